Context: an optimization exercise on an open-source flow, tuned for small area. The choices shown serve that exercise and are no tape-out recipe. The RTL was checked by simulation tests, not by an equivalence proof against the original design. Runs are listed by start time; runs that overlapped did not see each other's results, and the first one shown may already differ from the original design. Some runs may be left out. An edit can pass the tests and still lose a function that they never use.

===== design/flow/design.v =====
module accumlator #(
    parameter WIDTH = 16
) (
    input clock,
    input rstn,
    input clr,
    input add_sub,
    input [WIDTH-1:0] D,
    output [WIDTH-1:0] Q
);
  localparam DATA_WIDTH = WIDTH / 4;
  reg count0, count1, count2;
  reg [WIDTH:0] b_tmp0, b_tmp1, b_tmp2;
  reg [(DATA_WIDTH*1)-1:0] sum0;
  reg [(DATA_WIDTH*2)-1:0] sum1;
  reg [(DATA_WIDTH*3)-1:0] sum2;
  reg [(DATA_WIDTH*4)-1:0] sum3;
  reg add_sub0, add_sub1, add_sub2;
  reg clr0, clr1, clr2;
  always @(posedge clock or negedge rstn) begin
    if (~rstn) begin
      sum0     <= 0;
      clr0     <= 0;
      count0   <= 0;
      b_tmp0   <= 0;
      add_sub0 <= 0;
    end
    else begin
      case ({
        clr, add_sub
      })
        2'b00:   {count0, sum0} <= {1'b0, sum0} + {1'b0, D[(DATA_WIDTH*1)-1:0]};
        2'b01:   {count0, sum0} <= {1'b0, sum0} - {1'b0, D[(DATA_WIDTH*1)-1:0]};
        2'b10:   {count0, sum0} <= 0 + {1'b0, D[(DATA_WIDTH*1)-1:0]};
        default: {count0, sum0} <= 0 - {1'b0, D[(DATA_WIDTH*1)-1:0]};
      endcase
      clr0     <= clr;
      b_tmp0   <= D;
      add_sub0 <= add_sub;
    end
  end
  always @(posedge clock or negedge rstn) begin
    if (~rstn) begin
      sum1     <= 0;
      clr1     <= 0;
      count1   <= 0;
      b_tmp1   <= 0;
      add_sub1 <= 0;
    end
    else begin
      case ({
        clr0, add_sub0
      })
        2'b00:   {count1, sum1} <= {{1'b0, sum1[(DATA_WIDTH*2)-1:DATA_WIDTH]} + {1'b0, b_tmp0[(DATA_WIDTH*2)-1:DATA_WIDTH]} + count0, sum0};
        2'b01:   {count1, sum1} <= {{1'b0, sum1[(DATA_WIDTH*2)-1:DATA_WIDTH]} - {1'b0, b_tmp0[(DATA_WIDTH*2)-1:DATA_WIDTH]} - count0, sum0};
        2'b10:   {count1, sum1} <= 0 + {1'b0, b_tmp0[(DATA_WIDTH*2)-1:DATA_WIDTH]};
        default: {count1, sum1} <= 0 - {1'b0, b_tmp0[(DATA_WIDTH*2)-1:DATA_WIDTH]};
      endcase
      clr1     <= clr0;
      b_tmp1   <= b_tmp0;
      add_sub1 <= add_sub0;
    end
  end
  always @(posedge clock or negedge rstn) begin
    if (~rstn) begin
      sum2     <= 0;
      clr2     <= 0;
      count2   <= 0;
      b_tmp2   <= 0;
      add_sub2 <= 0;
    end
    else begin
      case ({
        clr1, add_sub1
      })
        2'b00:   {count2, sum2} <= {{1'b0, sum2[(DATA_WIDTH*3)-1:DATA_WIDTH*2]} + {1'b0, b_tmp1[(DATA_WIDTH*3)-1:DATA_WIDTH*2]} + count1, sum1};
        2'b01:   {count2, sum2} <= {{1'b0, sum2[(DATA_WIDTH*3)-1:DATA_WIDTH*2]} - {1'b0, b_tmp1[(DATA_WIDTH*3)-1:DATA_WIDTH*2]} - count1, sum1};
        2'b10:   {count2, sum2} <= 0 + {1'b0, b_tmp1[(DATA_WIDTH*3)-1:DATA_WIDTH*2]};
        default: {count2, sum2} <= 0 - {1'b0, b_tmp1[(DATA_WIDTH*3)-1:DATA_WIDTH*2]};
      endcase
      b_tmp2   <= b_tmp1;
      clr2     <= clr1;
      add_sub2 <= add_sub1;
    end
  end
  always @(posedge clock or negedge rstn) begin
    if (~rstn) begin
      sum3 <= 0;
    end
    else begin
      case ({
        clr2, add_sub2
      })
        2'b00:   sum3 <= {sum3[(DATA_WIDTH*4)-1:DATA_WIDTH*3] + {1'b0, b_tmp2[(DATA_WIDTH*4)-1:DATA_WIDTH*3]} + count2, sum2};
        2'b01:   sum3 <= {sum3[(DATA_WIDTH*4)-1:DATA_WIDTH*3] - {1'b0, b_tmp2[(DATA_WIDTH*4)-1:DATA_WIDTH*3]} - count2, sum2};
        2'b10:   sum3 <= 0 + {1'b0, b_tmp2[(DATA_WIDTH*4)-1:DATA_WIDTH*3]};
        default: sum3 <= 0 - {1'b0, b_tmp2[(DATA_WIDTH*4)-1:DATA_WIDTH*3]};
      endcase
    end
  end
  assign Q = sum3;
endmodule
module sin_rom (
    input         clka,
    input         rstn,
    input  [ 9:0] addra,
    output [15:0] douta
);
  reg [7:0] addr;
  always @(posedge clka or negedge rstn) begin
    if (~rstn) begin
      addr <= 8'd0;
    end
    else begin
      case (addra[9:8])
        2'b00: begin
          addr <= addra[7:0];
        end
        2'b01: begin
          addr <= ~addra[7:0];
        end
        2'b10: begin
          addr <= addra[7:0];
        end
        2'b11: begin
          addr <= ~addra[7:0];
        end
        default: begin
          addr <= 8'd0;
        end
      endcase
    end
  end
  reg [15:0] douta_buf;
  always @(posedge clka) begin
    if (~rstn) begin
      douta_buf <= 0;
    end
    else begin
      case (addr)
        8'h00: douta_buf <= 16'b0000000000000000;
        8'h01: douta_buf <= 16'b0000000011001001;
        8'h02: douta_buf <= 16'b0000000110010010;
        8'h03: douta_buf <= 16'b0000001001011011;
        8'h04: douta_buf <= 16'b0000001100100100;
        8'h05: douta_buf <= 16'b0000001111101101;
        8'h06: douta_buf <= 16'b0000010010110110;
        8'h07: douta_buf <= 16'b0000010101111111;
        8'h08: douta_buf <= 16'b0000011001000111;
        8'h09: douta_buf <= 16'b0000011100010000;
        8'h0A: douta_buf <= 16'b0000011111011001;
        8'h0B: douta_buf <= 16'b0000100010100010;
        8'h0C: douta_buf <= 16'b0000100101101010;
        8'h0D: douta_buf <= 16'b0000101000110011;
        8'h0E: douta_buf <= 16'b0000101011111011;
        8'h0F: douta_buf <= 16'b0000101111000011;
        8'h10: douta_buf <= 16'b0000110010001011;
        8'h11: douta_buf <= 16'b0000110101010011;
        8'h12: douta_buf <= 16'b0000111000011011;
        8'h13: douta_buf <= 16'b0000111011100011;
        8'h14: douta_buf <= 16'b0000111110101011;
        8'h15: douta_buf <= 16'b0001000001110010;
        8'h16: douta_buf <= 16'b0001000100111001;
        8'h17: douta_buf <= 16'b0001001000000001;
        8'h18: douta_buf <= 16'b0001001011001000;
        8'h19: douta_buf <= 16'b0001001110001110;
        8'h1A: douta_buf <= 16'b0001010001010101;
        8'h1B: douta_buf <= 16'b0001010100011011;
        8'h1C: douta_buf <= 16'b0001010111100010;
        8'h1D: douta_buf <= 16'b0001011010101000;
        8'h1E: douta_buf <= 16'b0001011101101101;
        8'h1F: douta_buf <= 16'b0001100000110011;
        8'h20: douta_buf <= 16'b0001100011111000;
        8'h21: douta_buf <= 16'b0001100110111101;
        8'h22: douta_buf <= 16'b0001101010000010;
        8'h23: douta_buf <= 16'b0001101101000111;
        8'h24: douta_buf <= 16'b0001110000001011;
        8'h25: douta_buf <= 16'b0001110011001111;
        8'h26: douta_buf <= 16'b0001110110010011;
        8'h27: douta_buf <= 16'b0001111001010110;
        8'h28: douta_buf <= 16'b0001111100011001;
        8'h29: douta_buf <= 16'b0001111111011100;
        8'h2A: douta_buf <= 16'b0010000010011111;
        8'h2B: douta_buf <= 16'b0010000101100001;
        8'h2C: douta_buf <= 16'b0010001000100011;
        8'h2D: douta_buf <= 16'b0010001011100101;
        8'h2E: douta_buf <= 16'b0010001110100110;
        8'h2F: douta_buf <= 16'b0010010001100111;
        8'h30: douta_buf <= 16'b0010010100101000;
        8'h31: douta_buf <= 16'b0010010111101000;
        8'h32: douta_buf <= 16'b0010011010101000;
        8'h33: douta_buf <= 16'b0010011101100111;
        8'h34: douta_buf <= 16'b0010100000100110;
        8'h35: douta_buf <= 16'b0010100011100101;
        8'h36: douta_buf <= 16'b0010100110100011;
        8'h37: douta_buf <= 16'b0010101001100001;
        8'h38: douta_buf <= 16'b0010101100011111;
        8'h39: douta_buf <= 16'b0010101111011100;
        8'h3A: douta_buf <= 16'b0010110010011000;
        8'h3B: douta_buf <= 16'b0010110101010101;
        8'h3C: douta_buf <= 16'b0010111000010001;
        8'h3D: douta_buf <= 16'b0010111011001100;
        8'h3E: douta_buf <= 16'b0010111110000111;
        8'h3F: douta_buf <= 16'b0011000001000001;
        8'h40: douta_buf <= 16'b0011000011111011;
        8'h41: douta_buf <= 16'b0011000110110101;
        8'h42: douta_buf <= 16'b0011001001101110;
        8'h43: douta_buf <= 16'b0011001100100110;
        8'h44: douta_buf <= 16'b0011001111011110;
        8'h45: douta_buf <= 16'b0011010010010110;
        8'h46: douta_buf <= 16'b0011010101001101;
        8'h47: douta_buf <= 16'b0011011000000100;
        8'h48: douta_buf <= 16'b0011011010111010;
        8'h49: douta_buf <= 16'b0011011101101111;
        8'h4A: douta_buf <= 16'b0011100000100100;
        8'h4B: douta_buf <= 16'b0011100011011000;
        8'h4C: douta_buf <= 16'b0011100110001100;
        8'h4D: douta_buf <= 16'b0011101001000000;
        8'h4E: douta_buf <= 16'b0011101011110010;
        8'h4F: douta_buf <= 16'b0011101110100101;
        8'h50: douta_buf <= 16'b0011110001010110;
        8'h51: douta_buf <= 16'b0011110100000111;
        8'h52: douta_buf <= 16'b0011110110111000;
        8'h53: douta_buf <= 16'b0011111001101000;
        8'h54: douta_buf <= 16'b0011111100010111;
        8'h55: douta_buf <= 16'b0011111111000101;
        8'h56: douta_buf <= 16'b0100000001110011;
        8'h57: douta_buf <= 16'b0100000100100001;
        8'h58: douta_buf <= 16'b0100000111001110;
        8'h59: douta_buf <= 16'b0100001001111010;
        8'h5A: douta_buf <= 16'b0100001100100101;
        8'h5B: douta_buf <= 16'b0100001111010000;
        8'h5C: douta_buf <= 16'b0100010001111010;
        8'h5D: douta_buf <= 16'b0100010100100100;
        8'h5E: douta_buf <= 16'b0100010111001101;
        8'h5F: douta_buf <= 16'b0100011001110101;
        8'h60: douta_buf <= 16'b0100011100011100;
        8'h61: douta_buf <= 16'b0100011111000011;
        8'h62: douta_buf <= 16'b0100100001101001;
        8'h63: douta_buf <= 16'b0100100100001111;
        8'h64: douta_buf <= 16'b0100100110110100;
        8'h65: douta_buf <= 16'b0100101001011000;
        8'h66: douta_buf <= 16'b0100101011111011;
        8'h67: douta_buf <= 16'b0100101110011110;
        8'h68: douta_buf <= 16'b0100110000111111;
        8'h69: douta_buf <= 16'b0100110011100001;
        8'h6A: douta_buf <= 16'b0100110110000001;
        8'h6B: douta_buf <= 16'b0100111000100001;
        8'h6C: douta_buf <= 16'b0100111010111111;
        8'h6D: douta_buf <= 16'b0100111101011110;
        8'h6E: douta_buf <= 16'b0100111111111011;
        8'h6F: douta_buf <= 16'b0101000010010111;
        8'h70: douta_buf <= 16'b0101000100110011;
        8'h71: douta_buf <= 16'b0101000111001110;
        8'h72: douta_buf <= 16'b0101001001101001;
        8'h73: douta_buf <= 16'b0101001100000010;
        8'h74: douta_buf <= 16'b0101001110011011;
        8'h75: douta_buf <= 16'b0101010000110011;
        8'h76: douta_buf <= 16'b0101010011001010;
        8'h77: douta_buf <= 16'b0101010101100000;
        8'h78: douta_buf <= 16'b0101010111110101;
        8'h79: douta_buf <= 16'b0101011010001010;
        8'h7A: douta_buf <= 16'b0101011100011101;
        8'h7B: douta_buf <= 16'b0101011110110000;
        8'h7C: douta_buf <= 16'b0101100001000010;
        8'h7D: douta_buf <= 16'b0101100011010100;
        8'h7E: douta_buf <= 16'b0101100101100100;
        8'h7F: douta_buf <= 16'b0101100111110011;
        8'h80: douta_buf <= 16'b0101101010000010;
        8'h81: douta_buf <= 16'b0101101100010000;
        8'h82: douta_buf <= 16'b0101101110011101;
        8'h83: douta_buf <= 16'b0101110000101001;
        8'h84: douta_buf <= 16'b0101110010110100;
        8'h85: douta_buf <= 16'b0101110100111110;
        8'h86: douta_buf <= 16'b0101110111000111;
        8'h87: douta_buf <= 16'b0101111001010000;
        8'h88: douta_buf <= 16'b0101111011010111;
        8'h89: douta_buf <= 16'b0101111101011110;
        8'h8A: douta_buf <= 16'b0101111111100011;
        8'h8B: douta_buf <= 16'b0110000001101000;
        8'h8C: douta_buf <= 16'b0110000011101100;
        8'h8D: douta_buf <= 16'b0110000101101111;
        8'h8E: douta_buf <= 16'b0110000111110001;
        8'h8F: douta_buf <= 16'b0110001001110001;
        8'h90: douta_buf <= 16'b0110001011110010;
        8'h91: douta_buf <= 16'b0110001101110001;
        8'h92: douta_buf <= 16'b0110001111101111;
        8'h93: douta_buf <= 16'b0110010001101100;
        8'h94: douta_buf <= 16'b0110010011101000;
        8'h95: douta_buf <= 16'b0110010101100011;
        8'h96: douta_buf <= 16'b0110010111011101;
        8'h97: douta_buf <= 16'b0110011001010111;
        8'h98: douta_buf <= 16'b0110011011001111;
        8'h99: douta_buf <= 16'b0110011101000110;
        8'h9A: douta_buf <= 16'b0110011110111101;
        8'h9B: douta_buf <= 16'b0110100000110010;
        8'h9C: douta_buf <= 16'b0110100010100110;
        8'h9D: douta_buf <= 16'b0110100100011001;
        8'h9E: douta_buf <= 16'b0110100110001100;
        8'h9F: douta_buf <= 16'b0110100111111101;
        8'hA0: douta_buf <= 16'b0110101001101101;
        8'hA1: douta_buf <= 16'b0110101011011100;
        8'hA2: douta_buf <= 16'b0110101101001010;
        8'hA3: douta_buf <= 16'b0110101110111000;
        8'hA4: douta_buf <= 16'b0110110000100100;
        8'hA5: douta_buf <= 16'b0110110010001111;
        8'hA6: douta_buf <= 16'b0110110011111001;
        8'hA7: douta_buf <= 16'b0110110101100010;
        8'hA8: douta_buf <= 16'b0110110111001010;
        8'hA9: douta_buf <= 16'b0110111000110000;
        8'hAA: douta_buf <= 16'b0110111010010110;
        8'hAB: douta_buf <= 16'b0110111011111011;
        8'hAC: douta_buf <= 16'b0110111101011111;
        8'hAD: douta_buf <= 16'b0110111111000001;
        8'hAE: douta_buf <= 16'b0111000000100011;
        8'hAF: douta_buf <= 16'b0111000010000011;
        8'hB0: douta_buf <= 16'b0111000011100010;
        8'hB1: douta_buf <= 16'b0111000101000001;
        8'hB2: douta_buf <= 16'b0111000110011110;
        8'hB3: douta_buf <= 16'b0111000111111010;
        8'hB4: douta_buf <= 16'b0111001001010101;
        8'hB5: douta_buf <= 16'b0111001010101111;
        8'hB6: douta_buf <= 16'b0111001100000111;
        8'hB7: douta_buf <= 16'b0111001101011111;
        8'hB8: douta_buf <= 16'b0111001110110101;
        8'hB9: douta_buf <= 16'b0111010000001011;
        8'hBA: douta_buf <= 16'b0111010001011111;
        8'hBB: douta_buf <= 16'b0111010010110010;
        8'hBC: douta_buf <= 16'b0111010100000100;
        8'hBD: douta_buf <= 16'b0111010101010101;
        8'hBE: douta_buf <= 16'b0111010110100101;
        8'hBF: douta_buf <= 16'b0111010111110100;
        8'hC0: douta_buf <= 16'b0111011001000001;
        8'hC1: douta_buf <= 16'b0111011010001110;
        8'hC2: douta_buf <= 16'b0111011011011001;
        8'hC3: douta_buf <= 16'b0111011100100011;
        8'hC4: douta_buf <= 16'b0111011101101100;
        8'hC5: douta_buf <= 16'b0111011110110100;
        8'hC6: douta_buf <= 16'b0111011111111010;
        8'hC7: douta_buf <= 16'b0111100001000000;
        8'hC8: douta_buf <= 16'b0111100010000100;
        8'hC9: douta_buf <= 16'b0111100011000111;
        8'hCA: douta_buf <= 16'b0111100100001001;
        8'hCB: douta_buf <= 16'b0111100101001010;
        8'hCC: douta_buf <= 16'b0111100110001010;
        8'hCD: douta_buf <= 16'b0111100111001000;
        8'hCE: douta_buf <= 16'b0111101000000101;
        8'hCF: douta_buf <= 16'b0111101001000010;
        8'hD0: douta_buf <= 16'b0111101001111101;
        8'hD1: douta_buf <= 16'b0111101010110110;
        8'hD2: douta_buf <= 16'b0111101011101111;
        8'hD3: douta_buf <= 16'b0111101100100110;
        8'hD4: douta_buf <= 16'b0111101101011101;
        8'hD5: douta_buf <= 16'b0111101110010010;
        8'hD6: douta_buf <= 16'b0111101111000101;
        8'hD7: douta_buf <= 16'b0111101111111000;
        8'hD8: douta_buf <= 16'b0111110000101001;
        8'hD9: douta_buf <= 16'b0111110001011010;
        8'hDA: douta_buf <= 16'b0111110010001001;
        8'hDB: douta_buf <= 16'b0111110010110111;
        8'hDC: douta_buf <= 16'b0111110011100011;
        8'hDD: douta_buf <= 16'b0111110100001111;
        8'hDE: douta_buf <= 16'b0111110100111001;
        8'hDF: douta_buf <= 16'b0111110101100010;
        8'hE0: douta_buf <= 16'b0111110110001010;
        8'hE1: douta_buf <= 16'b0111110110110000;
        8'hE2: douta_buf <= 16'b0111110111010110;
        8'hE3: douta_buf <= 16'b0111110111111010;
        8'hE4: douta_buf <= 16'b0111111000011101;
        8'hE5: douta_buf <= 16'b0111111000111111;
        8'hE6: douta_buf <= 16'b0111111001011111;
        8'hE7: douta_buf <= 16'b0111111001111111;
        8'hE8: douta_buf <= 16'b0111111010011101;
        8'hE9: douta_buf <= 16'b0111111010111010;
        8'hEA: douta_buf <= 16'b0111111011010101;
        8'hEB: douta_buf <= 16'b0111111011110000;
        8'hEC: douta_buf <= 16'b0111111100001001;
        8'hED: douta_buf <= 16'b0111111100100001;
        8'hEE: douta_buf <= 16'b0111111100111000;
        8'hEF: douta_buf <= 16'b0111111101001101;
        8'hF0: douta_buf <= 16'b0111111101100010;
        8'hF1: douta_buf <= 16'b0111111101110101;
        8'hF2: douta_buf <= 16'b0111111110000111;
        8'hF3: douta_buf <= 16'b0111111110010111;
        8'hF4: douta_buf <= 16'b0111111110100111;
        8'hF5: douta_buf <= 16'b0111111110110101;
        8'hF6: douta_buf <= 16'b0111111111000010;
        8'hF7: douta_buf <= 16'b0111111111001110;
        8'hF8: douta_buf <= 16'b0111111111011000;
        8'hF9: douta_buf <= 16'b0111111111100001;
        8'hFA: douta_buf <= 16'b0111111111101001;
        8'hFB: douta_buf <= 16'b0111111111110000;
        8'hFC: douta_buf <= 16'b0111111111110110;
        8'hFD: douta_buf <= 16'b0111111111111010;
        8'hFE: douta_buf <= 16'b0111111111111101;
        8'hFF: douta_buf <= 16'b0111111111111111;
      endcase
    end
  end
  reg [1:0] state;
  always @(posedge clka or negedge rstn) begin
    if (~rstn) begin
      state <= 2'd0;
    end
    else begin
      state[0] <= addra[9];
      state[1] <= state[0];
    end
  end
  reg [15:0] sin;
  always @(posedge clka or negedge rstn) begin
    if (~rstn) begin
      sin <= 16'd0;
    end
    else begin
      if (state[1]) begin
        sin <= ~douta_buf;
      end
      else begin
        sin <= douta_buf;
      end
    end
  end
  assign douta = sin;
endmodule
module sin_dds #(
    parameter OUTPUT_WIDTH = 12,
    parameter PHASE_WIDTH  = 32
) (
    input                     clock,
    input                     rstn,
    input                     en,
    input [PHASE_WIDTH-1 : 0] fre_word,
    input [PHASE_WIDTH-1 : 0] pha_word,
    output signed [OUTPUT_WIDTH-1 : 0] wave_sin
);
  wire [PHASE_WIDTH-1:0] Q;
  accumlator #(
      .WIDTH(PHASE_WIDTH)
  ) u_accumlator (
      .clock  (clock),
      .rstn   (rstn),
      .clr    (1'b0),
      .add_sub(1'b0),
      .D      (fre_word),
      .Q      (Q)
  );
  reg [PHASE_WIDTH-1:0] phase;
  always @(posedge clock or negedge rstn) begin
    if (~rstn) begin
      phase <= 0;
    end
    else begin
      phase <= Q + pha_word;
    end
  end
  reg [9:0] addr;
  always @(posedge clock or negedge rstn) begin
    if (~rstn) begin
      addr <= 0;
    end
    else begin
      addr <= phase[PHASE_WIDTH-1:PHASE_WIDTH-10];
    end
  end
  wire [15:0] douta;
  sin_rom u_sin_rom (
      .clka (clock),
      .rstn (rstn),
      .addra(addr),
      .douta(douta)
  );
  assign wave_sin = en ? douta >>> (16 - OUTPUT_WIDTH) : 'b0;
endmodule   
module triangle_dds (
    input             [31:0] incre_word,
    decre_word,
    input             [31:0] pha_word,
    input                    clk,
    rstn,
    en,
    output reg signed [13:0] data
);
  reg  [31:0] cnt;
  reg         direction;
  reg         sign;
  wire [31:0] cnt_total;
  wire [31:0] minus_cnt1, minus_cnt2;
  wire [31:0] next_cnt;
  assign cnt_total  = cnt + pha_word;
  assign minus_cnt1 = 32'h8000_0000 - cnt_total;
  assign minus_cnt2 = cnt_total - 32'hFFFF_FFFF;
  assign next_cnt   = (direction == 1'b0) ? cnt_total + incre_word : cnt_total + decre_word;
  always @(posedge clk or negedge rstn) begin
    if (!rstn) begin
      cnt  <= 32'b0;
      data <= 14'sb0;
    end
    else begin
      if (en) begin
        if (direction == 1'b0) cnt <= cnt + incre_word;
        else cnt <= cnt + decre_word;
        if ({sign, direction} == 2'b00) data <= cnt_total[31:18] << 1;
        else if ({sign, direction} == 2'b01) begin
          data <= minus_cnt1[31:18] << 1;
          if (minus_cnt1[30] == 1'b1) data <= 14'h1FFF;
        end
        else if ({sign, direction} == 2'b11) data <= minus_cnt1[31:18] << 1;
        else data <= minus_cnt2[31:18] << 1;
      end
    end
  end
  always @(posedge clk or negedge rstn) begin
    if (!rstn) begin
      direction <= 1'b0;
      sign      <= 1'b0;
    end
    else begin
      if (en == 1'b1) begin
        if (next_cnt[31] == 1'b1)   
          sign <= 1'b1;
        else if (next_cnt[31] == 1'b0)   
          sign <= 1'b0;
        if (next_cnt[31:30] == 2'b01 | next_cnt[31:30] == 2'b10) direction <= 1'b1;
        else if (next_cnt[31:30] == 2'b11 | next_cnt[31:30] == 2'b00) direction <= 1'b0;
      end
    end
  end
endmodule
module square_dds (
    input             [31:0] cnt_word,
    input             [31:0] cmp_word,
    input             [31:0] pha_word,
    input  signed     [13:0] amp_word,
    input                    clk,
    input                    rstn,
    input                    en,
    output reg signed [13:0] data
);
  reg  [31:0] cnt;
  wire [31:0] cnt_total;
  assign cnt_total = cnt + pha_word;
  always @(posedge clk, negedge rstn) begin
    if (!rstn) begin
      cnt <= 1'b0;
    end
    else begin
      if (en) begin
        if (cnt >= cnt_word) begin
          cnt <= 1'b0;
        end
        else begin
          cnt <= cnt + 1'b1;
        end
      end
      else begin
        cnt <= cnt;
      end
    end
  end
  always @(*) begin
    if (cnt_total >= cmp_word) data = amp_word;
    else data = 'b0;
  end
endmodule
module mult_pipe (
    input                    CLK,
    input                    RSTN,
    input  signed     [15:0] A,
    input  signed     [13:0] B,
    output reg signed [29:0] P
);
  reg signed [15:0] a_r;
  reg signed [13:0] b_r;
  reg signed [29:0] m_r;
  always @(posedge CLK or negedge RSTN) begin
    if (~RSTN) begin
      a_r <= 0;
      b_r <= 0;
      m_r <= 0;
      P   <= 0;
    end
    else begin
      a_r <= A;
      b_r <= B;
      m_r <= a_r * b_r;
      P   <= m_r;
    end
  end
endmodule   
module dds (
    input                clock,
    input                rstn,
    input                en,
    input         [ 1:0] wave_type,
    input  signed [15:0] amp_word,
    input         [31:0] pha_word,
    input         [31:0] sin_fre_word,
    input         [31:0] tri_incre_word,
    input         [31:0] tri_decre_word,
    input         [31:0] sqr_cnt_word,
    input         [31:0] sqr_cmp_word,
    output signed [13:0] wave_out
);
  wire signed [13:0] sine_wave;
  wire signed [13:0] triangle_wave;
  wire signed [13:0] square_wave;
  wire signed [13:0] mul_in;   
  wire signed [29:0] mul_out;   
  assign mul_in   = (wave_type == 2'b00) ? sine_wave : ((wave_type == 2'b01) ? triangle_wave : 14'b0);
  assign wave_out = wave_type[1] ? square_wave : mul_out[29:16];   
  sin_dds #(
      .OUTPUT_WIDTH(14),   
      .PHASE_WIDTH (32)    
  ) u_sin_dds (
      .clock   (clock),
      .rstn    (rstn),
      .en      (en),
      .fre_word(sin_fre_word),
      .pha_word(pha_word),
      .wave_sin(sine_wave)
  );
  triangle_dds u_triangle_dds (
      .incre_word(tri_incre_word),
      .decre_word(tri_decre_word),
      .pha_word  (pha_word),
      .clk       (clock),
      .rstn      (rstn),
      .en        (en),
      .data      (triangle_wave)
  );
  square_dds u_square_dds (
      .cnt_word(sqr_cnt_word),
      .cmp_word(sqr_cmp_word),
      .pha_word(pha_word),
      .amp_word(amp_word[13:0]),   
      .clk     (clock),
      .rstn    (rstn),
      .en      (en),
      .data    (square_wave)
  );
  mult_pipe MULT_MACRO_inst1 (
      .P    (mul_out),    
      .A    (amp_word),   
      .B    (mul_in),     
      .CLK  (clock),
      .RSTN (rstn)
  );
endmodule   

===== design/flow/config.mk =====
export PLATFORM = sky130hd
export DESIGN_NAME = dds
export DESIGN_NICKNAME = dds
export VERILOG_FILES = /design/flow/design.v
export SDC_FILE = /design/flow/constraint.sdc
export NUM_CORES = 4
export LEC_CHECK = 0
export CAP_MARGIN = 20
export CORE_MARGIN = 2
export CORE_UTILIZATION = 40
export SLEW_MARGIN = 20

===== design/flow/constraint.sdc =====
create_clock -name core_clock -period 13.0 [get_ports {clock}]
set_input_delay 2.6000 -clock core_clock [delete_from_list [all_inputs] [get_ports {clock}]]
set_output_delay 2.6000 -clock core_clock [all_outputs]
set_load 0.01 [all_outputs]

===== design/flow/run.sh =====
#!/bin/bash
# synth_recipe.tcl (not shown) runs the flow's synth.tcl, then flattens the netlist and writes it again
# the make line also repeats each setting of config.mk as NAME=value (left out here)
make -C /OpenROAD-flow-scripts/flow DESIGN_CONFIG=/design/flow/config.mk WORK_HOME=/design/flow/orfs CLKGATE_MAP_FILE= SYNTH_SCRIPT=/design/flow/synth_recipe.tcl finish

==> summary.md, run 1 <==
| Metric | Value |
|---|---|
| Setup Buffers After CTS | `0` |
| Number of synthesized flops with an enable pin | `0` |
| Worst-path maximum fanout | `14` |
| Grt total ovfl | `0` |
| Root Driver | `clkbuf_16` |
| Most common library cells after synthesis | `inv_1 (371), ha_1 (339), dfrtp_1 (313), nor2_1 (245), nand2_1 (231)` |
| Clock skew | `0.0615 ns` |
| Syn Std Cell Area | `30800 µm²` |
| Layout net count | `4252` |
| Die X | `282 µm` |
| Fill count | `7396` |
| Synth Flop Type | `dfrtp_1` |
| Clock Tree Buf Depth | `3` |
| Row count | `101` |
| Most frequent cell after synthesis | `inv_1` |
| CP Capture Type | `primary output` |
| Worst skew pair latency | `0.60 ns` |
| Max-cap viol count | `0` |
| Largest net degree at the start of global routing | `83` |
| FF-to-FF Start | `MULT_MACRO_inst1.b_r[6]` |
| Antenna Nets Post-Route | `0` |
| Drt wl/cell | `18.8 µm` |
| GRT Overall Usage | `21.9%` |
| TritonCTS clock tree | `built` |
| Number of global-route vias before repair | `24703` |
| WHS | `0.315 ns` |
| Vias per cell | `5.34` |
| Max_slew headroom | `24.0%` |
| Post_cts resized | `0` |
| Most common cell on crit path | `a21oi_1` |
| Worst path bufs/invs | `3` |
| CTS Buf Count | `40` |
| Clock sinks | `326` |
| Mapped Avg Cell Area | `9.30 µm²` |
| WS Path Type | `in2out` |
| Fmax achieved | `88.2 MHz` |
| Critical path's slowest cell | `clkdlybuf4s50_1` |
| Setup violators final | `0` |
| RSZ-0062 raised after global routing | `no` |
| Synth Register Bits | `326` |
| Routability congestion estimate | `0.941` |
| Via count | `24208` |
| Final Hold Fails | `0` |
| Worst reg2reg path depth | `22` |
| Clk slew on worst S/H paths | `0.06 ns` |
| Post-synth ARST share | `96.0%` |
| H-tree lvl count | `2` |
| Crit-path max cell delay | `0.49 ns` |
| Synth warn | `6` |
| DRC Markers | `0` |
| Initial DRC Count | `1732` |
| Worst Hold Class | `reg2reg` |
| Seq/Total Area, Yosys | `26.2%` |
| Die height | `282 µm` |
| First-pass GRT wire length | `136 mm` |
| Setup crit start | `pha_word[0]` |
| Netlist cell types | `89` |
| Setup_tns | `0 ns` |
| Hpwl dp | `65.9 mm` |
| Top Ports | `227` |
| CP required | `10.40 ns` |
| Core Area | `76200 µm²` |
| Initial antenna violation count | `2` |
| Synth Instances | `3318` |
| WHS Path Cells | `0` |
| Run status | `complete, no violations` |
| Die ar. | `79300 µm²` |
| PortBufs | `226` |
| Dominant cells by area after synthesis | `dfrtp_1 (25%), fa_1 (15%), ha_1 (14%)` |
| Crit path max-delay family | `compound AO/OA/AOI/OAI gates` |
| Post-synth top area share | `25.4%` |
| WP depth | `28` |
| Fin crit share | `87.2%` |
| Crit path DAT | `8.74 ns` |
| Synthesis-to-layout area growth | `15.0%` |
| Yosys top cell by area | `dfrtp_1` |
| Drt first pass iters | `6` |
| Slew Viols, Final | `0` |
| Final WL | `85.2 mm` |
| Final Critical Period | `11.34 ns` |
| Initial Util | `40.5%` |
| Fraction of layout cells with a size suffix above 1 | `5.28%` |
| Cts hold-fix bufs | `0` |
| CP startpoint kind | `primary input` |
| Worst Max-Slew Pin Slew | `1.14 ns` |
| Mapped Nets | `4098` |
| Hold path start | `MULT_MACRO_inst1.m_r[19]` |
## metrics by stage
stage / utilization (%) / instances / setup slack (ns) / instance area (µm²)
3_3_place_gp: 44.7 / 4459 / 1.70 / 34100
4_1_cts: 46.5 / 4534 / 1.58 / 35500
6_report: 46.5 / 4535 / 1.66 / 35500
2_1_floorplan: - / 3318 / 3.23 / 30800
3_5_place_dp: 44.7 / 4460 / 1.61 / 34100
5_1_grt: 46.5 / 4534 / 1.27 / 35500
## state kept, by name, summed over array words and instances (netlist names), 14 cells and up
name and cells:
u_sin_dds.u_accumlator.b_tmp1 16, u_sin_dds.u_accumlator.sum1 16, MULT_MACRO_inst1.m_r 14, u_sin_dds.u_accumlator.sum2 24, MULT_MACRO_inst1.P 14, u_triangle_dds.cnt 32
u_triangle_dds.data 14, u_square_dds.cnt 32, u_sin_dds.u_sin_rom.sin 14, MULT_MACRO_inst1.b_r 14, MULT_MACRO_inst1.a_r 16, u_sin_dds.u_accumlator.sum3 32
u_sin_dds.u_accumlator.b_tmp0 24
## area by class of cell
class / count / area [µm²] / share of cell area, %
multi-input cells: 2480 / 20800 / 58.8
flip-flops and latches: 326 / 8100 / 22.8
repair buffers: 249 / 2440 / 6.87
inverters: 375 / 1410 / 3.97
well taps: 1030 / 1290 / 3.63
clock buffers: 51 / 1080 / 3.06
clock inverters: 23 / 310 / 0.875
diodes: 1 / 2.50 / 0.00706
## cell families after synthesis
logic type	after synthesis	share of synthesized area, %
flops	326	26.2
compound gates	749	16.2
fa+ha+maj	567	28.5
simple gates	876	13.8
buf+inv	512	6.24
mux	89	3.31
xor+xnor	199	5.67
## path summary, 6_finish.rpt
check	slack, ns	to
setup / recovery	1.66	wave_out[6]
hold / removal	0.31	MULT_MACRO_inst1.P[19]
setup reg to reg	5.83	MULT_MACRO_inst1.m_r[29]
hold reg to reg	0.31	MULT_MACRO_inst1.P[19]
max in group asynchronous	9.10	MULT_MACRO_inst1.a_r[1]
min in group asynchronous	1.98	u_sin_dds.u_accumlator.sum2[7]
## cell usage in the layout (no fill, tap or decap), types with 23 or more instances in the layout
cell / count
a31oi_1: 23
a21o_1: 115
dfrtp_1: 309
o211ai_1: 29
o21ai_0: 137
a21oi_1: 192
xor2_1: 91
nand2b_1: 30
clkdlybuf4s50_1: 223
ha_1: 339
mux2i_1: 31
clkbuf_16: 41
and3_1: 25
nor3_1: 36
nand2_1: 231
nor2b_1: 41
nand4_1: 30
and2_1: 130
nor2_1: 245
nand3_1: 53
inv_1: 371
o21bai_1: 23
xnor2_1: 107
fa_1: 228
a211oi_1: 40
mux2_2: 53
## routing by layer
| layer | track usage [%] | share of wire, % | vias up |
|---|---|---|---|
| met4 | 6.36 | 2.8 | 2 |
| met5 | 0 | 0.015 | - |
| met1 | 28.5 | 42 | 11764 |
| li1 | - | - | 11654 |
| met3 | 3.09 | 5.6 | 143 |
| met2 | 37.9 | 49 | 645 |
Power of run 1 is not shown: the default activity estimate is doubtful for this run.
==> inputs of run 2 (changes only) <==
==> design/flow/design.v (replaced) <==
module accumlator (
    input         clock,
    input         rstn,
    input  [31:0] D,
    output [31:0] Q
);
  reg        c0, c1, c2;
  reg [31:8] b0;
  reg [31:16] b1;
  reg [31:24] b2;
  reg [7:0]  s0;
  reg [15:0] s1;
  reg [23:0] s2;
  reg [31:0] s3;
  always @(posedge clock or negedge rstn) begin
    if (~rstn) begin
      {c0, s0} <= 0;
      {c1, s1} <= 0;
      {c2, s2} <= 0;
      s3 <= 0;
      b0 <= 0;
      b1 <= 0;
      b2 <= 0;
    end
    else begin
      {c0, s0} <= {1'b0, s0} + {1'b0, D[7:0]};
      {c1, s1} <= {{1'b0, s1[15:8]} + {1'b0, b0[15:8]} + c0, s0};
      {c2, s2} <= {{1'b0, s2[23:16]} + {1'b0, b1[23:16]} + c1, s1};
      s3 <= {s3[31:24] + b2[31:24] + c2, s2};
      b0 <= D[31:8];
      b1 <= b0[31:16];
      b2 <= b1[31:24];
    end
  end
  assign Q = s3;
endmodule
module sin_rom(addra, douta);
  input [9:0] addra;
  wire [9:0] addra;
  output [15:0] douta;
  wire [15:0] douta;
  wire _0000_;
  wire _0001_;
  wire _0002_;
  wire _0003_;
  wire _0004_;
  wire _0005_;
  wire _0006_;
  wire _0007_;
  wire _0008_;
  wire _0009_;
  wire _0010_;
  wire _0011_;
  wire _0012_;
  wire _0013_;
  wire _0014_;
  wire _0015_;
  wire _0016_;
  wire _0017_;
  wire _0018_;
  wire _0019_;
  wire _0020_;
  wire _0021_;
  wire _0022_;
  wire _0023_;
  wire _0024_;
  wire _0025_;
  wire _0026_;
  wire _0027_;
  wire _0028_;
  wire _0029_;
  wire _0030_;
  wire _0031_;
  wire _0032_;
  wire _0033_;
  wire _0034_;
  wire _0035_;
  wire _0036_;
  wire _0037_;
  wire _0038_;
  wire _0039_;
  wire _0040_;
  wire _0041_;
  wire _0042_;
  wire _0043_;
  wire _0044_;
  wire _0045_;
  wire _0046_;
  wire _0047_;
  wire _0048_;
  wire _0049_;
  wire _0050_;
  wire _0051_;
  wire _0052_;
  wire _0053_;
  wire _0054_;
  wire _0055_;
  wire _0056_;
  wire _0057_;
  wire _0058_;
  wire _0059_;
  wire _0060_;
  wire _0061_;
  wire _0062_;
  wire _0063_;
  wire _0064_;
  wire _0065_;
  wire _0066_;
  wire _0067_;
  wire _0068_;
  wire _0069_;
  wire _0070_;
  wire _0071_;
  wire _0072_;
  wire _0073_;
  wire _0074_;
  wire _0075_;
  wire _0076_;
  wire _0077_;
  wire _0078_;
  wire _0079_;
  wire _0080_;
  wire _0081_;
  wire _0082_;
  wire _0083_;
  wire _0084_;
  wire _0085_;
  wire _0086_;
  wire _0087_;
  wire _0088_;
  wire _0089_;
  wire _0090_;
  wire _0091_;
  wire _0092_;
  wire _0093_;
  wire _0094_;
  wire _0095_;
  wire _0096_;
  wire _0097_;
  wire _0098_;
  wire _0099_;
  wire _0100_;
  wire _0101_;
  wire _0102_;
  wire _0103_;
  wire _0104_;
  wire _0105_;
  wire _0106_;
  wire _0107_;
  wire _0108_;
  wire _0109_;
  wire _0110_;
  wire _0111_;
  wire _0112_;
  wire _0113_;
  wire _0114_;
  wire _0115_;
  wire _0116_;
  wire _0117_;
  wire _0118_;
  wire _0119_;
  wire _0120_;
  wire _0121_;
  wire _0122_;
  wire _0123_;
  wire _0124_;
  wire _0125_;
  wire _0126_;
  wire _0127_;
  wire _0128_;
  wire _0129_;
  wire _0130_;
  wire _0131_;
  wire _0132_;
  wire _0133_;
  wire _0134_;
  wire _0135_;
  wire _0136_;
  wire _0137_;
  wire _0138_;
  wire _0139_;
  wire _0140_;
  wire _0141_;
  wire _0142_;
  wire _0143_;
  wire _0144_;
  wire _0145_;
  wire _0146_;
  wire _0147_;
  wire _0148_;
  wire _0149_;
  wire _0150_;
  wire _0151_;
  wire _0152_;
  wire _0153_;
  wire _0154_;
  wire _0155_;
  wire _0156_;
  wire _0157_;
  wire _0158_;
  wire _0159_;
  wire _0160_;
  wire _0161_;
  wire _0162_;
  wire _0163_;
  wire _0164_;
  wire _0165_;
  wire _0166_;
  wire _0167_;
  wire _0168_;
  wire _0169_;
  wire _0170_;
  wire _0171_;
  wire _0172_;
  wire _0173_;
  wire _0174_;
  wire _0175_;
  wire _0176_;
  wire _0177_;
  wire _0178_;
  wire _0179_;
  wire _0180_;
  wire _0181_;
  wire _0182_;
  wire _0183_;
  wire _0184_;
  wire _0185_;
  wire _0186_;
  wire _0187_;
  wire _0188_;
  wire _0189_;
  wire _0190_;
  wire _0191_;
  wire _0192_;
  wire _0193_;
  wire _0194_;
  wire _0195_;
  wire _0196_;
  wire _0197_;
  wire _0198_;
  wire _0199_;
  wire _0200_;
  wire _0201_;
  wire _0202_;
  wire _0203_;
  wire _0204_;
  wire _0205_;
  wire _0206_;
  wire _0207_;
  wire _0208_;
  wire _0209_;
  wire _0210_;
  wire _0211_;
  wire _0212_;
  wire _0213_;
  wire _0214_;
  wire _0215_;
  wire _0216_;
  wire _0217_;
  wire _0218_;
  wire _0219_;
  wire _0220_;
  wire _0221_;
  wire _0222_;
  wire _0223_;
  wire _0224_;
  wire _0225_;
  wire _0226_;
  wire _0227_;
  wire _0228_;
  wire _0229_;
  wire _0230_;
  wire _0231_;
  wire _0232_;
  wire _0233_;
  wire _0234_;
  wire _0235_;
  wire _0236_;
  wire _0237_;
  wire _0238_;
  wire _0239_;
  wire _0240_;
  wire _0241_;
  wire _0242_;
  wire _0243_;
  wire _0244_;
  wire _0245_;
  wire _0246_;
  wire _0247_;
  wire _0248_;
  wire _0249_;
  wire _0250_;
  wire _0251_;
  wire _0252_;
  wire _0253_;
  wire _0254_;
  wire _0255_;
  wire _0256_;
  wire _0257_;
  wire _0258_;
  wire _0259_;
  wire _0260_;
  wire _0261_;
  wire _0262_;
  wire _0263_;
  wire _0264_;
  wire _0265_;
  wire _0266_;
  wire _0267_;
  wire _0268_;
  wire _0269_;
  wire _0270_;
  wire _0271_;
  wire _0272_;
  wire _0273_;
  wire _0274_;
  wire _0275_;
  wire _0276_;
  wire _0277_;
  wire _0278_;
  wire _0279_;
  wire _0280_;
  wire _0281_;
  wire _0282_;
  wire _0283_;
  wire _0284_;
  wire _0285_;
  wire _0286_;
  wire _0287_;
  wire _0288_;
  wire _0289_;
  wire _0290_;
  wire _0291_;
  wire _0292_;
  wire _0293_;
  wire _0294_;
  wire _0295_;
  wire _0296_;
  wire _0297_;
  wire _0298_;
  wire _0299_;
  wire _0300_;
  wire _0301_;
  wire _0302_;
  wire _0303_;
  wire _0304_;
  wire _0305_;
  wire _0306_;
  wire _0307_;
  wire _0308_;
  wire _0309_;
  wire _0310_;
  wire _0311_;
  wire _0312_;
  wire _0313_;
  wire _0314_;
  wire _0315_;
  wire _0316_;
  wire _0317_;
  wire _0318_;
  wire _0319_;
  wire _0320_;
  wire _0321_;
  wire _0322_;
  wire _0323_;
  wire _0324_;
  wire _0325_;
  wire _0326_;
  wire _0327_;
  wire _0328_;
  wire _0329_;
  wire _0330_;
  wire _0331_;
  wire _0332_;
  wire _0333_;
  wire _0334_;
  wire _0335_;
  wire _0336_;
  wire _0337_;
  wire _0338_;
  wire _0339_;
  wire _0340_;
  wire _0341_;
  wire _0342_;
  wire _0343_;
  wire _0344_;
  wire _0345_;
  wire _0346_;
  wire _0347_;
  wire _0348_;
  wire _0349_;
  wire _0350_;
  wire _0351_;
  wire _0352_;
  wire _0353_;
  wire _0354_;
  wire _0355_;
  wire _0356_;
  wire _0357_;
  wire _0358_;
  wire _0359_;
  wire _0360_;
  wire _0361_;
  wire _0362_;
  wire _0363_;
  wire _0364_;
  wire _0365_;
  wire _0366_;
  wire _0367_;
  wire _0368_;
  wire _0369_;
  wire _0370_;
  wire _0371_;
  wire _0372_;
  wire _0373_;
  wire _0374_;
  wire _0375_;
  wire _0376_;
  wire _0377_;
  wire _0378_;
  wire _0379_;
  wire _0380_;
  wire _0381_;
  wire _0382_;
  wire _0383_;
  wire _0384_;
  wire _0385_;
  wire _0386_;
  wire _0387_;
  wire _0388_;
  wire _0389_;
  wire _0390_;
  wire _0391_;
  wire _0392_;
  wire _0393_;
  wire _0394_;
  wire _0395_;
  wire _0396_;
  wire _0397_;
  wire _0398_;
  wire _0399_;
  wire _0400_;
  wire _0401_;
  wire _0402_;
  wire _0403_;
  wire _0404_;
  wire _0405_;
  wire _0406_;
  wire _0407_;
  wire _0408_;
  wire _0409_;
  wire _0410_;
  wire _0411_;
  wire _0412_;
  wire _0413_;
  wire _0414_;
  wire _0415_;
  wire _0416_;
  wire _0417_;
  wire _0418_;
  wire _0419_;
  wire _0420_;
  wire _0421_;
  wire _0422_;
  wire _0423_;
  wire _0424_;
  wire _0425_;
  wire _0426_;
  wire _0427_;
  wire _0428_;
  wire _0429_;
  wire _0430_;
  wire _0431_;
  wire _0432_;
  wire _0433_;
  wire _0434_;
  wire _0435_;
  wire _0436_;
  wire _0437_;
  wire _0438_;
  wire _0439_;
  wire _0440_;
  wire _0441_;
  wire _0442_;
  wire _0443_;
  wire _0444_;
  wire _0445_;
  wire _0446_;
  wire _0447_;
  wire _0448_;
  wire _0449_;
  wire _0450_;
  wire _0451_;
  wire _0452_;
  wire _0453_;
  wire _0454_;
  wire _0455_;
  wire _0456_;
  wire _0457_;
  wire _0458_;
  wire _0459_;
  wire _0460_;
  wire _0461_;
  wire _0462_;
  wire _0463_;
  wire _0464_;
  wire _0465_;
  wire _0466_;
  wire _0467_;
  wire _0468_;
  wire _0469_;
  wire _0470_;
  wire _0471_;
  wire _0472_;
  wire _0473_;
  wire _0474_;
  wire _0475_;
  wire _0476_;
  wire _0477_;
  wire _0478_;
  wire _0479_;
  wire _0480_;
  wire _0481_;
  wire _0482_;
  wire _0483_;
  wire _0484_;
  wire _0485_;
  wire _0486_;
  wire _0487_;
  wire _0488_;
  wire _0489_;
  wire _0490_;
  wire _0491_;
  wire _0492_;
  wire _0493_;
  wire _0494_;
  wire _0495_;
  wire _0496_;
  wire _0497_;
  wire _0498_;
  wire _0499_;
  wire _0500_;
  wire _0501_;
  wire _0502_;
  wire _0503_;
  wire _0504_;
  wire _0505_;
  wire _0506_;
  wire _0507_;
  wire _0508_;
  wire _0509_;
  wire _0510_;
  wire _0511_;
  wire _0512_;
  wire _0513_;
  wire _0514_;
  wire _0515_;
  wire _0516_;
  wire _0517_;
  wire _0518_;
  wire _0519_;
  wire _0520_;
  wire _0521_;
  wire _0522_;
  wire _0523_;
  wire _0524_;
  wire _0525_;
  wire _0526_;
  wire _0527_;
  wire _0528_;
  wire _0529_;
  wire _0530_;
  wire _0531_;
  wire _0532_;
  wire _0533_;
  wire _0534_;
  wire _0535_;
  wire _0536_;
  wire _0537_;
  wire _0538_;
  wire _0539_;
  wire _0540_;
  wire _0541_;
  wire _0542_;
  wire _0543_;
  wire _0544_;
  wire _0545_;
  wire _0546_;
  wire _0547_;
  wire _0548_;
  wire _0549_;
  wire _0550_;
  wire _0551_;
  wire _0552_;
  wire _0553_;
  wire _0554_;
  wire _0555_;
  wire _0556_;
  wire _0557_;
  wire _0558_;
  wire _0559_;
  wire _0560_;
  wire _0561_;
  wire _0562_;
  wire _0563_;
  wire _0564_;
  wire _0565_;
  wire _0566_;
  wire _0567_;
  wire _0568_;
  wire _0569_;
  wire _0570_;
  wire _0571_;
  wire _0572_;
  wire _0573_;
  wire _0574_;
  wire _0575_;
  wire _0576_;
  wire _0577_;
  wire _0578_;
  wire _0579_;
  wire _0580_;
  wire _0581_;
  wire _0582_;
  wire _0583_;
  wire _0584_;
  wire _0585_;
  wire _0586_;
  wire _0587_;
  wire _0588_;
  wire _0589_;
  wire _0590_;
  wire _0591_;
  wire _0592_;
  wire _0593_;
  wire _0594_;
  wire _0595_;
  wire _0596_;
  wire _0597_;
  wire _0598_;
  wire _0599_;
  wire _0600_;
  wire [15:0] val;
  assign _0157_ = addra[4] ^ addra[8];
  assign _0168_ = ~_0157_;
  assign _0179_ = addra[1] ^ addra[8];
  assign _0189_ = addra[8] ^ addra[3];
  assign _0200_ = ~(_0179_ | _0189_);
  assign _0211_ = _0168_ | _0200_;
  assign _0222_ = addra[2] ^ addra[8];
  assign _0233_ = ~(_0222_ | _0189_);
  assign _0243_ = ~(_0211_ | _0233_);
  assign _0254_ = addra[6] ^ addra[8];
  assign _0265_ = addra[5] ^ addra[8];
  assign _0276_ = _0265_ & _0254_;
  assign _0287_ = ~((_0243_ & _0254_) | _0276_);
  assign _0297_ = addra[7] ^ addra[8];
  assign _0308_ = _0287_ & ~(_0297_);
  assign _0319_ = ~addra[9];
  assign douta[14] = _0308_ ^ _0319_;
  assign _0339_ = _0179_ & _0189_;
  assign _0350_ = _0168_ & ~(_0339_);
  assign _0361_ = _0222_ & _0189_;
  assign _0372_ = _0350_ & ~(_0361_);
  assign _0382_ = _0265_ & ~(_0372_);
  assign _0393_ = _0382_ | _0254_;
  assign _0404_ = ~(_0265_ | _0254_);
  assign _0415_ = addra[0] ^ addra[8];
  assign _0426_ = _0415_ & _0179_;
  assign _0436_ = ~(_0426_ | _0222_);
  assign _0447_ = _0189_ & ~(_0436_);
  assign _0458_ = _0447_ | _0157_;
  assign _0469_ = _0404_ & ~(_0458_);
  assign _0480_ = _0297_ & ~(_0469_);
  assign _0490_ = ~((_0393_ & _0308_) | _0480_);
  assign douta[13] = _0490_ ^ _0319_;
  assign _0511_ = _0415_ & _0222_;
  assign _0522_ = _0511_ & _0339_;
  assign _0532_ = _0168_ & ~(_0522_);
  assign _0543_ = _0265_ & ~(_0532_);
  assign _0554_ = ~_0297_;
  assign _0565_ = ~((_0543_ | _0287_) & _0554_);
  assign _0567_ = ~(_0415_ | _0179_);
  assign _0568_ = _0222_ & ~(_0567_);
  assign _0569_ = ~(_0568_ | _0189_);
  assign _0570_ = _0157_ & ~(_0569_);
  assign _0571_ = _0570_ | _0265_;
  assign _0572_ = ~_0222_;
  assign _0573_ = _0426_ & ~(_0572_);
  assign _0574_ = ~_0573_;
  assign _0575_ = _0157_ & _0189_;
  assign _0576_ = ~_0575_;
  assign _0577_ = ~((_0574_ | _0576_) & _0382_);
  assign _0578_ = ~((_0571_ & _0577_) | _0254_);
  assign _0579_ = ~(_0157_ | _0189_);
  assign _0580_ = _0179_ & _0222_;
  assign _0581_ = _0580_ | _0157_;
  assign _0582_ = _0579_ | ~(_0581_);
  assign _0583_ = _0265_ & ~(_0582_);
  assign _0584_ = _0583_ | _0254_;
  assign _0585_ = ~_0265_;
  assign _0586_ = _0585_ & ~(_0458_);
  assign _0587_ = ~((_0584_ | _0586_) & _0297_);
  assign _0588_ = ~((_0565_ | _0578_) & _0587_);
  assign douta[12] = _0588_ ^ addra[9];
  assign _0589_ = ~(_0576_ | _0436_);
  assign _0590_ = _0458_ & ~(_0589_);
  assign _0591_ = ~((_0590_ & _0585_) | _0583_);
  assign _0592_ = ~_0579_;
  assign _0593_ = _0573_ | _0592_;
  assign _0594_ = _0254_ & ~(_0265_);
  assign _0595_ = _0593_ | ~(_0594_);
  assign _0596_ = ~((_0591_ | _0254_) & _0595_);
  assign _0597_ = _0200_ & ~(_0222_);
  assign _0598_ = ~_0597_;
  assign _0599_ = _0575_ & ~(_0572_);
  assign _0600_ = ~((_0598_ & _0532_) | _0599_);
  assign _0000_ = ~_0372_;
  assign _0001_ = ~_0254_;
  assign _0002_ = ~((_0000_ | _0001_) & _0287_);
  assign _0003_ = ~((_0600_ | _0585_) & _0002_);
  assign _0004_ = _0157_ & ~(_0233_);
  assign _0005_ = _0004_ & ~(_0522_);
  assign _0006_ = _0382_ & ~(_0005_);
  assign _0007_ = _0522_ | _0265_;
  assign _0008_ = _0570_ & ~(_0007_);
  assign _0009_ = ~((_0006_ | _0008_) & _0001_);
  assign _0010_ = ~(_0003_ & _0009_);
  assign _0011_ = _0010_ | _0469_;
  assign _0012_ = _0554_ ? _0011_ : _0596_;
  assign douta[11] = _0012_ ^ _0319_;
  assign _0013_ = _0265_ & ~(_0157_);
  assign _0014_ = _0013_ & _0233_;
  assign _0015_ = _0222_ | ~(_0567_);
  assign _0016_ = _0015_ & ~(_0576_);
  assign _0017_ = _0001_ & ~(_0016_);
  assign _0018_ = ~((_0014_ | _0583_) & _0017_);
  assign _0019_ = _0233_ & ~(_0426_);
  assign _0020_ = ~(_0019_ | _0447_);
  assign _0021_ = ~_0404_;
  assign _0022_ = _0575_ | ~(_0594_);
  assign _0023_ = _0022_ | ~(_0593_);
  assign _0024_ = ~((_0020_ | _0021_) & _0023_);
  assign _0025_ = _0018_ & ~(_0024_);
  assign _0026_ = _0580_ & ~(_0189_);
  assign _0027_ = _0026_ | _0157_;
  assign _0028_ = _0189_ & ~(_0222_);
  assign _0029_ = _0028_ & ~(_0426_);
  assign _0030_ = _0189_ & ~(_0415_);
  assign _0031_ = ~(_0179_ | _0222_);
  assign _0032_ = _0030_ & ~(_0031_);
  assign _0033_ = ~_0032_;
  assign _0034_ = _0222_ & ~(_0179_);
  assign _0035_ = _0179_ & ~(_0222_);
  assign _0036_ = ~(_0034_ | _0035_);
  assign _0037_ = _0189_ & ~(_0036_);
  assign _0038_ = _0033_ & ~(_0037_);
  assign _0039_ = ~(_0038_ & _0570_);
  assign _0040_ = ~((_0027_ | _0029_) & _0039_);
  assign _0041_ = _0038_ & ~(_0233_);
  assign _0042_ = _0041_ ^ _0168_;
  assign _0043_ = _0265_ ? _0042_ : _0040_;
  assign _0044_ = _0031_ | _0189_;
  assign _0045_ = _0044_ & _0532_;
  assign _0046_ = ~_0276_;
  assign _0047_ = _0045_ | _0046_;
  assign _0048_ = _0570_ & ~(_0361_);
  assign _0049_ = _0157_ & ~(_0026_);
  assign _0050_ = ~_0028_;
  assign _0051_ = ~_0594_;
  assign _0052_ = ~((_0049_ & _0050_) | _0051_);
  assign _0053_ = ~((_0569_ | _0000_) & _0052_);
  assign _0054_ = ~((_0047_ | _0048_) & _0053_);
  assign _0055_ = ~((_0043_ & _0001_) | _0054_);
  assign _0056_ = _0554_ ? _0055_ : _0025_;
  assign douta[10] = _0056_ ^ addra[9];
  assign _0057_ = _0179_ & ~(_0415_);
  assign _0058_ = _0572_ ? _0415_ : _0057_;
  assign _0059_ = _0579_ & ~(_0058_);
  assign _0060_ = ~_0179_;
  assign _0061_ = _0059_ & ~(_0060_);
  assign _0062_ = _0061_ | _0254_;
  assign _0063_ = ~_0567_;
  assign _0064_ = ~(_0415_ | _0222_);
  assign _0065_ = ~(_0511_ | _0064_);
  assign _0066_ = _0063_ & ~(_0065_);
  assign _0067_ = _0567_ | _0426_;
  assign _0068_ = _0222_ ? _0067_ : _0179_;
  assign _0069_ = _0068_ & _0189_;
  assign _0070_ = ~(_0068_ | _0189_);
  assign _0071_ = ~(_0069_ | _0070_);
  assign _0072_ = ~((_0066_ & _0168_) | _0071_);
  assign _0073_ = ~((_0062_ | _0072_) & _0585_);
  assign _0074_ = _0071_ | ~(_0532_);
  assign _0075_ = _0028_ & ~(_0567_);
  assign _0076_ = _0157_ & ~(_0075_);
  assign _0077_ = _0522_ | ~(_0076_);
  assign _0078_ = _0064_ | _0189_;
  assign _0079_ = ~(_0078_ | _0036_);
  assign _0080_ = ~((_0077_ | _0079_) & _0254_);
  assign _0081_ = _0074_ & ~(_0080_);
  assign _0082_ = ~_0415_;
  assign _0083_ = _0179_ & ~(_0189_);
  assign _0084_ = ~_0083_;
  assign _0085_ = ~((_0082_ & _0222_) | _0084_);
  assign _0086_ = _0189_ & ~(_0179_);
  assign _0087_ = _0085_ | _0086_;
  assign _0088_ = ~_0511_;
  assign _0089_ = _0189_ & ~(_0064_);
  assign _0090_ = ~(_0088_ & _0089_);
  assign _0091_ = ~(_0090_ | _0426_);
  assign _0092_ = ~(_0087_ | _0091_);
  assign _0093_ = _0265_ & ~(_0254_);
  assign _0094_ = _0415_ & ~(_0179_);
  assign _0095_ = ~(_0094_ | _0189_);
  assign _0096_ = _0036_ | ~(_0095_);
  assign _0097_ = _0096_ ^ _0076_;
  assign _0098_ = ~(_0573_ | _0436_);
  assign _0099_ = _0189_ & ~(_0157_);
  assign _0100_ = ~_0099_;
  assign _0101_ = _0098_ | _0100_;
  assign _0102_ = ~((_0097_ & _0101_) | _0046_);
  assign _0103_ = ~((_0092_ & _0093_) | _0102_);
  assign _0104_ = ~((_0073_ | _0081_) & _0103_);
  assign _0105_ = ~_0189_;
  assign _0106_ = _0105_ & ~(_0573_);
  assign _0107_ = _0585_ & ~(_0106_);
  assign _0108_ = _0575_ | _0582_;
  assign _0109_ = ~((_0107_ & _0108_) | _0014_);
  assign _0110_ = _0098_ | _0589_;
  assign _0111_ = ~((_0110_ | _0021_) & _0297_);
  assign _0112_ = ~((_0109_ & _0254_) | _0111_);
  assign _0113_ = ~(_0361_ | _0233_);
  assign _0114_ = _0189_ & ~(_0568_);
  assign _0115_ = _0114_ & _0015_;
  assign _0116_ = _0113_ & ~(_0115_);
  assign _0117_ = _0116_ ? _0168_ : _0581_;
  assign _0118_ = _0093_ & ~(_0117_);
  assign _0119_ = _0112_ & ~(_0118_);
  assign _0120_ = ~((_0104_ & _0554_) | _0119_);
  assign douta[9] = _0120_ ^ addra[9];
  assign _0121_ = _0233_ & ~(_0094_);
  assign _0122_ = ~_0065_;
  assign _0123_ = ~((_0121_ | _0122_) & _0157_);
  assign _0124_ = _0066_ | _0592_;
  assign _0125_ = ~(_0124_ | _0034_);
  assign _0126_ = _0123_ & ~(_0125_);
  assign _0127_ = ~(_0067_ | _0222_);
  assign _0128_ = _0067_ & _0222_;
  assign _0129_ = ~(_0127_ | _0128_);
  assign _0130_ = ~((_0129_ & _0099_) | _0265_);
  assign _0131_ = _0031_ & ~(_0579_);
  assign _0132_ = ~((_0131_ | _0058_) & _0265_);
  assign _0133_ = ~(_0132_ & _0001_);
  assign _0134_ = ~((_0126_ & _0130_) | _0133_);
  assign _0135_ = _0554_ & ~(_0134_);
  assign _0136_ = _0088_ & ~(_0078_);
  assign _0137_ = _0089_ & ~(_0129_);
  assign _0138_ = _0136_ | _0137_;
  assign _0139_ = ~((_0138_ | _0157_) & _0585_);
  assign _0140_ = _0137_ | _0576_;
  assign _0141_ = _0415_ & ~(_0189_);
  assign _0142_ = _0141_ & ~(_0572_);
  assign _0143_ = _0142_ | _0168_;
  assign _0144_ = ~(_0129_ | _0189_);
  assign _0145_ = _0143_ | _0144_;
  assign _0146_ = _0140_ & ~(_0145_);
  assign _0147_ = _0415_ & ~(_0222_);
  assign _0148_ = ~((_0147_ | _0067_) & _0099_);
  assign _0149_ = ~(_0067_ | _0044_);
  assign _0150_ = _0149_ | _0585_;
  assign _0151_ = _0148_ & ~(_0150_);
  assign _0152_ = _0086_ & ~(_0064_);
  assign _0153_ = ~(_0152_ & _0157_);
  assign _0154_ = ~((_0151_ & _0153_) | _0001_);
  assign _0155_ = ~((_0139_ | _0146_) & _0154_);
  assign _0156_ = ~_0035_;
  assign _0158_ = _0147_ | _0105_;
  assign _0159_ = _0156_ & ~(_0158_);
  assign _0160_ = _0157_ & ~(_0083_);
  assign _0161_ = _0094_ & _0233_;
  assign _0162_ = _0160_ & ~(_0161_);
  assign _0163_ = _0159_ | ~(_0162_);
  assign _0164_ = _0147_ | ~(_0086_);
  assign _0165_ = _0085_ | _0157_;
  assign _0166_ = _0164_ & ~(_0165_);
  assign _0167_ = _0163_ & ~(_0166_);
  assign _0169_ = ~((_0575_ & _0580_) | _0265_);
  assign _0170_ = ~((_0169_ & _0067_) | _0254_);
  assign _0171_ = ~((_0167_ | _0585_) & _0170_);
  assign _0172_ = _0019_ | _0168_;
  assign _0173_ = ~((_0172_ | _0114_) & _0585_);
  assign _0174_ = ~((_0095_ & _0122_) | _0157_);
  assign _0175_ = _0036_ & ~(_0083_);
  assign _0176_ = _0174_ & ~(_0175_);
  assign _0177_ = ~((_0113_ & _0013_) | _0001_);
  assign _0178_ = ~((_0173_ | _0176_) & _0177_);
  assign _0180_ = ~((_0171_ & _0178_) | _0554_);
  assign _0181_ = ~((_0135_ & _0155_) | _0180_);
  assign douta[8] = _0181_ ^ _0319_;
  assign _0182_ = _0032_ & ~(_0580_);
  assign _0183_ = ~(_0182_ | _0152_);
  assign _0184_ = _0065_ & _0200_;
  assign _0185_ = _0049_ & ~(_0184_);
  assign _0186_ = _0183_ & _0185_;
  assign _0187_ = _0265_ & ~(_0186_);
  assign _0188_ = _0222_ ? _0067_ : _0082_;
  assign _0190_ = _0188_ & ~(_0189_);
  assign _0191_ = _0168_ & ~(_0091_);
  assign _0192_ = _0190_ | ~(_0191_);
  assign _0193_ = _0169_ & ~(_0082_);
  assign _0194_ = ~((_0187_ & _0192_) | _0193_);
  assign _0195_ = _0168_ & ~(_0233_);
  assign _0196_ = _0265_ & ~(_0028_);
  assign _0197_ = ~((_0131_ | _0195_) & _0196_);
  assign _0198_ = ~_0036_;
  assign _0199_ = ~((_0088_ & _0198_) | _0105_);
  assign _0201_ = ~_0243_;
  assign _0202_ = _0157_ & ~(_0086_);
  assign _0203_ = _0067_ & ~(_0189_);
  assign _0204_ = _0202_ & ~(_0203_);
  assign _0205_ = _0201_ & ~(_0204_);
  assign _0206_ = ~_0203_;
  assign _0207_ = ~((_0206_ & _0350_) | _0265_);
  assign _0208_ = ~((_0199_ | _0205_) & _0207_);
  assign _0209_ = _0197_ & _0208_;
  assign _0210_ = _0254_ ? _0209_ : _0194_;
  assign _0212_ = ~(_0121_ | _0142_);
  assign _0213_ = _0212_ & _0033_;
  assign _0214_ = _0213_ | _0168_;
  assign _0215_ = ~(_0184_ | _0027_);
  assign _0216_ = _0182_ | _0522_;
  assign _0217_ = ~(_0216_ | _0091_);
  assign _0218_ = ~(_0215_ & _0217_);
  assign _0219_ = ~((_0214_ & _0218_) | _0585_);
  assign _0220_ = _0233_ & ~(_0057_);
  assign _0221_ = _0185_ & ~(_0220_);
  assign _0223_ = _0057_ | ~(_0361_);
  assign _0224_ = _0028_ & ~(_0067_);
  assign _0225_ = _0223_ & ~(_0224_);
  assign _0226_ = _0063_ & ~(_0183_);
  assign _0227_ = _0083_ | _0157_;
  assign _0228_ = ~((_0226_ | _0227_) & _0585_);
  assign _0229_ = ~((_0221_ & _0225_) | _0228_);
  assign _0230_ = _0219_ | _0229_;
  assign _0231_ = ~(_0067_ & _0265_);
  assign _0232_ = _0579_ & ~(_0015_);
  assign _0234_ = ~((_0231_ | _0232_) & _0001_);
  assign _0235_ = ~_0049_;
  assign _0236_ = _0168_ & ~(_0086_);
  assign _0237_ = ~((_0236_ & _0206_) | _0265_);
  assign _0238_ = ~((_0204_ | _0235_) & _0237_);
  assign _0239_ = _0234_ | ~(_0238_);
  assign _0240_ = ~((_0230_ | _0001_) & _0239_);
  assign _0241_ = _0554_ ? _0240_ : _0210_;
  assign douta[7] = _0241_ ^ addra[9];
  assign _0242_ = ~((_0038_ & _0581_) | _0099_);
  assign _0244_ = _0019_ | _0027_;
  assign _0245_ = _0189_ & ~(_0127_);
  assign _0246_ = _0245_ & ~(_0580_);
  assign _0247_ = _0189_ & ~(_0066_);
  assign _0248_ = ~_0013_;
  assign _0249_ = ~((_0247_ | _0150_) & _0248_);
  assign _0250_ = ~((_0244_ | _0246_) & _0249_);
  assign _0251_ = ~((_0242_ | _0265_) & _0250_);
  assign _0252_ = ~((_0251_ & _0001_) | _0554_);
  assign _0253_ = _0141_ & ~(_0580_);
  assign _0255_ = ~((_0030_ & _0168_) | _0253_);
  assign _0256_ = ~(_0255_ & _0585_);
  assign _0257_ = _0140_ & ~(_0256_);
  assign _0258_ = _0105_ & ~(_0036_);
  assign _0259_ = _0157_ & ~(_0258_);
  assign _0260_ = ~((_0191_ & _0179_) | _0259_);
  assign _0261_ = _0265_ & ~(_0260_);
  assign _0262_ = ~((_0257_ | _0261_) & _0254_);
  assign _0263_ = _0168_ & ~(_0067_);
  assign _0264_ = _0263_ & ~(_0182_);
  assign _0266_ = _0265_ & ~(_0264_);
  assign _0267_ = ~((_0127_ | _0243_) & _0076_);
  assign _0268_ = ~((_0266_ & _0267_) | _0001_);
  assign _0269_ = _0037_ & ~(_0567_);
  assign _0270_ = _0269_ | _0168_;
  assign _0271_ = _0270_ | _0029_;
  assign _0272_ = _0157_ & ~(_0222_);
  assign _0273_ = _0272_ & ~(_0057_);
  assign _0274_ = _0271_ & ~(_0273_);
  assign _0275_ = _0141_ | _0157_;
  assign _0277_ = ~((_0188_ & _0189_) | _0275_);
  assign _0278_ = _0585_ & ~(_0277_);
  assign _0279_ = ~((_0274_ | _0144_) & _0278_);
  assign _0280_ = _0585_ & ~(_0030_);
  assign _0281_ = _0253_ | ~(_0280_);
  assign _0282_ = _0573_ & ~(_0157_);
  assign _0283_ = ~((_0281_ | _0282_) & _0001_);
  assign _0284_ = ~((_0592_ & _0415_) | _0585_);
  assign _0285_ = ~(_0212_ | _0127_);
  assign _0286_ = _0285_ & ~(_0157_);
  assign _0288_ = _0284_ & ~(_0286_);
  assign _0289_ = ~((_0283_ | _0288_) & _0554_);
  assign _0290_ = ~((_0268_ & _0279_) | _0289_);
  assign _0291_ = ~((_0252_ & _0262_) | _0290_);
  assign douta[6] = _0291_ ^ addra[9];
  assign _0292_ = _0106_ & ~(_0572_);
  assign _0293_ = _0292_ | _0168_;
  assign _0294_ = ~(_0098_ & _0579_);
  assign _0295_ = ~((_0293_ | _0226_) & _0294_);
  assign _0296_ = ~((_0079_ | _0000_) & _0404_);
  assign _0298_ = _0243_ & ~(_0069_);
  assign _0299_ = ~((_0296_ | _0298_) & _0297_);
  assign _0300_ = ~((_0295_ & _0594_) | _0299_);
  assign _0301_ = _0090_ | _0034_;
  assign _0302_ = _0203_ | _0026_;
  assign _0303_ = _0301_ & ~(_0302_);
  assign _0304_ = ~(_0038_ & _0004_);
  assign _0305_ = _0303_ ^ _0304_;
  assign _0306_ = _0254_ & ~(_0016_);
  assign _0307_ = _0089_ & ~(_0128_);
  assign _0309_ = ~((_0307_ | _0275_) & _0211_);
  assign _0310_ = ~((_0306_ & _0309_) | _0585_);
  assign _0311_ = ~((_0305_ | _0254_) & _0310_);
  assign _0312_ = _0031_ | ~(_0195_);
  assign _0313_ = ~(_0158_ | _0034_);
  assign _0314_ = ~((_0312_ | _0313_) & _0585_);
  assign _0315_ = ~((_0225_ & _0160_) | _0314_);
  assign _0316_ = _0105_ ? _0031_ : _0066_;
  assign _0317_ = _0316_ | _0275_;
  assign _0318_ = _0157_ & ~(_0136_);
  assign _0320_ = ~(_0318_ & _0183_);
  assign _0321_ = ~((_0317_ & _0320_) | _0585_);
  assign _0322_ = _0315_ | _0321_;
  assign _0323_ = _0585_ & ~(_0436_);
  assign _0324_ = _0590_ ? _0574_ : _0222_;
  assign _0325_ = ~(_0576_ & _0458_);
  assign _0326_ = ~((_0325_ & _0598_) | _0585_);
  assign _0327_ = ~((_0323_ & _0324_) | _0326_);
  assign _0328_ = ~((_0327_ | _0254_) & _0554_);
  assign _0329_ = ~((_0322_ & _0254_) | _0328_);
  assign _0330_ = ~((_0300_ & _0311_) | _0329_);
  assign douta[5] = _0330_ ^ addra[9];
  assign _0331_ = ~(_0142_ | _0211_);
  assign _0332_ = ~((_0149_ | _0157_) & _0585_);
  assign _0333_ = ~((_0331_ & _0301_) | _0332_);
  assign _0334_ = _0254_ & ~(_0333_);
  assign _0335_ = _0245_ | _0168_;
  assign _0336_ = _0147_ | _0057_;
  assign _0337_ = _0168_ & ~(_0336_);
  assign _0338_ = ~_0113_;
  assign _0340_ = ~((_0337_ & _0338_) | _0585_);
  assign _0341_ = ~((_0335_ | _0253_) & _0340_);
  assign _0342_ = ~((_0334_ & _0341_) | _0554_);
  assign _0343_ = _0100_ & ~(_0059_);
  assign _0344_ = _0343_ | _0115_;
  assign _0345_ = ~((_0091_ | _0070_) & _0157_);
  assign _0346_ = ~((_0344_ & _0345_) | _0585_);
  assign _0347_ = ~(_0049_ & _0598_);
  assign _0348_ = _0222_ ? _0415_ : _0179_;
  assign _0349_ = _0348_ & ~(_0105_);
  assign _0351_ = _0347_ | _0349_;
  assign _0352_ = _0036_ & ~(_0105_);
  assign _0353_ = _0352_ | _0157_;
  assign _0354_ = _0142_ | _0353_;
  assign _0355_ = _0354_ | _0144_;
  assign _0356_ = ~((_0351_ & _0355_) | _0265_);
  assign _0357_ = ~((_0346_ | _0356_) & _0001_);
  assign _0358_ = _0091_ | ~(_0162_);
  assign _0359_ = _0035_ | _0157_;
  assign _0360_ = ~((_0359_ | _0147_) & _0265_);
  assign _0362_ = _0358_ & ~(_0360_);
  assign _0363_ = _0227_ | ~(_0225_);
  assign _0364_ = _0141_ | _0168_;
  assign _0365_ = ~(_0158_ | _0128_);
  assign _0366_ = ~((_0364_ | _0365_) & _0585_);
  assign _0367_ = _0363_ & ~(_0366_);
  assign _0368_ = ~((_0362_ | _0367_) & _0254_);
  assign _0369_ = _0168_ & ~(_0200_);
  assign _0370_ = ~(_0067_ & _0189_);
  assign _0371_ = ~((_0369_ & _0370_) | _0265_);
  assign _0373_ = _0091_ | ~(_0204_);
  assign _0374_ = _0258_ | _0458_;
  assign _0375_ = ~((_0576_ | _0568_) & _0265_);
  assign _0376_ = _0374_ & ~(_0375_);
  assign _0377_ = ~((_0371_ & _0373_) | _0376_);
  assign _0378_ = ~((_0377_ | _0254_) & _0554_);
  assign _0379_ = _0368_ & ~(_0378_);
  assign _0380_ = ~((_0342_ & _0357_) | _0379_);
  assign douta[4] = _0380_ ^ _0319_;
  assign _0381_ = ~(_0216_ | _0141_);
  assign _0383_ = _0381_ ^ _0582_;
  assign _0384_ = ~(_0227_ | _0447_);
  assign _0385_ = _0265_ & ~(_0384_);
  assign _0386_ = _0079_ | ~(_0049_);
  assign _0387_ = _0089_ & ~(_0094_);
  assign _0388_ = _0386_ | _0387_;
  assign _0389_ = ~((_0385_ & _0388_) | _0254_);
  assign _0390_ = ~((_0383_ | _0265_) & _0389_);
  assign _0391_ = _0157_ & ~(_0511_);
  assign _0392_ = _0092_ | ~(_0391_);
  assign _0394_ = ~(_0158_ | _0567_);
  assign _0395_ = _0394_ | _0275_;
  assign _0396_ = ~((_0392_ & _0395_) | _0051_);
  assign _0397_ = _0075_ | ~(_0532_);
  assign _0398_ = _0397_ | _0184_;
  assign _0399_ = _0335_ | _0285_;
  assign _0400_ = ~((_0398_ & _0399_) | _0046_);
  assign _0401_ = _0396_ | _0400_;
  assign _0402_ = _0390_ & ~(_0401_);
  assign _0403_ = _0105_ & ~(_0348_);
  assign _0405_ = ~((_0403_ | _0245_) & _0157_);
  assign _0406_ = _0105_ & ~(_0188_);
  assign _0407_ = _0406_ | ~(_0195_);
  assign _0408_ = ~(_0370_ | _0580_);
  assign _0409_ = _0407_ | _0408_;
  assign _0410_ = ~((_0405_ & _0409_) | _0254_);
  assign _0411_ = _0286_ | _0195_;
  assign _0412_ = ~_0269_;
  assign _0413_ = _0089_ & ~(_0568_);
  assign _0414_ = ~(_0415_ | _0189_);
  assign _0416_ = _0413_ | _0414_;
  assign _0417_ = ~((_0416_ | _0201_) & _0254_);
  assign _0418_ = ~((_0411_ & _0412_) | _0417_);
  assign _0419_ = ~(_0410_ | _0418_);
  assign _0420_ = ~(_0285_ | _0353_);
  assign _0421_ = _0254_ & ~(_0420_);
  assign _0422_ = ~((_0067_ & _0089_) | _0168_);
  assign _0423_ = ~_0422_;
  assign _0424_ = _0423_ | _0406_;
  assign _0425_ = _0413_ | _0597_;
  assign _0427_ = ~((_0425_ | _0143_) & _0001_);
  assign _0428_ = ~(_0313_ | _0027_);
  assign _0429_ = _0428_ & ~(_0403_);
  assign _0430_ = ~((_0427_ | _0429_) & _0585_);
  assign _0431_ = ~((_0421_ & _0424_) | _0430_);
  assign _0432_ = ~((_0419_ & _0265_) | _0431_);
  assign _0433_ = _0297_ ? _0432_ : _0402_;
  assign douta[3] = _0433_ ^ _0319_;
  assign _0434_ = ~(_0217_ | _0067_);
  assign _0435_ = _0168_ ? _0116_ : _0434_;
  assign _0437_ = _0414_ | _0157_;
  assign _0438_ = ~(_0437_ | _0408_);
  assign _0439_ = _0001_ & ~(_0438_);
  assign _0440_ = _0172_ | _0026_;
  assign _0441_ = _0440_ | _0216_;
  assign _0442_ = ~((_0439_ & _0441_) | _0404_);
  assign _0443_ = ~((_0435_ & _0585_) | _0442_);
  assign _0444_ = ~((_0413_ | _0083_) & _0157_);
  assign _0445_ = _0444_ & ~(_0232_);
  assign _0446_ = ~((_0336_ & _0099_) | _0585_);
  assign _0448_ = ~((_0067_ | _0592_) & _0446_);
  assign _0449_ = _0157_ & ~(_0161_);
  assign _0450_ = _0449_ & ~(_0365_);
  assign _0451_ = ~((_0448_ | _0450_) & _0254_);
  assign _0452_ = ~((_0445_ & _0130_) | _0451_);
  assign _0453_ = _0443_ | _0452_;
  assign _0454_ = _0573_ | ~(_0089_);
  assign _0455_ = _0220_ | _0157_;
  assign _0456_ = _0454_ & ~(_0455_);
  assign _0457_ = _0456_ | _0046_;
  assign _0459_ = _0414_ & _0036_;
  assign _0460_ = ~(_0459_ | _0271_);
  assign _0461_ = _0030_ | _0352_;
  assign _0462_ = ~((_0461_ | _0143_) & _0594_);
  assign _0463_ = _0532_ & ~(_0037_);
  assign _0464_ = _0084_ & ~(_0232_);
  assign _0465_ = ~(_0463_ & _0464_);
  assign _0466_ = _0462_ | ~(_0465_);
  assign _0467_ = ~((_0457_ | _0460_) & _0466_);
  assign _0468_ = _0273_ & ~(_0030_);
  assign _0470_ = ~_0369_;
  assign _0471_ = ~(_0470_ | _0182_);
  assign _0472_ = ~((_0468_ | _0471_) & _0001_);
  assign _0473_ = _0034_ | ~(_0236_);
  assign _0474_ = _0473_ | _0149_;
  assign _0475_ = ~_0160_;
  assign _0476_ = ~((_0461_ | _0475_) & _0585_);
  assign _0477_ = _0474_ & ~(_0476_);
  assign _0478_ = ~((_0472_ & _0021_) | _0477_);
  assign _0479_ = _0467_ | _0478_;
  assign _0481_ = _0297_ ? _0479_ : _0453_;
  assign douta[2] = _0481_ ^ _0319_;
  assign _0482_ = _0580_ | _0339_;
  assign _0483_ = ~((_0482_ | _0567_) & _0422_);
  assign _0484_ = _0059_ | _0051_;
  assign _0485_ = _0483_ & ~(_0484_);
  assign _0486_ = ~(_0365_ & _0168_);
  assign _0487_ = ~((_0485_ & _0486_) | _0554_);
  assign _0488_ = ~(_0184_ | _0159_);
  assign _0489_ = _0223_ & ~(_0095_);
  assign _0491_ = _0157_ & ~(_0489_);
  assign _0492_ = ~((_0488_ & _0350_) | _0491_);
  assign _0493_ = _0276_ & ~(_0492_);
  assign _0494_ = _0487_ & ~(_0493_);
  assign _0495_ = _0255_ & ~(_0179_);
  assign _0496_ = ~((_0495_ | _0343_) & _0265_);
  assign _0497_ = _0488_ & ~(_0168_);
  assign _0498_ = _0318_ & ~(_0394_);
  assign _0499_ = _0585_ & ~(_0498_);
  assign _0500_ = ~(_0184_ | _0165_);
  assign _0501_ = _0387_ | ~(_0500_);
  assign _0502_ = ~((_0499_ & _0501_) | _0254_);
  assign _0503_ = ~((_0496_ | _0497_) & _0502_);
  assign _0504_ = _0339_ | _0168_;
  assign _0505_ = _0504_ | _0348_;
  assign _0506_ = ~((_0078_ | _0198_) & _0463_);
  assign _0507_ = ~((_0505_ & _0506_) | _0265_);
  assign _0508_ = _0168_ & ~(_0159_);
  assign _0509_ = _0078_ | _0034_;
  assign _0510_ = ~((_0508_ & _0509_) | _0585_);
  assign _0512_ = ~((_0138_ | _0211_) & _0510_);
  assign _0513_ = _0507_ | ~(_0512_);
  assign _0514_ = _0470_ | _0224_;
  assign _0515_ = _0365_ | _0235_;
  assign _0516_ = ~((_0514_ & _0515_) | _0265_);
  assign _0517_ = _0088_ & ~(_0019_);
  assign _0518_ = _0115_ | ~(_0517_);
  assign _0519_ = ~(_0044_ & _0582_);
  assign _0520_ = ~((_0519_ | _0032_) & _0265_);
  assign _0521_ = ~((_0518_ & _0157_) | _0520_);
  assign _0523_ = ~((_0516_ | _0521_) & _0001_);
  assign _0524_ = ~(_0523_ & _0554_);
  assign _0525_ = ~((_0513_ & _0254_) | _0524_);
  assign _0526_ = ~((_0494_ & _0503_) | _0525_);
  assign douta[1] = _0526_ ^ addra[9];
  assign _0527_ = _0415_ & ~(_0270_);
  assign _0528_ = _0594_ & ~(_0527_);
  assign _0529_ = _0121_ | _0157_;
  assign _0530_ = _0529_ | _0434_;
  assign _0531_ = _0049_ & ~(_0459_);
  assign _0533_ = _0246_ | ~(_0531_);
  assign _0534_ = ~(_0301_ & _0195_);
  assign _0535_ = ~((_0533_ & _0534_) | _0046_);
  assign _0536_ = ~((_0528_ & _0530_) | _0535_);
  assign _0537_ = _0142_ | ~(_0369_);
  assign _0538_ = _0205_ | ~(_0090_);
  assign _0539_ = ~((_0537_ | _0413_) & _0538_);
  assign _0540_ = _0029_ | ~(_0500_);
  assign _0541_ = ~((_0423_ | _0121_) & _0540_);
  assign _0542_ = _0265_ ? _0541_ : _0539_;
  assign _0544_ = ~(_0542_ & _0001_);
  assign _0545_ = ~(_0536_ & _0544_);
  assign _0546_ = ~((_0337_ & _0148_) | _0046_);
  assign _0547_ = ~((_0509_ & _0454_) | _0168_);
  assign _0548_ = _0546_ & ~(_0547_);
  assign _0549_ = _0121_ | ~(_0202_);
  assign _0550_ = _0549_ | _0413_;
  assign _0551_ = _0030_ | ~(_0036_);
  assign _0552_ = _0551_ | _0165_;
  assign _0553_ = ~((_0550_ & _0552_) | _0051_);
  assign _0555_ = _0548_ | _0553_;
  assign _0556_ = _0454_ | ~(_0352_);
  assign _0557_ = _0184_ | _0172_;
  assign _0558_ = ~(_0557_ | _0226_);
  assign _0559_ = ~((_0556_ & _0174_) | _0558_);
  assign _0560_ = ~((_0570_ & _0060_) | _0254_);
  assign _0561_ = ~(_0416_ & _0168_);
  assign _0562_ = ~((_0560_ & _0561_) | _0093_);
  assign _0563_ = ~((_0559_ & _0265_) | _0562_);
  assign _0564_ = _0555_ | _0563_;
  assign _0566_ = _0554_ ? _0564_ : _0545_;
  assign douta[0] = _0566_ ^ addra[9];
  assign val[15] = 1'h0;
  assign douta[15] = addra[9];
endmodule
module sin_dds (
    input         clock,
    input         rstn,
    input         en,
    input  [31:0] fre_word,
    input  [31:0] pha_word,
    output [13:0] wave_sin
);
  wire [31:0] Q;
  accumlator u_accumlator (
      .clock(clock),
      .rstn (rstn),
      .D    (fre_word),
      .Q    (Q)
  );
  wire [31:0] phase_sum = Q + pha_word;
  reg  [9:0] ph0, ph1, ph2, ph3;
  reg  [13:0] sin;
  wire [15:0] douta;
  always @(posedge clock or negedge rstn) begin
    if (~rstn) begin
      ph0 <= 0;
      ph1 <= 0;
      ph2 <= 0;
      ph3 <= 0;
      sin <= 0;
    end
    else begin
      ph0 <= phase_sum[31:22];
      ph1 <= ph0;
      ph2 <= ph1;
      ph3 <= ph2;
      sin <= douta[15:2];
    end
  end
  sin_rom u_sin_rom (
      .addra(ph3),
      .douta(douta)
  );
  assign wave_sin = en ? sin : 14'b0;
endmodule
module triangle_dds (
    input             [31:0] incre_word,
    decre_word,
    input             [31:0] pha_word,
    input                    clk,
    rstn,
    en,
    output reg signed [13:0] data
);
  reg  [31:0] cnt;
  reg         direction;
  reg         sign;
  wire [31:0] cnt_total;
  wire [31:0] minus_cnt1, minus_cnt2;
  wire [31:0] next_cnt;
  assign cnt_total  = cnt + pha_word;
  assign minus_cnt1 = 32'h8000_0000 - cnt_total;
  assign minus_cnt2 = cnt_total - 32'hFFFF_FFFF;
  assign next_cnt   = (direction == 1'b0) ? cnt_total + incre_word : cnt_total + decre_word;
  always @(posedge clk or negedge rstn) begin
    if (!rstn) begin
      cnt  <= 32'b0;
      data <= 14'sb0;
    end
    else begin
      if (en) begin
        if (direction == 1'b0) cnt <= cnt + incre_word;
        else cnt <= cnt + decre_word;
        if ({sign, direction} == 2'b00) data <= cnt_total[31:18] << 1;
        else if ({sign, direction} == 2'b01) begin
          data <= minus_cnt1[31:18] << 1;
          if (minus_cnt1[30] == 1'b1) data <= 14'h1FFF;
        end
        else if ({sign, direction} == 2'b11) data <= minus_cnt1[31:18] << 1;
        else data <= minus_cnt2[31:18] << 1;
      end
    end
  end
  always @(posedge clk or negedge rstn) begin
    if (!rstn) begin
      direction <= 1'b0;
      sign      <= 1'b0;
    end
    else begin
      if (en == 1'b1) begin
        if (next_cnt[31] == 1'b1)   
          sign <= 1'b1;
        else if (next_cnt[31] == 1'b0)   
          sign <= 1'b0;
        if (next_cnt[31:30] == 2'b01 | next_cnt[31:30] == 2'b10) direction <= 1'b1;
        else if (next_cnt[31:30] == 2'b11 | next_cnt[31:30] == 2'b00) direction <= 1'b0;
      end
    end
  end
endmodule
module square_dds (
    input             [31:0] cnt_word,
    input             [31:0] cmp_word,
    input             [31:0] pha_word,
    input  signed     [13:0] amp_word,
    input                    clk,
    input                    rstn,
    input                    en,
    output reg signed [13:0] data
);
  reg  [31:0] cnt;
  wire [31:0] cnt_total;
  assign cnt_total = cnt + pha_word;
  always @(posedge clk, negedge rstn) begin
    if (!rstn) begin
      cnt <= 1'b0;
    end
    else begin
      if (en) begin
        if (cnt >= cnt_word) begin
          cnt <= 1'b0;
        end
        else begin
          cnt <= cnt + 1'b1;
        end
      end
      else begin
        cnt <= cnt;
      end
    end
  end
  always @(*) begin
    if (cnt_total >= cmp_word) data = amp_word;
    else data = 'b0;
  end
endmodule
module mult_pipe (
    input             CLK,
    input             RSTN,
    input      [15:0] A,
    input      [13:0] B,
    output reg [13:0] P
);
  wire [13:0] prod_hi;
  reg  [13:0] p1, p2;
  mult_core u_core (
      .A(A),
      .B(B),
      .P(prod_hi)
  );
  always @(posedge CLK or negedge RSTN) begin
    if (~RSTN) begin
      p1 <= 0;
      p2 <= 0;
      P  <= 0;
    end
    else begin
      p1 <= prod_hi;
      p2 <= p1;
      P  <= p2;
    end
  end
endmodule
module mult_core (
    input  [15:0] A,
    input  [13:0] B,
    output [13:0] P
);
  wire pp1;
  wire pp2;
  wire pp3;
  wire pp4;
  wire pp5;
  wire pp6;
  wire pp7;
  wire pp8;
  wire pp9;
  wire pp10;
  wire pp11;
  wire pp12;
  wire pp13;
  wire pp14;
  wire pp15;
  wire pp16;
  wire pp17;
  wire pp18;
  wire pp19;
  wire pp20;
  wire pp21;
  wire pp22;
  wire pp23;
  wire pp24;
  wire pp25;
  wire pp26;
  wire pp27;
  wire pp28;
  wire pp29;
  wire pp30;
  wire pp31;
  wire pp32;
  wire pp33;
  wire pp34;
  wire pp35;
  wire pp36;
  wire pp37;
  wire pp38;
  wire pp39;
  wire pp40;
  wire pp41;
  wire pp42;
  wire pp43;
  wire pp44;
  wire pp45;
  wire pp46;
  wire pp47;
  wire pp48;
  wire pp49;
  wire pp50;
  wire pp51;
  wire pp52;
  wire pp53;
  wire pp54;
  wire pp55;
  wire pp56;
  wire pp57;
  wire pp58;
  wire pp59;
  wire pp60;
  wire pp61;
  wire pp62;
  wire pp63;
  wire pp64;
  wire pp65;
  wire pp66;
  wire pp67;
  wire pp68;
  wire pp69;
  wire pp70;
  wire pp71;
  wire pp72;
  wire pp73;
  wire pp74;
  wire pp75;
  wire pp76;
  wire pp77;
  wire pp78;
  wire pp79;
  wire pp80;
  wire pp81;
  wire pp82;
  wire pp83;
  wire pp84;
  wire pp85;
  wire pp86;
  wire pp87;
  wire pp88;
  wire pp89;
  wire pp90;
  wire pp91;
  wire pp92;
  wire pp93;
  wire pp94;
  wire pp95;
  wire pp96;
  wire pp97;
  wire pp98;
  wire pp99;
  wire pp100;
  wire pp101;
  wire pp102;
  wire pp103;
  wire pp104;
  wire pp105;
  wire pp106;
  wire pp107;
  wire pp108;
  wire pp109;
  wire pp110;
  wire pp111;
  wire pp112;
  wire pp113;
  wire pp114;
  wire pp115;
  wire pp116;
  wire pp117;
  wire pp118;
  wire pp119;
  wire pp120;
  wire pp121;
  wire pp122;
  wire pp123;
  wire pp124;
  wire pp125;
  wire pp126;
  wire pp127;
  wire pp128;
  wire pp129;
  wire pp130;
  wire pp131;
  wire pp132;
  wire pp133;
  wire pp134;
  wire pp135;
  wire pp136;
  wire pp137;
  wire pp138;
  wire pp139;
  wire pp140;
  wire pp141;
  wire pp142;
  wire pp143;
  wire pp144;
  wire pp145;
  wire pp146;
  wire pp147;
  wire pp148;
  wire pp149;
  wire pp150;
  wire pp151;
  wire pp152;
  wire pp153;
  wire pp154;
  wire pp155;
  wire pp156;
  wire pp157;
  wire pp158;
  wire pp159;
  wire pp160;
  wire pp161;
  wire pp162;
  wire pp163;
  wire pp164;
  wire pp165;
  wire pp166;
  wire pp167;
  wire pp168;
  wire pp169;
  wire pp170;
  wire pp171;
  wire pp172;
  wire pp173;
  wire pp174;
  wire pp175;
  wire pp176;
  wire pp177;
  wire pp178;
  wire pp179;
  wire pp180;
  wire pp181;
  wire pp182;
  wire pp183;
  wire pp184;
  wire pp185;
  wire pp186;
  wire pp187;
  wire pp188;
  wire pp189;
  wire pp190;
  wire pp191;
  wire pp192;
  wire pp193;
  wire pp194;
  wire pp195;
  wire pp196;
  wire pp197;
  wire pp198;
  wire pp199;
  wire pp200;
  wire pp201;
  wire pp202;
  wire pp203;
  wire pp204;
  wire pp205;
  wire pp206;
  wire pp207;
  wire pp208;
  wire pp209;
  wire pp210;
  wire pp211;
  wire pp212;
  wire pp213;
  wire pp214;
  wire pp215;
  wire pp216;
  wire pp217;
  wire pp218;
  wire pp219;
  wire pp220;
  wire pp221;
  wire pp222;
  wire pp223;
  wire pp224;
  wire s225;
  wire c226;
  wire s227;
  wire c228;
  wire s229;
  wire c230;
  wire s231;
  wire c232;
  wire s233;
  wire c234;
  wire s235;
  wire c236;
  wire s237;
  wire c238;
  wire s239;
  wire c240;
  wire s241;
  wire c242;
  wire s243;
  wire c244;
  wire s245;
  wire c246;
  wire s247;
  wire c248;
  wire s249;
  wire c250;
  wire s251;
  wire c252;
  wire s253;
  wire c254;
  wire s255;
  wire c256;
  wire s257;
  wire c258;
  wire s259;
  wire c260;
  wire s261;
  wire c262;
  wire s263;
  wire c264;
  wire s265;
  wire c266;
  wire s267;
  wire c268;
  wire s269;
  wire c270;
  wire s271;
  wire c272;
  wire s273;
  wire c274;
  wire s275;
  wire c276;
  wire s277;
  wire c278;
  wire s279;
  wire c280;
  wire s281;
  wire c282;
  wire s283;
  wire c284;
  wire s285;
  wire c286;
  wire s287;
  wire c288;
  wire s289;
  wire c290;
  wire s291;
  wire c292;
  wire s293;
  wire c294;
  wire s295;
  wire c296;
  wire s297;
  wire c298;
  wire s299;
  wire c300;
  wire s301;
  wire c302;
  wire s303;
  wire c304;
  wire s305;
  wire c306;
  wire s307;
  wire c308;
  wire s309;
  wire c310;
  wire s311;
  wire c312;
  wire s313;
  wire c314;
  wire s315;
  wire c316;
  wire s317;
  wire c318;
  wire s319;
  wire c320;
  wire s321;
  wire c322;
  wire s323;
  wire c324;
  wire s325;
  wire c326;
  wire s327;
  wire c328;
  wire s329;
  wire c330;
  wire s331;
  wire c332;
  wire s333;
  wire c334;
  wire s335;
  wire c336;
  wire s337;
  wire c338;
  wire s339;
  wire c340;
  wire s341;
  wire c342;
  wire s343;
  wire c344;
  wire s345;
  wire c346;
  wire s347;
  wire c348;
  wire s349;
  wire c350;
  wire s351;
  wire c352;
  wire s353;
  wire c354;
  wire s355;
  wire c356;
  wire s357;
  wire c358;
  wire s359;
  wire c360;
  wire s361;
  wire c362;
  wire s363;
  wire c364;
  wire s365;
  wire c366;
  wire s367;
  wire c368;
  wire s369;
  wire c370;
  wire s371;
  wire c372;
  wire s373;
  wire c374;
  wire s375;
  wire c376;
  wire s377;
  wire c378;
  wire s379;
  wire c380;
  wire s381;
  wire c382;
  wire s383;
  wire c384;
  wire s385;
  wire c386;
  wire s387;
  wire c388;
  wire s389;
  wire c390;
  wire s391;
  wire c392;
  wire s393;
  wire c394;
  wire s395;
  wire c396;
  wire s397;
  wire c398;
  wire s399;
  wire c400;
  wire s401;
  wire c402;
  wire s403;
  wire c404;
  wire s405;
  wire c406;
  wire s407;
  wire c408;
  wire s409;
  wire c410;
  wire s411;
  wire c412;
  wire s413;
  wire c414;
  wire s415;
  wire c416;
  wire s417;
  wire c418;
  wire s419;
  wire c420;
  wire s421;
  wire c422;
  wire s423;
  wire c424;
  wire s425;
  wire c426;
  wire s427;
  wire c428;
  wire s429;
  wire c430;
  wire s431;
  wire c432;
  wire s433;
  wire c434;
  wire s435;
  wire c436;
  wire s437;
  wire c438;
  wire s439;
  wire c440;
  wire s441;
  wire c442;
  wire s443;
  wire c444;
  wire s445;
  wire c446;
  wire s447;
  wire c448;
  wire s449;
  wire c450;
  wire s451;
  wire c452;
  wire s453;
  wire c454;
  wire s455;
  wire c456;
  wire s457;
  wire c458;
  wire s459;
  wire c460;
  wire s461;
  wire c462;
  wire s463;
  wire c464;
  wire s465;
  wire c466;
  wire s467;
  wire c468;
  wire s469;
  wire c470;
  wire s471;
  wire c472;
  wire s473;
  wire c474;
  wire s475;
  wire c476;
  wire s477;
  wire c478;
  wire s479;
  wire c480;
  wire s481;
  wire c482;
  wire s483;
  wire c484;
  wire s485;
  wire c486;
  wire s487;
  wire c488;
  wire s489;
  wire c490;
  wire s491;
  wire c492;
  wire s493;
  wire c494;
  wire s495;
  wire c496;
  wire s497;
  wire c498;
  wire s499;
  wire c500;
  wire s501;
  wire c502;
  wire s503;
  wire c504;
  wire s505;
  wire c506;
  wire s507;
  wire c508;
  wire s509;
  wire c510;
  wire s511;
  wire c512;
  wire s513;
  wire c514;
  wire s515;
  wire c516;
  wire s517;
  wire c518;
  wire s519;
  wire c520;
  wire s521;
  wire c522;
  wire s523;
  wire c524;
  wire s525;
  wire c526;
  wire s527;
  wire c528;
  wire s529;
  wire c530;
  wire s531;
  wire c532;
  wire s533;
  wire c534;
  wire s535;
  wire c536;
  wire s537;
  wire c538;
  wire s539;
  wire c540;
  wire s541;
  wire c542;
  wire s543;
  wire c544;
  wire s545;
  wire c546;
  wire s547;
  wire c548;
  wire s549;
  wire c550;
  wire s551;
  wire c552;
  wire s553;
  wire c554;
  wire s555;
  wire c556;
  wire s557;
  wire c558;
  wire s559;
  wire c560;
  wire s561;
  wire c562;
  wire s563;
  wire c564;
  wire s565;
  wire c566;
  wire s567;
  wire c568;
  wire s569;
  wire c570;
  wire s571;
  wire c572;
  wire s573;
  wire c574;
  wire s575;
  wire c576;
  wire s577;
  wire c578;
  wire s579;
  wire c580;
  wire s581;
  wire c582;
  wire s583;
  wire c584;
  wire s585;
  wire c586;
  wire lc587;
  wire lc588;
  wire lc589;
  wire lc590;
  wire lc591;
  wire lc592;
  wire lc593;
  wire lc594;
  wire lc595;
  wire lc596;
  wire lc597;
  wire lc598;
  wire lc599;
  wire lc600;
  wire lc601;
  wire lc602;
  wire s603;
  wire c604;
  wire s605;
  wire c606;
  wire s607;
  wire c608;
  wire s609;
  wire c610;
  wire s611;
  wire c612;
  wire s613;
  wire c614;
  wire s615;
  wire c616;
  wire s617;
  wire c618;
  wire s619;
  wire c620;
  wire s621;
  wire c622;
  wire s623;
  wire c624;
  wire s625;
  wire c626;
  wire s627;
  wire c628;
  wire s629;
  wire c630;
  assign pp1 = A[0] & B[0];
  assign pp2 = A[0] & B[1];
  assign pp3 = A[0] & B[2];
  assign pp4 = A[0] & B[3];
  assign pp5 = A[0] & B[4];
  assign pp6 = A[0] & B[5];
  assign pp7 = A[0] & B[6];
  assign pp8 = A[0] & B[7];
  assign pp9 = A[0] & B[8];
  assign pp10 = A[0] & B[9];
  assign pp11 = A[0] & B[10];
  assign pp12 = A[0] & B[11];
  assign pp13 = A[0] & B[12];
  assign pp14 = ~(A[0] & B[13]);
  assign pp15 = A[1] & B[0];
  assign pp16 = A[1] & B[1];
  assign pp17 = A[1] & B[2];
  assign pp18 = A[1] & B[3];
  assign pp19 = A[1] & B[4];
  assign pp20 = A[1] & B[5];
  assign pp21 = A[1] & B[6];
  assign pp22 = A[1] & B[7];
  assign pp23 = A[1] & B[8];
  assign pp24 = A[1] & B[9];
  assign pp25 = A[1] & B[10];
  assign pp26 = A[1] & B[11];
  assign pp27 = A[1] & B[12];
  assign pp28 = ~(A[1] & B[13]);
  assign pp29 = A[2] & B[0];
  assign pp30 = A[2] & B[1];
  assign pp31 = A[2] & B[2];
  assign pp32 = A[2] & B[3];
  assign pp33 = A[2] & B[4];
  assign pp34 = A[2] & B[5];
  assign pp35 = A[2] & B[6];
  assign pp36 = A[2] & B[7];
  assign pp37 = A[2] & B[8];
  assign pp38 = A[2] & B[9];
  assign pp39 = A[2] & B[10];
  assign pp40 = A[2] & B[11];
  assign pp41 = A[2] & B[12];
  assign pp42 = ~(A[2] & B[13]);
  assign pp43 = A[3] & B[0];
  assign pp44 = A[3] & B[1];
  assign pp45 = A[3] & B[2];
  assign pp46 = A[3] & B[3];
  assign pp47 = A[3] & B[4];
  assign pp48 = A[3] & B[5];
  assign pp49 = A[3] & B[6];
  assign pp50 = A[3] & B[7];
  assign pp51 = A[3] & B[8];
  assign pp52 = A[3] & B[9];
  assign pp53 = A[3] & B[10];
  assign pp54 = A[3] & B[11];
  assign pp55 = A[3] & B[12];
  assign pp56 = ~(A[3] & B[13]);
  assign pp57 = A[4] & B[0];
  assign pp58 = A[4] & B[1];
  assign pp59 = A[4] & B[2];
  assign pp60 = A[4] & B[3];
  assign pp61 = A[4] & B[4];
  assign pp62 = A[4] & B[5];
  assign pp63 = A[4] & B[6];
  assign pp64 = A[4] & B[7];
  assign pp65 = A[4] & B[8];
  assign pp66 = A[4] & B[9];
  assign pp67 = A[4] & B[10];
  assign pp68 = A[4] & B[11];
  assign pp69 = A[4] & B[12];
  assign pp70 = ~(A[4] & B[13]);
  assign pp71 = A[5] & B[0];
  assign pp72 = A[5] & B[1];
  assign pp73 = A[5] & B[2];
  assign pp74 = A[5] & B[3];
  assign pp75 = A[5] & B[4];
  assign pp76 = A[5] & B[5];
  assign pp77 = A[5] & B[6];
  assign pp78 = A[5] & B[7];
  assign pp79 = A[5] & B[8];
  assign pp80 = A[5] & B[9];
  assign pp81 = A[5] & B[10];
  assign pp82 = A[5] & B[11];
  assign pp83 = A[5] & B[12];
  assign pp84 = ~(A[5] & B[13]);
  assign pp85 = A[6] & B[0];
  assign pp86 = A[6] & B[1];
  assign pp87 = A[6] & B[2];
  assign pp88 = A[6] & B[3];
  assign pp89 = A[6] & B[4];
  assign pp90 = A[6] & B[5];
  assign pp91 = A[6] & B[6];
  assign pp92 = A[6] & B[7];
  assign pp93 = A[6] & B[8];
  assign pp94 = A[6] & B[9];
  assign pp95 = A[6] & B[10];
  assign pp96 = A[6] & B[11];
  assign pp97 = A[6] & B[12];
  assign pp98 = ~(A[6] & B[13]);
  assign pp99 = A[7] & B[0];
  assign pp100 = A[7] & B[1];
  assign pp101 = A[7] & B[2];
  assign pp102 = A[7] & B[3];
  assign pp103 = A[7] & B[4];
  assign pp104 = A[7] & B[5];
  assign pp105 = A[7] & B[6];
  assign pp106 = A[7] & B[7];
  assign pp107 = A[7] & B[8];
  assign pp108 = A[7] & B[9];
  assign pp109 = A[7] & B[10];
  assign pp110 = A[7] & B[11];
  assign pp111 = A[7] & B[12];
  assign pp112 = ~(A[7] & B[13]);
  assign pp113 = A[8] & B[0];
  assign pp114 = A[8] & B[1];
  assign pp115 = A[8] & B[2];
  assign pp116 = A[8] & B[3];
  assign pp117 = A[8] & B[4];
  assign pp118 = A[8] & B[5];
  assign pp119 = A[8] & B[6];
  assign pp120 = A[8] & B[7];
  assign pp121 = A[8] & B[8];
  assign pp122 = A[8] & B[9];
  assign pp123 = A[8] & B[10];
  assign pp124 = A[8] & B[11];
  assign pp125 = A[8] & B[12];
  assign pp126 = ~(A[8] & B[13]);
  assign pp127 = A[9] & B[0];
  assign pp128 = A[9] & B[1];
  assign pp129 = A[9] & B[2];
  assign pp130 = A[9] & B[3];
  assign pp131 = A[9] & B[4];
  assign pp132 = A[9] & B[5];
  assign pp133 = A[9] & B[6];
  assign pp134 = A[9] & B[7];
  assign pp135 = A[9] & B[8];
  assign pp136 = A[9] & B[9];
  assign pp137 = A[9] & B[10];
  assign pp138 = A[9] & B[11];
  assign pp139 = A[9] & B[12];
  assign pp140 = ~(A[9] & B[13]);
  assign pp141 = A[10] & B[0];
  assign pp142 = A[10] & B[1];
  assign pp143 = A[10] & B[2];
  assign pp144 = A[10] & B[3];
  assign pp145 = A[10] & B[4];
  assign pp146 = A[10] & B[5];
  assign pp147 = A[10] & B[6];
  assign pp148 = A[10] & B[7];
  assign pp149 = A[10] & B[8];
  assign pp150 = A[10] & B[9];
  assign pp151 = A[10] & B[10];
  assign pp152 = A[10] & B[11];
  assign pp153 = A[10] & B[12];
  assign pp154 = ~(A[10] & B[13]);
  assign pp155 = A[11] & B[0];
  assign pp156 = A[11] & B[1];
  assign pp157 = A[11] & B[2];
  assign pp158 = A[11] & B[3];
  assign pp159 = A[11] & B[4];
  assign pp160 = A[11] & B[5];
  assign pp161 = A[11] & B[6];
  assign pp162 = A[11] & B[7];
  assign pp163 = A[11] & B[8];
  assign pp164 = A[11] & B[9];
  assign pp165 = A[11] & B[10];
  assign pp166 = A[11] & B[11];
  assign pp167 = A[11] & B[12];
  assign pp168 = ~(A[11] & B[13]);
  assign pp169 = A[12] & B[0];
  assign pp170 = A[12] & B[1];
  assign pp171 = A[12] & B[2];
  assign pp172 = A[12] & B[3];
  assign pp173 = A[12] & B[4];
  assign pp174 = A[12] & B[5];
  assign pp175 = A[12] & B[6];
  assign pp176 = A[12] & B[7];
  assign pp177 = A[12] & B[8];
  assign pp178 = A[12] & B[9];
  assign pp179 = A[12] & B[10];
  assign pp180 = A[12] & B[11];
  assign pp181 = A[12] & B[12];
  assign pp182 = ~(A[12] & B[13]);
  assign pp183 = A[13] & B[0];
  assign pp184 = A[13] & B[1];
  assign pp185 = A[13] & B[2];
  assign pp186 = A[13] & B[3];
  assign pp187 = A[13] & B[4];
  assign pp188 = A[13] & B[5];
  assign pp189 = A[13] & B[6];
  assign pp190 = A[13] & B[7];
  assign pp191 = A[13] & B[8];
  assign pp192 = A[13] & B[9];
  assign pp193 = A[13] & B[10];
  assign pp194 = A[13] & B[11];
  assign pp195 = A[13] & B[12];
  assign pp196 = ~(A[13] & B[13]);
  assign pp197 = A[14] & B[0];
  assign pp198 = A[14] & B[1];
  assign pp199 = A[14] & B[2];
  assign pp200 = A[14] & B[3];
  assign pp201 = A[14] & B[4];
  assign pp202 = A[14] & B[5];
  assign pp203 = A[14] & B[6];
  assign pp204 = A[14] & B[7];
  assign pp205 = A[14] & B[8];
  assign pp206 = A[14] & B[9];
  assign pp207 = A[14] & B[10];
  assign pp208 = A[14] & B[11];
  assign pp209 = A[14] & B[12];
  assign pp210 = ~(A[14] & B[13]);
  assign pp211 = ~(A[15] & B[0]);
  assign pp212 = ~(A[15] & B[1]);
  assign pp213 = ~(A[15] & B[2]);
  assign pp214 = ~(A[15] & B[3]);
  assign pp215 = ~(A[15] & B[4]);
  assign pp216 = ~(A[15] & B[5]);
  assign pp217 = ~(A[15] & B[6]);
  assign pp218 = ~(A[15] & B[7]);
  assign pp219 = ~(A[15] & B[8]);
  assign pp220 = ~(A[15] & B[9]);
  assign pp221 = ~(A[15] & B[10]);
  assign pp222 = ~(A[15] & B[11]);
  assign pp223 = ~(A[15] & B[12]);
  assign pp224 = A[15] & B[13];
  assign {c226, s225} = {1'b0, pp14} + {1'b0, pp27} + {1'b0, pp40};
  assign {c228, s227} = {1'b0, pp28} + {1'b0, pp41} + {1'b0, pp54};
  assign {c230, s229} = {1'b0, pp42} + {1'b0, pp55} + {1'b0, pp68};
  assign s231 = pp81 ^ pp94;
  assign c232 = pp81 & pp94;
  assign {c234, s233} = {1'b0, pp56} + {1'b0, pp69} + {1'b0, pp82};
  assign s235 = pp10 ^ pp23;
  assign c236 = pp10 & pp23;
  assign {c238, s237} = {1'b0, pp11} + {1'b0, pp24} + {1'b0, pp37};
  assign s239 = pp50 ^ pp63;
  assign c240 = pp50 & pp63;
  assign {c242, s241} = {1'b0, pp12} + {1'b0, pp25} + {1'b0, pp38};
  assign {c244, s243} = {1'b0, pp51} + {1'b0, pp64} + {1'b0, pp77};
  assign s245 = pp90 ^ pp103;
  assign c246 = pp90 & pp103;
  assign {c248, s247} = {1'b0, pp13} + {1'b0, pp26} + {1'b0, pp39};
  assign {c250, s249} = {1'b0, pp52} + {1'b0, pp65} + {1'b0, pp78};
  assign {c252, s251} = {1'b0, pp91} + {1'b0, pp104} + {1'b0, pp117};
  assign s253 = pp130 ^ pp143;
  assign c254 = pp130 & pp143;
  assign {c256, s255} = {1'b0, pp53} + {1'b0, pp66} + {1'b0, pp79};
  assign {c258, s257} = {1'b0, pp92} + {1'b0, pp105} + {1'b0, pp118};
  assign {c260, s259} = {1'b0, pp131} + {1'b0, pp144} + {1'b0, pp157};
  assign {c262, s261} = {1'b0, pp170} + {1'b0, pp183} + {1'b0, 1'b1};
  assign {c264, s263} = {1'b0, pp67} + {1'b0, pp80} + {1'b0, pp93};
  assign {c266, s265} = {1'b0, pp106} + {1'b0, pp119} + {1'b0, pp132};
  assign {c268, s267} = {1'b0, pp145} + {1'b0, pp158} + {1'b0, pp171};
  assign {c270, s269} = {1'b0, pp184} + {1'b0, pp197} + {1'b0, c226};
  assign {c272, s271} = {1'b0, pp107} + {1'b0, pp120} + {1'b0, pp133};
  assign {c274, s273} = {1'b0, pp146} + {1'b0, pp159} + {1'b0, pp172};
  assign {c276, s275} = {1'b0, pp185} + {1'b0, pp198} + {1'b0, pp211};
  assign {c278, s277} = {1'b0, 1'b1} + {1'b0, c228} + {1'b0, s229};
  assign {c280, s279} = {1'b0, pp95} + {1'b0, pp108} + {1'b0, pp121};
  assign {c282, s281} = {1'b0, pp134} + {1'b0, pp147} + {1'b0, pp160};
  assign {c284, s283} = {1'b0, pp173} + {1'b0, pp186} + {1'b0, pp199};
  assign {c286, s285} = {1'b0, pp212} + {1'b0, c230} + {1'b0, c232};
  assign {c288, s287} = {1'b0, pp70} + {1'b0, pp83} + {1'b0, pp96};
  assign {c290, s289} = {1'b0, pp109} + {1'b0, pp122} + {1'b0, pp135};
  assign {c292, s291} = {1'b0, pp148} + {1'b0, pp161} + {1'b0, pp174};
  assign {c294, s293} = {1'b0, pp187} + {1'b0, pp200} + {1'b0, pp213};
  assign {c296, s295} = {1'b0, pp84} + {1'b0, pp97} + {1'b0, pp110};
  assign {c298, s297} = {1'b0, pp123} + {1'b0, pp136} + {1'b0, pp149};
  assign {c300, s299} = {1'b0, pp162} + {1'b0, pp175} + {1'b0, pp188};
  assign {c302, s301} = {1'b0, pp98} + {1'b0, pp111} + {1'b0, pp124};
  assign {c304, s303} = {1'b0, pp137} + {1'b0, pp150} + {1'b0, pp163};
  assign {c306, s305} = {1'b0, pp112} + {1'b0, pp125} + {1'b0, pp138};
  assign s307 = pp7 ^ pp20;
  assign c308 = pp7 & pp20;
  assign {c310, s309} = {1'b0, pp8} + {1'b0, pp21} + {1'b0, pp34};
  assign s311 = pp47 ^ pp60;
  assign c312 = pp47 & pp60;
  assign {c314, s313} = {1'b0, pp9} + {1'b0, pp22} + {1'b0, pp35};
  assign {c316, s315} = {1'b0, pp48} + {1'b0, pp61} + {1'b0, pp74};
  assign s317 = pp87 ^ pp100;
  assign c318 = pp87 & pp100;
  assign {c320, s319} = {1'b0, pp36} + {1'b0, pp49} + {1'b0, pp62};
  assign {c322, s321} = {1'b0, pp75} + {1'b0, pp88} + {1'b0, pp101};
  assign {c324, s323} = {1'b0, pp114} + {1'b0, pp127} + {1'b0, s235};
  assign {c326, s325} = {1'b0, pp76} + {1'b0, pp89} + {1'b0, pp102};
  assign {c328, s327} = {1'b0, pp115} + {1'b0, pp128} + {1'b0, pp141};
  assign {c330, s329} = {1'b0, c236} + {1'b0, s237} + {1'b0, s239};
  assign {c332, s331} = {1'b0, pp116} + {1'b0, pp129} + {1'b0, pp142};
  assign {c334, s333} = {1'b0, pp155} + {1'b0, c238} + {1'b0, c240};
  assign {c336, s335} = {1'b0, s241} + {1'b0, s243} + {1'b0, s245};
  assign {c338, s337} = {1'b0, pp156} + {1'b0, pp169} + {1'b0, c242};
  assign {c340, s339} = {1'b0, c244} + {1'b0, c246} + {1'b0, s247};
  assign {c342, s341} = {1'b0, s249} + {1'b0, s251} + {1'b0, s253};
  assign {c344, s343} = {1'b0, s225} + {1'b0, c248} + {1'b0, c250};
  assign {c346, s345} = {1'b0, c252} + {1'b0, c254} + {1'b0, s255};
  assign {c348, s347} = {1'b0, s257} + {1'b0, s259} + {1'b0, s261};
  assign {c350, s349} = {1'b0, s227} + {1'b0, c256} + {1'b0, c258};
  assign {c352, s351} = {1'b0, c260} + {1'b0, c262} + {1'b0, s263};
  assign {c354, s353} = {1'b0, s265} + {1'b0, s267} + {1'b0, s269};
  assign {c356, s355} = {1'b0, s231} + {1'b0, c264} + {1'b0, c266};
  assign {c358, s357} = {1'b0, c268} + {1'b0, c270} + {1'b0, s271};
  assign {c360, s359} = {1'b0, s273} + {1'b0, s275} + {1'b0, s277};
  assign {c362, s361} = {1'b0, s233} + {1'b0, c272} + {1'b0, c274};
  assign {c364, s363} = {1'b0, c276} + {1'b0, c278} + {1'b0, s279};
  assign {c366, s365} = {1'b0, s281} + {1'b0, s283} + {1'b0, s285};
  assign {c368, s367} = {1'b0, c234} + {1'b0, c280} + {1'b0, c282};
  assign {c370, s369} = {1'b0, c284} + {1'b0, c286} + {1'b0, s287};
  assign {c372, s371} = {1'b0, s289} + {1'b0, s291} + {1'b0, s293};
  assign {c374, s373} = {1'b0, pp201} + {1'b0, pp214} + {1'b0, c288};
  assign {c376, s375} = {1'b0, c290} + {1'b0, c292} + {1'b0, c294};
  assign {c378, s377} = {1'b0, s295} + {1'b0, s297} + {1'b0, s299};
  assign {c380, s379} = {1'b0, pp176} + {1'b0, pp189} + {1'b0, pp202};
  assign {c382, s381} = {1'b0, pp215} + {1'b0, c296} + {1'b0, c298};
  assign {c384, s383} = {1'b0, c300} + {1'b0, s301} + {1'b0, s303};
  assign {c386, s385} = {1'b0, pp151} + {1'b0, pp164} + {1'b0, pp177};
  assign {c388, s387} = {1'b0, pp190} + {1'b0, pp203} + {1'b0, pp216};
  assign {c390, s389} = {1'b0, c302} + {1'b0, c304} + {1'b0, s305};
  assign {c392, s391} = {1'b0, pp126} + {1'b0, pp139} + {1'b0, pp152};
  assign {c394, s393} = {1'b0, pp165} + {1'b0, pp178} + {1'b0, pp191};
  assign {c396, s395} = {1'b0, pp204} + {1'b0, pp217} + {1'b0, c306};
  assign {c398, s397} = {1'b0, pp140} + {1'b0, pp153} + {1'b0, pp166};
  assign {c400, s399} = {1'b0, pp179} + {1'b0, pp192} + {1'b0, pp205};
  assign {c402, s401} = {1'b0, pp154} + {1'b0, pp167} + {1'b0, pp180};
  assign s403 = pp5 ^ pp18;
  assign c404 = pp5 & pp18;
  assign {c406, s405} = {1'b0, pp6} + {1'b0, pp19} + {1'b0, pp32};
  assign s407 = pp45 ^ pp58;
  assign c408 = pp45 & pp58;
  assign {c410, s409} = {1'b0, pp33} + {1'b0, pp46} + {1'b0, pp59};
  assign {c412, s411} = {1'b0, pp72} + {1'b0, pp85} + {1'b0, s307};
  assign {c414, s413} = {1'b0, pp73} + {1'b0, pp86} + {1'b0, pp99};
  assign {c416, s415} = {1'b0, c308} + {1'b0, s309} + {1'b0, s311};
  assign {c418, s417} = {1'b0, pp113} + {1'b0, c310} + {1'b0, c312};
  assign {c420, s419} = {1'b0, s313} + {1'b0, s315} + {1'b0, s317};
  assign {c422, s421} = {1'b0, c314} + {1'b0, c316} + {1'b0, c318};
  assign {c424, s423} = {1'b0, s319} + {1'b0, s321} + {1'b0, s323};
  assign {c426, s425} = {1'b0, c320} + {1'b0, c322} + {1'b0, c324};
  assign {c428, s427} = {1'b0, s325} + {1'b0, s327} + {1'b0, s329};
  assign {c430, s429} = {1'b0, c326} + {1'b0, c328} + {1'b0, c330};
  assign {c432, s431} = {1'b0, s331} + {1'b0, s333} + {1'b0, s335};
  assign {c434, s433} = {1'b0, c332} + {1'b0, c334} + {1'b0, c336};
  assign {c436, s435} = {1'b0, s337} + {1'b0, s339} + {1'b0, s341};
  assign {c438, s437} = {1'b0, c338} + {1'b0, c340} + {1'b0, c342};
  assign {c440, s439} = {1'b0, s343} + {1'b0, s345} + {1'b0, s347};
  assign {c442, s441} = {1'b0, c344} + {1'b0, c346} + {1'b0, c348};
  assign {c444, s443} = {1'b0, s349} + {1'b0, s351} + {1'b0, s353};
  assign {c446, s445} = {1'b0, c350} + {1'b0, c352} + {1'b0, c354};
  assign {c448, s447} = {1'b0, s355} + {1'b0, s357} + {1'b0, s359};
  assign {c450, s449} = {1'b0, c356} + {1'b0, c358} + {1'b0, c360};
  assign {c452, s451} = {1'b0, s361} + {1'b0, s363} + {1'b0, s365};
  assign {c454, s453} = {1'b0, c362} + {1'b0, c364} + {1'b0, c366};
  assign {c456, s455} = {1'b0, s367} + {1'b0, s369} + {1'b0, s371};
  assign {c458, s457} = {1'b0, c368} + {1'b0, c370} + {1'b0, c372};
  assign {c460, s459} = {1'b0, s373} + {1'b0, s375} + {1'b0, s377};
  assign {c462, s461} = {1'b0, c374} + {1'b0, c376} + {1'b0, c378};
  assign {c464, s463} = {1'b0, s379} + {1'b0, s381} + {1'b0, s383};
  assign {c466, s465} = {1'b0, c380} + {1'b0, c382} + {1'b0, c384};
  assign {c468, s467} = {1'b0, s385} + {1'b0, s387} + {1'b0, s389};
  assign {c470, s469} = {1'b0, c386} + {1'b0, c388} + {1'b0, c390};
  assign {c472, s471} = {1'b0, s391} + {1'b0, s393} + {1'b0, s395};
  assign {c474, s473} = {1'b0, pp218} + {1'b0, c392} + {1'b0, c394};
  assign {c476, s475} = {1'b0, c396} + {1'b0, s397} + {1'b0, s399};
  assign {c478, s477} = {1'b0, pp193} + {1'b0, pp206} + {1'b0, pp219};
  assign {c480, s479} = {1'b0, c398} + {1'b0, c400} + {1'b0, s401};
  assign {c482, s481} = {1'b0, pp168} + {1'b0, pp181} + {1'b0, pp194};
  assign {c484, s483} = {1'b0, pp207} + {1'b0, pp220} + {1'b0, c402};
  assign {c486, s485} = {1'b0, pp182} + {1'b0, pp195} + {1'b0, pp208};
  assign s487 = pp4 ^ pp17;
  assign c488 = pp4 & pp17;
  assign {c490, s489} = {1'b0, pp31} + {1'b0, pp44} + {1'b0, pp57};
  assign {c492, s491} = {1'b0, pp71} + {1'b0, c404} + {1'b0, s405};
  assign {c494, s493} = {1'b0, c406} + {1'b0, c408} + {1'b0, s409};
  assign {c496, s495} = {1'b0, c410} + {1'b0, c412} + {1'b0, s413};
  assign {c498, s497} = {1'b0, c414} + {1'b0, c416} + {1'b0, s417};
  assign {c500, s499} = {1'b0, c418} + {1'b0, c420} + {1'b0, s421};
  assign {c502, s501} = {1'b0, c422} + {1'b0, c424} + {1'b0, s425};
  assign {c504, s503} = {1'b0, c426} + {1'b0, c428} + {1'b0, s429};
  assign {c506, s505} = {1'b0, c430} + {1'b0, c432} + {1'b0, s433};
  assign {c508, s507} = {1'b0, c434} + {1'b0, c436} + {1'b0, s437};
  assign {c510, s509} = {1'b0, c438} + {1'b0, c440} + {1'b0, s441};
  assign {c512, s511} = {1'b0, c442} + {1'b0, c444} + {1'b0, s445};
  assign {c514, s513} = {1'b0, c446} + {1'b0, c448} + {1'b0, s449};
  assign {c516, s515} = {1'b0, c450} + {1'b0, c452} + {1'b0, s453};
  assign {c518, s517} = {1'b0, c454} + {1'b0, c456} + {1'b0, s457};
  assign {c520, s519} = {1'b0, c458} + {1'b0, c460} + {1'b0, s461};
  assign {c522, s521} = {1'b0, c462} + {1'b0, c464} + {1'b0, s465};
  assign {c524, s523} = {1'b0, c466} + {1'b0, c468} + {1'b0, s469};
  assign {c526, s525} = {1'b0, c470} + {1'b0, c472} + {1'b0, s473};
  assign {c528, s527} = {1'b0, c474} + {1'b0, c476} + {1'b0, s477};
  assign {c530, s529} = {1'b0, c478} + {1'b0, c480} + {1'b0, s481};
  assign {c532, s531} = {1'b0, pp221} + {1'b0, c482} + {1'b0, c484};
  assign {c534, s533} = {1'b0, pp196} + {1'b0, pp209} + {1'b0, pp222};
  assign s535 = pp3 ^ pp16;
  assign c536 = pp3 & pp16;
  assign {c538, s537} = {1'b0, pp30} + {1'b0, pp43} + {1'b0, s487};
  assign {c540, s539} = {1'b0, s403} + {1'b0, c488} + {1'b0, s489};
  assign {c542, s541} = {1'b0, s407} + {1'b0, c490} + {1'b0, s491};
  assign {c544, s543} = {1'b0, s411} + {1'b0, c492} + {1'b0, s493};
  assign {c546, s545} = {1'b0, s415} + {1'b0, c494} + {1'b0, s495};
  assign {c548, s547} = {1'b0, s419} + {1'b0, c496} + {1'b0, s497};
  assign {c550, s549} = {1'b0, s423} + {1'b0, c498} + {1'b0, s499};
  assign {c552, s551} = {1'b0, s427} + {1'b0, c500} + {1'b0, s501};
  assign {c554, s553} = {1'b0, s431} + {1'b0, c502} + {1'b0, s503};
  assign {c556, s555} = {1'b0, s435} + {1'b0, c504} + {1'b0, s505};
  assign {c558, s557} = {1'b0, s439} + {1'b0, c506} + {1'b0, s507};
  assign {c560, s559} = {1'b0, s443} + {1'b0, c508} + {1'b0, s509};
  assign {c562, s561} = {1'b0, s447} + {1'b0, c510} + {1'b0, s511};
  assign {c564, s563} = {1'b0, s451} + {1'b0, c512} + {1'b0, s513};
  assign {c566, s565} = {1'b0, s455} + {1'b0, c514} + {1'b0, s515};
  assign {c568, s567} = {1'b0, s459} + {1'b0, c516} + {1'b0, s517};
  assign {c570, s569} = {1'b0, s463} + {1'b0, c518} + {1'b0, s519};
  assign {c572, s571} = {1'b0, s467} + {1'b0, c520} + {1'b0, s521};
  assign {c574, s573} = {1'b0, s471} + {1'b0, c522} + {1'b0, s523};
  assign {c576, s575} = {1'b0, s475} + {1'b0, c524} + {1'b0, s525};
  assign {c578, s577} = {1'b0, s479} + {1'b0, c526} + {1'b0, s527};
  assign {c580, s579} = {1'b0, s483} + {1'b0, c528} + {1'b0, s529};
  assign {c582, s581} = {1'b0, s485} + {1'b0, c530} + {1'b0, s531};
  assign {c584, s583} = {1'b0, c486} + {1'b0, c532} + {1'b0, s533};
  assign {c586, s585} = {1'b0, pp210} + {1'b0, pp223} + {1'b0, c534};
  assign lc587 = (pp1 & 1'b0) | (pp1 & 1'b0) | (1'b0 & 1'b0);
  assign lc588 = (pp2 & pp15) | (pp2 & lc587) | (pp15 & lc587);
  assign lc589 = (pp29 & s535) | (pp29 & lc588) | (s535 & lc588);
  assign lc590 = (c536 & s537) | (c536 & lc589) | (s537 & lc589);
  assign lc591 = (c538 & s539) | (c538 & lc590) | (s539 & lc590);
  assign lc592 = (c540 & s541) | (c540 & lc591) | (s541 & lc591);
  assign lc593 = (c542 & s543) | (c542 & lc592) | (s543 & lc592);
  assign lc594 = (c544 & s545) | (c544 & lc593) | (s545 & lc593);
  assign lc595 = (c546 & s547) | (c546 & lc594) | (s547 & lc594);
  assign lc596 = (c548 & s549) | (c548 & lc595) | (s549 & lc595);
  assign lc597 = (c550 & s551) | (c550 & lc596) | (s551 & lc596);
  assign lc598 = (c552 & s553) | (c552 & lc597) | (s553 & lc597);
  assign lc599 = (c554 & s555) | (c554 & lc598) | (s555 & lc598);
  assign lc600 = (c556 & s557) | (c556 & lc599) | (s557 & lc599);
  assign lc601 = (c558 & s559) | (c558 & lc600) | (s559 & lc600);
  assign lc602 = (c560 & s561) | (c560 & lc601) | (s561 & lc601);
  assign {c604, s603} = {1'b0, c562} + {1'b0, s563} + {1'b0, 1'b0};
  assign {c606, s605} = {1'b0, c564} + {1'b0, s565} + {1'b0, c604};
  assign {c608, s607} = {1'b0, c566} + {1'b0, s567} + {1'b0, c606};
  assign {c610, s609} = {1'b0, c568} + {1'b0, s569} + {1'b0, c608};
  assign {c612, s611} = {1'b0, c570} + {1'b0, s571} + {1'b0, c610};
  assign {c614, s613} = {1'b0, c572} + {1'b0, s573} + {1'b0, c612};
  assign {c616, s615} = {1'b0, c574} + {1'b0, s575} + {1'b0, c614};
  assign {c618, s617} = {1'b0, c576} + {1'b0, s577} + {1'b0, 1'b0};
  assign {c620, s619} = {1'b0, c578} + {1'b0, s579} + {1'b0, c618};
  assign {c622, s621} = {1'b0, c580} + {1'b0, s581} + {1'b0, c620};
  assign {c624, s623} = {1'b0, c582} + {1'b0, s583} + {1'b0, c622};
  assign {c626, s625} = {1'b0, c584} + {1'b0, s585} + {1'b0, c624};
  assign {c628, s627} = {1'b0, pp224} + {1'b0, c586} + {1'b0, c626};
  assign {c630, s629} = {1'b0, 1'b1} + {1'b0, 1'b0} + {1'b0, c628};
  wire [6:0] tlo_t = {s615, s613, s611, s609, s607, s605, s603};
  wire [6:0] thi_t = {s629, s627, s625, s623, s621, s619, s617};
  wire c16 = lc602;
  wire c23 = c616 | (c16 & (&tlo_t));
  wire [6:0] rlo = tlo_t + {6'b0, c16};
  wire [6:0] rhi = thi_t + {6'b0, c23};
  assign P = {rhi, rlo};
endmodule
module dds (
    input                clock,
    input                rstn,
    input                en,
    input         [ 1:0] wave_type,
    input  signed [15:0] amp_word,
    input         [31:0] pha_word,
    input         [31:0] sin_fre_word,
    input         [31:0] tri_incre_word,
    input         [31:0] tri_decre_word,
    input         [31:0] sqr_cnt_word,
    input         [31:0] sqr_cmp_word,
    output signed [13:0] wave_out
);
  wire [13:0] sine_wave;
  wire [13:0] triangle_wave;
  wire [13:0] square_wave;
  wire [13:0] mul_in;
  wire [13:0] mul_out;
  assign mul_in   = (wave_type == 2'b00) ? sine_wave : ((wave_type == 2'b01) ? triangle_wave : 14'b0);
  assign wave_out = wave_type[1] ? square_wave : mul_out;
  sin_dds u_sin_dds (
      .clock   (clock),
      .rstn    (rstn),
      .en      (en),
      .fre_word(sin_fre_word),
      .pha_word(pha_word),
      .wave_sin(sine_wave)
  );
  triangle_dds u_triangle_dds (
      .incre_word(tri_incre_word),
      .decre_word(tri_decre_word),
      .pha_word  (pha_word),
      .clk       (clock),
      .rstn      (rstn),
      .en        (en),
      .data      (triangle_wave)
  );
  square_dds u_square_dds (
      .cnt_word(sqr_cnt_word),
      .cmp_word(sqr_cmp_word),
      .pha_word(pha_word),
      .amp_word(amp_word[13:0]),
      .clk     (clock),
      .rstn    (rstn),
      .en      (en),
      .data    (square_wave)
  );
  mult_pipe u_mult (
      .CLK (clock),
      .RSTN(rstn),
      .A   (amp_word),
      .B   (mul_in),
      .P   (mul_out)
  );
endmodule
==> summary.md, run 2 <==
| Metric | Value |
|---|---|
| Final Critical Period | `11.28 ns` |
| Seq/Total Area, Yosys | `27.5%` |
| Mapped Avg Cell Area | `9.24 µm²` |
| Largest regs | `u_sin_dds.u_accumlator.s3: 32 flops, u_square_dds.cnt: 32 flops, u_triangle_dds.cnt: 32 flops` |
| Synth Instances | `3023` |
| Initial Util | `40.6%` |
| Core Area | `68800 µm²` |
| Synthesis-to-layout area growth | `16.5%` |
| Max-cap viol count | `0` |
| Worst Hold Class | `reg2reg` |
| Mapped Nets | `3711` |
| Most common library cells after synthesis | `dfrtp_1 (307), ha_1 (287), inv_1 (277), nand2_1 (231), nor2_1 (222)` |
| Layout net count | `3898` |
| Die ar. | `72000 µm²` |
| Via count | `23122` |
| Area occupied by multi-input gates | `18900 µm²` |
| Fmax achieved | `88.6 MHz` |
| Routability congestion estimate | `0.906` |
| GRT Overall Usage | `23.4%` |
| Row count | `96` |
| Dominant cells by area after synthesis | `dfrtp_1 (27%), fa_1 (13%), ha_1 (13%)` |
| Hpwl dp | `63.8 mm` |
| Clock Tree Buf Depth | `3` |
| Inserted Diodes | `0` |
| Synth Area in Adders | `26.4%` |
| Drt wl/cell | `19.9 µm` |
| Post_cts resized | `0` |
| TritonCTS clock tree | `built` |
| XOR/XNOR Fraction of Synth Area | `5.88%` |
| Grt total ovfl | `0` |
| Clk slew on worst S/H paths | `0.06 ns` |
| Largest net degree at the start of global routing | `115` |
| DRC Markers | `0` |
| WS Path Type | `in2out` |
| Post-synth top area share | `27.5%` |
| PortBufs | `226` |
| Setup violators final | `0` |
| Yosys top cell by area | `dfrtp_1` |
| First-pass GRT wire length | `132 mm` |
| H-tree lvl count | `2` |
| Max_slew headroom | `28.7%` |
| Netlist cell types | `81` |
| Root Driver | `clkbuf_16` |
| Clock sinks | `307` |
| Vias per cell | `5.55` |
| Most frequent cells in the layout | `dfrtp_1 (306), ha_1 (287), inv_1 (276)` |
| Number of synthesized flops with an enable pin | `0` |
| Most frequent cell after synthesis | `dfrtp_1` |
| CTS Buf Count | `35` |
| Fill count | `6434` |
| Worst skew pair latency | `0.56 ns` |
| Mux contribution to synthesized area | `2.64%` |
| Antenna Nets Post-Route | `0` |
| Fin crit share | `86.8%` |
| CP required | `10.40 ns` |
| Worst-path maximum fanout | `14` |
| Synth warn | `5` |
| Cts hold-fix bufs | `0` |
| Register Area | `7680 µm²` |
| RSZ-0062 raised after global routing | `no` |
| Drt first pass iters | `6` |
| Area share of and/or/nand/nor cells after synthesis | `16.1%` |
| Synth Register Bits | `307` |
| Setup_tns | `0 ns` |
| Main combinational cell family by area after synthesis | `adder cells` |
| Clock skew | `0.0341 ns` |
| Commonest non-fill, non-tap cell in the layout | `dfrtp_1` |
| Slew Viols, Final | `0` |
| Fraction of layout cells with a size suffix above 1 | `6.19%` |
| Run status | `complete, no violations` |
| Die height | `268 µm` |
| Top Ports | `227` |
| CP startpoint kind | `primary input` |
| Crit path DAT | `8.68 ns` |
| Post-synth ARST share | `100%` |
| Syn Std Cell Area | `27900 µm²` |
| Die X | `268 µm` |
| Initial antenna violation count | `0` |
| Synth Flop Type | `dfrtp_1` |
| Final WL | `83.0 mm` |
| Number of global-route vias before repair | `24284` |
| Worst Max-Slew Pin Slew | `1.07 ns` |
| Setup Buffers After CTS | `0` |
| Initial DRC Count | `1837` |
| CP Capture Type | `primary output` |
| Post-synthesis compound-gate area fraction | `16.1%` |
| Final Hold Fails | `0` |
[run 2: cell count changes in the layout (fill, tap and decap cells not counted), moves of 24 or more]
cell and change:
inv_1 -95, ha_1 -52, and2_1 +44, a21o_1 -43, fa_1 -40, mux2i_1 -27
nor2_1 -24, nor3_1 +24, xor2_1 -24
[run 2: cell families after synthesis]
family | count (synthesis)
compound gates | 678
mux | 63
simple gates | 915
xor+xnor | 186
buf+inv | 397
flops | 307
fa+ha+maj | 477
[run 2: critical path: stages]
cell and delay, ns:
clkdlybuf4s50_1 0.62, ha_1 0.28, a21o_1 0.16, a21oi_1 0.22, o21bai_1 0.09, a21o_1 0.20, a21oi_1 0.31, o211ai_1 0.22
a31oi_1 0.27, a21oi_1 0.20, o21ai_0 0.31, a311oi_1 0.22, a31oi_1 0.46, xnor2_1 0.18, ha_1 0.27, nor2b_1 0.13
o21ai_0 0.15, nand2b_1 0.08, a21oi_1 0.14, nor2b_1 0.06, o21ai_0 0.20, nand2b_1 0.40, nand3_1 0.23, o221ai_1 0.14
clkdlybuf4s50_1 0.53
[run 2: stage by stage]
step | setup WS [ns] | hold WS [ns] | instance area, µm² | cells | utilization, %
6_report | 1.72 | 0.332 | 32600 | 4164 | 47.3
5_1_grt | 1.15 | 0.334 | 32600 | 4164 | 47.3
4_1_cts | 1.69 | 0.331 | 32600 | 4164 | 47.3
3_5_place_dp | 1.63 | 0.335 | 31300 | 4104 | 45.5
3_3_place_gp | 1.76 | 0.332 | 31300 | 4104 | 45.5
2_1_floorplan | 2.76 | 0.331 | 27900 | 3023 | -
[run 2: layer usage]
metal | GRT usage (%) | wire length (µm) | vias up
li1 | - | - | 10819
met5 | 0 | 0 | -
met3 | 3.13 | 4270 | 166
met2 | 40.6 | 40700 | 702
met4 | 8.64 | 2930 | 0
met1 | 29.8 | 35200 | 11435
[run 2: path summary, 6_finish.rpt]
check | slack (ns) | to | depth (start not counted) | start
setup / recovery | 1.72 | wave_out[6] | 25 | pha_word[1]
hold / removal | 0.33 | u_sin_dds.u_accumlator.b2[31] | 0 | u_sin_dds.u_accumlator.b1[31]
setup reg to reg | 5.07 | u_mult.p1[13] | 24 | u_triangle_dds.data[13]
hold reg to reg | 0.33 | u_sin_dds.u_accumlator.b2[31] | 0 | u_sin_dds.u_accumlator.b1[31]
max in group asynchronous | 8.69 | u_triangle_dds.direction | 3 | rstn
min in group asynchronous | 2.13 | u_sin_dds.u_accumlator.s0[6] | 1 | rstn
[run 2: layout make-up]
| cell class | count | share of cell area, % |
|---|---|---|
| clock buffers | 46 | 3.16 |
| inverters | 279 | 3.22 |
| repair buffers | 268 | 7.92 |
| well taps | 931 | 3.58 |
| flip-flops and latches | 307 | 23.6 |
| clock inverters | 14 | 0.542 |
| multi-input cells | 2319 | 58.0 |
Power of run 2 is not shown: the default activity estimate is doubtful for this run.
==> inputs of run 3 (changes only) <==
--- a/design/flow/design.v
+++ b/design/flow/design.v
@@ -14,24 +14,56 @@
   reg [31:0] s3;
+  wire [7:0] a0_s, a1_s, a2_s, a3_s;
+  wire       a0_co, a1_co, a2_co, a3_co;
+  rca #(8) u_a0 (.a(s0),        .b(D[7:0]),    .ci(1'b0), .s(a0_s), .co(a0_co));
+  rca #(8) u_a1 (.a(s1[15:8]),  .b(b0[15:8]),  .ci(c0),   .s(a1_s), .co(a1_co));
+  rca #(8) u_a2 (.a(s2[23:16]), .b(b1[23:16]), .ci(c1),   .s(a2_s), .co(a2_co));
+  rca #(8) u_a3 (.a(s3[31:24]), .b(b2[31:24]), .ci(c2),   .s(a3_s), .co(a3_co));
   always @(posedge clock or negedge rstn) begin
     if (~rstn) begin
-      {c0, s0} <= 0;
-      {c1, s1} <= 0;
-      {c2, s2} <= 0;
-      s3 <= 0;
-      b0 <= 0;
-      b1 <= 0;
-      b2 <= 0;
+      {c0, s0}   <= 0;
+      s1[15:8]   <= 0;
+      s2[23:16]  <= 0;
+      s2[7:0]    <= 0;
+      s3[31:24]  <= 0;
+      b0         <= 0;
     end
     else begin
-      {c0, s0} <= {1'b0, s0} + {1'b0, D[7:0]};
-      {c1, s1} <= {{1'b0, s1[15:8]} + {1'b0, b0[15:8]} + c0, s0};
-      {c2, s2} <= {{1'b0, s2[23:16]} + {1'b0, b1[23:16]} + c1, s1};
-      s3 <= {s3[31:24] + b2[31:24] + c2, s2};
-      b0 <= D[31:8];
-      b1 <= b0[31:16];
-      b2 <= b1[31:24];
+      {c0, s0}   <= {a0_co, a0_s};
+      s1[15:8]   <= a1_s;
+      s2[23:16]  <= a2_s;
+      s2[7:0]    <= s1[7:0];
+      s3[31:24]  <= a3_s;
+      b0         <= D[31:8];
     end
   end
+  always @(posedge clock) begin
+    s1[7:0]    <= s0;
+    c1         <= a1_co;
+    s2[15:8]   <= s1[15:8];
+    c2         <= a2_co;
+    s3[23:0]   <= s2;
+    b1         <= b0[31:16];
+    b2         <= b1[31:24];
+  end
   assign Q = s3;
 endmodule
+module rca #(
+    parameter N = 8
+) (
+    input  [N-1:0] a,
+    input  [N-1:0] b,
+    input          ci,
+    output [N-1:0] s,
+    output         co
+);
+  wire [N:0] c;
+  assign c[0] = ci;
+  genvar i;
+  generate
+    for (i = 0; i < N; i = i + 1) begin : g_bit
+      assign {c[i+1], s[i]} = {1'b0, a[i]} + {1'b0, b[i]} + {1'b0, c[i]};
+    end
+  endgenerate
+  assign co = c[N];
+endmodule
 module sin_rom(addra, douta);
@@ -1277,3 +1309,6 @@
   );
-  wire [31:0] phase_sum = Q + pha_word;
+  wire        c22 = carry_out22(Q[21:0], pha_word[21:0]);
+  wire [9:0]  phase_top;
+  wire        unused_co;
+  rca #(10) u_top (.a(Q[31:22]), .b(pha_word[31:22]), .ci(c22), .s(phase_top), .co(unused_co));
   reg  [9:0] ph0, ph1, ph2, ph3;
@@ -1284,15 +1319,14 @@
       ph0 <= 0;
-      ph1 <= 0;
-      ph2 <= 0;
       ph3 <= 0;
-      sin <= 0;
     end
     else begin
-      ph0 <= phase_sum[31:22];
-      ph1 <= ph0;
-      ph2 <= ph1;
+      ph0 <= phase_top;
       ph3 <= ph2;
-      sin <= douta[15:2];
     end
   end
+  always @(posedge clock) begin
+    ph1 <= ph0;
+    ph2 <= ph1;
+    sin <= douta[15:2];
+  end
   sin_rom u_sin_rom (
@@ -1302,2 +1336,11 @@
   assign wave_sin = en ? sin : 14'b0;
+  function carry_out22(input [21:0] a, input [21:0] b);
+    integer i;
+    reg c;
+    begin
+      c = 1'b0;
+      for (i = 0; i < 22; i = i + 1) c = (a[i] & b[i]) | (c & (a[i] | b[i]));
+      carry_out22 = c;
+    end
+  endfunction
 endmodule
@@ -1312,30 +1355,35 @@
 );
-  reg  [31:0] cnt;
-  reg         direction;
-  reg         sign;
-  wire [31:0] cnt_total;
-  wire [31:0] minus_cnt1, minus_cnt2;
-  wire [31:0] next_cnt;
-  assign cnt_total  = cnt + pha_word;
-  assign minus_cnt1 = 32'h8000_0000 - cnt_total;
-  assign minus_cnt2 = cnt_total - 32'hFFFF_FFFF;
-  assign next_cnt   = (direction == 1'b0) ? cnt_total + incre_word : cnt_total + decre_word;
-  always @(posedge clk or negedge rstn) begin
-    if (!rstn) begin
-      cnt  <= 32'b0;
-      data <= 14'sb0;
-    end
-    else begin
-      if (en) begin
-        if (direction == 1'b0) cnt <= cnt + incre_word;
-        else cnt <= cnt + decre_word;
-        if ({sign, direction} == 2'b00) data <= cnt_total[31:18] << 1;
-        else if ({sign, direction} == 2'b01) begin
-          data <= minus_cnt1[31:18] << 1;
-          if (minus_cnt1[30] == 1'b1) data <= 14'h1FFF;
-        end
-        else if ({sign, direction} == 2'b11) data <= minus_cnt1[31:18] << 1;
-        else data <= minus_cnt2[31:18] << 1;
-      end
-    end
+  reg [31:0] cnt;
+  reg        direction;
+  reg        sign;
+  wire [31:0] x = direction ? decre_word : incre_word;
+  wire [15:0] ylo, yhi0;
+  wire        c16, unused_c32;
+  rca #(16) u_ylo (.a(cnt[15:0]),  .b(x[15:0]),  .ci(1'b0), .s(ylo),  .co(c16));
+  rca #(16) u_yhi (.a(cnt[31:16]), .b(x[31:16]), .ci(1'b0), .s(yhi0), .co(unused_c32));
+  wire [15:0] yhi = yhi0 + {15'b0, c16};
+  wire [31:0] cnt_next = {yhi, ylo};
+  wire [31:0] cs_s = cnt ^ pha_word ^ x;
+  wire [31:0] cs_c = (cnt & pha_word) | (cnt & x) | (pha_word & x);
+  wire        k30 = carry_out30(cs_s[29:0], {cs_c[28:0], 1'b0});
+  wire        n30 = cs_s[30] ^ cs_c[29] ^ k30;
+  wire        k31 = (cs_s[30] & cs_c[29]) | (cs_s[30] & k30) | (cs_c[29] & k30);
+  wire        n31 = cs_s[31] ^ cs_c[30] ^ k31;
+  wire        k18 = carry_out18(cnt[17:0], pha_word[17:0]);
+  wire [12:0] t;
+  wire        unused_t;
+  rca #(13) u_t (.a(cnt[30:18]), .b(pha_word[30:18]), .ci(k18), .s(t), .co(unused_t));
+  wire [17:0] lp = cnt[17:0] ^ pha_word[17:0];
+  wire        low_ones = &lp;                                           
+  wire        low_zero = (lp == {cnt[16:0] | pha_word[16:0], 1'b0});   
+  wire [12:0] m1 = ~t + {12'b0, low_zero};   
+  wire [12:0] m2 = t + {12'b0, low_ones};    
+  reg [13:0] data_next;
+  always @(*) begin
+    case ({sign, direction})
+      2'b00:   data_next = {t, 1'b0};
+      2'b01:   data_next = m1[12] ? 14'h1FFF : {m1, 1'b0};
+      2'b11:   data_next = {m1, 1'b0};
+      default: data_next = {m2, 1'b0};
+    endcase
   end
@@ -1343,2 +1391,4 @@
     if (!rstn) begin
+      cnt       <= 32'b0;
+      data      <= 14'sb0;
       direction <= 1'b0;
@@ -1346,13 +1396,27 @@
     end
-    else begin
-      if (en == 1'b1) begin
-        if (next_cnt[31] == 1'b1)   
-          sign <= 1'b1;
-        else if (next_cnt[31] == 1'b0)   
-          sign <= 1'b0;
-        if (next_cnt[31:30] == 2'b01 | next_cnt[31:30] == 2'b10) direction <= 1'b1;
-        else if (next_cnt[31:30] == 2'b11 | next_cnt[31:30] == 2'b00) direction <= 1'b0;
-      end
+    else if (en) begin
+      cnt       <= cnt_next;
+      data      <= data_next;
+      sign      <= n31;
+      direction <= n31 ^ n30;
     end
   end
+  function carry_out30(input [29:0] a, input [29:0] b);
+    integer i;
+    reg c;
+    begin
+      c = 1'b0;
+      for (i = 0; i < 30; i = i + 1) c = (a[i] & b[i]) | (c & (a[i] | b[i]));
+      carry_out30 = c;
+    end
+  endfunction
+  function carry_out18(input [17:0] a, input [17:0] b);
+    integer i;
+    reg c;
+    begin
+      c = 1'b0;
+      for (i = 0; i < 18; i = i + 1) c = (a[i] & b[i]) | (c & (a[i] | b[i]));
+      carry_out18 = c;
+    end
+  endfunction
 endmodule
@@ -1366,29 +1430,30 @@
     input                    en,
-    output reg signed [13:0] data
+    output     signed [13:0] data
 );
-  reg  [31:0] cnt;
-  wire [31:0] cnt_total;
-  assign cnt_total = cnt + pha_word;
+  reg [31:0] cnt;
+  wire wrap = carry_out32(cnt, ~cnt_word, 1'b1);
   always @(posedge clk, negedge rstn) begin
     if (!rstn) begin
-      cnt <= 1'b0;
+      cnt <= 32'b0;
     end
-    else begin
-      if (en) begin
-        if (cnt >= cnt_word) begin
-          cnt <= 1'b0;
-        end
-        else begin
-          cnt <= cnt + 1'b1;
-        end
-      end
-      else begin
-        cnt <= cnt;
-      end
+    else if (en) begin
+      if (wrap) cnt <= 32'b0;
+      else cnt <= cnt + 1'b1;
     end
   end
-  always @(*) begin
-    if (cnt_total >= cmp_word) data = amp_word;
-    else data = 'b0;
-  end
+  wire [31:0] cs_s = cnt ^ pha_word ^ ~cmp_word;
+  wire [31:0] cs_c = (cnt & pha_word) | (cnt & ~cmp_word) | (pha_word & ~cmp_word);
+  wire        c_sum = carry_out32(cnt, pha_word, 1'b0);
+  wire        c_row = carry_out32(cs_s, {cs_c[30:0], 1'b1}, 1'b0);
+  wire        ge = c_sum ? (cs_c[31] & c_row) : (cs_c[31] | c_row);
+  assign data = ge ? amp_word : 14'sb0;
+  function carry_out32(input [31:0] a, input [31:0] b, input ci);
+    integer i;
+    reg c;
+    begin
+      c = ci;
+      for (i = 0; i < 32; i = i + 1) c = (a[i] & b[i]) | (c & (a[i] | b[i]));
+      carry_out32 = c;
+    end
+  endfunction
 endmodule
@@ -1411,3 +1476,2 @@
       p1 <= 0;
-      p2 <= 0;
       P  <= 0;
@@ -1416,3 +1480,2 @@
       p1 <= prod_hi;
-      p2 <= p1;
       P  <= p2;
@@ -1420,2 +1483,3 @@
   end
+  always @(posedge CLK) p2 <= p1;
 endmodule
--- a/design/flow/config.mk
+++ b/design/flow/config.mk
@@ -9,3 +9,4 @@
 export CORE_MARGIN = 2
-export CORE_UTILIZATION = 40
+export CORE_UTILIZATION = 65
+export PLACE_DENSITY = 0.75
 export SLEW_MARGIN = 20
==> summary.md, run 3 <==
| Metric | Value |
|---|---|
| Run status | `complete, no violations` |
| Worst Hold Class | `reg2reg` |
| Clock skew | `0.0306 ns` |
| Most common cell on crit path | `fa_1` |
| WHS | `0.316 ns` |
| Setup violators final | `0` |
| Area after DPL | `28800 µm²` |
| Synth warn | `5` |
| Crit-path max cell delay | `0.61 ns` |
| Die height | `204 µm` |
| Critical path's slowest cell | `nor2_1` |
| Most common library cells after synthesis | `fa_1 (321), inv_1 (307), nor2_1 (216), nand2_1 (208), dfrtp_1 (193)` |
| Worst Max-Slew Pin Slew | `1.03 ns` |
| PortBufs | `226` |
| Largest net degree at the start of global routing | `86` |
| CTS Buf Count | `35` |
| Post_cts resized | `0` |
| RSZ-0062 raised after global routing | `no` |
| Most frequent cell after synthesis | `fa_1` |
| Root Driver | `clkbuf_16` |
| Layout net count | `3555` |
| CP Capture Type | `flop` |
| Setup Buffers After CTS | `0` |
| Synth Flop Type | `dfrtp_1` |
| Vias per cell | `6.25` |
| Worst-path maximum fanout | `12` |
| Mapped Nets | `3365` |
| Number of global-route vias before repair | `22675` |
| Row count | `73` |
| Drt first pass iters | `8` |
| Drt wl/cell | `23.8 µm` |
| Post-synth ARST share | `62.9%` |
| DRC Markers | `0` |
| Post-route cell area | `30000 µm²` |
| Largest regs | `u_sin_dds.u_accumlator.s3: 32 flops, u_square_dds.cnt: 32 flops, u_triangle_dds.cnt: 32 flops` |
| Initial antenna violation count | `2` |
| Synthesis-to-layout area growth | `15.7%` |
| Commonest non-fill, non-tap cell in the layout | `fa_1` |
| Final Critical Period | `11.65 ns` |
| Die ar. | `41500 µm²` |
| Routability congestion estimate | `1.05` |
| Antenna Nets Post-Route | `0` |
| Yosys top cell by area | `fa_1` |
| Post-synth top area share | `24.8%` |
| Max_slew headroom | `31.3%` |
| Clk slew on worst S/H paths | `0.06 ns` |
| Fmax achieved | `85.9 MHz` |
| Synth Instances | `2681` |
| Core Area | `39500 µm²` |
| WS Path Type | `in2reg` |
| Setup_tns | `0 ns` |
| Worst skew pair latency | `0.57 ns` |
| Via count | `21386` |
| H-tree lvl count | `2` |
| Final Hold Fails | `0` |
| Final core occ | `75.8%` |
| Top Ports | `227` |
| Fraction of layout cells with a size suffix above 1 | `5.04%` |
| Crit path DAT | `12.13 ns` |
| Cts hold-fix bufs | `0` |
| First-pass GRT wire length | `127 mm` |
| Most frequent cells in the layout | `fa_1 (321), inv_1 (307), clkdlybuf4s50_1 (223)` |
| Initial DRC Count | `1935` |
| Max-cap viol count | `0` |
| Seq/Total Area, Yosys | `27.4%` |
| CP required | `13.48 ns` |
| Inserted Diodes | `0` |
| Fin crit share | `89.6%` |
| CP startpoint kind | `primary input` |
| Mapped Avg Cell Area | `9.67 µm²` |
| TritonCTS clock tree | `built` |
| Slew Viols, Final | `0` |
| Final WL | `81.3 mm` |
| Clock sinks | `307` |
| Clock Tree Buf Depth | `3` |
| Dominant cells by area after synthesis | `fa_1 (25%), dfrtp_1 (19%), dfxtp_1 (8.8%)` |
| Die X | `204 µm` |
| Hpwl dp | `60.1 mm` |
| Syn Std Cell Area | `25900 µm²` |
| Initial Util | `65.5%` |
| Netlist cell types | `77` |
| GRT Overall Usage | `40.2%` |
| Synth Register Bits | `307` |
| Number of synthesized flops with an enable pin | `0` |
| Grt total ovfl | `0` |
## run 3: metrics by stage
stage          std cells  worst slack [ns]
4_1_cts             3423              1.35
6_report            3423              1.35
3_3_place_gp        3359              1.00
3_5_place_dp        3359             0.777
2_1_floorplan       2681              2.33
5_1_grt             3423             0.823
## run 3: cell families after synthesis
| family | synth area share (%) |
|---|---|
| AND/OR/NAND/NOR | 15.0 |
| buffers and inverters | 6.12 |
| multiplexers | 2.12 |
| AO/OA/AOI/OAI | 12.2 |
| XOR/XNOR | 3.95 |
| flip-flops | 27.4 |
| adder cells (fa/ha/maj) | 33.1 |
## run 3: layout make-up
type	count	area, µm²
clock buffers	43	967
clock inverters	21	236
fillers	2632	9570
inverters	311	1170
multi-input cells	1955	17300
flip-flops and latches	307	7110
well taps	525	657
repair buffers	261	2520
## run 3: path summary, 6_finish.rpt
check	start	endpoint	slack [ns]	cells past startpoint
worst max register to register	u_triangle_dds.direction	u_triangle_dds.cnt[28]	3.57	26
max in group asynchronous	rstn	u_triangle_dds.direction	9.59	2
worst min-delay path	u_sin_dds.ph2[7]	u_sin_dds.ph3[7]	0.32	0
min in group asynchronous	rstn	u_sin_dds.u_accumlator.c0	2.05	1
worst min register to register	u_sin_dds.ph2[7]	u_sin_dds.ph3[7]	0.32	0
worst max-delay path	pha_word[1]	u_triangle_dds.data[8]	1.35	37
## run 3: metal layers
layer  track usage (%)  vias to the layer above  routed length (µm)
li1                  -                     9289                   -
met1              49.0                    10496               29600
met2              66.9                     1243               39100
met3              7.57                      354                6900
met4              24.1                        4                5700
met5                 0                        -                  29
## run 3: critical path: cells and delay by family
| family | cells | cell delay, ns |
|---|---|---|
| xor gates and xnor gates | 1 | 0.16 |
| buffers and inverters | 4 | 0.87 |
| AOI/OAI and AO/OA | 14 | 1.94 |
| and+or+nand+nor | 5 | 1.25 |
| adders and majority gates | 13 | 5.29 |
Power of run 3 is not shown: the default activity estimate is doubtful for this run.
==> inputs of run 4 (changes only) <==
==> design/flow/flow/run.sh (new file) <==
#!/bin/bash
# Own layout flow: the standard synthesis, then the combinational logic
# between the registers is mapped again for area (registers, full and half
# adders kept as they are, full adders flipped to need fewer inverters), then
# the standard layout from floorplan to finish.
set -euo pipefail
W=$(pwd)
F=$W/flow
R=$W/orfs/results/${FLOW_PLATFORM}/dds/base
LIB=$FLOW_HOME/platforms/sky130hd/lib/sky130_fd_sc_hd__tt_025C_1v80.lib
YOSYS=$(command -v yosys || echo $FLOW_HOME/../tools/install/yosys/bin/yosys)
PORTBUF=${PORTBUF:-}
[ -f $F/portbuf.txt ] && PORTBUF=$(cat $F/portbuf.txt)
if [ -n "$PORTBUF" ]; then export BUFFER_PORTS_ARGS="-buffer_cell $PORTBUF"; fi

bash standard.sh synth > $W/flow_1_synth.log 2>&1
cp $R/1_2_yosys.v $W/std_1_2_yosys.v

KEEP=$(tr '\n' ' ' < $F/keep.txt)
cat > $W/resynth_a.ys <<EOY
read_liberty -ignore_miss_func -ignore_miss_dir $LIB
blackbox $KEEP
read_verilog $W/std_1_2_yosys.v
hierarchy -top $FLOW_TOP
flatten
opt_clean -purge
opt -purge
select -module $FLOW_TOP
write_json $W/resynth_a.json
EOY
$YOSYS -s $W/resynth_a.ys > $W/flow_2_resynth_a.log 2>&1
python3 $F/polar.py $W/resynth_a.json $W/resynth_b.json > $W/flow_3_polar.log 2>&1
cat > $W/resynth_b.ys <<EOY
read_json $W/resynth_b.json
hierarchy -top $FLOW_TOP
opt -purge
abc -liberty $LIB $(cat $F/dontuse.txt) -script $F/abc_area.script
opt_clean -purge
setundef -zero
hilomap -singleton -hicell sky130_fd_sc_hd__conb_1 HI -locell sky130_fd_sc_hd__conb_1 LO
splitnets
opt_clean -purge
insbuf -buf sky130_fd_sc_hd__buf_4 A X
check
stat -liberty $LIB
write_verilog -noattr -noexpr -nohex -nodec $W/resynth.v
EOY
$YOSYS -s $W/resynth_b.ys > $W/flow_4_resynth_b.log 2>&1

grep -oE "sky130_fd_sc_hd__df[a-z0-9_]+ [^ ]+" $W/std_1_2_yosys.v | sort > $W/regs_std.txt
grep -oE "sky130_fd_sc_hd__df[a-z0-9_]+ [^ ]+" $W/resynth.v | sort > $W/regs_new.txt
if cmp -s $W/regs_std.txt $W/regs_new.txt; then
  cp $W/resynth.v $R/1_2_yosys.v
  rm -f $R/1_synth.odb $R/1_synth.sdc
else
  echo "register mismatch; keeping the standard netlist" >> $W/flow_4_resynth_b.log
fi

bash standard.sh finish > $W/flow_5_layout.log 2>&1
==> design/flow/flow/abc_area.script (new file) <==
strash
dch -f
map -a
topo
==> design/flow/flow/dontuse.txt (new file) <==
-dont_use sky130_fd_sc_hd__probe_p_8 -dont_use sky130_fd_sc_hd__probec_p_8 -dont_use sky130_fd_sc_hd__lpflow_bleeder_1 -dont_use sky130_fd_sc_hd__lpflow_clkbufkapwr_1 -dont_use sky130_fd_sc_hd__lpflow_clkbufkapwr_16 -dont_use sky130_fd_sc_hd__lpflow_clkbufkapwr_2 -dont_use sky130_fd_sc_hd__lpflow_clkbufkapwr_4 -dont_use sky130_fd_sc_hd__lpflow_clkbufkapwr_8 -dont_use sky130_fd_sc_hd__lpflow_clkinvkapwr_1 -dont_use sky130_fd_sc_hd__lpflow_clkinvkapwr_16 -dont_use sky130_fd_sc_hd__lpflow_clkinvkapwr_2 -dont_use sky130_fd_sc_hd__lpflow_clkinvkapwr_4 -dont_use sky130_fd_sc_hd__lpflow_clkinvkapwr_8 -dont_use sky130_fd_sc_hd__lpflow_decapkapwr_12 -dont_use sky130_fd_sc_hd__lpflow_decapkapwr_3 -dont_use sky130_fd_sc_hd__lpflow_decapkapwr_4 -dont_use sky130_fd_sc_hd__lpflow_decapkapwr_6 -dont_use sky130_fd_sc_hd__lpflow_decapkapwr_8 -dont_use sky130_fd_sc_hd__lpflow_inputiso0n_1 -dont_use sky130_fd_sc_hd__lpflow_inputiso0p_1 -dont_use sky130_fd_sc_hd__lpflow_inputiso1n_1 -dont_use sky130_fd_sc_hd__lpflow_inputiso1p_1 -dont_use sky130_fd_sc_hd__lpflow_inputisolatch_1 -dont_use sky130_fd_sc_hd__lpflow_isobufsrc_1 -dont_use sky130_fd_sc_hd__lpflow_isobufsrc_16 -dont_use sky130_fd_sc_hd__lpflow_isobufsrc_2 -dont_use sky130_fd_sc_hd__lpflow_isobufsrc_4 -dont_use sky130_fd_sc_hd__lpflow_isobufsrc_8 -dont_use sky130_fd_sc_hd__lpflow_isobufsrckapwr_16 -dont_use sky130_fd_sc_hd__lpflow_lsbuf_lh_hl_isowell_tap_1 -dont_use sky130_fd_sc_hd__lpflow_lsbuf_lh_hl_isowell_tap_2 -dont_use sky130_fd_sc_hd__lpflow_lsbuf_lh_hl_isowell_tap_4 -dont_use sky130_fd_sc_hd__lpflow_lsbuf_lh_isowell_4 -dont_use sky130_fd_sc_hd__lpflow_lsbuf_lh_isowell_tap_1 -dont_use sky130_fd_sc_hd__lpflow_lsbuf_lh_isowell_tap_2 -dont_use sky130_fd_sc_hd__lpflow_lsbuf_lh_isowell_tap_4 
==> design/flow/flow/keep.txt (new file) <==
sky130_fd_sc_hd__conb_1
sky130_fd_sc_hd__decap_12
sky130_fd_sc_hd__decap_3
sky130_fd_sc_hd__decap_4
sky130_fd_sc_hd__decap_6
sky130_fd_sc_hd__decap_8
sky130_fd_sc_hd__dfbbn_1
sky130_fd_sc_hd__dfbbn_2
sky130_fd_sc_hd__dfbbp_1
sky130_fd_sc_hd__dfrbp_1
sky130_fd_sc_hd__dfrbp_2
sky130_fd_sc_hd__dfrtn_1
sky130_fd_sc_hd__dfrtp_1
sky130_fd_sc_hd__dfrtp_2
sky130_fd_sc_hd__dfrtp_4
sky130_fd_sc_hd__dfsbp_1
sky130_fd_sc_hd__dfsbp_2
sky130_fd_sc_hd__dfstp_1
sky130_fd_sc_hd__dfstp_2
sky130_fd_sc_hd__dfstp_4
sky130_fd_sc_hd__dfxbp_1
sky130_fd_sc_hd__dfxbp_2
sky130_fd_sc_hd__dfxtp_1
sky130_fd_sc_hd__dfxtp_2
sky130_fd_sc_hd__dfxtp_4
sky130_fd_sc_hd__diode_2
sky130_fd_sc_hd__dlclkp_1
sky130_fd_sc_hd__dlclkp_2
sky130_fd_sc_hd__dlclkp_4
sky130_fd_sc_hd__dlrbn_1
sky130_fd_sc_hd__dlrbn_2
sky130_fd_sc_hd__dlrbp_1
sky130_fd_sc_hd__dlrbp_2
sky130_fd_sc_hd__dlrtn_1
sky130_fd_sc_hd__dlrtn_2
sky130_fd_sc_hd__dlrtn_4
sky130_fd_sc_hd__dlrtp_1
sky130_fd_sc_hd__dlrtp_2
sky130_fd_sc_hd__dlrtp_4
sky130_fd_sc_hd__dlxbn_1
sky130_fd_sc_hd__dlxbn_2
sky130_fd_sc_hd__dlxbp_1
sky130_fd_sc_hd__dlxtn_1
sky130_fd_sc_hd__dlxtn_2
sky130_fd_sc_hd__dlxtn_4
sky130_fd_sc_hd__dlxtp_1
sky130_fd_sc_hd__edfxbp_1
sky130_fd_sc_hd__edfxtp_1
sky130_fd_sc_hd__fa_1
sky130_fd_sc_hd__fa_2
sky130_fd_sc_hd__fa_4
sky130_fd_sc_hd__fah_1
sky130_fd_sc_hd__fahcin_1
sky130_fd_sc_hd__fahcon_1
sky130_fd_sc_hd__ha_1
sky130_fd_sc_hd__ha_2
sky130_fd_sc_hd__ha_4
sky130_fd_sc_hd__lpflow_bleeder_1
sky130_fd_sc_hd__lpflow_decapkapwr_12
sky130_fd_sc_hd__lpflow_decapkapwr_3
sky130_fd_sc_hd__lpflow_decapkapwr_4
sky130_fd_sc_hd__lpflow_decapkapwr_6
sky130_fd_sc_hd__lpflow_decapkapwr_8
sky130_fd_sc_hd__lpflow_inputisolatch_1
sky130_fd_sc_hd__sdfbbn_1
sky130_fd_sc_hd__sdfbbn_2
sky130_fd_sc_hd__sdfbbp_1
sky130_fd_sc_hd__sdfrbp_1
sky130_fd_sc_hd__sdfrbp_2
sky130_fd_sc_hd__sdfrtn_1
sky130_fd_sc_hd__sdfrtp_1
sky130_fd_sc_hd__sdfrtp_2
sky130_fd_sc_hd__sdfrtp_4
sky130_fd_sc_hd__sdfsbp_1
sky130_fd_sc_hd__sdfsbp_2
sky130_fd_sc_hd__sdfstp_1
sky130_fd_sc_hd__sdfstp_2
sky130_fd_sc_hd__sdfstp_4
sky130_fd_sc_hd__sdfxbp_1
sky130_fd_sc_hd__sdfxbp_2
sky130_fd_sc_hd__sdfxtp_1
sky130_fd_sc_hd__sdfxtp_2
sky130_fd_sc_hd__sdfxtp_4
sky130_fd_sc_hd__sdlclkp_1
sky130_fd_sc_hd__sdlclkp_2
sky130_fd_sc_hd__sdlclkp_4
sky130_fd_sc_hd__sedfxbp_1
sky130_fd_sc_hd__sedfxbp_2
sky130_fd_sc_hd__sedfxtp_1
sky130_fd_sc_hd__sedfxtp_2
sky130_fd_sc_hd__sedfxtp_4
==> design/flow/flow/polar.py (new file) <==
#!/usr/bin/env python3
"""Flip full adders (fa cells are self-dual: complementing all three inputs
complements both outputs) to minimise inverters between black-box cells.
Reads/writes a yosys JSON netlist of generic gates plus black-box cells."""
import json, sys, collections
FA = ('sky130_fd_sc_hd__fa_1', 'sky130_fd_sc_hd__fa_2', 'sky130_fd_sc_hd__fa_4')
FA_IN, FA_OUT = ('A', 'B', 'CIN'), ('COUT', 'SUM')
d = json.load(open(sys.argv[1]))
top = [m for m in d['modules'] if d['modules'][m].get('attributes', {}).get('top')]
mname = top[0] if top else 'dds'
m = d['modules'][mname]
cells = m['cells']
# drivers
drv = {}
for cn, c in cells.items():
    for p, bits in c['connections'].items():
        if c.get('port_directions', {}).get(p) == 'output':
            for i, b in enumerate(bits):
                if isinstance(b, int): drv[b] = (cn, p)
for pn, p in m['ports'].items():
    if p['direction'] == 'input':
        for b in p['bits']:
            if isinstance(b, int): drv[b] = ('$PORT', pn)
loads = collections.defaultdict(list)
for cn, c in cells.items():
    for p, bits in c['connections'].items():
        if c.get('port_directions', {}).get(p) == 'input':
            for b in bits:
                if isinstance(b, int): loads[b].append((cn, p))
outbits = set()
for pn, p in m['ports'].items():
    if p['direction'] == 'output':
        for b in p['bits']:
            if isinstance(b, int): outbits.add(b)

def base(b):
    par = 0
    seen = 0
    while b in drv and cells.get(drv[b][0], {}).get('type') == '$_NOT_' and seen < 50:
        b = cells[drv[b][0]]['connections']['A'][0]; par ^= 1; seen += 1
    return b, par

fas = [cn for cn, c in cells.items() if c['type'] in FA]
flip = {cn: 0 for cn in fas}
def kind(b):
    if b not in drv: return 'const'
    cn, p = drv[b]
    if cn == '$PORT': return 'fixed'
    t = cells[cn]['type']
    if t in FA: return 'fa'
    if t.startswith('$'): return 'logic'
    return 'fixed'

def native(b):
    k = kind(b)
    if k == 'fa': return flip[drv[b][0]]
    return 0

# collect fa input demands
fa_inputs = {cn: [base(cells[cn]['connections'][p][0]) if isinstance(cells[cn]['connections'][p][0], int) else (None, 0) for p in FA_IN] for cn in fas}
# fixed demands: non-fa black-box inputs (flops, ha), output ports: require true value of their (base, par) source
fixed_demand = collections.defaultdict(set)
for cn, c in cells.items():
    t = c['type']
    if t in FA or t.startswith('$'): continue
    for p, bits in c['connections'].items():
        if c.get('port_directions', {}).get(p) == 'input':
            for b in bits:
                if isinstance(b, int):
                    bb, par = base(b)
                    fixed_demand[bb].add(par)
for b in outbits:
    bb, par = base(b); fixed_demand[bb].add(par)
def cost_of_base(bb, fa_pols):
    k = kind(bb)
    if k in ('logic', 'const') or bb is None: return 0.0
    nat = native(bb)
    pols = set(p ^ nat for p in fixed_demand.get(bb, ())) | set(p ^ nat for p in fa_pols)
    c = 1.0 if 1 in pols else 0.0
    if k == 'fa' and nat == 1 and logic_load.get(bb): c += 0.3
    return c
logic_load = {}
for cn in fas:
    for p in FA_OUT:
        b = cells[cn]['connections'][p][0]
        logic_load[b] = any(cells[l]['type'].startswith('$') and cells[l]['type'] != '$_NOT_' for l, _ in loads[b])

def demands():
    dm = collections.defaultdict(list)
    for cn in fas:
        for (bb, par) in fa_inputs[cn]:
            if bb is not None: dm[bb].append(par ^ flip[cn])
    return dm
def total():
    dm = demands()
    bases = set(dm) | set(fixed_demand) | set(cells[cn]['connections'][p][0] for cn in fas for p in FA_OUT)
    return sum(cost_of_base(b, dm.get(b, [])) for b in bases)

cur = total()
pass
for it in range(20):
    improved = False
    for cn in fas:
        flip[cn] ^= 1
        t = total()
        if t < cur - 1e-9:
            cur = t; improved = True
        else:
            flip[cn] ^= 1
    pass
    if not improved: break

# rewrite: for flipped fa, invert inputs and outputs with $_NOT_ cells
nextbit = [max(b for c in cells.values() for bits in c['connections'].values() for b in bits if isinstance(b, int)) + 1]
for p in m['ports'].values():
    for b in p['bits']:
        if isinstance(b, int): nextbit[0] = max(nextbit[0], b + 1)
def nb():
    nextbit[0] += 1; return nextbit[0] - 1
k = 0
def add_not(a, y):
    global k
    k += 1
    cells[f'$polar_not${k}'] = {'hide_name': 1, 'type': '$_NOT_', 'parameters': {}, 'attributes': {},
                                'port_directions': {'A': 'input', 'Y': 'output'},
                                'connections': {'A': [a], 'Y': [y]}}
for cn in fas:
    if not flip[cn]: continue
    c = cells[cn]
    for p in FA_IN:
        a = c['connections'][p][0]
        if isinstance(a, str):
            c['connections'][p] = ['1' if a == '0' else '0']
        else:
            y = nb(); add_not(a, y); c['connections'][p] = [y]
    for p in FA_OUT:
        o = c['connections'][p][0]
        y = nb(); c['connections'][p] = [y]; add_not(y, o)
json.dump(d, open(sys.argv[2], 'w'))
==> design/flow/standard.sh (new file) <==
#!/bin/bash
# synth_recipe.tcl (not shown) runs the flow's synth.tcl, then flattens the netlist and writes it again
# the make line also repeats each setting of config.mk as NAME=value (left out here)
make -C /OpenROAD-flow-scripts/flow DESIGN_CONFIG=/design/flow/config.mk WORK_HOME=/design/flow/orfs CLKGATE_MAP_FILE= SYNTH_SCRIPT=/design/flow/synth_recipe.tcl "${@:-finish}"
removed: design/flow/run.sh
==> summary.md, run 4 <==
| Metric | Value |
|---|---|
| Run status | `complete, no violations` |
| WHS Path Cells | `0` |
| Synth warn | `5` |
| Fraction of layout cells with a size suffix above 1 | `4.33%` |
| Antenna Nets Post-Route | `0` |
| Final Critical Period | `12.05 ns` |
| Setup_tns | `0 ns` |
| Die X | `197 µm` |
| Drt first pass iters | `7` |
| Die height | `197 µm` |
| Hold endpoint | `u_sin_dds.u_accumlator.s2[6]` |
| Number of global-route vias before repair | `23049` |
| Core Area | `36700 µm²` |
| Synthesis-to-layout area growth | `17.6%` |
| Crit-path max cell delay | `0.63 ns` |
| Hpwl dp | `57.9 mm` |
| Setup violators final | `0` |
| Max-cap viol count | `0` |
| CP startpoint kind | `primary input` |
| CTS Buf Count | `35` |
| Synth Instances | `2612` |
| DRC Markers | `0` |
| Row count | `70` |
| Setup Buffers After CTS | `0` |
| TritonCTS clock tree | `built` |
| Drt wl/cell | `22.9 µm` |
| FF-to-FF Start | `u_triangle_dds.direction` |
| Die ar. | `38900 µm²` |
| Clock skew | `0.0129 ns` |
| Clock Tree Buf Depth | `3` |
| Root Driver | `clkbuf_16` |
| Initial antenna violation count | `3` |
| Via count | `21807` |
| First-pass GRT wire length | `123 mm` |
| Vias per cell | `6.41` |
| Crit path DAT | `12.44 ns` |
| WS Path Type | `in2reg` |
| Initial Util | `66.1%` |
| Worst Max-Slew Pin Slew | `1.15 ns` |
| Max_slew headroom | `23.0%` |
| Most common cell on crit path | `nor2_1` |
| Clk slew on worst S/H paths | `0.06 ns` |
| GRT Overall Usage | `41.3%` |
| CP Capture Type | `flop` |
| Mapped Nets | `3296` |
| Hold path start | `u_sin_dds.u_accumlator.s1[6]` |
| Clock sinks | `307` |
| Layout net count | `3588` |
| Final core occ | `77.7%` |
| PortBufs | `226` |
| Routability congestion estimate | `1.05` |
| Setup crit start | `pha_word[1]` |
| CP required | `13.38 ns` |
| Post_cts resized | `0` |
| RSZ-0062 raised after global routing | `no` |
| Fin crit share | `92.7%` |
| Grt total ovfl | `0` |
| Worst Hold Class | `reg2reg` |
| H-tree lvl count | `2` |
| Syn Std Cell Area | `24200 µm²` |
| Worst-path maximum fanout | `13` |
| Most frequent cells in the layout | `nand2_1 (393), clkinv_1 (328), nor2_1 (328)` |
| Fmax achieved | `83.0 MHz` |
| Initial DRC Count | `2434` |
| Mapped Avg Cell Area | `9.28 µm²` |
| Slew Viols, Final | `0` |
| Largest net degree at the start of global routing | `73` |
| Commonest non-fill, non-tap cell in the layout | `nand2_1` |
| Top Ports | `227` |
| FF-to-FF setup slack | `3.16 ns` |
| R2r endpoint | `u_triangle_dds.cnt[31]` |
| Cts hold-fix bufs | `0` |
| Worst skew pair latency | `0.56 ns` |
| Final Hold Fails | `0` |
| Final WL | `77.7 mm` |
| Worst reg2reg path depth | `25` |
| Critical path's slowest cell | `nor2_1` |
| Largest regs | `u_sin_dds.u_accumlator.s3: 32 flops, u_square_dds.cnt: 32 flops, u_triangle_dds.cnt: 32 flops` |
-- run 4: worst max path at each step --
stage | to | slack [ns] | cells after the start
6_report | u_triangle_dds.data[1] | 0.95 | 47
5_1_grt | u_triangle_dds.data[1] | 0.34 | 47
4_1_cts | u_triangle_dds.data[1] | 1.03 | 47
3_5_place_dp | u_triangle_dds.data[2] | 0.58 | 47
3_3_place_gp | u_triangle_dds.data[1] | 0.82 | 47
2_1_floorplan | u_mult.p1[13] | 2.06 | 27
-- run 4: metrics by stage --
step           instance area, µm²  std cells  hold slack, ns  setup WS [ns]
5_1_grt                     28500       3400           0.326          0.341
3_3_place_gp                27300       3334           0.310          0.822
3_5_place_dp                27300       3335           0.312          0.582
2_1_floorplan               24200       2612           0.310           2.06
6_report                    28500       3401           0.320          0.947
4_1_cts                     28500       3399           0.326           1.03
-- run 4: layout make-up --
class	count	area, µm²
multi-input cells	1977	15900
fillers	2364	8170
flip-flops and latches	307	7110
repair buffers	255	2490
inverters	328	1230
clock buffers	48	1010
well taps	468	586
clock inverters	16	169
diodes	2	5.00
-- run 4: worst max-delay path: cells and delay by family --
kind	cells	cell delay, ns
AO/OA/AOI/OAI	10	1.33
buffers and inverters	4	1.02
XOR/XNOR	2	0.33
adder cells (fa/ha/maj)	13	4.96
AND/OR/NAND/NOR	18	2.20
-- run 4: per-layer routing --
metal	track usage [%]	up-vias	part of all wire, %
met5	0	-	0.035
met4	23.3	4	6.3
met3	10.6	448	12
met2	67.4	1600	47
met1	50.4	10422	35
li1	-	9333	-
Power of run 4 is not shown: the default activity estimate is doubtful for this run.
==> inputs of run 5 (changes only) <==
--- a/design/flow/flow/run.sh
+++ b/design/flow/flow/run.sh
@@ -11,5 +11,3 @@
 YOSYS=$(command -v yosys || echo $FLOW_HOME/../tools/install/yosys/bin/yosys)
-PORTBUF=${PORTBUF:-}
-[ -f $F/portbuf.txt ] && PORTBUF=$(cat $F/portbuf.txt)
-if [ -n "$PORTBUF" ]; then export BUFFER_PORTS_ARGS="-buffer_cell $PORTBUF"; fi
+if [ -f $F/env.sh ]; then source $F/env.sh; fi
 
==> design/flow/flow/env.sh (new file) <==
export BUFFER_PORTS_ARGS="-buffer_cell sky130_fd_sc_hd__buf_1"
export CTS_ARGS="-sink_clustering_enable -repair_clock_nets -dont_use_dummy_load -buf_list sky130_fd_sc_hd__clkbuf_4 -sink_clustering_size 8 -sink_clustering_max_diameter 40"
==> summary.md, run 5 <==
| Metric | Value |
|---|---|
| Run status | `complete, no violations` |
| Mapped Avg Cell Area | `9.28 µm²` |
| Fin crit share | `86.4%` |
| CP Capture Type | `flop` |
| Routability congestion estimate | `0.988` |
| Crit path DAT | `11.92 ns` |
| CP startpoint kind | `primary input` |
| Initial antenna violation count | `2` |
| Largest regs | `u_sin_dds.u_accumlator.s3: 32 flops, u_square_dds.cnt: 32 flops, u_triangle_dds.cnt: 32 flops` |
| Final Hold Fails | `0` |
| WHS | `0.305 ns` |
| Drt first pass iters | `6` |
| Setup Buffers After CTS | `0` |
| Syn Std Cell Area | `24200 µm²` |
| Initial DRC Count | `1934` |
| Via count | `21364` |
| Worst-path maximum fanout | `15` |
| Synth Instances | `2612` |
| Setup crit start | `wave_type[0]` |
| Final worst slack | `1.77 ns` |
| Layout net count | `3604` |
| DRC Markers | `0` |
| Fmax achieved | `89.1 MHz` |
| Clock Tree Buf Depth | `3` |
| Worst reg2reg path depth | `26` |
| Post_cts resized | `0` |
| Largest net degree at the start of global routing | `152` |
| Root Driver | `clkbuf_4` |
| CTS Buf Count | `50` |
| Hpwl dp | `58.9 mm` |
| Max_slew headroom | `18.3%` |
| TritonCTS clock tree | `built` |
| Row count | `70` |
| FF-to-FF Start | `u_triangle_dds.direction` |
| Initial Util | `66.1%` |
| Die ar. | `38900 µm²` |
| Vias per cell | `6.30` |
| PortBufs | `226` |
| Final core occ | `71.8%` |
| Synthesis-to-layout area growth | `8.60%` |
| Core Area | `36700 µm²` |
| Worst skew pair latency | `0.78 ns` |
| Worst slack, placed | `0.989 ns` |
| Max-cap viol count | `0` |
| CP required | `13.69 ns` |
| Clock sinks | `307` |
| Die height | `197 µm` |
| Final WL | `74.6 mm` |
| Cts hold-fix bufs | `0` |
| Worst Max-Slew Pin Slew | `1.22 ns` |
| Synth warn | `5` |
| Drt wl/cell | `22.0 µm` |
| Antenna Nets Post-Route | `0` |
| Most frequent cells in the layout | `nand2_1 (393), clkinv_1 (328), nor2_1 (328)` |
| Clk slew on worst S/H paths | `0.09 ns` |
| Slew Viols, Final | `0` |
| Number of global-route vias before repair | `22590` |
| Fraction of layout cells with a size suffix above 1 | `4.18%` |
| CP endpoint | `u_mult.p1[13]` |
| FF-to-FF setup slack | `3.35 ns` |
| Top Ports | `227` |
| WS Path Type | `in2reg` |
| Mapped Nets | `3296` |
| Die X | `197 µm` |
| Clock skew | `0.135 ns` |
| Setup violators final | `0` |
| Commonest non-fill, non-tap cell in the layout | `nand2_1` |
| H-tree lvl count | `2` |
| Setup_tns | `0 ns` |
| Final Critical Period | `11.23 ns` |
| First-pass GRT wire length | `118 mm` |
| R2r endpoint | `u_triangle_dds.cnt[31]` |
| Worst Hold Class | `reg2reg` |
| RSZ-0062 raised after global routing | `no` |
| Grt total ovfl | `0` |
| GRT Overall Usage | `39.8%` |
## run 5: layout make-up
class                   count  area [µm²]
diodes                      3        7.51
multi-input cells        1977       15900
well taps                 468         586
repair buffers            256        1090
fillers                  2665       10400
flip-flops and latches    307        7110
clock buffers              50         375
inverters                 328        1230
## run 5: worst min path at each step
stage,start,to,slack (ns),depth (start not counted)
6_report,u_mult.p2[5],u_mult.P[5],0.30,0
5_1_grt,u_sin_dds.ph2[4],u_sin_dds.ph3[4],0.31,0
4_1_cts,u_sin_dds.ph2[3],u_sin_dds.ph3[3],0.29,0
3_5_place_dp,u_sin_dds.u_accumlator.s2[11],u_sin_dds.u_accumlator.s3[11],0.31,0
3_3_place_gp,u_sin_dds.u_accumlator.s2[11],u_sin_dds.u_accumlator.s3[11],0.31,0
2_1_floorplan,u_sin_dds.ph1[0],u_sin_dds.ph2[0],0.31,0
## run 5: worst max-delay path, stage by stage
cell	delay (ns)
buf_1	0.26
nor2_1	0.74
nand2_1	0.10
a21oi_1	0.96
clkinv_1	0.50
nor2_1	0.25
fa_1	0.20
clkinv_1	0.08
fa_1	0.39
fa_1	0.45
fa_1	0.46
fa_1	0.39
clkinv_1	0.06
ha_1	0.14
clkinv_1	0.09
fa_1	0.42
fa_1	0.47
fa_1	0.45
fa_1	0.42
fa_1	0.43
fa_1	0.52
o41ai_1	0.53
ha_1	0.27
ha_1	0.21
nand2_1	0.10
nor3_1	0.22
xor2_1	0.19
## run 5: per-stage QoR
stage	instance area, µm²	instances
finish	26300	3389
global placement	25900	3336
CTS	26300	3386
detailed placement	25900	3336
floorplan	24200	2612
global route	26300	3389
## run 5: layer usage
metal	GRT usage [%]	up-vias	wire length, µm
met5	0	-	0
met4	20.4	0	4190
met1	50.0	10378	27900
met3	8.98	330	7480
li1	-	9341	-
met2	65.3	1315	35100
Power of run 5 is not shown: the default activity estimate is doubtful for this run.
==> inputs of run 6 (changes only) <==
==> design/flow/flow/env.sh (replaced) <==
export BUFFER_PORTS_ARGS="-buffer_cell sky130_fd_sc_hd__buf_1"
export CTS_ARGS="-sink_clustering_enable -repair_clock_nets -dont_use_dummy_load -buf_list sky130_fd_sc_hd__clkbuf_8 -sink_clustering_size 12 -sink_clustering_max_diameter 50"
==> summary.md, run 6 <==
| Metric | Value |
|---|---|
| Drt wl/cell | `22.3 µm` |
| Core Area | `36700 µm²` |
| Max_slew headroom | `22.0%` |
| TritonCTS clock tree | `built` |
| M1 WL | `28.2 mm` |
| Root Driver | `clkbuf_8` |
| WS Path Type | `in2reg` |
| Setup_tns | `0 ns` |
| Crit-path max cell delay | `0.58 ns` |
| Synthesis-to-layout area growth | `9.12%` |
| Grt total ovfl | `0` |
| Clock Tree Buf Depth | `3` |
| Synth warn | `5` |
| Worst slack, placed | `0.989 ns` |
| Vias per cell | `6.31` |
| Fraction of layout cells with a size suffix above 1 | `3.75%` |
| Run status | `complete, no violations` |
| Routability congestion estimate | `0.988` |
| CP startpoint kind | `primary input` |
| Die height | `197 µm` |
| Most common cell on crit path | `nor2_1` |
| Hpwl dp | `58.9 mm` |
| DRC Markers | `0` |
| Final Critical Period | `11.41 ns` |
| Via count | `21276` |
| PortBufs | `226` |
| Fin crit share | `87.8%` |
| Worst-path maximum fanout | `13` |
| GRT Overall Usage | `40.1%` |
| Slew Viols, Final | `0` |
| Cts hold-fix bufs | `0` |
| CP Capture Type | `flop` |
| Mapped Avg Cell Area | `9.28 µm²` |
| Commonest non-fill, non-tap cell in the layout | `nand2_1` |
| Mapped Nets | `3296` |
| Critical path's slowest cell | `nor2_1` |
| Top Ports | `227` |
| Clock skew | `0.0707 ns` |
| Worst Max-Slew Pin Slew | `1.17 ns` |
| Number of global-route vias before repair | `22642` |
| Largest net degree at the start of global routing | `152` |
| WHS | `0.291 ns` |
| Routed wl met2 | `35.5 mm` |
| Clock sinks | `307` |
| Fill count | `2641` |
| Setup Buffers After CTS | `0` |
| RSZ-0062 raised after global routing | `no` |
| Largest regs | `u_sin_dds.u_accumlator.s3: 32 flops, u_square_dds.cnt: 32 flops, u_triangle_dds.cnt: 32 flops` |
| Setup violators final | `0` |
| Initial antenna violation count | `0` |
| Clk slew on worst S/H paths | `0.08 ns` |
| Most frequent cells in the layout | `nand2_1 (393), clkinv_1 (328), nor2_1 (328)` |
| Layout net count | `3591` |
| Worst Hold Class | `reg2reg` |
| Initial DRC Count | `1981` |
| Max-cap viol count | `0` |
| First-pass GRT wire length | `119 mm` |
| Final WL | `75.4 mm` |
| Syn Std Cell Area | `24200 µm²` |
| Die X | `197 µm` |
| Initial Util | `66.1%` |
| Post_cts resized | `0` |
| Final Hold Fails | `0` |
| Synth Instances | `2612` |
| Row count | `70` |
| CP required | `13.43 ns` |
| Area occupied by multi-input gates | `15900 µm²` |
| Area after DPL | `25900 µm²` |
| Post-route cell area | `26500 µm²` |
| Worst skew pair latency | `0.60 ns` |
| Die ar. | `38900 µm²` |
| Drt first pass iters | `6` |
| Crit path DAT | `11.84 ns` |
| Fmax achieved | `87.6 MHz` |
| Max Used Layer | `met4` |
| Antenna Nets Post-Route | `0` |
| Final worst slack | `1.59 ns` |
| Inserted Diodes | `0` |
| Met3 WL post-DR | `7.50 mm` |
| Register Area | `7110 µm²` |
| CTS Buf Count | `37` |
| H-tree lvl count | `2` |
-- run 6: area by class of cell --
cell class	count	share of cell area, %
Tap cell	468	2.21
Clock buffer	37	1.92
Multi-Input combinational cell	1977	60.2
Sequential cell	307	26.9
Inverter	328	4.65
Timing Repair Buffer	256	4.13
-- run 6: path summary, 6_finish.rpt --
kind,end,cells past startpoint,start,slack [ns]
max,u_triangle_dds.data[10],47,pha_word[2],1.59
min,u_mult.P[5],0,u_mult.p2[5],0.29
max reg2reg,u_triangle_dds.cnt[31],26,u_triangle_dds.direction,3.35
min reg2reg,u_mult.P[5],0,u_mult.p2[5],0.29
max in group asynchronous,u_mult.P[3],2,rstn,9.59
min in group asynchronous,u_sin_dds.u_accumlator.s0[7],1,rstn,2.06
-- run 6: per-stage QoR --
step / cells / utilization, %
finish: 3373 / 72.1
global route: 3373 / 72.1
CTS: 3373 / 72.1
global placement: 3336 / 70.7
detailed placement: 3336 / 70.7
floorplan: 2612 / -
-- run 6: metal layers --
layer / GRT usage [%] / vias to the layer above
li1: - / 9299
met1: 50.3 / 10333
met2: 66.1 / 1324
met3: 9.05 / 320
met4: 20.2 / 0
met5: 0 / -
-- run 6: critical path, delay by kind of cell --
family	cells	cell delay, ns
adder cells (fa/ha/maj)	13	4.89
AND/OR/NAND/NOR	17	1.92
AO/OA/AOI/OAI	10	1.30
buffers and inverters	5	0.79
XOR/XNOR	2	0.31
Power of run 6 is not shown: the default activity estimate is doubtful for this run.
--- run 7: outline of the changes from run 6 ---
design/flow/design.v: 2631 -> 1623 lines; modules unchanged: 6
  sin_rom: edited, 1226 -> 202 lines
  triangle_dds: edited, 76 -> 83 lines
  square_dds: edited, 37 -> 46 lines
==> module sin_rom as of run 7 <==
module sin_rom (
    input  [ 9:0] addra,
    output [15:0] douta
);
  wire [7:0] idx = addra[8] ? ~addra[7:0] : addra[7:0];
  wire [5:0] seg = idx[7:2];
  wire [1:0] frac = idx[1:0];
  reg  [12:0] base;
  reg  [5:0] slope;
  reg  [0:0] res;
  always @(*) begin
    case (seg)
      6'd0: begin base = 13'd0; slope = 6'd50; end
      6'd1: begin base = 13'd201; slope = 6'd50; end
      6'd2: begin base = 13'd401; slope = 6'd50; end
      6'd3: begin base = 13'd602; slope = 6'd50; end
      6'd4: begin base = 13'd802; slope = 6'd50; end
      6'd5: begin base = 13'd1002; slope = 6'd50; end
      6'd6: begin base = 13'd1202; slope = 6'd49; end
      6'd7: begin base = 13'd1400; slope = 6'd49; end
      6'd8: begin base = 13'd1598; slope = 6'd49; end
      6'd9: begin base = 13'd1794; slope = 6'd49; end
      6'd10: begin base = 13'd1989; slope = 6'd49; end
      6'd11: begin base = 13'd2184; slope = 6'd48; end
      6'd12: begin base = 13'd2377; slope = 6'd48; end
      6'd13: begin base = 13'd2568; slope = 6'd48; end
      6'd14: begin base = 13'd2759; slope = 6'd47; end
      6'd15: begin base = 13'd2947; slope = 6'd47; end
      6'd16: begin base = 13'd3134; slope = 6'd46; end
      6'd17: begin base = 13'd3319; slope = 6'd46; end
      6'd18: begin base = 13'd3502; slope = 6'd45; end
      6'd19: begin base = 13'd3682; slope = 6'd45; end
      6'd20: begin base = 13'd3861; slope = 6'd44; end
      6'd21: begin base = 13'd4036; slope = 6'd44; end
      6'd22: begin base = 13'd4211; slope = 6'd43; end
      6'd23: begin base = 13'd4382; slope = 6'd42; end
      6'd24: begin base = 13'd4551; slope = 6'd41; end
      6'd25: begin base = 13'd4716; slope = 6'd41; end
      6'd26: begin base = 13'd4879; slope = 6'd40; end
      6'd27: begin base = 13'd5039; slope = 6'd39; end
      6'd28: begin base = 13'd5195; slope = 6'd39; end
      6'd29: begin base = 13'd5350; slope = 6'd38; end
      6'd30: begin base = 13'd5501; slope = 6'd37; end
      6'd31: begin base = 13'd5648; slope = 6'd36; end
      6'd32: begin base = 13'd5792; slope = 6'd35; end
      6'd33: begin base = 13'd5933; slope = 6'd34; end
      6'd34: begin base = 13'd6068; slope = 6'd34; end
      6'd35: begin base = 13'd6203; slope = 6'd32; end
      6'd36: begin base = 13'd6331; slope = 6'd32; end
      6'd37: begin base = 13'd6458; slope = 6'd30; end
      6'd38: begin base = 13'd6578; slope = 6'd30; end
      6'd39: begin base = 13'd6696; slope = 6'd29; end
      6'd40: begin base = 13'd6810; slope = 6'd28; end
      6'd41: begin base = 13'd6921; slope = 6'd26; end
      6'd42: begin base = 13'd7026; slope = 6'd25; end
      6'd43: begin base = 13'd7127; slope = 6'd24; end
      6'd44: begin base = 13'd7224; slope = 6'd23; end
      6'd45: begin base = 13'd7317; slope = 6'd22; end
      6'd46: begin base = 13'd7405; slope = 6'd21; end
      6'd47: begin base = 13'd7489; slope = 6'd20; end
      6'd48: begin base = 13'd7567; slope = 6'd19; end
      6'd49: begin base = 13'd7642; slope = 6'd18; end
      6'd50: begin base = 13'd7713; slope = 6'd16; end
      6'd51: begin base = 13'd7778; slope = 6'd15; end
      6'd52: begin base = 13'd7839; slope = 6'd14; end
      6'd53: begin base = 13'd7895; slope = 6'd13; end
      6'd54: begin base = 13'd7945; slope = 6'd12; end
      6'd55: begin base = 13'd7991; slope = 6'd11; end
      6'd56: begin base = 13'd8034; slope = 6'd9; end
      6'd57: begin base = 13'd8071; slope = 6'd8; end
      6'd58: begin base = 13'd8103; slope = 6'd7; end
      6'd59: begin base = 13'd8129; slope = 6'd6; end
      6'd60: begin base = 13'd8152; slope = 6'd4; end
      6'd61: begin base = 13'd8169; slope = 6'd3; end
      6'd62: begin base = 13'd8182; slope = 6'd2; end
      6'd63: begin base = 13'd8188; slope = 6'd1; end
      default: begin base = 13'd0; slope = 6'd0; end
    endcase
  end
  always @(*) begin
    case (idx)
      8'd9: res = 1'd1;
      8'd10: res = 1'd1;
      8'd11: res = 1'd1;
      8'd26: res = 1'd1;
      8'd27: res = 1'd1;
      8'd29: res = 1'd1;
      8'd30: res = 1'd1;
      8'd31: res = 1'd1;
      8'd40: res = 1'd1;
      8'd41: res = 1'd1;
      8'd45: res = 1'd1;
      8'd46: res = 1'd1;
      8'd47: res = 1'd1;
      8'd48: res = 1'd1;
      8'd49: res = 1'd1;
      8'd50: res = 1'd1;
      8'd52: res = 1'd1;
      8'd53: res = 1'd1;
      8'd57: res = 1'd1;
      8'd58: res = 1'd1;
      8'd59: res = 1'd1;
      8'd60: res = 1'd1;
      8'd61: res = 1'd1;
      8'd65: res = 1'd1;
      8'd66: res = 1'd1;
      8'd67: res = 1'd1;
      8'd74: res = 1'd1;
      8'd75: res = 1'd1;
      8'd76: res = 1'd1;
      8'd77: res = 1'd1;
      8'd82: res = 1'd1;
      8'd83: res = 1'd1;
      8'd84: res = 1'd1;
      8'd85: res = 1'd1;
      8'd93: res = 1'd1;
      8'd94: res = 1'd1;
      8'd95: res = 1'd1;
      8'd98: res = 1'd1;
      8'd99: res = 1'd1;
      8'd100: res = 1'd1;
      8'd101: res = 1'd1;
      8'd105: res = 1'd1;
      8'd106: res = 1'd1;
      8'd107: res = 1'd1;
      8'd109: res = 1'd1;
      8'd110: res = 1'd1;
      8'd111: res = 1'd1;
      8'd112: res = 1'd1;
      8'd113: res = 1'd1;
      8'd114: res = 1'd1;
      8'd125: res = 1'd1;
      8'd126: res = 1'd1;
      8'd129: res = 1'd1;
      8'd130: res = 1'd1;
      8'd131: res = 1'd1;
      8'd135: res = 1'd1;
      8'd136: res = 1'd1;
      8'd137: res = 1'd1;
      8'd142: res = 1'd1;
      8'd143: res = 1'd1;
      8'd144: res = 1'd1;
      8'd145: res = 1'd1;
      8'd150: res = 1'd1;
      8'd151: res = 1'd1;
      8'd152: res = 1'd1;
      8'd153: res = 1'd1;
      8'd154: res = 1'd1;
      8'd156: res = 1'd1;
      8'd157: res = 1'd1;
      8'd158: res = 1'd1;
      8'd160: res = 1'd1;
      8'd161: res = 1'd1;
      8'd166: res = 1'd1;
      8'd167: res = 1'd1;
      8'd169: res = 1'd1;
      8'd170: res = 1'd1;
      8'd171: res = 1'd1;
      8'd173: res = 1'd1;
      8'd174: res = 1'd1;
      8'd175: res = 1'd1;
      8'd177: res = 1'd1;
      8'd178: res = 1'd1;
      8'd179: res = 1'd1;
      8'd192: res = 1'd1;
      8'd193: res = 1'd1;
      8'd194: res = 1'd1;
      8'd196: res = 1'd1;
      8'd197: res = 1'd1;
      8'd202: res = 1'd1;
      8'd203: res = 1'd1;
      8'd205: res = 1'd1;
      8'd206: res = 1'd1;
      8'd207: res = 1'd1;
      8'd216: res = 1'd1;
      8'd217: res = 1'd1;
      8'd218: res = 1'd1;
      8'd220: res = 1'd1;
      8'd221: res = 1'd1;
      8'd222: res = 1'd1;
      8'd225: res = 1'd1;
      8'd226: res = 1'd1;
      8'd227: res = 1'd1;
      8'd236: res = 1'd1;
      8'd237: res = 1'd1;
      8'd238: res = 1'd1;
      8'd241: res = 1'd1;
      8'd242: res = 1'd1;
      8'd243: res = 1'd1;
      8'd245: res = 1'd1;
      8'd246: res = 1'd1;
      8'd247: res = 1'd1;
      8'd252: res = 1'd1;
      8'd253: res = 1'd1;
      8'd254: res = 1'd1;
      default: res = 1'd0;
    endcase
  end
  wire [7:0] prod = ({8{frac[0]}} & ({{2{1'b0}}, slope} << 0)) + ({8{frac[1]}} & ({{2{1'b0}}, slope} << 1));
  wire [12:0] val = base + {{5{1'b0}}, prod} + {{12{1'b0}}, res};
  assign douta = addra[9] ? {1'b1, ~val, 2'b11} : {1'b0, val, 2'b00};
endmodule
==> module triangle_dds as of run 7 <==
module triangle_dds (
    input             [31:0] incre_word,
    decre_word,
    input             [31:0] pha_word,
    input                    clk,
    rstn,
    en,
    output reg signed [13:0] data
);
  reg [31:0] cnt;
  reg        direction;
  reg        sign;
  wire        sel_d = en & direction;
  wire        sel_i = en & ~direction;
  wire [31:0] x = ({32{sel_d}} & decre_word) | ({32{sel_i}} & incre_word);
  wire [10:0] y0;
  wire [10:0] y1a;
  wire [9:0]  y2a;
  wire        c11, c22a, unused_c32;
  rca #(11) u_y0 (.a(cnt[10:0]),  .b(x[10:0]),  .ci(1'b0), .s(y0),  .co(c11));
  rca #(11) u_y1 (.a(cnt[21:11]), .b(x[21:11]), .ci(1'b0), .s(y1a), .co(c22a));
  rca #(10) u_y2 (.a(cnt[31:22]), .b(x[31:22]), .ci(1'b0), .s(y2a), .co(unused_c32));
  wire        c22 = c22a | (c11 & (&y1a));
  wire [10:0] y1 = y1a + {10'b0, c11};
  wire [9:0]  y2 = y2a + {9'b0, c22};
  wire [31:0] cnt_next = {y2, y1, y0};
  wire        k30 = carry_out30(cnt_next[29:0], pha_word[29:0]);
  wire        n30 = cnt_next[30] ^ pha_word[30] ^ k30;
  wire        k31 = (cnt_next[30] & pha_word[30]) | (cnt_next[30] & k30) | (pha_word[30] & k30);
  wire        n31 = cnt_next[31] ^ pha_word[31] ^ k31;
  wire        k18 = carry_out18(cnt[17:0], pha_word[17:0]);
  wire [12:0] t;
  wire        unused_t;
  rca #(13) u_t (.a(cnt[30:18]), .b(pha_word[30:18]), .ci(k18), .s(t), .co(unused_t));
  wire [17:0] lp = cnt[17:0] ^ pha_word[17:0];
  wire        low_ones = &lp;                                           
  wire        low_zero = (lp == {cnt[16:0] | pha_word[16:0], 1'b0});   
  wire [12:0] m1 = ~t + {12'b0, low_zero};   
  wire [12:0] m2 = t + {12'b0, low_ones};    
  reg [13:0] data_next;
  always @(*) begin
    case ({sign, direction})
      2'b00:   data_next = {t, 1'b0};
      2'b01:   data_next = m1[12] ? 14'h1FFF : {m1, 1'b0};
      2'b11:   data_next = {m1, 1'b0};
      default: data_next = {m2, 1'b0};
    endcase
  end
  always @(posedge clk or negedge rstn) begin
    if (!rstn) begin
      cnt       <= 32'b0;
      data      <= 14'sb0;
      direction <= 1'b0;
      sign      <= 1'b0;
    end
    else begin
      cnt <= cnt_next;
      if (en) begin
        data      <= data_next;
        sign      <= n31;
        direction <= n31 ^ n30;
      end
    end
  end
  function carry_out30(input [29:0] a, input [29:0] b);
    integer i;
    reg c;
    begin
      c = 1'b0;
      for (i = 0; i < 30; i = i + 1) c = (a[i] & b[i]) | (c & (a[i] | b[i]));
      carry_out30 = c;
    end
  endfunction
  function carry_out18(input [17:0] a, input [17:0] b);
    integer i;
    reg c;
    begin
      c = 1'b0;
      for (i = 0; i < 18; i = i + 1) c = (a[i] & b[i]) | (c & (a[i] | b[i]));
      carry_out18 = c;
    end
  endfunction
endmodule
==> module square_dds, changes in run 7 <==
@@ -12,2 +12,12 @@
   wire wrap = carry_out32(cnt, ~cnt_word, 1'b1);
+  wire [32:0] ic;
+  wire [31:0] inc;
+  assign ic[0] = en;
+  genvar i;
+  generate
+    for (i = 0; i < 32; i = i + 1) begin : g_inc
+      assign inc[i]  = cnt[i] ^ ic[i];
+      assign ic[i+1] = cnt[i] & ic[i];
+    end
+  endgenerate
   always @(posedge clk, negedge rstn) begin
@@ -16,5 +26,4 @@
     end
-    else if (en) begin
-      if (wrap) cnt <= 32'b0;
-      else cnt <= cnt + 1'b1;
+    else begin
+      cnt <= (en & wrap) ? 32'b0 : inc;
     end
--- a/design/flow/flow/run.sh
+++ b/design/flow/flow/run.sh
@@ -1,6 +1,2 @@
 #!/bin/bash
-# Own layout flow: the standard synthesis, then the combinational logic
-# between the registers is mapped again for area (registers, full and half
-# adders kept as they are, full adders flipped to need fewer inverters), then
-# the standard layout from floorplan to finish.
 set -euo pipefail
@@ -16,2 +12,18 @@
 
+rm -rf $W/scripts_area
+cp -r $FLOW_HOME/scripts $W/scripts_area
+cp $F/abc_synth.script $W/scripts_area/abc_speed.script
+mkdir -p $W/std_results
+cp $R/1_2_yosys.v $R/1_synth.odb $R/1_synth.sdc $W/std_results/
+rm -f $R/1_2_yosys.v $R/1_synth.odb $R/1_synth.sdc
+bash standard.sh SCRIPTS_DIR=$W/scripts_area $R/1_2_yosys.v > $W/flow_1b_synth_area.log 2>&1 || cp $W/std_1_2_yosys.v $R/1_2_yosys.v
+grep -oE "sky130_fd_sc_hd__df[a-z0-9_]+ [^ ]+" $W/std_1_2_yosys.v | sort > $W/regs_std.txt
+grep -oE "sky130_fd_sc_hd__df[a-z0-9_]+ [^ ]+" $R/1_2_yosys.v | sort > $W/regs_area.txt
+if cmp -s $W/regs_std.txt $W/regs_area.txt; then
+  cp $R/1_2_yosys.v $W/area_1_2_yosys.v
+else
+  echo "register mismatch; using the standard netlist" >> $W/flow_1b_synth_area.log
+  cp $W/std_1_2_yosys.v $W/area_1_2_yosys.v
+fi
+
 KEEP=$(tr '\n' ' ' < $F/keep.txt)
@@ -20,3 +32,3 @@
 blackbox $KEEP
-read_verilog $W/std_1_2_yosys.v
+read_verilog $W/area_1_2_yosys.v
 hierarchy -top $FLOW_TOP
@@ -47,3 +59,2 @@
 
-grep -oE "sky130_fd_sc_hd__df[a-z0-9_]+ [^ ]+" $W/std_1_2_yosys.v | sort > $W/regs_std.txt
 grep -oE "sky130_fd_sc_hd__df[a-z0-9_]+ [^ ]+" $W/resynth.v | sort > $W/regs_new.txt
@@ -51,6 +62,7 @@
   cp $W/resynth.v $R/1_2_yosys.v
-  rm -f $R/1_synth.odb $R/1_synth.sdc
 else
-  echo "register mismatch; keeping the standard netlist" >> $W/flow_4_resynth_b.log
+  echo "register mismatch; using the synthesis netlist" >> $W/flow_4_resynth_b.log
+  cp $W/area_1_2_yosys.v $R/1_2_yosys.v
 fi
+rm -f $R/1_synth.odb $R/1_synth.sdc
 
==> design/flow/flow/abc_area.script (replaced) <==
strash
dc2
dch -f
map -a -F 2
strash
dch -f
map -a
topo
==> design/flow/flow/abc_synth.script (new file) <==
strash
dch
map -a
topo
==> design/flow/flow/env.sh (replaced) <==
export BUFFER_PORTS_ARGS="-buffer_cell sky130_fd_sc_hd__buf_1"
export CTS_ARGS="-sink_clustering_enable -repair_clock_nets -dont_use_dummy_load -buf_list sky130_fd_sc_hd__clkbuf_4 -sink_clustering_size 8 -sink_clustering_max_diameter 40"
--- a/design/flow/flow/keep.txt
+++ b/design/flow/flow/keep.txt
@@ -54,5 +54,2 @@
 sky130_fd_sc_hd__fahcon_1
-sky130_fd_sc_hd__ha_1
-sky130_fd_sc_hd__ha_2
-sky130_fd_sc_hd__ha_4
 sky130_fd_sc_hd__lpflow_bleeder_1
--- a/design/flow/config.mk
+++ b/design/flow/config.mk
@@ -9,4 +9,4 @@
 export CORE_MARGIN = 2
-export CORE_UTILIZATION = 65
-export PLACE_DENSITY = 0.75
+export CORE_UTILIZATION = 50
+export PLACE_DENSITY = 0.65
 export SLEW_MARGIN = 20
==> summary.md, run 7 <==
| Metric | Value |
|---|---|
| Synth Instances | `2261` |
| Layout net count | `3080` |
| Initial DRC Count | `1163` |
| Final Hold Fails | `0` |
| Synth warn | `6` |
| Fin crit share | `85.3%` |
| RSZ-0062 raised after global routing | `no` |
| Worst Hold Class | `reg2reg` |
| CP required | `13.57 ns` |
| Syn Std Cell Area | `21200 µm²` |
| Drt first pass iters | `5` |
| Fmax achieved | `90.2 MHz` |
| Mapped Nets | `2767` |
| Clk slew on worst S/H paths | `0.08 ns` |
| Row count | `75` |
| Hpwl dp | `49.7 mm` |
| Number of global-route vias before repair | `18218` |
| GRT Overall Usage | `29.4%` |
| Final WL | `62.3 mm` |
| Cts hold-fix bufs | `0` |
| Setup violators final | `0` |
| Max-cap viol count | `0` |
| Max_slew headroom | `35.9%` |
| Synthesis-to-layout area growth | `10.4%` |
| Final Critical Period | `11.08 ns` |
| Grt total ovfl | `0` |
| DRC Markers | `0` |
| Setup crit start | `en` |
| Die ar. | `44000 µm²` |
| Run status | `complete, no violations` |
| Worst reg2reg path depth | `56` |
| FF-to-FF setup slack | `3.05 ns` |
| Most frequent cells in the layout | `nand2_1 (375), nor2_1 (340), fa_1 (293)` |
| R2r endpoint | `u_triangle_dds.direction` |
| CP startpoint kind | `primary input` |
| Setup_tns | `0 ns` |
| Post_cts resized | `0` |
| Drt wl/cell | `20.0 µm` |
| Clock sinks | `307` |
| Crit-path max cell delay | `0.48 ns` |
| Clock Tree Buf Depth | `3` |
| CTS Buf Count | `52` |
| Critical path's slowest cell | `fa_1` |
| Commonest non-fill, non-tap cell in the layout | `nand2_1` |
| Largest regs | `u_sin_dds.u_accumlator.s3: 32 flops, u_square_dds.cnt: 32 flops, u_triangle_dds.cnt: 32 flops` |
| Root Driver | `clkbuf_4` |
| CP Capture Type | `flop` |
| Initial Util | `50.6%` |
| Worst-path maximum fanout | `11` |
| Crit path DAT | `11.65 ns` |
| Largest net degree at the start of global routing | `149` |
| Most common cell on crit path | `fa_1` |
| WS Path Type | `in2reg` |
| Via count | `17695` |
| Mapped Avg Cell Area | `9.36 µm²` |
| Worst Max-Slew Pin Slew | `0.938 ns` |
| Clock skew | `0.0979 ns` |
| FF-to-FF Start | `u_triangle_dds.direction` |
| Die height | `210 µm` |
| WHS Path Cells | `0` |
| Setup Buffers After CTS | `0` |
| Worst skew pair latency | `0.78 ns` |
| Fill count | `3791` |
| Hold endpoint | `u_mult.P[0]` |
| Fraction of layout cells with a size suffix above 1 | `5.91%` |
| Slew Viols, Final | `0` |
| Die X | `210 µm` |
| Routability congestion estimate | `0.938` |
| Top Ports | `227` |
| TritonCTS clock tree | `built` |
| First-pass GRT wire length | `99.8 mm` |
| Antenna Nets Post-Route | `0` |
| Core Area | `41900 µm²` |
| Initial antenna violation count | `11` |
| Vias per cell | `5.68` |
| Hold path start | `u_mult.p2[0]` |
| PortBufs | `226` |
| H-tree lvl count | `2` |
[run 7: cell type report]
| type | instances | area (µm²) | share of cell area (%) |
|---|---|---|---|
| Sequential cell | 307 | 7110 | 30.4 |
| Timing Repair Buffer | 259 | 1110 | 4.76 |
| Tap cell | 539 | 674 | 2.88 |
| Antenna cell | 6 | 15.0 | 0.0642 |
| Inverter | 290 | 1090 | 4.66 |
| Multi-Input combinational cell | 1664 | 13000 | 55.5 |
| Clock buffer | 52 | 390 | 1.67 |
[run 7: worst max path at each step]
stage | to | slack, ns
floorplan | u_triangle_dds.direction | 1.33
global placement | u_triangle_dds.direction | 1.31
detailed placement | u_triangle_dds.data[12] | 1.16
CTS | u_triangle_dds.data[12] | 1.91
global route | u_triangle_dds.direction | 0.96
finish | u_triangle_dds.direction | 1.92
[run 7: stage by stage]
stage | setup slack, ns | hold WS, ns | instance area [µm²] | utilization (%) | cells
after CTS | 1.91 | 0.296 | 23400 | 55.8 | 3111
after detailed placement | 1.16 | 0.312 | 23000 | 54.9 | 3059
after global routing | 0.957 | 0.303 | 23400 | 55.8 | 3114
after floorplan | 1.33 | 0.310 | 21200 | - | 2261
final | 1.92 | 0.299 | 23400 | 55.9 | 3117
after global placement | 1.31 | 0.311 | 23000 | 54.9 | 3059
[run 7: worst max-delay path: cells and delay by family]
family | cells | cell delay, ns
compound gates | 14 | 2.35
buf+inv | 2 | 0.21
fa+ha+maj | 11 | 4.89
xor+xnor | 3 | 0.55
simple gates | 13 | 1.04
[run 7: metal layers]
| layer | global-route usage, % | vias to the layer above | routed length (µm) |
|---|---|---|---|
| li1 | - | 8151 | - |
| met1 | 37.4 | 8718 | 25000 |
| met2 | 50.1 | 665 | 30500 |
| met3 | 5.85 | 151 | 4440 |
| met4 | 10.9 | 10 | 2310 |
| met5 | 0 | - | 71 |
Power of run 7 is not shown: the default activity estimate is doubtful for this run.
==> inputs of run 8 (changes only) <==
--- a/design/flow/design.v
+++ b/design/flow/design.v
@@ -68,203 +68,1227 @@
 endmodule
-module sin_rom (
-    input  [ 9:0] addra,
-    output [15:0] douta
-);
-  wire [7:0] idx = addra[8] ? ~addra[7:0] : addra[7:0];
-  wire [5:0] seg = idx[7:2];
-  wire [1:0] frac = idx[1:0];
-  reg  [12:0] base;
-  reg  [5:0] slope;
-  reg  [0:0] res;
-  always @(*) begin
-    case (seg)
-      6'd0: begin base = 13'd0; slope = 6'd50; end
-      6'd1: begin base = 13'd201; slope = 6'd50; end
-      6'd2: begin base = 13'd401; slope = 6'd50; end
-      6'd3: begin base = 13'd602; slope = 6'd50; end
-      6'd4: begin base = 13'd802; slope = 6'd50; end
-      6'd5: begin base = 13'd1002; slope = 6'd50; end
-      6'd6: begin base = 13'd1202; slope = 6'd49; end
-      6'd7: begin base = 13'd1400; slope = 6'd49; end
-      6'd8: begin base = 13'd1598; slope = 6'd49; end
-      6'd9: begin base = 13'd1794; slope = 6'd49; end
-      6'd10: begin base = 13'd1989; slope = 6'd49; end
-      6'd11: begin base = 13'd2184; slope = 6'd48; end
-      6'd12: begin base = 13'd2377; slope = 6'd48; end
-      6'd13: begin base = 13'd2568; slope = 6'd48; end
-      6'd14: begin base = 13'd2759; slope = 6'd47; end
-      6'd15: begin base = 13'd2947; slope = 6'd47; end
-      6'd16: begin base = 13'd3134; slope = 6'd46; end
-      6'd17: begin base = 13'd3319; slope = 6'd46; end
-      6'd18: begin base = 13'd3502; slope = 6'd45; end
-      6'd19: begin base = 13'd3682; slope = 6'd45; end
-      6'd20: begin base = 13'd3861; slope = 6'd44; end
-      6'd21: begin base = 13'd4036; slope = 6'd44; end
-      6'd22: begin base = 13'd4211; slope = 6'd43; end
-      6'd23: begin base = 13'd4382; slope = 6'd42; end
-      6'd24: begin base = 13'd4551; slope = 6'd41; end
-      6'd25: begin base = 13'd4716; slope = 6'd41; end
-      6'd26: begin base = 13'd4879; slope = 6'd40; end
-      6'd27: begin base = 13'd5039; slope = 6'd39; end
-      6'd28: begin base = 13'd5195; slope = 6'd39; end
-      6'd29: begin base = 13'd5350; slope = 6'd38; end
-      6'd30: begin base = 13'd5501; slope = 6'd37; end
-      6'd31: begin base = 13'd5648; slope = 6'd36; end
-      6'd32: begin base = 13'd5792; slope = 6'd35; end
-      6'd33: begin base = 13'd5933; slope = 6'd34; end
-      6'd34: begin base = 13'd6068; slope = 6'd34; end
-      6'd35: begin base = 13'd6203; slope = 6'd32; end
-      6'd36: begin base = 13'd6331; slope = 6'd32; end
-      6'd37: begin base = 13'd6458; slope = 6'd30; end
-      6'd38: begin base = 13'd6578; slope = 6'd30; end
-      6'd39: begin base = 13'd6696; slope = 6'd29; end
-      6'd40: begin base = 13'd6810; slope = 6'd28; end
-      6'd41: begin base = 13'd6921; slope = 6'd26; end
-      6'd42: begin base = 13'd7026; slope = 6'd25; end
-      6'd43: begin base = 13'd7127; slope = 6'd24; end
-      6'd44: begin base = 13'd7224; slope = 6'd23; end
-      6'd45: begin base = 13'd7317; slope = 6'd22; end
-      6'd46: begin base = 13'd7405; slope = 6'd21; end
-      6'd47: begin base = 13'd7489; slope = 6'd20; end
-      6'd48: begin base = 13'd7567; slope = 6'd19; end
-      6'd49: begin base = 13'd7642; slope = 6'd18; end
-      6'd50: begin base = 13'd7713; slope = 6'd16; end
-      6'd51: begin base = 13'd7778; slope = 6'd15; end
-      6'd52: begin base = 13'd7839; slope = 6'd14; end
-      6'd53: begin base = 13'd7895; slope = 6'd13; end
-      6'd54: begin base = 13'd7945; slope = 6'd12; end
-      6'd55: begin base = 13'd7991; slope = 6'd11; end
-      6'd56: begin base = 13'd8034; slope = 6'd9; end
-      6'd57: begin base = 13'd8071; slope = 6'd8; end
-      6'd58: begin base = 13'd8103; slope = 6'd7; end
-      6'd59: begin base = 13'd8129; slope = 6'd6; end
-      6'd60: begin base = 13'd8152; slope = 6'd4; end
-      6'd61: begin base = 13'd8169; slope = 6'd3; end
-      6'd62: begin base = 13'd8182; slope = 6'd2; end
-      6'd63: begin base = 13'd8188; slope = 6'd1; end
-      default: begin base = 13'd0; slope = 6'd0; end
-    endcase
-  end
-  always @(*) begin
-    case (idx)
-      8'd9: res = 1'd1;
-      8'd10: res = 1'd1;
-      8'd11: res = 1'd1;
-      8'd26: res = 1'd1;
-      8'd27: res = 1'd1;
-      8'd29: res = 1'd1;
-      8'd30: res = 1'd1;
-      8'd31: res = 1'd1;
-      8'd40: res = 1'd1;
-      8'd41: res = 1'd1;
-      8'd45: res = 1'd1;
-      8'd46: res = 1'd1;
-      8'd47: res = 1'd1;
-      8'd48: res = 1'd1;
-      8'd49: res = 1'd1;
-      8'd50: res = 1'd1;
-      8'd52: res = 1'd1;
-      8'd53: res = 1'd1;
-      8'd57: res = 1'd1;
-      8'd58: res = 1'd1;
-      8'd59: res = 1'd1;
-      8'd60: res = 1'd1;
-      8'd61: res = 1'd1;
-      8'd65: res = 1'd1;
-      8'd66: res = 1'd1;
-      8'd67: res = 1'd1;
-      8'd74: res = 1'd1;
-      8'd75: res = 1'd1;
-      8'd76: res = 1'd1;
-      8'd77: res = 1'd1;
-      8'd82: res = 1'd1;
-      8'd83: res = 1'd1;
-      8'd84: res = 1'd1;
-      8'd85: res = 1'd1;
-      8'd93: res = 1'd1;
-      8'd94: res = 1'd1;
-      8'd95: res = 1'd1;
-      8'd98: res = 1'd1;
-      8'd99: res = 1'd1;
-      8'd100: res = 1'd1;
-      8'd101: res = 1'd1;
-      8'd105: res = 1'd1;
-      8'd106: res = 1'd1;
-      8'd107: res = 1'd1;
-      8'd109: res = 1'd1;
-      8'd110: res = 1'd1;
-      8'd111: res = 1'd1;
-      8'd112: res = 1'd1;
-      8'd113: res = 1'd1;
-      8'd114: res = 1'd1;
-      8'd125: res = 1'd1;
-      8'd126: res = 1'd1;
-      8'd129: res = 1'd1;
-      8'd130: res = 1'd1;
-      8'd131: res = 1'd1;
-      8'd135: res = 1'd1;
-      8'd136: res = 1'd1;
-      8'd137: res = 1'd1;
-      8'd142: res = 1'd1;
-      8'd143: res = 1'd1;
-      8'd144: res = 1'd1;
-      8'd145: res = 1'd1;
-      8'd150: res = 1'd1;
-      8'd151: res = 1'd1;
-      8'd152: res = 1'd1;
-      8'd153: res = 1'd1;
-      8'd154: res = 1'd1;
-      8'd156: res = 1'd1;
-      8'd157: res = 1'd1;
-      8'd158: res = 1'd1;
-      8'd160: res = 1'd1;
-      8'd161: res = 1'd1;
-      8'd166: res = 1'd1;
-      8'd167: res = 1'd1;
-      8'd169: res = 1'd1;
-      8'd170: res = 1'd1;
-      8'd171: res = 1'd1;
-      8'd173: res = 1'd1;
-      8'd174: res = 1'd1;
-      8'd175: res = 1'd1;
-      8'd177: res = 1'd1;
-      8'd178: res = 1'd1;
-      8'd179: res = 1'd1;
-      8'd192: res = 1'd1;
-      8'd193: res = 1'd1;
-      8'd194: res = 1'd1;
-      8'd196: res = 1'd1;
-      8'd197: res = 1'd1;
-      8'd202: res = 1'd1;
-      8'd203: res = 1'd1;
-      8'd205: res = 1'd1;
-      8'd206: res = 1'd1;
-      8'd207: res = 1'd1;
-      8'd216: res = 1'd1;
-      8'd217: res = 1'd1;
-      8'd218: res = 1'd1;
-      8'd220: res = 1'd1;
-      8'd221: res = 1'd1;
-      8'd222: res = 1'd1;
-      8'd225: res = 1'd1;
-      8'd226: res = 1'd1;
-      8'd227: res = 1'd1;
-      8'd236: res = 1'd1;
-      8'd237: res = 1'd1;
-      8'd238: res = 1'd1;
-      8'd241: res = 1'd1;
-      8'd242: res = 1'd1;
-      8'd243: res = 1'd1;
-      8'd245: res = 1'd1;
-      8'd246: res = 1'd1;
-      8'd247: res = 1'd1;
-      8'd252: res = 1'd1;
-      8'd253: res = 1'd1;
-      8'd254: res = 1'd1;
-      default: res = 1'd0;
-    endcase
-  end
-  wire [7:0] prod = ({8{frac[0]}} & ({{2{1'b0}}, slope} << 0)) + ({8{frac[1]}} & ({{2{1'b0}}, slope} << 1));
-  wire [12:0] val = base + {{5{1'b0}}, prod} + {{12{1'b0}}, res};
-  assign douta = addra[9] ? {1'b1, ~val, 2'b11} : {1'b0, val, 2'b00};
+module sin_rom(addra, douta);
+  input [9:0] addra;
+  wire [9:0] addra;
+  output [15:0] douta;
+  wire [15:0] douta;
+  wire _0000_;
+  wire _0001_;
+  wire _0002_;
+  wire _0003_;
+  wire _0004_;
+  wire _0005_;
+  wire _0006_;
+  wire _0007_;
+  wire _0008_;
+  wire _0009_;
+  wire _0010_;
+  wire _0011_;
+  wire _0012_;
+  wire _0013_;
+  wire _0014_;
+  wire _0015_;
+  wire _0016_;
+  wire _0017_;
+  wire _0018_;
+  wire _0019_;
+  wire _0020_;
+  wire _0021_;
+  wire _0022_;
+  wire _0023_;
+  wire _0024_;
+  wire _0025_;
+  wire _0026_;
+  wire _0027_;
+  wire _0028_;
+  wire _0029_;
+  wire _0030_;
+  wire _0031_;
+  wire _0032_;
+  wire _0033_;
+  wire _0034_;
+  wire _0035_;
+  wire _0036_;
+  wire _0037_;
+  wire _0038_;
+  wire _0039_;
+  wire _0040_;
+  wire _0041_;
+  wire _0042_;
+  wire _0043_;
+  wire _0044_;
+  wire _0045_;
+  wire _0046_;
+  wire _0047_;
+  wire _0048_;
+  wire _0049_;
+  wire _0050_;
+  wire _0051_;
+  wire _0052_;
+  wire _0053_;
+  wire _0054_;
+  wire _0055_;
+  wire _0056_;
+  wire _0057_;
+  wire _0058_;
+  wire _0059_;
+  wire _0060_;
+  wire _0061_;
+  wire _0062_;
+  wire _0063_;
+  wire _0064_;
+  wire _0065_;
+  wire _0066_;
+  wire _0067_;
+  wire _0068_;
+  wire _0069_;
+  wire _0070_;
+  wire _0071_;
+  wire _0072_;
+  wire _0073_;
+  wire _0074_;
+  wire _0075_;
+  wire _0076_;
+  wire _0077_;
+  wire _0078_;
+  wire _0079_;
+  wire _0080_;
+  wire _0081_;
+  wire _0082_;
+  wire _0083_;
+  wire _0084_;
+  wire _0085_;
+  wire _0086_;
+  wire _0087_;
+  wire _0088_;
+  wire _0089_;
+  wire _0090_;
+  wire _0091_;
+  wire _0092_;
+  wire _0093_;
+  wire _0094_;
+  wire _0095_;
+  wire _0096_;
+  wire _0097_;
+  wire _0098_;
+  wire _0099_;
+  wire _0100_;
+  wire _0101_;
+  wire _0102_;
+  wire _0103_;
+  wire _0104_;
+  wire _0105_;
+  wire _0106_;
+  wire _0107_;
+  wire _0108_;
+  wire _0109_;
+  wire _0110_;
+  wire _0111_;
+  wire _0112_;
+  wire _0113_;
+  wire _0114_;
+  wire _0115_;
+  wire _0116_;
+  wire _0117_;
+  wire _0118_;
+  wire _0119_;
+  wire _0120_;
+  wire _0121_;
+  wire _0122_;
+  wire _0123_;
+  wire _0124_;
+  wire _0125_;
+  wire _0126_;
+  wire _0127_;
+  wire _0128_;
+  wire _0129_;
+  wire _0130_;
+  wire _0131_;
+  wire _0132_;
+  wire _0133_;
+  wire _0134_;
+  wire _0135_;
+  wire _0136_;
+  wire _0137_;
+  wire _0138_;
+  wire _0139_;
+  wire _0140_;
+  wire _0141_;
+  wire _0142_;
+  wire _0143_;
+  wire _0144_;
+  wire _0145_;
+  wire _0146_;
+  wire _0147_;
+  wire _0148_;
+  wire _0149_;
+  wire _0150_;
+  wire _0151_;
+  wire _0152_;
+  wire _0153_;
+  wire _0154_;
+  wire _0155_;
+  wire _0156_;
+  wire _0157_;
+  wire _0158_;
+  wire _0159_;
+  wire _0160_;
+  wire _0161_;
+  wire _0162_;
+  wire _0163_;
+  wire _0164_;
+  wire _0165_;
+  wire _0166_;
+  wire _0167_;
+  wire _0168_;
+  wire _0169_;
+  wire _0170_;
+  wire _0171_;
+  wire _0172_;
+  wire _0173_;
+  wire _0174_;
+  wire _0175_;
+  wire _0176_;
+  wire _0177_;
+  wire _0178_;
+  wire _0179_;
+  wire _0180_;
+  wire _0181_;
+  wire _0182_;
+  wire _0183_;
+  wire _0184_;
+  wire _0185_;
+  wire _0186_;
+  wire _0187_;
+  wire _0188_;
+  wire _0189_;
+  wire _0190_;
+  wire _0191_;
+  wire _0192_;
+  wire _0193_;
+  wire _0194_;
+  wire _0195_;
+  wire _0196_;
+  wire _0197_;
+  wire _0198_;
+  wire _0199_;
+  wire _0200_;
+  wire _0201_;
+  wire _0202_;
+  wire _0203_;
+  wire _0204_;
+  wire _0205_;
+  wire _0206_;
+  wire _0207_;
+  wire _0208_;
+  wire _0209_;
+  wire _0210_;
+  wire _0211_;
+  wire _0212_;
+  wire _0213_;
+  wire _0214_;
+  wire _0215_;
+  wire _0216_;
+  wire _0217_;
+  wire _0218_;
+  wire _0219_;
+  wire _0220_;
+  wire _0221_;
+  wire _0222_;
+  wire _0223_;
+  wire _0224_;
+  wire _0225_;
+  wire _0226_;
+  wire _0227_;
+  wire _0228_;
+  wire _0229_;
+  wire _0230_;
+  wire _0231_;
+  wire _0232_;
+  wire _0233_;
+  wire _0234_;
+  wire _0235_;
+  wire _0236_;
+  wire _0237_;
+  wire _0238_;
+  wire _0239_;
+  wire _0240_;
+  wire _0241_;
+  wire _0242_;
+  wire _0243_;
+  wire _0244_;
+  wire _0245_;
+  wire _0246_;
+  wire _0247_;
+  wire _0248_;
+  wire _0249_;
+  wire _0250_;
+  wire _0251_;
+  wire _0252_;
+  wire _0253_;
+  wire _0254_;
+  wire _0255_;
+  wire _0256_;
+  wire _0257_;
+  wire _0258_;
+  wire _0259_;
+  wire _0260_;
+  wire _0261_;
+  wire _0262_;
+  wire _0263_;
+  wire _0264_;
+  wire _0265_;
+  wire _0266_;
+  wire _0267_;
+  wire _0268_;
+  wire _0269_;
+  wire _0270_;
+  wire _0271_;
+  wire _0272_;
+  wire _0273_;
+  wire _0274_;
+  wire _0275_;
+  wire _0276_;
+  wire _0277_;
+  wire _0278_;
+  wire _0279_;
+  wire _0280_;
+  wire _0281_;
+  wire _0282_;
+  wire _0283_;
+  wire _0284_;
+  wire _0285_;
+  wire _0286_;
+  wire _0287_;
+  wire _0288_;
+  wire _0289_;
+  wire _0290_;
+  wire _0291_;
+  wire _0292_;
+  wire _0293_;
+  wire _0294_;
+  wire _0295_;
+  wire _0296_;
+  wire _0297_;
+  wire _0298_;
+  wire _0299_;
+  wire _0300_;
+  wire _0301_;
+  wire _0302_;
+  wire _0303_;
+  wire _0304_;
+  wire _0305_;
+  wire _0306_;
+  wire _0307_;
+  wire _0308_;
+  wire _0309_;
+  wire _0310_;
+  wire _0311_;
+  wire _0312_;
+  wire _0313_;
+  wire _0314_;
+  wire _0315_;
+  wire _0316_;
+  wire _0317_;
+  wire _0318_;
+  wire _0319_;
+  wire _0320_;
+  wire _0321_;
+  wire _0322_;
+  wire _0323_;
+  wire _0324_;
+  wire _0325_;
+  wire _0326_;
+  wire _0327_;
+  wire _0328_;
+  wire _0329_;
+  wire _0330_;
+  wire _0331_;
+  wire _0332_;
+  wire _0333_;
+  wire _0334_;
+  wire _0335_;
+  wire _0336_;
+  wire _0337_;
+  wire _0338_;
+  wire _0339_;
+  wire _0340_;
+  wire _0341_;
+  wire _0342_;
+  wire _0343_;
+  wire _0344_;
+  wire _0345_;
+  wire _0346_;
+  wire _0347_;
+  wire _0348_;
+  wire _0349_;
+  wire _0350_;
+  wire _0351_;
+  wire _0352_;
+  wire _0353_;
+  wire _0354_;
+  wire _0355_;
+  wire _0356_;
+  wire _0357_;
+  wire _0358_;
+  wire _0359_;
+  wire _0360_;
+  wire _0361_;
+  wire _0362_;
+  wire _0363_;
+  wire _0364_;
+  wire _0365_;
+  wire _0366_;
+  wire _0367_;
+  wire _0368_;
+  wire _0369_;
+  wire _0370_;
+  wire _0371_;
+  wire _0372_;
+  wire _0373_;
+  wire _0374_;
+  wire _0375_;
+  wire _0376_;
+  wire _0377_;
+  wire _0378_;
+  wire _0379_;
+  wire _0380_;
+  wire _0381_;
+  wire _0382_;
+  wire _0383_;
+  wire _0384_;
+  wire _0385_;
+  wire _0386_;
+  wire _0387_;
+  wire _0388_;
+  wire _0389_;
+  wire _0390_;
+  wire _0391_;
+  wire _0392_;
+  wire _0393_;
+  wire _0394_;
+  wire _0395_;
+  wire _0396_;
+  wire _0397_;
+  wire _0398_;
+  wire _0399_;
+  wire _0400_;
+  wire _0401_;
+  wire _0402_;
+  wire _0403_;
+  wire _0404_;
+  wire _0405_;
+  wire _0406_;
+  wire _0407_;
+  wire _0408_;
+  wire _0409_;
+  wire _0410_;
+  wire _0411_;
+  wire _0412_;
+  wire _0413_;
+  wire _0414_;
+  wire _0415_;
+  wire _0416_;
+  wire _0417_;
+  wire _0418_;
+  wire _0419_;
+  wire _0420_;
+  wire _0421_;
+  wire _0422_;
+  wire _0423_;
+  wire _0424_;
+  wire _0425_;
+  wire _0426_;
+  wire _0427_;
+  wire _0428_;
+  wire _0429_;
+  wire _0430_;
+  wire _0431_;
+  wire _0432_;
+  wire _0433_;
+  wire _0434_;
+  wire _0435_;
+  wire _0436_;
+  wire _0437_;
+  wire _0438_;
+  wire _0439_;
+  wire _0440_;
+  wire _0441_;
+  wire _0442_;
+  wire _0443_;
+  wire _0444_;
+  wire _0445_;
+  wire _0446_;
+  wire _0447_;
+  wire _0448_;
+  wire _0449_;
+  wire _0450_;
+  wire _0451_;
+  wire _0452_;
+  wire _0453_;
+  wire _0454_;
+  wire _0455_;
+  wire _0456_;
+  wire _0457_;
+  wire _0458_;
+  wire _0459_;
+  wire _0460_;
+  wire _0461_;
+  wire _0462_;
+  wire _0463_;
+  wire _0464_;
+  wire _0465_;
+  wire _0466_;
+  wire _0467_;
+  wire _0468_;
+  wire _0469_;
+  wire _0470_;
+  wire _0471_;
+  wire _0472_;
+  wire _0473_;
+  wire _0474_;
+  wire _0475_;
+  wire _0476_;
+  wire _0477_;
+  wire _0478_;
+  wire _0479_;
+  wire _0480_;
+  wire _0481_;
+  wire _0482_;
+  wire _0483_;
+  wire _0484_;
+  wire _0485_;
+  wire _0486_;
+  wire _0487_;
+  wire _0488_;
+  wire _0489_;
+  wire _0490_;
+  wire _0491_;
+  wire _0492_;
+  wire _0493_;
+  wire _0494_;
+  wire _0495_;
+  wire _0496_;
+  wire _0497_;
+  wire _0498_;
+  wire _0499_;
+  wire _0500_;
+  wire _0501_;
+  wire _0502_;
+  wire _0503_;
+  wire _0504_;
+  wire _0505_;
+  wire _0506_;
+  wire _0507_;
+  wire _0508_;
+  wire _0509_;
+  wire _0510_;
+  wire _0511_;
+  wire _0512_;
+  wire _0513_;
+  wire _0514_;
+  wire _0515_;
+  wire _0516_;
+  wire _0517_;
+  wire _0518_;
+  wire _0519_;
+  wire _0520_;
+  wire _0521_;
+  wire _0522_;
+  wire _0523_;
+  wire _0524_;
+  wire _0525_;
+  wire _0526_;
+  wire _0527_;
+  wire _0528_;
+  wire _0529_;
+  wire _0530_;
+  wire _0531_;
+  wire _0532_;
+  wire _0533_;
+  wire _0534_;
+  wire _0535_;
+  wire _0536_;
+  wire _0537_;
+  wire _0538_;
+  wire _0539_;
+  wire _0540_;
+  wire _0541_;
+  wire _0542_;
+  wire _0543_;
+  wire _0544_;
+  wire _0545_;
+  wire _0546_;
+  wire _0547_;
+  wire _0548_;
+  wire _0549_;
+  wire _0550_;
+  wire _0551_;
+  wire _0552_;
+  wire _0553_;
+  wire _0554_;
+  wire _0555_;
+  wire _0556_;
+  wire _0557_;
+  wire _0558_;
+  wire _0559_;
+  wire _0560_;
+  wire _0561_;
+  wire _0562_;
+  wire _0563_;
+  wire _0564_;
+  wire _0565_;
+  wire _0566_;
+  wire _0567_;
+  wire _0568_;
+  wire _0569_;
+  wire _0570_;
+  wire _0571_;
+  wire _0572_;
+  wire _0573_;
+  wire _0574_;
+  wire _0575_;
+  wire _0576_;
+  wire _0577_;
+  wire _0578_;
+  wire _0579_;
+  wire _0580_;
+  wire _0581_;
+  wire _0582_;
+  wire _0583_;
+  wire _0584_;
+  wire _0585_;
+  wire _0586_;
+  wire _0587_;
+  wire _0588_;
+  wire _0589_;
+  wire _0590_;
+  wire _0591_;
+  wire _0592_;
+  wire _0593_;
+  wire _0594_;
+  wire _0595_;
+  wire _0596_;
+  wire _0597_;
+  wire _0598_;
+  wire _0599_;
+  wire _0600_;
+  wire [15:0] val;
+  assign _0157_ = addra[4] ^ addra[8];
+  assign _0168_ = ~_0157_;
+  assign _0179_ = addra[1] ^ addra[8];
+  assign _0189_ = addra[8] ^ addra[3];
+  assign _0200_ = ~(_0179_ | _0189_);
+  assign _0211_ = _0168_ | _0200_;
+  assign _0222_ = addra[2] ^ addra[8];
+  assign _0233_ = ~(_0222_ | _0189_);
+  assign _0243_ = ~(_0211_ | _0233_);
+  assign _0254_ = addra[6] ^ addra[8];
+  assign _0265_ = addra[5] ^ addra[8];
+  assign _0276_ = _0265_ & _0254_;
+  assign _0287_ = ~((_0243_ & _0254_) | _0276_);
+  assign _0297_ = addra[7] ^ addra[8];
+  assign _0308_ = _0287_ & ~(_0297_);
+  assign _0319_ = ~addra[9];
+  assign douta[14] = _0308_ ^ _0319_;
+  assign _0339_ = _0179_ & _0189_;
+  assign _0350_ = _0168_ & ~(_0339_);
+  assign _0361_ = _0222_ & _0189_;
+  assign _0372_ = _0350_ & ~(_0361_);
+  assign _0382_ = _0265_ & ~(_0372_);
+  assign _0393_ = _0382_ | _0254_;
+  assign _0404_ = ~(_0265_ | _0254_);
+  assign _0415_ = addra[0] ^ addra[8];
+  assign _0426_ = _0415_ & _0179_;
+  assign _0436_ = ~(_0426_ | _0222_);
+  assign _0447_ = _0189_ & ~(_0436_);
+  assign _0458_ = _0447_ | _0157_;
+  assign _0469_ = _0404_ & ~(_0458_);
+  assign _0480_ = _0297_ & ~(_0469_);
+  assign _0490_ = ~((_0393_ & _0308_) | _0480_);
+  assign douta[13] = _0490_ ^ _0319_;
+  assign _0511_ = _0415_ & _0222_;
+  assign _0522_ = _0511_ & _0339_;
+  assign _0532_ = _0168_ & ~(_0522_);
+  assign _0543_ = _0265_ & ~(_0532_);
+  assign _0554_ = ~_0297_;
+  assign _0565_ = ~((_0543_ | _0287_) & _0554_);
+  assign _0567_ = ~(_0415_ | _0179_);
+  assign _0568_ = _0222_ & ~(_0567_);
+  assign _0569_ = ~(_0568_ | _0189_);
+  assign _0570_ = _0157_ & ~(_0569_);
+  assign _0571_ = _0570_ | _0265_;
+  assign _0572_ = ~_0222_;
+  assign _0573_ = _0426_ & ~(_0572_);
+  assign _0574_ = ~_0573_;
+  assign _0575_ = _0157_ & _0189_;
+  assign _0576_ = ~_0575_;
+  assign _0577_ = ~((_0574_ | _0576_) & _0382_);
+  assign _0578_ = ~((_0571_ & _0577_) | _0254_);
+  assign _0579_ = ~(_0157_ | _0189_);
+  assign _0580_ = _0179_ & _0222_;
+  assign _0581_ = _0580_ | _0157_;
+  assign _0582_ = _0579_ | ~(_0581_);
+  assign _0583_ = _0265_ & ~(_0582_);
+  assign _0584_ = _0583_ | _0254_;
+  assign _0585_ = ~_0265_;
+  assign _0586_ = _0585_ & ~(_0458_);
+  assign _0587_ = ~((_0584_ | _0586_) & _0297_);
+  assign _0588_ = ~((_0565_ | _0578_) & _0587_);
+  assign douta[12] = _0588_ ^ addra[9];
+  assign _0589_ = ~(_0576_ | _0436_);
+  assign _0590_ = _0458_ & ~(_0589_);
+  assign _0591_ = ~((_0590_ & _0585_) | _0583_);
+  assign _0592_ = ~_0579_;
+  assign _0593_ = _0573_ | _0592_;
+  assign _0594_ = _0254_ & ~(_0265_);
+  assign _0595_ = _0593_ | ~(_0594_);
+  assign _0596_ = ~((_0591_ | _0254_) & _0595_);
+  assign _0597_ = _0200_ & ~(_0222_);
+  assign _0598_ = ~_0597_;
+  assign _0599_ = _0575_ & ~(_0572_);
+  assign _0600_ = ~((_0598_ & _0532_) | _0599_);
+  assign _0000_ = ~_0372_;
+  assign _0001_ = ~_0254_;
+  assign _0002_ = ~((_0000_ | _0001_) & _0287_);
+  assign _0003_ = ~((_0600_ | _0585_) & _0002_);
+  assign _0004_ = _0157_ & ~(_0233_);
+  assign _0005_ = _0004_ & ~(_0522_);
+  assign _0006_ = _0382_ & ~(_0005_);
+  assign _0007_ = _0522_ | _0265_;
+  assign _0008_ = _0570_ & ~(_0007_);
+  assign _0009_ = ~((_0006_ | _0008_) & _0001_);
+  assign _0010_ = ~(_0003_ & _0009_);
+  assign _0011_ = _0010_ | _0469_;
+  assign _0012_ = _0554_ ? _0011_ : _0596_;
+  assign douta[11] = _0012_ ^ _0319_;
+  assign _0013_ = _0265_ & ~(_0157_);
+  assign _0014_ = _0013_ & _0233_;
+  assign _0015_ = _0222_ | ~(_0567_);
+  assign _0016_ = _0015_ & ~(_0576_);
+  assign _0017_ = _0001_ & ~(_0016_);
+  assign _0018_ = ~((_0014_ | _0583_) & _0017_);
+  assign _0019_ = _0233_ & ~(_0426_);
+  assign _0020_ = ~(_0019_ | _0447_);
+  assign _0021_ = ~_0404_;
+  assign _0022_ = _0575_ | ~(_0594_);
+  assign _0023_ = _0022_ | ~(_0593_);
+  assign _0024_ = ~((_0020_ | _0021_) & _0023_);
+  assign _0025_ = _0018_ & ~(_0024_);
+  assign _0026_ = _0580_ & ~(_0189_);
+  assign _0027_ = _0026_ | _0157_;
+  assign _0028_ = _0189_ & ~(_0222_);
+  assign _0029_ = _0028_ & ~(_0426_);
+  assign _0030_ = _0189_ & ~(_0415_);
+  assign _0031_ = ~(_0179_ | _0222_);
+  assign _0032_ = _0030_ & ~(_0031_);
+  assign _0033_ = ~_0032_;
+  assign _0034_ = _0222_ & ~(_0179_);
+  assign _0035_ = _0179_ & ~(_0222_);
+  assign _0036_ = ~(_0034_ | _0035_);
+  assign _0037_ = _0189_ & ~(_0036_);
+  assign _0038_ = _0033_ & ~(_0037_);
+  assign _0039_ = ~(_0038_ & _0570_);
+  assign _0040_ = ~((_0027_ | _0029_) & _0039_);
+  assign _0041_ = _0038_ & ~(_0233_);
+  assign _0042_ = _0041_ ^ _0168_;
+  assign _0043_ = _0265_ ? _0042_ : _0040_;
+  assign _0044_ = _0031_ | _0189_;
+  assign _0045_ = _0044_ & _0532_;
+  assign _0046_ = ~_0276_;
+  assign _0047_ = _0045_ | _0046_;
+  assign _0048_ = _0570_ & ~(_0361_);
+  assign _0049_ = _0157_ & ~(_0026_);
+  assign _0050_ = ~_0028_;
+  assign _0051_ = ~_0594_;
+  assign _0052_ = ~((_0049_ & _0050_) | _0051_);
+  assign _0053_ = ~((_0569_ | _0000_) & _0052_);
+  assign _0054_ = ~((_0047_ | _0048_) & _0053_);
+  assign _0055_ = ~((_0043_ & _0001_) | _0054_);
+  assign _0056_ = _0554_ ? _0055_ : _0025_;
+  assign douta[10] = _0056_ ^ addra[9];
+  assign _0057_ = _0179_ & ~(_0415_);
+  assign _0058_ = _0572_ ? _0415_ : _0057_;
+  assign _0059_ = _0579_ & ~(_0058_);
+  assign _0060_ = ~_0179_;
+  assign _0061_ = _0059_ & ~(_0060_);
+  assign _0062_ = _0061_ | _0254_;
+  assign _0063_ = ~_0567_;
+  assign _0064_ = ~(_0415_ | _0222_);
+  assign _0065_ = ~(_0511_ | _0064_);
+  assign _0066_ = _0063_ & ~(_0065_);
+  assign _0067_ = _0567_ | _0426_;
+  assign _0068_ = _0222_ ? _0067_ : _0179_;
+  assign _0069_ = _0068_ & _0189_;
+  assign _0070_ = ~(_0068_ | _0189_);
+  assign _0071_ = ~(_0069_ | _0070_);
+  assign _0072_ = ~((_0066_ & _0168_) | _0071_);
+  assign _0073_ = ~((_0062_ | _0072_) & _0585_);
+  assign _0074_ = _0071_ | ~(_0532_);
+  assign _0075_ = _0028_ & ~(_0567_);
+  assign _0076_ = _0157_ & ~(_0075_);
+  assign _0077_ = _0522_ | ~(_0076_);
+  assign _0078_ = _0064_ | _0189_;
+  assign _0079_ = ~(_0078_ | _0036_);
+  assign _0080_ = ~((_0077_ | _0079_) & _0254_);
+  assign _0081_ = _0074_ & ~(_0080_);
+  assign _0082_ = ~_0415_;
+  assign _0083_ = _0179_ & ~(_0189_);
+  assign _0084_ = ~_0083_;
+  assign _0085_ = ~((_0082_ & _0222_) | _0084_);
+  assign _0086_ = _0189_ & ~(_0179_);
+  assign _0087_ = _0085_ | _0086_;
+  assign _0088_ = ~_0511_;
+  assign _0089_ = _0189_ & ~(_0064_);
+  assign _0090_ = ~(_0088_ & _0089_);
+  assign _0091_ = ~(_0090_ | _0426_);
+  assign _0092_ = ~(_0087_ | _0091_);
+  assign _0093_ = _0265_ & ~(_0254_);
+  assign _0094_ = _0415_ & ~(_0179_);
+  assign _0095_ = ~(_0094_ | _0189_);
+  assign _0096_ = _0036_ | ~(_0095_);
+  assign _0097_ = _0096_ ^ _0076_;
+  assign _0098_ = ~(_0573_ | _0436_);
+  assign _0099_ = _0189_ & ~(_0157_);
+  assign _0100_ = ~_0099_;
+  assign _0101_ = _0098_ | _0100_;
+  assign _0102_ = ~((_0097_ & _0101_) | _0046_);
+  assign _0103_ = ~((_0092_ & _0093_) | _0102_);
+  assign _0104_ = ~((_0073_ | _0081_) & _0103_);
+  assign _0105_ = ~_0189_;
+  assign _0106_ = _0105_ & ~(_0573_);
+  assign _0107_ = _0585_ & ~(_0106_);
+  assign _0108_ = _0575_ | _0582_;
+  assign _0109_ = ~((_0107_ & _0108_) | _0014_);
+  assign _0110_ = _0098_ | _0589_;
+  assign _0111_ = ~((_0110_ | _0021_) & _0297_);
+  assign _0112_ = ~((_0109_ & _0254_) | _0111_);
+  assign _0113_ = ~(_0361_ | _0233_);
+  assign _0114_ = _0189_ & ~(_0568_);
+  assign _0115_ = _0114_ & _0015_;
+  assign _0116_ = _0113_ & ~(_0115_);
+  assign _0117_ = _0116_ ? _0168_ : _0581_;
+  assign _0118_ = _0093_ & ~(_0117_);
+  assign _0119_ = _0112_ & ~(_0118_);
+  assign _0120_ = ~((_0104_ & _0554_) | _0119_);
+  assign douta[9] = _0120_ ^ addra[9];
+  assign _0121_ = _0233_ & ~(_0094_);
+  assign _0122_ = ~_0065_;
+  assign _0123_ = ~((_0121_ | _0122_) & _0157_);
+  assign _0124_ = _0066_ | _0592_;
+  assign _0125_ = ~(_0124_ | _0034_);
+  assign _0126_ = _0123_ & ~(_0125_);
+  assign _0127_ = ~(_0067_ | _0222_);
+  assign _0128_ = _0067_ & _0222_;
+  assign _0129_ = ~(_0127_ | _0128_);
+  assign _0130_ = ~((_0129_ & _0099_) | _0265_);
+  assign _0131_ = _0031_ & ~(_0579_);
+  assign _0132_ = ~((_0131_ | _0058_) & _0265_);
+  assign _0133_ = ~(_0132_ & _0001_);
+  assign _0134_ = ~((_0126_ & _0130_) | _0133_);
+  assign _0135_ = _0554_ & ~(_0134_);
+  assign _0136_ = _0088_ & ~(_0078_);
+  assign _0137_ = _0089_ & ~(_0129_);
+  assign _0138_ = _0136_ | _0137_;
+  assign _0139_ = ~((_0138_ | _0157_) & _0585_);
+  assign _0140_ = _0137_ | _0576_;
+  assign _0141_ = _0415_ & ~(_0189_);
+  assign _0142_ = _0141_ & ~(_0572_);
+  assign _0143_ = _0142_ | _0168_;
+  assign _0144_ = ~(_0129_ | _0189_);
+  assign _0145_ = _0143_ | _0144_;
+  assign _0146_ = _0140_ & ~(_0145_);
+  assign _0147_ = _0415_ & ~(_0222_);
+  assign _0148_ = ~((_0147_ | _0067_) & _0099_);
+  assign _0149_ = ~(_0067_ | _0044_);
+  assign _0150_ = _0149_ | _0585_;
+  assign _0151_ = _0148_ & ~(_0150_);
+  assign _0152_ = _0086_ & ~(_0064_);
+  assign _0153_ = ~(_0152_ & _0157_);
+  assign _0154_ = ~((_0151_ & _0153_) | _0001_);
+  assign _0155_ = ~((_0139_ | _0146_) & _0154_);
+  assign _0156_ = ~_0035_;
+  assign _0158_ = _0147_ | _0105_;
+  assign _0159_ = _0156_ & ~(_0158_);
+  assign _0160_ = _0157_ & ~(_0083_);
+  assign _0161_ = _0094_ & _0233_;
+  assign _0162_ = _0160_ & ~(_0161_);
+  assign _0163_ = _0159_ | ~(_0162_);
+  assign _0164_ = _0147_ | ~(_0086_);
+  assign _0165_ = _0085_ | _0157_;
+  assign _0166_ = _0164_ & ~(_0165_);
+  assign _0167_ = _0163_ & ~(_0166_);
+  assign _0169_ = ~((_0575_ & _0580_) | _0265_);
+  assign _0170_ = ~((_0169_ & _0067_) | _0254_);
+  assign _0171_ = ~((_0167_ | _0585_) & _0170_);
+  assign _0172_ = _0019_ | _0168_;
+  assign _0173_ = ~((_0172_ | _0114_) & _0585_);
+  assign _0174_ = ~((_0095_ & _0122_) | _0157_);
+  assign _0175_ = _0036_ & ~(_0083_);
+  assign _0176_ = _0174_ & ~(_0175_);
+  assign _0177_ = ~((_0113_ & _0013_) | _0001_);
+  assign _0178_ = ~((_0173_ | _0176_) & _0177_);
+  assign _0180_ = ~((_0171_ & _0178_) | _0554_);
+  assign _0181_ = ~((_0135_ & _0155_) | _0180_);
+  assign douta[8] = _0181_ ^ _0319_;
+  assign _0182_ = _0032_ & ~(_0580_);
+  assign _0183_ = ~(_0182_ | _0152_);
+  assign _0184_ = _0065_ & _0200_;
+  assign _0185_ = _0049_ & ~(_0184_);
+  assign _0186_ = _0183_ & _0185_;
+  assign _0187_ = _0265_ & ~(_0186_);
+  assign _0188_ = _0222_ ? _0067_ : _0082_;
+  assign _0190_ = _0188_ & ~(_0189_);
+  assign _0191_ = _0168_ & ~(_0091_);
+  assign _0192_ = _0190_ | ~(_0191_);
+  assign _0193_ = _0169_ & ~(_0082_);
+  assign _0194_ = ~((_0187_ & _0192_) | _0193_);
+  assign _0195_ = _0168_ & ~(_0233_);
+  assign _0196_ = _0265_ & ~(_0028_);
+  assign _0197_ = ~((_0131_ | _0195_) & _0196_);
+  assign _0198_ = ~_0036_;
+  assign _0199_ = ~((_0088_ & _0198_) | _0105_);
+  assign _0201_ = ~_0243_;
+  assign _0202_ = _0157_ & ~(_0086_);
+  assign _0203_ = _0067_ & ~(_0189_);
+  assign _0204_ = _0202_ & ~(_0203_);
+  assign _0205_ = _0201_ & ~(_0204_);
+  assign _0206_ = ~_0203_;
+  assign _0207_ = ~((_0206_ & _0350_) | _0265_);
+  assign _0208_ = ~((_0199_ | _0205_) & _0207_);
+  assign _0209_ = _0197_ & _0208_;
+  assign _0210_ = _0254_ ? _0209_ : _0194_;
+  assign _0212_ = ~(_0121_ | _0142_);
+  assign _0213_ = _0212_ & _0033_;
+  assign _0214_ = _0213_ | _0168_;
+  assign _0215_ = ~(_0184_ | _0027_);
+  assign _0216_ = _0182_ | _0522_;
+  assign _0217_ = ~(_0216_ | _0091_);
+  assign _0218_ = ~(_0215_ & _0217_);
+  assign _0219_ = ~((_0214_ & _0218_) | _0585_);
+  assign _0220_ = _0233_ & ~(_0057_);
+  assign _0221_ = _0185_ & ~(_0220_);
+  assign _0223_ = _0057_ | ~(_0361_);
+  assign _0224_ = _0028_ & ~(_0067_);
+  assign _0225_ = _0223_ & ~(_0224_);
+  assign _0226_ = _0063_ & ~(_0183_);
+  assign _0227_ = _0083_ | _0157_;
+  assign _0228_ = ~((_0226_ | _0227_) & _0585_);
+  assign _0229_ = ~((_0221_ & _0225_) | _0228_);
+  assign _0230_ = _0219_ | _0229_;
+  assign _0231_ = ~(_0067_ & _0265_);
+  assign _0232_ = _0579_ & ~(_0015_);
+  assign _0234_ = ~((_0231_ | _0232_) & _0001_);
+  assign _0235_ = ~_0049_;
+  assign _0236_ = _0168_ & ~(_0086_);
+  assign _0237_ = ~((_0236_ & _0206_) | _0265_);
+  assign _0238_ = ~((_0204_ | _0235_) & _0237_);
+  assign _0239_ = _0234_ | ~(_0238_);
+  assign _0240_ = ~((_0230_ | _0001_) & _0239_);
+  assign _0241_ = _0554_ ? _0240_ : _0210_;
+  assign douta[7] = _0241_ ^ addra[9];
+  assign _0242_ = ~((_0038_ & _0581_) | _0099_);
+  assign _0244_ = _0019_ | _0027_;
+  assign _0245_ = _0189_ & ~(_0127_);
+  assign _0246_ = _0245_ & ~(_0580_);
+  assign _0247_ = _0189_ & ~(_0066_);
+  assign _0248_ = ~_0013_;
+  assign _0249_ = ~((_0247_ | _0150_) & _0248_);
+  assign _0250_ = ~((_0244_ | _0246_) & _0249_);
+  assign _0251_ = ~((_0242_ | _0265_) & _0250_);
+  assign _0252_ = ~((_0251_ & _0001_) | _0554_);
+  assign _0253_ = _0141_ & ~(_0580_);
+  assign _0255_ = ~((_0030_ & _0168_) | _0253_);
+  assign _0256_ = ~(_0255_ & _0585_);
+  assign _0257_ = _0140_ & ~(_0256_);
+  assign _0258_ = _0105_ & ~(_0036_);
+  assign _0259_ = _0157_ & ~(_0258_);
+  assign _0260_ = ~((_0191_ & _0179_) | _0259_);
+  assign _0261_ = _0265_ & ~(_0260_);
+  assign _0262_ = ~((_0257_ | _0261_) & _0254_);
+  assign _0263_ = _0168_ & ~(_0067_);
+  assign _0264_ = _0263_ & ~(_0182_);
+  assign _0266_ = _0265_ & ~(_0264_);
+  assign _0267_ = ~((_0127_ | _0243_) & _0076_);
+  assign _0268_ = ~((_0266_ & _0267_) | _0001_);
+  assign _0269_ = _0037_ & ~(_0567_);
+  assign _0270_ = _0269_ | _0168_;
+  assign _0271_ = _0270_ | _0029_;
+  assign _0272_ = _0157_ & ~(_0222_);
+  assign _0273_ = _0272_ & ~(_0057_);
+  assign _0274_ = _0271_ & ~(_0273_);
+  assign _0275_ = _0141_ | _0157_;
+  assign _0277_ = ~((_0188_ & _0189_) | _0275_);
+  assign _0278_ = _0585_ & ~(_0277_);
+  assign _0279_ = ~((_0274_ | _0144_) & _0278_);
+  assign _0280_ = _0585_ & ~(_0030_);
+  assign _0281_ = _0253_ | ~(_0280_);
+  assign _0282_ = _0573_ & ~(_0157_);
+  assign _0283_ = ~((_0281_ | _0282_) & _0001_);
+  assign _0284_ = ~((_0592_ & _0415_) | _0585_);
+  assign _0285_ = ~(_0212_ | _0127_);
+  assign _0286_ = _0285_ & ~(_0157_);
+  assign _0288_ = _0284_ & ~(_0286_);
+  assign _0289_ = ~((_0283_ | _0288_) & _0554_);
+  assign _0290_ = ~((_0268_ & _0279_) | _0289_);
+  assign _0291_ = ~((_0252_ & _0262_) | _0290_);
+  assign douta[6] = _0291_ ^ addra[9];
+  assign _0292_ = _0106_ & ~(_0572_);
+  assign _0293_ = _0292_ | _0168_;
+  assign _0294_ = ~(_0098_ & _0579_);
+  assign _0295_ = ~((_0293_ | _0226_) & _0294_);
+  assign _0296_ = ~((_0079_ | _0000_) & _0404_);
+  assign _0298_ = _0243_ & ~(_0069_);
+  assign _0299_ = ~((_0296_ | _0298_) & _0297_);
+  assign _0300_ = ~((_0295_ & _0594_) | _0299_);
+  assign _0301_ = _0090_ | _0034_;
+  assign _0302_ = _0203_ | _0026_;
+  assign _0303_ = _0301_ & ~(_0302_);
+  assign _0304_ = ~(_0038_ & _0004_);
+  assign _0305_ = _0303_ ^ _0304_;
+  assign _0306_ = _0254_ & ~(_0016_);
+  assign _0307_ = _0089_ & ~(_0128_);
+  assign _0309_ = ~((_0307_ | _0275_) & _0211_);
+  assign _0310_ = ~((_0306_ & _0309_) | _0585_);
+  assign _0311_ = ~((_0305_ | _0254_) & _0310_);
+  assign _0312_ = _0031_ | ~(_0195_);
+  assign _0313_ = ~(_0158_ | _0034_);
+  assign _0314_ = ~((_0312_ | _0313_) & _0585_);
+  assign _0315_ = ~((_0225_ & _0160_) | _0314_);
+  assign _0316_ = _0105_ ? _0031_ : _0066_;
+  assign _0317_ = _0316_ | _0275_;
+  assign _0318_ = _0157_ & ~(_0136_);
+  assign _0320_ = ~(_0318_ & _0183_);
+  assign _0321_ = ~((_0317_ & _0320_) | _0585_);
+  assign _0322_ = _0315_ | _0321_;
+  assign _0323_ = _0585_ & ~(_0436_);
+  assign _0324_ = _0590_ ? _0574_ : _0222_;
+  assign _0325_ = ~(_0576_ & _0458_);
+  assign _0326_ = ~((_0325_ & _0598_) | _0585_);
+  assign _0327_ = ~((_0323_ & _0324_) | _0326_);
+  assign _0328_ = ~((_0327_ | _0254_) & _0554_);
+  assign _0329_ = ~((_0322_ & _0254_) | _0328_);
+  assign _0330_ = ~((_0300_ & _0311_) | _0329_);
+  assign douta[5] = _0330_ ^ addra[9];
+  assign _0331_ = ~(_0142_ | _0211_);
+  assign _0332_ = ~((_0149_ | _0157_) & _0585_);
+  assign _0333_ = ~((_0331_ & _0301_) | _0332_);
+  assign _0334_ = _0254_ & ~(_0333_);
+  assign _0335_ = _0245_ | _0168_;
+  assign _0336_ = _0147_ | _0057_;
+  assign _0337_ = _0168_ & ~(_0336_);
+  assign _0338_ = ~_0113_;
+  assign _0340_ = ~((_0337_ & _0338_) | _0585_);
+  assign _0341_ = ~((_0335_ | _0253_) & _0340_);
+  assign _0342_ = ~((_0334_ & _0341_) | _0554_);
+  assign _0343_ = _0100_ & ~(_0059_);
+  assign _0344_ = _0343_ | _0115_;
+  assign _0345_ = ~((_0091_ | _0070_) & _0157_);
+  assign _0346_ = ~((_0344_ & _0345_) | _0585_);
+  assign _0347_ = ~(_0049_ & _0598_);
+  assign _0348_ = _0222_ ? _0415_ : _0179_;
+  assign _0349_ = _0348_ & ~(_0105_);
+  assign _0351_ = _0347_ | _0349_;
+  assign _0352_ = _0036_ & ~(_0105_);
+  assign _0353_ = _0352_ | _0157_;
+  assign _0354_ = _0142_ | _0353_;
+  assign _0355_ = _0354_ | _0144_;
+  assign _0356_ = ~((_0351_ & _0355_) | _0265_);
+  assign _0357_ = ~((_0346_ | _0356_) & _0001_);
+  assign _0358_ = _0091_ | ~(_0162_);
+  assign _0359_ = _0035_ | _0157_;
+  assign _0360_ = ~((_0359_ | _0147_) & _0265_);
+  assign _0362_ = _0358_ & ~(_0360_);
+  assign _0363_ = _0227_ | ~(_0225_);
+  assign _0364_ = _0141_ | _0168_;
+  assign _0365_ = ~(_0158_ | _0128_);
+  assign _0366_ = ~((_0364_ | _0365_) & _0585_);
+  assign _0367_ = _0363_ & ~(_0366_);
+  assign _0368_ = ~((_0362_ | _0367_) & _0254_);
+  assign _0369_ = _0168_ & ~(_0200_);
+  assign _0370_ = ~(_0067_ & _0189_);
+  assign _0371_ = ~((_0369_ & _0370_) | _0265_);
+  assign _0373_ = _0091_ | ~(_0204_);
+  assign _0374_ = _0258_ | _0458_;
+  assign _0375_ = ~((_0576_ | _0568_) & _0265_);
+  assign _0376_ = _0374_ & ~(_0375_);
+  assign _0377_ = ~((_0371_ & _0373_) | _0376_);
+  assign _0378_ = ~((_0377_ | _0254_) & _0554_);
+  assign _0379_ = _0368_ & ~(_0378_);
+  assign _0380_ = ~((_0342_ & _0357_) | _0379_);
+  assign douta[4] = _0380_ ^ _0319_;
+  assign _0381_ = ~(_0216_ | _0141_);
+  assign _0383_ = _0381_ ^ _0582_;
+  assign _0384_ = ~(_0227_ | _0447_);
+  assign _0385_ = _0265_ & ~(_0384_);
+  assign _0386_ = _0079_ | ~(_0049_);
+  assign _0387_ = _0089_ & ~(_0094_);
+  assign _0388_ = _0386_ | _0387_;
+  assign _0389_ = ~((_0385_ & _0388_) | _0254_);
+  assign _0390_ = ~((_0383_ | _0265_) & _0389_);
+  assign _0391_ = _0157_ & ~(_0511_);
+  assign _0392_ = _0092_ | ~(_0391_);
+  assign _0394_ = ~(_0158_ | _0567_);
+  assign _0395_ = _0394_ | _0275_;
+  assign _0396_ = ~((_0392_ & _0395_) | _0051_);
+  assign _0397_ = _0075_ | ~(_0532_);
+  assign _0398_ = _0397_ | _0184_;
+  assign _0399_ = _0335_ | _0285_;
+  assign _0400_ = ~((_0398_ & _0399_) | _0046_);
+  assign _0401_ = _0396_ | _0400_;
+  assign _0402_ = _0390_ & ~(_0401_);
+  assign _0403_ = _0105_ & ~(_0348_);
+  assign _0405_ = ~((_0403_ | _0245_) & _0157_);
+  assign _0406_ = _0105_ & ~(_0188_);
+  assign _0407_ = _0406_ | ~(_0195_);
+  assign _0408_ = ~(_0370_ | _0580_);
+  assign _0409_ = _0407_ | _0408_;
+  assign _0410_ = ~((_0405_ & _0409_) | _0254_);
+  assign _0411_ = _0286_ | _0195_;
+  assign _0412_ = ~_0269_;
+  assign _0413_ = _0089_ & ~(_0568_);
+  assign _0414_ = ~(_0415_ | _0189_);
+  assign _0416_ = _0413_ | _0414_;
+  assign _0417_ = ~((_0416_ | _0201_) & _0254_);
+  assign _0418_ = ~((_0411_ & _0412_) | _0417_);
+  assign _0419_ = ~(_0410_ | _0418_);
+  assign _0420_ = ~(_0285_ | _0353_);
+  assign _0421_ = _0254_ & ~(_0420_);
+  assign _0422_ = ~((_0067_ & _0089_) | _0168_);
+  assign _0423_ = ~_0422_;
+  assign _0424_ = _0423_ | _0406_;
+  assign _0425_ = _0413_ | _0597_;
+  assign _0427_ = ~((_0425_ | _0143_) & _0001_);
+  assign _0428_ = ~(_0313_ | _0027_);
+  assign _0429_ = _0428_ & ~(_0403_);
+  assign _0430_ = ~((_0427_ | _0429_) & _0585_);
+  assign _0431_ = ~((_0421_ & _0424_) | _0430_);
+  assign _0432_ = ~((_0419_ & _0265_) | _0431_);
+  assign _0433_ = _0297_ ? _0432_ : _0402_;
+  assign douta[3] = _0433_ ^ _0319_;
+  assign _0434_ = ~(_0217_ | _0067_);
+  assign _0435_ = _0168_ ? _0116_ : _0434_;
+  assign _0437_ = _0414_ | _0157_;
+  assign _0438_ = ~(_0437_ | _0408_);
+  assign _0439_ = _0001_ & ~(_0438_);
+  assign _0440_ = _0172_ | _0026_;
+  assign _0441_ = _0440_ | _0216_;
+  assign _0442_ = ~((_0439_ & _0441_) | _0404_);
+  assign _0443_ = ~((_0435_ & _0585_) | _0442_);
+  assign _0444_ = ~((_0413_ | _0083_) & _0157_);
+  assign _0445_ = _0444_ & ~(_0232_);
+  assign _0446_ = ~((_0336_ & _0099_) | _0585_);
+  assign _0448_ = ~((_0067_ | _0592_) & _0446_);
+  assign _0449_ = _0157_ & ~(_0161_);
+  assign _0450_ = _0449_ & ~(_0365_);
+  assign _0451_ = ~((_0448_ | _0450_) & _0254_);
+  assign _0452_ = ~((_0445_ & _0130_) | _0451_);
+  assign _0453_ = _0443_ | _0452_;
+  assign _0454_ = _0573_ | ~(_0089_);
+  assign _0455_ = _0220_ | _0157_;
+  assign _0456_ = _0454_ & ~(_0455_);
+  assign _0457_ = _0456_ | _0046_;
+  assign _0459_ = _0414_ & _0036_;
+  assign _0460_ = ~(_0459_ | _0271_);
+  assign _0461_ = _0030_ | _0352_;
+  assign _0462_ = ~((_0461_ | _0143_) & _0594_);
+  assign _0463_ = _0532_ & ~(_0037_);
+  assign _0464_ = _0084_ & ~(_0232_);
+  assign _0465_ = ~(_0463_ & _0464_);
+  assign _0466_ = _0462_ | ~(_0465_);
+  assign _0467_ = ~((_0457_ | _0460_) & _0466_);
+  assign _0468_ = _0273_ & ~(_0030_);
+  assign _0470_ = ~_0369_;
+  assign _0471_ = ~(_0470_ | _0182_);
+  assign _0472_ = ~((_0468_ | _0471_) & _0001_);
+  assign _0473_ = _0034_ | ~(_0236_);
+  assign _0474_ = _0473_ | _0149_;
+  assign _0475_ = ~_0160_;
+  assign _0476_ = ~((_0461_ | _0475_) & _0585_);
+  assign _0477_ = _0474_ & ~(_0476_);
+  assign _0478_ = ~((_0472_ & _0021_) | _0477_);
+  assign _0479_ = _0467_ | _0478_;
+  assign _0481_ = _0297_ ? _0479_ : _0453_;
+  assign douta[2] = _0481_ ^ _0319_;
+  assign _0482_ = _0580_ | _0339_;
+  assign _0483_ = ~((_0482_ | _0567_) & _0422_);
+  assign _0484_ = _0059_ | _0051_;
+  assign _0485_ = _0483_ & ~(_0484_);
+  assign _0486_ = ~(_0365_ & _0168_);
+  assign _0487_ = ~((_0485_ & _0486_) | _0554_);
+  assign _0488_ = ~(_0184_ | _0159_);
+  assign _0489_ = _0223_ & ~(_0095_);
+  assign _0491_ = _0157_ & ~(_0489_);
+  assign _0492_ = ~((_0488_ & _0350_) | _0491_);
+  assign _0493_ = _0276_ & ~(_0492_);
+  assign _0494_ = _0487_ & ~(_0493_);
+  assign _0495_ = _0255_ & ~(_0179_);
+  assign _0496_ = ~((_0495_ | _0343_) & _0265_);
+  assign _0497_ = _0488_ & ~(_0168_);
+  assign _0498_ = _0318_ & ~(_0394_);
+  assign _0499_ = _0585_ & ~(_0498_);
+  assign _0500_ = ~(_0184_ | _0165_);
+  assign _0501_ = _0387_ | ~(_0500_);
+  assign _0502_ = ~((_0499_ & _0501_) | _0254_);
+  assign _0503_ = ~((_0496_ | _0497_) & _0502_);
+  assign _0504_ = _0339_ | _0168_;
+  assign _0505_ = _0504_ | _0348_;
+  assign _0506_ = ~((_0078_ | _0198_) & _0463_);
+  assign _0507_ = ~((_0505_ & _0506_) | _0265_);
+  assign _0508_ = _0168_ & ~(_0159_);
+  assign _0509_ = _0078_ | _0034_;
+  assign _0510_ = ~((_0508_ & _0509_) | _0585_);
+  assign _0512_ = ~((_0138_ | _0211_) & _0510_);
+  assign _0513_ = _0507_ | ~(_0512_);
+  assign _0514_ = _0470_ | _0224_;
+  assign _0515_ = _0365_ | _0235_;
+  assign _0516_ = ~((_0514_ & _0515_) | _0265_);
+  assign _0517_ = _0088_ & ~(_0019_);
+  assign _0518_ = _0115_ | ~(_0517_);
+  assign _0519_ = ~(_0044_ & _0582_);
+  assign _0520_ = ~((_0519_ | _0032_) & _0265_);
+  assign _0521_ = ~((_0518_ & _0157_) | _0520_);
+  assign _0523_ = ~((_0516_ | _0521_) & _0001_);
+  assign _0524_ = ~(_0523_ & _0554_);
+  assign _0525_ = ~((_0513_ & _0254_) | _0524_);
+  assign _0526_ = ~((_0494_ & _0503_) | _0525_);
+  assign douta[1] = _0526_ ^ addra[9];
+  assign _0527_ = _0415_ & ~(_0270_);
+  assign _0528_ = _0594_ & ~(_0527_);
+  assign _0529_ = _0121_ | _0157_;
+  assign _0530_ = _0529_ | _0434_;
+  assign _0531_ = _0049_ & ~(_0459_);
+  assign _0533_ = _0246_ | ~(_0531_);
+  assign _0534_ = ~(_0301_ & _0195_);
+  assign _0535_ = ~((_0533_ & _0534_) | _0046_);
+  assign _0536_ = ~((_0528_ & _0530_) | _0535_);
+  assign _0537_ = _0142_ | ~(_0369_);
+  assign _0538_ = _0205_ | ~(_0090_);
+  assign _0539_ = ~((_0537_ | _0413_) & _0538_);
+  assign _0540_ = _0029_ | ~(_0500_);
+  assign _0541_ = ~((_0423_ | _0121_) & _0540_);
+  assign _0542_ = _0265_ ? _0541_ : _0539_;
+  assign _0544_ = ~(_0542_ & _0001_);
+  assign _0545_ = ~(_0536_ & _0544_);
+  assign _0546_ = ~((_0337_ & _0148_) | _0046_);
+  assign _0547_ = ~((_0509_ & _0454_) | _0168_);
+  assign _0548_ = _0546_ & ~(_0547_);
+  assign _0549_ = _0121_ | ~(_0202_);
+  assign _0550_ = _0549_ | _0413_;
+  assign _0551_ = _0030_ | ~(_0036_);
+  assign _0552_ = _0551_ | _0165_;
+  assign _0553_ = ~((_0550_ & _0552_) | _0051_);
+  assign _0555_ = _0548_ | _0553_;
+  assign _0556_ = _0454_ | ~(_0352_);
+  assign _0557_ = _0184_ | _0172_;
+  assign _0558_ = ~(_0557_ | _0226_);
+  assign _0559_ = ~((_0556_ & _0174_) | _0558_);
+  assign _0560_ = ~((_0570_ & _0060_) | _0254_);
+  assign _0561_ = ~(_0416_ & _0168_);
+  assign _0562_ = ~((_0560_ & _0561_) | _0093_);
+  assign _0563_ = ~((_0559_ & _0265_) | _0562_);
+  assign _0564_ = _0555_ | _0563_;
+  assign _0566_ = _0554_ ? _0564_ : _0545_;
+  assign douta[0] = _0566_ ^ addra[9];
+  assign val[15] = 1'h0;
+  assign douta[15] = addra[9];
 endmodule
--- a/design/flow/flow/run.sh
+++ b/design/flow/flow/run.sh
@@ -1,2 +1,7 @@
 #!/bin/bash
+# Own layout flow: the standard synthesis, then the combinational logic
+# between the registers is mapped again for area (registers and full adders
+# kept as they are, full adders flipped to need fewer inverters, half adders
+# mapped again as logic), then the standard layout from floorplan to
+# finish, with small port buffers and a clock tree without dummy loads.
 set -euo pipefail
@@ -12,18 +17,2 @@
 
-rm -rf $W/scripts_area
-cp -r $FLOW_HOME/scripts $W/scripts_area
-cp $F/abc_synth.script $W/scripts_area/abc_speed.script
-mkdir -p $W/std_results
-cp $R/1_2_yosys.v $R/1_synth.odb $R/1_synth.sdc $W/std_results/
-rm -f $R/1_2_yosys.v $R/1_synth.odb $R/1_synth.sdc
-bash standard.sh SCRIPTS_DIR=$W/scripts_area $R/1_2_yosys.v > $W/flow_1b_synth_area.log 2>&1 || cp $W/std_1_2_yosys.v $R/1_2_yosys.v
-grep -oE "sky130_fd_sc_hd__df[a-z0-9_]+ [^ ]+" $W/std_1_2_yosys.v | sort > $W/regs_std.txt
-grep -oE "sky130_fd_sc_hd__df[a-z0-9_]+ [^ ]+" $R/1_2_yosys.v | sort > $W/regs_area.txt
-if cmp -s $W/regs_std.txt $W/regs_area.txt; then
-  cp $R/1_2_yosys.v $W/area_1_2_yosys.v
-else
-  echo "register mismatch; using the standard netlist" >> $W/flow_1b_synth_area.log
-  cp $W/std_1_2_yosys.v $W/area_1_2_yosys.v
-fi
-
 KEEP=$(tr '\n' ' ' < $F/keep.txt)
@@ -32,3 +21,3 @@
 blackbox $KEEP
-read_verilog $W/area_1_2_yosys.v
+read_verilog $W/std_1_2_yosys.v
 hierarchy -top $FLOW_TOP
@@ -59,2 +48,3 @@
 
+grep -oE "sky130_fd_sc_hd__df[a-z0-9_]+ [^ ]+" $W/std_1_2_yosys.v | sort > $W/regs_std.txt
 grep -oE "sky130_fd_sc_hd__df[a-z0-9_]+ [^ ]+" $W/resynth.v | sort > $W/regs_new.txt
@@ -62,7 +52,6 @@
   cp $W/resynth.v $R/1_2_yosys.v
+  rm -f $R/1_synth.odb $R/1_synth.sdc
 else
-  echo "register mismatch; using the synthesis netlist" >> $W/flow_4_resynth_b.log
-  cp $W/area_1_2_yosys.v $R/1_2_yosys.v
+  echo "register mismatch; keeping the standard netlist" >> $W/flow_4_resynth_b.log
 fi
-rm -f $R/1_synth.odb $R/1_synth.sdc
 
removed: design/flow/flow/abc_synth.script
==> summary.md, run 8 <==
| Metric | Value |
|---|---|
| Run status | `complete, no violations` |
| Drt first pass iters | `6` |
| Via count | `19589` |
| CP required | `13.71 ns` |
| Crit path DAT | `11.95 ns` |
| Initial Util | `50.6%` |
| RSZ-0062 raised after global routing | `no` |
| PortBufs | `226` |
| Worst Hold Class | `reg2reg` |
| Final Hold Fails | `0` |
| Fill count | `4017` |
| Row count | `76` |
| Area after DPL | `23700 µm²` |
| Most common cell on crit path | `fa_1` |
| Routability congestion estimate | `0.959` |
| Slew Viols, Final | `0` |
| Top Ports | `227` |
| Layout net count | `3298` |
| Worst Max-Slew Pin Slew | `1.09 ns` |
| Syn Std Cell Area | `21800 µm²` |
| Commonest non-fill, non-tap cell in the layout | `nand2_1` |
| Final WL | `69.9 mm` |
| Drt wl/cell | `20.7 µm` |
| Critical path's slowest cell | `fa_1` |
| WS Path Type | `in2reg` |
| Fin crit share | `86.4%` |
| Clock skew | `0.0978 ns` |
| Vias per cell | `5.80` |
| Setup_tns | `0 ns` |
| Final core occ | `55.9%` |
| H-tree lvl count | `2` |
| Cts hold-fix bufs | `0` |
| Worst-path maximum fanout | `18` |
| DRC Markers | `0` |
| Initial antenna violation count | `3` |
| Antenna Nets Post-Route | `0` |
| Hpwl dp | `55.0 mm` |
| Clock sinks | `307` |
| Largest net degree at the start of global routing | `71` |
| TritonCTS clock tree | `built` |
| Max-cap viol count | `0` |
| Die height | `213 µm` |
| Synth Instances | `2478` |
| Final Critical Period | `11.24 ns` |
| Mapped Avg Cell Area | `8.80 µm²` |
| GRT Overall Usage | `32.3%` |
| Crit-path max cell delay | `0.48 ns` |
| Fraction of layout cells with a size suffix above 1 | `4.19%` |
| Clock Tree Buf Depth | `3` |
| Synthesis-to-layout area growth | `10.5%` |
| Worst skew pair latency | `0.79 ns` |
| Fmax achieved | `89.0 MHz` |
| Clk slew on worst S/H paths | `0.09 ns` |
| Post_cts resized | `0` |
| Most frequent cells in the layout | `nand2_1 (427), nor2_1 (398), clkinv_1 (317)` |
| Largest regs | `u_sin_dds.u_accumlator.s3: 32 flops, u_square_dds.cnt: 32 flops, u_triangle_dds.cnt: 32 flops` |
| Initial DRC Count | `1698` |
| Number of global-route vias before repair | `20681` |
| First-pass GRT wire length | `112 mm` |
| Setup violators final | `0` |
| Die X | `213 µm` |
| Core Area | `43100 µm²` |
| Setup Buffers After CTS | `0` |
| Post-route cell area | `24100 µm²` |
| CP startpoint kind | `primary input` |
| CP Capture Type | `flop` |
| Root Driver | `clkbuf_4` |
| Die ar. | `45300 µm²` |
| Synth warn | `5` |
| CTS Buf Count | `53` |
| Grt total ovfl | `0` |
| Mapped Nets | `2981` |
| Max_slew headroom | `27.3%` |
-- run 8: layer usage --
layer	vias to the layer above	part of all wire (%)	track usage (%)
met5	-	0.024	0
met4	2	3.8	12.8
met3	204	7.6	5.40
met2	903	47	53.4
met1	9605	41	42.5
li1	8875	-	-
-- run 8: stage by stage --
stage               hold slack, ns  setup slack, ns  std cells
detailed placement           0.312             1.00       3325
global route                 0.285             1.15       3380
floorplan                    0.310             1.76       2478
CTS                          0.288             1.85       3378
finish                       0.286             1.76       3380
global placement             0.310             1.16       3325
-- run 8: layout make-up --
type	instances	area, µm²	share of cell area [%]
inverters	317	1190	4.94
repair buffers	262	1120	4.66
diodes	2	5.00	0.0208
clock buffers	53	398	1.65
well taps	585	732	3.04
multi-input cells	1854	13500	56.2
flip-flops and latches	307	7110	29.5
-- run 8: worst paths after layout --
path / startpoint / endpoint / slack [ns] / cells after the start
min: u_mult.p2[0] / u_mult.P[0] / 0.29 / 0
min reg2reg: u_mult.p2[0] / u_mult.P[0] / 0.29 / 0
max in group asynchronous: rstn / u_mult.P[1] / 9.52 / 2
min in group asynchronous: rstn / u_sin_dds.u_accumlator.s0[7] / 1.95 / 1
max: en / u_triangle_dds.direction / 1.76 / 41
max reg2reg: u_triangle_dds.direction / u_triangle_dds.direction / 2.39 / 40
-- run 8: critical path, delay by kind of cell --
| family | cells | cell delay, ns |
|---|---|---|
| adder cells (fa/ha/maj) | 11 | 5.02 |
| AO/OA/AOI/OAI | 11 | 1.77 |
| AND/OR/NAND/NOR | 10 | 1.19 |
| buffers and inverters | 7 | 0.97 |
| XOR/XNOR | 2 | 0.40 |
Power of run 8 is not shown: the default activity estimate is doubtful for this run.
==> inputs of run 9 (changes only) <==
==> design/flow/design.v: back to that of run 7 <==
--- a/design/flow/flow/run.sh
+++ b/design/flow/flow/run.sh
@@ -1,7 +1,2 @@
 #!/bin/bash
-# Own layout flow: the standard synthesis, then the combinational logic
-# between the registers is mapped again for area (registers and full adders
-# kept as they are, full adders flipped to need fewer inverters, half adders
-# mapped again as logic), then the standard layout from floorplan to
-# finish, with small port buffers and a clock tree without dummy loads.
 set -euo pipefail
@@ -17,2 +12,18 @@
 
+rm -rf $W/scripts_area
+cp -r $FLOW_HOME/scripts $W/scripts_area
+cp $F/abc_synth.script $W/scripts_area/abc_speed.script
+mkdir -p $W/std_results
+cp $R/1_2_yosys.v $R/1_synth.odb $R/1_synth.sdc $W/std_results/
+rm -f $R/1_2_yosys.v $R/1_synth.odb $R/1_synth.sdc
+bash standard.sh SCRIPTS_DIR=$W/scripts_area $R/1_2_yosys.v > $W/flow_1b_synth_area.log 2>&1 || cp $W/std_1_2_yosys.v $R/1_2_yosys.v
+grep -oE "sky130_fd_sc_hd__df[a-z0-9_]+ [^ ]+" $W/std_1_2_yosys.v | sort > $W/regs_std.txt
+grep -oE "sky130_fd_sc_hd__df[a-z0-9_]+ [^ ]+" $R/1_2_yosys.v | sort > $W/regs_area.txt
+if cmp -s $W/regs_std.txt $W/regs_area.txt; then
+  cp $R/1_2_yosys.v $W/area_1_2_yosys.v
+else
+  echo "register mismatch; using the standard netlist" >> $W/flow_1b_synth_area.log
+  cp $W/std_1_2_yosys.v $W/area_1_2_yosys.v
+fi
+
 KEEP=$(tr '\n' ' ' < $F/keep.txt)
@@ -21,3 +32,3 @@
 blackbox $KEEP
-read_verilog $W/std_1_2_yosys.v
+read_verilog $W/area_1_2_yosys.v
 hierarchy -top $FLOW_TOP
@@ -48,3 +59,2 @@
 
-grep -oE "sky130_fd_sc_hd__df[a-z0-9_]+ [^ ]+" $W/std_1_2_yosys.v | sort > $W/regs_std.txt
 grep -oE "sky130_fd_sc_hd__df[a-z0-9_]+ [^ ]+" $W/resynth.v | sort > $W/regs_new.txt
@@ -52,6 +62,7 @@
   cp $W/resynth.v $R/1_2_yosys.v
-  rm -f $R/1_synth.odb $R/1_synth.sdc
 else
-  echo "register mismatch; keeping the standard netlist" >> $W/flow_4_resynth_b.log
+  echo "register mismatch; using the synthesis netlist" >> $W/flow_4_resynth_b.log
+  cp $W/area_1_2_yosys.v $R/1_2_yosys.v
 fi
+rm -f $R/1_synth.odb $R/1_synth.sdc
 
==> design/flow/flow/abc_synth.script (new file) <==
strash
dc2
dch -f
map -a
strash
dch -f
map -a
topo
==> design/flow/flow/env.sh (replaced) <==
export BUFFER_PORTS_ARGS="-buffer_cell sky130_fd_sc_hd__buf_1"
export CTS_ARGS="-sink_clustering_enable -repair_clock_nets -dont_use_dummy_load -buf_list sky130_fd_sc_hd__clkbuf_4 -sink_clustering_size 10 -sink_clustering_max_diameter 50"
==> summary.md, run 9 <==
| Metric | Value |
|---|---|
| Worst-path maximum fanout | `14` |
| Clock sinks | `307` |
| Drt wl/cell | `19.7 µm` |
| Core Area | `41800 µm²` |
| Post_cts resized | `0` |
| Most frequent cells in the layout | `nand2_1 (346), nor2_1 (342), clkinv_1 (294)` |
| Commonest non-fill, non-tap cell in the layout | `nand2_1` |
| CP startpoint kind | `primary input` |
| CP Capture Type | `primary output` |
| Run status | `complete, no violations` |
| DRC Markers | `0` |
| Root Driver | `clkbuf_4` |
| Post-route cell area | `23000 µm²` |
| PortBufs | `226` |
| Crit-path max cell delay | `0.50 ns` |
| Initial DRC Count | `1301` |
| Setup Buffers After CTS | `0` |
| Largest net degree at the start of global routing | `73` |
| Max-cap viol count | `0` |
| Mapped Avg Cell Area | `9.45 µm²` |
| Die ar. | `43700 µm²` |
| Crit path max-delay family | `compound AO/OA/AOI/OAI gates` |
| Hpwl dp | `47.4 mm` |
| Worst slack, placed | `1.09 ns` |
| Layout net count | `3020` |
| Number of global-route vias before repair | `17983` |
| H-tree lvl count | `2` |
| Synth Instances | `2225` |
| Syn Std Cell Area | `21000 µm²` |
| Mapped Nets | `2731` |
| Worst skew pair latency | `0.77 ns` |
| Worst Hold Class | `reg2reg` |
| Grt total ovfl | `0` |
| Routability congestion estimate | `0.957` |
| Cts hold-fix bufs | `0` |
| Fill count | `3828` |
| Worst Max-Slew Pin Slew | `0.992 ns` |
| Setup violators final | `0` |
| Most common cell on crit path | `a221oi_1` |
| WHS | `0.302 ns` |
| Area after DPL | `22700 µm²` |
| Final Hold Fails | `0` |
| TritonCTS clock tree | `built` |
| Drt first pass iters | `7` |
| Die X | `209 µm` |
| Clock skew | `0.0866 ns` |
| Setup_tns | `0 ns` |
| RSZ-0062 raised after global routing | `no` |
| Fraction of layout cells with a size suffix above 1 | `4.86%` |
| Initial antenna violation count | `1` |
| Synthesis-to-layout area growth | `9.48%` |
| Top Ports | `227` |
| Final Critical Period | `11.56 ns` |
| Worst path bufs/invs | `2` |
| First-pass GRT wire length | `96.9 mm` |
| GRT Overall Usage | `28.5%` |
| Largest regs | `u_sin_dds.u_accumlator.s3: 32 flops, u_square_dds.cnt: 32 flops, u_triangle_dds.cnt: 32 flops` |
| Critical path's slowest cell | `fa_1` |
| Clock Tree Buf Depth | `3` |
| Clk slew on worst S/H paths | `0.10 ns` |
| Slew Viols, Final | `0` |
| WS Path Type | `in2out` |
| Vias per cell | `5.72` |
| Row count | `75` |
| Die height | `209 µm` |
| Antenna Nets Post-Route | `0` |
| CP required | `10.40 ns` |
| Synth warn | `6` |
| Crit path DAT | `8.96 ns` |
| CTS Buf Count | `42` |
| Final worst slack | `1.44 ns` |
| Fin crit share | `88.9%` |
| Max_slew headroom | `33.6%` |
| Final WL | `60.0 mm` |
| Via count | `17461` |
| Initial Util | `50.3%` |
| Fmax achieved | `86.5 MHz` |
[run 9: final timing paths]
path                                              start  slack [ns]                            end  cells past startpoint
min in group asynchronous                          rstn        1.92  u_sin_dds.u_accumlator.s1[15]                      1
hold / removal             u_sin_dds.u_accumlator.s1[6]        0.30   u_sin_dds.u_accumlator.s2[6]                      0
setup reg to reg               u_triangle_dds.direction        3.29       u_triangle_dds.direction                     43
setup / recovery                            pha_word[1]        1.44                   wave_out[10]                     36
hold reg to reg            u_sin_dds.u_accumlator.s1[6]        0.30   u_sin_dds.u_accumlator.s2[6]                      0
max in group asynchronous                          rstn        9.51                   u_mult.p1[0]                      2
[run 9: layout make-up]
cell class,count,area (µm²),share of cell area [%]
inverters,294,1100,4.80
flip-flops and latches,307,7110,30.9
well taps,539,674,2.93
repair buffers,245,995,4.32
multi-input cells,1624,12800,55.7
diodes,1,2.50,0.0109
clock buffers,42,315,1.37
[run 9: routing by layer]
metal  track usage, %  vias to the layer above  part of all wire (%)
li1                 -                     8007                     -
met1             38.9                     8592                    43
met2             46.2                      707                    47
met3             4.24                      155                   6.2
met4             11.2                        0                   3.7
met5                0                        -                     0
[run 9: per-stage QoR]
step / util, % / instances
3_3_place_gp: 54.4 / 3009
5_1_grt: 55.1 / 3052
6_report: 55.1 / 3052
4_1_cts: 55.1 / 3051
2_1_floorplan: - / 2225
3_5_place_dp: 54.4 / 3009
Power of run 9 is not shown: the default activity estimate is doubtful for this run.
==> inputs of run 10 (changes only) <==
==> design/flow/flow/env.sh (replaced) <==
export BUFFER_PORTS_ARGS="-buffer_cell sky130_fd_sc_hd__buf_1"
export CTS_ARGS="-sink_clustering_enable -repair_clock_nets -dont_use_dummy_load -buf_list sky130_fd_sc_hd__clkbuf_4 -sink_clustering_size 8 -sink_clustering_max_diameter 40"
==> summary.md, run 10 <==
| Metric | Value |
|---|---|
| DRC Markers | `0` |
| Core Area | `41800 µm²` |
| CP required | `10.40 ns` |
| Antenna Nets Post-Route | `0` |
| Root Driver | `clkbuf_4` |
| Die X | `209 µm` |
| Final core occ | `55.3%` |
| Largest regs | `u_sin_dds.u_accumlator.s3: 32 flops, u_square_dds.cnt: 32 flops, u_triangle_dds.cnt: 32 flops` |
| Routability congestion estimate | `0.957` |
| Met2 Track Usage GR | `46.2%` |
| Drt wl/cell | `19.6 µm` |
| Max-cap viol count | `0` |
| Setup_tns | `0 ns` |
| Max_slew headroom | `33.5%` |
| GRT Overall Usage | `28.5%` |
| Area occupied by multi-input gates | `12800 µm²` |
| Worst Max-Slew Pin Slew | `0.994 ns` |
| TritonCTS clock tree | `built` |
| PortBufs | `226` |
| Initial antenna violation count | `1` |
| Synth Instances | `2225` |
| Slew Viols, Final | `0` |
| Crit-path max cell delay | `0.50 ns` |
| Register Area | `7110 µm²` |
| RSZ-0062 raised after global routing | `no` |
| Vias per cell | `5.73` |
| Number of global-route vias before repair | `18079` |
| Crit path DAT | `8.95 ns` |
| Clk slew on worst S/H paths | `0.09 ns` |
| GR Util met1 | `38.7%` |
| Synthesis-to-layout area growth | `9.94%` |
| Most common cell on crit path | `a221oi_1` |
| Worst slack, placed | `1.09 ns` |
| Worst Hold Class | `reg2reg` |
| Clock skew | `0.128 ns` |
| Syn Std Cell Area | `21000 µm²` |
| H-tree lvl count | `2` |
| Fill count | `3825` |
| Die ar. | `43700 µm²` |
| Worst skew pair latency | `0.83 ns` |
| Cts hold-fix bufs | `0` |
| Row count | `75` |
| Fmax achieved | `86.6 MHz` |
| Fin crit share | `88.9%` |
| Final worst slack | `1.45 ns` |
| Initial Util | `50.3%` |
| Die height | `209 µm` |
| Final Critical Period | `11.55 ns` |
| Grt total ovfl | `0` |
| Run status | `complete, no violations` |
| Worst-path maximum fanout | `14` |
| Busiest grt layer | `met2` |
| Setup violators final | `0` |
| Clock Tree Buf Depth | `3` |
| Largest net degree at the start of global routing | `73` |
| Via count | `17565` |
| CTS Buf Count | `55` |
| Most frequent cells in the layout | `nand2_1 (346), nor2_1 (342), clkinv_1 (294)` |
| Post_cts resized | `0` |
| Mapped Nets | `2731` |
| Clock sinks | `307` |
| Mapped Avg Cell Area | `9.45 µm²` |
| Final Hold Fails | `0` |
| CP Capture Type | `primary output` |
| Commonest non-fill, non-tap cell in the layout | `nand2_1` |
| CP startpoint kind | `primary input` |
| Critical path's slowest cell | `fa_1` |
| First-pass GRT wire length | `97.0 mm` |
| M3 GR Usage | `4.16%` |
| WS Path Type | `in2out` |
| Synth warn | `6` |
| Fraction of layout cells with a size suffix above 1 | `5.35%` |
| Initial DRC Count | `1244` |
| Hpwl dp | `47.4 mm` |
| Layout net count | `3033` |
| Setup Buffers After CTS | `0` |
| Final WL | `60.1 mm` |
| Top Ports | `227` |
| Drt first pass iters | `8` |
-- run 10: per-stage QoR --
| step | hold WS [ns] | instance area [µm²] | instances |
|---|---|---|---|
| detailed placement | 0.312 | 22700 | 3009 |
| CTS | 0.307 | 23100 | 3064 |
| floorplan | 0.310 | 21000 | 2225 |
| global placement | 0.311 | 22700 | 3009 |
| finish | 0.306 | 23100 | 3065 |
| global route | 0.302 | 23100 | 3065 |
-- run 10: cell type report --
cell class	count	area share [%]
Antenna cell	1	0.0108
Clock buffer	55	1.79
Inverter	294	4.77
Multi-Input combinational cell	1624	55.4
Sequential cell	307	30.8
Tap cell	539	2.92
Timing Repair Buffer	245	4.30
-- run 10: worst paths after layout --
kind                                          startpoint                       endpoint  slack (ns)  cells past startpoint
max                                          pha_word[1]                   wave_out[10]        1.45                     36
min                        u_sin_dds.u_accumlator.b1[24]  u_sin_dds.u_accumlator.b2[24]        0.31                      0
min in group asynchronous                           rstn  u_sin_dds.u_accumlator.s1[11]        1.87                      1
max reg2reg                     u_triangle_dds.direction       u_triangle_dds.direction        3.30                     43
min reg2reg                u_sin_dds.u_accumlator.b1[24]  u_sin_dds.u_accumlator.b2[24]        0.31                      0
max in group asynchronous                           rstn               u_sin_dds.ph3[4]        9.57                      2
-- run 10: metal layers --
metal,wire [µm],vias up
li1,-,8032
met1,25600,8651
met2,28200,709
met3,3670,173
met4,2500,0
met5,0,-
-- run 10: worst max-delay path: cells and delay by family --
| kind | cells | cell delay [ns] |
|---|---|---|
| adder cells (fa/ha/maj) | 1 | 0.50 |
| AND/OR/NAND/NOR | 10 | 1.22 |
| AO/OA/AOI/OAI | 23 | 4.07 |
| buffers and inverters | 2 | 0.56 |
Power of run 10 is not shown: the default activity estimate is doubtful for this run.
==> inputs of run 11 (changes only) <==
==> design/flow/flow/abc_area.script (replaced) <==
strash
dc2
&get -n
&deepsyn -T 400
&put
dch -f
map -a
strash
dch -f
map -a
topo
==> summary.md, run 11 <==
| Metric | Value |
|---|---|
| Run status | `complete, no violations` |
| WHS Path Cells | `0` |
| Grt total ovfl | `0` |
| WS Path Type | `in2out` |
| Crit-path max cell delay | `0.50 ns` |
| First-pass GRT wire length | `98.2 mm` |
| Worst Max-Slew Pin Slew | `0.898 ns` |
| Crit path max-delay family | `compound AO/OA/AOI/OAI gates` |
| Top Ports | `227` |
| Drt wl/cell | `19.7 µm` |
| H-tree lvl count | `2` |
| CP required | `10.40 ns` |
| Max-cap viol count | `0` |
| Fin crit share | `90.7%` |
| WP depth | `43` |
| Cts hold-fix bufs | `0` |
| Number of global-route vias before repair | `18184` |
| Hpwl dp | `48.2 mm` |
| Clock sinks | `307` |
| Fraction of layout cells with a size suffix above 1 | `5.19%` |
| Die ar. | `43600 µm²` |
| Via count | `17392` |
| GRT Overall Usage | `29.1%` |
| Routed wl met2 | `30.0 mm` |
| Setup_tns | `0 ns` |
| Max Used Layer | `met5` |
| Fmax achieved | `84.8 MHz` |
| FF-to-FF setup slack | `3.18 ns` |
| Drt first pass iters | `5` |
| R2r endpoint | `u_triangle_dds.direction` |
| Worst slack, placed | `1.08 ns` |
| Root Driver | `clkbuf_4` |
| Synthesis-to-layout area growth | `10.2%` |
| Most common cell on crit path | `nor2_1` |
| Slew Viols, Final | `0` |
| Mapped Avg Cell Area | `9.36 µm²` |
| Worst Hold Class | `reg2reg` |
| Final Critical Period | `11.79 ns` |
| PortBufs | `226` |
| Initial Util | `50.3%` |
| Layout net count | `3050` |
| Initial antenna violation count | `12` |
| Hold endpoint | `u_mult.p2[12]` |
| Setup Buffers After CTS | `0` |
| Final WL | `60.9 mm` |
| Worst reg2reg path depth | `46` |
| Largest net degree at the start of global routing | `78` |
| Final Hold Fails | `0` |
| CP startpoint kind | `primary input` |
| Die X | `209 µm` |
| Syn Std Cell Area | `21000 µm²` |
| Final worst slack | `1.21 ns` |
| RSZ-0062 raised after global routing | `no` |
| Clock skew | `0.0980 ns` |
| Clk slew on worst S/H paths | `0.08 ns` |
| TritonCTS clock tree | `built` |
| Commonest non-fill, non-tap cell in the layout | `nor2_1` |
| Die height | `209 µm` |
| Worst path bufs/invs | `3` |
| Worst skew pair latency | `0.79 ns` |
| CP Capture Type | `primary output` |
| Met3 WL post-DR | `4.15 mm` |
| FF-to-FF Start | `u_triangle_dds.direction` |
| Mapped Nets | `2746` |
| Post_cts resized | `0` |
| Synth warn | `6` |
| M1 WL | `24.8 mm` |
| Crit path DAT | `9.19 ns` |
| Max_slew headroom | `40.1%` |
| Critical path's slowest cell | `fa_1` |
| Core Area | `41700 µm²` |
| Worst-path maximum fanout | `14` |
| Most frequent cells in the layout | `nor2_1 (366), nand2_1 (331), fa_1 (293)` |
| Clock Tree Buf Depth | `3` |
| Hold path start | `u_mult.p1[12]` |
| Vias per cell | `5.63` |
| WHS | `0.303 ns` |
| Setup violators final | `0` |
| Synth Instances | `2240` |
| Initial DRC Count | `1048` |
| Fill count | `3875` |
| Routability congestion estimate | `0.935` |
| DRC Markers | `0` |
| Largest regs | `u_sin_dds.u_accumlator.s3: 32 flops, u_square_dds.cnt: 32 flops, u_triangle_dds.cnt: 32 flops` |
| CTS Buf Count | `53` |
| Antenna Nets Post-Route | `0` |
| Row count | `75` |
run 11: how the worst max path moves through the flow:
stage	from	endpoint	slack, ns
2_1_floorplan	en	u_triangle_dds.direction	1.50
3_5_place_dp	en	u_triangle_dds.direction	1.08
6_report	pha_word[1]	wave_out[11]	1.21
4_1_cts	pha_word[1]	wave_out[11]	1.31
3_3_place_gp	en	u_triangle_dds.direction	1.23
5_1_grt	pha_word[1]	wave_out[11]	0.29
run 11: layout make-up:
cell class              count  area [µm²]  share of cell area, %
repair buffers            249        1030                   4.45
inverters                 289        1080                   4.70
flip-flops and latches    307        7110                   30.8
diodes                      6        15.0                 0.0650
multi-input cells        1644       12800                   55.3
clock buffers              53         398                   1.72
well taps                 539         674                   2.92
run 11: routing by layer:
| metal | global-route usage (%) | up-vias |
|---|---|---|
| met1 | 37.7 | 8567 |
| met3 | 5.43 | 140 |
| met4 | 9.85 | 14 |
| li1 | - | 8012 |
| met5 | 0 | - |
| met2 | 49.3 | 659 |
run 11: through the flow:
step           std cells  area (µm²)  utilization (%)
2_1_floorplan       2240       21000                -
3_3_place_gp        3028       22700             54.4
3_5_place_dp        3028       22700             54.4
4_1_cts             3081       23100             55.4
5_1_grt             3085       23100             55.4
6_report            3087       23100             55.4
Power of run 11 is not shown: the default activity estimate is doubtful for this run.
==> inputs of run 12 (changes only) <==
==> design/flow/design.v (replaced) <==
module accumlator (
    input         clock,
    input         rstn,
    input  [31:0] D,
    output [31:0] Q
);
  reg        c0, c1, c2;
  reg [31:8] b0;
  reg [31:16] b1;
  reg [31:24] b2;
  reg [7:0]  s0;
  reg [15:0] s1;
  reg [23:0] s2;
  reg [31:0] s3;
  wire [7:0] a0_s, a1_s, a2_s, a3_s;
  wire       a0_co, a1_co, a2_co, a3_co;
  rca #(8) u_a0 (.a(s0),        .b(D[7:0]),    .ci(1'b0), .s(a0_s), .co(a0_co));
  rca #(8) u_a1 (.a(s1[15:8]),  .b(b0[15:8]),  .ci(c0),   .s(a1_s), .co(a1_co));
  rca #(8) u_a2 (.a(s2[23:16]), .b(b1[23:16]), .ci(c1),   .s(a2_s), .co(a2_co));
  rca #(8) u_a3 (.a(s3[31:24]), .b(b2[31:24]), .ci(c2),   .s(a3_s), .co(a3_co));
  always @(posedge clock or negedge rstn) begin
    if (~rstn) begin
      {c0, s0}   <= 0;
      s1[15:8]   <= 0;
      s2[23:16]  <= 0;
      s2[7:0]    <= 0;
      s3[31:24]  <= 0;
      b0         <= 0;
    end
    else begin
      {c0, s0}   <= {a0_co, a0_s};
      s1[15:8]   <= a1_s;
      s2[23:16]  <= a2_s;
      s2[7:0]    <= s1[7:0];
      s3[31:24]  <= a3_s;
      b0         <= D[31:8];
    end
  end
  always @(posedge clock) begin
    s1[7:0]    <= s0;
    c1         <= a1_co;
    s2[15:8]   <= s1[15:8];
    c2         <= a2_co;
    s3[23:0]   <= s2;
    b1         <= b0[31:16];
    b2         <= b1[31:24];
  end
  assign Q = s3;
endmodule
module rca #(
    parameter N = 8
) (
    input  [N-1:0] a,
    input  [N-1:0] b,
    input          ci,
    output [N-1:0] s,
    output         co
);
  wire [N:0] c;
  assign c[0] = ci;
  genvar i;
  generate
    for (i = 0; i < N; i = i + 1) begin : g_bit
      assign {c[i+1], s[i]} = {1'b0, a[i]} + {1'b0, b[i]} + {1'b0, c[i]};
    end
  endgenerate
  assign co = c[N];
endmodule
module sin_rom (
    input  [ 9:0] addra,
    output [15:0] douta
);
  wire [7:0] idx = addra[8] ? ~addra[7:0] : addra[7:0];
  wire [5:0] seg = idx[7:2];
  wire [1:0] frac = idx[1:0];
  reg  [12:0] base;
  reg  [5:0] slope;
  reg  [0:0] res;
  always @(*) begin
    case (seg)
      6'd0: begin base = 13'd0; slope = 6'd50; end
      6'd1: begin base = 13'd201; slope = 6'd50; end
      6'd2: begin base = 13'd401; slope = 6'd50; end
      6'd3: begin base = 13'd602; slope = 6'd50; end
      6'd4: begin base = 13'd802; slope = 6'd50; end
      6'd5: begin base = 13'd1002; slope = 6'd50; end
      6'd6: begin base = 13'd1202; slope = 6'd49; end
      6'd7: begin base = 13'd1400; slope = 6'd49; end
      6'd8: begin base = 13'd1598; slope = 6'd49; end
      6'd9: begin base = 13'd1794; slope = 6'd49; end
      6'd10: begin base = 13'd1989; slope = 6'd49; end
      6'd11: begin base = 13'd2184; slope = 6'd48; end
      6'd12: begin base = 13'd2377; slope = 6'd48; end
      6'd13: begin base = 13'd2568; slope = 6'd48; end
      6'd14: begin base = 13'd2759; slope = 6'd47; end
      6'd15: begin base = 13'd2947; slope = 6'd47; end
      6'd16: begin base = 13'd3134; slope = 6'd46; end
      6'd17: begin base = 13'd3319; slope = 6'd46; end
      6'd18: begin base = 13'd3502; slope = 6'd45; end
      6'd19: begin base = 13'd3682; slope = 6'd45; end
      6'd20: begin base = 13'd3861; slope = 6'd44; end
      6'd21: begin base = 13'd4036; slope = 6'd44; end
      6'd22: begin base = 13'd4211; slope = 6'd43; end
      6'd23: begin base = 13'd4382; slope = 6'd42; end
      6'd24: begin base = 13'd4551; slope = 6'd41; end
      6'd25: begin base = 13'd4716; slope = 6'd41; end
      6'd26: begin base = 13'd4879; slope = 6'd40; end
      6'd27: begin base = 13'd5039; slope = 6'd39; end
      6'd28: begin base = 13'd5195; slope = 6'd39; end
      6'd29: begin base = 13'd5350; slope = 6'd38; end
      6'd30: begin base = 13'd5501; slope = 6'd37; end
      6'd31: begin base = 13'd5648; slope = 6'd36; end
      6'd32: begin base = 13'd5792; slope = 6'd35; end
      6'd33: begin base = 13'd5933; slope = 6'd34; end
      6'd34: begin base = 13'd6068; slope = 6'd34; end
      6'd35: begin base = 13'd6203; slope = 6'd32; end
      6'd36: begin base = 13'd6331; slope = 6'd32; end
      6'd37: begin base = 13'd6458; slope = 6'd30; end
      6'd38: begin base = 13'd6578; slope = 6'd30; end
      6'd39: begin base = 13'd6696; slope = 6'd29; end
      6'd40: begin base = 13'd6810; slope = 6'd28; end
      6'd41: begin base = 13'd6921; slope = 6'd26; end
      6'd42: begin base = 13'd7026; slope = 6'd25; end
      6'd43: begin base = 13'd7127; slope = 6'd24; end
      6'd44: begin base = 13'd7224; slope = 6'd23; end
      6'd45: begin base = 13'd7317; slope = 6'd22; end
      6'd46: begin base = 13'd7405; slope = 6'd21; end
      6'd47: begin base = 13'd7489; slope = 6'd20; end
      6'd48: begin base = 13'd7567; slope = 6'd19; end
      6'd49: begin base = 13'd7642; slope = 6'd18; end
      6'd50: begin base = 13'd7713; slope = 6'd16; end
      6'd51: begin base = 13'd7778; slope = 6'd15; end
      6'd52: begin base = 13'd7839; slope = 6'd14; end
      6'd53: begin base = 13'd7895; slope = 6'd13; end
      6'd54: begin base = 13'd7945; slope = 6'd12; end
      6'd55: begin base = 13'd7991; slope = 6'd11; end
      6'd56: begin base = 13'd8034; slope = 6'd9; end
      6'd57: begin base = 13'd8071; slope = 6'd8; end
      6'd58: begin base = 13'd8103; slope = 6'd7; end
      6'd59: begin base = 13'd8129; slope = 6'd6; end
      6'd60: begin base = 13'd8152; slope = 6'd4; end
      6'd61: begin base = 13'd8169; slope = 6'd3; end
      6'd62: begin base = 13'd8182; slope = 6'd2; end
      6'd63: begin base = 13'd8188; slope = 6'd1; end
      default: begin base = 13'd0; slope = 6'd0; end
    endcase
  end
  always @(*) begin
    case (idx)
      8'd9: res = 1'd1;
      8'd10: res = 1'd1;
      8'd11: res = 1'd1;
      8'd26: res = 1'd1;
      8'd27: res = 1'd1;
      8'd29: res = 1'd1;
      8'd30: res = 1'd1;
      8'd31: res = 1'd1;
      8'd40: res = 1'd1;
      8'd41: res = 1'd1;
      8'd45: res = 1'd1;
      8'd46: res = 1'd1;
      8'd47: res = 1'd1;
      8'd48: res = 1'd1;
      8'd49: res = 1'd1;
      8'd50: res = 1'd1;
      8'd52: res = 1'd1;
      8'd53: res = 1'd1;
      8'd57: res = 1'd1;
      8'd58: res = 1'd1;
      8'd59: res = 1'd1;
      8'd60: res = 1'd1;
      8'd61: res = 1'd1;
      8'd65: res = 1'd1;
      8'd66: res = 1'd1;
      8'd67: res = 1'd1;
      8'd74: res = 1'd1;
      8'd75: res = 1'd1;
      8'd76: res = 1'd1;
      8'd77: res = 1'd1;
      8'd82: res = 1'd1;
      8'd83: res = 1'd1;
      8'd84: res = 1'd1;
      8'd85: res = 1'd1;
      8'd93: res = 1'd1;
      8'd94: res = 1'd1;
      8'd95: res = 1'd1;
      8'd98: res = 1'd1;
      8'd99: res = 1'd1;
      8'd100: res = 1'd1;
      8'd101: res = 1'd1;
      8'd105: res = 1'd1;
      8'd106: res = 1'd1;
      8'd107: res = 1'd1;
      8'd109: res = 1'd1;
      8'd110: res = 1'd1;
      8'd111: res = 1'd1;
      8'd112: res = 1'd1;
      8'd113: res = 1'd1;
      8'd114: res = 1'd1;
      8'd125: res = 1'd1;
      8'd126: res = 1'd1;
      8'd129: res = 1'd1;
      8'd130: res = 1'd1;
      8'd131: res = 1'd1;
      8'd135: res = 1'd1;
      8'd136: res = 1'd1;
      8'd137: res = 1'd1;
      8'd142: res = 1'd1;
      8'd143: res = 1'd1;
      8'd144: res = 1'd1;
      8'd145: res = 1'd1;
      8'd150: res = 1'd1;
      8'd151: res = 1'd1;
      8'd152: res = 1'd1;
      8'd153: res = 1'd1;
      8'd154: res = 1'd1;
      8'd156: res = 1'd1;
      8'd157: res = 1'd1;
      8'd158: res = 1'd1;
      8'd160: res = 1'd1;
      8'd161: res = 1'd1;
      8'd166: res = 1'd1;
      8'd167: res = 1'd1;
      8'd169: res = 1'd1;
      8'd170: res = 1'd1;
      8'd171: res = 1'd1;
      8'd173: res = 1'd1;
      8'd174: res = 1'd1;
      8'd175: res = 1'd1;
      8'd177: res = 1'd1;
      8'd178: res = 1'd1;
      8'd179: res = 1'd1;
      8'd192: res = 1'd1;
      8'd193: res = 1'd1;
      8'd194: res = 1'd1;
      8'd196: res = 1'd1;
      8'd197: res = 1'd1;
      8'd202: res = 1'd1;
      8'd203: res = 1'd1;
      8'd205: res = 1'd1;
      8'd206: res = 1'd1;
      8'd207: res = 1'd1;
      8'd216: res = 1'd1;
      8'd217: res = 1'd1;
      8'd218: res = 1'd1;
      8'd220: res = 1'd1;
      8'd221: res = 1'd1;
      8'd222: res = 1'd1;
      8'd225: res = 1'd1;
      8'd226: res = 1'd1;
      8'd227: res = 1'd1;
      8'd236: res = 1'd1;
      8'd237: res = 1'd1;
      8'd238: res = 1'd1;
      8'd241: res = 1'd1;
      8'd242: res = 1'd1;
      8'd243: res = 1'd1;
      8'd245: res = 1'd1;
      8'd246: res = 1'd1;
      8'd247: res = 1'd1;
      8'd252: res = 1'd1;
      8'd253: res = 1'd1;
      8'd254: res = 1'd1;
      default: res = 1'd0;
    endcase
  end
  wire [7:0] prod = ({8{frac[0]}} & ({{2{1'b0}}, slope} << 0)) + ({8{frac[1]}} & ({{2{1'b0}}, slope} << 1));
  wire [12:0] val = base + {{5{1'b0}}, prod} + {{12{1'b0}}, res};
  assign douta = addra[9] ? {1'b1, ~val, 2'b11} : {1'b0, val, 2'b00};
endmodule
module sin_dds (
    input         clock,
    input         rstn,
    input         en,
    input  [31:0] fre_word,
    input  [31:0] pha_word,
    output [13:0] wave_sin
);
  wire [31:0] Q;
  accumlator u_accumlator (
      .clock(clock),
      .rstn (rstn),
      .D    (fre_word),
      .Q    (Q)
  );
  wire        c22 = carry_out22(Q[21:0], pha_word[21:0]);
  wire [9:0]  phase_top;
  wire        unused_co;
  rca #(10) u_top (.a(Q[31:22]), .b(pha_word[31:22]), .ci(c22), .s(phase_top), .co(unused_co));
  reg  [9:0] ph0, ph1, ph2, ph3;
  reg  [13:0] sin;
  wire [15:0] douta;
  always @(posedge clock or negedge rstn) begin
    if (~rstn) begin
      ph0 <= 0;
      ph3 <= 0;
    end
    else begin
      ph0 <= phase_top;
      ph3 <= ph2;
    end
  end
  always @(posedge clock) begin
    ph1 <= ph0;
    ph2 <= ph1;
    sin <= douta[15:2];
  end
  sin_rom u_sin_rom (
      .addra(ph3),
      .douta(douta)
  );
  assign wave_sin = en ? sin : 14'b0;
  function carry_out22(input [21:0] a, input [21:0] b);
    integer i;
    reg c;
    begin
      c = 1'b0;
      for (i = 0; i < 22; i = i + 1) c = (a[i] & b[i]) | (c & (a[i] | b[i]));
      carry_out22 = c;
    end
  endfunction
endmodule
module triangle_dds (
    input             [31:0] incre_word,
    decre_word,
    input             [31:0] pha_word,
    input                    clk,
    rstn,
    en,
    output reg signed [13:0] data
);
  reg [31:0] cnt;
  reg        direction;
  reg        sign;
  wire        sel_d = en & direction;
  wire        sel_i = en & ~direction;
  wire [31:0] x = ({32{sel_d}} & decre_word) | ({32{sel_i}} & incre_word);
  wire [10:0] y0;
  wire [10:0] y1a;
  wire [9:0]  y2a;
  wire        c11, c22a, unused_c32;
  rca #(11) u_y0 (.a(cnt[10:0]),  .b(x[10:0]),  .ci(1'b0), .s(y0),  .co(c11));
  rca #(11) u_y1 (.a(cnt[21:11]), .b(x[21:11]), .ci(1'b0), .s(y1a), .co(c22a));
  rca #(10) u_y2 (.a(cnt[31:22]), .b(x[31:22]), .ci(1'b0), .s(y2a), .co(unused_c32));
  wire        c22 = c22a | (c11 & (&y1a));
  wire [10:0] y1 = y1a + {10'b0, c11};
  wire [9:0]  y2 = y2a + {9'b0, c22};
  wire [31:0] cnt_next = {y2, y1, y0};
  wire        k30 = carry_out30(cnt_next[29:0], pha_word[29:0]);
  wire        n30 = cnt_next[30] ^ pha_word[30] ^ k30;
  wire        k31 = (cnt_next[30] & pha_word[30]) | (cnt_next[30] & k30) | (pha_word[30] & k30);
  wire        n31 = cnt_next[31] ^ pha_word[31] ^ k31;
  wire        k18 = carry_out18(cnt[17:0], pha_word[17:0]);
  wire [12:0] t;
  wire        unused_t;
  rca #(13) u_t (.a(cnt[30:18]), .b(pha_word[30:18]), .ci(k18), .s(t), .co(unused_t));
  wire [17:0] lp = cnt[17:0] ^ pha_word[17:0];
  wire        low_ones = &lp;                                           
  wire        low_zero = (lp == {cnt[16:0] | pha_word[16:0], 1'b0});   
  wire [12:0] m1 = ~t + {12'b0, low_zero};   
  wire [12:0] m2 = t + {12'b0, low_ones};    
  reg [13:0] data_next;
  always @(*) begin
    case ({sign, direction})
      2'b00:   data_next = {t, 1'b0};
      2'b01:   data_next = m1[12] ? 14'h1FFF : {m1, 1'b0};
      2'b11:   data_next = {m1, 1'b0};
      default: data_next = {m2, 1'b0};
    endcase
  end
  always @(posedge clk or negedge rstn) begin
    if (!rstn) begin
      cnt       <= 32'b0;
      data      <= 14'sb0;
      direction <= 1'b0;
      sign      <= 1'b0;
    end
    else begin
      cnt <= cnt_next;
      if (en) begin
        data      <= data_next;
        sign      <= n31;
        direction <= n31 ^ n30;
      end
    end
  end
  function carry_out30(input [29:0] a, input [29:0] b);
    integer i;
    reg c;
    begin
      c = 1'b0;
      for (i = 0; i < 30; i = i + 1) c = (a[i] & b[i]) | (c & (a[i] | b[i]));
      carry_out30 = c;
    end
  endfunction
  function carry_out18(input [17:0] a, input [17:0] b);
    integer i;
    reg c;
    begin
      c = 1'b0;
      for (i = 0; i < 18; i = i + 1) c = (a[i] & b[i]) | (c & (a[i] | b[i]));
      carry_out18 = c;
    end
  endfunction
endmodule
module square_dds (
    input             [31:0] cnt_word,
    input             [31:0] cmp_word,
    input             [31:0] pha_word,
    input  signed     [13:0] amp_word,
    input                    clk,
    input                    rstn,
    input                    en,
    output     signed [13:0] data
);
  reg [31:0] cnt;
  wire wrap = carry_out32(cnt, ~cnt_word, 1'b1);
  wire [32:0] ic;
  wire [31:0] inc;
  assign ic[0] = en;
  genvar i;
  generate
    for (i = 0; i < 32; i = i + 1) begin : g_inc
      assign inc[i]  = cnt[i] ^ ic[i];
      assign ic[i+1] = cnt[i] & ic[i];
    end
  endgenerate
  always @(posedge clk, negedge rstn) begin
    if (!rstn) begin
      cnt <= 32'b0;
    end
    else begin
      cnt <= (en & wrap) ? 32'b0 : inc;
    end
  end
  wire [31:0] cs_s = cnt ^ pha_word ^ ~cmp_word;
  wire [31:0] cs_c = (cnt & pha_word) | (cnt & ~cmp_word) | (pha_word & ~cmp_word);
  wire        c_sum = carry_out32(cnt, pha_word, 1'b0);
  wire        c_row = carry_out32(cs_s, {cs_c[30:0], 1'b1}, 1'b0);
  wire        ge = c_sum ? (cs_c[31] & c_row) : (cs_c[31] | c_row);
  assign data = ge ? amp_word : 14'sb0;
  function carry_out32(input [31:0] a, input [31:0] b, input ci);
    integer i;
    reg c;
    begin
      c = ci;
      for (i = 0; i < 32; i = i + 1) c = (a[i] & b[i]) | (c & (a[i] | b[i]));
      carry_out32 = c;
    end
  endfunction
endmodule
module mult_pipe (
    input             CLK,
    input             RSTN,
    input      [15:0] A,
    input      [13:0] B,
    output reg [13:0] P
);
  wire [13:0] prod_hi;
  reg  [13:0] p1, p2;
  mult_core u_core (
      .A(A),
      .B(B),
      .P(prod_hi)
  );
  always @(posedge CLK or negedge RSTN) begin
    if (~RSTN) begin
      p1 <= 0;
      P  <= 0;
    end
    else begin
      p1 <= prod_hi;
      P  <= p2;
    end
  end
  always @(posedge CLK) p2 <= p1;
endmodule
module mult_core (
    input  [15:0] A,
    input  [13:0] B,
    output [13:0] P
);
  wire one0;
  wire two0;
  wire neg0;
  wire pp1;
  wire pp2;
  wire pp3;
  wire pp4;
  wire pp5;
  wire pp6;
  wire pp7;
  wire pp8;
  wire pp9;
  wire pp10;
  wire pp11;
  wire pp12;
  wire pp13;
  wire pp14;
  wire pp15;
  wire pp16;
  wire pp17;
  wire one1;
  wire two1;
  wire neg1;
  wire pp18;
  wire pp19;
  wire pp20;
  wire pp21;
  wire pp22;
  wire pp23;
  wire pp24;
  wire pp25;
  wire pp26;
  wire pp27;
  wire pp28;
  wire pp29;
  wire pp30;
  wire pp31;
  wire pp32;
  wire pp33;
  wire pp34;
  wire one2;
  wire two2;
  wire neg2;
  wire pp35;
  wire pp36;
  wire pp37;
  wire pp38;
  wire pp39;
  wire pp40;
  wire pp41;
  wire pp42;
  wire pp43;
  wire pp44;
  wire pp45;
  wire pp46;
  wire pp47;
  wire pp48;
  wire pp49;
  wire pp50;
  wire pp51;
  wire one3;
  wire two3;
  wire neg3;
  wire pp52;
  wire pp53;
  wire pp54;
  wire pp55;
  wire pp56;
  wire pp57;
  wire pp58;
  wire pp59;
  wire pp60;
  wire pp61;
  wire pp62;
  wire pp63;
  wire pp64;
  wire pp65;
  wire pp66;
  wire pp67;
  wire pp68;
  wire one4;
  wire two4;
  wire neg4;
  wire pp69;
  wire pp70;
  wire pp71;
  wire pp72;
  wire pp73;
  wire pp74;
  wire pp75;
  wire pp76;
  wire pp77;
  wire pp78;
  wire pp79;
  wire pp80;
  wire pp81;
  wire pp82;
  wire pp83;
  wire pp84;
  wire pp85;
  wire one5;
  wire two5;
  wire neg5;
  wire pp86;
  wire pp87;
  wire pp88;
  wire pp89;
  wire pp90;
  wire pp91;
  wire pp92;
  wire pp93;
  wire pp94;
  wire pp95;
  wire pp96;
  wire pp97;
  wire pp98;
  wire pp99;
  wire pp100;
  wire pp101;
  wire pp102;
  wire one6;
  wire two6;
  wire neg6;
  wire pp103;
  wire pp104;
  wire pp105;
  wire pp106;
  wire pp107;
  wire pp108;
  wire pp109;
  wire pp110;
  wire pp111;
  wire pp112;
  wire pp113;
  wire pp114;
  wire pp115;
  wire pp116;
  wire pp117;
  wire pp118;
  wire pp119;
  wire s120;
  wire c121;
  wire s122;
  wire c123;
  wire s124;
  wire c125;
  wire s126;
  wire c127;
  wire s128;
  wire c129;
  wire s130;
  wire c131;
  wire s132;
  wire c133;
  wire s134;
  wire c135;
  wire s136;
  wire c137;
  wire s138;
  wire c139;
  wire s140;
  wire c141;
  wire s142;
  wire c143;
  wire s144;
  wire c145;
  wire s146;
  wire c147;
  wire s148;
  wire c149;
  wire s150;
  wire c151;
  wire s152;
  wire c153;
  wire s154;
  wire c155;
  wire s156;
  wire c157;
  wire s158;
  wire c159;
  wire s160;
  wire c161;
  wire s162;
  wire c163;
  wire s164;
  wire c165;
  wire s166;
  wire c167;
  wire s168;
  wire c169;
  wire s170;
  wire c171;
  wire s172;
  wire c173;
  wire s174;
  wire c175;
  wire s176;
  wire c177;
  wire s178;
  wire c179;
  wire s180;
  wire c181;
  wire s182;
  wire c183;
  wire s184;
  wire c185;
  wire s186;
  wire c187;
  wire s188;
  wire c189;
  wire s190;
  wire c191;
  wire s192;
  wire c193;
  wire s194;
  wire c195;
  wire s196;
  wire c197;
  wire s198;
  wire c199;
  wire s200;
  wire c201;
  wire s202;
  wire c203;
  wire s204;
  wire c205;
  wire s206;
  wire c207;
  wire s208;
  wire c209;
  wire s210;
  wire c211;
  wire s212;
  wire c213;
  wire s214;
  wire c215;
  wire s216;
  wire c217;
  wire s218;
  wire c219;
  wire s220;
  wire c221;
  wire s222;
  wire c223;
  wire s224;
  wire c225;
  wire s226;
  wire c227;
  wire s228;
  wire c229;
  wire s230;
  wire c231;
  wire s232;
  wire c233;
  wire s234;
  wire c235;
  wire s236;
  wire c237;
  wire s238;
  wire c239;
  wire s240;
  wire c241;
  wire s242;
  wire c243;
  wire s244;
  wire c245;
  wire s246;
  wire c247;
  wire s248;
  wire c249;
  wire s250;
  wire c251;
  wire s252;
  wire c253;
  wire s254;
  wire c255;
  wire s256;
  wire c257;
  wire s258;
  wire c259;
  wire s260;
  wire c261;
  wire s262;
  wire c263;
  wire s264;
  wire c265;
  wire s266;
  wire c267;
  wire s268;
  wire c269;
  wire s270;
  wire c271;
  wire s272;
  wire c273;
  wire s274;
  wire c275;
  wire s276;
  wire c277;
  wire s278;
  wire c279;
  wire s280;
  wire c281;
  wire s282;
  wire c283;
  wire s284;
  wire c285;
  wire s286;
  wire c287;
  wire s288;
  wire c289;
  wire s290;
  wire c291;
  wire s292;
  wire c293;
  wire s294;
  wire c295;
  wire s296;
  wire c297;
  wire s298;
  wire c299;
  wire s300;
  wire c301;
  wire s302;
  wire c303;
  wire s304;
  wire c305;
  wire s306;
  wire c307;
  wire s308;
  wire c309;
  wire s310;
  wire c311;
  wire lc312;
  wire lc313;
  wire lc314;
  wire lc315;
  wire lc316;
  wire lc317;
  wire lc318;
  wire lc319;
  wire lc320;
  wire lc321;
  wire lc322;
  wire lc323;
  wire lc324;
  wire lc325;
  wire lc326;
  wire lc327;
  wire s328;
  wire c329;
  wire s330;
  wire c331;
  wire s332;
  wire c333;
  wire s334;
  wire c335;
  wire s336;
  wire c337;
  wire s338;
  wire c339;
  wire s340;
  wire c341;
  wire s342;
  wire c343;
  wire s344;
  wire c345;
  wire s346;
  wire c347;
  wire s348;
  wire c349;
  wire s350;
  wire c351;
  wire s352;
  wire c353;
  wire s354;
  wire c355;
  assign one0 = B[0] ^ 1'b0;
  assign two0 = (B[1] & ~B[0] & ~1'b0) | (~B[1] & B[0] & 1'b0);
  assign neg0 = B[1];
  assign pp1 = ((one0 & A[0]) | (two0 & 1'b0)) ^ neg0;
  assign pp2 = ((one0 & A[1]) | (two0 & A[0])) ^ neg0;
  assign pp3 = ((one0 & A[2]) | (two0 & A[1])) ^ neg0;
  assign pp4 = ((one0 & A[3]) | (two0 & A[2])) ^ neg0;
  assign pp5 = ((one0 & A[4]) | (two0 & A[3])) ^ neg0;
  assign pp6 = ((one0 & A[5]) | (two0 & A[4])) ^ neg0;
  assign pp7 = ((one0 & A[6]) | (two0 & A[5])) ^ neg0;
  assign pp8 = ((one0 & A[7]) | (two0 & A[6])) ^ neg0;
  assign pp9 = ((one0 & A[8]) | (two0 & A[7])) ^ neg0;
  assign pp10 = ((one0 & A[9]) | (two0 & A[8])) ^ neg0;
  assign pp11 = ((one0 & A[10]) | (two0 & A[9])) ^ neg0;
  assign pp12 = ((one0 & A[11]) | (two0 & A[10])) ^ neg0;
  assign pp13 = ((one0 & A[12]) | (two0 & A[11])) ^ neg0;
  assign pp14 = ((one0 & A[13]) | (two0 & A[12])) ^ neg0;
  assign pp15 = ((one0 & A[14]) | (two0 & A[13])) ^ neg0;
  assign pp16 = ((one0 & A[15]) | (two0 & A[14])) ^ neg0;
  assign pp17 = ~(((one0 & A[15]) | (two0 & A[15])) ^ neg0);
  assign one1 = B[2] ^ B[1];
  assign two1 = (B[3] & ~B[2] & ~B[1]) | (~B[3] & B[2] & B[1]);
  assign neg1 = B[3];
  assign pp18 = ((one1 & A[0]) | (two1 & 1'b0)) ^ neg1;
  assign pp19 = ((one1 & A[1]) | (two1 & A[0])) ^ neg1;
  assign pp20 = ((one1 & A[2]) | (two1 & A[1])) ^ neg1;
  assign pp21 = ((one1 & A[3]) | (two1 & A[2])) ^ neg1;
  assign pp22 = ((one1 & A[4]) | (two1 & A[3])) ^ neg1;
  assign pp23 = ((one1 & A[5]) | (two1 & A[4])) ^ neg1;
  assign pp24 = ((one1 & A[6]) | (two1 & A[5])) ^ neg1;
  assign pp25 = ((one1 & A[7]) | (two1 & A[6])) ^ neg1;
  assign pp26 = ((one1 & A[8]) | (two1 & A[7])) ^ neg1;
  assign pp27 = ((one1 & A[9]) | (two1 & A[8])) ^ neg1;
  assign pp28 = ((one1 & A[10]) | (two1 & A[9])) ^ neg1;
  assign pp29 = ((one1 & A[11]) | (two1 & A[10])) ^ neg1;
  assign pp30 = ((one1 & A[12]) | (two1 & A[11])) ^ neg1;
  assign pp31 = ((one1 & A[13]) | (two1 & A[12])) ^ neg1;
  assign pp32 = ((one1 & A[14]) | (two1 & A[13])) ^ neg1;
  assign pp33 = ((one1 & A[15]) | (two1 & A[14])) ^ neg1;
  assign pp34 = ~(((one1 & A[15]) | (two1 & A[15])) ^ neg1);
  assign one2 = B[4] ^ B[3];
  assign two2 = (B[5] & ~B[4] & ~B[3]) | (~B[5] & B[4] & B[3]);
  assign neg2 = B[5];
  assign pp35 = ((one2 & A[0]) | (two2 & 1'b0)) ^ neg2;
  assign pp36 = ((one2 & A[1]) | (two2 & A[0])) ^ neg2;
  assign pp37 = ((one2 & A[2]) | (two2 & A[1])) ^ neg2;
  assign pp38 = ((one2 & A[3]) | (two2 & A[2])) ^ neg2;
  assign pp39 = ((one2 & A[4]) | (two2 & A[3])) ^ neg2;
  assign pp40 = ((one2 & A[5]) | (two2 & A[4])) ^ neg2;
  assign pp41 = ((one2 & A[6]) | (two2 & A[5])) ^ neg2;
  assign pp42 = ((one2 & A[7]) | (two2 & A[6])) ^ neg2;
  assign pp43 = ((one2 & A[8]) | (two2 & A[7])) ^ neg2;
  assign pp44 = ((one2 & A[9]) | (two2 & A[8])) ^ neg2;
  assign pp45 = ((one2 & A[10]) | (two2 & A[9])) ^ neg2;
  assign pp46 = ((one2 & A[11]) | (two2 & A[10])) ^ neg2;
  assign pp47 = ((one2 & A[12]) | (two2 & A[11])) ^ neg2;
  assign pp48 = ((one2 & A[13]) | (two2 & A[12])) ^ neg2;
  assign pp49 = ((one2 & A[14]) | (two2 & A[13])) ^ neg2;
  assign pp50 = ((one2 & A[15]) | (two2 & A[14])) ^ neg2;
  assign pp51 = ~(((one2 & A[15]) | (two2 & A[15])) ^ neg2);
  assign one3 = B[6] ^ B[5];
  assign two3 = (B[7] & ~B[6] & ~B[5]) | (~B[7] & B[6] & B[5]);
  assign neg3 = B[7];
  assign pp52 = ((one3 & A[0]) | (two3 & 1'b0)) ^ neg3;
  assign pp53 = ((one3 & A[1]) | (two3 & A[0])) ^ neg3;
  assign pp54 = ((one3 & A[2]) | (two3 & A[1])) ^ neg3;
  assign pp55 = ((one3 & A[3]) | (two3 & A[2])) ^ neg3;
  assign pp56 = ((one3 & A[4]) | (two3 & A[3])) ^ neg3;
  assign pp57 = ((one3 & A[5]) | (two3 & A[4])) ^ neg3;
  assign pp58 = ((one3 & A[6]) | (two3 & A[5])) ^ neg3;
  assign pp59 = ((one3 & A[7]) | (two3 & A[6])) ^ neg3;
  assign pp60 = ((one3 & A[8]) | (two3 & A[7])) ^ neg3;
  assign pp61 = ((one3 & A[9]) | (two3 & A[8])) ^ neg3;
  assign pp62 = ((one3 & A[10]) | (two3 & A[9])) ^ neg3;
  assign pp63 = ((one3 & A[11]) | (two3 & A[10])) ^ neg3;
  assign pp64 = ((one3 & A[12]) | (two3 & A[11])) ^ neg3;
  assign pp65 = ((one3 & A[13]) | (two3 & A[12])) ^ neg3;
  assign pp66 = ((one3 & A[14]) | (two3 & A[13])) ^ neg3;
  assign pp67 = ((one3 & A[15]) | (two3 & A[14])) ^ neg3;
  assign pp68 = ~(((one3 & A[15]) | (two3 & A[15])) ^ neg3);
  assign one4 = B[8] ^ B[7];
  assign two4 = (B[9] & ~B[8] & ~B[7]) | (~B[9] & B[8] & B[7]);
  assign neg4 = B[9];
  assign pp69 = ((one4 & A[0]) | (two4 & 1'b0)) ^ neg4;
  assign pp70 = ((one4 & A[1]) | (two4 & A[0])) ^ neg4;
  assign pp71 = ((one4 & A[2]) | (two4 & A[1])) ^ neg4;
  assign pp72 = ((one4 & A[3]) | (two4 & A[2])) ^ neg4;
  assign pp73 = ((one4 & A[4]) | (two4 & A[3])) ^ neg4;
  assign pp74 = ((one4 & A[5]) | (two4 & A[4])) ^ neg4;
  assign pp75 = ((one4 & A[6]) | (two4 & A[5])) ^ neg4;
  assign pp76 = ((one4 & A[7]) | (two4 & A[6])) ^ neg4;
  assign pp77 = ((one4 & A[8]) | (two4 & A[7])) ^ neg4;
  assign pp78 = ((one4 & A[9]) | (two4 & A[8])) ^ neg4;
  assign pp79 = ((one4 & A[10]) | (two4 & A[9])) ^ neg4;
  assign pp80 = ((one4 & A[11]) | (two4 & A[10])) ^ neg4;
  assign pp81 = ((one4 & A[12]) | (two4 & A[11])) ^ neg4;
  assign pp82 = ((one4 & A[13]) | (two4 & A[12])) ^ neg4;
  assign pp83 = ((one4 & A[14]) | (two4 & A[13])) ^ neg4;
  assign pp84 = ((one4 & A[15]) | (two4 & A[14])) ^ neg4;
  assign pp85 = ~(((one4 & A[15]) | (two4 & A[15])) ^ neg4);
  assign one5 = B[10] ^ B[9];
  assign two5 = (B[11] & ~B[10] & ~B[9]) | (~B[11] & B[10] & B[9]);
  assign neg5 = B[11];
  assign pp86 = ((one5 & A[0]) | (two5 & 1'b0)) ^ neg5;
  assign pp87 = ((one5 & A[1]) | (two5 & A[0])) ^ neg5;
  assign pp88 = ((one5 & A[2]) | (two5 & A[1])) ^ neg5;
  assign pp89 = ((one5 & A[3]) | (two5 & A[2])) ^ neg5;
  assign pp90 = ((one5 & A[4]) | (two5 & A[3])) ^ neg5;
  assign pp91 = ((one5 & A[5]) | (two5 & A[4])) ^ neg5;
  assign pp92 = ((one5 & A[6]) | (two5 & A[5])) ^ neg5;
  assign pp93 = ((one5 & A[7]) | (two5 & A[6])) ^ neg5;
  assign pp94 = ((one5 & A[8]) | (two5 & A[7])) ^ neg5;
  assign pp95 = ((one5 & A[9]) | (two5 & A[8])) ^ neg5;
  assign pp96 = ((one5 & A[10]) | (two5 & A[9])) ^ neg5;
  assign pp97 = ((one5 & A[11]) | (two5 & A[10])) ^ neg5;
  assign pp98 = ((one5 & A[12]) | (two5 & A[11])) ^ neg5;
  assign pp99 = ((one5 & A[13]) | (two5 & A[12])) ^ neg5;
  assign pp100 = ((one5 & A[14]) | (two5 & A[13])) ^ neg5;
  assign pp101 = ((one5 & A[15]) | (two5 & A[14])) ^ neg5;
  assign pp102 = ~(((one5 & A[15]) | (two5 & A[15])) ^ neg5);
  assign one6 = B[12] ^ B[11];
  assign two6 = (B[13] & ~B[12] & ~B[11]) | (~B[13] & B[12] & B[11]);
  assign neg6 = B[13];
  assign pp103 = ((one6 & A[0]) | (two6 & 1'b0)) ^ neg6;
  assign pp104 = ((one6 & A[1]) | (two6 & A[0])) ^ neg6;
  assign pp105 = ((one6 & A[2]) | (two6 & A[1])) ^ neg6;
  assign pp106 = ((one6 & A[3]) | (two6 & A[2])) ^ neg6;
  assign pp107 = ((one6 & A[4]) | (two6 & A[3])) ^ neg6;
  assign pp108 = ((one6 & A[5]) | (two6 & A[4])) ^ neg6;
  assign pp109 = ((one6 & A[6]) | (two6 & A[5])) ^ neg6;
  assign pp110 = ((one6 & A[7]) | (two6 & A[6])) ^ neg6;
  assign pp111 = ((one6 & A[8]) | (two6 & A[7])) ^ neg6;
  assign pp112 = ((one6 & A[9]) | (two6 & A[8])) ^ neg6;
  assign pp113 = ((one6 & A[10]) | (two6 & A[9])) ^ neg6;
  assign pp114 = ((one6 & A[11]) | (two6 & A[10])) ^ neg6;
  assign pp115 = ((one6 & A[12]) | (two6 & A[11])) ^ neg6;
  assign pp116 = ((one6 & A[13]) | (two6 & A[12])) ^ neg6;
  assign pp117 = ((one6 & A[14]) | (two6 & A[13])) ^ neg6;
  assign pp118 = ((one6 & A[15]) | (two6 & A[14])) ^ neg6;
  assign pp119 = ~(((one6 & A[15]) | (two6 & A[15])) ^ neg6);
  assign s120 = pp11 ^ pp26;
  assign c121 = pp11 & pp26;
  assign s122 = pp12 ^ pp27;
  assign c123 = pp12 & pp27;
  assign s124 = pp13 ^ pp28 ^ pp43;
  assign c125 = (pp13 & pp28) | (pp13 & pp43) | (pp28 & pp43);
  assign s126 = pp58 ^ pp73;
  assign c127 = pp58 & pp73;
  assign s128 = pp14 ^ pp29 ^ pp44;
  assign c129 = (pp14 & pp29) | (pp14 & pp44) | (pp29 & pp44);
  assign s130 = pp59 ^ pp74;
  assign c131 = pp59 & pp74;
  assign s132 = pp15 ^ pp30 ^ pp45;
  assign c133 = (pp15 & pp30) | (pp15 & pp45) | (pp30 & pp45);
  assign s134 = pp60 ^ pp75;
  assign c135 = pp60 & pp75;
  assign s136 = pp16 ^ pp31 ^ pp46;
  assign c137 = (pp16 & pp31) | (pp16 & pp46) | (pp31 & pp46);
  assign s138 = pp61 ^ pp76;
  assign c139 = pp61 & pp76;
  assign s140 = pp17 ^ pp32 ^ pp47;
  assign c141 = (pp17 & pp32) | (pp17 & pp47) | (pp32 & pp47);
  assign s142 = pp62 ^ pp77 ^ pp92;
  assign c143 = (pp62 & pp77) | (pp62 & pp92) | (pp77 & pp92);
  assign s144 = pp33 ^ pp48 ^ pp63;
  assign c145 = (pp33 & pp48) | (pp33 & pp63) | (pp48 & pp63);
  assign s146 = pp78 ^ pp93;
  assign c147 = pp78 & pp93;
  assign s148 = pp34 ^ pp49 ^ pp64;
  assign c149 = (pp34 & pp49) | (pp34 & pp64) | (pp49 & pp64);
  assign s150 = pp50 ^ pp65;
  assign c151 = pp50 & pp65;
  assign s152 = pp7 ^ pp22;
  assign c153 = pp7 & pp22;
  assign s154 = pp8 ^ pp23;
  assign c155 = pp8 & pp23;
  assign s156 = pp9 ^ pp24 ^ pp39;
  assign c157 = (pp9 & pp24) | (pp9 & pp39) | (pp24 & pp39);
  assign s158 = pp54 ^ pp69;
  assign c159 = pp54 & pp69;
  assign s160 = pp10 ^ pp25 ^ pp40;
  assign c161 = (pp10 & pp25) | (pp10 & pp40) | (pp25 & pp40);
  assign s162 = pp55 ^ pp70;
  assign c163 = pp55 & pp70;
  assign s164 = pp41 ^ pp56 ^ pp71;
  assign c165 = (pp41 & pp56) | (pp41 & pp71) | (pp56 & pp71);
  assign s166 = pp86 ^ neg5 ^ s120;
  assign c167 = (pp86 & neg5) | (pp86 & s120) | (neg5 & s120);
  assign s168 = pp42 ^ pp57 ^ pp72;
  assign c169 = (pp42 & pp57) | (pp42 & pp72) | (pp57 & pp72);
  assign s170 = pp87 ^ c121 ^ s122;
  assign c171 = (pp87 & c121) | (pp87 & s122) | (c121 & s122);
  assign s172 = pp88 ^ pp103 ^ neg6;
  assign c173 = (pp88 & pp103) | (pp88 & neg6) | (pp103 & neg6);
  assign s174 = c123 ^ s124 ^ s126;
  assign c175 = (c123 & s124) | (c123 & s126) | (s124 & s126);
  assign s176 = pp89 ^ pp104 ^ c125;
  assign c177 = (pp89 & pp104) | (pp89 & c125) | (pp104 & c125);
  assign s178 = c127 ^ s128 ^ s130;
  assign c179 = (c127 & s128) | (c127 & s130) | (s128 & s130);
  assign s180 = pp90 ^ pp105 ^ c129;
  assign c181 = (pp90 & pp105) | (pp90 & c129) | (pp105 & c129);
  assign s182 = c131 ^ s132 ^ s134;
  assign c183 = (c131 & s132) | (c131 & s134) | (s132 & s134);
  assign s184 = pp91 ^ pp106 ^ c133;
  assign c185 = (pp91 & pp106) | (pp91 & c133) | (pp106 & c133);
  assign s186 = c135 ^ s136 ^ s138;
  assign c187 = (c135 & s136) | (c135 & s138) | (s136 & s138);
  assign s188 = pp107 ^ 1'b1 ^ c137;
  assign c189 = (pp107 & 1'b1) | (pp107 & c137) | (1'b1 & c137);
  assign s190 = c139 ^ s140 ^ s142;
  assign c191 = (c139 & s140) | (c139 & s142) | (s140 & s142);
  assign s192 = pp108 ^ 1'b1 ^ c141;
  assign c193 = (pp108 & 1'b1) | (pp108 & c141) | (1'b1 & c141);
  assign s194 = c143 ^ s144 ^ s146;
  assign c195 = (c143 & s144) | (c143 & s146) | (s144 & s146);
  assign s196 = pp79 ^ pp94 ^ pp109;
  assign c197 = (pp79 & pp94) | (pp79 & pp109) | (pp94 & pp109);
  assign s198 = c145 ^ c147 ^ s148;
  assign c199 = (c145 & c147) | (c145 & s148) | (c147 & s148);
  assign s200 = pp80 ^ pp95 ^ pp110;
  assign c201 = (pp80 & pp95) | (pp80 & pp110) | (pp95 & pp110);
  assign s202 = 1'b1 ^ c149 ^ s150;
  assign c203 = (1'b1 & c149) | (1'b1 & s150) | (c149 & s150);
  assign s204 = pp51 ^ pp66 ^ pp81;
  assign c205 = (pp51 & pp66) | (pp51 & pp81) | (pp66 & pp81);
  assign s206 = pp96 ^ pp111 ^ c151;
  assign c207 = (pp96 & pp111) | (pp96 & c151) | (pp111 & c151);
  assign s208 = pp67 ^ pp82 ^ pp97;
  assign c209 = (pp67 & pp82) | (pp67 & pp97) | (pp82 & pp97);
  assign s210 = pp112 ^ 1'b1;
  assign c211 = pp112 & 1'b1;
  assign s212 = pp68 ^ pp83 ^ pp98;
  assign c213 = (pp68 & pp83) | (pp68 & pp98) | (pp83 & pp98);
  assign s214 = pp84 ^ pp99;
  assign c215 = pp84 & pp99;
  assign s216 = pp5 ^ pp20;
  assign c217 = pp5 & pp20;
  assign s218 = pp6 ^ pp21;
  assign c219 = pp6 & pp21;
  assign s220 = pp37 ^ pp52 ^ neg3;
  assign c221 = (pp37 & pp52) | (pp37 & neg3) | (pp52 & neg3);
  assign s222 = pp38 ^ pp53 ^ c153;
  assign c223 = (pp38 & pp53) | (pp38 & c153) | (pp53 & c153);
  assign s224 = neg4 ^ c155 ^ s156;
  assign c225 = (neg4 & c155) | (neg4 & s156) | (c155 & s156);
  assign s226 = c157 ^ c159 ^ s160;
  assign c227 = (c157 & c159) | (c157 & s160) | (c159 & s160);
  assign s228 = c161 ^ c163 ^ s164;
  assign c229 = (c161 & c163) | (c161 & s164) | (c163 & s164);
  assign s230 = c165 ^ c167 ^ s168;
  assign c231 = (c165 & c167) | (c165 & s168) | (c167 & s168);
  assign s232 = c169 ^ c171 ^ s172;
  assign c233 = (c169 & c171) | (c169 & s172) | (c171 & s172);
  assign s234 = c173 ^ c175 ^ s176;
  assign c235 = (c173 & c175) | (c173 & s176) | (c175 & s176);
  assign s236 = c177 ^ c179 ^ s180;
  assign c237 = (c177 & c179) | (c177 & s180) | (c179 & s180);
  assign s238 = c181 ^ c183 ^ s184;
  assign c239 = (c181 & c183) | (c181 & s184) | (c183 & s184);
  assign s240 = c185 ^ c187 ^ s188;
  assign c241 = (c185 & c187) | (c185 & s188) | (c187 & s188);
  assign s242 = c189 ^ c191 ^ s192;
  assign c243 = (c189 & c191) | (c189 & s192) | (c191 & s192);
  assign s244 = c193 ^ c195 ^ s196;
  assign c245 = (c193 & c195) | (c193 & s196) | (c195 & s196);
  assign s246 = c197 ^ c199 ^ s200;
  assign c247 = (c197 & c199) | (c197 & s200) | (c199 & s200);
  assign s248 = c201 ^ c203 ^ s204;
  assign c249 = (c201 & c203) | (c201 & s204) | (c203 & s204);
  assign s250 = c205 ^ c207 ^ s208;
  assign c251 = (c205 & c207) | (c205 & s208) | (c207 & s208);
  assign s252 = pp113 ^ c209 ^ c211;
  assign c253 = (pp113 & c209) | (pp113 & c211) | (c209 & c211);
  assign s254 = pp114 ^ 1'b1 ^ c213;
  assign c255 = (pp114 & 1'b1) | (pp114 & c213) | (1'b1 & c213);
  assign s256 = pp85 ^ pp100 ^ pp115;
  assign c257 = (pp85 & pp100) | (pp85 & pp115) | (pp100 & pp115);
  assign s258 = pp101 ^ pp116;
  assign c259 = pp101 & pp116;
  assign s260 = pp3 ^ pp18;
  assign c261 = pp3 & pp18;
  assign s262 = pp4 ^ pp19;
  assign c263 = pp4 & pp19;
  assign s264 = pp35 ^ neg2 ^ s216;
  assign c265 = (pp35 & neg2) | (pp35 & s216) | (neg2 & s216);
  assign s266 = pp36 ^ c217 ^ s218;
  assign c267 = (pp36 & c217) | (pp36 & s218) | (c217 & s218);
  assign s268 = s152 ^ c219 ^ s220;
  assign c269 = (s152 & c219) | (s152 & s220) | (c219 & s220);
  assign s270 = s154 ^ c221 ^ s222;
  assign c271 = (s154 & c221) | (s154 & s222) | (c221 & s222);
  assign s272 = s158 ^ c223 ^ s224;
  assign c273 = (s158 & c223) | (s158 & s224) | (c223 & s224);
  assign s274 = s162 ^ c225 ^ s226;
  assign c275 = (s162 & c225) | (s162 & s226) | (c225 & s226);
  assign s276 = s166 ^ c227 ^ s228;
  assign c277 = (s166 & c227) | (s166 & s228) | (c227 & s228);
  assign s278 = s170 ^ c229 ^ s230;
  assign c279 = (s170 & c229) | (s170 & s230) | (c229 & s230);
  assign s280 = s174 ^ c231 ^ s232;
  assign c281 = (s174 & c231) | (s174 & s232) | (c231 & s232);
  assign s282 = s178 ^ c233 ^ s234;
  assign c283 = (s178 & c233) | (s178 & s234) | (c233 & s234);
  assign s284 = s182 ^ c235 ^ s236;
  assign c285 = (s182 & c235) | (s182 & s236) | (c235 & s236);
  assign s286 = s186 ^ c237 ^ s238;
  assign c287 = (s186 & c237) | (s186 & s238) | (c237 & s238);
  assign s288 = s190 ^ c239 ^ s240;
  assign c289 = (s190 & c239) | (s190 & s240) | (c239 & s240);
  assign s290 = s194 ^ c241 ^ s242;
  assign c291 = (s194 & c241) | (s194 & s242) | (c241 & s242);
  assign s292 = s198 ^ c243 ^ s244;
  assign c293 = (s198 & c243) | (s198 & s244) | (c243 & s244);
  assign s294 = s202 ^ c245 ^ s246;
  assign c295 = (s202 & c245) | (s202 & s246) | (c245 & s246);
  assign s296 = s206 ^ c247 ^ s248;
  assign c297 = (s206 & c247) | (s206 & s248) | (c247 & s248);
  assign s298 = s210 ^ c249 ^ s250;
  assign c299 = (s210 & c249) | (s210 & s250) | (c249 & s250);
  assign s300 = s212 ^ c251 ^ s252;
  assign c301 = (s212 & c251) | (s212 & s252) | (c251 & s252);
  assign s302 = s214 ^ c253 ^ s254;
  assign c303 = (s214 & c253) | (s214 & s254) | (c253 & s254);
  assign s304 = c215 ^ c255 ^ s256;
  assign c305 = (c215 & c255) | (c215 & s256) | (c255 & s256);
  assign s306 = 1'b1 ^ c257 ^ s258;
  assign c307 = (1'b1 & c257) | (1'b1 & s258) | (c257 & s258);
  assign s308 = pp102 ^ pp117 ^ c259;
  assign c309 = (pp102 & pp117) | (pp102 & c259) | (pp117 & c259);
  assign s310 = pp118 ^ 1'b1;
  assign c311 = pp118 & 1'b1;
  assign lc312 = (pp1 & neg0) | (pp1 & 1'b0) | (neg0 & 1'b0);
  assign lc313 = (pp2 & 1'b0) | (pp2 & lc312) | (1'b0 & lc312);
  assign lc314 = (neg1 & s260) | (neg1 & lc313) | (s260 & lc313);
  assign lc315 = (c261 & s262) | (c261 & lc314) | (s262 & lc314);
  assign lc316 = (c263 & s264) | (c263 & lc315) | (s264 & lc315);
  assign lc317 = (c265 & s266) | (c265 & lc316) | (s266 & lc316);
  assign lc318 = (c267 & s268) | (c267 & lc317) | (s268 & lc317);
  assign lc319 = (c269 & s270) | (c269 & lc318) | (s270 & lc318);
  assign lc320 = (c271 & s272) | (c271 & lc319) | (s272 & lc319);
  assign lc321 = (c273 & s274) | (c273 & lc320) | (s274 & lc320);
  assign lc322 = (c275 & s276) | (c275 & lc321) | (s276 & lc321);
  assign lc323 = (c277 & s278) | (c277 & lc322) | (s278 & lc322);
  assign lc324 = (c279 & s280) | (c279 & lc323) | (s280 & lc323);
  assign lc325 = (c281 & s282) | (c281 & lc324) | (s282 & lc324);
  assign lc326 = (c283 & s284) | (c283 & lc325) | (s284 & lc325);
  assign lc327 = (c285 & s286) | (c285 & lc326) | (s286 & lc326);
  assign s328 = c287 ^ s288 ^ 1'b0;
  assign c329 = (c287 & s288) | (c287 & 1'b0) | (s288 & 1'b0);
  assign s330 = c289 ^ s290 ^ c329;
  assign c331 = (c289 & s290) | (c289 & c329) | (s290 & c329);
  assign s332 = c291 ^ s292 ^ c331;
  assign c333 = (c291 & s292) | (c291 & c331) | (s292 & c331);
  assign s334 = c293 ^ s294 ^ c333;
  assign c335 = (c293 & s294) | (c293 & c333) | (s294 & c333);
  assign s336 = c295 ^ s296 ^ c335;
  assign c337 = (c295 & s296) | (c295 & c335) | (s296 & c335);
  assign s338 = c297 ^ s298 ^ c337;
  assign c339 = (c297 & s298) | (c297 & c337) | (s298 & c337);
  assign s340 = c299 ^ s300 ^ c339;
  assign c341 = (c299 & s300) | (c299 & c339) | (s300 & c339);
  assign s342 = c301 ^ s302 ^ 1'b0;
  assign c343 = (c301 & s302) | (c301 & 1'b0) | (s302 & 1'b0);
  assign s344 = c303 ^ s304 ^ c343;
  assign c345 = (c303 & s304) | (c303 & c343) | (s304 & c343);
  assign s346 = c305 ^ s306 ^ c345;
  assign c347 = (c305 & s306) | (c305 & c345) | (s306 & c345);
  assign s348 = c307 ^ s308 ^ c347;
  assign c349 = (c307 & s308) | (c307 & c347) | (s308 & c347);
  assign s350 = c309 ^ s310 ^ c349;
  assign c351 = (c309 & s310) | (c309 & c349) | (s310 & c349);
  assign s352 = pp119 ^ c311 ^ c351;
  assign c353 = (pp119 & c311) | (pp119 & c351) | (c311 & c351);
  assign s354 = 1'b1 ^ 1'b0 ^ c353;
  assign c355 = (1'b1 & 1'b0) | (1'b1 & c353) | (1'b0 & c353);
  wire [6:0] tlo = {s340, s338, s336, s334, s332, s330, s328};
  wire [6:0] thi = {s354, s352, s350, s348, s346, s344, s342};
  wire c23 = c341 | (lc327 & (&tlo));
  wire [6:0] rlo = tlo + {6'b0, lc327};
  wire [6:0] rhi = thi + {6'b0, c23};
  assign P = {rhi, rlo};
endmodule
module dds (
    input                clock,
    input                rstn,
    input                en,
    input         [ 1:0] wave_type,
    input  signed [15:0] amp_word,
    input         [31:0] pha_word,
    input         [31:0] sin_fre_word,
    input         [31:0] tri_incre_word,
    input         [31:0] tri_decre_word,
    input         [31:0] sqr_cnt_word,
    input         [31:0] sqr_cmp_word,
    output signed [13:0] wave_out
);
  wire [13:0] sine_wave;
  wire [13:0] triangle_wave;
  wire [13:0] square_wave;
  wire [13:0] mul_in;
  wire [13:0] mul_out;
  assign mul_in   = (wave_type == 2'b00) ? sine_wave : ((wave_type == 2'b01) ? triangle_wave : 14'b0);
  assign wave_out = wave_type[1] ? square_wave : mul_out;
  sin_dds u_sin_dds (
      .clock   (clock),
      .rstn    (rstn),
      .en      (en),
      .fre_word(sin_fre_word),
      .pha_word(pha_word),
      .wave_sin(sine_wave)
  );
  triangle_dds u_triangle_dds (
      .incre_word(tri_incre_word),
      .decre_word(tri_decre_word),
      .pha_word  (pha_word),
      .clk       (clock),
      .rstn      (rstn),
      .en        (en),
      .data      (triangle_wave)
  );
  square_dds u_square_dds (
      .cnt_word(sqr_cnt_word),
      .cmp_word(sqr_cmp_word),
      .pha_word(pha_word),
      .amp_word(amp_word[13:0]),
      .clk     (clock),
      .rstn    (rstn),
      .en      (en),
      .data    (square_wave)
  );
  mult_pipe u_mult (
      .CLK (clock),
      .RSTN(rstn),
      .A   (amp_word),
      .B   (mul_in),
      .P   (mul_out)
  );
endmodule
==> summary.md, run 12 <==
| Metric | Value |
|---|---|
| Run status | `complete, no violations` |
| WS Path Type | `in2reg` |
| Area after DPL | `22000 µm²` |
| Area occupied by multi-input gates | `12100 µm²` |
| Routability congestion estimate | `0.960` |
| Final Critical Period | `11.04 ns` |
| Most common cell on crit path | `nand2_1` |
| Fin crit share | `84.9%` |
| Synth warn | `6` |
| Mapped Nets | `2659` |
| Max-cap viol count | `0` |
| DRC Markers | `0` |
| Setup violators final | `0` |
| Via count | `17409` |
| CTS Buf Count | `53` |
| Critical path's slowest cell | `fa_1` |
| Worst Max-Slew Pin Slew | `0.958 ns` |
| Final Hold Fails | `0` |
| Commonest non-fill, non-tap cell in the layout | `nor2_1` |
| First-pass GRT wire length | `93.3 mm` |
| Worst slack, placed | `1.17 ns` |
| Worst skew pair latency | `0.76 ns` |
| Number of global-route vias before repair | `17683` |
| FF-to-FF Start | `u_triangle_dds.direction` |
| Die height | `205 µm` |
| CP Capture Type | `flop` |
| Die X | `205 µm` |
| GRT Overall Usage | `28.3%` |
| Syn Std Cell Area | `20300 µm²` |
| Cts hold-fix bufs | `0` |
| Setup_tns | `0 ns` |
| Worst Hold Class | `reg2reg` |
| Clock Tree Buf Depth | `3` |
| Fraction of layout cells with a size suffix above 1 | `6.06%` |
| Largest regs | `u_sin_dds.u_accumlator.s3: 32 flops, u_square_dds.cnt: 32 flops, u_triangle_dds.cnt: 32 flops` |
| WHS Path Cells | `0` |
| Antenna Nets Post-Route | `0` |
| Setup Buffers After CTS | `0` |
| Fill count | `3736` |
| Setup crit start | `en` |
| Crit-path max cell delay | `0.43 ns` |
| Final WL | `57.7 mm` |
| Row count | `73` |
| Die ar. | `42200 µm²` |
| Vias per cell | `5.64` |
| Drt first pass iters | `6` |
| H-tree lvl count | `2` |
| TritonCTS clock tree | `built` |
| Largest net degree at the start of global routing | `74` |
| Layout net count | `2967` |
| Worst reg2reg path depth | `53` |
| Initial Util | `50.8%` |
| Most frequent cells in the layout | `nor2_1 (328), clkinv_1 (308), nand2_1 (252)` |
| CP required | `13.65 ns` |
| Register Area | `7110 µm²` |
| CP startpoint kind | `primary input` |
| Clk slew on worst S/H paths | `0.09 ns` |
| Max_slew headroom | `36.1%` |
| Worst-path maximum fanout | `14` |
| Fmax achieved | `90.6 MHz` |
| Hold path start | `u_sin_dds.ph2[4]` |
| Hpwl dp | `45.8 mm` |
| Final worst slack | `1.96 ns` |
| Post_cts resized | `0` |
| Clock skew | `0.0830 ns` |
| Slew Viols, Final | `0` |
| Initial antenna violation count | `3` |
| Core Area | `39900 µm²` |
| Mapped Avg Cell Area | `9.00 µm²` |
| Synthesis-to-layout area growth | `10.7%` |
| Top Ports | `227` |
| Root Driver | `clkbuf_4` |
| Clock sinks | `307` |
| Synth Instances | `2253` |
| PortBufs | `226` |
| RSZ-0062 raised after global routing | `no` |
| Crit path DAT | `11.69 ns` |
| Final core occ | `56.2%` |
| Post-route cell area | `22400 µm²` |
| Grt total ovfl | `0` |
| Drt wl/cell | `18.7 µm` |
| Initial DRC Count | `1136` |
## run 12: cell type report
type                    count  area share (%)
repair buffers            253            4.70
inverters                 308            5.15
multi-input cells        1638            53.7
flip-flops and latches    307            31.7
well taps                 525            2.93
diodes                      2          0.0223
clock buffers              53            1.77
## run 12: worst max-delay path, delay by kind of cell
family	cells	cell delay [ns]
fa+ha+maj	11	4.64
simple gates	21	1.77
compound gates	9	1.22
buf+inv	13	1.27
xor+xnor	1	0.17
## run 12: routing by layer
metal	vias to the layer above	wire, µm	track usage, %
met5	-	26	0
li1	8269	-	-
met1	8392	25400	38.4
met3	141	3280	4.36
met2	603	27100	46.3
met4	4	1930	10.3
## run 12: worst paths after layout
path	to	slack, ns
max	u_triangle_dds.direction	1.96
min	u_sin_dds.ph3[4]	0.31
max reg2reg	u_triangle_dds.direction	3.34
min reg2reg	u_sin_dds.ph3[4]	0.31
max in group asynchronous	u_mult.p1[0]	9.55
min in group asynchronous	u_sin_dds.u_accumlator.b0[8]	1.90
## run 12: through the flow
stage / hold slack [ns] / std cells
3_5_place_dp: 0.312 / 3031
6_report: 0.313 / 3086
4_1_cts: 0.321 / 3084
2_1_floorplan: 0.310 / 2253
5_1_grt: 0.320 / 3086
3_3_place_gp: 0.310 / 3031
Power of run 12 is not shown: the default activity estimate is doubtful for this run.
==> inputs of run 13 (changes only) <==
--- a/design/flow/config.mk
+++ b/design/flow/config.mk
@@ -10,2 +10,3 @@
 export CORE_UTILIZATION = 50
+export GPL_TIMING_DRIVEN = 0
 export PLACE_DENSITY = 0.65
==> summary.md, run 13 <==
| Metric | Value |
|---|---|
| Initial DRC Count | `1150` |
| Largest net degree at the start of global routing | `34` |
| CP Capture Type | `flop` |
| Run status | `complete, no violations` |
| Final worst slack | `0.920 ns` |
| Final Hold Fails | `0` |
| Crit-path max cell delay | `0.75 ns` |
| Clock sinks | `307` |
| Most common cell on crit path | `fa_1` |
| Vias per cell | `5.65` |
| PortBufs | `226` |
| Synth warn | `6` |
| Drt wl/cell | `17.7 µm` |
| RSZ-0062 raised after global routing | `no` |
| TritonCTS clock tree | `built` |
| Number of global-route vias before repair | `17800` |
| Post-route cell area | `22600 µm²` |
| GRT Overall Usage | `27.2%` |
| Mapped Nets | `2659` |
| H-tree lvl count | `2` |
| Synthesis-to-layout area growth | `11.4%` |
| Row count | `73` |
| Routability congestion estimate | `0.886` |
| Clock Tree Buf Depth | `3` |
| Fill count | `3671` |
| Die ar. | `42200 µm²` |
| Antenna Nets Post-Route | `0` |
| Max-cap viol count | `0` |
| Worst Hold Class | `reg2reg` |
| Register Area | `7110 µm²` |
| CP required | `13.72 ns` |
| Most frequent cells in the layout | `nor2_1 (328), clkinv_1 (307), nand2_1 (252)` |
| Core Area | `39900 µm²` |
| Critical path's slowest cell | `buf_1` |
| Area after DPL | `22100 µm²` |
| Crit path DAT | `12.80 ns` |
| DRC Markers | `0` |
| Final non-filler cell total | `3077` |
| Layout net count | `2959` |
| Worst slack, placed | `-1.22 ns` |
| Max_slew headroom | `30.8%` |
| Root Driver | `clkbuf_4` |
| Synth Instances | `2253` |
| Area occupied by multi-input gates | `12100 µm²` |
| WHS | `0.316 ns` |
| Cts hold-fix bufs | `0` |
| Worst skew pair latency | `0.80 ns` |
| Grt total ovfl | `0` |
| Top Ports | `227` |
| Final Critical Period | `12.08 ns` |
| Commonest non-fill, non-tap cell in the layout | `nor2_1` |
| Fmax achieved | `82.8 MHz` |
| Mapped Avg Cell Area | `9.00 µm²` |
| Via count | `17385` |
| Syn Std Cell Area | `20300 µm²` |
| Worst-path maximum fanout | `14` |
| CTS Buf Count | `50` |
| Initial antenna violation count | `1` |
| Fraction of layout cells with a size suffix above 1 | `6.08%` |
| Initial Util | `50.8%` |
| Largest regs | `u_sin_dds.u_accumlator.s3: 32 flops, u_square_dds.cnt: 32 flops, u_triangle_dds.cnt: 32 flops` |
| Slew Viols, Final | `0` |
| WS Path Type | `in2reg` |
| Setup violators final | `0` |
| Die height | `205 µm` |
| CP startpoint kind | `primary input` |
| Placed cells | `3020` |
| Hpwl dp | `43.2 mm` |
| Final WL | `54.5 mm` |
| First-pass GRT wire length | `91.0 mm` |
| Clock skew | `0.118 ns` |
| Worst Max-Slew Pin Slew | `1.04 ns` |
| Die X | `205 µm` |
| Fin crit share | `92.9%` |
| Drt first pass iters | `7` |
| Clk slew on worst S/H paths | `0.10 ns` |
## run 13: worst max-delay path: cells and delay by family
kind	cells	cell delay (ns)
buf+inv	9	3.15
simple gates	9	1.79
compound gates	3	1.15
fa+ha+maj	10	3.69
xor+xnor	2	0.40
## run 13: layout make-up
| cell class | instances | area share [%] |
|---|---|---|
| tap | 525 | 2.91 |
| sequential | 307 | 31.5 |
| timing repair buffer | 248 | 5.20 |
| clock buffer | 50 | 1.66 |
| antenna | 1 | 0.0111 |
| multi-input combinational | 1638 | 53.6 |
| inverter | 308 | 5.14 |
## run 13: what timing repair did
action	in CTS	in global routing
setup buffers	0	3
hold endpoints to repair	0	0
endpoints found under the setup margin	6	9
gates resized for setup	1	1
## run 13: metrics by stage
stage	setup TNS [ns]	util [%]
after floorplan	0	-
after global placement	-67.23	54.6
after detailed placement	-7.60	55.5
after CTS	0	56.4
after global routing	0	56.6
final	0	56.6
## run 13: final timing paths
| kind | slack, ns | to | depth (start not counted) | start |
|---|---|---|---|---|
| setup / recovery | 0.92 | u_mult.p1[13] | 33 | en |
| hold / removal | 0.32 | u_mult.p2[4] | 0 | u_mult.p1[4] |
| setup reg to reg | 2.99 | u_triangle_dds.direction | 53 | u_triangle_dds.direction |
| hold reg to reg | 0.32 | u_mult.p2[4] | 0 | u_mult.p1[4] |
| max in group asynchronous | 10.16 | u_mult.P[0] | 3 | rstn |
| min in group asynchronous | 1.90 | u_triangle_dds.cnt[18] | 1 | rstn |
## run 13: routing by layer
metal / global-route usage [%] / vias to the layer above / share of wire, %
met5: 0 / - / 0
met4: 9.28 / 0 / 2.9
met3: 4.17 / 101 / 5.8
met2: 43.7 / 548 / 46
met1: 37.8 / 8473 / 45
li1: - / 8263 / -
Power of run 13 is not shown: the default activity estimate is doubtful for this run.
==> inputs of run 14 (changes only) <==
==> design/flow/flow/env.sh (replaced) <==
export BUFFER_PORTS_ARGS="-buffer_cell sky130_fd_sc_hd__buf_1"
export CTS_ARGS="-sink_clustering_enable -repair_clock_nets -dont_use_dummy_load -buf_list sky130_fd_sc_hd__clkbuf_4 -sink_clustering_size 9 -sink_clustering_max_diameter 45"
--- a/design/flow/config.mk
+++ b/design/flow/config.mk
@@ -10,3 +10,2 @@
 export CORE_UTILIZATION = 50
-export GPL_TIMING_DRIVEN = 0
 export PLACE_DENSITY = 0.65
==> summary.md, run 14 <==
| Metric | Value |
|---|---|
| Fmax achieved | `90.7 MHz` |
| Crit path max-delay family | `adder cells` |
| Row count | `73` |
| PortBufs | `226` |
| Clock skew | `0.119 ns` |
| WS Path Type | `in2reg` |
| Final Critical Period | `11.02 ns` |
| Worst-path maximum fanout | `14` |
| Most common cell on crit path | `nand2_1` |
| Initial DRC Count | `1142` |
| Setup Buffers After CTS | `0` |
| FF-to-FF Start | `u_triangle_dds.direction` |
| GRT Overall Usage | `28.3%` |
| Final WL | `57.7 mm` |
| Mapped Nets | `2659` |
| Die height | `205 µm` |
| Via count | `17405` |
| Grt total ovfl | `0` |
| Layout net count | `2961` |
| Cts hold-fix bufs | `0` |
| Largest regs | `u_sin_dds.u_accumlator.s3: 32 flops, u_square_dds.cnt: 32 flops, u_triangle_dds.cnt: 32 flops` |
| Hold endpoint | `u_mult.P[7]` |
| Commonest non-fill, non-tap cell in the layout | `nor2_1` |
| Core Area | `39900 µm²` |
| CP required | `13.64 ns` |
| Drt first pass iters | `8` |
| Clk slew on worst S/H paths | `0.10 ns` |
| Worst skew pair latency | `0.77 ns` |
| Fin crit share | `84.8%` |
| Crit-path max cell delay | `0.43 ns` |
| CP Capture Type | `flop` |
| Slew Viols, Final | `0` |
| Synth Instances | `2253` |
| RSZ-0062 raised after global routing | `no` |
| Die X | `205 µm` |
| Vias per cell | `5.65` |
| Setup violators final | `0` |
| Final Hold Fails | `0` |
| Setup_tns | `0 ns` |
| Final core occ | `56.1%` |
| Number of global-route vias before repair | `17675` |
| Routability congestion estimate | `0.960` |
| TritonCTS clock tree | `built` |
| Fraction of layout cells with a size suffix above 1 | `5.84%` |
| Syn Std Cell Area | `20300 µm²` |
| Synthesis-to-layout area growth | `10.4%` |
| Mapped Avg Cell Area | `9.00 µm²` |
| CTS Buf Count | `47` |
| Die ar. | `42200 µm²` |
| Most frequent cells in the layout | `nor2_1 (328), clkinv_1 (308), nand2_1 (252)` |
| Root Driver | `clkbuf_4` |
| Worst Hold Class | `reg2reg` |
| Crit path DAT | `11.66 ns` |
| Placed cells | `3031` |
| Hpwl dp | `45.8 mm` |
| CP startpoint kind | `primary input` |
| Post_cts resized | `0` |
| Initial Util | `50.8%` |
| Largest net degree at the start of global routing | `74` |
| Initial antenna violation count | `4` |
| Synth warn | `6` |
| Max_slew headroom | `36.0%` |
| Critical path's slowest cell | `fa_1` |
| Hold path start | `u_mult.p2[7]` |
| DRC Markers | `0` |
| Top Ports | `227` |
| Drt wl/cell | `18.7 µm` |
| Clock Tree Buf Depth | `3` |
| Worst Max-Slew Pin Slew | `0.960 ns` |
| Worst reg2reg path depth | `52` |
| Max-cap viol count | `0` |
| R2r endpoint | `u_triangle_dds.direction` |
| Post-route cell area | `22400 µm²` |
| FF-to-FF setup slack | `3.36 ns` |
| Final non-filler cell total | `3080` |
| Worst path bufs/invs | `12` |
| Area after DPL | `22000 µm²` |
| WHS Path Cells | `0` |
| First-pass GRT wire length | `93.4 mm` |
| Run status | `complete, no violations` |
| Antenna Nets Post-Route | `0` |
| H-tree lvl count | `2` |
| Clock sinks | `307` |
-- run 14: per-stage QoR --
| step | hold WS, ns | setup slack (ns) |
|---|---|---|
| floorplan | 0.310 | 1.50 |
| global placement | 0.310 | 1.36 |
| detailed placement | 0.312 | 1.17 |
| CTS | 0.305 | 2.02 |
| global route | 0.310 | 1.15 |
| finish | 0.304 | 1.98 |
-- run 14: how the worst max path moves through the flow --
stage / startpoint / endpoint / slack [ns] / depth (start not counted)
2_1_floorplan: en / u_mult.p1[13] / 1.50 / 32
3_3_place_gp: en / u_triangle_dds.direction / 1.36 / 54
3_5_place_dp: en / u_triangle_dds.direction / 1.17 / 55
4_1_cts: en / u_triangle_dds.direction / 2.02 / 55
5_1_grt: en / u_triangle_dds.direction / 1.15 / 55
6_report: en / u_triangle_dds.direction / 1.98 / 54
-- run 14: layer usage --
metal / vias up / part of all wire, % / track usage (%)
met5: - / 0.049 / 0
met4: 4 / 3.2 / 10.4
met3: 140 / 6.0 / 4.45
met2: 640 / 47 / 46.4
met1: 8356 / 44 / 38.3
li1: 8265 / - / -
-- run 14: worst register-to-register path: cells and delay by family (launching register included) --
family,cells,cell delay (ns)
xor gates and xnor gates,2,0.38
AOI/OAI and AO/OA,7,0.93
and+or+nand+nor,22,1.94
buffers and inverters,10,1.08
DFF,1,0.57
adders and majority gates,11,4.64
-- run 14: layout make-up --
cell class	instances	area, µm²
sequential	307	7110
inverter	308	1160
fill	3738	17500
antenna	2	5.00
timing repair buffer	253	1050
multi-input combinational	1638	12100
tap	525	657
clock buffer	47	353
Power of run 14 is not shown: the default activity estimate is doubtful for this run.

what the ideal ports hide:
How much do the figures lean on ideal ports? The routed layouts below were timed once more, with nothing changed but the port constraints.
Step 1 sets driving cells, clkbuf_16 on the clock port and buf_2 on the other inputs (assumed; they add their load-dependent delay and slew).
Step 2 adds t to the input delays and takes it off the output delays; t is the mean of the earliest and latest rising clock arrival at the registers after step 1. Input paths then give back, and output paths get back, about the clock's delay inside the block.
a / b / c = ideal ports / drivers / drivers and shift; a / b = the first two.
| run | t, ns | slack for setup (ns) | worst setup path at the end | clock arrival spread, ns | pins driven straight from the clock port |
|---|---|---|---|---|---|
| run 1 | 0.633 | 1.660 / 1.622 / 1.622 | input to output | 0.062 / 0.063 | 1 |
| run 2 | 0.609 | 1.720 / 1.674 / 1.674 | input to output | 0.036 / 0.036 | 1 |
| run 3 | 0.607 | 1.352 / 1.378 / 0.771 | input to register | 0.031 / 0.032 | 1 |
| run 4 | 0.606 | 0.947 / 0.980 / 0.374 | input to register | 0.019 / 0.018 | 1 |
| run 5 | 0.768 | 1.774 / 1.763 / 0.994 | input to register | 0.135 / 0.135 | 1 |
| run 6 | 0.616 | 1.587 / 1.618 / 1.002 | input to register | 0.074 / 0.074 | 1 |
| run 7 | 0.787 | 1.916 / 1.931 / 1.143 | input to register | 0.100 / 0.101 | 1 |
| run 8 | 0.790 | 1.764 / 1.797 / 1.007 | input to register | 0.097 / 0.098 | 1 |
| run 9 | 0.770 | 1.442 / 1.415 / 1.129 | input to register | 0.111 / 0.111 | 1 |
| run 10 | 0.821 | 1.447 / 1.420 / 1.026 | input to register | 0.128 / 0.129 | 1 |
| run 11 | 0.790 | 1.211 / 1.178 / 1.088 | input to register | 0.099 / 0.100 | 1 |
| run 12 | 0.786 | 1.963 / 1.997 / 1.211 | input to register | 0.129 / 0.130 | 1 |
| run 13 | 0.793 | 0.920 / 0.941 / 0.148 | input to register | 0.124 / 0.124 | 1 |
| run 14 | 0.773 | 1.978 / 2.014 / 1.241 | input to register | 0.126 / 0.126 | 1 |
After both steps setup and hold are still met in every run listed. For run 5, which loses most, drivers alone change the setup slack by -0.011 ns; drivers and shift together by -0.780 ns.
